What follows belongs to an exercise in optimizing a design on an open flow for small area and a short achievable clock period; a production flow would make more cautious choices.
RTL that was checked went through simulation tests only; none was proved equivalent to the original.
Runs are listed by start time; runs that overlapped did not see each other's results, and the first one shown may already differ from the original design.
Not every run is shown, and edits may drop behaviour that the tests do not exercise.
Function not checked in runs 3 to 7, 13 to 17, 32 and 44: the RTL went through the layout flow alone.
In runs 31 to 42 and 44 the design's own scripts or RTL, not TritonCTS, make the clock network.
No driver is modelled on the clock port, so clock power and skew are understated where the tree is cut down; a real chip needs a root buffer or a tree.
Power figures rest on the tool's default switching activity, not on a simulated workload.

## flow/run.sh

```bash
#!/bin/bash
# synth_recipe.tcl (not shown) runs the flow's synth.tcl, then flattens the netlist and writes it again
# the make line also repeats each setting of config.mk as NAME=value (left out here)
make -C /OpenROAD-flow-scripts/flow DESIGN_CONFIG=/design/flow/config.mk WORK_HOME=/design/flow/orfs CLKGATE_MAP_FILE= SYNTH_SCRIPT=/design/flow/synth_recipe.tcl finish
```

## flow/config.mk

```make
export PLATFORM = sky130hd
export DESIGN_NAME = cnn_top_with_pool
export DESIGN_NICKNAME = cnn_top_with_pool
export VERILOG_FILES = /design/flow/design.v
export SDC_FILE = /design/flow/constraint.sdc
export NUM_CORES = 4
export LEC_CHECK = 0
export CAP_MARGIN = 20
export CORE_MARGIN = 2
export CORE_UTILIZATION = 40
export SLEW_MARGIN = 20
```

## flow/constraint.sdc

```tcl
create_clock -name core_clock -period 4.0 [get_ports {clk}]
set_input_delay 0.8000 -clock core_clock [delete_from_list [all_inputs] [get_ports {clk}]]
set_output_delay 0.8000 -clock core_clock [all_outputs]
set_load 0.01 [all_outputs]
```

## flow/design.v

```verilog
module linebuffer_3x3 #
(
    parameter DATA_W = 8,
    parameter IMG_W  = 8      
)
(
    input  wire                     clk,
    input  wire                     rst,
    input  wire                     in_valid,
    input  wire signed [DATA_W-1:0] pixel_in,
    output reg                      out_valid,
    output reg signed [DATA_W-1:0]  p00, p01, p02,
    output reg signed [DATA_W-1:0]  p10, p11, p12,
    output reg signed [DATA_W-1:0]  p20, p21, p22
);
    reg signed [DATA_W-1:0] line1 [0:IMG_W-1];
    reg signed [DATA_W-1:0] line2 [0:IMG_W-1];
    integer i;
    reg [15:0] col;  
    always @(posedge clk) begin
        if (rst) begin
            for (i=0; i<IMG_W; i=i+1) begin
                line1[i] <= 0;
                line2[i] <= 0;
            end
            col <= 0;
            out_valid <= 0;
            p00 <= 0; p01 <= 0; p02 <= 0;
            p10 <= 0; p11 <= 0; p12 <= 0;
            p20 <= 0; p21 <= 0; p22 <= 0;
        end
        else if (in_valid) begin
            line2[col] <= line1[col];
            line1[col] <= pixel_in;
            if (col >= 2) begin
                p00 <= line2[col-2];
                p01 <= line2[col-1];
                p02 <= line2[col];
                p10 <= line1[col-2];
                p11 <= line1[col-1];
                p12 <= line1[col];
                p20 <= 0;  
                p21 <= 0;
                p22 <= 0;
                out_valid <= 1'b1;
            end else begin
                out_valid <= 1'b0;
            end
            if (col == IMG_W-1)
                col <= 0;
            else
                col <= col + 1;
        end else begin
            out_valid <= 0;
        end
    end
endmodule
module conv3x3_single_ch #
(
    parameter DATA_W = 8,
    parameter FRAC   = 4,
    parameter W00=0,parameter W01=0,parameter W02=0,
    parameter W10=0,parameter W11=0,parameter W12=0,
    parameter W20=0,parameter W21=0,parameter W22=0,
    parameter BIAS=0
)
(
    input  wire                     clk,
    input  wire                     rst,
    input  wire                     in_valid,
    input  wire signed [DATA_W-1:0] p00,p01,p02,p10,p11,p12,p20,p21,p22,
    output reg  signed [DATA_W-1:0] out_data,
    output reg                      out_valid
);
    reg signed [DATA_W+12:0] acc;
    reg signed [DATA_W+7:0]  prod;
    always @(posedge clk) begin
        if (rst) begin
            out_valid<=0; out_data<=0;
        end else if (in_valid) begin
            acc=0;
            prod=p00*W00; acc=acc+prod;
            prod=p01*W01; acc=acc+prod;
            prod=p02*W02; acc=acc+prod;
            prod=p10*W10; acc=acc+prod;
            prod=p11*W11; acc=acc+prod;
            prod=p12*W12; acc=acc+prod;
            prod=p20*W20; acc=acc+prod;
            prod=p21*W21; acc=acc+prod;
            prod=p22*W22; acc=acc+prod;
            acc=acc+(BIAS<<<FRAC);
            out_data<=acc>>>FRAC;
            out_valid<=1;
        end else
            out_valid<=0;
    end
endmodule
module batchnorm_scale_shift #
(
    parameter DATA_W = 8,
    parameter FRAC   = 4,
    parameter GAMMA  = (1<<FRAC),  
    parameter BETA   = 0           
)
(
    input  wire                     clk,
    input  wire                     rst,
    input  wire signed [DATA_W-1:0] in_data,
    input  wire                     in_valid,
    output reg  signed [DATA_W-1:0] out_data,
    output reg                      out_valid
);
    reg signed [DATA_W+7:0] mult, res;
    always @(posedge clk) begin
        if (rst) begin
            out_data  <= 0;
            out_valid <= 0;
        end else begin
            if (in_valid) begin
                mult = in_data * GAMMA;
                res  = (mult >>> FRAC) + BETA;
                out_data <= res[DATA_W-1:0];
                out_valid <= 1'b1;
            end else
                out_valid <= 1'b0;
        end
    end
endmodule
module leaky_relu #
(
    parameter DATA_W = 8,
    parameter FRAC   = 4,
    parameter A_NUM  = 1,
    parameter A_DEN  = 4
)
(
    input  wire                     clk,
    input  wire                     rst,
    input  wire signed [DATA_W-1:0] in_data,
    input  wire                     in_valid,
    output reg  signed [DATA_W-1:0] out_data,
    output reg                      out_valid
);
    reg signed [DATA_W+7:0] prod;
    reg signed [DATA_W+7:0] scaled;    
    always @(posedge clk) begin
        if (rst) begin
            out_data  <= 0;
            out_valid <= 0;
        end
        else begin
            if (in_valid) begin
                if (in_data[DATA_W-1] == 1'b0) begin
                    out_data <= in_data;
                end
                else begin
                    prod = in_data * A_NUM;
                    if (A_DEN == 1)
                        scaled = prod;
                    else if (A_DEN == 2)
                        scaled = prod >>> 1;
                    else if (A_DEN == 4)
                        scaled = prod >>> 2;
                    else
                        scaled = prod / A_DEN;
                    out_data <= scaled[DATA_W-1:0];
                end
                out_valid <= 1'b1;
            end
            else begin
                out_valid <= 1'b0;
            end
        end
    end
endmodule
module linebuffer_2x2 #
(
    parameter DATA_W = 8,
    parameter IMG_W  = 8
)
(
    input  wire                     clk,
    input  wire                     rst,
    input  wire                     in_valid,
    input  wire signed [DATA_W-1:0] pixel_in,
    output reg                      out_valid,
    output reg signed [DATA_W-1:0]  p00, p01,
    output reg signed [DATA_W-1:0]  p10, p11
);
    reg signed [DATA_W-1:0] linebuf [0:IMG_W-1];
    integer i;
    reg [15:0] col;
    reg row_valid;
    always @(posedge clk) begin
        if (rst) begin
            col <= 0;
            out_valid <= 0;
            for (i=0;i<IMG_W;i=i+1)
                linebuf[i] <= 0;
        end else if (in_valid) begin
            if (col < IMG_W)
                col <= col + 1;
            else
                col <= 1;
            if (row_valid && col >= 2) begin
                p00 <= linebuf[col-2];
                p01 <= linebuf[col-1];
                p10 <= pixel_in;
                p11 <= pixel_in;  
                out_valid <= 1;
            end else begin
                out_valid <= 0;
            end
            linebuf[col-1] <= pixel_in;
        end else begin
            out_valid <= 0;
        end
    end
    always @(posedge clk) begin
        if (rst)
            row_valid <= 0;
        else if (in_valid && col == IMG_W)
            row_valid <= 1;
    end
endmodule
module maxpool2x2 #
(
    parameter DATA_W = 8
)
(
    input  wire                     clk,
    input  wire                     rst,
    input  wire                     in_valid,
    input  wire signed [DATA_W-1:0] p00,
    input  wire signed [DATA_W-1:0] p01,
    input  wire signed [DATA_W-1:0] p10,
    input  wire signed [DATA_W-1:0] p11,
    output reg  signed [DATA_W-1:0] out_data,
    output reg                      out_valid
);
    reg signed [DATA_W-1:0] max1;
    reg signed [DATA_W-1:0] max2;
    always @(posedge clk) begin
        if (rst) begin
            out_valid <= 1'b0;
            out_data  <= {DATA_W{1'b0}};
            max1 <= {DATA_W{1'b0}};
            max2 <= {DATA_W{1'b0}};
        end else begin
            if (in_valid) begin
                if (p00 > p01) max1 <= p00;
                else           max1 <= p01;
                if (p10 > p11) max2 <= p10;
                else           max2 <= p11;
                if ( (p00 > p01 ? p00 : p01) > (p10 > p11 ? p10 : p11) )
                    out_data <= (p00 > p01 ? p00 : p01);
                else
                    out_data <= (p10 > p11 ? p10 : p11);
                out_valid <= 1'b1;
            end else begin
                out_valid <= 1'b0;
            end
        end
    end
endmodule
module cnn_top_with_pool #
(
    parameter DATA_W = 8,
    parameter FRAC   = 4,
    parameter IMG_W  = 32
)
(
    input  wire                     clk,
    input  wire                     rst,
    input  wire                     in_valid,
    input  wire signed [DATA_W-1:0] pixel_in,
    output reg                      out_valid,
    output reg signed [DATA_W-1:0]  out_data
);
    wire lb_valid;
    wire signed [DATA_W-1:0] p00,p01,p02,p10,p11,p12,p20,p21,p22;
    linebuffer_3x3 #(.DATA_W(DATA_W), .IMG_W(IMG_W)) lb (
        .clk(clk), .rst(rst),
        .in_valid(in_valid), .pixel_in(pixel_in),
        .out_valid(lb_valid),
        .p00(p00),.p01(p01),.p02(p02),
        .p10(p10),.p11(p11),.p12(p12),
        .p20(p20),.p21(p21),.p22(p22)
    );
    wire conv_in_valid = lb_valid;
    wire conv_out_valid;
    wire signed [DATA_W-1:0] conv_out_data;
    conv3x3_single_ch #(
        .DATA_W(DATA_W), .FRAC(FRAC),
        .W00(0),  .W01(-16), .W02(0),
        .W10(-16),.W11(64),  .W12(-16),
        .W20(0),  .W21(-16), .W22(0),
        .BIAS(0)
    ) conv (
        .clk(clk), .rst(rst), .in_valid(conv_in_valid),
        .p00(p00),.p01(p01),.p02(p02),
        .p10(p10),.p11(p11),.p12(p12),
        .p20(p20),.p21(p21),.p22(p22),
        .out_data(conv_out_data), .out_valid(conv_out_valid)
    );
    wire bn_in_valid = conv_out_valid;
    wire bn_out_valid;
    wire signed [DATA_W-1:0] bn_out_data;
    batchnorm_scale_shift #(
        .DATA_W(DATA_W), .FRAC(FRAC),
        .GAMMA(24), .BETA(4)
    ) bn (
        .clk(clk), .rst(rst),
        .in_data(conv_out_data), .in_valid(bn_in_valid),
        .out_data(bn_out_data), .out_valid(bn_out_valid)
    );
    wire relu_in_valid = bn_out_valid;
    wire relu_out_valid;
    wire signed [DATA_W-1:0] relu_out_data;
    leaky_relu #(
        .DATA_W(DATA_W), .FRAC(FRAC),
        .A_NUM(1), .A_DEN(4)
    ) lrelu (
        .clk(clk), .rst(rst),
        .in_data(bn_out_data), .in_valid(relu_in_valid),
        .out_data(relu_out_data), .out_valid(relu_out_valid)
    );
    wire lb2_valid;
    wire signed [DATA_W-1:0] pb00,pb01,pb10,pb11;
    linebuffer_2x2 #(.DATA_W(DATA_W), .IMG_W(IMG_W)) pool_lb (
        .clk(clk), .rst(rst),
        .in_valid(relu_out_valid),
        .pixel_in(relu_out_data),
        .out_valid(lb2_valid),
        .p00(pb00), .p01(pb01),
        .p10(pb10), .p11(pb11)
    );
    wire pool_in_valid = lb2_valid;
    wire pool_out_valid;
    wire signed [DATA_W-1:0] pool_out_data;
    maxpool2x2 #(.DATA_W(DATA_W)) pool (
        .clk(clk), .rst(rst),
        .in_valid(pool_in_valid),
        .p00(pb00), .p01(pb01),
        .p10(pb10), .p11(pb11),
        .out_data(pool_out_data), .out_valid(pool_out_valid)
    );
    always @(posedge clk) begin
        if (rst) begin
            out_valid     <= 0;
            out_data      <= 0;
        end else begin
            if (pool_out_valid) begin
                out_valid <= 1'b1;
                out_data  <= pool_out_data;
            end else begin
                out_valid <= 1'b0;
            end
        end
    end
endmodule
```

==> run notes, run 1 <==
- Outcome: complete, no violations
- Std-Cell Core Area: 118000 um2
- Sequential element share of the synthesized area: a little under three fifths
- Aggregate routed wire length: 132000 um
- Pre-CTS WS: 0.437 ns
- Pin count of the biggest net entering global routing: 119
- Maximum resistive drop on vdd: 0.353 mV
- Most frequent cell on the critical path: fa_1
- Cell area reported after detailed placement: roughly 50000 um2
- Post-synthesis cell area: 47300 um2
- Kind of critical path: flip-flop to flip-flop
- Syn nets: 3397
- Wire length of the first global-routing pass: around 200000 um
- Data arrival time of the critical path: 4.16 ns
- Post-synthesis share of cell area spent on full adders, half adders and majority gates: 2.10%
- Post-route setup TNS: 0 ns
- Capture point of the critical path: conv.out_data[7]
- Buffers plus inverters on the worst setup path: 1
- Number of warnings reported in the yosys synthesis log: 7
- Number of design rule violations left after detail routing: 0
- Number of sinks driven by the clock tree: 907
- Count of max-cap constraint violations: 0
- Number of fill cells in the layout: 10228
- Post-Syn Area per Cell: 14.3 um2
- Worst Path Required: between 4 and 5 ns
- Post-Layout Cell Count: 4954
- Worst-case reg-to-reg path depth: 12
- End-of-flow core utilization: 45.4%
- Multiplexer share of the synthesized area: 22.6%
- Total leakage power: 19.5 nW
- Chip width: roughly 350 um
- Number of antenna-violating nets in the routed design: 0
- Power density of the placed cells: between 400 and 500 nW/um2
- Layout Area Growth over Synthesis: 12.8%
- Vert. Die Dim: between 300 and 400 um
- Count of instances resized after the clock tree is built: 0
- Inserted Clock Buffers: between 90 and 100
- Number of buffers added for setup after CTS: 0
- Xor and xnor area share after synthesis: 1.11%
- Maximum fanout count along the critical path: 4
- Number of vias in the routed layout: around 29000
- RSZ-0062 raised after global routing: false
- Post-synthesis instance total: between 3000 and 4000
- Worst clock skew: 0.0410 ns
- Relative slew slack: 28.2%
- Net count, final: 3416
- HPWL after detailed placement: 87500 um
- Largest family of logic cells by synthesized area: multiplexers
- Setup slack of the worst register-to-register path: 0.43 ns
- Yosys reg bits: 907
- CTS tree: yes
- Delay of the slowest cell on the worst path: between 0.5 and 0.6 ns
- Antenna violations before repair: 6
- Boundary pin count: 20
- Commonest non-fill, non-tap cell in the layout: edfxtp_1
- Setup Viol. Count Final: 0
- Commonest cells after routing, fill and taps aside: edfxtp_1, mux4_2, nor2_1
- Grt peak-use layer: met2
- Count of endpoints failing hold in the final timing report: 0
- Compound-Gate Fraction of Synth Area: 2.53%
- Met3 global-route usage: 4.40%
- Worst setup EP type: flip-flop
- Category of cells accounting for the largest share of critical-path delay: simple AND/OR/NAND/NOR gates
- Count of final max-slew check failures: 0
- Crit share post-route: around 89%
- Distinct cell type count of the synthesized netlist: 63
- Share of cells above drive strength 1: 25.4%
- TritonRoute pass-1 iters: 6
- CP Depth: 12
- Avg Vias per Cell: approximately 5.9
- Maximum root-to-sink buffer count: 3
- Share of async-settable or async-resettable flops after synthesis: 0%
- Clock latency reported for the late side of the worst-skew pair: around 0.7 ns
- Post-CTS Hold Buffers: 0
- Number of placement rows: 126
- Met2 usage: about a third
- Cells after DPL: roughly 4800
- Maximum frequency from static timing analysis: 280 MHz
- Worst setup path startpoint: lb.p01[0]
- Final critical delay including setup and external delays: 3.57 ns
- First-iteration detailed-routing DRC count: 3004
- Worst path slowest cell: or4_4
- Worst r2r dst: conv.out_data[7]
- Fraction of met1 tracks used by global routing: between 30% and 40%
- Clk slew on worst S/H paths: about 0.060 ns
- Routability Congestion: 0.856
- Critical register-to-register path startpoint: lb.p01[0]
- Flip-flop cell with the highest count after synthesis: edfxtp_1
- Final setup slack of the worst path: 0.429 ns
- DIE AREA: 121000 um2
- Number of global-route vias before repair: 29070
- Number of flops mapped to enable cells by yosys: just under 800
- Hold Crit Class: flip-flop to flip-flop
- Actual transition at the worst max-transition pin: 1.07 ns
- Effective utilization at floorplan: 40.2%
- Global-route congestion overflow total: 0
- Worst Setup Start Kind: flip-flop
- GRT Overall Usage: 21.9%
- Routed wire per std cell: between 20 and 30 um
- Total non-filler cell area in the finished layout: 53400 um2
- Cell breakdown of the critical path: or4_4, nor2_1, xor2_1, fa_1, inv_1, fa_1, ha_1, o21ai_0, o21bai_1, a21oi_1, or4_1, o2111ai_1
- Clock root buffer: clkbuf_16
- Port Buffer Count: 19
- Simple-gate area share of the yosys netlist: 13.3%
- H-tree level count: 3
synthesized netlist by cell type, types with 8 or more instances:
cell / instances / area share (%)
nor3_1: 16 / 0.17
xor2_1: 32 / 0.59
a22o_1: 8 / 0.15
buf_1: 27 / 0.21
nor2_1: 367 / 2.9
or2_2: 33 / 0.44
mux2_2: 36 / 0.86
edfxtp_1: 792 / 50
nand2b_1: 45 / 0.59
dfxtp_1: 115 / 4.9
o211ai_1: 29 / 0.46
ha_1: 57 / 1.5
xnor2_1: 28 / 0.52
a21oi_1: 33 / 0.35
and3_1: 263 / 3.5
nand4b_1: 8 / 0.15
mux2i_1: 98 / 2.1
and2_1: 260 / 3.4
nand4_1: 8 / 0.11
mux2i_4: 8 / 0.38
inv_1: 65 / 0.52
mux4_2: 406 / 19
clkbuf_1: 185 / 1.5
fa_1: 14 / 0.59
nand2_1: 133 / 1.1
nor2_2: 10 / 0.13
a222oi_1: 11 / 0.23
o21ai_0: 20 / 0.21
buf_2: 37 / 0.39
buf_4: 30 / 0.48
a211oi_1: 16 / 0.25
a31oi_1: 8 / 0.11
nand3_1: 38 / 0.40
o221ai_1: 10 / 0.19
state kept, by name, indices dropped and copies added, names as in the netlist, 6 cells and up, named ones only:
| signal | count |
|---|---|
| lb.line1 | 256 |
| lb.line2 | 256 |
| pool_lb.linebuf | 256 |
| lb.col | 16 |
| pool_lb.col | 16 |
| bn.out_data | 8 |
| conv.out_data | 8 |
| lb.p01 | 8 |
| lb.p10 | 8 |
| lb.p12 | 8 |
| lrelu.out_data | 8 |
| out_data | 8 |
| pool.out_data | 8 |
| pool_lb.p00 | 8 |
| pool_lb.p01 | 8 |
| pool_lb.p11 | 8 |
| lb.p11 | 6 |
per-layer routing:
| metal | share of wire, % | wire (um) |
|---|---|---|
| met5 | 0.029 | 39 |
| met3 | 8.1 | 10700 |
| met4 | 2.9 | 3840 |
| met2 | 48 | 63000 |
| met1 | 41 | 54900 |
worst register-to-register path, cell delays in order, from the launching register on:
cell and delay (ns):
dfxtp_1 0.33, or4_4 0.55, nor2_1 0.13, xor2_1 0.23, fa_1 0.42, inv_1 0.09
fa_1 0.41, ha_1 0.34, o21ai_0 0.09, o21bai_1 0.13, a21oi_1 0.12, or4_1 0.53
o2111ai_1 0.12
power breakdown:
| part | internal [mW] | switching, mW |
|---|---|---|
| Sequential | 10.6 | 0.220 |
| Clock | 5.61 | 3.93 |
| Combinational | 1.33 | 1.87 |
layout make-up:
class / count / area [um2] / share of cell area [%]
repair buffers: 202 / 1870 / 3.50
flip-flops and latches: 907 / 26100 / 48.9
multi-input cells: 2058 / 19900 / 37.2
diodes: 1 / 2.50 / 0.00469
inverters: 66 / 248 / 0.464
well taps: 1536 / 1920 / 3.60
clock buffers: 120 / 2630 / 4.92
clock inverters: 64 / 757 / 1.42
logic make-up (layout without fill, tap and decap cells):
kind of cell             after synthesis  count (layout)
AND/OR/NAND/NOR                     1211            1211
flip-flops                           907             907
multiplexers                         548             548
buffers and inverters                350             452
AO/OA/AOI/OAI                        168             168
adder cells (fa/ha/maj)               71              71
XOR/XNOR                              60              60
other                                  0               1
stage by stage:
stage | power, mW | hold slack [ns]
detailed placement | 14.2 | 0.456
global placement | 14.2 | 0.448
finish | 23.5 | 0.463
global route | 24.3 | 0.502
floorplan | 13.0 | 0.436
CTS | 23.7 | 0.464
worst min path at each step:
stage	startpoint	endpoint	slack [ns]	cells past startpoint
5_1_grt	lb.p11[5]	lb.p11[5]	0.50	2
2_1_floorplan	pool_lb.row_valid	pool_lb.out_valid	0.44	2
4_1_cts	lb.p12[7]	lb.p12[7]	0.46	2
6_report	lb.p12[7]	lb.p12[7]	0.46	2
3_3_place_gp	lb.p12[7]	lb.p12[7]	0.45	2
3_5_place_dp	lb.p12[7]	lb.p12[7]	0.46	2
==> inputs of run 2 (changes only) <==
--- a/flow/design.v
+++ b/flow/design.v
@@ -277,85 +277,79 @@
     output reg                      out_valid,
     output reg signed [DATA_W-1:0]  out_data
 );
-    wire lb_valid;
-    wire signed [DATA_W-1:0] p00,p01,p02,p10,p11,p12,p20,p21,p22;
-    linebuffer_3x3 #(.DATA_W(DATA_W), .IMG_W(IMG_W)) lb (
-        .clk(clk), .rst(rst),
-        .in_valid(in_valid), .pixel_in(pixel_in),
-        .out_valid(lb_valid),
-        .p00(p00),.p01(p01),.p02(p02),
-        .p10(p10),.p11(p11),.p12(p12),
-        .p20(p20),.p21(p21),.p22(p22)
-    );
-    wire conv_in_valid = lb_valid;
-    wire conv_out_valid;
-    wire signed [DATA_W-1:0] conv_out_data;
-    conv3x3_single_ch #(
-        .DATA_W(DATA_W), .FRAC(FRAC),
-        .W00(0),  .W01(-16), .W02(0),
-        .W10(-16),.W11(64),  .W12(-16),
-        .W20(0),  .W21(-16), .W22(0),
-        .BIAS(0)
-    ) conv (
-        .clk(clk), .rst(rst), .in_valid(conv_in_valid),
-        .p00(p00),.p01(p01),.p02(p02),
-        .p10(p10),.p11(p11),.p12(p12),
-        .p20(p20),.p21(p21),.p22(p22),
-        .out_data(conv_out_data), .out_valid(conv_out_valid)
-    );
-    wire bn_in_valid = conv_out_valid;
-    wire bn_out_valid;
-    wire signed [DATA_W-1:0] bn_out_data;
-    batchnorm_scale_shift #(
-        .DATA_W(DATA_W), .FRAC(FRAC),
-        .GAMMA(24), .BETA(4)
-    ) bn (
-        .clk(clk), .rst(rst),
-        .in_data(conv_out_data), .in_valid(bn_in_valid),
-        .out_data(bn_out_data), .out_valid(bn_out_valid)
-    );
-    wire relu_in_valid = bn_out_valid;
-    wire relu_out_valid;
-    wire signed [DATA_W-1:0] relu_out_data;
-    leaky_relu #(
-        .DATA_W(DATA_W), .FRAC(FRAC),
-        .A_NUM(1), .A_DEN(4)
-    ) lrelu (
-        .clk(clk), .rst(rst),
-        .in_data(bn_out_data), .in_valid(relu_in_valid),
-        .out_data(relu_out_data), .out_valid(relu_out_valid)
-    );
-    wire lb2_valid;
-    wire signed [DATA_W-1:0] pb00,pb01,pb10,pb11;
-    linebuffer_2x2 #(.DATA_W(DATA_W), .IMG_W(IMG_W)) pool_lb (
-        .clk(clk), .rst(rst),
-        .in_valid(relu_out_valid),
-        .pixel_in(relu_out_data),
-        .out_valid(lb2_valid),
-        .p00(pb00), .p01(pb01),
-        .p10(pb10), .p11(pb11)
-    );
-    wire pool_in_valid = lb2_valid;
-    wire pool_out_valid;
-    wire signed [DATA_W-1:0] pool_out_data;
-    maxpool2x2 #(.DATA_W(DATA_W)) pool (
-        .clk(clk), .rst(rst),
-        .in_valid(pool_in_valid),
-        .p00(pb00), .p01(pb01),
-        .p10(pb10), .p11(pb11),
-        .out_data(pool_out_data), .out_valid(pool_out_valid)
-    );
+    integer i;
+    reg       v0;
+    reg [7:0] p0;
+    always @(posedge clk) begin
+        p0 <= pixel_in;
+        if (rst) v0 <= 1'b0;
+        else     v0 <= in_valid;
+    end
+    reg  [4:0] col;           
+    reg        row1;          
+    reg  [7:0] x1;            
+    reg  [7:0] t;             
+    reg  [7:0] yl [0:29];     
+    reg  [7:0] c_r;
+    reg        vc;
+    wire       feat = |col[4:1];
+    wire [7:0] yold = row1 ? yl[29] : 8'd0;
     always @(posedge clk) begin
         if (rst) begin
-            out_valid     <= 0;
-            out_data      <= 0;
-        end else begin
-            if (pool_out_valid) begin
-                out_valid <= 1'b1;
-                out_data  <= pool_out_data;
-            end else begin
-                out_valid <= 1'b0;
-            end
+            col  <= 5'd0;
+            row1 <= 1'b0;
+        end else if (v0) begin
+            col <= col + 5'd1;
+            if (&col) row1 <= 1'b1;
+        end
+        if (v0) begin
+            x1 <= p0;
+            t  <= {p0[5:0], 2'b00} - x1;
+        end
+        if (v0 && feat) begin
+            yl[0] <= p0 + x1;
+            for (i = 1; i < 30; i = i + 1)
+                yl[i] <= yl[i-1];
+        end
+        c_r <= t - yold;
+        if (rst) vc <= 1'b0;
+        else     vc <= v0 & feat;
+    end
+    wire [7:0] b = c_r + {c_r[7], c_r[7:1]} + 8'd4;
+    reg  signed [7:0] f_r;
+    reg        vf;
+    always @(posedge clk) begin
+        f_r <= b[7] ? {b[7], b[7], b[7:2]} : b;
+        if (rst) vf <= 1'b0;
+        else     vf <= vc;
+    end
+    reg  [4:0] d;             
+    reg        any;           
+    reg        row2;          
+    reg  signed [7:0] fl [0:30];     
+    reg  signed [7:0] q;             
+    wire       push = |d;
+    wire signed [7:0] fnext = push ? fl[29] : fl[30];
+    wire signed [7:0] r = (f_r > q) ? f_r : q;
+    always @(posedge clk) begin
+        if (rst) begin
+            d    <= 5'd31;
+            any  <= 1'b0;
+            row2 <= 1'b0;
+        end else if (vf) begin
+            d   <= d + 5'd1;
+            any <= 1'b1;
+            if (any && (&d)) row2 <= 1'b1;
+        end
+        if (vf && push) begin
+            fl[0] <= f_r;
+            for (i = 1; i < 31; i = i + 1)
+                fl[i] <= fl[i-1];
         end
+        if (vf)
+            q <= (f_r > fnext) ? f_r : fnext;
+        out_data <= r;
+        if (rst) out_valid <= 1'b0;
+        else     out_valid <= vf & push & row2;
     end
 endmodule
==> run 2 against run 1 <==
Against the previous run:
- clock power shrank about 50%
- largest cell class unchanged
- die area shrank 60%
- routed wire length shrank 83%
- still clean
==> run notes, run 2 <==
- Outcome: complete, no violations
- Count of final max-slew check failures: 0 (unchanged)
- Worst setup EP type: flip-flop
- Syn nets: 936 (-72%)
- Number of antenna-violating nets in the routed design: 0 (unchanged)
- RSZ-0062 raised after global routing: false
- Aggregate routed wire length: 22900 um (-83%)
- H-tree level count: 2 (-1)
- Clk slew on worst S/H paths: 0.06 ns (about the same)
- Maximum frequency from static timing analysis: 288 MHz (+2.8%)
- Number of flops mapped to enable cells by yosys: 512 (-35%)
- Final critical delay including setup and external delays: 3.47 ns (-0.0980 ns)
- Delay of the slowest cell on the worst path: 0.49 ns (-0.06 ns)
- Share of async-settable or async-resettable flops after synthesis: 0% (unchanged)
- Number of buffers added for setup after CTS: 0 (unchanged)
- Inserted Clock Buffers: 51 (-48%)
- Post-CTS Hold Buffers: 0 (unchanged)
- Category of cells accounting for the largest share of critical-path delay: compound AO/OA/AOI/OAI gates
- Count of endpoints failing hold in the final timing report: 0 (unchanged)
- Actual transition at the worst max-transition pin: 0.833 ns (-0.239 ns)
- Relative slew slack: 44.4% (+16 points)
- Avg Vias per Cell: 4.64 (-21%)
- Maximum fanout count along the critical path: 18 (+14)
- Hold wc startpoint: fl[1][6]
- Top cells by count, synth: edfxtp_1, ha_1, dfxtp_1
- First-iteration detailed-routing DRC count: 657 (-78%)
- Post-Layout Cell Count: 1589 (-68%)
- Std-Cell Core Area: 46400 um2 (-61%)
- Port Buffer Count: 19 (unchanged)
- CP Depth: 12 (unchanged)
- Net count, final: 1008 (-70%)
- Total Power: 12.4 mW (-47%)
- Cells after DPL: 1495 (-69%)
- Total leakage power: 7.10 nW (-64%)
- Post-synthesis cell area: 18700 um2 (-60%)
- Most area-consuming cells after synthesis: edfxtp_1, dfxtp_1, ha_1
- Commonest non-fill, non-tap cell in the layout: edfxtp_1
- Share of total power consumed by net switching: 21.1% (-4.5 points)
- DIE AREA: 48500 um2 (-60%)
- Flip-flop cell with the highest count after synthesis: edfxtp_1
- Routability Congestion: 0.791 (-7.7%)
- Yosys reg bits: 561 (-38%)
- Worst path slowest cell: ha_1
- Buffers plus inverters on the worst setup path: 2 (+1)
- Worst r2r dst: q[3]
- Number of global-route vias before repair: 7199 (-75%)
- Sequential element share of the synthesized area: 87.4% (+32 points)
- Count of instances resized after the clock tree is built: 0 (unchanged)
- Proportion of power drawn by the clock network: 38.7% (-1.8 points)
- Count of max-cap constraint violations: 0 (unchanged)
- CTS tree: yes
- Number of sinks driven by the clock tree: 561 (-38%)
- Largest area contributor in the synthesized netlist: edfxtp_1
- Clock root buffer: clkbuf_16
- Number of flip-flops in the largest register: 248
- Share of cells above drive strength 1: 11.9% (-13 points)
- Number of warnings reported in the yosys synthesis log: 3 (-4)
- Chip width: 220 um (-37%)
- Number of fill cells in the layout: 3799 (-63%)
- Number of placement rows: 79 (-37%)
- Psw: 2.62 mW (-56%)
- TritonRoute pass-1 iters: 6 (unchanged)
- Setup slack of the worst register-to-register path: 0.53 ns (+0.10 ns)
- Largest regs: fl (248), yl (240)
- Depth of the worst hold-timing path: 0 (-2)
- Layout Area Growth over Synthesis: 14.6%
- Number of vias in the routed layout: 7374 (-75%)
- Share of total power in sequential cells: 53.6% (+7.7 points)
- Worst Setup Start Kind: flip-flop
- Hold Crit Class: flip-flop to flip-flop
- Kind of critical path: flip-flop to flip-flop
- Cell with the most instances after synthesis: edfxtp_1
- Power density of the placed cells: 578 nW/um2 (+31%)
- Wire length of the first global-routing pass: 37300 um (-81%)
- Maximum resistive drop on vdd: 0.390 mV (+11%)
- Data arrival time of the critical path: 3.74 ns (-0.42 ns)
- Worst-case reg-to-reg path depth: 12 (unchanged)
- Maximum root-to-sink buffer count: 3 (unchanged)
- Worst clock skew: 0.0224 ns (-0.0185 ns)
- Vert. Die Dim: 220 um (-37%)
- Effective utilization at floorplan: 40.4% (+0.19 points)
- GRT Overall Usage: 9.62% (-12 points)
- Critical register-to-register path startpoint: d[1]
- Antenna violations before repair: 0 (-6)
- Commonest cells after routing, fill and taps aside: edfxtp_1, ha_1, clkbuf_16
- Setup Viol. Count Final: 0 (unchanged)
- Distinct cell type count of the synthesized netlist: 50 (-21%)
- Part of the power in combinational logic: 7.7% (-5.9 points)
- Number of design rule violations left after detail routing: 0 (unchanged)
- Pin count of the biggest net entering global routing: 156 (+31%)
- Cell breakdown of the critical path: inv_2, ha_4, nor4b_4, buf_4, mux2i_1, ha_1, nand2_2, a211oi_2, a311o_1, nand2b_1, o21ai_0, o311ai_0
- Post-route setup TNS: 0 ns (unchanged)
- Clock latency reported for the late side of the worst-skew pair: 0.57 ns (-0.13 ns)
- Worst Path Required: 4.27 ns (-0.32 ns)
- Worst-case hold path end point: fl[2][6]
- Largest reg by FF count: fl
- Internal power: 9.78 mW (-44%)
- HPWL after detailed placement: 11800 um (-87%)
- Crit share post-route: 86.8% (-2.5 points)
- Global-route congestion overflow total: 0 (unchanged)
- Post-synthesis instance total: 869 (-74%)
- Boundary pin count: 20 (unchanged)
- Worst Hold Slack: 0.409 ns (-0.0549 ns)
- Post-Syn Area per Cell: 21.5 um2 (+51%)
- Antenna Cells: 0 (-1)
- Area share of the largest cell type after synthesis: 82.1% (+32 points)
- Routed wire per std cell: 14.4 um (-46%)
run 2: worst max path at each step:
stage          start       end  slack (ns)
2_1_floorplan   d[0]  fl[0][0]       -0.89
3_5_place_dp    d[1]      q[3]        0.59
5_1_grt         d[0]      q[7]        0.33
4_1_cts         d[1]      q[3]        0.57
3_3_place_gp    d[1]      q[4]        0.78
6_report        d[1]      q[3]        0.53
run 2: power by group through the flow:
stage          clock network (mW)  logic [mW]  registers [mW]
2_1_floorplan                   0       0.735            6.73
5_1_grt                      5.22        1.08            6.66
4_1_cts                      4.97       0.969            6.65
6_report                     4.80       0.954            6.65
3_5_place_dp                    0       0.961            6.77
3_3_place_gp                    0       0.937            6.77
run 2: layout make-up:
cell class              count  area, um2  area share, %
clock buffers              66       1390           6.50
inverters                  39        146          0.682
multi-input cells         260       2200           10.2
flip-flops and latches    561      16400           76.2
clock inverters            28        292           1.36
repair buffers             28        312           1.45
well taps                 607        759           3.54
run 2: through the flow:
stage / util [%] / area (um2) / setup slack, ns
3_3_place_gp: 42.6 / 19800 / 0.778
2_1_floorplan: - / 18800 / -0.892
5_1_grt: 46.3 / 21500 / 0.335
6_report: 46.3 / 21500 / 0.527
3_5_place_dp: 42.6 / 19800 / 0.593
4_1_cts: 46.3 / 21500 / 0.571
run 2: cell families (layout without fill, tap and decap cells):
group                    count (synthesis)  after routing  share of synthesized area (%)
AO/OA/AOI/OAI                           73             73                           2.68
XOR/XNOR                                30             30                           1.44
adder cells (fa/ha/maj)                 56             56                           3.86
buffers and inverters                   48            161                           1.13
flip-flops                             561            561                           87.4
multiplexers                            25             25                           1.42
AND/OR/NAND/NOR                         76             76                           2.09
run 2: metal layers:
| layer | up-vias | part of all wire (%) | routed length, um | GRT usage [%] |
|---|---|---|---|---|
| met5 | - | 0 | 0 | 0 |
| met4 | 0 | 2.7 | 625 | 3.78 |
| met3 | 59 | 4.1 | 945 | 2.31 |
| met2 | 124 | 41 | 9480 | 12.9 |
| met1 | 3684 | 52 | 11900 | 14.9 |
| li1 | 3507 | - | - | - |
==> inputs of run 3 (changes only) <==
--- a/flow/design.v
+++ b/flow/design.v
@@ -278,78 +278,106 @@
     output reg signed [DATA_W-1:0]  out_data
 );
     integer i;
-    reg       v0;
-    reg [7:0] p0;
-    always @(posedge clk) begin
-        p0 <= pixel_in;
-        if (rst) v0 <= 1'b0;
-        else     v0 <= in_valid;
-    end
     reg  [4:0] col;           
     reg        row1;          
-    reg  [7:0] x1;            
-    reg  [7:0] t;             
-    reg  [7:0] yl [0:29];     
-    reg  [7:0] c_r;
-    reg        vc;
-    wire       feat = |col[4:1];
-    wire [7:0] yold = row1 ? yl[29] : 8'd0;
+    reg  [7:0] p0;
+    reg        v0;            
+    reg        fe0;           
+    reg        m0;            
     always @(posedge clk) begin
+        p0 <= pixel_in;
         if (rst) begin
             col  <= 5'd0;
             row1 <= 1'b0;
-        end else if (v0) begin
-            col <= col + 5'd1;
-            if (&col) row1 <= 1'b1;
+            v0   <= 1'b0;
+            fe0  <= 1'b0;
+        end else begin
+            v0  <= in_valid;
+            fe0 <= in_valid & (|col[4:1]);
+            if (in_valid) begin
+                col <= col + 5'd1;
+                if (&col) row1 <= 1'b1;
+            end
         end
+        m0 <= row1;
+    end
+    reg  [7:0] x1, x2;        
+    reg  [7:0] y1;            
+    reg  [7:0] a1;            
+    reg        fe1, m1;
+    always @(posedge clk) begin
         if (v0) begin
             x1 <= p0;
-            t  <= {p0[5:0], 2'b00} - x1;
+            x2 <= x1;
         end
-        if (v0 && feat) begin
-            yl[0] <= p0 + x1;
+        y1 <= p0 + x1;
+        a1 <= {x1[5:0], 2'b00} - x2;
+        m1 <= m0;
+        if (rst) fe1 <= 1'b0;
+        else     fe1 <= fe0;
+    end
+    reg  [7:0] yl [0:29];     
+    reg  [7:0] c2;
+    reg        fe2;
+    wire [7:0] yold = yl[29] & {8{m1}};
+    always @(posedge clk) begin
+        if (fe1) begin
+            yl[0] <= y1;
             for (i = 1; i < 30; i = i + 1)
                 yl[i] <= yl[i-1];
         end
-        c_r <= t - yold;
-        if (rst) vc <= 1'b0;
-        else     vc <= v0 & feat;
-    end
-    wire [7:0] b = c_r + {c_r[7], c_r[7:1]} + 8'd4;
-    reg  signed [7:0] f_r;
-    reg        vf;
-    always @(posedge clk) begin
-        f_r <= b[7] ? {b[7], b[7], b[7:2]} : b;
-        if (rst) vf <= 1'b0;
-        else     vf <= vc;
+        c2 <= a1 - yold;
+        if (rst) fe2 <= 1'b0;
+        else     fe2 <= fe1;
+    end
+    reg  [7:0] b3;
+    reg        fe3;
+    always @(posedge clk) begin
+        b3 <= c2 + {c2[7], c2[7:1]} + 8'd4;
+        if (rst) fe3 <= 1'b0;
+        else     fe3 <= fe2;
+    end
+    reg  signed [7:0] f4;
+    reg        fe4;
+    always @(posedge clk) begin
+        f4 <= b3[7] ? {b3[7], b3[7], b3[7:2]} : b3;
+        if (rst) fe4 <= 1'b0;
+        else     fe4 <= fe3;
     end
     reg  [4:0] d;             
     reg        any;           
     reg        row2;          
+    reg        push;          
+    reg        res;           
     reg  signed [7:0] fl [0:30];     
     reg  signed [7:0] q;             
-    wire       push = |d;
-    wire signed [7:0] fnext = push ? fl[29] : fl[30];
-    wire signed [7:0] r = (f_r > q) ? f_r : q;
+    wire signed [7:0] fa = fl[29];
+    wire signed [7:0] fb = fl[30];
+    wire signed [7:0] qa = (f4 > fa) ? f4 : fa;
+    wire signed [7:0] qb = (f4 > fb) ? f4 : fb;
     always @(posedge clk) begin
         if (rst) begin
             d    <= 5'd31;
             any  <= 1'b0;
             row2 <= 1'b0;
-        end else if (vf) begin
-            d   <= d + 5'd1;
-            any <= 1'b1;
+            push <= 1'b1;
+            res  <= 1'b0;
+        end else if (fe4) begin
+            d    <= d + 5'd1;
+            any  <= 1'b1;
             if (any && (&d)) row2 <= 1'b1;
+            push <= ~(&d);
+            res  <= ~(&d) & (row2 | (any & (&d)));
         end
-        if (vf && push) begin
-            fl[0] <= f_r;
+        if (fe4 && push) begin
+            fl[0] <= f4;
             for (i = 1; i < 31; i = i + 1)
                 fl[i] <= fl[i-1];
         end
-        if (vf)
-            q <= (f_r > fnext) ? f_r : fnext;
-        out_data <= r;
+        if (fe4)
+            q <= push ? qa : qb;
+        out_data <= (f4 > q) ? f4 : q;
         if (rst) out_valid <= 1'b0;
-        else     out_valid <= vf & push & row2;
+        else     out_valid <= fe4 & res;
     end
 endmodule
==> run 3 against run 2 <==
Against the previous run:
- combinational power grew 15%
- clock power is 1% higher
- non-clock buffer count shrank 2
- fmax rose by 40%
- critical endpoint is now fl[27][0]
- largest cell class unchanged
==> run notes, run 3 <==
- Avg Vias per Cell: 4.63 (-0.23%)
- Flip-flop cell with the highest count after synthesis: edfxtp_1
- Share of cells above drive strength 1: 9.85% (-2.1 points)
- Outcome: complete, no violations
- Routability Congestion: 0.778 (-1.6%)
- Std-Cell Core Area: 47900 um2 (+3.4%)
- Number of antenna-violating nets in the routed design: 0 (unchanged)
- Number of flip-flops in the largest register: 248 (unchanged)
- Delay of the slowest cell on the worst path: 0.75 ns (+0.26 ns)
- Xor and xnor area share after synthesis: 1.44% (-0.0079 points)
- Wire length of the first global-routing pass: 39000 um (+4.4%)
- Count of instances resized after the clock tree is built: 0 (unchanged)
- Commonest cells after routing, fill and taps aside: edfxtp_1, dfxtp_1, ha_1
- Met2 usage: 12.9% (-0.023 points)
- Number of flops mapped to enable cells by yosys: 512 (unchanged)
- Maximum resistive drop on vdd: 0.390 mV (-0.12%)
- Maximum root-to-sink buffer count: 3 (unchanged)
- Hold Crit Class: flip-flop to flip-flop
- Global-route congestion overflow total: 0 (unchanged)
- Count of final max-slew check failures: 0 (unchanged)
- Antenna violations before repair: 0 (unchanged)
- Number of sinks driven by the clock tree: 592 (+5.5%)
- Routed wire per std cell: 14.2 um (-2.0%)
- Buffers plus inverters on the worst setup path: 1 (-1)
- Multiplexer share of the synthesized area: 1.21% (-0.21 points)
- Worst path slowest cell: dfxtp_1
- Largest family of logic cells by synthesized area: adder cells
- Yosys reg bits: 592 (+5.5%)
- DIE AREA: 50600 um2 (+4.2%)
- Setup Viol. Count Final: 0 (unchanged)
- Total leakage power: 7.49 nW (+5.4%)
- Boundary pin count: 20 (unchanged)
- GRT Overall Usage: 9.53% (-0.090 points)
- Number of global-route vias before repair: 7635 (+6.1%)
- Post-route setup TNS: 0 ns (unchanged)
- Distinct cell type count of the synthesized netlist: 43 (-14%)
- Worst clock skew: 0.0163 ns (-0.00616 ns)
- Data arrival time of the critical path: 2.68 ns (-1.06 ns)
- CTS tree: yes
- Actual transition at the worst max-transition pin: 0.849 ns (+0.0159 ns)
- Clock root buffer: clkbuf_16
- Sequential element share of the synthesized area: 87.0% (-0.40 points)
- Syn nets: 1013 (+8.2%)
- Clk slew on worst S/H paths: 0.06 ns (about the same)
- Vert. Die Dim: 225 um (+2.1%)
- Area share of the largest cell type after synthesis: 78.8% (-3.4 points)
- TritonRoute pass-1 iters: 4 (-2)
- Number of design rule violations left after detail routing: 0 (unchanged)
- Pin count of the biggest net entering global routing: 83 (-47%)
- Maximum frequency from static timing analysis: 403 MHz (+40%)
- Relative slew slack: 43.4% (-1.1 points)
- Largest reg by FF count: fl
- Cell with the most instances after synthesis: edfxtp_1
- Count of endpoints failing hold in the final timing report: 0 (unchanged)
- Number of warnings reported in the yosys synthesis log: 3 (unchanged)
- Maximum fanout count along the critical path: 51 (+33)
- Worst Path Required: 4.20 ns (-0.07 ns)
- H-tree level count: 2 (unchanged)
- Crit share post-route: 62.0% (-25 points)
- Total Power: 13.0 mW (+5.2%)
- Power density of the placed cells: 586 nW/um2 (+1.5%)
- Commonest non-fill, non-tap cell in the layout: edfxtp_1
- Worst setup EP type: flip-flop
- Port Buffer Count: 19 (unchanged)
- RSZ-0062 raised after global routing: false
- Post-CTS Hold Buffers: 0 (unchanged)
- Most area-consuming cells after synthesis: edfxtp_1, dfxtp_1, ha_1
- Largest area contributor in the synthesized netlist: edfxtp_1
- Category of cells accounting for the largest share of critical-path delay: flip-flops
- Antenna Cells: 0 (unchanged)
- Inserted Clock Buffers: 53 (+3.9%)
- Met3 global-route usage: 2.41% (+0.10 points)
- Count of max-cap constraint violations: 0 (unchanged)
- Net count, final: 1085 (+7.6%)
- Post-Syn Area per Cell: 20.8 um2 (-3.5%)
- HPWL after detailed placement: 12200 um (+3.5%)
- Largest regs: fl (248), yl (240)
- Kind of critical path: flip-flop to flip-flop
- Cell breakdown of the critical path: and2_4, buf_4
- Worst Setup Start Kind: flip-flop
- Number of buffers added for setup after CTS: 0 (unchanged)
- Clock latency reported for the late side of the worst-skew pair: 0.57 ns (about the same)
- Chip width: 225 um (+2.1%)
- Compound-Gate Fraction of Synth Area: 2.67% (-0.014 points)
- Aggregate routed wire length: 23700 um (+3.1%)
- Fraction of met1 tracks used by global routing: 14.6% (-0.30 points)
- Layout Area Growth over Synthesis: 14.0%
- Share of async-settable or async-resettable flops after synthesis: 0% (unchanged)
- Simple-gate area share of the yosys netlist: 2.44% (+0.35 points)
- Top cells by count, synth: edfxtp_1, dfxtp_1, ha_1
- Post-synthesis instance total: 939 (+8.1%)
- Post-synthesis cell area: 19500 um2 (+4.3%)
- Grt peak-use layer: met1
- First-iteration detailed-routing DRC count: 623 (-5.2%)
- Effective utilization at floorplan: 40.7% (+0.33 points)
- Number of placement rows: 80 (+1.3%)
- Number of vias in the routed layout: 7737 (+4.9%)
- Final critical delay including setup and external delays: 2.48 ns (-0.991 ns)
- Post-synthesis share of cell area spent on full adders, half adders and majority gates: 4.15% (+0.29 points)
## run 3: changes by cell type after synthesis, sizes merged, moves of 5 or more
cell and change:
nor2 +19, ha +7, o221ai +7, nand3 -5, o311ai -8, o21ai -6, inv +9, nor2b +6
dfxtp +31
## run 3: worst paths after layout
kind              depth (start not counted)  slack, ns  from   endpoint
setup / recovery                          2       1.52  push  fl[27][0]
hold reg to reg                           0       0.34    m0         m1
setup reg to reg                          2       1.52  push  fl[27][0]
hold / removal                            0       0.34    m0         m1
## run 3: metrics by stage
| stage | area [um2] | std cells | worst slack (ns) | hold slack [ns] | utilization (%) |
|---|---|---|---|---|---|
| after detailed placement | 20500 | 1571 | 1.50 | 0.327 | 42.9 |
| after floorplan | 19500 | 939 | 0.423 | 0.310 | - |
| after CTS | 22200 | 1671 | 1.50 | 0.340 | 46.4 |
| final | 22200 | 1671 | 1.52 | 0.336 | 46.4 |
| after global placement | 20500 | 1571 | 1.62 | 0.316 | 42.9 |
| after global routing | 22200 | 1671 | 1.33 | 0.352 | 46.4 |
## run 3: power breakdown
group / leakage, nW / internal, mW / total, mW / switching, mW
Sequential: 5.28 / 6.89 / 7.08 / 0.184
Combinational: 1.38 / 0.580 / 1.10 / 0.517
Clock: 0.825 / 2.79 / 4.87 / 2.08
## run 3: cells by family (layout without fill, tap and decap cells)
kind of cell	Yosys count	after routing
AOI/OAI and AO/OA	74	74
DFF	592	592
and+or+nand+nor	99	99
buffers and inverters	57	174
adders and majority gates	63	63
muxes	22	22
xor gates and xnor gates	32	32
## run 3: final cells by class
class | instances | area, um2
clock inverters | 19 | 154
multi-input cells | 290 | 2330
fillers | 3937 | 25700
repair buffers | 26 | 293
flip-flops and latches | 592 | 17000
inverters | 48 | 180
well taps | 615 | 769
clock buffers | 81 | 1540
## run 3: worst reg2reg max path, cell delays in order (launching register included)
cell     delay, ns
dfxtp_1       0.75
and2_4        0.71
buf_4         0.62
## run 3: routing by layer
layer	part of all wire, %	up-vias
met3	5.1	54
met1	52	3842
li1	-	3716
met2	41	125
met4	2.3	0
met5	0	-
==> inputs of run 4 (changes only) <==
--- a/flow/config.mk
+++ b/flow/config.mk
@@ -5,7 +5,9 @@
 export SDC_FILE = /design/flow/constraint.sdc
 export NUM_CORES = 4
 export LEC_CHECK = 0
+export ABC_CLOCK_PERIOD_IN_PS = 1800
 export CAP_MARGIN = 20
 export CORE_MARGIN = 2
 export CORE_UTILIZATION = 40
+export SETUP_SLACK_MARGIN = 2.2
 export SLEW_MARGIN = 20
==> run 4 against run 3 <==
Against the previous run:
- still clean on timing, DRC and antenna
- synthesized area is the same
- register-to-register slack improved by 0.41 ns
- utilization rose by 1.7 points
- total power grew 4.7%
- sequential cell count unchanged
- global-route usage rose by 0.49 points
- clock skew up 0.0026 ns
- routed wire length is 6.7% higher
- final cell count grew 2.5%
- cell area is 3.7% higher
- synthesized cell count is the same
- sequential power up 0.6%
==> run notes, run 4 <==
- Post-synthesis instance total: 939 (unchanged)
- Count of max-cap constraint violations: 0 (unchanged)
- Layout Area Growth over Synthesis: 18.2%
- TritonRoute pass-1 iters: 4 (unchanged)
- Number of design rule violations left after detail routing: 0 (unchanged)
- Largest reg by FF count: fl
- Clock latency reported for the late side of the worst-skew pair: 0.58 ns (about the same)
- Boundary pin count: 20 (unchanged)
- Commonest cells after routing, fill and taps aside: edfxtp_1, dfxtp_1, clkbuf_16
- Actual transition at the worst max-transition pin: 0.900 ns (+0.0507 ns)
- DIE AREA: 50600 um2 (unchanged)
- Antenna violations before repair: 0 (unchanged)
- Routability Congestion: 0.739 (-5.0%)
- Relative slew slack: 40.0% (-3.4 points)
- Avg Vias per Cell: 4.61 (-0.50%)
- Distinct cell type count of the synthesized netlist: 43 (unchanged)
- Share of total power in sequential cells: 52.1% (-2.2 points)
- Total Power: 13.7 mW (+4.7%)
- Critical register-to-register path startpoint: fl[30][5]
- Proportion of power drawn by the clock network: 37.7% (+0.4 points)
- Most area-consuming cells after synthesis: edfxtp_1, dfxtp_1, ha_1
- H-tree level count: 2 (unchanged)
- Worst path slowest cell: a211o_4
- Number of flip-flops in the largest register: 248 (unchanged)
- Post-route setup TNS: 0 ns (unchanged)
- Most frequent cell on the critical path: and3_4
- Category of cells accounting for the largest share of critical-path delay: compound AO/OA/AOI/OAI gates
- Share of async-settable or async-resettable flops after synthesis: 0% (unchanged)
- Cells after DPL: 1573 (+0.13%)
- Power density of the placed cells: 592 nW/um2 (+0.96%)
- Setup Viol. Count Final: 0 (unchanged)
- Maximum root-to-sink buffer count: 3 (unchanged)
- Number of antenna-violating nets in the routed design: 0 (unchanged)
- Total leakage power: 7.82 nW (+4.4%)
- Antenna Cells: 0 (unchanged)
- Syn nets: 1013 (unchanged)
- Count of final max-slew check failures: 0 (unchanged)
- Internal power: 10.7 mW (+4.4%)
- Depth of the worst hold-timing path: 0 (unchanged)
- Chip width: 225 um (unchanged)
- Worst Path Required: 4.31 ns (+0.11 ns)
- First-iteration detailed-routing DRC count: 501 (-20%)
- Maximum fanout count along the critical path: 8 (-84%)
- RSZ-0062 raised after global routing: true
- HPWL after detailed placement: 12500 um (+2.5%)
- Number of warnings reported in the yosys synthesis log: 3 (unchanged)
- Global-route congestion overflow total: 0 (unchanged)
- Aggregate routed wire length: 25200 um (+6.7%)
- Kind of critical path: flip-flop to flip-flop
- Share of cells above drive strength 1: 20.9% (+11 points)
- Cell with the most instances after synthesis: edfxtp_1
- Part of the power in combinational logic: 10.2% (+1.8 points)
- Hold wc startpoint: m0
- Share of total power consumed by net switching: 21.5% (+0.25 points)
- Largest area contributor in the synthesized netlist: edfxtp_1
- Post-synthesis cell area: 19500 um2 (unchanged)
- Cell breakdown of the critical path: inv_2, ha_4, and3_4, o2111ai_2, and3_4, a211o_4, o221ai_2, a21oi_2
- End-of-flow core utilization: 48.1% (+1.7 points)
- Post-CTS Hold Buffers: 0 (unchanged)
- Commonest non-fill, non-tap cell in the layout: edfxtp_1
- Maximum frequency from static timing analysis: 483 MHz (+20%)
- Crit share post-route: 51.7% (-10 points)
- Outcome: complete, no violations
- Number of vias in the routed layout: 7887 (+1.9%)
- Final critical delay including setup and external delays: 2.07 ns (-0.413 ns)
- Total non-filler cell area in the finished layout: 23100 um2 (+3.7%)
- Routed wire per std cell: 14.7 um (+4.2%)
- Inserted Clock Buffers: 55 (+3.8%)
- Psw: 2.94 mW (+5.9%)
- Number of flops mapped to enable cells by yosys: 512 (unchanged)
- Worst setup path startpoint: fl[30][5]
- Port Buffer Count: 19 (unchanged)
- Worst clock skew: 0.0188 ns (+0.00257 ns)
- Pin count of the biggest net entering global routing: 99 (+19%)
- Post-Syn Area per Cell: 20.8 um2 (unchanged)
- Worst-case reg-to-reg path depth: 8 (+6)
- Vert. Die Dim: 225 um (unchanged)
- Net count, final: 1126 (+3.8%)
- Number of sinks driven by the clock tree: 592 (unchanged)
- Worst Setup Start Kind: flip-flop
- Area share of the largest cell type after synthesis: 78.8% (unchanged)
- Wire length of the first global-routing pass: 40800 um (+4.7%)
- Number of global-route vias before repair: 7849 (+2.8%)
- Count of endpoints failing hold in the final timing report: 0 (unchanged)
- Data arrival time of the critical path: 2.38 ns (-0.30 ns)
- Worst setup EP type: flip-flop
- Clock root buffer: clkbuf_16
- GRT Overall Usage: 10.0% (+0.49 points)
- Largest regs: fl (248), yl (240)
- Clk slew on worst S/H paths: 0.06 ns (about the same)
- Effective utilization at floorplan: 40.7% (unchanged)
- Post-Layout Cell Count: 1712 (+2.5%)
- Maximum resistive drop on vdd: 0.361 mV (-7.2%)
- Hold Crit Class: flip-flop to flip-flop
- Worst-case hold path end point: m1
- Cell area reported after detailed placement: 20600 um2 (+0.48%)
- Std-Cell Core Area: 47900 um2 (unchanged)
- Number of placement rows: 80 (unchanged)
- Sequential element share of the synthesized area: 87.0% (unchanged)
- Delay of the slowest cell on the worst path: 0.38 ns (-0.37 ns)
- Buffers plus inverters on the worst setup path: 1 (unchanged)
- CTS tree: yes
- Worst r2r dst: q[6]
- Setup slack of the worst register-to-register path: 1.93 ns (+0.41 ns)
- Flip-flop cell with the highest count after synthesis: edfxtp_1
- Yosys reg bits: 592 (unchanged)
- Top cells by count, synth: edfxtp_1, dfxtp_1, ha_1
run 4: cell counts after synthesis:
No cell type changed its count.
run 4: layout make-up:
cell class | instances | area, um2
inverters | 48 | 183
flip-flops and latches | 592 | 17000
repair buffers | 63 | 573
multi-input cells | 292 | 2710
clock inverters | 19 | 215
clock buffers | 83 | 1600
fillers | 3872 | 24900
well taps | 615 | 769
run 4: what timing repair did:
action / CTS / global route
setup buffers: 26 / 9
setup endpoints to repair: 397 / 104
pin swaps: 29 / 38
cloned: 2 / 0
gates resized for setup: 78 / 39
run 4: how the worst max path moves through the flow:
stage                end  slack [ns]  depth (start not counted)
6_report            q[6]        1.93                          8
5_1_grt             q[4]        1.86                          9
4_1_cts             q[3]        1.94                          8
3_5_place_dp    fl[4][2]        1.54                          2
3_3_place_gp   fl[29][0]        1.63                          2
2_1_floorplan   fl[0][0]        1.14                          3
run 4: worst reg2reg max path: cells and delay by family (launching register included):
| kind | cells | cell delay [ns] |
|---|---|---|
| and+or+nand+nor | 2 | 0.37 |
| adders and majority gates | 1 | 0.26 |
| AOI/OAI and AO/OA | 4 | 0.75 |
| buffers and inverters | 1 | 0.06 |
| DFF | 1 | 0.37 |
run 4: logic make-up after synthesis:
family	Yosys count	share of synthesized area, %
buf+inv	57	1.12
compound gates	74	2.67
flops	592	87.0
simple gates	99	2.44
fa+ha+maj	63	4.15
mux	22	1.21
xor+xnor	32	1.44
run 4: layer usage:
metal	vias up	track usage (%)	wire [um]	part of all wire [%]
met2	103	14.1	10600	42
met4	0	3.59	598	2.4
met1	3928	15.1	13000	51
met5	-	0	0	0
met3	50	2.48	999	4.0
li1	3806	-	-	-
run 4: power groups by stage:
stage	Combinational, mW	Sequential [mW]	Clock [mW]
detailed placement	1.16	7.22	0
finish	1.39	7.12	5.15
global route	1.55	7.15	5.55
CTS	1.29	7.11	5.33
global placement	1.14	7.22	0
floorplan	0.906	7.17	0
run 4: per-stage QoR:
step	setup slack, ns	hold WS, ns
global route	1.86	0.334
finish	1.93	0.327
global placement	1.63	0.319
floorplan	1.14	0.310
detailed placement	1.54	0.319
CTS	1.94	0.332
==> inputs of run 5 (changes only) <==
--- a/flow/design.v
+++ b/flow/design.v
@@ -350,11 +350,10 @@
     reg        push;          
     reg        res;           
     reg  signed [7:0] fl [0:30];     
-    reg  signed [7:0] q;             
-    wire signed [7:0] fa = fl[29];
-    wire signed [7:0] fb = fl[30];
-    wire signed [7:0] qa = (f4 > fa) ? f4 : fa;
-    wire signed [7:0] qb = (f4 > fb) ? f4 : fb;
+    reg  signed [7:0] f1;            
+    reg  signed [7:0] g5;            
+    reg  signed [7:0] f5;
+    reg        v5;
     always @(posedge clk) begin
         if (rst) begin
             d    <= 5'd31;
@@ -375,9 +374,15 @@
                 fl[i] <= fl[i-1];
         end
         if (fe4)
-            q <= push ? qa : qb;
-        out_data <= (f4 > q) ? f4 : q;
+            f1 <= f4;
+        g5 <= (f1 > fl[30]) ? f1 : fl[30];
+        f5 <= f4;
+        if (rst) v5 <= 1'b0;
+        else     v5 <= fe4 & res;
+    end
+    always @(posedge clk) begin
+        out_data <= (f5 > g5) ? f5 : g5;
         if (rst) out_valid <= 1'b0;
-        else     out_valid <= fe4 & res;
+        else     out_valid <= v5;
     end
 endmodule
==> run 5 against run 4 <==
Against the previous run:
- still clean
- clock skew up 0.0038 ns
- register-to-register slack better by 0.13 ns
- sequential power up 2%
- cell area up 0.54%
- via count down 1.9%
- non-clock buffer count down 16
- total power up 1.0%
==> run notes, run 5 <==
- Maximum frequency from static timing analysis: 516 MHz (+6.7%)
- Number of sinks driven by the clock tree: 609 (+2.9%)
- Effective utilization at floorplan: 40.3% (-0.37 points)
- Post-CTS Hold Buffers: 0 (unchanged)
- Number of antenna-violating nets in the routed design: 0 (unchanged)
- Aggregate routed wire length: 25000 um (-0.97%)
- Avg Vias per Cell: 4.57 (-0.74%)
- Proportion of power drawn by the clock network: 39.7% (+2.0 points)
- Data arrival time of the critical path: 2.41 ns (+0.03 ns)
- Maximum resistive drop on vdd: 0.337 mV (-6.9%)
- Number of warnings reported in the yosys synthesis log: 3 (unchanged)
- Area share of the largest cell type after synthesis: 78.3% (-0.43 points)
- Net count, final: 1087 (-3.5%)
- Share of total power consumed by net switching: 20.8% (-0.68 points)
- Worst Path Required: 4.47 ns (+0.16 ns)
- Total non-filler cell area in the finished layout: 23200 um2 (+0.54%)
- Clock latency reported for the late side of the worst-skew pair: 0.61 ns (+0.03 ns)
- Post-route setup TNS: 0 ns (unchanged)
- Share of total power in sequential cells: 52.7% (+0.6 points)
- Cells after DPL: 1563 (-0.64%)
- Post-synthesis instance total: 920 (-2.0%)
- Syn nets: 986 (-2.7%)
- Power density of the placed cells: 595 nW/um2 (+0.48%)
- Clk slew on worst S/H paths: 0.06 ns (about the same)
- Clock root buffer: clkbuf_16
- Layout Area Growth over Synthesis: 18.2% (about the same)
- End-of-flow core utilization: 47.7% (-0.44 points)
- GRT Overall Usage: 9.72% (-0.30 points)
- Hold Crit Class: flip-flop to flip-flop
- Setup Viol. Count Final: 0 (unchanged)
- Antenna violations before repair: 0 (unchanged)
- Flip-flop cell with the highest count after synthesis: edfxtp_1
- Actual transition at the worst max-transition pin: 0.818 ns (-0.0819 ns)
- Final critical delay including setup and external delays: 1.94 ns (-0.130 ns)
- Top cells by count, synth: edfxtp_1, dfxtp_1, ha_1
- Number of flip-flops in the largest register: 248 (unchanged)
- Post-Syn Area per Cell: 21.3 um2 (+2.6%)
- HPWL after detailed placement: 12200 um (-2.5%)
- Pre-CTS WS: 1.85 ns (+0.313 ns)
- Pin count of the biggest net entering global routing: 58 (-41%)
- Yosys reg bits: 609 (+2.9%)
- Number of placement rows: 81 (+1.3%)
- Number of global-route vias before repair: 7698 (-1.9%)
- Number of design rule violations left after detail routing: 0 (unchanged)
- Routed wire per std cell: 14.8 um (+0.20%)
- Number of flops mapped to enable cells by yosys: 512 (unchanged)
- Routability Congestion: 0.743 (+0.45%)
- Maximum fanout count along the critical path: 2 (-6)
- Share of cells above drive strength 1: 20.7% (-0.13 points)
- Final setup slack of the worst path: 2.06 ns (+0.130 ns)
- Inserted Clock Buffers: 57 (+3.6%)
- Total leakage power: 7.89 nW (+0.94%)
- Std-Cell Core Area: 48600 um2 (+1.5%)
- Boundary pin count: 20 (unchanged)
- TritonRoute pass-1 iters: 4 (unchanged)
- Global-route congestion overflow total: 0 (unchanged)
- Wire length of the first global-routing pass: 39500 um (-3.3%)
- Antenna Cells: 0 (unchanged)
- Psw: 2.88 mW (-2.2%)
- Internal power: 10.9 mW (+1.9%)
- CTS tree: yes
- Post-Layout Cell Count: 1692 (-1.2%)
- H-tree level count: 2 (unchanged)
- Cell area reported after detailed placement: 20700 um2 (+0.42%)
- RSZ-0062 raised after global routing: true
- Count of endpoints failing hold in the final timing report: 0 (unchanged)
- Share of async-settable or async-resettable flops after synthesis: 0% (unchanged)
- Number of vias in the routed layout: 7737 (-1.9%)
- Largest regs: fl (248), yl (240)
- Chip width: 226 um (+0.27%)
- Port Buffer Count: 19 (unchanged)
- Cell with the most instances after synthesis: edfxtp_1
- Distinct cell type count of the synthesized netlist: 47 (+9.3%)
- Largest area contributor in the synthesized netlist: edfxtp_1
- Relative slew slack: 45.4% (+5.4 points)
- Count of final max-slew check failures: 0 (unchanged)
- Maximum root-to-sink buffer count: 3 (unchanged)
- Outcome: complete, no violations
- Crit share post-route: 48.5% (-3.2 points)
- Worst clock skew: 0.0226 ns (+0.00381 ns)
- Number of fill cells in the layout: 3943 (+1.8%)
- Worst Setup Start Kind: flip-flop
- Vert. Die Dim: 226 um (+0.27%)
- Kind of critical path: flip-flop to flip-flop
- Total Power: 13.8 mW (+1.0%)
- Count of max-cap constraint violations: 0 (unchanged)
- DIE AREA: 50900 um2 (+0.54%)
- Post-synthesis cell area: 19600 um2 (+0.55%)
- First-iteration detailed-routing DRC count: 589 (+18%)
- Worst setup EP type: flip-flop
- Part of the power in combinational logic: 7.7% (-2.5 points)
- Sequential element share of the synthesized area: 88.2% (+1.3 points)
- Largest reg by FF count: fl
- Commonest cells after routing, fill and taps aside: edfxtp_1, dfxtp_1, clkbuf_16
- Most area-consuming cells after synthesis: edfxtp_1, dfxtp_1, ha_1
- Worst Hold Slack: 0.353 ns (+0.0266 ns)
- Commonest non-fill, non-tap cell in the layout: edfxtp_1
==> run 5: changes by cell type after synthesis, sizes merged, moves of 3 or more <==
cell,change
a21oi,-10
ha,-8
mux2,+8
nor2,-8
mux2i,-7
xnor2,-7
o221ai,-7
nor4,+3
dfxtp,+17
a21boi,+3
==> run 5: layout make-up <==
type	count	area [um2]	share of cell area (%)
clock inverter	33	383	1.65
sequential	609	17300	74.8
timing repair buffer	47	464	2.00
multi-input combinational	256	2470	10.6
inverter	50	188	0.809
clock buffer	75	1570	6.79
tap	622	778	3.36
==> run 5: final timing paths <==
check           to  slack, ns       from  cells after the start
max          c2[6]       2.06  yl[29][0]                      8
min             m1       0.35         m0                      0
max reg2reg  c2[6]       2.06  yl[29][0]                      8
min reg2reg     m1       0.35         m0                      0
==> run 5: cells by family (layout without fill, tap and decap cells) <==
| logic type | after synthesis | count (layout) | share of synthesized area [%] |
|---|---|---|---|
| AO/OA/AOI/OAI | 54 | 54 | 1.94 |
| multiplexers | 23 | 23 | 1.46 |
| AND/OR/NAND/NOR | 97 | 99 | 2.51 |
| adder cells (fa/ha/maj) | 55 | 55 | 3.62 |
| XOR/XNOR | 25 | 25 | 1.12 |
| buffers and inverters | 57 | 205 | 1.13 |
| flip-flops | 609 | 609 | 88.2 |
==> run 5: power groups by stage <==
stage	logic, mW	registers (mW)	clock network, mW
2_1_floorplan	0.599	7.35	0
3_3_place_gp	0.819	7.39	0
3_5_place_dp	0.843	7.39	0
4_1_cts	0.926	7.26	5.67
5_1_grt	1.16	7.29	5.92
6_report	1.06	7.27	5.47
==> run 5: metal layers <==
layer  vias up  routed length [um]  GRT usage (%)
met4         0                 626           4.36
met2       120               10800           13.7
met3        48                1000           2.46
met1      3872               12600           14.2
li1       3697                   -              -
met5         -                   0              0
==> run 5: critical path: stages, from the launching register on <==
cell,delay (ns)
edfxtp_1,0.37
and2_4,0.17
ha_4,0.17
fa_2,0.36
nor2b_2,0.14
o21ai_2,0.08
a21boi_2,0.16
nor4_1,0.07
a311o_1,0.29
==> run 5: what timing repair did <==
item / 4_1_cts / 5_1_grt
gates resized for setup: 60 / 46
cloned: 2 / 1
endpoints found under the hold margin: 0 / 0
buffers inserted: 9 / 9
setup endpoints to repair: 252 / 92
pin swaps: 15 / 21
==> inputs of run 6 (changes only) <==
==> flow/config.mk (replaced) <==
export PLATFORM = sky130hd
export DESIGN_NAME = cnn_top_with_pool
export DESIGN_NICKNAME = cnn_top_with_pool
export VERILOG_FILES = /design/flow/design.v
export SDC_FILE = /design/flow/constraint.sdc
export NUM_CORES = 4
export LEC_CHECK = 0
export ABC_CLOCK_PERIOD_IN_PS = 1600
export CAP_MARGIN = 20
export CORE_MARGIN = 2
export CORE_UTILIZATION = 60
export CTS_CLUSTER_DIAMETER = 60
export CTS_CLUSTER_SIZE = 30
export SETUP_SLACK_MARGIN = 2.4
export SLEW_MARGIN = 20
==> run 6 against run 5 <==
Against the previous run:
- synthesized cell count unchanged
- cell area decreased by 2.4%
- final cell count decreased by 12%
- clock skew decreased by 0.0046 ns
- register-to-register slack got worse by 0.02 ns
- via count decreased by 0.53%
- clock power decreased by 26%
==> run notes, run 6 <==
- Outcome: complete, no violations
- Maximum root-to-sink buffer count: 3 (unchanged)
- Count of final max-slew check failures: 0 (unchanged)
- Most area-consuming cells after synthesis: edfxtp_1, dfxtp_1, ha_1
- Kind of critical path: flip-flop to flip-flop
- Setup slack of the worst register-to-register path: 2.04 ns (-0.02 ns)
- Number of flops mapped to enable cells by yosys: 512 (unchanged)
- Grt peak-use layer: met2
- GRT Overall Usage: 14.7% (+5.0 points)
- Avg Vias per Cell: 5.18 (+13%)
- Post-synthesis instance total: 920 (unchanged)
- Chip width: 185 um (-18%)
- Vert. Die Dim: 185 um (-18%)
- Maximum frequency from static timing analysis: 511 MHz (-0.88%)
- Cell with the most instances after synthesis: edfxtp_1
- Number of sinks driven by the clock tree: 609 (unchanged)
- End-of-flow core utilization: 69.9% (+22 points)
- First-iteration detailed-routing DRC count: 702 (+19%)
- CTS tree: yes
- Final critical delay including setup and external delays: 1.96 ns (+0.0173 ns)
- Post-Syn Area per Cell: 21.3 um2 (unchanged)
- Largest reg by FF count: fl
- Worst r2r dst: b3[7]
- Critical register-to-register path startpoint: c2[2]
- Net count, final: 1084 (-0.28%)
- Clock latency reported for the late side of the worst-skew pair: 0.53 ns (-0.08 ns)
- Total leakage power: 7.69 nW (-2.6%)
- Pre-CTS WS: 1.83 ns (-0.0247 ns)
- Post-synthesis cell area: 19600 um2 (unchanged)
- Actual transition at the worst max-transition pin: 0.739 ns (-0.0787 ns)
- Met3 global-route usage: 2.65% (+0.19 points)
- Worst Path Required: 4.41 ns (-0.06 ns)
- Post-route setup TNS: 0 ns (unchanged)
- Power density of the placed cells: 554 nW/um2 (-6.9%)
- Port Buffer Count: 19 (unchanged)
- Share of cells above drive strength 1: 22.9% (+2.2 points)
- Commonest cells after routing, fill and taps aside: edfxtp_1, dfxtp_1, inv_1
- Depth of the worst hold-timing path: 0 (unchanged)
- DIE AREA: 34200 um2 (-33%)
- Commonest non-fill, non-tap cell in the layout: edfxtp_1
- H-tree level count: 2 (unchanged)
- Hold Crit Class: flip-flop to flip-flop
- RSZ-0062 raised after global routing: true
- Number of antenna-violating nets in the routed design: 0 (unchanged)
- Worst-case reg-to-reg path depth: 9 (+1)
- Effective utilization at floorplan: 60.6% (+20 points)
- Number of placement rows: 66 (-19%)
- Share of async-settable or async-resettable flops after synthesis: 0% (unchanged)
- Met2 usage: 23.0% (+9.3 points)
- Number of warnings reported in the yosys synthesis log: 3 (unchanged)
- Maximum resistive drop on vdd: 0.372 mV (+10%)
- Total Power: 12.5 mW (-9.1%)
- Worst Setup Start Kind: flip-flop
- Boundary pin count: 20 (unchanged)
- Layout Area Growth over Synthesis: 15.4%
- Global-route congestion overflow total: 0 (unchanged)
- Wire length of the first global-routing pass: 39500 um (+0.11%)
- Antenna violations before repair: 0 (unchanged)
- Hold wc startpoint: m0
- Largest regs: fl (248), yl (240)
- Fraction of met1 tracks used by global routing: 21.5% (+7.3 points)
- Number of vias in the routed layout: 7696 (-0.53%)
- Worst clock skew: 0.0180 ns (-0.00462 ns)
- HPWL after detailed placement: 12500 um (+1.9%)
- Area share of the largest cell type after synthesis: 78.3% (unchanged)
- Number of global-route vias before repair: 7610 (-1.1%)
- Pin count of the biggest net entering global routing: 110 (+90%)
- Distinct cell type count of the synthesized netlist: 47 (unchanged)
- Largest area contributor in the synthesized netlist: edfxtp_1
- Worst-case hold path end point: m1
- Routability Congestion: 0.812 (+9.3%)
- Number of flip-flops in the largest register: 248 (unchanged)
- Routed wire per std cell: 17.0 um (+15%)
- Antenna Cells: 0 (unchanged)
- Yosys reg bits: 609 (unchanged)
- TritonRoute pass-1 iters: 6 (+2)
- Maximum fanout count along the critical path: 2 (unchanged)
- Number of design rule violations left after detail routing: 0 (unchanged)
- Data arrival time of the critical path: 2.37 ns (-0.04 ns)
- Clk slew on worst S/H paths: 0.10 ns (+0.04 ns)
- Sequential element share of the synthesized area: 88.2% (unchanged)
- Relative slew slack: 50.6% (+5.2 points)
- Worst setup EP type: flip-flop
- Worst Hold Slack: 0.354 ns (+0.000573 ns)
- Std-Cell Core Area: 32400 um2 (-33%)
- Setup Viol. Count Final: 0 (unchanged)
- Flip-flop cell with the highest count after synthesis: edfxtp_1
- Count of max-cap constraint violations: 0 (unchanged)
- Final setup slack of the worst path: 2.04 ns (-0.0173 ns)
- Clock root buffer: clkbuf_16
- Aggregate routed wire length: 25200 um (+0.99%)
- Top cells by count, synth: edfxtp_1, dfxtp_1, ha_1
- Inserted Clock Buffers: 36 (-37%)
- Crit share post-route: 48.9% (+0.43 points)
- Count of endpoints failing hold in the final timing report: 0 (unchanged)
- Syn nets: 986 (unchanged)
-- run 6: cell counts after synthesis --
No cell type changed its count.
-- run 6: cell type report --
type,count,area (um2)
flip-flops and latches,609,17300
fillers,2039,9730
multi-input cells,256,2610
clock buffers,40,947
repair buffers,65,681
well taps,442,553
clock inverters,23,310
inverters,50,188
-- run 6: worst max-delay path by stage --
stage / startpoint / endpoint / cells past startpoint / slack (ns)
2_1_floorplan: fe4 / fl[0][0] / 3 / 1.14
5_1_grt: c2[1] / b3[7] / 9 / 1.96
3_3_place_gp: rst / d[1] / 2 / 1.92
3_5_place_dp: rst / d[1] / 2 / 1.83
6_report: c2[2] / b3[7] / 9 / 2.04
4_1_cts: c2[2] / b3[7] / 9 / 2.03
-- run 6: worst max-delay path, cell delays in order, from the launching register on --
cell      delay (ns)
dfxtp_2         0.35
ha_4            0.27
ha_4            0.13
inv_2           0.03
fa_2            0.36
nor2b_4         0.13
o21ai_2         0.07
a21boi_2        0.17
nor4_2          0.05
a311o_1         0.27
-- run 6: kinds of logic after synthesis --
group                    share of synthesized area [%]
buffers and inverters                             1.13
AND/OR/NAND/NOR                                   2.51
XOR/XNOR                                          1.12
AO/OA/AOI/OAI                                     1.94
flip-flops                                        88.2
adder cells (fa/ha/maj)                           3.62
multiplexers                                      1.46
-- run 6: where the power goes --
part           switching, mW  leakage, nW  total (mW)  internal, mW
Sequential             0.174         5.42        7.27          7.09
Clock                   2.10        0.611        4.07          1.97
Combinational          0.514         1.65        1.21         0.693
Total                   2.78         7.69        12.5          9.76
-- run 6: per-layer routing --
layer	routed length (um)	vias to the layer above
met5	0	-
li1	-	3675
met4	551	0
met1	12000	3848
met2	11800	130
met3	942	43
-- run 6: through the flow --
stage	cell area, um2	cells
2_1_floorplan	19800	920
3_3_place_gp	20600	1379
3_5_place_dp	20600	1379
4_1_cts	22300	1475
5_1_grt	22600	1485
6_report	22600	1485
-- run 6: repair_timing --
| item | CTS | global route |
|---|---|---|
| buffers inserted | 30 | 9 |
| gates resized for setup | 77 | 54 |
| cloned | 3 | 1 |
| hold buffers | 0 | 0 |
| endpoints found under the setup margin | 407 | 202 |
| pin swaps | 33 | 26 |
==> inputs of run 7 (changes only) <==
--- a/flow/config.mk
+++ b/flow/config.mk
@@ -10,6 +10,6 @@
 export CORE_MARGIN = 2
 export CORE_UTILIZATION = 60
 export CTS_CLUSTER_DIAMETER = 60
-export CTS_CLUSTER_SIZE = 30
+export CTS_CLUSTER_SIZE = 50
 export SETUP_SLACK_MARGIN = 2.4
 export SLEW_MARGIN = 20
==> run 7 against run 6 <==
Against the previous run:
- sequential power about the same
- via count about the same
- non-clock buffer count decreased by 2
- synthesized cell count unchanged
- global-route usage about the same
- critical path depth unchanged
- critical endpoint unchanged
- highest routed layer unchanged
==> run notes, run 7 <==
- Outcome: complete, no violations
- Effective utilization at floorplan: 60.6% (unchanged)
- Number of sinks driven by the clock tree: 609 (unchanged)
- Distinct cell type count of the synthesized netlist: 47 (unchanged)
- Total leakage power: 7.66 nW (-0.29%)
- Clock root buffer: clkbuf_16
- Final critical delay including setup and external delays: 1.97 ns (+0.00881 ns)
- Crit share post-route: 49.1% (+0.22 points)
- Number of placement rows: 66 (unchanged)
- Routed wire per std cell: 17.1 um (+0.35%)
- Global-route congestion overflow total: 0 (unchanged)
- Post-Syn Area per Cell: 21.3 um2 (unchanged)
- RSZ-0062 raised after global routing: true
- Area share of the largest cell type after synthesis: 78.3% (unchanged)
- Maximum root-to-sink buffer count: 3 (unchanged)
- Number of fill cells in the layout: 2038 (-0.049%)
- Layout Area Growth over Synthesis: 15.1%
- Pin count of the biggest net entering global routing: 110 (unchanged)
- Number of design rule violations left after detail routing: 0 (unchanged)
- Syn nets: 986 (unchanged)
- Maximum resistive drop on vdd: 0.367 mV (-1.3%)
- Worst path slowest cell: fa_2
- Number of global-route vias before repair: 7631 (+0.28%)
- GRT Overall Usage: 14.8% (+0.032 points)
- Cell breakdown of the critical path: ha_4, ha_4, inv_2, fa_2, nor2b_4, o21ai_2, a21boi_2, nor4_2, a311o_1
- Sequential element share of the synthesized area: 88.2% (unchanged)
- Maximum frequency from static timing analysis: 509 MHz (-0.45%)
- Antenna Cells: 0 (unchanged)
- Setup Viol. Count Final: 0 (unchanged)
- Relative slew slack: 48.9% (-1.7 points)
- Yosys reg bits: 609 (unchanged)
- Worst clock skew: 0.0189 ns (+0.000906 ns)
- First-iteration detailed-routing DRC count: 677 (-3.6%)
- Actual transition at the worst max-transition pin: 0.765 ns (+0.0258 ns)
- Kind of critical path: flip-flop to flip-flop
- Commonest non-fill, non-tap cell in the layout: edfxtp_1
- Buffers plus inverters on the worst setup path: 1 (unchanged)
- End-of-flow core utilization: 69.8% (-0.19 points)
- Number of flip-flops in the largest register: 248 (unchanged)
- Flip-flop cell with the highest count after synthesis: edfxtp_1
- DIE AREA: 34200 um2 (unchanged)
- Cells after DPL: 1379 (unchanged)
- Most area-consuming cells after synthesis: edfxtp_1, dfxtp_1, ha_1
- Top cells by count, synth: edfxtp_1, dfxtp_1, ha_1
- Std-Cell Core Area: 32400 um2 (unchanged)
- Net count, final: 1082 (-0.18%)
- Clk slew on worst S/H paths: 0.10 ns (about the same)
- Largest regs: fl (248), yl (240)
- Number of warnings reported in the yosys synthesis log: 3 (unchanged)
- Number of flops mapped to enable cells by yosys: 512 (unchanged)
- Boundary pin count: 20 (unchanged)
- Maximum fanout count along the critical path: 2 (unchanged)
- Antenna violations before repair: 0 (unchanged)
- Power density of the placed cells: 553 nW/um2 (-0.15%)
- Worst Setup Start Kind: flip-flop
- Post-Layout Cell Count: 1483 (-0.13%)
- H-tree level count: 2 (unchanged)
- Count of final max-slew check failures: 0 (unchanged)
- Clock latency reported for the late side of the worst-skew pair: 0.54 ns (about the same)
- Post-route setup TNS: 0 ns (unchanged)
- Vert. Die Dim: 185 um (unchanged)
- Largest reg by FF count: fl
- Share of cells above drive strength 1: 22.5% (-0.44 points)
- TritonRoute pass-1 iters: 5 (-1)
- Delay of the slowest cell on the worst path: 0.36 ns (about the same)
- HPWL after detailed placement: 12500 um (unchanged)
- Avg Vias per Cell: 5.18 (about the same)
- Post-synthesis instance total: 920 (unchanged)
- Post-synthesis cell area: 19600 um2 (unchanged)
- Wire length of the first global-routing pass: 39600 um (+0.10%)
- Inserted Clock Buffers: 36 (unchanged)
- Commonest cells after routing, fill and taps aside: edfxtp_1, dfxtp_1, inv_1
- Category of cells accounting for the largest share of critical-path delay: adder cells
- Aggregate routed wire length: 25300 um (+0.21%)
- Routability Congestion: 0.812 (unchanged)
- Worst Path Required: 4.41 ns (about the same)
- Count of endpoints failing hold in the final timing report: 0 (unchanged)
- Worst Hold Slack: 0.366 ns (+0.0117 ns)
- Data arrival time of the critical path: 2.38 ns (about the same)
- Largest area contributor in the synthesized netlist: edfxtp_1
- Number of antenna-violating nets in the routed design: 0 (unchanged)
- Number of vias in the routed layout: 7689 (-0.091%)
- Worst setup EP type: flip-flop
- Share of async-settable or async-resettable flops after synthesis: 0% (unchanged)
- Count of max-cap constraint violations: 0 (unchanged)
- Cell with the most instances after synthesis: edfxtp_1
- CTS tree: yes
- Chip width: 185 um (unchanged)
- Port Buffer Count: 19 (unchanged)
- Most frequent cell on the critical path: ha_4
- Hold Crit Class: flip-flop to flip-flop
## run 7: cell counts after synthesis
No cell type changed its count.
## run 7: stage by stage
step,setup slack [ns],cell area [um2],total power [mW]
finish,2.03,22600,12.5
global route,1.95,22600,13.0
CTS,2.04,22300,12.5
detailed placement,1.83,20600,8.32
global placement,1.92,20600,8.27
floorplan,1.14,19800,8.03
## run 7: power by group
group          total [mW]  switching (mW)  internal (mW)
combinational        1.21           0.519          0.688
clock                4.01            2.07           1.94
sequential           7.27           0.174           7.09
## run 7: path summary, 6_finish.rpt
kind / start / end / slack (ns) / cells after the start
worst min register to register: m0 / m1 / 0.37 / 0
worst max register to register: c2[2] / b3[7] / 2.03 / 9
worst min-delay path: m0 / m1 / 0.37 / 0
worst max-delay path: c2[2] / b3[7] / 2.03 / 9
## run 7: cell families after synthesis
group,count (synthesis),synth area share (%)
DFF,609,88.2
and+or+nand+nor,97,2.51
buffers and inverters,57,1.13
adders and majority gates,55,3.62
AOI/OAI and AO/OA,54,1.94
xor gates and xnor gates,25,1.12
muxes,23,1.46
## run 7: layout make-up
| cell class | count | area (um2) | area share (%) |
|---|---|---|---|
| timing repair buffer | 63 | 666 | 2.95 |
| multi-input combinational | 256 | 2590 | 11.5 |
| tap | 442 | 553 | 2.45 |
| clock buffer | 40 | 937 | 4.15 |
| sequential | 609 | 17300 | 76.8 |
| inverter | 50 | 188 | 0.831 |
| clock inverter | 23 | 300 | 1.33 |
## run 7: timing repair
| item | in CTS | in global routing |
|---|---|---|
| gates resized for setup | 76 | 52 |
| gates cloned | 3 | 1 |
| pin swaps | 30 | 28 |
| setup buffers | 28 | 9 |
| setup endpoints to repair | 407 | 202 |
| hold buffers | 0 | 0 |
## run 7: layer usage
metal,track usage (%),wire (um),up-vias
met1,21.4,12100,3867
met2,23.3,11900,115
li1,-,-,3670
met3,2.63,898,37
met4,4.70,484,0
met5,0,0,-
==> inputs of run 8 (changes only) <==
--- a/flow/design.v
+++ b/flow/design.v
@@ -278,6 +278,28 @@
     output reg signed [DATA_W-1:0]  out_data
 );
     integer i;
+    function gt;
+        input [7:0] a, b;
+        reg   [7:0] ua, ub, g0, e0;
+        reg   [3:0] g1, e1;
+        reg   [1:0] g2, e2;
+        integer j;
+        begin
+            ua = {~a[7], a[6:0]};
+            ub = {~b[7], b[6:0]};
+            g0 = ua & ~ub;
+            e0 = ~(ua ^ ub);
+            for (j = 0; j < 4; j = j + 1) begin
+                g1[j] = g0[2*j+1] | (e0[2*j+1] & g0[2*j]);
+                e1[j] = e0[2*j+1] & e0[2*j];
+            end
+            for (j = 0; j < 2; j = j + 1) begin
+                g2[j] = g1[2*j+1] | (e1[2*j+1] & g1[2*j]);
+                e2[j] = e1[2*j+1] & e1[2*j];
+            end
+            gt = g2[1] | (e2[1] & g2[0]);
+        end
+    endfunction
     reg  [4:0] col;           
     reg        row1;          
     reg  [7:0] p0;
@@ -302,23 +324,29 @@
         m0 <= row1;
     end
     reg  [7:0] x1, x2;        
-    reg  [7:0] y1;            
-    reg  [7:0] a1;            
+    reg  [4:0] yl1;           
+    reg  [3:0] yh1;           
+    reg  [4:0] al1;           
+    reg  [3:0] ah1;           
     reg        fe1, m1;
     always @(posedge clk) begin
         if (v0) begin
             x1 <= p0;
             x2 <= x1;
         end
-        y1 <= p0 + x1;
-        a1 <= {x1[5:0], 2'b00} - x2;
-        m1 <= m0;
+        yl1 <= {1'b0, p0[3:0]} + {1'b0, x1[3:0]};
+        yh1 <= p0[7:4] + x1[7:4];
+        al1 <= {1'b0, x1[1:0], 2'b00} - {1'b0, x2[3:0]};
+        ah1 <= x1[5:2] - x2[7:4];
+        m1  <= m0;
         if (rst) fe1 <= 1'b0;
         else     fe1 <= fe0;
     end
     reg  [7:0] yl [0:29];     
-    reg  [7:0] c2;
+    reg  [4:0] cl2;           
+    reg  [3:0] ch2;           
     reg        fe2;
+    wire [7:0] y1   = {yh1 + {3'b000, yl1[4]}, yl1[3:0]};
     wire [7:0] yold = yl[29] & {8{m1}};
     always @(posedge clk) begin
         if (fe1) begin
@@ -326,21 +354,31 @@
             for (i = 1; i < 30; i = i + 1)
                 yl[i] <= yl[i-1];
         end
-        c2 <= a1 - yold;
+        cl2 <= {1'b0, al1[3:0]} - {1'b0, yold[3:0]};
+        ch2 <= ah1 - yold[7:4] - {3'b000, al1[4]};
         if (rst) fe2 <= 1'b0;
         else     fe2 <= fe1;
     end
-    reg  [7:0] b3;
+    reg  [3:0] bl3;           
+    reg  [1:0] bc3;           
+    reg  [3:0] bh3;           
     reg        fe3;
-    always @(posedge clk) begin
-        b3 <= c2 + {c2[7], c2[7:1]} + 8'd4;
+    wire [3:0] chm  = ch2 - 4'd1;
+    wire [3:0] hs0  = ch2 + {ch2[3], ch2[3:1]};
+    wire [3:0] hs1  = chm + {chm[3], chm[3:1]};
+    wire       c4   = ch2[0] ^ cl2[4];
+    wire [5:0] blo  = {2'b00, cl2[3:0]} + {2'b00, c4, cl2[3:1]} + 6'd4;
+    always @(posedge clk) begin
+        bl3 <= blo[3:0];
+        bc3 <= blo[5:4];
+        bh3 <= cl2[4] ? hs1 : hs0;
         if (rst) fe3 <= 1'b0;
         else     fe3 <= fe2;
     end
-    reg  signed [7:0] f4;
+    reg  [7:0] b4;
     reg        fe4;
     always @(posedge clk) begin
-        f4 <= b3[7] ? {b3[7], b3[7], b3[7:2]} : b3;
+        b4 <= {bh3 + {2'b00, bc3}, bl3};
         if (rst) fe4 <= 1'b0;
         else     fe4 <= fe3;
     end
@@ -351,9 +389,9 @@
     reg        res;           
     reg  signed [7:0] fl [0:30];     
     reg  signed [7:0] f1;            
-    reg  signed [7:0] g5;            
-    reg  signed [7:0] f5;
+    reg  signed [7:0] a5, b5, f5;    
     reg        v5;
+    wire signed [7:0] f4 = b4[7] ? {b4[7], b4[7], b4[7:2]} : b4;
     always @(posedge clk) begin
         if (rst) begin
             d    <= 5'd31;
@@ -375,14 +413,23 @@
         end
         if (fe4)
             f1 <= f4;
-        g5 <= (f1 > fl[30]) ? f1 : fl[30];
+        a5 <= f1;
+        b5 <= fl[30];
         f5 <= f4;
         if (rst) v5 <= 1'b0;
         else     v5 <= fe4 & res;
     end
+    reg  signed [7:0] g6, f6;
+    reg        v6;
+    always @(posedge clk) begin
+        g6 <= gt(a5, b5) ? a5 : b5;
+        f6 <= f5;
+        if (rst) v6 <= 1'b0;
+        else     v6 <= v5;
+    end
     always @(posedge clk) begin
-        out_data <= (f5 > g5) ? f5 : g5;
+        out_data <= gt(f6, g6) ? f6 : g6;
         if (rst) out_valid <= 1'b0;
-        else     out_valid <= v5;
+        else     out_valid <= v6;
     end
 endmodule
--- a/flow/config.mk
+++ b/flow/config.mk
@@ -10,6 +10,6 @@
 export CORE_MARGIN = 2
 export CORE_UTILIZATION = 60
 export CTS_CLUSTER_DIAMETER = 60
-export CTS_CLUSTER_SIZE = 50
+export CTS_CLUSTER_SIZE = 30
 export SETUP_SLACK_MARGIN = 2.4
 export SLEW_MARGIN = 20
==> run 8 against run 7 <==
Against the previous run:
- still clean on timing, DRC and antenna
- register-to-register slack improved by 0.22 ns
- final cell count decreased by 1.1%
- sequential share of layout area rose by 1.8 points
- clock skew shrank 0.0020 ns
- sequential power rose by 4.7%
- first-iteration DRC count decreased by 24%
- synthesized area grew 3.0%
- combinational power shrank 17%
- non-clock buffer count shrank 22
- critical path depth is 8 lower
- total power rose by 2.1%
- cell area increased by 1.2%
- critical path type is now flip-flop to output port
- critical endpoint is now out_data[5]
- largest power group unchanged
==> run notes, run 8 <==
- Outcome: complete, no violations
- Maximum fanout count along the critical path: 1 (-1)
- Maximum root-to-sink buffer count: 3 (unchanged)
- Cell with the most instances after synthesis: edfxtp_1
- Power density of the placed cells: 558 nW/um2 (+0.97%)
- TritonRoute pass-1 iters: 4 (-1)
- Worst Setup Start Kind: flip-flop
- Most area-consuming cells after synthesis: edfxtp_1, dfxtp_1, ha_1
- Layout Area Growth over Synthesis: 13.0%
- Count of final max-slew check failures: 0 (unchanged)
- Std-Cell Core Area: 33400 um2 (+3.1%)
- Antenna Cells: 0 (unchanged)
- Number of sinks driven by the clock tree: 639 (+4.9%)
- Worst clock skew: 0.0170 ns (-0.00195 ns)
- Setup Viol. Count Final: 0 (unchanged)
- Count of max-cap constraint violations: 0 (unchanged)
- Vert. Die Dim: 188 um (+1.5%)
- GRT Overall Usage: 14.3% (-0.47 points)
- Pin count of the biggest net entering global routing: 64 (-42%)
- H-tree level count: 2 (unchanged)
- Number of antenna-violating nets in the routed design: 0 (unchanged)
- Number of placement rows: 67 (+1.5%)
- HPWL after detailed placement: 12900 um (+3.6%)
- Largest regs: fl (248), yl (240)
- Worst path slowest cell: dfxtp_2
- Post-Syn Area per Cell: 22.0 um2 (+3.4%)
- Cell area reported after detailed placement: 21200 um2 (+2.7%)
- First-iteration detailed-routing DRC count: 512 (-24%)
- Number of flip-flops in the largest register: 248 (unchanged)
- Net count, final: 1069 (-1.2%)
- Share of async-settable or async-resettable flops after synthesis: 0% (unchanged)
- Count of endpoints failing hold in the final timing report: 0 (unchanged)
- Post-Layout Cell Count: 1466 (-1.1%)
- Category of cells accounting for the largest share of critical-path delay: flip-flops
- Worst setup EP type: output port
- Maximum frequency from static timing analysis: 562 MHz (+11%)
- Buffers plus inverters on the worst setup path: 1 (unchanged)
- Commonest cells after routing, fill and taps aside: edfxtp_1, dfxtp_1, ha_1
- Crit share post-route: 44.4% (-4.7 points)
- Clock root buffer: clkbuf_16
- Post-synthesis cell area: 20200 um2 (+3.0%)
- Maximum resistive drop on vdd: 0.401 mV (+9.2%)
- Cell breakdown of the critical path: buf_6
- Number of warnings reported in the yosys synthesis log: 3 (unchanged)
- Top cells by count, synth: edfxtp_1, dfxtp_1, ha_1
- RSZ-0062 raised after global routing: true
- Routability Congestion: 0.734 (-9.5%)
- Worst Path Required: 3.20 ns (-1.21 ns)
- Clk slew on worst S/H paths: 0.10 ns (about the same)
- Post-route setup TNS: 0 ns (unchanged)
- Chip width: 188 um (+1.5%)
- Inserted Clock Buffers: 37 (+2.8%)
- Boundary pin count: 20 (unchanged)
- DIE AREA: 35200 um2 (+3.0%)
- Port Buffer Count: 19 (unchanged)
- Number of global-route vias before repair: 7653 (+0.29%)
- Flip-flop cell with the highest count after synthesis: edfxtp_1
- CTS tree: yes
- Wire length of the first global-routing pass: 40100 um (+1.3%)
- Delay of the slowest cell on the worst path: 0.33 ns (-0.03 ns)
- Post-CTS Hold Buffers: 0 (unchanged)
- Post-synthesis instance total: 917 (-0.33%)
- Cells after DPL: 1384 (+0.36%)
- Aggregate routed wire length: 24600 um (-2.7%)
- Number of design rule violations left after detail routing: 0 (unchanged)
- Total leakage power: 7.78 nW (+1.5%)
- Kind of critical path: flip-flop to output port
- Yosys reg bits: 639 (+4.9%)
- Clock latency reported for the late side of the worst-skew pair: 0.54 ns (about the same)
- Avg Vias per Cell: 5.06 (-2.3%)
- Relative slew slack: 43.5% (-5.4 points)
- Final setup slack of the worst path: 2.22 ns (+0.188 ns)
- Sequential element share of the synthesized area: 88.6% (+0.38 points)
- Pre-CTS WS: 1.82 ns (-0.0129 ns)
- Largest reg by FF count: fl
- Final critical delay including setup and external delays: 1.78 ns (-0.188 ns)
- Syn nets: 994 (+0.81%)
- Hold Crit Class: flip-flop to flip-flop
- Routed wire per std cell: 16.8 um (-1.5%)
- Antenna violations before repair: 0 (unchanged)
- Commonest non-fill, non-tap cell in the layout: edfxtp_1
- Share of cells above drive strength 1: 19.4% (-3.1 points)
- Global-route congestion overflow total: 0 (unchanged)
- Actual transition at the worst max-transition pin: 0.846 ns (+0.0809 ns)
- Effective utilization at floorplan: 60.6% (about the same)
- Number of flops mapped to enable cells by yosys: 512 (unchanged)
- Distinct cell type count of the synthesized netlist: 35 (-26%)
- Data arrival time of the critical path: 0.98 ns (-1.40 ns)
- Number of vias in the routed layout: 7425 (-3.4%)
- Area share of the largest cell type after synthesis: 76.0% (-2.3 points)
- Largest area contributor in the synthesized netlist: edfxtp_1
- Total non-filler cell area in the finished layout: 22800 um2 (+1.2%)
[run 8: cell count changes after synthesis, sizes merged, moves of 6 or more]
cell / delta
dfxtp: +30
nor2: -16
xor2: +7
fa: +7
o21ai: -6
nand4: -6
[run 8: final cells by class]
cell class,instances,area [um2]
clock inverter,27,333
tap,448,561
clock buffer,38,930
inverter,45,176
fill,2139,10500
sequential,639,18000
timing repair buffer,41,450
multi-input combinational,228,2420
[run 8: timing repair]
action,CTS,global route
gates resized for setup,84,30
setup endpoints to repair,460,127
setup buffers,11,4
cloned,2,0
pin swaps,10,22
[run 8: where the power goes]
part | switching [mW] | internal (mW)
registers | 0.171 | 7.44
clock network | 2.21 | 1.92
logic | 0.456 | 0.554
total | 2.84 | 9.91
[run 8: layer usage]
| metal | wire (um) | track usage, % | vias to the layer above |
|---|---|---|---|
| met2 | 11500 | 22.6 | 84 |
| met3 | 719 | 2.49 | 53 |
| li1 | - | - | 3575 |
| met1 | 11700 | 20.8 | 3713 |
| met5 | 0 | 0 | - |
| met4 | 659 | 4.51 | 0 |
[run 8: path summary, 6_finish.rpt]
| kind | to | slack [ns] | cells past startpoint | startpoint |
|---|---|---|---|---|
| setup / recovery | out_data[5] | 2.22 | 1 | out_data[5] |
| hold / removal | b4[2] | 0.32 | 0 | bl3[2] |
| setup reg to reg | g6[1] | 2.25 | 7 | b5[2] |
| hold reg to reg | b4[2] | 0.32 | 0 | bl3[2] |
[run 8: cell families after synthesis]
kind of cell | share of synthesized area (%)
flops | 88.6
fa+ha+maj | 4.46
simple gates | 1.55
buf+inv | 0.965
compound gates | 1.66
xor+xnor | 1.47
mux | 1.27
[run 8: through the flow]
stage / hold slack [ns] / util (%) / power (mW)
global route: 0.332 / 68.5 / 13.3
finish: 0.324 / 68.5 / 12.8
floorplan: 0.310 / - / 8.29
detailed placement: 0.315 / 63.4 / 8.59
CTS: 0.324 / 68.0 / 12.8
global placement: 0.313 / 63.4 / 8.54
==> inputs of run 9 (changes only) <==
--- a/flow/design.v
+++ b/flow/design.v
@@ -389,7 +389,8 @@
     reg        res;           
     reg  signed [7:0] fl [0:30];     
     reg  signed [7:0] f1;            
-    reg  signed [7:0] a5, b5, f5;    
+    reg  signed [7:0] g5;            
+    reg  signed [7:0] f5;
     reg        v5;
     wire signed [7:0] f4 = b4[7] ? {b4[7], b4[7], b4[7:2]} : b4;
     always @(posedge clk) begin
@@ -413,23 +414,14 @@
         end
         if (fe4)
             f1 <= f4;
-        a5 <= f1;
-        b5 <= fl[30];
+        g5 <= gt(f1, fl[30]) ? f1 : fl[30];
         f5 <= f4;
         if (rst) v5 <= 1'b0;
         else     v5 <= fe4 & res;
     end
-    reg  signed [7:0] g6, f6;
-    reg        v6;
     always @(posedge clk) begin
-        g6 <= gt(a5, b5) ? a5 : b5;
-        f6 <= f5;
-        if (rst) v6 <= 1'b0;
-        else     v6 <= v5;
-    end
-    always @(posedge clk) begin
-        out_data <= gt(f6, g6) ? f6 : g6;
+        out_data <= gt(f5, g5) ? f5 : g5;
         if (rst) out_valid <= 1'b0;
-        else     out_valid <= v6;
+        else     out_valid <= v5;
     end
 endmodule
==> run 9 against run 8 <==
Against the previous run:
- global-route usage grew 0.34 points
- clock skew grew 0.0026 ns
- critical path type is now flip-flop to flip-flop
- still clean
- sequential cell count decreased by 25
- setup slack lost 0.089 ns
==> run notes, run 9 <==
- Net count, final: 1059 (-0.94%)
- Relative slew slack: 52.2% (+8.7 points)
- Antenna violations before repair: 0 (unchanged)
- Largest reg by FF count: fl
- CP Depth: 7 (+6)
- Worst Setup Start Kind: flip-flop
- Number of antenna-violating nets in the routed design: 0 (unchanged)
- Share of cells above drive strength 1: 18.5% (-0.86 points)
- Largest area contributor in the synthesized netlist: edfxtp_1
- Post-Layout Cell Count: 1448 (-1.2%)
- Worst clock skew: 0.0196 ns (+0.00262 ns)
- Setup Viol. Count Final: 0 (unchanged)
- Number of sinks driven by the clock tree: 614 (-3.9%)
- Vert. Die Dim: 186 um (-1.0%)
- Number of design rule violations left after detail routing: 0 (unchanged)
- Final critical delay including setup and external delays: 1.87 ns (+0.0894 ns)
- HPWL after detailed placement: 12800 um (-0.49%)
- Std-Cell Core Area: 32500 um2 (-2.5%)
- Maximum resistive drop on vdd: 0.382 mV (-4.6%)
- Total Power: 12.6 mW (-1.4%)
- Outcome: complete, no violations
- Total non-filler cell area in the finished layout: 22500 um2 (-1.5%)
- FF/Latch Area: 17500 um2 (-2.8%)
- Actual transition at the worst max-transition pin: 0.717 ns (-0.129 ns)
- Effective utilization at floorplan: 60.8% (+0.24 points)
- Maximum frequency from static timing analysis: 536 MHz (-4.8%)
- Routed wire per std cell: 17.0 um (+1.2%)
- Grt peak-use layer: met2
- Count of max-cap constraint violations: 0 (unchanged)
- Clock latency reported for the late side of the worst-skew pair: 0.54 ns (about the same)
- Aggregate routed wire length: 24600 um (about the same)
- Final setup slack of the worst path: 2.13 ns (-0.0894 ns)
- Largest regs: fl (248), yl (240)
- Worst r2r dst: g5[5]
- Cell breakdown of the critical path: inv_2, ha_4, and4b_1, a211oi_2, o211ai_4, buf_12, mux2_4
- First-iteration detailed-routing DRC count: 439 (-14%)
- Count of final max-slew check failures: 0 (unchanged)
- Crit share post-route: 46.7% (+2.2 points)
- Capture point of the critical path: g5[5]
- Worst Hold Slack: 0.332 ns (+0.00872 ns)
- Worst setup EP type: flip-flop
- Pre-CTS WS: 1.82 ns (+0.00569 ns)
- Hold Crit Class: flip-flop to flip-flop
- Kind of critical path: flip-flop to flip-flop
- Post-synthesis cell area: 19800 um2 (-2.1%)
- Multi-input gate area: 2510 um2 (+3.6%)
- Met3 global-route usage: 2.70% (+0.21 points)
- Delay of the slowest cell on the worst path: 0.44 ns (+0.11 ns)
- Clock root buffer: clkbuf_16
- Distinct cell type count of the synthesized netlist: 36 (+2.9%)
- Critical register-to-register path startpoint: fl[30][2]
- Syn nets: 984 (-1.0%)
- Sequential element share of the synthesized area: 88.0% (-0.62 points)
- Area share of the largest cell type after synthesis: 77.7% (+1.6 points)
- Maximum fanout count along the critical path: 8 (+7)
- Most area-consuming cells after synthesis: edfxtp_1, dfxtp_1, ha_1
- Routability Congestion: 0.771 (+4.9%)
- Share of async-settable or async-resettable flops after synthesis: 0% (unchanged)
- Number of flops mapped to enable cells by yosys: 512 (unchanged)
- Number of warnings reported in the yosys synthesis log: 3 (unchanged)
- Total leakage power: 7.66 nW (-1.6%)
- Post-CTS Hold Buffers: 0 (unchanged)
- Layout Area Growth over Synthesis: 13.7%
- Port Buffer Count: 19 (unchanged)
- TritonRoute pass-1 iters: 4 (unchanged)
- Number of flip-flops in the largest register: 248 (unchanged)
- Worst path slowest cell: edfxtp_1
- Cells after DPL: 1365 (-1.4%)
- Setup slack of the worst register-to-register path: 2.13 ns (-0.12 ns)
- Avg Vias per Cell: 5.16 (+1.8%)
- Cell with the most instances after synthesis: edfxtp_1
- Cell area reported after detailed placement: 20700 um2 (-2.2%)
- Inserted Clock Buffers: 37 (unchanged)
- Post-Syn Area per Cell: 21.9 um2 (-0.81%)
- Flip-flop cell with the highest count after synthesis: edfxtp_1
- Global-route congestion overflow total: 0 (unchanged)
- Worst setup path startpoint: fl[30][2]
- Number of global-route vias before repair: 7551 (-1.3%)
- Power density of the placed cells: 559 nW/um2 (about the same)
- Number of placement rows: 66 (-1.5%)
- Maximum root-to-sink buffer count: 3 (unchanged)
- Buffers plus inverters on the worst setup path: 2 (+1)
- Worst Path Required: 4.41 ns (+1.21 ns)
- Category of cells accounting for the largest share of critical-path delay: flip-flops
- DIE AREA: 34500 um2 (-2.1%)
- End-of-flow core utilization: 69.2% (+0.72 points)
- Top cells by count, synth: edfxtp_1, dfxtp_1, ha_1
- RSZ-0062 raised after global routing: true
- Met2 usage: 23.6% (+0.92 points)
- GRT Overall Usage: 14.7% (+0.34 points)
- Wire length of the first global-routing pass: 39100 um (-2.3%)
- Yosys reg bits: 614 (-3.9%)
- Worst-case reg-to-reg path depth: 7 (unchanged)
- Post-synthesis instance total: 905 (-1.3%)
- H-tree level count: 2 (unchanged)
- Boundary pin count: 20 (unchanged)
- Pin count of the biggest net entering global routing: 121 (+89%)
- Chip width: 186 um (-1.0%)
- Post-route setup TNS: 0 ns (unchanged)
- Count of endpoints failing hold in the final timing report: 0 (unchanged)
- Commonest non-fill, non-tap cell in the layout: edfxtp_1
- Number of vias in the routed layout: 7465 (+0.54%)
- Fraction of met1 tracks used by global routing: 20.3% (-0.46 points)
- Commonest cells after routing, fill and taps aside: edfxtp_1, dfxtp_1, inv_1
- Antenna Cells: 0 (unchanged)
- Clk slew on worst S/H paths: 0.09 ns (about the same)
- CTS tree: yes
- Data arrival time of the critical path: 2.28 ns (+1.30 ns)
- Number of fill cells in the layout: 2057 (-3.8%)
==> run 9: cell count changes in the layout (fill, tap and decap cells not counted), moves of 3 or more <==
cell     before  now
a21oi_1      11    8
buf_12        6    3
dfxtp_1      98   80
dfxtp_2      23   15
inv_1        33   46
==> run 9: metal layers <==
metal | vias up | wire, um
li1 | 3533 | -
met1 | 3773 | 11300
met2 | 104 | 11700
met3 | 55 | 765
met4 | 0 | 831
met5 | - | 0
==> run 9: repair_timing <==
action	CTS	global route
resized for setup	82	35
gates cloned	4	0
buffers inserted	12	2
setup endpoints to repair	392	63
pin swaps	17	15
==> run 9: worst min path at each step <==
stage | start | endpoint | slack [ns] | depth (start not counted)
3_5_place_dp | bl3[1] | b4[1] | 0.32 | 0
3_3_place_gp | bl3[2] | b4[2] | 0.32 | 0
5_1_grt | m0 | m1 | 0.34 | 0
2_1_floorplan | m0 | m1 | 0.31 | 0
6_report | m0 | m1 | 0.33 | 0
4_1_cts | m0 | m1 | 0.33 | 0
==> run 9: power by group <==
group	switching [mW]	internal, mW	total [mW]
Sequential	0.164	7.16	7.33
Combinational	0.546	0.659	1.20
Clock	2.11	1.94	4.04
==> run 9: area by class of cell <==
class | count | area share, %
clock inverter | 24 | 1.35
multi-input combinational | 231 | 11.2
inverter | 56 | 0.967
clock buffer | 41 | 4.27
sequential | 614 | 77.6
tap | 442 | 2.46
timing repair buffer | 40 | 2.23
==> run 9: cells by family (layout without fill, tap and decap cells) <==
kind of cell	count (synthesis)	count (layout)	share of synthesized area, %
buffers and inverters	62	161	1.18
AO/OA/AOI/OAI	44	44	1.70
AND/OR/NAND/NOR	59	61	1.61
flip-flops	614	614	88.0
XOR/XNOR	35	35	1.55
multiplexers	23	23	1.30
adder cells (fa/ha/maj)	68	68	4.68
==> inputs of run 10 (changes only) <==
--- a/flow/design.v
+++ b/flow/design.v
@@ -389,8 +389,7 @@
     reg        res;           
     reg  signed [7:0] fl [0:30];     
     reg  signed [7:0] f1;            
-    reg  signed [7:0] g5;            
-    reg  signed [7:0] f5;
+    reg  signed [7:0] a5, b5, f5;    
     reg        v5;
     wire signed [7:0] f4 = b4[7] ? {b4[7], b4[7], b4[7:2]} : b4;
     always @(posedge clk) begin
@@ -414,14 +413,23 @@
         end
         if (fe4)
             f1 <= f4;
-        g5 <= gt(f1, fl[30]) ? f1 : fl[30];
+        a5 <= f1;
+        b5 <= fl[30];
         f5 <= f4;
         if (rst) v5 <= 1'b0;
         else     v5 <= fe4 & res;
     end
+    reg  signed [7:0] g6, f6;
+    reg        v6;
     always @(posedge clk) begin
-        out_data <= gt(f5, g5) ? f5 : g5;
+        g6 <= gt(a5, b5) ? a5 : b5;
+        f6 <= f5;
+        if (rst) v6 <= 1'b0;
+        else     v6 <= v5;
+    end
+    always @(posedge clk) begin
+        out_data <= gt(f6, g6) ? f6 : g6;
         if (rst) out_valid <= 1'b0;
-        else     out_valid <= v5;
+        else     out_valid <= v6;
     end
 endmodule
--- a/flow/config.mk
+++ b/flow/config.mk
@@ -9,7 +9,8 @@
 export CAP_MARGIN = 20
 export CORE_MARGIN = 2
 export CORE_UTILIZATION = 60
-export CTS_CLUSTER_DIAMETER = 60
-export CTS_CLUSTER_SIZE = 30
+export CTS_BUF_LIST = sky130_fd_sc_hd__clkbuf_8 sky130_fd_sc_hd__clkbuf_16
+export CTS_CLUSTER_DIAMETER = 40
+export CTS_CLUSTER_SIZE = 20
 export SETUP_SLACK_MARGIN = 2.4
 export SLEW_MARGIN = 20
==> run 10 against run 9 <==
Against the previous run:
- die area grew 2.1%
- final cell count is 5.1% higher
- setup slack improved by 0.071 ns
- clock-buffer cell count is 33 higher
- first-iteration DRC count up 12%
- sequential share of layout area shrank 2.6 points
- worst hold slack lost 0.013 ns
- non-clock buffer count rose by 1
- sequential cell count increased by 25
- global-route usage rose by 0.34 points
- clock skew grew 0.0032 ns
==> run notes, run 10 <==
- Top cells by count, synth: edfxtp_1, dfxtp_1, ha_1
- Total leakage power: 8.35 nW (+9.0%)
- Routed wire per std cell: 16.8 um (-1.2%)
- First-iteration detailed-routing DRC count: 493 (+12%)
- Crit share post-route: 44.9% (-1.8 points)
- Number of sinks driven by the clock tree: 639 (+4.1%)
- Worst Path Required: 3.20 ns (-1.21 ns)
- Clk slew on worst S/H paths: 0.07 ns (-0.02 ns)
- Boundary pin count: 20 (unchanged)
- Maximum resistive drop on vdd: 0.510 mV (+33%)
- Cell breakdown of the critical path: buf_2
- Flip-flop cell with the highest count after synthesis: edfxtp_1
- Avg Vias per Cell: 5.07 (-1.7%)
- Number of design rule violations left after detail routing: 0 (unchanged)
- Final critical delay including setup and external delays: 1.80 ns (-0.0706 ns)
- Post-route setup TNS: 0 ns (unchanged)
- CP Depth: 1 (-6)
- Post-synthesis cell area: 20200 um2 (+2.1%)
- Global-route congestion overflow total: 0 (unchanged)
- TritonRoute pass-1 iters: 6 (+2)
- Post-Syn Area per Cell: 22.0 um2 (+0.81%)
- Count of final max-slew check failures: 0 (unchanged)
- Number of flops mapped to enable cells by yosys: 512 (unchanged)
- End-of-flow core utilization: 71.9% (+2.7 points)
- Antenna violations before repair: 0 (unchanged)
- HPWL after detailed placement: 12900 um (+0.50%)
- Clock latency reported for the late side of the worst-skew pair: 0.57 ns (+0.03 ns)
- Largest area contributor in the synthesized netlist: edfxtp_1
- Number of antenna-violating nets in the routed design: 0 (unchanged)
- Commonest cells after routing, fill and taps aside: edfxtp_1, dfxtp_1, clkbuf_16
- Share of async-settable or async-resettable flops after synthesis: 0% (unchanged)
- Number of global-route vias before repair: 8030 (+6.3%)
- Hold Crit Class: flip-flop to flip-flop
- Post-synthesis instance total: 917 (+1.3%)
- Std-Cell Core Area: 33400 um2 (+2.5%)
- Critical register-to-register path startpoint: a5[5]
- Clock root buffer: clkbuf_16
- Buffers plus inverters on the worst setup path: 1 (-1)
- Worst setup path startpoint: out_data[4]
- Worst-case reg-to-reg path depth: 6 (-1)
- Net count, final: 1100 (+3.9%)
- Depth of the worst hold-timing path: 0 (unchanged)
- Setup slack of the worst register-to-register path: 2.24 ns (+0.11 ns)
- Aggregate routed wire length: 25600 um (+3.8%)
- Actual transition at the worst max-transition pin: 0.876 ns (+0.159 ns)
- Category of cells accounting for the largest share of critical-path delay: flip-flops
- Relative slew slack: 41.5% (-11 points)
- Setup Viol. Count Final: 0 (unchanged)
- CTS tree: yes
- H-tree level count: 3 (+1)
- Number of warnings reported in the yosys synthesis log: 3 (unchanged)
- Count of max-cap constraint violations: 0 (unchanged)
- Number of placement rows: 67 (+1.5%)
- Maximum root-to-sink buffer count: 3 (unchanged)
- Maximum frequency from static timing analysis: 557 MHz (+3.9%)
- Pin count of the biggest net entering global routing: 64 (-47%)
- Delay of the slowest cell on the worst path: 0.32 ns (-0.12 ns)
- Post-CTS Hold Buffers: 0 (unchanged)
- Outcome: complete, no violations
- Syn nets: 994 (+1.0%)
- Wire length of the first global-routing pass: 41400 um (+5.8%)
- Share of cells above drive strength 1: 23.2% (+4.7 points)
- Area share of the largest cell type after synthesis: 76.0% (-1.6 points)
- Sequential element share of the synthesized area: 88.6% (+0.62 points)
- Number of vias in the routed layout: 7713 (+3.3%)
- Power density of the placed cells: 626 nW/um2 (+12%)
- Commonest non-fill, non-tap cell in the layout: edfxtp_1
- Largest reg by FF count: fl
- Worst r2r dst: g6[4]
- RSZ-0062 raised after global routing: true
- Chip width: 188 um (+1.0%)
- Yosys reg bits: 639 (+4.1%)
- Effective utilization at floorplan: 60.6% (-0.24 points)
- Distinct cell type count of the synthesized netlist: 35 (-2.8%)
- Capture point of the critical path: out_data[4]
- Antenna Cells: 0 (unchanged)
- Cell with the most instances after synthesis: edfxtp_1
- Data arrival time of the critical path: 1.00 ns (-1.28 ns)
- Routability Congestion: 0.734 (-4.7%)
- Count of endpoints failing hold in the final timing report: 0 (unchanged)
- GRT Overall Usage: 15.0% (+0.34 points)
- Worst clock skew: 0.0228 ns (+0.00323 ns)
- Vert. Die Dim: 188 um (+1.0%)
- Worst setup EP type: output port
- Number of flip-flops in the largest register: 248 (unchanged)
- DIE AREA: 35200 um2 (+2.1%)
- Worst path slowest cell: dfxtp_1
- Most area-consuming cells after synthesis: edfxtp_1, dfxtp_1, ha_1
- Maximum fanout count along the critical path: 1 (-7)
- Inserted Clock Buffers: 68 (+84%)
- Port Buffer Count: 19 (unchanged)
- Worst Setup Start Kind: flip-flop
- Largest regs: fl (248), yl (240)
- Kind of critical path: flip-flop to output port
- Layout Area Growth over Synthesis: 18.6%
run 10: cell families after synthesis:
kind of cell,share of synthesized area [%]
compound gates,1.66
xor+xnor,1.47
fa+ha+maj,4.46
buf+inv,0.965
flops,88.6
mux,1.27
simple gates,1.55
run 10: cell type report:
cell class                      count  area (um2)
Timing Repair Buffer               41         489
Clock inverter                     47         518
Sequential cell                   639       18000
Inverter                           45         176
Fill cell                        2035        9380
Clock buffer                       74        1850
Multi-Input combinational cell    228        2420
Tap cell                          448         561
run 10: per-layer routing:
layer / GRT usage [%] / vias to the layer above / part of all wire, %
li1: - / 3682 / -
met1: 21.2 / 3856 / 46
met2: 22.5 / 117 / 47
met3: 4.04 / 58 / 4.0
met4: 6.18 / 0 / 2.6
met5: 0 / - / 0
run 10: metrics by stage:
step	setup WS [ns]	cell area (um2)	hold WS, ns	total power [mW]	cells
finish	2.20	24000	0.319	15.0	1522
global route	2.16	24000	0.323	15.6	1522
CTS	2.17	23800	0.320	15.1	1516
detailed placement	1.82	21200	0.315	8.59	1384
global placement	1.95	21200	0.313	8.54	1384
floorplan	1.14	20300	0.310	8.29	917
run 10: repair_timing:
item,4_1_cts,5_1_grt
pin swaps,10,20
buffers inserted,9,4
gates cloned,2,2
endpoints found under the setup margin,459,188
resized for setup,80,34
run 10: worst min path at each step:
stage	from	endpoint	slack [ns]
after global placement	bl3[2]	b4[2]	0.31
final	bl3[0]	b4[0]	0.32
after floorplan	f5[7]	f6[7]	0.31
after CTS	bl3[0]	b4[0]	0.32
after detailed placement	f5[3]	f6[3]	0.31
after global routing	bl3[0]	b4[0]	0.32
run 10: where the power goes:
part / switching [mW] / total (mW) / internal (mW)
registers: 0.173 / 7.63 / 7.45
logic: 0.453 / 0.990 / 0.537
clock network: 2.62 / 6.41 / 3.78
==> inputs of run 11 (changes only) <==
--- a/flow/config.mk
+++ b/flow/config.mk
@@ -9,8 +9,7 @@
 export CAP_MARGIN = 20
 export CORE_MARGIN = 2
 export CORE_UTILIZATION = 60
-export CTS_BUF_LIST = sky130_fd_sc_hd__clkbuf_8 sky130_fd_sc_hd__clkbuf_16
-export CTS_CLUSTER_DIAMETER = 40
-export CTS_CLUSTER_SIZE = 20
-export SETUP_SLACK_MARGIN = 2.4
+export CTS_CLUSTER_DIAMETER = 60
+export CTS_CLUSTER_SIZE = 30
+export SETUP_SLACK_MARGIN = 2.25
 export SLEW_MARGIN = 20
==> run 11 against run 10 <==
Against the previous run:
- die area is the same
- critical path type unchanged
- register-to-register slack is essentially flat
- clock-buffer cell count shrank 36
- sequential cell count is the same
==> run notes, run 11 <==
- Maximum root-to-sink buffer count: 3 (unchanged)
- Worst-case reg-to-reg path depth: 6 (unchanged)
- Number of vias in the routed layout: 7482 (-3.0%)
- Count of max-cap constraint violations: 0 (unchanged)
- Depth of the worst hold-timing path: 0 (unchanged)
- Number of flip-flops in the largest register: 248 (unchanged)
- Largest reg by FF count: fl
- Hold Crit Class: flip-flop to flip-flop
- Clk slew on worst S/H paths: 0.10 ns (+0.03 ns)
- Most area-consuming cells after synthesis: edfxtp_1, dfxtp_1, ha_1
- Worst Path Required: 3.20 ns (about the same)
- Worst clock skew: 0.0182 ns (-0.00458 ns)
- Critical register-to-register path startpoint: f6[2]
- Multi-input gate area: 2340 um2 (-3.3%)
- Maximum frequency from static timing analysis: 556 MHz (-0.13%)
- Delay of the slowest cell on the worst path: 0.36 ns (+0.04 ns)
- Met3 global-route usage: 2.75% (-1.3 points)
- Largest area contributor in the synthesized netlist: edfxtp_1
- Std-Cell Core Area: 33400 um2 (unchanged)
- Antenna Cells: 0 (unchanged)
- Kind of critical path: flip-flop to output port
- Post-Layout Cell Count: 1455 (-4.4%)
- Commonest cells after routing, fill and taps aside: edfxtp_1, dfxtp_1, ha_1
- Net count, final: 1059 (-3.7%)
- Worst Hold Slack: 0.325 ns (+0.00650 ns)
- Setup Viol. Count Final: 0 (unchanged)
- Worst path slowest cell: dfxtp_2
- Number of warnings reported in the yosys synthesis log: 3 (unchanged)
- Global-route congestion overflow total: 0 (unchanged)
- First-iteration detailed-routing DRC count: 472 (-4.3%)
- Worst setup EP type: output port
- TritonRoute pass-1 iters: 4 (-2)
- Avg Vias per Cell: 5.14 (+1.5%)
- Count of final max-slew check failures: 0 (unchanged)
- Number of antenna-violating nets in the routed design: 0 (unchanged)
- Chip width: 188 um (unchanged)
- RSZ-0062 raised after global routing: true
- Pin count of the biggest net entering global routing: 90 (+41%)
- Grt peak-use layer: met2
- Buffers plus inverters on the worst setup path: 1 (unchanged)
- DIE AREA: 35200 um2 (unchanged)
- Outcome: complete, no violations
- Post-CTS Hold Buffers: 0 (unchanged)
- Final setup slack of the worst path: 2.20 ns (-0.00227 ns)
- GRT Overall Usage: 14.0% (-0.97 points)
- Top cells by count, synth: edfxtp_1, dfxtp_1, ha_1
- Hold wc startpoint: bl3[3]
- Distinct cell type count of the synthesized netlist: 35 (unchanged)
- Cell area reported after detailed placement: 21000 um2 (-0.50%)
- Routability Congestion: 0.724 (-1.4%)
- Largest regs: fl (248), yl (240)
- CP Depth: 1 (unchanged)
- Pre-CTS WS: 1.86 ns (+0.0428 ns)
- Vert. Die Dim: 188 um (unchanged)
- CTS tree: yes
- Worst r2r dst: out_data[1]
- Sequential element share of the synthesized area: 88.6% (unchanged)
- Cell with the most instances after synthesis: edfxtp_1
- Yosys reg bits: 639 (unchanged)
- Routed wire per std cell: 16.7 um (-0.43%)
- Total leakage power: 7.68 nW (-8.0%)
- Share of cells above drive strength 1: 17.1% (-6.1 points)
- HPWL after detailed placement: 12500 um (-2.7%)
- Number of design rule violations left after detail routing: 0 (unchanged)
- Share of async-settable or async-resettable flops after synthesis: 0% (unchanged)
- Cells after DPL: 1383 (-0.072%)
- Aggregate routed wire length: 24300 um (-4.8%)
- Maximum resistive drop on vdd: 0.336 mV (-34%)
- Flip-flop cell with the highest count after synthesis: edfxtp_1
- Post-route setup TNS: 0 ns (unchanged)
- Number of placement rows: 67 (unchanged)
- Number of sinks driven by the clock tree: 639 (unchanged)
- Inserted Clock Buffers: 36 (-47%)
- Number of global-route vias before repair: 7603 (-5.3%)
- Post-synthesis instance total: 917 (unchanged)
- Layout Area Growth over Synthesis: 12.2%
- Data arrival time of the critical path: 1.00 ns (about the same)
- Post-synthesis cell area: 20200 um2 (unchanged)
- Total Power: 12.5 mW (-16%)
- End-of-flow core utilization: 68.0% (-3.9 points)
- Relative slew slack: 43.8% (+2.3 points)
- Actual transition at the worst max-transition pin: 0.842 ns (-0.0348 ns)
- FF/Latch Area: 18000 um2 (about the same)
- Number of flops mapped to enable cells by yosys: 512 (unchanged)
- Total non-filler cell area in the finished layout: 22700 um2 (-5.4%)
- Clock root buffer: clkbuf_16
- Power density of the placed cells: 553 nW/um2 (-12%)
- H-tree level count: 2 (-1)
- Post-Syn Area per Cell: 22.0 um2 (unchanged)
- Syn nets: 994 (unchanged)
- Maximum fanout count along the critical path: 1 (unchanged)
- Cell breakdown of the critical path: buf_6
- Number of fill cells in the layout: 2164 (+6.3%)
- Crit share post-route: 45.0% (+0.057 points)
- Count of endpoints failing hold in the final timing report: 0 (unchanged)
- Effective utilization at floorplan: 60.6% (unchanged)
- Setup slack of the worst register-to-register path: 2.24 ns (about the same)
- Clock latency reported for the late side of the worst-skew pair: 0.53 ns (-0.04 ns)
- Port Buffer Count: 19 (unchanged)
- Fraction of met1 tracks used by global routing: 20.1% (-1.1 points)
- Boundary pin count: 20 (unchanged)
- Worst Setup Start Kind: flip-flop
- Wire length of the first global-routing pass: 39400 um (-4.7%)
- Met2 usage: 22.4% (-0.17 points)
- Category of cells accounting for the largest share of critical-path delay: flip-flops
- Worst-case hold path end point: b4[3]
- Commonest non-fill, non-tap cell in the layout: edfxtp_1
- Area share of the largest cell type after synthesis: 76.0% (unchanged)
- Antenna violations before repair: 0 (unchanged)
- Final critical delay including setup and external delays: 1.80 ns (+0.00227 ns)
## run 11: power by group
group	internal, mW	switching [mW]	leakage [nW]
clock network	1.87	2.22	0.608
logic	0.457	0.396	1.39
registers	7.44	0.171	5.68
## run 11: layer usage
layer | part of all wire, % | up-vias | routed length (um)
met5 | 0 | - | 0
met4 | 2.0 | 0 | 475
met3 | 3.0 | 43 | 719
met2 | 48 | 82 | 11700
met1 | 47 | 3800 | 11500
li1 | - | 3557 | -
## run 11: final cells by class
class	instances	share of cell area, %
Clock buffer	38	4.10
Sequential cell	639	79.2
Tap cell	448	2.47
Clock inverter	25	1.43
Timing Repair Buffer	32	1.79
Multi-Input combinational cell	228	10.3
Inverter	45	0.744
## run 11: worst max-delay path by stage
stage               startpoint        end  slack (ns)
floorplan                  fe4   fl[0][0]        1.14
global placement           rst       d[1]        1.94
detailed placement         rst        fe0        1.86
CTS                  out_valid  out_valid        2.16
global route         out_valid  out_valid        2.15
finish               out_valid  out_valid        2.20
## run 11: kinds of logic after synthesis
family                   count (synthesis)  synth area share, %
buffers and inverters                   52                0.965
adder cells (fa/ha/maj)                 66                 4.46
flip-flops                             639                 88.6
AO/OA/AOI/OAI                           44                 1.66
XOR/XNOR                                34                 1.47
AND/OR/NAND/NOR                         59                 1.55
multiplexers                            23                 1.27
## run 11: timing repair
| item | in CTS | in global routing |
|---|---|---|
| setup endpoints to repair | 398 | 162 |
| buffers inserted | 5 | 0 |
| resized for setup | 79 | 26 |
| pin swaps | 12 | 10 |
| cloned | 2 | 2 |
==> inputs of run 12 (changes only) <==
==> flow/flow/run.sh (new file) <==
#!/bin/bash
# The standard layout, except that synthesis leaves the adders to ABC
# instead of mapping them onto the library's half- and full-adder cells.
set -euo pipefail
bash standard.sh ADDER_MAP_FILE= finish > standard_make.log 2>&1
==> flow/standard.sh (new file) <==
#!/bin/bash
# synth_recipe.tcl (not shown) runs the flow's synth.tcl, then flattens the netlist and writes it again
# the make line also repeats each setting of config.mk as NAME=value (left out here)
make -C /OpenROAD-flow-scripts/flow DESIGN_CONFIG=/design/flow/config.mk WORK_HOME=/design/flow/orfs CLKGATE_MAP_FILE= SYNTH_SCRIPT=/design/flow/synth_recipe.tcl "${@:-finish}"
--- a/flow/config.mk
+++ b/flow/config.mk
@@ -11,5 +11,5 @@
 export CORE_UTILIZATION = 60
 export CTS_CLUSTER_DIAMETER = 60
 export CTS_CLUSTER_SIZE = 30
-export SETUP_SLACK_MARGIN = 2.25
+export SETUP_SLACK_MARGIN = 2.4
 export SLEW_MARGIN = 20
removed: flow/run.sh
==> run 12 against run 11 <==
Against the previous run:
- clock-buffer cell count is 2 higher
- routed wire length rose by 1.8%
- die area fell by 1.8%
- sequential power hardly changed
- non-clock buffer count rose by 13
- global-route usage up 0.47 points
- largest power group unchanged
- first-iteration DRC count up 0.42%
- critical path type unchanged
- critical path depth is the same
- still clean on timing, DRC and antenna
- sequential cell count stayed put
- synthesized area fell by 1.8%
- clock skew grew 0.0013 ns
- clock power is 3% lower
==> run notes, run 12 <==
- Part of the power in combinational logic: 4.8% (-2.0 points)
- First-iteration detailed-routing DRC count: 474 (+0.42%)
- Boundary pin count: 20 (unchanged)
- Yosys reg bits: 639 (unchanged)
- Clock latency reported for the late side of the worst-skew pair: 0.53 ns (about the same)
- Worst Path Required: 3.20 ns (about the same)
- Layout Area Growth over Synthesis: 11.9%
- Crit share post-route: 44.4% (-0.58 points)
- Pre-CTS WS: 1.80 ns (-0.0559 ns)
- Most area-consuming cells after synthesis: edfxtp_1, dfxtp_1, xnor2_1
- Actual transition at the worst max-transition pin: 0.852 ns (+0.0106 ns)
- Share of total power consumed by net switching: 21.1% (-1.0 points)
- Proportion of power drawn by the clock network: 32.6% (about the same)
- Share of total power in sequential cells: 62.5% (+1.8 points)
- Antenna Cells: 0 (unchanged)
- TritonRoute pass-1 iters: 4 (unchanged)
- Number of warnings reported in the yosys synthesis log: 3 (unchanged)
- Area share of the largest cell type after synthesis: 77.5% (+1.4 points)
- Relative slew slack: 43.2% (-0.63 points)
- H-tree level count: 2 (unchanged)
- Routed wire per std cell: 16.8 um (+0.52%)
- Number of flip-flops in the largest register: 248 (unchanged)
- Worst clock skew: 0.0195 ns (+0.00129 ns)
- Maximum fanout count along the critical path: 1 (unchanged)
- Psw: 2.56 mW (-7.9%)
- Delay of the slowest cell on the worst path: 0.34 ns (-0.02 ns)
- Worst path slowest cell: dfxtp_2
- Cell with the most instances after synthesis: edfxtp_1
- Number of design rule violations left after detail routing: 0 (unchanged)
- Largest area contributor in the synthesized netlist: edfxtp_1
- Commonest non-fill, non-tap cell in the layout: edfxtp_1
- Data arrival time of the critical path: 0.98 ns (-0.02 ns)
- Commonest cells after routing, fill and taps aside: edfxtp_1, dfxtp_1, xnor2_1
- Net count, final: 1018 (-3.9%)
- Maximum resistive drop on vdd: 0.401 mV (+19%)
- Maximum root-to-sink buffer count: 3 (unchanged)
- Pin count of the biggest net entering global routing: 129 (+43%)
- Number of antenna-violating nets in the routed design: 0 (unchanged)
- Chip width: 186 um (-0.90%)
- Distinct cell type count of the synthesized netlist: 46 (+31%)
- Share of async-settable or async-resettable flops after synthesis: 0% (unchanged)
- Number of vias in the routed layout: 7589 (+1.4%)
- Kind of critical path: flip-flop to output port
- Power density of the placed cells: 546 nW/um2 (-1.3%)
- Setup Viol. Count Final: 0 (unchanged)
- Number of global-route vias before repair: 7410 (-2.5%)
- Count of max-cap constraint violations: 0 (unchanged)
- Number of flops mapped to enable cells by yosys: 512 (unchanged)
- Cell breakdown of the critical path: buf_6
- Worst setup EP type: output port
- Internal power: 9.56 mW (-2.1%)
- Syn nets: 939 (-5.5%)
- Hold Crit Class: flip-flop to flip-flop
- GRT Overall Usage: 14.5% (+0.47 points)
- Post-synthesis cell area: 19800 um2 (-1.8%)
- Port Buffer Count: 19 (unchanged)
- Final critical delay including setup and external delays: 1.78 ns (-0.0232 ns)
- RSZ-0062 raised after global routing: true
- Worst Setup Start Kind: flip-flop
- Largest reg by FF count: fl
- HPWL after detailed placement: 13200 um (+5.3%)
- Sequential element share of the synthesized area: 90.3% (+1.7 points)
- CTS tree: yes
- Category of cells accounting for the largest share of critical-path delay: flip-flops
- Clock root buffer: clkbuf_16
- Largest regs: fl (248), yl (240)
- Total leakage power: 7.31 nW (-4.8%)
- Vert. Die Dim: 186 um (-0.90%)
- Clk slew on worst S/H paths: 0.08 ns (-0.02 ns)
- Maximum frequency from static timing analysis: 563 MHz (+1.3%)
- Inserted Clock Buffers: 37 (+2.8%)
- Flip-flop cell with the highest count after synthesis: edfxtp_1
- Number of sinks driven by the clock tree: 639 (unchanged)
- Top cells by count, synth: edfxtp_1, dfxtp_1, xnor2_1
- Buffers plus inverters on the worst setup path: 1 (unchanged)
- Outcome: complete, no violations
- Std-Cell Core Area: 32500 um2 (-2.5%)
- Routability Congestion: 0.778 (+7.5%)
- Post-synthesis instance total: 928 (+1.2%)
- Aggregate routed wire length: 24800 um (+1.8%)
- Number of placement rows: 66 (-1.5%)
- Setup slack of the worst register-to-register path: 2.30 ns (+0.06 ns)
- Final setup slack of the worst path: 2.22 ns (+0.0232 ns)
- Effective utilization at floorplan: 61.0% (+0.40 points)
- DIE AREA: 34600 um2 (-1.8%)
- Count of endpoints failing hold in the final timing report: 0 (unchanged)
- Global-route congestion overflow total: 0 (unchanged)
- Share of cells above drive strength 1: 17.1% (-0.026 points)
- Avg Vias per Cell: 5.15 (+0.12%)
- Post-route setup TNS: 0 ns (unchanged)
- Antenna violations before repair: 0 (unchanged)
- Post-Syn Area per Cell: 21.4 um2 (-3.0%)
- Count of final max-slew check failures: 0 (unchanged)
- Wire length of the first global-routing pass: 38800 um (-1.5%)
run 12: cell types whose count changed in the layout (fill, tap and decap cells not counted), sizes merged, moves of 8 or more:
| cell | previous run | this run |
|---|---|---|
| ha | 56 | 0 |
| inv | 62 | 35 |
| xnor2 | 19 | 42 |
| nor2 | 10 | 28 |
| buf | 20 | 34 |
| maj3 | 0 | 12 |
| a21o | 10 | 0 |
| fa | 10 | 0 |
| nand2 | 17 | 26 |
| a21oi | 14 | 22 |
| o21ai | 3 | 11 |
run 12: cells by family after synthesis:
| kind of cell | synth area share, % |
|---|---|
| compound gates | 2.09 |
| simple gates | 2.77 |
| fa+ha+maj | 0.624 |
| flops | 90.3 |
| xor+xnor | 2.74 |
| mux | 0.901 |
| buf+inv | 0.611 |
run 12: metal layers:
metal  GRT usage [%]  vias up  part of all wire (%)
li1                -     3626                     -
met5               0        -                     0
met3            2.68       57                   3.2
met4            5.04        0                   2.8
met2            23.5      101                    48
met1            20.1     3805                    46
run 12: worst register-to-register path, delay by kind of cell (launching register included):
family / cells / cell delay [ns]
buffers and inverters: 1 / 0.04
and+or+nand+nor: 2 / 0.28
DFF: 1 / 0.34
muxes: 1 / 0.32
AOI/OAI and AO/OA: 2 / 0.63
run 12: final cells by class:
cell class              instances  area, um2
multi-input cells             259       1950
well taps                     442        553
inverters                      25       93.8
repair buffers                 45        469
clock buffers                  40        958
fillers                      2095      10300
flip-flops and latches        639      18000
clock inverters                24        240
run 12: final timing paths:
check,start,to,cells after the start
max reg2reg,g6[3],out_data[3],6
max,out_data[2],out_data[2],1
min,m0,m1,0
min reg2reg,m0,m1,0
run 12: metrics by stage:
step	hold WS, ns	area (um2)	total power [mW]	cells	utilization, %
4_1_cts	0.329	22000	12.2	1460	67.6
3_3_place_gp	0.315	20700	8.22	1388	63.5
5_1_grt	0.339	22200	12.6	1474	68.3
3_5_place_dp	0.312	20700	8.25	1388	63.5
2_1_floorplan	0.310	19900	8.01	928	-
6_report	0.323	22200	12.1	1474	68.3
run 12: power by group through the flow:
stage	sequential (mW)	combinational (mW)	clock, mW
2_1_floorplan	7.67	0.341	0
3_3_place_gp	7.70	0.519	0
3_5_place_dp	7.71	0.537	0
4_1_cts	7.57	0.572	4.10
5_1_grt	7.61	0.641	4.36
6_report	7.58	0.583	3.96
run 12: what timing repair did:
item	4_1_cts	5_1_grt
cloned	2	1
endpoints found under the setup margin	219	219
buffers inserted	6	13
pin swaps	9	13
resized for setup	73	35
hold buffers	0	0
==> inputs of run 13 (changes only) <==
--- a/flow/design.v
+++ b/flow/design.v
@@ -302,45 +302,34 @@
     endfunction
     reg  [4:0] col;           
     reg        row1;          
-    reg  [7:0] p0;
-    reg        v0;            
-    reg        fe0;           
-    reg        m0;            
+    reg  [7:0] x1, x2;        
+    reg  [4:0] yl1;           
+    reg  [3:0] yh1;           
+    reg  [4:0] al1;           
+    reg  [3:0] ah1;           
+    reg        fe1;           
+    reg        m1;            
     always @(posedge clk) begin
-        p0 <= pixel_in;
         if (rst) begin
             col  <= 5'd0;
             row1 <= 1'b0;
-            v0   <= 1'b0;
-            fe0  <= 1'b0;
+            fe1  <= 1'b0;
         end else begin
-            v0  <= in_valid;
-            fe0 <= in_valid & (|col[4:1]);
+            fe1 <= in_valid & (|col[4:1]);
             if (in_valid) begin
                 col <= col + 5'd1;
                 if (&col) row1 <= 1'b1;
             end
         end
-        m0 <= row1;
-    end
-    reg  [7:0] x1, x2;        
-    reg  [4:0] yl1;           
-    reg  [3:0] yh1;           
-    reg  [4:0] al1;           
-    reg  [3:0] ah1;           
-    reg        fe1, m1;
-    always @(posedge clk) begin
-        if (v0) begin
-            x1 <= p0;
+        m1 <= row1;
+        if (in_valid && !rst) begin
+            x1 <= pixel_in;
             x2 <= x1;
         end
-        yl1 <= {1'b0, p0[3:0]} + {1'b0, x1[3:0]};
-        yh1 <= p0[7:4] + x1[7:4];
+        yl1 <= {1'b0, pixel_in[3:0]} + {1'b0, x1[3:0]};
+        yh1 <= pixel_in[7:4] + x1[7:4];
         al1 <= {1'b0, x1[1:0], 2'b00} - {1'b0, x2[3:0]};
         ah1 <= x1[5:2] - x2[7:4];
-        m1  <= m0;
-        if (rst) fe1 <= 1'b0;
-        else     fe1 <= fe0;
     end
     reg  [7:0] yl [0:29];     
     reg  [4:0] cl2;           
==> run 13 against run 12 <==
Against the previous run:
- critical path depth increased by 6
- clock skew rose by 0.0058 ns
- synthesized area down 1.6%
- clock power decreased by 1%
- clock-buffer cell count up 3
- largest power group unchanged
- sequential cell count is 11 lower
- via count down 2.8%
- combinational power up 5.1%
==> run notes, run 13 <==
- Outcome: complete, no violations
- Commonest cells after routing, fill and taps aside: edfxtp_1, dfxtp_1, clkbuf_16
- Avg Vias per Cell: 5.10 (-0.87%)
- Aggregate routed wire length: 23300 um (-6.1%)
- Clock root buffer: clkbuf_16
- Total Power: 12.0 mW (-0.87%)
- GRT Overall Usage: 13.6% (-0.89 points)
- Most frequent cell on the critical path: maj3_2
- Post-route setup TNS: 0 ns (unchanged)
- Sequential element share of the synthesized area: 90.6% (+0.29 points)
- Worst path slowest cell: dfxtp_2
- Compound-Gate Fraction of Synth Area: 1.69% (-0.40 points)
- Post-synthesis cell area: 19500 um2 (-1.6%)
- Count of max-cap constraint violations: 0 (unchanged)
- Number of placement rows: 66 (unchanged)
- Vert. Die Dim: 184 um (-0.76%)
- Xor and xnor area share after synthesis: 2.82% (+0.088 points)
- Count of endpoints failing hold in the final timing report: 0 (unchanged)
- Worst clock skew: 0.0253 ns (+0.00576 ns)
- Area share of the largest cell type after synthesis: 78.7% (+1.2 points)
- Buffers plus inverters on the worst setup path: 1 (unchanged)
- Chip width: 184 um (-0.76%)
- Commonest non-fill, non-tap cell in the layout: edfxtp_1
- Depth of the worst hold-timing path: 0 (unchanged)
- Largest reg by FF count: fl
- Clock latency reported for the late side of the worst-skew pair: 0.53 ns (about the same)
- Flip-flop cell with the highest count after synthesis: edfxtp_1
- Largest area contributor in the synthesized netlist: edfxtp_1
- Global-route congestion overflow total: 0 (unchanged)
- Number of antenna-violating nets in the routed design: 0 (unchanged)
- Maximum root-to-sink buffer count: 3 (unchanged)
- RSZ-0062 raised after global routing: true
- Std-Cell Core Area: 32300 um2 (-0.76%)
- Final critical delay including setup and external delays: 2.07 ns (+0.290 ns)
- Largest family of logic cells by synthesized area: XOR/XNOR gates
- Antenna violations before repair: 0 (unchanged)
- Wire length of the first global-routing pass: 36500 um (-6.1%)
- TritonRoute pass-1 iters: 4 (unchanged)
- Post-synthesis share of cell area spent on full adders, half adders and majority gates: 0.756% (+0.13 points)
- Cell with the most instances after synthesis: edfxtp_1
- Post-Syn Area per Cell: 21.7 um2 (+1.4%)
- Top cells by count, synth: edfxtp_1, dfxtp_1, xnor2_1
- Post-CTS Hold Buffers: 0 (unchanged)
- Share of async-settable or async-resettable flops after synthesis: 0% (unchanged)
- Relative slew slack: 51.0% (+7.8 points)
- Maximum resistive drop on vdd: 0.414 mV (+3.1%)
- Effective utilization at floorplan: 60.5% (-0.49 points)
- Net count, final: 989 (-2.8%)
- Total leakage power: 7.26 nW (-0.60%)
- Routed wire per std cell: 16.1 um (-4.2%)
- CP Depth: 7 (+6)
- Pin count of the biggest net entering global routing: 150 (+16%)
- Category of cells accounting for the largest share of critical-path delay: adder cells
- Most area-consuming cells after synthesis: edfxtp_1, dfxtp_1, xnor2_1
- Largest regs: fl (248), yl (240)
- First-iteration detailed-routing DRC count: 582 (+23%)
- Worst-case reg-to-reg path depth: 7 (+1)
- Setup Viol. Count Final: 0 (unchanged)
- Power density of the placed cells: 547 nW/um2 (+0.31%)
- Multiplexer share of the synthesized area: 1.13% (+0.23 points)
- DIE AREA: 34000 um2 (-1.5%)
- Worst Path Required: 4.40 ns (+1.20 ns)
- Number of sinks driven by the clock tree: 628 (-1.7%)
- Share of cells above drive strength 1: 15.3% (-1.7 points)
- Number of design rule violations left after detail routing: 0 (unchanged)
- Data arrival time of the critical path: 2.47 ns (+1.49 ns)
- Yosys reg bits: 628 (-1.7%)
- Port Buffer Count: 19 (unchanged)
- Number of flip-flops in the largest register: 248 (unchanged)
- Inserted Clock Buffers: 37 (unchanged)
- Layout Area Growth over Synthesis: 12.4%
- Number of flops mapped to enable cells by yosys: 512 (unchanged)
- Count of final max-slew check failures: 0 (unchanged)
- Delay of the slowest cell on the worst path: 0.33 ns (about the same)
- Crit share post-route: 51.6% (+7.2 points)
- HPWL after detailed placement: 11300 um (-14%)
- Simple-gate area share of the yosys netlist: 2.54% (-0.24 points)
- Post-synthesis instance total: 901 (-2.9%)
- Hold Crit Class: flip-flop to flip-flop
- Maximum frequency from static timing analysis: 484 MHz (-14%)
- Distinct cell type count of the synthesized netlist: 41 (-11%)
- Actual transition at the worst max-transition pin: 0.735 ns (-0.117 ns)
- Number of warnings reported in the yosys synthesis log: 3 (unchanged)
- Kind of critical path: flip-flop to flip-flop
- Routability Congestion: 0.770 (-1.1%)
- H-tree level count: 2 (unchanged)
- Clk slew on worst S/H paths: 0.08 ns (about the same)
- Boundary pin count: 20 (unchanged)
- Number of vias in the routed layout: 7380 (-2.8%)
- Maximum fanout count along the critical path: 4 (+3)
- Worst setup EP type: flip-flop
- CTS tree: yes
- Cell breakdown of the critical path: nand2b_4, maj3_2, maj3_2, maj3_2, o21ai_4, buf_6, mux2_4
- Syn nets: 912 (-2.9%)
- Antenna Cells: 0 (unchanged)
- Number of global-route vias before repair: 7115 (-4.0%)
- Worst Setup Start Kind: flip-flop
## run 13: timing repair
action,in CTS,in global routing
pin swaps,8,6
cloned,1,3
setup buffers,13,5
endpoints found under the setup margin,364,266
gates resized for setup,52,21
## run 13: logic make-up after synthesis
family | after synthesis
AO/OA/AOI/OAI | 48
adder cells (fa/ha/maj) | 14
AND/OR/NAND/NOR | 102
buffers and inverters | 26
multiplexers | 20
flip-flops | 628
XOR/XNOR | 63
## run 13: area by class of cell
type                    count  area (um2)
inverters                  19        71.3
clock buffers              43         990
clock inverters            22         218
flip-flops and latches    628       17700
multi-input cells         247        1890
fillers                  2011       10300
well taps                 442         553
repair buffers             45         519
## run 13: layer usage
metal | track usage (%) | vias up | routed length, um
met4 | 4.06 | 0 | 452
met2 | 21.3 | 95 | 11000
met1 | 19.8 | 3723 | 11000
met5 | 0 | - | 0
met3 | 2.69 | 36 | 780
li1 | - | 3526 | -
## run 13: worst paths after layout
kind,from,end,slack (ns)
worst max-delay path,g6[0],out_data[3],1.93
worst min-delay path,f5[5],f6[5],0.33
worst max register to register,g6[0],out_data[3],1.93
worst min register to register,f5[5],f6[5],0.33
## run 13: worst reg2reg max path, delay by kind of cell (launching register included)
kind | cells | cell delay, ns
simple gates | 1 | 0.13
flops | 1 | 0.33
fa+ha+maj | 3 | 0.91
buf+inv | 1 | 0.15
compound gates | 1 | 0.15
mux | 1 | 0.30
## run 13: where the power goes
group | total [mW] | internal, mW | switching [mW]
Clock | 3.92 | 1.88 | 2.04
Sequential | 7.48 | 7.32 | 0.165
Combinational | 0.613 | 0.329 | 0.283
Total | 12.0 | 9.53 | 2.49
## run 13: metrics by stage
stage          setup WS, ns  util [%]  instances  instance area (um2)  hold WS [ns]
4_1_cts                1.93      67.4       1438                21800         0.330
5_1_grt                1.88      68.0       1446                22000         0.333
6_report               1.93      68.0       1446                22000         0.328
3_5_place_dp           1.41      63.2       1359                20400         0.312
3_3_place_gp           1.48      63.2       1359                20400         0.317
2_1_floorplan          1.27         -        901                19700         0.310
==> inputs of run 14 (changes only) <==
--- a/flow/design.v
+++ b/flow/design.v
@@ -364,60 +364,62 @@
         if (rst) fe3 <= 1'b0;
         else     fe3 <= fe2;
     end
-    reg  [7:0] b4;
+    reg  signed [7:0] f4;
     reg        fe4;
+    wire [7:0] b = {bh3 + {2'b00, bc3}, bl3};
     always @(posedge clk) begin
-        b4 <= {bh3 + {2'b00, bc3}, bl3};
+        f4 <= b[7] ? {b[7], b[7], b[7:2]} : b;
         if (rst) fe4 <= 1'b0;
         else     fe4 <= fe3;
     end
+    reg  signed [7:0] fl [0:31];     
+    reg  signed [7:0] f5;
+    reg        c29, c30;      
+    reg        sl5;           
+    reg        fe5;
+    always @(posedge clk) begin
+        f5  <= f4;
+        c29 <= gt(f4, fl[29]);
+        c30 <= gt(f4, fl[30]);
+        if (rst) begin
+            fe5 <= 1'b0;
+            sl5 <= 1'b0;
+        end else begin
+            fe5 <= fe4;
+            sl5 <= fe5;
+        end
+    end
     reg  [4:0] d;             
     reg        any;           
     reg        row2;          
-    reg        push;          
     reg        res;           
-    reg  signed [7:0] fl [0:30];     
-    reg  signed [7:0] f1;            
-    reg  signed [7:0] a5, b5, f5;    
-    reg        v5;
-    wire signed [7:0] f4 = b4[7] ? {b4[7], b4[7], b4[7:2]} : b4;
+    reg  signed [7:0] p6, f6;        
+    reg        v6;
     always @(posedge clk) begin
         if (rst) begin
             d    <= 5'd31;
             any  <= 1'b0;
             row2 <= 1'b0;
-            push <= 1'b1;
             res  <= 1'b0;
-        end else if (fe4) begin
+        end else if (fe5) begin
             d    <= d + 5'd1;
             any  <= 1'b1;
             if (any && (&d)) row2 <= 1'b1;
-            push <= ~(&d);
             res  <= ~(&d) & (row2 | (any & (&d)));
         end
-        if (fe4 && push) begin
-            fl[0] <= f4;
+        if (fe5) begin
+            fl[0] <= f5;
             for (i = 1; i < 31; i = i + 1)
                 fl[i] <= fl[i-1];
+            fl[31] <= (sl5 ? c29 : c30) ? f5 : fl[30];
         end
-        if (fe4)
-            f1 <= f4;
-        a5 <= f1;
-        b5 <= fl[30];
-        f5 <= f4;
-        if (rst) v5 <= 1'b0;
-        else     v5 <= fe4 & res;
-    end
-    reg  signed [7:0] g6, f6;
-    reg        v6;
-    always @(posedge clk) begin
-        g6 <= gt(a5, b5) ? a5 : b5;
+        p6 <= fl[31];
         f6 <= f5;
         if (rst) v6 <= 1'b0;
-        else     v6 <= v5;
+        else     v6 <= fe5 & res;
     end
     always @(posedge clk) begin
-        out_data <= gt(f6, g6) ? f6 : g6;
+        out_data <= gt(f6, p6) ? f6 : p6;
         if (rst) out_valid <= 1'b0;
         else     out_valid <= v6;
     end
==> run 14 against run 13 <==
Against the previous run:
- critical endpoint is now out_data[1]
- worst hold slack gained 0.022 ns
- first-iteration DRC count down 9.3%
- synthesized area shrank 0.81%
- sequential power decreased by 0.7%
- register-to-register slack improved by 0.22 ns
- cell area shrank 0.71%
- largest power group unchanged
- non-clock buffer count is 2 lower
- fmax up 12%
- largest cell class unchanged
==> run notes, run 14 <==
- Maximum root-to-sink buffer count: 3 (unchanged)
- Post-Syn Area per Cell: 21.3 um2 (-1.7%)
- Number of warnings reported in the yosys synthesis log: 3 (unchanged)
- Area share of the largest cell type after synthesis: 79.3% (+0.64 points)
- Wire length of the first global-routing pass: 38100 um (+4.6%)
- Total leakage power: 7.15 nW (-1.6%)
- RSZ-0062 raised after global routing: true
- Cell with the most instances after synthesis: edfxtp_1
- Count of endpoints failing hold in the final timing report: 0 (unchanged)
- Clock root buffer: clkbuf_16
- Maximum fanout count along the critical path: 5 (+1)
- Maximum resistive drop on vdd: 0.373 mV (-9.8%)
- First-iteration detailed-routing DRC count: 528 (-9.3%)
- Most area-consuming cells after synthesis: edfxtp_1, dfxtp_1, xnor2_1
- Proportion of power drawn by the clock network: 32.5% (about the same)
- Data arrival time of the critical path: 2.26 ns (-0.21 ns)
- Number of global-route vias before repair: 7384 (+3.8%)
- Depth of the worst hold-timing path: 0 (unchanged)
- Power density of the placed cells: 557 nW/um2 (+1.7%)
- Part of the power in combinational logic: 6.3% (+1.2 points)
- GRT Overall Usage: 14.3% (+0.67 points)
- Worst-case reg-to-reg path depth: 6 (-1)
- Number of vias in the routed layout: 7541 (+2.2%)
- Psw: 2.60 mW (+4.5%)
- Worst Path Required: 4.42 ns (+0.02 ns)
- Actual transition at the worst max-transition pin: 0.580 ns (-0.155 ns)
- Flip-flop cell with the highest count after synthesis: edfxtp_1
- Worst r2r dst: out_data[1]
- Global-route congestion overflow total: 0 (unchanged)
- Sequential element share of the synthesized area: 89.9% (-0.71 points)
- Number of flops mapped to enable cells by yosys: 512 (unchanged)
- Avg Vias per Cell: 5.34 (+4.6%)
- Crit share post-route: 46.0% (-5.6 points)
- HPWL after detailed placement: 12200 um (+7.7%)
- Number of antenna-violating nets in the routed design: 0 (unchanged)
- Category of cells accounting for the largest share of critical-path delay: compound AO/OA/AOI/OAI gates
- Pin count of the biggest net entering global routing: 118 (-21%)
- Worst Setup Start Kind: flip-flop
- Count of max-cap constraint violations: 0 (unchanged)
- Std-Cell Core Area: 31700 um2 (-1.8%)
- Boundary pin count: 20 (unchanged)
- Share of total power in sequential cells: 61.3% (-1.0 points)
- Setup Viol. Count Final: 0 (unchanged)
- Clk slew on worst S/H paths: 0.09 ns (about the same)
- Number of sinks driven by the clock tree: 614 (-2.2%)
- Count of final max-slew check failures: 0 (unchanged)
- Share of cells above drive strength 1: 16.7% (+1.4 points)
- Total Power: 12.1 mW (+0.99%)
- CTS tree: yes
- TritonRoute pass-1 iters: 4 (unchanged)
- Post-synthesis instance total: 909 (+0.89%)
- Distinct cell type count of the synthesized netlist: 49 (+20%)
- Commonest non-fill, non-tap cell in the layout: edfxtp_1
- Final critical delay including setup and external delays: 1.84 ns (-0.224 ns)
- Number of design rule violations left after detail routing: 0 (unchanged)
- Worst setup path startpoint: p6[2]
- Share of async-settable or async-resettable flops after synthesis: 0% (unchanged)
- Clock latency reported for the late side of the worst-skew pair: 0.53 ns (about the same)
- Hold Crit Class: flip-flop to flip-flop
- Aggregate routed wire length: 24000 um (+3.0%)
- Yosys reg bits: 614 (-2.2%)
- Port Buffer Count: 19 (unchanged)
- Largest reg by FF count: fl
- Commonest cells after routing, fill and taps aside: edfxtp_1, dfxtp_1, xnor2_1
- Outcome: complete, no violations
- Inserted Clock Buffers: 37 (unchanged)
- Setup slack of the worst register-to-register path: 2.16 ns (+0.22 ns)
- Antenna violations before repair: 0 (unchanged)
- Worst clock skew: 0.0139 ns (-0.0114 ns)
- Worst-case hold path end point: p6[7]
- DIE AREA: 33800 um2 (-0.79%)
- Delay of the slowest cell on the worst path: 0.36 ns (+0.03 ns)
- Cell breakdown of the critical path: inv_2, a222oi_1, a221o_1, maj3_2, o21ai_4, mux2_4
- Chip width: 184 um (-0.40%)
- Largest regs: fl (256), yl (240)
- Top cells by count, synth: edfxtp_1, dfxtp_1, xnor2_1
- Maximum frequency from static timing analysis: 543 MHz (+12%)
- Number of placement rows: 65 (-1.5%)
- Net count, final: 996 (+0.71%)
- Critical register-to-register path startpoint: p6[2]
- Worst path slowest cell: a221o_1
- Vert. Die Dim: 184 um (-0.40%)
- Post-route setup TNS: 0 ns (unchanged)
- Syn nets: 920 (+0.88%)
- Internal power: 9.53 mW (about the same)
- Post-synthesis cell area: 19400 um2 (-0.81%)
- H-tree level count: 2 (unchanged)
- Routability Congestion: 0.779 (+1.2%)
- Buffers plus inverters on the worst setup path: 1 (unchanged)
- Relative slew slack: 61.3% (+10 points)
- Worst setup EP type: flip-flop
- Effective utilization at floorplan: 61.1% (+0.59 points)
- Kind of critical path: flip-flop to flip-flop
- Number of flip-flops in the largest register: 256 (+3.2%)
- Antenna Cells: 0 (unchanged)
- Layout Area Growth over Synthesis: 12.5%
- Share of total power consumed by net switching: 21.4% (+0.71 points)
- Hold wc startpoint: fl[31][7]
- Routed wire per std cell: 17.0 um (+5.4%)
- Largest area contributor in the synthesized netlist: edfxtp_1
- Post-CTS Hold Buffers: 0 (unchanged)
run 14: power by group through the flow:
stage               clock [mW]  combinational (mW)  sequential (mW)
global route              4.31               0.835             7.48
global placement             0               0.683             7.55
detailed placement           0               0.710             7.56
floorplan                    0               0.504             7.52
CTS                       4.10               0.728             7.43
finish                    3.94               0.759             7.43
run 14: worst max-delay path by stage:
stage	to	slack (ns)	depth (start not counted)
floorplan	d[4]	1.11	4
global placement	yl1[4]	1.72	5
detailed placement	yl1[4]	1.66	5
CTS	out_data[1]	2.16	6
global route	out_data[1]	2.09	6
finish	out_data[1]	2.16	6
run 14: what timing repair did:
item | in CTS | in global routing
pin swaps | 8 | 10
setup endpoints to repair | 322 | 340
buffers inserted | 12 | 4
gates cloned | 0 | 1
gates resized for setup | 58 | 41
run 14: worst register-to-register path, delay by kind of cell (launching register included):
family / cells / cell delay [ns]
compound gates: 3 / 0.69
flops: 1 / 0.33
buf+inv: 1 / 0.06
mux: 1 / 0.34
fa+ha+maj: 1 / 0.32
run 14: metrics by stage:
stage / setup slack [ns] / hold slack [ns] / util [%] / cells / instance area, um2
floorplan: 1.11 / 0.323 / - / 909 / 19500
global placement: 1.72 / 0.327 / 63.7 / 1331 / 20200
detailed placement: 1.66 / 0.330 / 63.7 / 1331 / 20200
CTS: 2.16 / 0.352 / 68.0 / 1408 / 21600
global route: 2.09 / 0.356 / 68.7 / 1413 / 21800
finish: 2.16 / 0.350 / 68.7 / 1413 / 21800
run 14: cell type report:
class | instances | area [um2]
clock buffer | 39 | 943
tap | 402 | 503
timing repair buffer | 43 | 467
fill | 2018 | 9920
multi-input combinational | 260 | 2070
sequential | 614 | 17400
inverter | 29 | 109
clock inverter | 26 | 267
run 14: logic make-up after synthesis:
logic type,share of synthesized area (%)
flip-flops,89.9
XOR/XNOR,2.80
multiplexers,0.975
adder cells (fa/ha/maj),0.910
AO/OA/AOI/OAI,2.23
AND/OR/NAND/NOR,2.56
buffers and inverters,0.678
run 14: layer usage:
layer | vias to the layer above | global-route usage (%) | share of wire, %
met3 | 40 | 2.58 | 3.3
met1 | 3831 | 21.0 | 48
met5 | - | 0 | 0
met4 | 0 | 4.83 | 2.1
met2 | 91 | 22.0 | 47
li1 | 3579 | - | -
==> inputs of run 15 (changes only) <==
--- a/flow/design.v
+++ b/flow/design.v
@@ -263,6 +263,80 @@
         end
     end
 endmodule
+module cnn_s1_logic (
+    input  wire [7:0] px, x1, x2,
+    output wire [4:0] yl,
+    output wire [3:0] yh,
+    output wire [4:0] al,
+    output wire [3:0] ah
+);
+    assign yl = {1'b0, px[3:0]} + {1'b0, x1[3:0]};
+    assign yh = px[7:4] + x1[7:4];
+    assign al = {1'b0, x1[1:0], 2'b00} - {1'b0, x2[3:0]};
+    assign ah = x1[5:2] - x2[7:4];
+endmodule
+module cnn_s2_logic (
+    input  wire [4:0] yl1,
+    input  wire [3:0] yh1,
+    input  wire [4:0] al1,
+    input  wire [3:0] ah1,
+    input  wire [7:0] yold,
+    output wire [7:0] y,
+    output wire [4:0] cl,
+    output wire [3:0] ch
+);
+    assign y  = {yh1 + {3'b000, yl1[4]}, yl1[3:0]};
+    assign cl = {1'b0, al1[3:0]} - {1'b0, yold[3:0]};
+    assign ch = ah1 - yold[7:4] - {3'b000, al1[4]};
+endmodule
+module cnn_s3_logic (
+    input  wire [4:0] cl2,
+    input  wire [3:0] ch2,
+    output wire [3:0] bl,
+    output wire [1:0] bc,
+    output wire [3:0] bh
+);
+    wire [3:0] chm = ch2 - 4'd1;
+    wire [3:0] hs0 = ch2 + {ch2[3], ch2[3:1]};
+    wire [3:0] hs1 = chm + {chm[3], chm[3:1]};
+    wire       c4  = ch2[0] ^ cl2[4];
+    wire [5:0] blo = {2'b00, cl2[3:0]} + {2'b00, c4, cl2[3:1]} + 6'd4;
+    assign bl = blo[3:0];
+    assign bc = blo[5:4];
+    assign bh = cl2[4] ? hs1 : hs0;
+endmodule
+module cnn_s4_logic (
+    input  wire [3:0] bl3,
+    input  wire [1:0] bc3,
+    input  wire [3:0] bh3,
+    output wire [7:0] f
+);
+    wire [7:0] b = {bh3 + {2'b00, bc3}, bl3};
+    assign f = b[7] ? {b[7], b[7], b[7:2]} : b;
+endmodule
+module cnn_gt8 (
+    input  wire [7:0] a, b,
+    output wire       gt
+);
+    wire [7:0] ua = {~a[7], a[6:0]};
+    wire [7:0] ub = {~b[7], b[6:0]};
+    wire [7:0] g0 = ua & ~ub;
+    wire [7:0] e0 = ~(ua ^ ub);
+    wire [3:0] g1 = {g0[7] | (e0[7] & g0[6]), g0[5] | (e0[5] & g0[4]),
+                     g0[3] | (e0[3] & g0[2]), g0[1] | (e0[1] & g0[0])};
+    wire [3:0] e1 = {e0[7] & e0[6], e0[5] & e0[4], e0[3] & e0[2], e0[1] & e0[0]};
+    wire [1:0] g2 = {g1[3] | (e1[3] & g1[2]), g1[1] | (e1[1] & g1[0])};
+    wire       e2 = e1[3] & e1[2];
+    assign gt = g2[1] | (e2 & g2[0]);
+endmodule
+module cnn_max8 (
+    input  wire [7:0] a, b,
+    output wire [7:0] m
+);
+    wire gt;
+    cnn_gt8 cmp (.a(a), .b(b), .gt(gt));
+    assign m = gt ? a : b;
+endmodule
 module cnn_top_with_pool #
 (
     parameter DATA_W = 8,
@@ -278,28 +352,6 @@
     output reg signed [DATA_W-1:0]  out_data
 );
     integer i;
-    function gt;
-        input [7:0] a, b;
-        reg   [7:0] ua, ub, g0, e0;
-        reg   [3:0] g1, e1;
-        reg   [1:0] g2, e2;
-        integer j;
-        begin
-            ua = {~a[7], a[6:0]};
-            ub = {~b[7], b[6:0]};
-            g0 = ua & ~ub;
-            e0 = ~(ua ^ ub);
-            for (j = 0; j < 4; j = j + 1) begin
-                g1[j] = g0[2*j+1] | (e0[2*j+1] & g0[2*j]);
-                e1[j] = e0[2*j+1] & e0[2*j];
-            end
-            for (j = 0; j < 2; j = j + 1) begin
-                g2[j] = g1[2*j+1] | (e1[2*j+1] & g1[2*j]);
-                e2[j] = e1[2*j+1] & e1[2*j];
-            end
-            gt = g2[1] | (e2[1] & g2[0]);
-        end
-    endfunction
     reg  [4:0] col;           
     reg        row1;          
     reg  [7:0] x1, x2;        
@@ -309,6 +361,10 @@
     reg  [3:0] ah1;           
     reg        fe1;           
     reg        m1;            
+    wire [4:0] yl_n, al_n;
+    wire [3:0] yh_n, ah_n;
+    cnn_s1_logic s1 (.px(pixel_in), .x1(x1), .x2(x2),
+                     .yl(yl_n), .yh(yh_n), .al(al_n), .ah(ah_n));
     always @(posedge clk) begin
         if (rst) begin
             col  <= 5'd0;
@@ -326,25 +382,28 @@
             x1 <= pixel_in;
             x2 <= x1;
         end
-        yl1 <= {1'b0, pixel_in[3:0]} + {1'b0, x1[3:0]};
-        yh1 <= pixel_in[7:4] + x1[7:4];
-        al1 <= {1'b0, x1[1:0], 2'b00} - {1'b0, x2[3:0]};
-        ah1 <= x1[5:2] - x2[7:4];
+        yl1 <= yl_n;
+        yh1 <= yh_n;
+        al1 <= al_n;
+        ah1 <= ah_n;
     end
     reg  [7:0] yl [0:29];     
     reg  [4:0] cl2;           
     reg  [3:0] ch2;           
     reg        fe2;
-    wire [7:0] y1   = {yh1 + {3'b000, yl1[4]}, yl1[3:0]};
-    wire [7:0] yold = yl[29] & {8{m1}};
+    wire [7:0] y1;
+    wire [4:0] cl_n;
+    wire [3:0] ch_n;
+    cnn_s2_logic s2 (.yl1(yl1), .yh1(yh1), .al1(al1), .ah1(ah1),
+                     .yold(yl[29] & {8{m1}}), .y(y1), .cl(cl_n), .ch(ch_n));
     always @(posedge clk) begin
         if (fe1) begin
             yl[0] <= y1;
             for (i = 1; i < 30; i = i + 1)
                 yl[i] <= yl[i-1];
         end
-        cl2 <= {1'b0, al1[3:0]} - {1'b0, yold[3:0]};
-        ch2 <= ah1 - yold[7:4] - {3'b000, al1[4]};
+        cl2 <= cl_n;
+        ch2 <= ch_n;
         if (rst) fe2 <= 1'b0;
         else     fe2 <= fe1;
     end
@@ -352,23 +411,22 @@
     reg  [1:0] bc3;           
     reg  [3:0] bh3;           
     reg        fe3;
-    wire [3:0] chm  = ch2 - 4'd1;
-    wire [3:0] hs0  = ch2 + {ch2[3], ch2[3:1]};
-    wire [3:0] hs1  = chm + {chm[3], chm[3:1]};
-    wire       c4   = ch2[0] ^ cl2[4];
-    wire [5:0] blo  = {2'b00, cl2[3:0]} + {2'b00, c4, cl2[3:1]} + 6'd4;
-    always @(posedge clk) begin
-        bl3 <= blo[3:0];
-        bc3 <= blo[5:4];
-        bh3 <= cl2[4] ? hs1 : hs0;
+    wire [3:0] bl_n, bh_n;
+    wire [1:0] bc_n;
+    cnn_s3_logic s3 (.cl2(cl2), .ch2(ch2), .bl(bl_n), .bc(bc_n), .bh(bh_n));
+    always @(posedge clk) begin
+        bl3 <= bl_n;
+        bc3 <= bc_n;
+        bh3 <= bh_n;
         if (rst) fe3 <= 1'b0;
         else     fe3 <= fe2;
     end
     reg  signed [7:0] f4;
     reg        fe4;
-    wire [7:0] b = {bh3 + {2'b00, bc3}, bl3};
+    wire [7:0] f_n;
+    cnn_s4_logic s4 (.bl3(bl3), .bc3(bc3), .bh3(bh3), .f(f_n));
     always @(posedge clk) begin
-        f4 <= b[7] ? {b[7], b[7], b[7:2]} : b;
+        f4 <= f_n;
         if (rst) fe4 <= 1'b0;
         else     fe4 <= fe3;
     end
@@ -377,10 +435,13 @@
     reg        c29, c30;      
     reg        sl5;           
     reg        fe5;
+    wire       c29_n, c30_n;
+    cnn_gt8 g29 (.a(f4), .b(fl[29]), .gt(c29_n));
+    cnn_gt8 g30 (.a(f4), .b(fl[30]), .gt(c30_n));
     always @(posedge clk) begin
         f5  <= f4;
-        c29 <= gt(f4, fl[29]);
-        c30 <= gt(f4, fl[30]);
+        c29 <= c29_n;
+        c30 <= c30_n;
         if (rst) begin
             fe5 <= 1'b0;
             sl5 <= 1'b0;
@@ -418,8 +479,10 @@
         if (rst) v6 <= 1'b0;
         else     v6 <= fe5 & res;
     end
+    wire [7:0] r_n;
+    cnn_max8 mx (.a(f6), .b(p6), .m(r_n));
     always @(posedge clk) begin
-        out_data <= gt(f6, p6) ? f6 : p6;
+        out_data <= r_n;
         if (rst) out_valid <= 1'b0;
         else     out_valid <= v6;
     end
--- a/flow/config.mk
+++ b/flow/config.mk
@@ -13,3 +13,4 @@
 export CTS_CLUSTER_SIZE = 30
 export SETUP_SLACK_MARGIN = 2.4
 export SLEW_MARGIN = 20
+export SYNTH_HIERARCHICAL = 1
==> run 15 against run 14 <==
Against the previous run:
- clock skew down 0.00052 ns
- final cell count up 1.3%
- non-clock buffer count down 6
- fmax up 4.9%
- total power up 0.84%
- still clean on timing, DRC and antenna
- worst hold slack worse by 0.0039 ns
- combinational power up 16%
- setup slack better by 0.086 ns
- utilization down 1.2 points
- first-iteration DRC count down 1.7%
==> run notes, run 15 <==
- Largest reg by FF count: fl
- Crit share post-route: 43.9% (-2.2 points)
- Final critical delay including setup and external delays: 1.76 ns (-0.0862 ns)
- Multi-input gate area: 2140 um2 (+3.5%)
- Commonest cells after routing, fill and taps aside: edfxtp_1, dfxtp_1, xnor2_1
- Net count, final: 974 (-2.2%)
- DIE AREA: 34300 um2 (+1.5%)
- Internal power: 9.55 mW (+0.14%)
- Cell with the most instances after synthesis: edfxtp_1
- Area share of the largest cell type after synthesis: 78.2% (-1.2 points)
- Number of global-route vias before repair: 7187 (-2.7%)
- Largest regs: fl (256), yl (240)
- Wire length of the first global-routing pass: 36800 um (-3.6%)
- RSZ-0062 raised after global routing: true
- Setup Viol. Count Final: 0 (unchanged)
- Delay of the slowest cell on the worst path: 0.33 ns (-0.03 ns)
- Capture point of the critical path: out_data[1]
- Outcome: complete, no violations
- Depth of the worst hold-timing path: 0 (unchanged)
- Cells after DPL: 1354 (+1.7%)
- Number of placement rows: 66 (+1.5%)
- Clock latency reported for the late side of the worst-skew pair: 0.52 ns (about the same)
- Most area-consuming cells after synthesis: edfxtp_1, dfxtp_1, xnor2_1
- Post-synthesis cell area: 19700 um2 (+1.5%)
- Clock root buffer: clkbuf_16
- Number of sinks driven by the clock tree: 614 (unchanged)
- Worst Setup Start Kind: flip-flop
- GRT Overall Usage: 13.5% (-0.73 points)
- Routability Congestion: 0.777 (-0.32%)
- TritonRoute pass-1 iters: 4 (unchanged)
- Category of cells accounting for the largest share of critical-path delay: flip-flops
- Port Buffer Count: 19 (unchanged)
- Number of flip-flops in the largest register: 256 (unchanged)
- Hold Crit Class: flip-flop to flip-flop
- Pin count of the biggest net entering global routing: 109 (-7.6%)
- Relative slew slack: 68.3% (+6.9 points)
- Part of the power in combinational logic: 7.2% (+0.9 points)
- Total leakage power: 7.15 nW (about the same)
- Number of vias in the routed layout: 7294 (-3.3%)
- Largest area contributor in the synthesized netlist: edfxtp_1
- Number of antenna-violating nets in the routed design: 0 (unchanged)
- Worst clock skew: 0.0134 ns (-0.000523 ns)
- Flip-flop cell with the highest count after synthesis: edfxtp_1
- Layout Area Growth over Synthesis: 11.2%
- Aggregate routed wire length: 23000 um (-4.1%)
- Antenna Cells: 0 (unchanged)
- Worst-case reg-to-reg path depth: 5 (-1)
- Count of final max-slew check failures: 0 (unchanged)
- Maximum resistive drop on vdd: 0.367 mV (-1.7%)
- CP Depth: 1 (-5)
- Power density of the placed cells: 559 nW/um2 (+0.50%)
- Number of design rule violations left after detail routing: 0 (unchanged)
- Yosys reg bits: 614 (unchanged)
- Maximum frequency from static timing analysis: 570 MHz (+4.9%)
- Actual transition at the worst max-transition pin: 0.476 ns (-0.104 ns)
- Share of cells above drive strength 1: 17.2% (+0.47 points)
- Post-route setup TNS: 0 ns (unchanged)
- Proportion of power drawn by the clock network: 31.8% (-0.7 points)
- Commonest non-fill, non-tap cell in the layout: edfxtp_1
- Critical register-to-register path startpoint: m1
- Post-Layout Cell Count: 1431 (+1.3%)
- Worst path slowest cell: dfxtp_2
- Share of total power consumed by net switching: 22.0% (+0.55 points)
- Kind of critical path: flip-flop to output port
- Antenna violations before repair: 0 (unchanged)
- Effective utilization at floorplan: 60.8% (-0.34 points)
- Cell breakdown of the critical path: buf_6
- Inserted Clock Buffers: 37 (unchanged)
- Worst r2r dst: cl2[4]
- Std-Cell Core Area: 32400 um2 (+2.1%)
- Chip width: 185 um (+0.73%)
- Top cells by count, synth: edfxtp_1, dfxtp_1, xnor2_1
- Psw: 2.69 mW (+3.4%)
- Maximum fanout count along the critical path: 1 (-4)
- Count of max-cap constraint violations: 0 (unchanged)
- Avg Vias per Cell: 5.10 (-4.5%)
- Distinct cell type count of the synthesized netlist: 57 (+16%)
- H-tree level count: 2 (unchanged)
- Buffers plus inverters on the worst setup path: 1 (unchanged)
- HPWL after detailed placement: 11800 um (-2.9%)
- Sequential element share of the synthesized area: 88.5% (-1.3 points)
- CTS tree: yes
- Post-Syn Area per Cell: 21.9 um2 (+2.5%)
- Total Power: 12.2 mW (+0.84%)
- Global-route congestion overflow total: 0 (unchanged)
- Boundary pin count: 20 (unchanged)
- Share of async-settable or async-resettable flops after synthesis: 0% (unchanged)
- Number of flops mapped to enable cells by yosys: 512 (unchanged)
- Post-CTS Hold Buffers: 0 (unchanged)
- Maximum root-to-sink buffer count: 3 (unchanged)
- Setup slack of the worst register-to-register path: 2.30 ns (+0.14 ns)
- Worst setup EP type: output port
- Worst Path Required: 3.20 ns (-1.22 ns)
- Clk slew on worst S/H paths: 0.08 ns (about the same)
- Vert. Die Dim: 185 um (+0.73%)
- FF/Latch Area: 17400 um2 (about the same)
- Data arrival time of the critical path: 0.96 ns (-1.30 ns)
- Worst setup path startpoint: out_data[1]
- Count of endpoints failing hold in the final timing report: 0 (unchanged)
- Routed wire per std cell: 16.1 um (-5.3%)
- Post-synthesis instance total: 900 (-0.99%)
- Syn nets: 911 (-0.98%)
- Worst Hold Slack: 0.346 ns (-0.00390 ns)
- Share of total power in sequential cells: 61.0% (-0.3 points)
- First-iteration detailed-routing DRC count: 519 (-1.7%)
- Number of fill cells in the layout: 2135 (+5.8%)
- Number of warnings reported in the yosys synthesis log: 11 (+8)
==> run 15: routing by layer <==
metal | vias up | GRT usage (%) | routed length (um)
met3 | 45 | 2.42 | 705
met1 | 3651 | 19.4 | 11000
met2 | 96 | 21.3 | 10700
met5 | - | 0 | 0
met4 | 0 | 4.63 | 597
li1 | 3502 | - | -
==> run 15: Yosys stat by module (local to each module, per instance), excerpt <==
module,cells inside,cell area (um2)
cnn_s4_logic,26,233
cnn_max8,9,131
cnn_s2_logic,41,312
cnn_top_with_pool,680,17900
cnn_s3_logic,35,251
cnn_gt8,20,155
==> run 15: kinds of logic (layout without fill, tap and decap cells) <==
logic type | Yosys count | after routing | share of synthesized area (%)
fa+ha+maj | 19 | 19 | 1.06
flops | 614 | 614 | 88.5
compound gates | 53 | 53 | 2.13
xor+xnor | 70 | 70 | 3.21
mux | 23 | 23 | 1.56
simple gates | 81 | 81 | 2.45
buf+inv | 40 | 129 | 1.05
==> run 15: through the flow <==
step                      util (%)  setup WS (ns)  cell area [um2]
after floorplan                  -           1.07            19700
after global placement        63.2           1.75            20500
after detailed placement      63.2           1.69            20500
after CTS                     67.1           2.20            21700
after global routing          67.6           2.20            21900
final                         67.6           2.24            21900
==> run 15: power groups by stage <==
stage | combinational [mW] | clock, mW | sequential (mW)
5_1_grt | 0.960 | 4.27 | 7.51
3_5_place_dp | 0.834 | 0 | 7.61
3_3_place_gp | 0.807 | 0 | 7.59
2_1_floorplan | 0.648 | 0 | 7.55
6_report | 0.881 | 3.89 | 7.47
4_1_cts | 0.850 | 4.04 | 7.46
==> run 15: what timing repair did <==
action	CTS	global route
pin swaps	2	5
setup endpoints to repair	250	192
cloned	0	1
setup buffers	5	6
resized for setup	43	26
==> run 15: area by class of cell <==
class,count,area share [%]
Sequential cell,614,79.7
Multi-Input combinational cell,246,9.79
Clock buffer,37,4.23
Tap cell,442,2.53
Timing Repair Buffer,37,2.02
Clock inverter,28,1.25
Inverter,27,0.463
==> run 15: worst min-delay path by stage <==
| stage | startpoint | endpoint | slack (ns) |
|---|---|---|---|
| 2_1_floorplan | fl[31][0] | p6[0] | 0.32 |
| 3_3_place_gp | fl[31][3] | p6[3] | 0.33 |
| 3_5_place_dp | fl[31][1] | p6[1] | 0.33 |
| 4_1_cts | fl[31][4] | p6[4] | 0.35 |
| 5_1_grt | fl[31][4] | p6[4] | 0.35 |
| 6_report | fl[31][4] | p6[4] | 0.35 |
==> inputs of run 16 (changes only) <==
--- a/flow/design.v
+++ b/flow/design.v
@@ -264,32 +264,17 @@
     end
 endmodule
 module cnn_s1_logic (
-    input  wire [7:0] px, x1, x2,
-    output wire [4:0] yl,
-    output wire [3:0] yh,
-    output wire [4:0] al,
-    output wire [3:0] ah
-);
-    assign yl = {1'b0, px[3:0]} + {1'b0, x1[3:0]};
-    assign yh = px[7:4] + x1[7:4];
-    assign al = {1'b0, x1[1:0], 2'b00} - {1'b0, x2[3:0]};
-    assign ah = x1[5:2] - x2[7:4];
-endmodule
-module cnn_s2_logic (
-    input  wire [4:0] yl1,
-    input  wire [3:0] yh1,
-    input  wire [4:0] al1,
-    input  wire [3:0] ah1,
-    input  wire [7:0] yold,
-    output wire [7:0] y,
+    input  wire [7:0] px, x1, t, yold,
+    output wire [7:0] y, tn,
     output wire [4:0] cl,
     output wire [3:0] ch
 );
-    assign y  = {yh1 + {3'b000, yl1[4]}, yl1[3:0]};
-    assign cl = {1'b0, al1[3:0]} - {1'b0, yold[3:0]};
-    assign ch = ah1 - yold[7:4] - {3'b000, al1[4]};
+    assign y  = px + x1;
+    assign tn = {px[5:0], 2'b00} - x1;
+    assign cl = {1'b0, t[3:0]} - {1'b0, yold[3:0]};
+    assign ch = t[7:4] - yold[7:4];
 endmodule
-module cnn_s3_logic (
+module cnn_s2_logic (
     input  wire [4:0] cl2,
     input  wire [3:0] ch2,
     output wire [3:0] bl,
@@ -305,7 +290,7 @@
     assign bc = blo[5:4];
     assign bh = cl2[4] ? hs1 : hs0;
 endmodule
-module cnn_s4_logic (
+module cnn_s3_logic (
     input  wire [3:0] bl3,
     input  wire [1:0] bc3,
     input  wire [3:0] bh3,
@@ -354,58 +339,41 @@
     integer i;
     reg  [4:0] col;           
     reg        row1;          
-    reg  [7:0] x1, x2;        
-    reg  [4:0] yl1;           
-    reg  [3:0] yh1;           
-    reg  [4:0] al1;           
-    reg  [3:0] ah1;           
-    reg        fe1;           
-    reg        m1;            
-    wire [4:0] yl_n, al_n;
-    wire [3:0] yh_n, ah_n;
-    cnn_s1_logic s1 (.px(pixel_in), .x1(x1), .x2(x2),
-                     .yl(yl_n), .yh(yh_n), .al(al_n), .ah(ah_n));
+    reg  [7:0] x1;            
+    reg  [7:0] t;             
+    reg  [7:0] yl [0:29];     
+    reg  [4:0] cl2;           
+    reg  [3:0] ch2;           
+    reg        fe2;           
+    wire       feat = |col[4:1];
+    wire [7:0] y_n, t_n;
+    wire [4:0] cl_n;
+    wire [3:0] ch_n;
+    cnn_s1_logic s1 (.px(pixel_in), .x1(x1), .t(t), .yold(yl[29] & {8{row1}}),
+                     .y(y_n), .tn(t_n), .cl(cl_n), .ch(ch_n));
     always @(posedge clk) begin
         if (rst) begin
             col  <= 5'd0;
             row1 <= 1'b0;
-            fe1  <= 1'b0;
+            fe2  <= 1'b0;
         end else begin
-            fe1 <= in_valid & (|col[4:1]);
+            fe2 <= in_valid & feat;
             if (in_valid) begin
                 col <= col + 5'd1;
                 if (&col) row1 <= 1'b1;
             end
         end
-        m1 <= row1;
-        if (in_valid && !rst) begin
+        if (in_valid) begin
             x1 <= pixel_in;
-            x2 <= x1;
+            t  <= t_n;
         end
-        yl1 <= yl_n;
-        yh1 <= yh_n;
-        al1 <= al_n;
-        ah1 <= ah_n;
-    end
-    reg  [7:0] yl [0:29];     
-    reg  [4:0] cl2;           
-    reg  [3:0] ch2;           
-    reg        fe2;
-    wire [7:0] y1;
-    wire [4:0] cl_n;
-    wire [3:0] ch_n;
-    cnn_s2_logic s2 (.yl1(yl1), .yh1(yh1), .al1(al1), .ah1(ah1),
-                     .yold(yl[29] & {8{m1}}), .y(y1), .cl(cl_n), .ch(ch_n));
-    always @(posedge clk) begin
-        if (fe1) begin
-            yl[0] <= y1;
+        if (in_valid && feat) begin
+            yl[0] <= y_n;
             for (i = 1; i < 30; i = i + 1)
                 yl[i] <= yl[i-1];
         end
         cl2 <= cl_n;
         ch2 <= ch_n;
-        if (rst) fe2 <= 1'b0;
-        else     fe2 <= fe1;
     end
     reg  [3:0] bl3;           
     reg  [1:0] bc3;           
@@ -413,7 +381,7 @@
     reg        fe3;
     wire [3:0] bl_n, bh_n;
     wire [1:0] bc_n;
-    cnn_s3_logic s3 (.cl2(cl2), .ch2(ch2), .bl(bl_n), .bc(bc_n), .bh(bh_n));
+    cnn_s2_logic s2 (.cl2(cl2), .ch2(ch2), .bl(bl_n), .bc(bc_n), .bh(bh_n));
     always @(posedge clk) begin
         bl3 <= bl_n;
         bc3 <= bc_n;
@@ -424,7 +392,7 @@
     reg  signed [7:0] f4;
     reg        fe4;
     wire [7:0] f_n;
-    cnn_s4_logic s4 (.bl3(bl3), .bc3(bc3), .bh3(bh3), .f(f_n));
+    cnn_s3_logic s3 (.bl3(bl3), .bc3(bc3), .bh3(bh3), .f(f_n));
     always @(posedge clk) begin
         f4 <= f_n;
         if (rst) fe4 <= 1'b0;
==> run 16 against run 15 <==
Against the previous run:
- non-clock buffer count increased by 27
- sequential power fell by 2%
- setup slack lost 0.15 ns
- synthesized cell count is 1.6% higher
- clock-buffer cell count rose by 5
- combinational power increased by 12%
==> run notes, run 16 <==
- Power density of the placed cells: 557 nW/um2 (-0.51%)
- Multiplexer share of the synthesized area: 1.58% (+0.018 points)
- Psw: 2.63 mW (-2.3%)
- Maximum frequency from static timing analysis: 524 MHz (-8.0%)
- Flip-flop cell with the highest count after synthesis: edfxtp_1
- Outcome: complete, no violations
- Largest area contributor in the synthesized netlist: edfxtp_1
- Total leakage power: 7.31 nW (+2.3%)
- Number of fill cells in the layout: 1930 (-9.6%)
- Syn nets: 925 (+1.5%)
- Worst-case reg-to-reg path depth: 6 (+1)
- Worst Path Required: 4.26 ns (+1.06 ns)
- Worst Setup Start Kind: flip-flop
- Largest family of logic cells by synthesized area: XOR/XNOR gates
- Chip width: 184 um (-0.56%)
- Relative slew slack: 67.7% (-0.57 points)
- Share of async-settable or async-resettable flops after synthesis: 0% (unchanged)
- Cell area reported after detailed placement: 20200 um2 (-1.1%)
- Sequential element share of the synthesized area: 87.5% (-1.0 points)
- Area share of the largest cell type after synthesis: 79.1% (+0.91 points)
- Commonest non-fill, non-tap cell in the layout: edfxtp_1
- CTS tree: yes
- Post-synthesis cell area: 19400 um2 (-1.2%)
- HPWL after detailed placement: 13400 um (+13%)
- Setup Viol. Count Final: 0 (unchanged)
- Critical register-to-register path startpoint: x1[0]
- Number of global-route vias before repair: 7569 (+5.3%)
- Top cells by count, synth: edfxtp_1, dfxtp_1, xnor2_1
- Avg Vias per Cell: 5.41 (+6.1%)
- Antenna violations before repair: 0 (unchanged)
- Number of flops mapped to enable cells by yosys: 512 (unchanged)
- Crit share post-route: 47.7% (+3.8 points)
- Share of total power consumed by net switching: 21.4% (-0.59 points)
- Part of the power in combinational logic: 8.0% (+0.8 points)
- First-iteration detailed-routing DRC count: 565 (+8.9%)
- Number of sinks driven by the clock tree: 594 (-3.3%)
- GRT Overall Usage: 15.5% (+1.9 points)
- Total non-filler cell area in the finished layout: 22100 um2 (+0.97%)
- Final critical delay including setup and external delays: 1.91 ns (+0.152 ns)
- Std-Cell Core Area: 31700 um2 (-2.0%)
- Net count, final: 1009 (+3.6%)
- Vert. Die Dim: 184 um (-0.56%)
- Post-synthesis instance total: 914 (+1.6%)
- Number of vias in the routed layout: 7713 (+5.7%)
- Internal power: 9.66 mW (+1.2%)
- Clock latency reported for the late side of the worst-skew pair: 0.54 ns (+0.02 ns)
- Worst-case hold path end point: p6[4]
- Number of design rule violations left after detail routing: 0 (unchanged)
- Routability Congestion: 0.877 (+13%)
- Pre-CTS WS: 1.06 ns (-0.631 ns)
- FF/Latch Area: 17000 um2 (-2.3%)
- Maximum resistive drop on vdd: 0.350 mV (-4.7%)
- Boundary pin count: 20 (unchanged)
- Number of antenna-violating nets in the routed design: 0 (unchanged)
- Kind of critical path: flip-flop to flip-flop
- Yosys reg bits: 594 (-3.3%)
- Simple-gate area share of the yosys netlist: 2.91% (+0.46 points)
- Maximum fanout count along the critical path: 5 (+4)
- Proportion of power drawn by the clock network: 32.3% (+0.5 points)
- Data arrival time of the critical path: 2.16 ns (+1.20 ns)
- Hold Crit Class: flip-flop to flip-flop
- TritonRoute pass-1 iters: 4 (unchanged)
- Post-route setup TNS: 0 ns (unchanged)
- RSZ-0062 raised after global routing: true
- Number of warnings reported in the yosys synthesis log: 11 (unchanged)
- Final setup slack of the worst path: 2.09 ns (-0.152 ns)
- Global-route congestion overflow total: 0 (unchanged)
- Worst Hold Slack: 0.345 ns (-0.00103 ns)
- Share of cells above drive strength 1: 21.0% (+3.8 points)
- Count of endpoints failing hold in the final timing report: 0 (unchanged)
- Aggregate routed wire length: 25800 um (+12%)
- Distinct cell type count of the synthesized netlist: 63 (+11%)
- Clk slew on worst S/H paths: 0.10 ns (+0.02 ns)
- Actual transition at the worst max-transition pin: 0.485 ns (+0.00858 ns)
- Largest regs: fl (256), yl (240)
- Depth of the worst hold-timing path: 0 (unchanged)
- Multi-input gate area: 2390 um2 (+12%)
- Commonest cells after routing, fill and taps aside: edfxtp_1, dfxtp_1, xnor2_1
- Port Buffer Count: 19 (unchanged)
- Hold wc startpoint: fl[31][4]
- Worst setup EP type: flip-flop
- Number of flip-flops in the largest register: 256 (unchanged)
- Pin count of the biggest net entering global routing: 100 (-8.3%)
- Effective utilization at floorplan: 61.3% (+0.54 points)
- H-tree level count: 2 (unchanged)
- Xor and xnor area share after synthesis: 3.02% (-0.19 points)
- Post-Syn Area per Cell: 21.3 um2 (-2.7%)
- Wire length of the first global-routing pass: 40700 um (+11%)
- Clock root buffer: clkbuf_16
- Antenna Cells: 0 (unchanged)
- Share of total power in sequential cells: 59.6% (-1.4 points)
- Worst clock skew: 0.0267 ns (+0.0133 ns)
- Maximum root-to-sink buffer count: 3 (unchanged)
- Total Power: 12.3 mW (+0.45%)
- Routed wire per std cell: 18.1 um (+13%)
- Count of max-cap constraint violations: 0 (unchanged)
- Compound-Gate Fraction of Synth Area: 2.89% (+0.76 points)
- Worst r2r dst: t[7]
- Count of final max-slew check failures: 0 (unchanged)
- Most area-consuming cells after synthesis: edfxtp_1, dfxtp_1, xnor2_1
- Post-synthesis share of cell area spent on full adders, half adders and majority gates: 0.843% (-0.22 points)
- Layout Area Growth over Synthesis: 13.6%
- Cell with the most instances after synthesis: edfxtp_1
- Largest reg by FF count: fl
- Setup slack of the worst register-to-register path: 2.09 ns (-0.21 ns)
- Inserted Clock Buffers: 36 (-2.7%)
- Number of placement rows: 65 (-1.5%)
- DIE AREA: 33900 um2 (-1.1%)
==> run 16: cell types whose count changed after synthesis, moves of 6 or more <==
cell	change
nor2_1	+7
nand2_1	+6
xnor2_1	-9
dfxtp_1	-20
==> run 16: metrics by stage <==
step                utilization (%)  cells
floorplan                         -    914
global placement               63.8   1324
detailed placement             63.8   1324
CTS                            69.4   1418
global route                   69.6   1426
finish                         69.6   1426
==> run 16: timing repair <==
action / 4_1_cts / 5_1_grt
endpoints found under the setup margin: 479 / 70
gates cloned: 6 / 0
pin swaps: 13 / 15
hold buffers: 0 / 0
gates resized for setup: 92 / 23
setup buffers: 24 / 8
==> run 16: kinds of logic (layout without fill, tap and decap cells) <==
family	Yosys count	after routing
compound gates	71	72
flops	594	594
xor+xnor	65	65
buf+inv	46	155
mux	23	23
simple gates	100	100
fa+ha+maj	15	15
==> run 16: layout make-up <==
cell class / count / area share [%]
flip-flops and latches: 594 / 77.2
multi-input cells: 275 / 10.8
clock buffers: 42 / 4.46
repair buffers: 64 / 3.60
well taps: 402 / 2.28
clock inverters: 22 / 1.20
inverters: 27 / 0.459
==> run 16: modules after synthesis (local to each module, per instance) <==
module | flip-flops and latches | cells inside
cnn_top_with_pool | 594 | 659
cnn_s2_logic | 0 | 35
cnn_s1_logic | 0 | 125
cnn_max8 | 0 | 9
cnn_s3_logic | 0 | 26
cnn_gt8 | 0 | 20
==> run 16: worst max-delay path, stage by stage, from the launching register on <==
cell and delay [ns]:
edfxtp_1 0.52, buf_4 0.20, o21ai_4 0.20, o2111ai_4 0.20, a41oi_2 0.28, o31ai_2 0.10
xnor2_1 0.14
==> run 16: worst max-delay path by stage <==
stage             start  slack [ns]  endpoint
2_1_floorplan  in_valid        1.06  yl[0][0]
3_3_place_gp   in_valid        1.16  yl[5][2]
3_5_place_dp   in_valid        1.06  yl[9][2]
4_1_cts           x1[0]        2.12  yl[0][5]
5_1_grt           x1[0]        1.99      t[7]
6_report          x1[0]        2.09      t[7]
==> run 16: routing by layer <==
| layer | global-route usage (%) | share of wire (%) |
|---|---|---|
| met2 | 23.9 | 46 |
| met1 | 23.0 | 48 |
| met4 | 4.61 | 2.1 |
| met3 | 2.75 | 3.7 |
| met5 | 0 | 0 |
==> run 16: power groups by stage <==
stage                     Sequential [mW]  Clock (mW)  Combinational, mW
after floorplan                      7.37           0              0.687
after global placement               7.44           0              0.847
after detailed placement             7.46           0              0.873
after CTS                            7.32        4.12              0.966
after global routing                 7.37        4.36               1.07
final                                7.33        3.98              0.987
==> inputs of run 17 (changes only) <==
==> flow/flow/run.sh (replaced) <==
#!/bin/bash
# The standard layout, except that synthesis leaves the adders to ABC
# instead of mapping them onto the library's half- and full-adder cells, and
# clock tree synthesis adds no dummy loads.
set -euo pipefail
bash standard.sh ADDER_MAP_FILE= \
  "CTS_ARGS=-sink_clustering_enable -repair_clock_nets -sink_clustering_size 30 -sink_clustering_max_diameter 60 -dont_use_dummy_load" \
  finish > standard_make.log 2>&1
==> run 17 against run 16 <==
Against the previous run:
- still clean
- utilization decreased by 0.91 points
- global-route usage about the same
- cell area decreased by 1.3%
- combinational power about the same
- non-clock buffer count increased by 1
- clock power decreased by 17%
- routed wire length decreased by 0.29%
- synthesized area unchanged
- sequential power about the same
- critical path type unchanged
==> run notes, run 17 <==
- Net count, final: 1010 (+0.099%)
- Pre-CTS WS: 1.06 ns (unchanged)
- GRT Overall Usage: 15.4% (-0.041 points)
- Worst r2r dst: t[7]
- Post-synthesis share of cell area spent on full adders, half adders and majority gates: 0.843% (unchanged)
- Post-Layout Cell Count: 1400 (-1.8%)
- Maximum fanout count along the critical path: 5 (unchanged)
- Worst setup EP type: flip-flop
- Worst path slowest cell: edfxtp_1
- End-of-flow core utilization: 68.7% (-0.91 points)
- Maximum root-to-sink buffer count: 3 (unchanged)
- Yosys reg bits: 594 (unchanged)
- Power density of the placed cells: 534 nW/um2 (-4.1%)
- H-tree level count: 2 (unchanged)
- Multiplexer share of the synthesized area: 1.58% (unchanged)
- Worst-case hold path end point: p6[7]
- Fraction of met1 tracks used by global routing: 23.2% (+0.11 points)
- Worst Setup Start Kind: flip-flop
- Largest family of logic cells by synthesized area: XOR/XNOR gates
- Worst setup path startpoint: x1[0]
- Final setup slack of the worst path: 2.09 ns (-0.00713 ns)
- Sequential element share of the synthesized area: 87.5% (unchanged)
- Depth of the worst hold-timing path: 0 (unchanged)
- Count of final max-slew check failures: 0 (unchanged)
- Cells after DPL: 1324 (unchanged)
- Commonest non-fill, non-tap cell in the layout: edfxtp_1
- Distinct cell type count of the synthesized netlist: 63 (unchanged)
- Met3 global-route usage: 2.44% (-0.32 points)
- Simple-gate area share of the yosys netlist: 2.91% (unchanged)
- Boundary pin count: 20 (unchanged)
- Actual transition at the worst max-transition pin: 0.482 ns (-0.00253 ns)
- Antenna violations before repair: 0 (unchanged)
- Post-CTS Hold Buffers: 0 (unchanged)
- Clk slew on worst S/H paths: 0.09 ns (about the same)
- Met2 usage: 23.7% (-0.17 points)
- Port Buffer Count: 19 (unchanged)
- Worst-case reg-to-reg path depth: 6 (unchanged)
- Critical register-to-register path startpoint: x1[0]
- Inserted Clock Buffers: 36 (unchanged)
- Pin count of the biggest net entering global routing: 100 (unchanged)
- HPWL after detailed placement: 13400 um (unchanged)
- Effective utilization at floorplan: 61.3% (unchanged)
- Post-route setup TNS: 0 ns (unchanged)
- Top cells by count, synth: edfxtp_1, dfxtp_1, xnor2_1
- Number of design rule violations left after detail routing: 0 (unchanged)
- Compound-Gate Fraction of Synth Area: 2.89% (unchanged)
- Number of sinks driven by the clock tree: 594 (unchanged)
- Largest regs: fl (256), yl (240)
- Number of flops mapped to enable cells by yosys: 512 (unchanged)
- Number of antenna-violating nets in the routed design: 0 (unchanged)
- Crit share post-route: 47.9% (+0.18 points)
- Number of vias in the routed layout: 7723 (+0.13%)
- Share of async-settable or async-resettable flops after synthesis: 0% (unchanged)
- Clock root buffer: clkbuf_16
- First-iteration detailed-routing DRC count: 585 (+3.5%)
- TritonRoute pass-1 iters: 5 (+1)
- Std-Cell Core Area: 31700 um2 (unchanged)
- Setup Viol. Count Final: 0 (unchanged)
- Post-synthesis instance total: 914 (unchanged)
- Count of max-cap constraint violations: 0 (unchanged)
- Number of warnings reported in the yosys synthesis log: 11 (unchanged)
- Data arrival time of the critical path: 2.16 ns (about the same)
- Global-route congestion overflow total: 0 (unchanged)
- Syn nets: 925 (unchanged)
- Hold wc startpoint: fl[31][7]
- Cell breakdown of the critical path: buf_4, o21ai_4, o2111ai_4, a41oi_2, o31ai_2, xnor2_1
- Commonest cells after routing, fill and taps aside: edfxtp_1, dfxtp_1, xnor2_1
- DIE AREA: 33900 um2 (unchanged)
- Cell area reported after detailed placement: 20200 um2 (unchanged)
- Total Power: 11.6 mW (-5.3%)
- Largest area contributor in the synthesized netlist: edfxtp_1
- Cell with the most instances after synthesis: edfxtp_1
- Worst Path Required: 4.25 ns (about the same)
- CTS tree: yes
- Layout Area Growth over Synthesis: 12.1%
- Routed wire per std cell: 18.4 um (+1.6%)
- Post-synthesis cell area: 19400 um2 (unchanged)
- Worst clock skew: 0.0298 ns (+0.00314 ns)
- Clock latency reported for the late side of the worst-skew pair: 0.53 ns (about the same)
- Area share of the largest cell type after synthesis: 79.1% (unchanged)
- Total non-filler cell area in the finished layout: 21800 um2 (-1.3%)
- Largest reg by FF count: fl
- Most area-consuming cells after synthesis: edfxtp_1, dfxtp_1, xnor2_1
- Outcome: complete, no violations
- Final critical delay including setup and external delays: 1.91 ns (+0.00713 ns)
- Grt peak-use layer: met2
- Maximum frequency from static timing analysis: 522 MHz (-0.37%)
- Flip-flop cell with the highest count after synthesis: edfxtp_1
- Relative slew slack: 67.9% (+0.17 points)
- Setup slack of the worst register-to-register path: 2.09 ns (about the same)
- Number of placement rows: 65 (unchanged)
- Count of endpoints failing hold in the final timing report: 0 (unchanged)
- Post-Syn Area per Cell: 21.3 um2 (unchanged)
- Aggregate routed wire length: 25700 um (-0.29%)
- Number of global-route vias before repair: 7555 (-0.18%)
- Hold Crit Class: flip-flop to flip-flop
- Kind of critical path: flip-flop to flip-flop
- Maximum resistive drop on vdd: 0.306 mV (-12%)
- Avg Vias per Cell: 5.52 (+2.0%)
- Chip width: 184 um (unchanged)
- RSZ-0062 raised after global routing: true
- Vert. Die Dim: 184 um (unchanged)
- Xor and xnor area share after synthesis: 3.02% (unchanged)
- Number of flip-flops in the largest register: 256 (unchanged)
- Delay of the slowest cell on the worst path: 0.52 ns (about the same)
- Wire length of the first global-routing pass: 40600 um (-0.19%)
- Share of cells above drive strength 1: 19.6% (-1.4 points)
- Worst Hold Slack: 0.329 ns (-0.0158 ns)
- Total leakage power: 7.17 nW (-1.9%)
- Routability Congestion: 0.877 (unchanged)
run 17: cell count changes in the layout (fill, tap and decap cells not counted), moves of 2 or more:
cell / change
inv_6: -4
clkinv_8: -3
clkinv_2: -4
bufinv_16: -3
clkinv_4: -3
clkbuf_1: -2
clkbuf_8: -2
run 17: what timing repair did:
item	CTS	global route
setup buffers	23	9
setup endpoints to repair	478	86
gates cloned	6	1
pin swaps	13	12
gates resized for setup	93	28
run 17: logic make-up (layout without fill, tap and decap cells):
| group | count (synthesis) | count (layout) |
|---|---|---|
| simple gates | 100 | 100 |
| mux | 23 | 23 |
| xor+xnor | 65 | 65 |
| flops | 594 | 594 |
| other cells | 0 | 1 |
| compound gates | 71 | 72 |
| buf+inv | 46 | 128 |
| fa+ha+maj | 15 | 15 |
run 17: layout make-up:
class,instances,area (um2)
Sequential cell,594,17000
Fill cell,1962,9920
Multi-Input combinational cell,275,2420
Clock buffer,36,901
Timing Repair Buffer,65,823
Tap cell,402,503
Inverter,27,101
Antenna cell,1,2.50
run 17: routing by layer:
layer	wire, um	part of all wire (%)
met5	0	0
met4	617	2.4
met3	882	3.4
met2	11900	46
met1	12400	48
run 17: critical path: cells and delay by family (launching register included):
family / cells / cell delay (ns)
AO/OA/AOI/OAI: 4 / 0.79
XOR/XNOR: 1 / 0.14
buffers and inverters: 1 / 0.20
flip-flops: 1 / 0.52
run 17: worst max path at each step:
stage               endpoint  slack, ns
floorplan           yl[0][0]       1.06
finish                  t[7]       2.09
global placement    yl[5][2]       1.16
global route            t[7]       2.00
CTS                 yl[0][5]       2.13
detailed placement  yl[9][2]       1.06
run 17: where the power goes:
part           total, mW  internal, mW  switching [mW]
logic               1.01         0.592           0.416
registers           7.33          7.05           0.281
clock network       3.30          1.60            1.70
run 17: Yosys stat by module, one instance, submodules excluded:
module / flip-flops and latches / cells inside / cell area [um2]
cnn_s3_logic: 0 / 26 / 233
cnn_s1_logic: 0 / 125 / 862
cnn_gt8: 0 / 20 / 155
cnn_top_with_pool: 594 / 659 / 17500
cnn_max8: 0 / 9 / 131
cnn_s2_logic: 0 / 35 / 251
==> inputs of run 18 (changes only) <==
--- a/flow/design.v
+++ b/flow/design.v
@@ -264,17 +264,32 @@
     end
 endmodule
 module cnn_s1_logic (
-    input  wire [7:0] px, x1, t, yold,
-    output wire [7:0] y, tn,
+    input  wire [7:0] px, x1, x2,
+    output wire [4:0] yl,
+    output wire [3:0] yh,
+    output wire [4:0] al,
+    output wire [3:0] ah
+);
+    assign yl = {1'b0, px[3:0]} + {1'b0, x1[3:0]};
+    assign yh = px[7:4] + x1[7:4];
+    assign al = {1'b0, x1[1:0], 2'b00} - {1'b0, x2[3:0]};
+    assign ah = x1[5:2] - x2[7:4];
+endmodule
+module cnn_s2_logic (
+    input  wire [4:0] yl1,
+    input  wire [3:0] yh1,
+    input  wire [4:0] al1,
+    input  wire [3:0] ah1,
+    input  wire [7:0] yold,
+    output wire [7:0] y,
     output wire [4:0] cl,
     output wire [3:0] ch
 );
-    assign y  = px + x1;
-    assign tn = {px[5:0], 2'b00} - x1;
-    assign cl = {1'b0, t[3:0]} - {1'b0, yold[3:0]};
-    assign ch = t[7:4] - yold[7:4];
+    assign y  = {yh1 + {3'b000, yl1[4]}, yl1[3:0]};
+    assign cl = {1'b0, al1[3:0]} - {1'b0, yold[3:0]};
+    assign ch = ah1 - yold[7:4] - {3'b000, al1[4]};
 endmodule
-module cnn_s2_logic (
+module cnn_s3_logic (
     input  wire [4:0] cl2,
     input  wire [3:0] ch2,
     output wire [3:0] bl,
@@ -290,7 +305,7 @@
     assign bc = blo[5:4];
     assign bh = cl2[4] ? hs1 : hs0;
 endmodule
-module cnn_s3_logic (
+module cnn_s4_logic (
     input  wire [3:0] bl3,
     input  wire [1:0] bc3,
     input  wire [3:0] bh3,
@@ -314,14 +329,6 @@
     wire       e2 = e1[3] & e1[2];
     assign gt = g2[1] | (e2 & g2[0]);
 endmodule
-module cnn_max8 (
-    input  wire [7:0] a, b,
-    output wire [7:0] m
-);
-    wire gt;
-    cnn_gt8 cmp (.a(a), .b(b), .gt(gt));
-    assign m = gt ? a : b;
-endmodule
 module cnn_top_with_pool #
 (
     parameter DATA_W = 8,
@@ -339,41 +346,58 @@
     integer i;
     reg  [4:0] col;           
     reg        row1;          
-    reg  [7:0] x1;            
-    reg  [7:0] t;             
-    reg  [7:0] yl [0:29];     
-    reg  [4:0] cl2;           
-    reg  [3:0] ch2;           
-    reg        fe2;           
-    wire       feat = |col[4:1];
-    wire [7:0] y_n, t_n;
-    wire [4:0] cl_n;
-    wire [3:0] ch_n;
-    cnn_s1_logic s1 (.px(pixel_in), .x1(x1), .t(t), .yold(yl[29] & {8{row1}}),
-                     .y(y_n), .tn(t_n), .cl(cl_n), .ch(ch_n));
+    reg  [7:0] x1, x2;        
+    reg  [4:0] yl1;           
+    reg  [3:0] yh1;           
+    reg  [4:0] al1;           
+    reg  [3:0] ah1;           
+    reg        fe1;           
+    reg        m1;            
+    wire [4:0] yl_n, al_n;
+    wire [3:0] yh_n, ah_n;
+    cnn_s1_logic s1 (.px(pixel_in), .x1(x1), .x2(x2),
+                     .yl(yl_n), .yh(yh_n), .al(al_n), .ah(ah_n));
     always @(posedge clk) begin
         if (rst) begin
             col  <= 5'd0;
             row1 <= 1'b0;
-            fe2  <= 1'b0;
+            fe1  <= 1'b0;
         end else begin
-            fe2 <= in_valid & feat;
+            fe1 <= in_valid & (|col[4:1]);
             if (in_valid) begin
                 col <= col + 5'd1;
                 if (&col) row1 <= 1'b1;
             end
         end
-        if (in_valid) begin
+        m1 <= row1;
+        if (in_valid && !rst) begin
             x1 <= pixel_in;
-            t  <= t_n;
+            x2 <= x1;
         end
-        if (in_valid && feat) begin
-            yl[0] <= y_n;
+        yl1 <= yl_n;
+        yh1 <= yh_n;
+        al1 <= al_n;
+        ah1 <= ah_n;
+    end
+    reg  [7:0] yl [0:29];     
+    reg  [4:0] cl2;           
+    reg  [3:0] ch2;           
+    reg        fe2;
+    wire [7:0] y1;
+    wire [4:0] cl_n;
+    wire [3:0] ch_n;
+    cnn_s2_logic s2 (.yl1(yl1), .yh1(yh1), .al1(al1), .ah1(ah1),
+                     .yold(yl[29] & {8{m1}}), .y(y1), .cl(cl_n), .ch(ch_n));
+    always @(posedge clk) begin
+        if (fe1) begin
+            yl[0] <= y1;
             for (i = 1; i < 30; i = i + 1)
                 yl[i] <= yl[i-1];
         end
         cl2 <= cl_n;
         ch2 <= ch_n;
+        if (rst) fe2 <= 1'b0;
+        else     fe2 <= fe1;
     end
     reg  [3:0] bl3;           
     reg  [1:0] bc3;           
@@ -381,7 +405,7 @@
     reg        fe3;
     wire [3:0] bl_n, bh_n;
     wire [1:0] bc_n;
-    cnn_s2_logic s2 (.cl2(cl2), .ch2(ch2), .bl(bl_n), .bc(bc_n), .bh(bh_n));
+    cnn_s3_logic s3 (.cl2(cl2), .ch2(ch2), .bl(bl_n), .bc(bc_n), .bh(bh_n));
     always @(posedge clk) begin
         bl3 <= bl_n;
         bc3 <= bc_n;
@@ -392,7 +416,7 @@
     reg  signed [7:0] f4;
     reg        fe4;
     wire [7:0] f_n;
-    cnn_s3_logic s3 (.bl3(bl3), .bc3(bc3), .bh3(bh3), .f(f_n));
+    cnn_s4_logic s4 (.bl3(bl3), .bc3(bc3), .bh3(bh3), .f(f_n));
     always @(posedge clk) begin
         f4 <= f_n;
         if (rst) fe4 <= 1'b0;
@@ -401,15 +425,20 @@
     reg  signed [7:0] fl [0:31];     
     reg  signed [7:0] f5;
     reg        c29, c30;      
+    reg        cr5;           
     reg        sl5;           
     reg        fe5;
-    wire       c29_n, c30_n;
+    wire       c29_n, c30_n, c31_n, cf_n;
+    wire       merge = sl5 ? c29 : c30;     
     cnn_gt8 g29 (.a(f4), .b(fl[29]), .gt(c29_n));
     cnn_gt8 g30 (.a(f4), .b(fl[30]), .gt(c30_n));
+    cnn_gt8 g31 (.a(f4), .b(fl[31]), .gt(c31_n));
+    cnn_gt8 gf5 (.a(f4), .b(f5),     .gt(cf_n));
     always @(posedge clk) begin
         f5  <= f4;
         c29 <= c29_n;
         c30 <= c30_n;
+        cr5 <= fe5 ? (merge ? cf_n : c30_n) : c31_n;
         if (rst) begin
             fe5 <= 1'b0;
             sl5 <= 1'b0;
@@ -422,8 +451,6 @@
     reg        any;           
     reg        row2;          
     reg        res;           
-    reg  signed [7:0] p6, f6;        
-    reg        v6;
     always @(posedge clk) begin
         if (rst) begin
             d    <= 5'd31;
@@ -440,18 +467,10 @@
             fl[0] <= f5;
             for (i = 1; i < 31; i = i + 1)
                 fl[i] <= fl[i-1];
-            fl[31] <= (sl5 ? c29 : c30) ? f5 : fl[30];
+            fl[31] <= merge ? f5 : fl[30];
         end
-        p6 <= fl[31];
-        f6 <= f5;
-        if (rst) v6 <= 1'b0;
-        else     v6 <= fe5 & res;
-    end
-    wire [7:0] r_n;
-    cnn_max8 mx (.a(f6), .b(p6), .m(r_n));
-    always @(posedge clk) begin
-        out_data <= r_n;
+        out_data <= cr5 ? f5 : fl[31];
         if (rst) out_valid <= 1'b0;
-        else     out_valid <= v6;
+        else     out_valid <= fe5 & res;
     end
 endmodule
==> flow/flow/run.sh (replaced) <==
#!/bin/bash
# The standard layout, except that synthesis leaves the adders to ABC
# instead of mapping them onto the library's half- and full-adder cells.
set -euo pipefail
bash standard.sh ADDER_MAP_FILE= finish > standard_make.log 2>&1
==> run 18 against run 17 <==
Against the previous run:
- routed wire length shrank 9.6%
- clock-buffer cell count increased by 7
- still clean on timing, DRC and antenna
- worst hold slack better by 0.068 ns
- largest cell class unchanged
- non-clock buffer count decreased by 26
- sequential power barely moved
- utilization decreased by 0.46 points
- sequential share of layout area is 0.63 points higher
- via count fell by 4.8%
- critical path type is now flip-flop to output port
- setup slack better by 0.17 ns
==> run notes, run 18 <==
- Area share of the largest cell type after synthesis: 78.9% (-0.12 points)
- Number of design rule violations left after detail routing: 0 (unchanged)
- Clk slew on worst S/H paths: 0.10 ns (about the same)
- Maximum frequency from static timing analysis: 572 MHz (+9.5%)
- Multi-input gate area: 2230 um2 (-8.2%)
- Routability Congestion: 0.773 (-12%)
- Share of async-settable or async-resettable flops after synthesis: 0% (unchanged)
- Antenna violations before repair: 0 (unchanged)
- Most area-consuming cells after synthesis: edfxtp_1, dfxtp_1, xnor2_1
- First-iteration detailed-routing DRC count: 545 (-6.8%)
- Actual transition at the worst max-transition pin: 0.503 ns (+0.0206 ns)
- Effective utilization at floorplan: 61.2% (-0.066 points)
- Yosys reg bits: 598 (+0.67%)
- HPWL after detailed placement: 11900 um (-11%)
- Clock root buffer: clkbuf_16
- GRT Overall Usage: 14.0% (-1.4 points)
- Share of cells above drive strength 1: 16.8% (-2.8 points)
- Number of fill cells in the layout: 2010 (+2.4%)
- Commonest non-fill, non-tap cell in the layout: edfxtp_1
- Post-synthesis instance total: 906 (-0.88%)
- Syn nets: 917 (-0.86%)
- Count of final max-slew check failures: 0 (unchanged)
- Relative slew slack: 66.5% (-1.4 points)
- Number of global-route vias before repair: 7308 (-3.3%)
- Buffers plus inverters on the worst setup path: 1 (unchanged)
- Final setup slack of the worst path: 2.25 ns (+0.167 ns)
- Largest regs: fl (256), yl (240)
- Power density of the placed cells: 563 nW/um2 (+5.5%)
- Largest reg by FF count: fl
- Pre-CTS WS: 1.71 ns (+0.653 ns)
- Number of flops mapped to enable cells by yosys: 512 (unchanged)
- H-tree level count: 2 (unchanged)
- Layout Area Growth over Synthesis: 11.5%
- Outcome: complete, no violations
- Worst setup EP type: output port
- Crit share post-route: 43.7% (-4.2 points)
- Number of vias in the routed layout: 7355 (-4.8%)
- Net count, final: 981 (-2.9%)
- Worst clock skew: 0.0295 ns (-0.000312 ns)
- Number of flip-flops in the largest register: 256 (unchanged)
- Avg Vias per Cell: 5.14 (-6.8%)
- CTS tree: yes
- Chip width: 184 um (about the same)
- Cell breakdown of the critical path: buf_2
- Setup Viol. Count Final: 0 (unchanged)
- FF/Latch Area: 17100 um2 (+0.39%)
- Final critical delay including setup and external delays: 1.75 ns (-0.167 ns)
- Hold Crit Class: flip-flop to flip-flop
- Worst Path Required: 3.20 ns (-1.05 ns)
- Post-route setup TNS: 0 ns (unchanged)
- Worst Setup Start Kind: flip-flop
- Top cells by count, synth: edfxtp_1, dfxtp_1, xnor2_1
- Sequential element share of the synthesized area: 87.8% (+0.28 points)
- Total leakage power: 7.10 nW (-1.0%)
- Pin count of the biggest net entering global routing: 108 (+8.0%)
- DIE AREA: 33900 um2 (+0.14%)
- Worst path slowest cell: dfxtp_1
- TritonRoute pass-1 iters: 4 (-1)
- Wire length of the first global-routing pass: 37600 um (-7.4%)
- RSZ-0062 raised after global routing: true
- Commonest cells after routing, fill and taps aside: edfxtp_1, dfxtp_1, xnor2_1
- Number of warnings reported in the yosys synthesis log: 11 (unchanged)
- Maximum resistive drop on vdd: 0.387 mV (+26%)
- Inserted Clock Buffers: 36 (unchanged)
- Maximum fanout count along the critical path: 1 (-4)
- Port Buffer Count: 19 (unchanged)
- Boundary pin count: 20 (unchanged)
- Count of max-cap constraint violations: 0 (unchanged)
- Number of sinks driven by the clock tree: 598 (+0.67%)
- Delay of the slowest cell on the worst path: 0.31 ns (-0.21 ns)
- Number of antenna-violating nets in the routed design: 0 (unchanged)
- Std-Cell Core Area: 31800 um2 (+0.26%)
- Flip-flop cell with the highest count after synthesis: edfxtp_1
- Largest area contributor in the synthesized netlist: edfxtp_1
- Data arrival time of the critical path: 0.95 ns (-1.21 ns)
- Count of endpoints failing hold in the final timing report: 0 (unchanged)
- Clock latency reported for the late side of the worst-skew pair: 0.53 ns (about the same)
- Antenna Cells: 0 (-1)
- Post-Syn Area per Cell: 21.5 um2 (+1.0%)
- Vert. Die Dim: 184 um (about the same)
- Number of placement rows: 65 (unchanged)
- Maximum root-to-sink buffer count: 3 (unchanged)
- Aggregate routed wire length: 23300 um (-9.6%)
- Category of cells accounting for the largest share of critical-path delay: flip-flops
- Global-route congestion overflow total: 0 (unchanged)
- Distinct cell type count of the synthesized netlist: 56 (-11%)
- Cell with the most instances after synthesis: edfxtp_1
- Post-CTS Hold Buffers: 0 (unchanged)
- Kind of critical path: flip-flop to output port
- Post-synthesis cell area: 19500 um2 (+0.15%)
- Routed wire per std cell: 16.3 um (-12%)
==> run 18: changes by cell type in the layout (fill, tap and decap cells not counted), moves of 7 or more <==
| cell | change |
|---|---|
| buf_4 | -16 |
| dfxtp_1 | +15 |
| xnor2_1 | +14 |
| dfxtp_2 | -11 |
| buf_6 | -9 |
| mux2_2 | +8 |
| mux2_4 | -8 |
| inv_1 | +7 |
| nand2_1 | -7 |
| nor2_1 | -7 |
==> run 18: modules after synthesis (local to each module, per instance) <==
module             times used  cell area [um2]
cnn_top_with_pool           1            17700
cnn_s1_logic                1              370
cnn_s2_logic                1              312
cnn_s3_logic                1              251
cnn_s4_logic                1              233
cnn_gt8                     4              155
==> run 18: metal layers <==
metal	GRT usage [%]	wire length (um)	up-vias
met5	0	0	-
met4	4.03	501	0
met3	2.69	836	44
met2	21.6	10500	98
met1	20.8	11400	3681
li1	-	-	3532
==> run 18: where the power goes <==
part	switching, mW	total (mW)	internal (mW)
combinational	0.376	0.937	0.561
sequential	0.319	7.32	7.00
clock	2.00	3.97	1.97
==> run 18: cell type report <==
cell class	instances	area share, %
clock inverter	21	1.23
sequential	598	78.8
tap	435	2.51
timing repair buffer	39	2.00
multi-input combinational	262	10.3
inverter	33	0.571
clock buffer	43	4.61
==> run 18: cell families after synthesis <==
| family | after synthesis | synth area share [%] |
|---|---|---|
| AO/OA/AOI/OAI | 60 | 2.46 |
| XOR/XNOR | 72 | 3.33 |
| adder cells (fa/ha/maj) | 22 | 1.25 |
| buffers and inverters | 46 | 1.11 |
| flip-flops | 598 | 87.8 |
| multiplexers | 24 | 1.48 |
| AND/OR/NAND/NOR | 84 | 2.58 |
==> run 18: final timing paths <==
check | slack (ns) | end | cells after the start | from
worst max-delay path | 2.25 | out_data[2] | 1 | out_data[2]
worst min-delay path | 0.40 | yl[26][3] | 0 | yl[25][3]
worst max register to register | 2.31 | cl2[4] | 5 | m1
worst min register to register | 0.40 | yl[26][3] | 0 | yl[25][3]
==> run 18: stage by stage <==
step | instances | util (%) | total power [mW] | cell area, um2 | hold WS, ns
after floorplan | 906 | - | 8.12 | 19500 | 0.330
after detailed placement | 1355 | 63.7 | 8.39 | 20300 | 0.359
after CTS | 1426 | 68.0 | 12.3 | 21600 | 0.385
after global placement | 1355 | 63.7 | 8.36 | 20300 | 0.363
final | 1431 | 68.3 | 12.2 | 21700 | 0.397
after global routing | 1431 | 68.3 | 12.7 | 21700 | 0.400
==> run 18: what timing repair did <==
item | in CTS | in global routing
setup buffers | 7 | 5
pin swaps | 2 | 2
hold endpoints to repair | 0 | 0
setup endpoints to repair | 396 | 214
gates resized for setup | 40 | 9
==> inputs of run 19 (changes only) <==
==> flow/flow/run.sh (replaced) <==
#!/bin/bash
# The standard layout, except that synthesis leaves the adders to ABC
# instead of mapping them onto the library's half- and full-adder cells, and
# clock tree synthesis adds no dummy loads.
set -euo pipefail
bash standard.sh ADDER_MAP_FILE= \
  "CTS_ARGS=-sink_clustering_enable -repair_clock_nets -sink_clustering_size 30 -sink_clustering_max_diameter 60 -dont_use_dummy_load" \
  finish > standard_make.log 2>&1
==> run 19 against run 18 <==
Against the previous run:
- fmax is 0.85% higher
- synthesized area stayed put
- register-to-register slack hardly changed
- total power is 5.6% lower
- sequential cell count stayed put
- via count is 0.37% lower
- clock-buffer cell count is 7 lower
- largest power group unchanged
==> run notes, run 19 <==
- Share of total power consumed by net switching: 20.7% (-1.4 points)
- Most area-consuming cells after synthesis: edfxtp_1, dfxtp_1, xnor2_1
- RSZ-0062 raised after global routing: true
- Largest regs: fl (256), yl (240)
- GRT Overall Usage: 14.1% (+0.064 points)
- Number of design rule violations left after detail routing: 0 (unchanged)
- Setup Viol. Count Final: 0 (unchanged)
- Maximum fanout count along the critical path: 1 (unchanged)
- Post-synthesis instance total: 906 (unchanged)
- Maximum frequency from static timing analysis: 577 MHz (+0.85%)
- Vert. Die Dim: 184 um (unchanged)
- Flip-flop cell with the highest count after synthesis: edfxtp_1
- Buffers plus inverters on the worst setup path: 1 (unchanged)
- Share of cells above drive strength 1: 14.8% (-2.0 points)
- Routability Congestion: 0.773 (unchanged)
- First-iteration detailed-routing DRC count: 553 (+1.5%)
- Cell with the most instances after synthesis: edfxtp_1
- Aggregate routed wire length: 23500 um (+0.99%)
- Number of flip-flops in the largest register: 256 (unchanged)
- HPWL after detailed placement: 11900 um (unchanged)
- Data arrival time of the critical path: 0.93 ns (-0.02 ns)
- Crit share post-route: 43.3% (-0.37 points)
- Post-route setup TNS: 0 ns (unchanged)
- Count of endpoints failing hold in the final timing report: 0 (unchanged)
- Clock latency reported for the late side of the worst-skew pair: 0.53 ns (about the same)
- Outcome: complete, no violations
- Count of max-cap constraint violations: 0 (unchanged)
- Distinct cell type count of the synthesized netlist: 56 (unchanged)
- Setup slack of the worst register-to-register path: 2.31 ns (about the same)
- Xor and xnor area share after synthesis: 3.33% (unchanged)
- Maximum resistive drop on vdd: 0.383 mV (-0.90%)
- Simple-gate area share of the yosys netlist: 2.58% (unchanged)
- Worst path slowest cell: dfxtp_1
- Syn nets: 917 (unchanged)
- CTS tree: yes
- Yosys reg bits: 598 (unchanged)
- Final setup slack of the worst path: 2.27 ns (+0.0147 ns)
- Maximum root-to-sink buffer count: 3 (unchanged)
- Pin count of the biggest net entering global routing: 92 (-15%)
- Compound-Gate Fraction of Synth Area: 2.46% (unchanged)
- Total non-filler cell area in the finished layout: 21400 um2 (-1.5%)
- Number of vias in the routed layout: 7328 (-0.37%)
- Post-synthesis share of cell area spent on full adders, half adders and majority gates: 1.25% (unchanged)
- Global-route congestion overflow total: 0 (unchanged)
- Number of antenna-violating nets in the routed design: 0 (unchanged)
- Delay of the slowest cell on the worst path: 0.31 ns (about the same)
- Port Buffer Count: 19 (unchanged)
- Antenna Cells: 0 (unchanged)
- Net count, final: 982 (+0.10%)
- FF/Latch Area: 17100 um2 (unchanged)
- Final critical delay including setup and external delays: 1.73 ns (-0.0147 ns)
- Worst Path Required: 3.20 ns (about the same)
- Sequential element share of the synthesized area: 87.8% (unchanged)
- Effective utilization at floorplan: 61.2% (unchanged)
- Layout Area Growth over Synthesis: 9.75%
- Clock root buffer: clkbuf_16
- Inserted Clock Buffers: 36 (unchanged)
- Area share of the largest cell type after synthesis: 78.9% (unchanged)
- Worst Setup Start Kind: flip-flop
- Proportion of power drawn by the clock network: 28.6% (-3.9 points)
- Multiplexer share of the synthesized area: 1.48% (unchanged)
- Kind of critical path: flip-flop to output port
- Count of final max-slew check failures: 0 (unchanged)
- Cell area reported after detailed placement: 20300 um2 (unchanged)
- Cell breakdown of the critical path: buf_2
- Category of cells accounting for the largest share of critical-path delay: flip-flops
- Wire length of the first global-routing pass: 37700 um (+0.15%)
- Number of fill cells in the layout: 2050 (+2.0%)
- Number of placement rows: 65 (unchanged)
- Actual transition at the worst max-transition pin: 0.468 ns (-0.0353 ns)
- Psw: 2.39 mW (-11%)
- Number of warnings reported in the yosys synthesis log: 11 (unchanged)
- Part of the power in combinational logic: 8.0% (+0.3 points)
- Total Power: 11.5 mW (-5.6%)
- Clk slew on worst S/H paths: 0.10 ns (about the same)
- Worst Hold Slack: 0.356 ns (-0.0409 ns)
- Boundary pin count: 20 (unchanged)
- Relative slew slack: 68.8% (+2.4 points)
- Internal power: 9.15 mW (-4.0%)
- Worst setup EP type: output port
- H-tree level count: 2 (unchanged)
- Std-Cell Core Area: 31800 um2 (unchanged)
- Share of total power in sequential cells: 63.4% (+3.5 points)
- Multi-input gate area: 2230 um2 (unchanged)
- Antenna violations before repair: 0 (unchanged)
- Post-Syn Area per Cell: 21.5 um2 (unchanged)
- Number of global-route vias before repair: 7264 (-0.60%)
- Top cells by count, synth: edfxtp_1, dfxtp_1, xnor2_1
- Number of sinks driven by the clock tree: 598 (unchanged)
- Worst clock skew: 0.0645 ns (+0.0350 ns)
- Largest area contributor in the synthesized netlist: edfxtp_1
- Routed wire per std cell: 16.7 um (+2.9%)
- Commonest cells after routing, fill and taps aside: edfxtp_1, dfxtp_1, xnor2_1
- Commonest non-fill, non-tap cell in the layout: edfxtp_1
- Largest family of logic cells by synthesized area: XOR/XNOR gates
- Avg Vias per Cell: 5.22 (+1.5%)
- Post-synthesis cell area: 19500 um2 (unchanged)
- Share of async-settable or async-resettable flops after synthesis: 0% (unchanged)
- Chip width: 184 um (unchanged)
- Largest reg by FF count: fl
- Hold Crit Class: flip-flop to flip-flop
- Number of flops mapped to enable cells by yosys: 512 (unchanged)
- Total leakage power: 6.95 nW (-2.1%)
- Power density of the placed cells: 540 nW/um2 (-4.1%)
- DIE AREA: 33900 um2 (unchanged)
- TritonRoute pass-1 iters: 4 (unchanged)
- Pre-CTS WS: 1.71 ns (unchanged)
## run 19: cells by family after synthesis
group,after synthesis
flip-flops,598
AND/OR/NAND/NOR,84
XOR/XNOR,72
AO/OA/AOI/OAI,60
buffers and inverters,46
multiplexers,24
adder cells (fa/ha/maj),22
## run 19: per-stage QoR
stage / utilization, % / cells
after floorplan: - / 906
after global placement: 63.7 / 1355
after detailed placement: 63.7 / 1355
after CTS: 66.9 / 1399
after global routing: 67.2 / 1404
final: 67.2 / 1404
## run 19: power groups by stage
stage	clock network [mW]	registers, mW	logic (mW)
after floorplan	0	7.38	0.740
after global placement	0	7.45	0.906
after detailed placement	0	7.47	0.926
after CTS	3.44	7.32	0.904
after global routing	3.65	7.36	1.01
final	3.30	7.32	0.922
## run 19: per-layer routing
metal | part of all wire (%) | GRT usage (%) | up-vias
li1 | - | - | 3501
met1 | 49 | 21.1 | 3699
met2 | 45 | 21.5 | 87
met3 | 3.4 | 2.61 | 41
met4 | 2.1 | 4.16 | 0
met5 | 0 | 0 | -
## run 19: layout make-up
class	count	share of cell area [%]
sequential	598	80.1
inverter	33	0.580
timing repair buffer	40	2.20
multi-input combinational	262	10.4
clock buffer	36	4.21
tap	435	2.55
## run 19: Yosys stat by module, one instance, submodules excluded
module             times used  cell area [um2]  cells
cnn_top_with_pool           1            17700    675
cnn_s1_logic                1              370     49
cnn_s2_logic                1              312     41
cnn_s3_logic                1              251     35
cnn_s4_logic                1              233     26
cnn_gt8                     4              155     20
## run 19: path summary, 6_finish.rpt
path,start,to,cells past startpoint
min,yl[14][4],yl[15][4],0
max,out_data[2],out_data[2],1
max reg2reg,m1,cl2[4],5
min reg2reg,yl[14][4],yl[15][4],0
## run 19: what timing repair did
item / CTS / global route
pin swaps: 2 / 2
hold buffers: 0 / 0
endpoints found under the hold margin: 0 / 0
cloned: 1 / 0
gates resized for setup: 40 / 10
setup buffers: 7 / 5
endpoints found under the setup margin: 396 / 161
==> inputs of run 20 (changes only) <==
--- a/flow/config.mk
+++ b/flow/config.mk
@@ -9,8 +9,6 @@
 export CAP_MARGIN = 20
 export CORE_MARGIN = 2
 export CORE_UTILIZATION = 60
-export CTS_CLUSTER_DIAMETER = 60
-export CTS_CLUSTER_SIZE = 30
-export SETUP_SLACK_MARGIN = 2.4
+export SETUP_SLACK_MARGIN = 2.3
 export SLEW_MARGIN = 20
 export SYNTH_HIERARCHICAL = 1
==> run 20 against run 19 <==
Against the previous run:
- largest power group unchanged
- largest cell class unchanged
- global-route usage increased by 0.10 points
- worst hold slack lost 0.0082 ns
- setup slack got worse by 0.0084 ns
- routed wire length fell by 1.5%
- combinational power down 1%
- sequential cell count unchanged
- die area stayed put
- total power grew 0.63%
==> run notes, run 20 <==
- Delay of the slowest cell on the worst path: 0.32 ns (about the same)
- Sequential element share of the synthesized area: 87.8% (unchanged)
- Maximum root-to-sink buffer count: 3 (unchanged)
- Worst r2r dst: cl2[4]
- Met1 Routed Length: 11500 um (-1.1%)
- Cell breakdown of the critical path: buf_6
- Cell with the most instances after synthesis: edfxtp_1
- Worst clock skew: 0.0405 ns (-0.0241 ns)
- Flip-flop cell with the highest count after synthesis: edfxtp_1
- Number of placement rows: 65 (unchanged)
- Commonest non-fill, non-tap cell in the layout: edfxtp_1
- Routed length on met3: 742 um (-6.7%)
- Std-Cell Core Area: 31800 um2 (unchanged)
- Worst Path Required: 3.20 ns (about the same)
- GRT Overall Usage: 14.2% (+0.10 points)
- Share of cells above drive strength 1: 14.2% (-0.53 points)
- Clock latency reported for the late side of the worst-skew pair: 0.54 ns (about the same)
- Clk slew on worst S/H paths: 0.07 ns (-0.03 ns)
- Actual transition at the worst max-transition pin: 0.739 ns (+0.271 ns)
- Post-Syn Area per Cell: 21.5 um2 (unchanged)
- Largest regs: fl (256), yl (240)
- Capture point of the critical path: out_data[0]
- Avg Vias per Cell: 5.24 (+0.32%)
- CTS tree: yes
- Antenna Cells: 0 (unchanged)
- Most area-consuming cells after synthesis: edfxtp_1, dfxtp_1, xnor2_1
- Post-Layout Cell Count: 1398 (-0.43%)
- Max layer used: met4
- Aggregate routed wire length: 23200 um (-1.5%)
- Global-route congestion overflow total: 0 (unchanged)
- Commonest cells after routing, fill and taps aside: edfxtp_1, dfxtp_1, xnor2_1
- Layout Area Growth over Synthesis: 9.16%
- Largest area contributor in the synthesized netlist: edfxtp_1
- CP Depth: 1 (unchanged)
- Effective utilization at floorplan: 61.2% (unchanged)
- Routability Congestion: 0.774 (+0.14%)
- Antenna violations before repair: 0 (unchanged)
- Worst setup path startpoint: out_data[0]
- Number of global-route vias before repair: 7333 (+0.95%)
- Count of final max-slew check failures: 0 (unchanged)
- Share of async-settable or async-resettable flops after synthesis: 0% (unchanged)
- Worst path slowest cell: dfxtp_2
- Number of vias in the routed layout: 7320 (-0.11%)
- Net count, final: 976 (-0.61%)
- RSZ-0062 raised after global routing: true
- Distinct cell type count of the synthesized netlist: 56 (unchanged)
- DIE AREA: 33900 um2 (unchanged)
- Wire length of the first global-routing pass: 37900 um (+0.59%)
- Maximum frequency from static timing analysis: 574 MHz (-0.48%)
- Number of flops mapped to enable cells by yosys: 512 (unchanged)
- Yosys reg bits: 598 (unchanged)
- Post-synthesis cell area: 19500 um2 (unchanged)
- Vert. Die Dim: 184 um (unchanged)
- Number of antenna-violating nets in the routed design: 0 (unchanged)
- Crit share post-route: 43.5% (+0.21 points)
- H-tree level count: 2 (unchanged)
- Maximum resistive drop on vdd: 0.322 mV (-16%)
- Number of sinks driven by the clock tree: 598 (unchanged)
- Post-route setup TNS: 0 ns (unchanged)
- Port Buffer Count: 19 (unchanged)
- Setup slack of the worst register-to-register path: 2.30 ns (about the same)
- Hold Crit Class: flip-flop to flip-flop
- Outcome: complete, no violations
- Setup Viol. Count Final: 0 (unchanged)
- HPWL after detailed placement: 12100 um (+1.8%)
- Buffers plus inverters on the worst setup path: 1 (unchanged)
- Chip width: 184 um (unchanged)
- Depth of the worst hold-timing path: 0 (unchanged)
- TritonRoute pass-1 iters: 4 (unchanged)
- Category of cells accounting for the largest share of critical-path delay: flip-flops
- Total leakage power: 6.89 nW (-0.91%)
- Boundary pin count: 20 (unchanged)
- Power density of the placed cells: 546 nW/um2 (+1.2%)
- Cells after DPL: 1355 (unchanged)
- Clock root buffer: clkbuf_16
- Count of max-cap constraint violations: 0 (unchanged)
- Count of endpoints failing hold in the final timing report: 0 (unchanged)
- Worst Setup Start Kind: flip-flop
- First-iteration detailed-routing DRC count: 572 (+3.4%)
- Amount of wire on met2 after detailed routing: 10400 um (-1.9%)
- Maximum fanout count along the critical path: 1 (unchanged)
- Worst-case reg-to-reg path depth: 5 (unchanged)
- Data arrival time of the critical path: 0.94 ns (about the same)
- Syn nets: 917 (unchanged)
- Pin count of the biggest net entering global routing: 84 (-8.7%)
- Critical register-to-register path startpoint: yl[29][0]
- Area share of the largest cell type after synthesis: 78.9% (unchanged)
- Number of flip-flops in the largest register: 256 (unchanged)
- Worst setup EP type: output port
- Number of warnings reported in the yosys synthesis log: 11 (unchanged)
- Post-synthesis instance total: 906 (unchanged)
- Routed wire per std cell: 16.6 um (-1.0%)
- Number of design rule violations left after detail routing: 0 (unchanged)
- Largest reg by FF count: fl
- Relative slew slack: 50.7% (-18 points)
- Final critical delay including setup and external delays: 1.74 ns (+0.00837 ns)
- Kind of critical path: flip-flop to output port
- Inserted Clock Buffers: 37 (+2.8%)
- Top cells by count, synth: edfxtp_1, dfxtp_1, xnor2_1
run 20: cell counts after synthesis:
Identical to the previous run, type by type.
run 20: final cells by class:
| type | count | area (um2) |
|---|---|---|
| sequential | 598 | 17100 |
| fill | 2048 | 10500 |
| multi-input combinational | 262 | 2210 |
| clock buffer | 37 | 926 |
| tap | 435 | 544 |
| timing repair buffer | 33 | 342 |
| inverter | 33 | 124 |
run 20: worst min path at each step:
stage / startpoint / to / slack, ns
5_1_grt: row1 / m1 / 0.36
4_1_cts: row1 / m1 / 0.35
3_3_place_gp: row1 / m1 / 0.36
2_1_floorplan: row1 / m1 / 0.33
3_5_place_dp: row1 / m1 / 0.35
6_report: row1 / m1 / 0.35
run 20: timing repair:
action / 4_1_cts / 5_1_grt
setup endpoints to repair: 387 / 93
pin swaps: 4 / 3
hold buffers: 0 / 0
resized for setup: 44 / 18
buffers inserted: 5 / 1
run 20: cells by family (layout without fill, tap and decap cells):
kind of cell	Yosys count	after routing	synth area share, %
DFF	598	598	87.8
and+or+nand+nor	84	84	2.58
xor gates and xnor gates	72	72	3.33
AOI/OAI and AO/OA	60	60	2.46
buffers and inverters	46	103	1.11
muxes	24	24	1.48
adders and majority gates	22	22	1.25
run 20: stage by stage:
step	total power, mW	hold slack [ns]	worst slack [ns]	utilization (%)	area [um2]
floorplan	8.12	0.331	1.08	-	19500
global placement	8.36	0.357	1.48	63.6	20200
detailed placement	8.39	0.355	1.36	63.6	20200
CTS	11.8	0.351	2.07	66.7	21200
global route	12.1	0.357	2.22	66.9	21300
finish	11.6	0.348	2.26	66.9	21300
run 20: Yosys stat by module, one instance, submodules excluded:
module	flip-flops and latches	copies in the design	cell area [um2]
cnn_s4_logic	0	1	233
cnn_s2_logic	0	1	312
cnn_s1_logic	0	1	370
cnn_gt8	0	4	155
cnn_top_with_pool	598	1	17700
cnn_s3_logic	0	1	251
run 20: where the power goes:
group	total, mW	switching [mW]	internal, mW
combinational	0.912	0.364	0.548
sequential	7.33	0.326	7.01
clock	3.37	1.72	1.64
total	11.6	2.41	9.20
run 20: metal layers:
metal,vias to the layer above,global-route usage [%]
met5,-,0
met4,0,4.58
met3,36,2.69
met2,86,21.6
met1,3705,21.1
li1,3493,-
==> inputs of run 21 (changes only) <==
--- a/flow/config.mk
+++ b/flow/config.mk
@@ -8,7 +8,7 @@
 export ABC_CLOCK_PERIOD_IN_PS = 1600
 export CAP_MARGIN = 20
 export CORE_MARGIN = 2
-export CORE_UTILIZATION = 60
-export SETUP_SLACK_MARGIN = 2.3
+export CORE_UTILIZATION = 70
+export SETUP_SLACK_MARGIN = 2.4
 export SLEW_MARGIN = 20
 export SYNTH_HIERARCHICAL = 1
==> run 21 against run 20 <==
Against the previous run:
- non-clock buffer count unchanged
- register-to-register slack gained 0.02 ns
- routed wire length shrank 1.9%
- synthesized cell count did not move
- sequential power about the same
- clock-buffer cell count stayed put
- worst hold slack better by 0.023 ns
- setup slack about the same
- clock power decreased by 1%
- clock skew decreased by 0.017 ns
- cell area about the same
==> run notes, run 21 <==
- Grt peak-use layer: met2
- Maximum resistive drop on vdd: 0.417 mV (+30%)
- Number of placement rows: 61 (-6.2%)
- Met3 global-route usage: 2.87% (+0.18 points)
- Effective utilization at floorplan: 70.7% (+9.4 points)
- Number of flip-flops in the largest register: 256 (unchanged)
- Setup Viol. Count Final: 0 (unchanged)
- Post-Syn Area per Cell: 21.5 um2 (unchanged)
- Worst setup path startpoint: out_data[6]
- Cell breakdown of the critical path: buf_2
- Post-synthesis instance total: 906 (unchanged)
- End-of-flow core utilization: 77.1% (+10 points)
- Net count, final: 976 (unchanged)
- Post-route setup TNS: 0 ns (unchanged)
- Routability Congestion: 0.779 (+0.68%)
- Final setup slack of the worst path: 2.26 ns (-0.000340 ns)
- Top cells by count, synth: edfxtp_1, dfxtp_1, xnor2_1
- Yosys reg bits: 598 (unchanged)
- Power density of the placed cells: 546 nW/um2 (about the same)
- Hold Crit Class: flip-flop to flip-flop
- Sequential element share of the synthesized area: 87.8% (unchanged)
- Buffers plus inverters on the worst setup path: 1 (unchanged)
- Clock latency reported for the late side of the worst-skew pair: 0.52 ns (-0.02 ns)
- Avg Vias per Cell: 5.43 (+3.7%)
- Number of design rule violations left after detail routing: 0 (unchanged)
- Count of final max-slew check failures: 0 (unchanged)
- CTS tree: yes
- Commonest non-fill, non-tap cell in the layout: edfxtp_1
- Setup slack of the worst register-to-register path: 2.32 ns (+0.02 ns)
- Count of max-cap constraint violations: 0 (unchanged)
- Number of sinks driven by the clock tree: 598 (unchanged)
- Pre-CTS WS: 1.36 ns (-0.000290 ns)
- Share of cells above drive strength 1: 14.6% (+0.42 points)
- Delay of the slowest cell on the worst path: 0.31 ns (about the same)
- Worst path slowest cell: dfxtp_1
- Cell with the most instances after synthesis: edfxtp_1
- Maximum frequency from static timing analysis: 574 MHz (about the same)
- Critical register-to-register path startpoint: yl[29][0]
- Number of vias in the routed layout: 7284 (-0.49%)
- Hold wc startpoint: row1
- Clock root buffer: clkbuf_16
- Relative slew slack: 67.5% (+17 points)
- Total non-filler cell area in the finished layout: 21200 um2 (about the same)
- Distinct cell type count of the synthesized netlist: 56 (unchanged)
- Worst clock skew: 0.0239 ns (-0.0166 ns)
- Number of global-route vias before repair: 6991 (-4.7%)
- Flip-flop cell with the highest count after synthesis: edfxtp_1
- Cell area reported after detailed placement: 20200 um2 (-0.23%)
- Layout Area Growth over Synthesis: 9.11% (about the same)
- Depth of the worst hold-timing path: 0 (unchanged)
- Syn nets: 917 (unchanged)
- First-iteration detailed-routing DRC count: 623 (+8.9%)
- Cells after DPL: 1294 (-4.5%)
- Boundary pin count: 20 (unchanged)
- Wire length of the first global-routing pass: 35400 um (-6.6%)
- RSZ-0062 raised after global routing: true
- Total Power: 11.6 mW (about the same)
- DIE AREA: 29200 um2 (-14%)
- Largest area contributor in the synthesized netlist: edfxtp_1
- Area share of the largest cell type after synthesis: 78.9% (unchanged)
- Number of warnings reported in the yosys synthesis log: 11 (unchanged)
- Inserted Clock Buffers: 37 (unchanged)
- Global-route congestion overflow total: 0 (unchanged)
- Final critical delay including setup and external delays: 1.74 ns (+0.000340 ns)
- Maximum fanout count along the critical path: 1 (unchanged)
- Pin count of the biggest net entering global routing: 104 (+24%)
- Crit share post-route: 43.5% (about the same)
- Maximum root-to-sink buffer count: 3 (unchanged)
- Number of flops mapped to enable cells by yosys: 512 (unchanged)
- Count of endpoints failing hold in the final timing report: 0 (unchanged)
- Share of async-settable or async-resettable flops after synthesis: 0% (unchanged)
- Worst setup EP type: output port
- Worst Path Required: 3.20 ns (about the same)
- Aggregate routed wire length: 22700 um (-1.9%)
- HPWL after detailed placement: 11700 um (-3.2%)
- Worst-case hold path end point: m1
- Category of cells accounting for the largest share of critical-path delay: flip-flops
- Data arrival time of the critical path: 0.94 ns (about the same)
- Largest regs: fl (256), yl (240)
- Commonest cells after routing, fill and taps aside: edfxtp_1, dfxtp_1, xnor2_1
- GRT Overall Usage: 15.6% (+1.5 points)
- Kind of critical path: flip-flop to output port
- CP Depth: 1 (unchanged)
- Clk slew on worst S/H paths: 0.07 ns (about the same)
- Vert. Die Dim: 171 um (-7.3%)
- Most area-consuming cells after synthesis: edfxtp_1, dfxtp_1, xnor2_1
- Worst Hold Slack: 0.371 ns (+0.0227 ns)
- Fraction of met1 tracks used by global routing: 23.7% (+2.5 points)
- Largest reg by FF count: fl
- Met2 usage: 23.7% (+2.2 points)
- Worst r2r dst: cl2[4]
- Antenna Cells: 0 (unchanged)
- Worst-case reg-to-reg path depth: 5 (unchanged)
- TritonRoute pass-1 iters: 4 (unchanged)
- Worst Setup Start Kind: flip-flop
- Chip width: 171 um (-7.3%)
- Antenna violations before repair: 0 (unchanged)
- Actual transition at the worst max-transition pin: 0.487 ns (-0.252 ns)
- Port Buffer Count: 19 (unchanged)
- Post-CTS Hold Buffers: 0 (unchanged)
- H-tree level count: 2 (unchanged)
- Post-synthesis cell area: 19500 um2 (unchanged)
- Number of antenna-violating nets in the routed design: 0 (unchanged)
- Routed wire per std cell: 16.9 um (+2.3%)
- Std-Cell Core Area: 27600 um2 (-13%)
- Post-Layout Cell Count: 1341 (-4.1%)
- Outcome: complete, no violations
- Total leakage power: 6.91 nW (+0.39%)
-- run 21: changes by cell type in the layout (fill, tap and decap cells not counted), sizes merged --
cell	previous run	this run
clkdlybuf4s50	7	5
clkbuf	37	38
dlymetal6s2s	1	2
-- run 21: layout make-up --
cell class	count	area, um2
clock buffer	37	926
tap	378	473
multi-input combinational	262	2210
inverter	33	124
timing repair buffer	33	398
sequential	598	17100
fill	1464	6300
-- run 21: power by group --
part	internal [mW]	leakage, nW	total, mW	switching [mW]
Sequential	7.01	5.34	7.33	0.320
Clock	1.64	0.456	3.33	1.69
Combinational	0.571	1.12	0.947	0.376
Total	9.22	6.91	11.6	2.38
-- run 21: per-layer routing --
layer  share of wire [%]  wire [um]
met5                   0          0
met4                 2.1        469
met3                 3.3        759
met2                  46      10400
met1                  49      11100
-- run 21: logic make-up (layout without fill, tap and decap cells) --
group / Yosys count / in the layout / synth area share, %
flops: 598 / 598 / 87.8
buf+inv: 46 / 103 / 1.11
xor+xnor: 72 / 72 / 3.33
simple gates: 84 / 84 / 2.58
mux: 24 / 24 / 1.48
fa+ha+maj: 22 / 22 / 1.25
compound gates: 60 / 60 / 2.46
-- run 21: timing repair --
action                                  4_1_cts  5_1_grt
endpoints found under the setup margin      417      206
pin swaps                                     2        2
setup buffers                                 7        3
gates resized for setup                      40       21
-- run 21: worst max path at each step --
stage | to | slack (ns)
final | out_data[6] | 2.26
after global routing | out_data[6] | 2.21
after CTS | out_data[6] | 2.23
after detailed placement | x1[0] | 1.36
after global placement | x1[0] | 1.50
after floorplan | d[4] | 1.08
-- run 21: per-module statistics from Yosys, one instance, submodules excluded --
| module | area [um2] | times used | flops+latches |
|---|---|---|---|
| cnn_s2_logic | 312 | 1 | 0 |
| cnn_s3_logic | 251 | 1 | 0 |
| cnn_s1_logic | 370 | 1 | 0 |
| cnn_gt8 | 155 | 4 | 0 |
| cnn_s4_logic | 233 | 1 | 0 |
| cnn_top_with_pool | 17700 | 1 | 598 |
==> inputs of run 22 (changes only) <==
==> flow/flow/run.sh (replaced) <==
#!/bin/bash
# The standard layout, except that synthesis leaves the adders to ABC
# instead of mapping them onto the library's half- and full-adder cells, and
# clock tree synthesis builds the tree from clkbuf_8 below a clkbuf_16 root,
# without dummy loads.
set -euo pipefail
bash standard.sh ADDER_MAP_FILE= \
  "CTS_ARGS=-sink_clustering_enable -repair_clock_nets -dont_use_dummy_load -root_buf sky130_fd_sc_hd__clkbuf_16 -buf_list sky130_fd_sc_hd__clkbuf_8 -sink_clustering_size 20 -sink_clustering_max_diameter 50" \
  finish > standard_make.log 2>&1
--- a/flow/config.mk
+++ b/flow/config.mk
@@ -8,7 +8,7 @@
 export ABC_CLOCK_PERIOD_IN_PS = 1600
 export CAP_MARGIN = 20
 export CORE_MARGIN = 2
-export CORE_UTILIZATION = 70
-export SETUP_SLACK_MARGIN = 2.4
+export CORE_UTILIZATION = 60
+export SETUP_SLACK_MARGIN = 2.3
 export SLEW_MARGIN = 20
 export SYNTH_HIERARCHICAL = 1
==> run 22 against run 21 <==
Against the previous run:
- still clean
- global-route usage fell by 1.5 points
- final cell count increased by 4.8%
- via count increased by 0.80%
- total power shrank 5.3%
- synthesized area unchanged
- clock-buffer cell count increased by 7
- utilization is 11 points lower
- largest cell class unchanged
==> run notes, run 22 <==
- Share of cells above drive strength 1: 14.8% (+0.19 points)
- FF/Latch Area: 17100 um2 (about the same)
- Number of design rule violations left after detail routing: 0 (unchanged)
- Number of flops mapped to enable cells by yosys: 512 (unchanged)
- Total leakage power: 6.77 nW (-2.0%)
- Data arrival time of the critical path: 0.95 ns (about the same)
- First-iteration detailed-routing DRC count: 526 (-16%)
- Met3 global-route usage: 2.67% (-0.20 points)
- CP Depth: 1 (unchanged)
- Clock root buffer: clkbuf_16
- HPWL after detailed placement: 12100 um (+3.3%)
- Hold Crit Class: flip-flop to flip-flop
- Final setup slack of the worst path: 2.25 ns (-0.0130 ns)
- Outcome: complete, no violations
- Largest regs: fl (256), yl (240)
- Maximum root-to-sink buffer count: 3 (unchanged)
- Net count, final: 984 (+0.82%)
- Worst-case reg-to-reg path depth: 5 (unchanged)
- Chip width: 184 um (+7.8%)
- Maximum resistive drop on vdd: 0.297 mV (-29%)
- Depth of the worst hold-timing path: 0 (unchanged)
- Post-Syn Area per Cell: 21.5 um2 (unchanged)
- Internal power: 8.65 mW (-6.2%)
- Worst Path Required: 3.20 ns (about the same)
- Number of sinks driven by the clock tree: 598 (unchanged)
- Largest reg by FF count: fl
- Number of vias in the routed layout: 7342 (+0.80%)
- Largest area contributor in the synthesized netlist: edfxtp_1
- TritonRoute pass-1 iters: 4 (unchanged)
- Aggregate routed wire length: 23400 um (+2.8%)
- Yosys reg bits: 598 (unchanged)
- Pre-CTS WS: 1.36 ns (+0.000290 ns)
- Vert. Die Dim: 184 um (+7.8%)
- Top cells by count, synth: edfxtp_1, dfxtp_1, xnor2_1
- Count of max-cap constraint violations: 0 (unchanged)
- Routed wire per std cell: 16.6 um (-1.9%)
- Cell area reported after detailed placement: 20200 um2 (+0.24%)
- Layout Area Growth over Synthesis: 7.89%
- Effective utilization at floorplan: 61.2% (-9.4 points)
- Number of antenna-violating nets in the routed design: 0 (unchanged)
- Power density of the placed cells: 523 nW/um2 (-4.2%)
- Commonest non-fill, non-tap cell in the layout: edfxtp_1
- Syn nets: 917 (unchanged)
- Share of async-settable or async-resettable flops after synthesis: 0% (unchanged)
- Clock latency reported for the late side of the worst-skew pair: 0.51 ns (about the same)
- Boundary pin count: 20 (unchanged)
- Clk slew on worst S/H paths: 0.10 ns (+0.03 ns)
- Maximum fanout count along the critical path: 1 (unchanged)
- Number of global-route vias before repair: 7373 (+5.5%)
- Commonest cells after routing, fill and taps aside: edfxtp_1, dfxtp_1, xnor2_1
- Distinct cell type count of the synthesized netlist: 56 (unchanged)
- Area share of the largest cell type after synthesis: 78.9% (unchanged)
- Buffers plus inverters on the worst setup path: 1 (unchanged)
- Worst clock skew: 0.0417 ns (+0.0178 ns)
- Number of placement rows: 65 (+6.6%)
- Pin count of the biggest net entering global routing: 84 (-19%)
- Post-synthesis cell area: 19500 um2 (unchanged)
- Routability Congestion: 0.774 (-0.68%)
- Worst Hold Slack: 0.377 ns (+0.00632 ns)
- Relative slew slack: 51.1% (-16 points)
- Number of flip-flops in the largest register: 256 (unchanged)
- Category of cells accounting for the largest share of critical-path delay: flip-flops
- Met2 usage: 21.6% (-2.2 points)
- Antenna violations before repair: 0 (unchanged)
- Multi-input gate area: 2210 um2 (unchanged)
- Maximum frequency from static timing analysis: 570 MHz (-0.74%)
- Flip-flop cell with the highest count after synthesis: edfxtp_1
- Most area-consuming cells after synthesis: edfxtp_1, dfxtp_1, xnor2_1
- Delay of the slowest cell on the worst path: 0.32 ns (about the same)
- Post-synthesis instance total: 906 (unchanged)
- Post-route setup TNS: 0 ns (unchanged)
- Std-Cell Core Area: 31800 um2 (+15%)
- Setup Viol. Count Final: 0 (unchanged)
- Kind of critical path: flip-flop to output port
- Count of final max-slew check failures: 0 (unchanged)
- Worst setup EP type: output port
- Psw: 2.34 mW (-1.7%)
- Fraction of met1 tracks used by global routing: 20.9% (-2.8 points)
- Global-route congestion overflow total: 0 (unchanged)
- H-tree level count: 2 (unchanged)
- Worst Setup Start Kind: flip-flop
- Part of the power in combinational logic: 8.2% (about the same)
- Avg Vias per Cell: 5.22 (-3.9%)
- Actual transition at the worst max-transition pin: 0.734 ns (+0.247 ns)
- Antenna Cells: 0 (unchanged)
- Post-CTS Hold Buffers: 0 (unchanged)
- Share of total power consumed by net switching: 21.3% (+0.78 points)
- GRT Overall Usage: 14.1% (-1.5 points)
- Proportion of power drawn by the clock network: 25.1% (-3.6 points)
- Total non-filler cell area in the finished layout: 21000 um2 (-1.1%)
- Count of endpoints failing hold in the final timing report: 0 (unchanged)
- Inserted Clock Buffers: 44 (+19%)
- Grt peak-use layer: met2
- Port Buffer Count: 19 (unchanged)
- Cell breakdown of the critical path: buf_2
- Wire length of the first global-routing pass: 37900 um (+7.0%)
- Number of fill cells in the layout: 2070 (+41%)
- Number of warnings reported in the yosys synthesis log: 11 (unchanged)
- Sequential element share of the synthesized area: 87.8% (unchanged)
- Cell with the most instances after synthesis: edfxtp_1
- CTS tree: yes
- Final critical delay including setup and external delays: 1.75 ns (+0.0130 ns)
- DIE AREA: 33900 um2 (+16%)
- RSZ-0062 raised after global routing: true
- Post-Layout Cell Count: 1406 (+4.8%)
- Worst path slowest cell: dfxtp_1
- Cells after DPL: 1355 (+4.7%)
- Crit share post-route: 43.9% (+0.33 points)
- Share of total power in sequential cells: 66.6% (+3.5 points)
run 22: cell counts after synthesis:
Identical to the previous run, type by type.
run 22: path summary, 6_finish.rpt:
path                     from     endpoint  slack (ns)
setup / recovery  out_data[1]  out_data[1]        2.25
setup reg to reg    yl[29][0]       cl2[4]        2.28
hold reg to reg     yl[17][2]    yl[18][2]        0.38
hold / removal      yl[17][2]    yl[18][2]        0.38
run 22: metrics by stage:
stage	power (mW)	util (%)
after detailed placement	8.39	63.6
after CTS	11.1	65.8
after global routing	11.5	66.1
after global placement	8.36	63.6
final	11.0	66.1
after floorplan	8.12	-
run 22: logic make-up after synthesis:
| logic type | count (synthesis) | share of synthesized area, % |
|---|---|---|
| compound gates | 60 | 2.46 |
| xor+xnor | 72 | 3.33 |
| fa+ha+maj | 22 | 1.25 |
| buf+inv | 46 | 1.11 |
| flops | 598 | 87.8 |
| mux | 24 | 1.48 |
| simple gates | 84 | 2.58 |
run 22: metal layers:
metal	wire [um]	vias to the layer above
li1	-	3494
met1	11400	3709
met2	10700	93
met3	750	46
met4	558	0
met5	0	-
run 22: area by class of cell:
cell class	count	area share, %
clock buffers	44	3.15
repair buffers	34	1.70
inverters	33	0.590
well taps	435	2.59
multi-input cells	262	10.5
flip-flops and latches	598	81.4
run 22: power by group through the flow:
stage               clock, mW  combinational [mW]  sequential [mW]
finish                   2.76               0.906             7.33
global route             3.12                1.00             7.38
CTS                      2.91               0.896             7.32
detailed placement          0               0.927             7.46
global placement            0               0.914             7.44
floorplan                   0               0.739             7.38
run 22: repair_timing:
action                     4_1_cts  5_1_grt
setup buffers                    5        2
resized for setup               41       19
setup endpoints to repair      351       90
pin swaps                        3        2
run 22: per-module statistics from Yosys, one instance, submodules excluded:
module             copies in the design  area [um2]  cells
cnn_s1_logic                          1         370     49
cnn_s2_logic                          1         312     41
cnn_gt8                               4         155     20
cnn_top_with_pool                     1       17700    675
cnn_s3_logic                          1         251     35
cnn_s4_logic                          1         233     26
==> inputs of run 23 (changes only) <==
==> flow/flow/run.sh (replaced) <==
#!/bin/bash
# The standard layout (standard.sh), with two changes:
#  - synthesis leaves the adders to ABC instead of mapping them onto the
#    library's half- and full-adder cells (ADDER_MAP_FILE empty);
#  - clock tree synthesis adds no dummy loads, and flow/cts_hook.tcl then
#    drives TritonCTS's leaf buffers straight from three root buffers on the
#    clock port, removing the H-tree buffers in between.
# make's output goes to standard_make.log; each ORFS step logs under orfs/logs.
set -euo pipefail
here=$(pwd)
bash standard.sh ADDER_MAP_FILE= \
  "CTS_ARGS=-sink_clustering_enable -repair_clock_nets -dont_use_dummy_load -sink_clustering_size 30 -sink_clustering_max_diameter 60" \
  "PRE_CTS_TCL=$here/flow/cts_hook.tcl" \
  finish > standard_make.log 2>&1
==> flow/flow/cts_hook.tcl (new file) <==
# Run before ORFS's clock tree synthesis. Wraps clock_tree_synthesis so that,
# once TritonCTS has built its tree, the intermediate H-tree buffers are
# removed: the leaf buffers are driven straight from a few root buffers on the
# clock port, each placed at the centre of the leaf buffers it drives.
set ::my_cts_roots 3

rename clock_tree_synthesis my_tritoncts
proc clock_tree_synthesis { args } {
  my_tritoncts {*}$args
  my_flatten_clock_tree
}

proc my_flatten_clock_tree { } {
  set block [ord::get_db_block]
  set db [ord::get_db]
  set port_net [$block findNet clk]
  set master [$db findMaster sky130_fd_sc_hd__clkbuf_16]

  # clock buffers: instances whose master name has clkbuf and whose A pin is on a clock net
  set bufs {}
  foreach inst [$block getInsts] {
    set m [[$inst getMaster] getName]
    if { [string match "sky130_fd_sc_hd__clkbuf_*" $m] } {
      set a [$inst findITerm A]
      set x [$inst findITerm X]
      if { $a eq "NULL" || $x eq "NULL" } { continue }
      set an [$a getNet]
      set xn [$x getNet]
      if { $an eq "NULL" || $xn eq "NULL" } { continue }
      if { [$an getSigType] ne "CLOCK" && $an ne $port_net } { continue }
      lappend bufs $inst
    }
  }
  # leaves: buffers whose output drives anything that is not a clock buffer
  set leaves {}
  set inner {}
  foreach inst $bufs {
    set xn [[$inst findITerm X] getNet]
    set leaf 0
    foreach it [$xn getITerms] {
      if { [$it isOutputSignal] } { continue }
      set li [$it getInst]
      if { [lsearch -exact $bufs $li] < 0 } { set leaf 1; break }
    }
    if { $leaf } { lappend leaves $inst } else { lappend inner $inst }
  }
  puts "my_flatten_clock_tree: [llength $bufs] clock buffers, [llength $leaves] leaves, [llength $inner] inner"
  if { [llength $leaves] < 2 } { return }
  # a leaf buffer must not also drive other clock buffers
  foreach inst $leaves {
    foreach it [[[$inst findITerm X] getNet] getITerms] {
      if { [$it isOutputSignal] } { continue }
      if { [lsearch -exact $bufs [$it getInst]] >= 0 } {
        puts "my_flatten_clock_tree: leaf [$inst getName] drives a clock buffer, tree left as built"
        return
      }
    }
  }
  # nothing but the inner buffers may sit on the port net
  foreach it [$port_net getITerms] {
    if { [lsearch -exact $inner [$it getInst]] < 0 } {
      puts "my_flatten_clock_tree: port net drives [[$it getInst] getName], tree left as built"
      return
    }
  }
  # remove the inner buffers and their nets
  foreach inst $inner {
    set xn [[$inst findITerm X] getNet]
    foreach it [$xn getITerms] { $it disconnect }
    [$inst findITerm A] disconnect
    odb::dbInst_destroy $inst
    if { $xn ne $port_net } { odb::dbNet_destroy $xn }
  }
  # group the leaves by x into my_cts_roots groups of equal size
  set pts {}
  foreach inst $leaves {
    set loc [$inst getLocation]
    lappend pts [list [lindex $loc 0] [lindex $loc 1] $inst]
  }
  set pts [lsort -integer -index 0 $pts]
  set n [llength $pts]
  set k $::my_cts_roots
  for { set g 0 } { $g < $k } { incr g } {
    set lo [expr { $g * $n / $k }]
    set hi [expr { ($g + 1) * $n / $k }]
    set grp [lrange $pts $lo [expr { $hi - 1 }]]
    set sx 0; set sy 0
    foreach p $grp { incr sx [lindex $p 0]; incr sy [lindex $p 1] }
    set cx [expr { $sx / [llength $grp] }]
    set cy [expr { $sy / [llength $grp] }]
    set rb [odb::dbInst_create $block $master "clkbuf_root_${g}_clk"]
    set rn [odb::dbNet_create $block "clknet_root_${g}_clk"]
    $rn setSigType CLOCK
    [$rb findITerm A] connect $port_net
    [$rb findITerm X] connect $rn
    $rb setLocation $cx $cy
    $rb setPlacementStatus PLACED
    foreach p $grp { [[lindex $p 2] findITerm A] connect $rn }
  }
  puts "my_flatten_clock_tree: [llength $leaves] leaves now driven by $k root buffers"
}
==> run 23 against run 22 <==
Against the previous run:
- sequential cell count unchanged
- first-iteration DRC count up 11%
- still clean
- fmax is 4.1% higher
- global-route usage down 0.13 points
- via count shrank 0.19%
- die area unchanged
- register-to-register slack gained 0.04 ns
- largest power group unchanged
- final cell count fell by 0.71%
- clock power increased by 17%
==> run notes, run 23 <==
- Outcome: complete, no violations
- Depth of the worst hold-timing path: 0 (unchanged)
- RSZ-0062 raised after global routing: true
- Worst setup EP type: flip-flop
- Flip-flop cell with the highest count after synthesis: edfxtp_1
- Total non-filler cell area in the finished layout: 21200 um2 (+0.74%)
- Largest reg by FF count: fl
- Number of placement rows: 65 (unchanged)
- Area share of the largest cell type after synthesis: 78.9% (unchanged)
- Setup Viol. Count Final: 0 (unchanged)
- Hold wc startpoint: row1
- Worst path slowest cell: edfxtp_1
- Distinct cell type count of the synthesized netlist: 56 (unchanged)
- Cell with the most instances after synthesis: edfxtp_1
- Setup slack of the worst register-to-register path: 2.32 ns (+0.04 ns)
- Yosys reg bits: 598 (unchanged)
- Share of async-settable or async-resettable flops after synthesis: 0% (unchanged)
- Avg Vias per Cell: 5.25 (+0.52%)
- Largest regs: fl (256), yl (240)
- Sequential element share of the synthesized area: 87.8% (unchanged)
- Number of sinks driven by the clock tree: 598 (unchanged)
- Commonest cells after routing, fill and taps aside: edfxtp_1, dfxtp_1, xnor2_1
- Worst r2r dst: cl2[4]
- Data arrival time of the critical path: 1.96 ns (+1.01 ns)
- Global-route congestion overflow total: 0 (unchanged)
- Chip width: 184 um (unchanged)
- Number of vias in the routed layout: 7328 (-0.19%)
- Net count, final: 974 (-1.0%)
- Aggregate routed wire length: 23100 um (-1.1%)
- Top cells by count, synth: edfxtp_1, dfxtp_1, xnor2_1
- Number of global-route vias before repair: 7330 (-0.58%)
- Cell area reported after detailed placement: 20200 um2 (unchanged)
- Post-route setup TNS: 0 ns (unchanged)
- Largest area contributor in the synthesized netlist: edfxtp_1
- Number of antenna-violating nets in the routed design: 0 (unchanged)
- Port Buffer Count: 19 (unchanged)
- Count of final max-slew check failures: 0 (unchanged)
- Antenna violations before repair: 0 (unchanged)
- First-iteration detailed-routing DRC count: 584 (+11%)
- Number of flops mapped to enable cells by yosys: 512 (unchanged)
- Total leakage power: 6.84 nW (+1.0%)
- Delay of the slowest cell on the worst path: 0.36 ns (+0.04 ns)
- Post-Syn Area per Cell: 21.5 um2 (unchanged)
- Number of fill cells in the layout: 2056 (-0.68%)
- Std-Cell Core Area: 31800 um2 (unchanged)
- Maximum fanout count along the critical path: 2 (+1)
- Commonest non-fill, non-tap cell in the layout: edfxtp_1
- Worst clock skew: 0.0406 ns (-0.00106 ns)
- Final critical delay including setup and external delays: 1.68 ns (-0.0698 ns)
- Cell breakdown of the critical path: and2_4, nor2b_4, maj3_2, maj3_2, maj3_2
- Clock latency reported for the late side of the worst-skew pair: 0.40 ns (-0.11 ns)
- Routability Congestion: 0.774 (unchanged)
- Post-synthesis instance total: 906 (unchanged)
- TritonRoute pass-1 iters: 4 (unchanged)
- Boundary pin count: 20 (unchanged)
- Vert. Die Dim: 184 um (unchanged)
- Maximum frequency from static timing analysis: 594 MHz (+4.1%)
- Number of flip-flops in the largest register: 256 (unchanged)
- Worst-case hold path end point: m1
- DIE AREA: 33900 um2 (unchanged)
- Number of design rule violations left after detail routing: 0 (unchanged)
- Clk slew on worst S/H paths: 0.07 ns (-0.03 ns)
- Number of warnings reported in the yosys synthesis log: 11 (unchanged)
- Syn nets: 917 (unchanged)
- Routed wire per std cell: 16.6 um (-0.37%)
- Share of cells above drive strength 1: 13.7% (-1.1 points)
- Relative slew slack: 50.1% (-0.98 points)
- Most frequent cell on the critical path: maj3_2
- Actual transition at the worst max-transition pin: 0.748 ns (+0.0147 ns)
- Power density of the placed cells: 540 nW/um2 (+3.3%)
- Critical register-to-register path startpoint: yl[29][0]
- Count of max-cap constraint violations: 0 (unchanged)
- Antenna Cells: 0 (unchanged)
- Maximum resistive drop on vdd: 0.324 mV (+9.0%)
- Pin count of the biggest net entering global routing: 84 (unchanged)
- Layout Area Growth over Synthesis: 8.69%
- Hold Crit Class: flip-flop to flip-flop
- Count of endpoints failing hold in the final timing report: 0 (unchanged)
- Post-synthesis cell area: 19500 um2 (unchanged)
- HPWL after detailed placement: 12100 um (unchanged)
- Wire length of the first global-routing pass: 37900 um (about the same)
- Effective utilization at floorplan: 61.2% (unchanged)
- Worst Setup Start Kind: flip-flop
- Worst-case reg-to-reg path depth: 5 (unchanged)
- Worst Path Required: 4.28 ns (+1.08 ns)
- Kind of critical path: flip-flop to flip-flop
- Most area-consuming cells after synthesis: edfxtp_1, dfxtp_1, xnor2_1
- Crit share post-route: 42.1% (-1.7 points)
- GRT Overall Usage: 14.0% (-0.13 points)
## run 23: cell counts after synthesis
No cell type changed its count.
## run 23: cell type report, clock buffers not listed
cell class,instances,area [um2],area share [%]
sequential,598,17100,80.8
buffer,3,75.1,0.355
timing repair buffer,33,303,1.43
tap,435,544,2.57
multi-input combinational,262,2210,10.5
inverter,33,124,0.585
## run 23: critical path: cells and delay by family (launching register included)
family,cells,cell delay [ns]
adders and majority gates,3,0.92
DFF,1,0.36
and+or+nand+nor,2,0.29
## run 23: per-layer routing
| metal | vias up | GRT usage [%] | wire length [um] |
|---|---|---|---|
| li1 | 3487 | - | - |
| met1 | 3713 | 21.1 | 11400 |
| met2 | 81 | 21.5 | 10500 |
| met3 | 47 | 2.49 | 752 |
| met4 | 0 | 3.90 | 533 |
| met5 | - | 0 | 0 |
## run 23: worst max-delay path by stage
stage	start	to	slack, ns	cells after the start
after global routing	yl[29][0]	cl2[4]	2.26	5
after detailed placement	rst	x1[7]	1.36	2
after floorplan	fe5	d[4]	1.08	5
final	yl[29][0]	cl2[4]	2.32	5
after global placement	rst	x1[0]	1.48	2
after CTS	m1	cl2[4]	2.29	5
## run 23: what timing repair did
action / 4_1_cts / 5_1_grt
endpoints found under the setup margin: 389 / 109
pin swaps: 4 / 3
gates resized for setup: 50 / 6
hold buffers: 0 / 0
setup buffers: 5 / 1
## run 23: power breakdown
part	total (mW)	internal [mW]	switching, mW
Clock	3.23	1.55	1.68
Combinational	0.883	0.519	0.364
Sequential	7.32	7.00	0.319
Total	11.4	9.07	2.37
## run 23: stage by stage
| step | hold WS (ns) | util (%) | total power, mW | instances | setup WS [ns] |
|---|---|---|---|---|---|
| 6_report | 0.348 | 66.6 | 11.4 | 1396 | 2.32 |
| 5_1_grt | 0.357 | 66.6 | 11.9 | 1396 | 2.26 |
| 4_1_cts | 0.351 | 66.5 | 11.6 | 1395 | 2.29 |
| 3_5_place_dp | 0.355 | 63.6 | 8.39 | 1355 | 1.36 |
| 3_3_place_gp | 0.357 | 63.6 | 8.36 | 1355 | 1.48 |
| 2_1_floorplan | 0.331 | - | 8.12 | 906 | 1.08 |
## run 23: modules after synthesis (local to each module, per instance)
module	flops+latches	cells
cnn_s2_logic	0	41
cnn_s4_logic	0	26
cnn_top_with_pool	598	675
cnn_s1_logic	0	49
cnn_s3_logic	0	35
cnn_gt8	0	20
## run 23: logic make-up after synthesis
kind of cell | after synthesis | synth area share [%]
buffers and inverters | 46 | 1.11
muxes | 24 | 1.48
and+or+nand+nor | 84 | 2.58
xor gates and xnor gates | 72 | 3.33
AOI/OAI and AO/OA | 60 | 2.46
DFF | 598 | 87.8
adders and majority gates | 22 | 1.25
==> inputs of run 24 (changes only) <==
--- a/flow/design.v
+++ b/flow/design.v
@@ -275,19 +275,27 @@
     assign al = {1'b0, x1[1:0], 2'b00} - {1'b0, x2[3:0]};
     assign ah = x1[5:2] - x2[7:4];
 endmodule
-module cnn_s2_logic (
+module cnn_s2_y (
     input  wire [4:0] yl1,
     input  wire [3:0] yh1,
-    input  wire [4:0] al1,
-    input  wire [3:0] ah1,
-    input  wire [7:0] yold,
-    output wire [7:0] y,
-    output wire [4:0] cl,
+    output wire [7:0] y
+);
+    assign y = {yh1 + {3'b000, yl1[4]}, yl1[3:0]};
+endmodule
+module cnn_s2_cl (
+    input  wire [3:0] al,
+    input  wire [3:0] yold,
+    output wire [4:0] cl
+);
+    assign cl = {1'b0, al} - {1'b0, yold};
+endmodule
+module cnn_s2_ch (
+    input  wire [3:0] ah,
+    input  wire [3:0] yold,
+    input  wire       ab,
     output wire [3:0] ch
 );
-    assign y  = {yh1 + {3'b000, yl1[4]}, yl1[3:0]};
-    assign cl = {1'b0, al1[3:0]} - {1'b0, yold[3:0]};
-    assign ch = ah1 - yold[7:4] - {3'b000, al1[4]};
+    assign ch = ah - yold - {3'b000, ab};
 endmodule
 module cnn_s3_logic (
     input  wire [4:0] cl2,
@@ -344,6 +352,13 @@
     output reg signed [DATA_W-1:0]  out_data
 );
     integer i;
+    reg  [7:0] p0;
+    reg        v0;            
+    always @(posedge clk) begin
+        p0 <= pixel_in;
+        if (rst) v0 <= 1'b0;
+        else     v0 <= in_valid;
+    end
     reg  [4:0] col;           
     reg        row1;          
     reg  [7:0] x1, x2;        
@@ -352,10 +367,10 @@
     reg  [4:0] al1;           
     reg  [3:0] ah1;           
     reg        fe1;           
-    reg        m1;            
+    reg        mw1;           
     wire [4:0] yl_n, al_n;
     wire [3:0] yh_n, ah_n;
-    cnn_s1_logic s1 (.px(pixel_in), .x1(x1), .x2(x2),
+    cnn_s1_logic s1 (.px(p0), .x1(x1), .x2(x2),
                      .yl(yl_n), .yh(yh_n), .al(al_n), .ah(ah_n));
     always @(posedge clk) begin
         if (rst) begin
@@ -363,15 +378,15 @@
             row1 <= 1'b0;
             fe1  <= 1'b0;
         end else begin
-            fe1 <= in_valid & (|col[4:1]);
-            if (in_valid) begin
+            fe1 <= v0 & (|col[4:1]);
+            if (v0) begin
                 col <= col + 5'd1;
                 if (&col) row1 <= 1'b1;
             end
         end
-        m1 <= row1;
-        if (in_valid && !rst) begin
-            x1 <= pixel_in;
+        mw1 <= row1 | (&col);
+        if (v0) begin
+            x1 <= p0;
             x2 <= x1;
         end
         yl1 <= yl_n;
@@ -386,14 +401,17 @@
     wire [7:0] y1;
     wire [4:0] cl_n;
     wire [3:0] ch_n;
-    cnn_s2_logic s2 (.yl1(yl1), .yh1(yh1), .al1(al1), .ah1(ah1),
-                     .yold(yl[29] & {8{m1}}), .y(y1), .cl(cl_n), .ch(ch_n));
+    cnn_s2_y  s2y (.yl1(yl1), .yh1(yh1), .y(y1));
+    cnn_s2_cl s2l (.al(al1[3:0]), .yold(yl[29][3:0]), .cl(cl_n));
+    cnn_s2_ch s2h (.ah(ah1), .yold(yl[29][7:4]), .ab(al1[4]), .ch(ch_n));
     always @(posedge clk) begin
         if (fe1) begin
             yl[0] <= y1;
-            for (i = 1; i < 30; i = i + 1)
+            for (i = 1; i < 29; i = i + 1)
                 yl[i] <= yl[i-1];
         end
+        if (rst)      yl[29] <= 8'd0;
+        else if (fe1) yl[29] <= yl[28] & {8{mw1}};
         cl2 <= cl_n;
         ch2 <= ch_n;
         if (rst) fe2 <= 1'b0;
==> run 24 against run 23 <==
Against the previous run:
- routed wire length grew 6.2%
- still clean
- sequential cell count rose by 9
- setup slack improved by 0.044 ns
- synthesized cell count is 3.6% higher
- critical endpoint is now out_data[1]
- final cell count up 2.4%
- sequential share of layout area down 0.29 points
- worst hold slack improved by 0.041 ns
- clock skew rose by 0.0066 ns
- critical path depth shrank 4
- synthesized area is 1.2% higher
- via count is 1.6% higher
- first-iteration DRC count is 20% lower
==> run notes, run 24 <==
- Outcome: complete, no violations
- Final critical delay including setup and external delays: 1.64 ns (-0.0440 ns)
- Antenna violations before repair: 0 (unchanged)
- Category of cells accounting for the largest share of critical-path delay: flip-flops
- Number of design rule violations left after detail routing: 0 (unchanged)
- Total Power: 11.5 mW (+0.20%)
- Number of placement rows: 66 (+1.5%)
- Global-route congestion overflow total: 0 (unchanged)
- Count of max-cap constraint violations: 0 (unchanged)
- GRT Overall Usage: 14.3% (+0.25 points)
- Data arrival time of the critical path: 0.84 ns (-1.12 ns)
- TritonRoute pass-1 iters: 6 (+2)
- Worst setup EP type: output port
- Net count, final: 1000 (+2.7%)
- Distinct cell type count of the synthesized netlist: 56 (unchanged)
- Setup slack of the worst register-to-register path: 2.37 ns (+0.05 ns)
- Std-Cell Core Area: 32500 um2 (+2.1%)
- Most area-consuming cells after synthesis: edfxtp_1, dfxtp_1, xnor2_1
- Flip-flop cell with the highest count after synthesis: edfxtp_1
- RSZ-0062 raised after global routing: false
- Largest regs: fl (256), yl (240)
- Post-CTS Hold Buffers: 0 (unchanged)
- Kind of critical path: flip-flop to output port
- Area share of the largest cell type after synthesis: 76.8% (-2.1 points)
- Number of warnings reported in the yosys synthesis log: 11 (unchanged)
- Buffers plus inverters on the worst setup path: 1 (+1)
- Relative slew slack: 61.3% (+11 points)
- Worst Setup Start Kind: flip-flop
- Maximum fanout count along the critical path: 1 (-1)
- Antenna Cells: 0 (unchanged)
- Routed wire per std cell: 17.2 um (+3.7%)
- Cell with the most instances after synthesis: edfxtp_1
- Port Buffer Count: 19 (unchanged)
- Number of global-route vias before repair: 7341 (+0.15%)
- Share of async-settable or async-resettable flops after synthesis: 0% (unchanged)
- Commonest cells after routing, fill and taps aside: edfxtp_1, dfxtp_1, xnor2_1
- Hold Crit Class: flip-flop to flip-flop
- Worst Path Required: 3.20 ns (-1.08 ns)
- Cell breakdown of the critical path: buf_2
- Critical register-to-register path startpoint: sl5
- Commonest non-fill, non-tap cell in the layout: edfxtp_1
- Worst-case reg-to-reg path depth: 2 (-3)
- Total leakage power: 6.92 nW (+1.1%)
- Count of final max-slew check failures: 0 (unchanged)
- Post-route setup TNS: 0 ns (unchanged)
- Number of vias in the routed layout: 7448 (+1.6%)
- Top cells by count, synth: edfxtp_1, dfxtp_1, xnor2_1
- Number of flops mapped to enable cells by yosys: 504 (-1.6%)
- Worst-case hold path end point: fl[2][3]
- Avg Vias per Cell: 5.21 (-0.71%)
- Sequential element share of the synthesized area: 87.3% (-0.51 points)
- Maximum resistive drop on vdd: 0.492 mV (+52%)
- Post-Syn Area per Cell: 21.0 um2 (-2.4%)
- Clock latency reported for the late side of the worst-skew pair: 0.42 ns (+0.02 ns)
- Largest reg by FF count: fl
- Routability Congestion: 0.747 (-3.5%)
- Pin count of the biggest net entering global routing: 130 (+55%)
- DIE AREA: 34300 um2 (+1.1%)
- Number of antenna-violating nets in the routed design: 0 (unchanged)
- HPWL after detailed placement: 13000 um (+7.5%)
- Total non-filler cell area in the finished layout: 21400 um2 (+0.93%)
- Number of fill cells in the layout: 2133 (+3.7%)
- Yosys reg bits: 607 (+1.5%)
- Cell area reported after detailed placement: 20500 um2 (+1.2%)
- Largest area contributor in the synthesized netlist: edfxtp_1
- Setup Viol. Count Final: 0 (unchanged)
- Maximum frequency from static timing analysis: 609 MHz (+2.7%)
- Layout Area Growth over Synthesis: 8.43%
- Boundary pin count: 20 (unchanged)
- Share of cells above drive strength 1: 13.1% (-0.67 points)
- CP Depth: 1 (-4)
- Crit share post-route: 41.0% (-1.1 points)
- Chip width: 185 um (+0.57%)
- Post-synthesis instance total: 939 (+3.6%)
- Worst Hold Slack: 0.390 ns (+0.0414 ns)
- Clk slew on worst S/H paths: 0.09 ns (+0.02 ns)
- First-iteration detailed-routing DRC count: 466 (-20%)
- Worst r2r dst: fl[31][7]
- Count of endpoints failing hold in the final timing report: 0 (unchanged)
- Syn nets: 950 (+3.6%)
- Vert. Die Dim: 185 um (+0.57%)
- Actual transition at the worst max-transition pin: 0.581 ns (-0.168 ns)
- Delay of the slowest cell on the worst path: 0.32 ns (-0.04 ns)
- Aggregate routed wire length: 24500 um (+6.2%)
- Power density of the placed cells: 536 nW/um2 (-0.72%)
- Effective utilization at floorplan: 60.7% (-0.53 points)
- Worst clock skew: 0.0472 ns (+0.00658 ns)
- Number of flip-flops in the largest register: 256 (unchanged)
- Depth of the worst hold-timing path: 0 (unchanged)
- Number of sinks driven by the clock tree: 607 (+1.5%)
- Post-synthesis cell area: 19700 um2 (+1.2%)
- Hold wc startpoint: fl[1][3]
- Worst path slowest cell: dfxtp_1
- Wire length of the first global-routing pass: 38600 um (+2.0%)
-- run 24: modules after synthesis (local to each module, per instance), excerpt --
| module | copies in the design | area, um2 |
|---|---|---|
| cnn_gt8 | 4 | 155 |
| cnn_s2_ch | 1 | 145 |
| cnn_s2_cl | 1 | 113 |
| cnn_s2_y | 1 | 80.1 |
| cnn_s3_logic | 1 | 251 |
| cnn_s4_logic | 1 | 233 |
| cnn_top_with_pool | 1 | 17900 |
-- run 24: cell families (layout without fill, tap and decap cells) --
logic type | after synthesis | after routing | share of synthesized area (%)
XOR/XNOR | 71 | 71 | 3.25
AO/OA/AOI/OAI | 69 | 69 | 2.71
AND/OR/NAND/NOR | 99 | 99 | 2.98
adder cells (fa/ha/maj) | 21 | 21 | 1.18
multiplexers | 24 | 24 | 1.46
flip-flops | 607 | 607 | 87.3
buffers and inverters | 48 | 96 | 1.14
-- run 24: repair_timing --
action | CTS | global route
setup endpoints to repair | 328 | 170
pin swaps | 0 | 0
buffers inserted | 1 | 2
resized for setup | 38 | 3
gates cloned | 0 | 0
-- run 24: worst max path at each step --
stage,from,endpoint,slack (ns)
after global routing,out_data[1],out_data[1],2.31
after CTS,rst,col[4],2.17
after detailed placement,rst,col[4],1.47
final,out_data[1],out_data[1],2.36
after floorplan,fe5,d[4],1.08
after global placement,rst,col[4],1.51
-- run 24: routing by layer --
metal,vias to the layer above,routed length [um],global-route usage (%)
met4,0,654,4.19
met5,-,0,0
met1,3760,11800,21.3
met2,73,11400,22.1
met3,44,652,2.26
li1,3571,-,-
-- run 24: where the power goes --
part | internal, mW | leakage (nW) | switching, mW
combinational | 0.518 | 1.09 | 0.355
sequential | 7.02 | 5.39 | 0.310
clock | 1.55 | 0.431 | 1.70
-- run 24: area by class of cell, clock buffers not listed --
type                       instances  area [um2]  share of cell area, %
sequential                       607       17200                   80.5
multi-input combinational        284        2320                   10.8
tap                              442         553                   2.59
timing repair buffer              28         290                   1.36
inverter                          33         124                  0.580
buffer                             3        75.1                  0.351
-- run 24: through the flow --
stage / worst slack (ns) / utilization, % / instances
global route: 2.31 / 65.8 / 1429
global placement: 1.51 / 63.1 / 1391
floorplan: 1.08 / - / 939
detailed placement: 1.47 / 63.1 / 1391
finish: 2.36 / 65.8 / 1429
CTS: 2.17 / 65.7 / 1427
-- run 24: worst register-to-register path, stage by stage, from the launching register on --
cell and delay, ns:
dfxtp_1 0.48, mux2i_4 0.50, mux2_2 0.38
==> inputs of run 25 (changes only) <==
--- a/flow/flow/run.sh
+++ b/flow/flow/run.sh
@@ -3,7 +3,7 @@
 #  - synthesis leaves the adders to ABC instead of mapping them onto the
 #    library's half- and full-adder cells (ADDER_MAP_FILE empty);
 #  - clock tree synthesis adds no dummy loads, and flow/cts_hook.tcl then
-#    drives TritonCTS's leaf buffers straight from three root buffers on the
+#    drives TritonCTS's leaf buffers straight from four root buffers on the
 #    clock port, removing the H-tree buffers in between.
 # make's output goes to standard_make.log; each ORFS step logs under orfs/logs.
 set -euo pipefail
--- a/flow/flow/cts_hook.tcl
+++ b/flow/flow/cts_hook.tcl
@@ -2,7 +2,7 @@
 # once TritonCTS has built its tree, the intermediate H-tree buffers are
 # removed: the leaf buffers are driven straight from a few root buffers on the
 # clock port, each placed at the centre of the leaf buffers it drives.
-set ::my_cts_roots 3
+set ::my_cts_roots 4
 
 rename clock_tree_synthesis my_tritoncts
 proc clock_tree_synthesis { args } {
==> run 25 against run 24 <==
Against the previous run:
- still clean
- cell area is 0.33% higher
- synthesized area unchanged
- utilization grew 0.22 points
- final cell count grew 0.14%
- routed wire length about the same
- total power is 0.45% higher
- synthesized cell count did not move
- sequential power hardly changed
- global-route usage about the same
- setup slack lost 0.023 ns
- first-iteration DRC count increased by 1.1%
- register-to-register slack better by 0.03 ns
- largest cell class unchanged
==> run notes, run 25 <==
- Post-CTS Hold Buffers: 0 (unchanged)
- Share of cells above drive strength 1: 13.0% (-0.026 points)
- Kind of critical path: flip-flop to output port
- Yosys reg bits: 607 (unchanged)
- Number of sinks driven by the clock tree: 607 (unchanged)
- Final critical delay including setup and external delays: 1.66 ns (+0.0233 ns)
- Pin count of the biggest net entering global routing: 130 (unchanged)
- Port Buffer Count: 19 (unchanged)
- Worst path slowest cell: dfxtp_1
- Actual transition at the worst max-transition pin: 0.562 ns (-0.0184 ns)
- Distinct cell type count of the synthesized netlist: 56 (unchanged)
- Commonest cells after routing, fill and taps aside: edfxtp_1, dfxtp_1, xnor2_1
- Area share of the largest cell type after synthesis: 76.8% (unchanged)
- Post-Layout Cell Count: 1431 (+0.14%)
- Count of endpoints failing hold in the final timing report: 0 (unchanged)
- Antenna violations before repair: 0 (unchanged)
- Post-Syn Area per Cell: 21.0 um2 (unchanged)
- Setup Viol. Count Final: 0 (unchanged)
- Layout Area Growth over Synthesis: 8.79%
- Vert. Die Dim: 185 um (unchanged)
- Count of max-cap constraint violations: 0 (unchanged)
- Cells after DPL: 1391 (unchanged)
- Outcome: complete, no violations
- Delay of the slowest cell on the worst path: 0.30 ns (-0.02 ns)
- Number of global-route vias before repair: 7351 (+0.14%)
- Effective utilization at floorplan: 60.7% (unchanged)
- Crit share post-route: 41.6% (+0.58 points)
- Syn nets: 950 (unchanged)
- Data arrival time of the critical path: 0.86 ns (+0.02 ns)
- Commonest non-fill, non-tap cell in the layout: edfxtp_1
- Global-route congestion overflow total: 0 (unchanged)
- Cell with the most instances after synthesis: edfxtp_1
- Relative slew slack: 62.5% (+1.2 points)
- Largest area contributor in the synthesized netlist: edfxtp_1
- Maximum fanout count along the critical path: 1 (unchanged)
- Aggregate routed wire length: 24500 um (about the same)
- Maximum frequency from static timing analysis: 601 MHz (-1.4%)
- Share of async-settable or async-resettable flops after synthesis: 0% (unchanged)
- Number of design rule violations left after detail routing: 0 (unchanged)
- TritonRoute pass-1 iters: 4 (-2)
- Top cells by count, synth: edfxtp_1, dfxtp_1, xnor2_1
- Number of vias in the routed layout: 7490 (+0.56%)
- Net count, final: 1002 (+0.20%)
- Worst Setup Start Kind: flip-flop
- Clock latency reported for the late side of the worst-skew pair: 0.37 ns (-0.05 ns)
- Antenna Cells: 0 (unchanged)
- Number of fill cells in the layout: 2125 (-0.38%)
- Number of antenna-violating nets in the routed design: 0 (unchanged)
- Total non-filler cell area in the finished layout: 21400 um2 (+0.33%)
- Wire length of the first global-routing pass: 38600 um (-0.13%)
- Total leakage power: 6.95 nW (+0.41%)
- Std-Cell Core Area: 32500 um2 (unchanged)
- RSZ-0062 raised after global routing: false
- Chip width: 185 um (unchanged)
- Cell area reported after detailed placement: 20500 um2 (unchanged)
- Cell breakdown of the critical path: clkdlybuf4s15_1
- Avg Vias per Cell: 5.23 (+0.42%)
- Number of placement rows: 66 (unchanged)
- Worst Path Required: 3.20 ns (about the same)
- Maximum resistive drop on vdd: 0.403 mV (-18%)
- Number of warnings reported in the yosys synthesis log: 11 (unchanged)
- Routed wire per std cell: 17.2 um (-0.13%)
- Most area-consuming cells after synthesis: edfxtp_1, dfxtp_1, xnor2_1
- Clk slew on worst S/H paths: 0.09 ns (about the same)
- First-iteration detailed-routing DRC count: 471 (+1.1%)
- End-of-flow core utilization: 66.0% (+0.22 points)
- Number of flops mapped to enable cells by yosys: 504 (unchanged)
- Sequential element share of the synthesized area: 87.3% (unchanged)
- Post-synthesis cell area: 19700 um2 (unchanged)
- Post-route setup TNS: 0 ns (unchanged)
- Count of final max-slew check failures: 0 (unchanged)
- Worst setup EP type: output port
- Buffers plus inverters on the worst setup path: 1 (unchanged)
- Largest reg by FF count: fl
- Hold Crit Class: flip-flop to flip-flop
- Number of flip-flops in the largest register: 256 (unchanged)
- Post-synthesis instance total: 939 (unchanged)
- GRT Overall Usage: 14.2% (about the same)
- HPWL after detailed placement: 13000 um (unchanged)
- Worst clock skew: 0.0315 ns (-0.0157 ns)
- Boundary pin count: 20 (unchanged)
- Power density of the placed cells: 537 nW/um2 (+0.12%)
- Flip-flop cell with the highest count after synthesis: edfxtp_1
- Largest regs: fl (256), yl (240)
- DIE AREA: 34300 um2 (unchanged)
- Routability Congestion: 0.747 (unchanged)
- Category of cells accounting for the largest share of critical-path delay: flip-flops
## run 25: cell type report, clock buffers not listed
cell class	count	area, um2	share of cell area [%]
sequential	607	17200	80.3
buffer	4	100	0.467
inverter	33	124	0.578
timing repair buffer	29	337	1.57
multi-input combinational	284	2320	10.8
tap	442	553	2.58
## run 25: logic make-up after synthesis
group,synth area share [%]
buffers and inverters,1.14
multiplexers,1.46
AO/OA/AOI/OAI,2.71
adder cells (fa/ha/maj),1.18
flip-flops,87.3
AND/OR/NAND/NOR,2.98
XOR/XNOR,3.25
## run 25: what timing repair did
item | in CTS | in global routing
gates cloned | 0 | 1
resized for setup | 33 | 4
endpoints found under the setup margin | 320 | 155
endpoints found under the hold margin | 0 | 0
buffers inserted | 1 | 2
## run 25: modules after synthesis (local to each module, per instance), excerpt
module / cells / times used / cell area [um2] / flip-flops and latches
cnn_gt8: 20 / 4 / 155 / 0
cnn_s1_logic: 49 / 1 / 370 / 0
cnn_s2_cl: 14 / 1 / 113 / 0
cnn_s2_y: 11 / 1 / 80.1 / 0
cnn_s3_logic: 35 / 1 / 251 / 0
cnn_s4_logic: 26 / 1 / 233 / 0
cnn_top_with_pool: 706 / 1 / 17900 / 607
## run 25: final timing paths
check / from / to / slack (ns) / cells past startpoint
setup / recovery: out_data[5] / out_data[5] / 2.34 / 1
hold / removal: fl[1][3] / fl[2][3] / 0.39 / 0
setup reg to reg: yl[29][0] / cl2[4] / 2.40 / 4
hold reg to reg: fl[1][3] / fl[2][3] / 0.39 / 0
## run 25: metal layers
metal | GRT usage (%) | share of wire, % | vias to the layer above | wire length, um
met3 | 2.20 | 2.3 | 41 | 567
met1 | 21.2 | 49 | 3794 | 11900
met2 | 22.2 | 47 | 82 | 11400
met5 | 0 | 0 | - | 0
met4 | 4.19 | 2.6 | 0 | 640
li1 | - | - | 3573 | -
## run 25: power by group
group / internal [mW] / leakage [nW] / total (mW) / switching, mW
combinational: 0.523 / 1.11 / 0.878 / 0.355
clock: 1.60 / 0.444 / 3.30 / 1.70
sequential: 7.02 / 5.39 / 7.33 / 0.311
total: 9.15 / 6.95 / 11.5 / 2.36
## run 25: metrics by stage
stage	hold WS, ns	setup slack, ns	total power, mW
after floorplan	0.377	1.08	8.13
after global placement	0.400	1.51	8.36
after detailed placement	0.395	1.47	8.40
after CTS	0.395	2.16	11.7
after global routing	0.390	2.31	12.0
final	0.393	2.34	11.5
==> inputs of run 26 (changes only) <==
--- a/flow/flow/run.sh
+++ b/flow/flow/run.sh
@@ -3,7 +3,7 @@
 #  - synthesis leaves the adders to ABC instead of mapping them onto the
 #    library's half- and full-adder cells (ADDER_MAP_FILE empty);
 #  - clock tree synthesis adds no dummy loads, and flow/cts_hook.tcl then
-#    drives TritonCTS's leaf buffers straight from four root buffers on the
+#    drives TritonCTS's leaf buffers straight from three root buffers on the
 #    clock port, removing the H-tree buffers in between.
 # make's output goes to standard_make.log; each ORFS step logs under orfs/logs.
 set -euo pipefail
--- a/flow/flow/cts_hook.tcl
+++ b/flow/flow/cts_hook.tcl
@@ -2,7 +2,7 @@
 # once TritonCTS has built its tree, the intermediate H-tree buffers are
 # removed: the leaf buffers are driven straight from a few root buffers on the
 # clock port, each placed at the centre of the leaf buffers it drives.
-set ::my_cts_roots 4
+set ::my_cts_roots 3
 
 rename clock_tree_synthesis my_tritoncts
 proc clock_tree_synthesis { args } {
--- a/flow/config.mk
+++ b/flow/config.mk
@@ -9,6 +9,6 @@
 export CAP_MARGIN = 20
 export CORE_MARGIN = 2
 export CORE_UTILIZATION = 60
-export SETUP_SLACK_MARGIN = 2.3
+export SETUP_SLACK_MARGIN = 2.45
 export SLEW_MARGIN = 20
 export SYNTH_HIERARCHICAL = 1
==> run 26 against run 25 <==
Against the previous run:
- still clean
- critical path depth did not move
- sequential cell count did not move
- global-route usage rose by 0.33 points
- clock power fell by 2%
- die area did not move
- routed wire length rose by 0.85%
- critical endpoint is now out_data[1]
- highest routed layer unchanged
==> run notes, run 26 <==
- Cell with the most instances after synthesis: edfxtp_1
- Aggregate routed wire length: 24800 um (+0.85%)
- Antenna violations before repair: 0 (unchanged)
- Post-synthesis instance total: 939 (unchanged)
- Worst Path Required: 3.20 ns (about the same)
- Total non-filler cell area in the finished layout: 21600 um2 (+0.55%)
- Maximum fanout count along the critical path: 1 (unchanged)
- Pin count of the biggest net entering global routing: 85 (-35%)
- Effective utilization at floorplan: 60.7% (unchanged)
- First-iteration detailed-routing DRC count: 455 (-3.4%)
- Count of endpoints failing hold in the final timing report: 0 (unchanged)
- Vert. Die Dim: 185 um (unchanged)
- Worst Hold Slack: 0.389 ns (-0.00361 ns)
- Routed wire per std cell: 17.2 um (+0.15%)
- Outcome: complete, no violations
- Kind of critical path: flip-flop to output port
- Commonest non-fill, non-tap cell in the layout: edfxtp_1
- Count of final max-slew check failures: 0 (unchanged)
- RSZ-0062 raised after global routing: true
- Worst path slowest cell: dfxtp_2
- Boundary pin count: 20 (unchanged)
- Antenna Cells: 0 (unchanged)
- Hold Crit Class: flip-flop to flip-flop
- Count of max-cap constraint violations: 0 (unchanged)
- Post-Syn Area per Cell: 21.0 um2 (unchanged)
- Number of flops mapped to enable cells by yosys: 504 (unchanged)
- Wire length of the first global-routing pass: 39300 um (+1.8%)
- Clk slew on worst S/H paths: 0.09 ns (about the same)
- Post-route setup TNS: 0 ns (unchanged)
- Sequential element share of the synthesized area: 87.3% (unchanged)
- Buffers plus inverters on the worst setup path: 1 (unchanged)
- Delay of the slowest cell on the worst path: 0.32 ns (+0.02 ns)
- Actual transition at the worst max-transition pin: 0.528 ns (-0.0345 ns)
- Crit share post-route: 40.9% (-0.73 points)
- Avg Vias per Cell: 5.23 (about the same)
- Number of antenna-violating nets in the routed design: 0 (unchanged)
- Total leakage power: 7.00 nW (+0.83%)
- Number of warnings reported in the yosys synthesis log: 11 (unchanged)
- Relative slew slack: 64.8% (+2.3 points)
- Yosys reg bits: 607 (unchanged)
- TritonRoute pass-1 iters: 5 (+1)
- Top cells by count, synth: edfxtp_1, dfxtp_1, xnor2_1
- Layout Area Growth over Synthesis: 9.39%
- Worst setup EP type: output port
- GRT Overall Usage: 14.6% (+0.33 points)
- Post-CTS Hold Buffers: 0 (unchanged)
- Global-route congestion overflow total: 0 (unchanged)
- Data arrival time of the critical path: 0.83 ns (-0.03 ns)
- Worst clock skew: 0.0484 ns (+0.0169 ns)
- HPWL after detailed placement: 13000 um (unchanged)
- DIE AREA: 34300 um2 (unchanged)
- Number of placement rows: 66 (unchanged)
- Number of design rule violations left after detail routing: 0 (unchanged)
- Chip width: 185 um (unchanged)
- Share of async-settable or async-resettable flops after synthesis: 0% (unchanged)
- Cell breakdown of the critical path: buf_6
- Share of cells above drive strength 1: 15.2% (+2.2 points)
- Number of global-route vias before repair: 7428 (+1.0%)
- Maximum frequency from static timing analysis: 612 MHz (+1.8%)
- Routability Congestion: 0.747 (unchanged)
- Setup Viol. Count Final: 0 (unchanged)
- Power density of the placed cells: 535 nW/um2 (-0.29%)
- Category of cells accounting for the largest share of critical-path delay: flip-flops
- Port Buffer Count: 19 (unchanged)
- Commonest cells after routing, fill and taps aside: edfxtp_1, dfxtp_1, xnor2_1
- Maximum resistive drop on vdd: 0.489 mV (+21%)
- Area share of the largest cell type after synthesis: 76.8% (unchanged)
- Post-synthesis cell area: 19700 um2 (unchanged)
- Largest reg by FF count: fl
- Distinct cell type count of the synthesized netlist: 56 (unchanged)
- Cell area reported after detailed placement: 20500 um2 (unchanged)
- Worst Setup Start Kind: flip-flop
- Net count, final: 1012 (+1.0%)
- Largest regs: fl (256), yl (240)
- Clock latency reported for the late side of the worst-skew pair: 0.42 ns (+0.05 ns)
- Flip-flop cell with the highest count after synthesis: edfxtp_1
- Number of vias in the routed layout: 7541 (+0.68%)
- Number of sinks driven by the clock tree: 607 (unchanged)
- Largest area contributor in the synthesized netlist: edfxtp_1
- Most area-consuming cells after synthesis: edfxtp_1, dfxtp_1, xnor2_1
- Syn nets: 950 (unchanged)
- Final critical delay including setup and external delays: 1.63 ns (-0.0293 ns)
- Number of flip-flops in the largest register: 256 (unchanged)
- Std-Cell Core Area: 32500 um2 (unchanged)
run 26: cell count changes in the layout (fill, tap and decap cells not counted), sizes merged:
cell           delta
buf              +14
bufbuf            +1
clkbuf            -4
clkdlybuf4s15     -2
clkdlybuf4s18     +1
run 26: worst reg2reg max path: stages (launching register included):
cell     delay [ns]
dfxtp_2        0.33
nor2b_4        0.13
maj3_2         0.32
maj3_2         0.33
maj3_2         0.30
run 26: cell type report, clock buffers not listed:
cell class | instances | area [um2]
Tap cell | 442 | 553
Multi-Input combinational cell | 284 | 2320
Inverter | 33 | 124
Sequential cell | 607 | 17200
Buffer | 3 | 75.1
Fill cell | 2114 | 10900
Timing Repair Buffer | 40 | 457
run 26: cell families after synthesis:
| family | share of synthesized area (%) |
|---|---|
| buffers and inverters | 1.14 |
| AO/OA/AOI/OAI | 2.71 |
| XOR/XNOR | 3.25 |
| flip-flops | 87.3 |
| multiplexers | 1.46 |
| AND/OR/NAND/NOR | 2.98 |
| adder cells (fa/ha/maj) | 1.18 |
run 26: power breakdown:
group | switching [mW] | internal, mW
clock network | 1.70 | 1.55
registers | 0.311 | 7.03
logic | 0.369 | 0.577
total | 2.38 | 9.16
run 26: final timing paths:
check | start | to | slack, ns | depth (start not counted)
min | fl[1][3] | fl[2][3] | 0.39 | 0
max | out_data[1] | out_data[1] | 2.37 | 1
min reg2reg | fl[1][3] | fl[2][3] | 0.39 | 0
max reg2reg | yl[29][0] | cl2[4] | 2.49 | 4
run 26: per-module statistics from Yosys, one instance, submodules excluded:
| module | area [um2] | copies in the design | flops+latches | cells inside |
|---|---|---|---|---|
| cnn_top_with_pool | 17900 | 1 | 607 | 706 |
| cnn_s1_logic | 370 | 1 | 0 | 49 |
| cnn_s3_logic | 251 | 1 | 0 | 35 |
| cnn_s4_logic | 233 | 1 | 0 | 26 |
| cnn_gt8 | 155 | 4 | 0 | 20 |
| cnn_s2_ch | 145 | 1 | 0 | 18 |
| cnn_s2_cl | 113 | 1 | 0 | 14 |
| cnn_s2_y | 80.1 | 1 | 0 | 11 |
run 26: metal layers:
metal  share of wire (%)  vias to the layer above  global-route usage, %  routed length, um
li1                    -                     3601                      -                  -
met1                  48                     3823                   21.5              11900
met2                  47                       71                   22.9              11500
met3                 2.7                       46                   2.26                664
met4                 2.7                        0                   4.35                675
met5                   0                        -                      0                  0
run 26: through the flow:
stage	utilization, %	power [mW]	cells	worst slack [ns]
finish	66.4	11.5	1441	2.37
global route	66.4	12.0	1441	2.32
CTS	66.2	11.7	1437	2.33
detailed placement	63.1	8.40	1391	1.47
global placement	63.1	8.36	1391	1.51
floorplan	-	8.13	939	1.08
run 26: repair_timing:
item / 4_1_cts / 5_1_grt
endpoints found under the setup margin: 424 / 21
pin swaps: 2 / 4
resized for setup: 44 / 16
setup buffers: 10 / 4
gates cloned: 1 / 0
==> inputs of run 27 (changes only) <==
--- a/flow/flow/run.sh
+++ b/flow/flow/run.sh
@@ -3,7 +3,7 @@
 #  - synthesis leaves the adders to ABC instead of mapping them onto the
 #    library's half- and full-adder cells (ADDER_MAP_FILE empty);
 #  - clock tree synthesis adds no dummy loads, and flow/cts_hook.tcl then
-#    drives TritonCTS's leaf buffers straight from three root buffers on the
+#    drives TritonCTS's leaf buffers straight from four root buffers on the
 #    clock port, removing the H-tree buffers in between.
 # make's output goes to standard_make.log; each ORFS step logs under orfs/logs.
 set -euo pipefail
--- a/flow/flow/cts_hook.tcl
+++ b/flow/flow/cts_hook.tcl
@@ -2,7 +2,7 @@
 # once TritonCTS has built its tree, the intermediate H-tree buffers are
 # removed: the leaf buffers are driven straight from a few root buffers on the
 # clock port, each placed at the centre of the leaf buffers it drives.
-set ::my_cts_roots 3
+set ::my_cts_roots 4
 
 rename clock_tree_synthesis my_tritoncts
 proc clock_tree_synthesis { args } {
--- a/flow/config.mk
+++ b/flow/config.mk
@@ -9,6 +9,6 @@
 export CAP_MARGIN = 20
 export CORE_MARGIN = 2
 export CORE_UTILIZATION = 60
-export SETUP_SLACK_MARGIN = 2.45
+export SETUP_SLACK_MARGIN = 2.65
 export SLEW_MARGIN = 20
 export SYNTH_HIERARCHICAL = 1
==> run 27 against run 26 <==
Against the previous run:
- routed wire length is 2.5% higher
- critical endpoint is now out_data[4]
- synthesized area stayed put
- combinational power is 8% higher
- total power is 1.2% higher
- utilization is 0.93 points higher
- largest cell class unchanged
- highest routed layer unchanged
- synthesized cell count stayed put
- final cell count is 1.6% higher
- first-iteration DRC count is 15% higher
- sequential share of layout area is 1.1 points lower
- clock power is 2% higher
- still clean
==> run notes, run 27 <==
- Outcome: complete, no violations
- Wire length of the first global-routing pass: 40600 um (+3.3%)
- Chip width: 185 um (unchanged)
- Post-synthesis instance total: 939 (unchanged)
- Net count, final: 1035 (+2.3%)
- Share of cells above drive strength 1: 18.3% (+3.1 points)
- Part of the power in combinational logic: 8.7% (+0.5 points)
- Number of flip-flops in the largest register: 256 (unchanged)
- Boundary pin count: 20 (unchanged)
- Layout Area Growth over Synthesis: 10.9%
- Top cells by count, synth: edfxtp_1, dfxtp_1, xnor2_1
- Total leakage power: 7.20 nW (+2.8%)
- Relative slew slack: 72.3% (+7.5 points)
- Antenna Cells: 0 (unchanged)
- Data arrival time of the critical path: 0.78 ns (-0.05 ns)
- Post-Syn Area per Cell: 21.0 um2 (unchanged)
- Met2 usage: 24.5% (+1.6 points)
- Crit share post-route: 39.6% (-1.3 points)
- Port Buffer Count: 19 (unchanged)
- Syn nets: 950 (unchanged)
- Yosys reg bits: 607 (unchanged)
- Largest area contributor in the synthesized netlist: edfxtp_1
- Number of sinks driven by the clock tree: 607 (unchanged)
- TritonRoute pass-1 iters: 4 (-1)
- HPWL after detailed placement: 13400 um (+2.7%)
- Grt peak-use layer: met2
- Count of final max-slew check failures: 0 (unchanged)
- Pin count of the biggest net entering global routing: 94 (+11%)
- Number of warnings reported in the yosys synthesis log: 11 (unchanged)
- Number of design rule violations left after detail routing: 0 (unchanged)
- Final critical delay including setup and external delays: 1.58 ns (-0.0505 ns)
- Proportion of power drawn by the clock network: 28.4% (+0.2 points)
- Buffers plus inverters on the worst setup path: 1 (unchanged)
- Distinct cell type count of the synthesized netlist: 56 (unchanged)
- GRT Overall Usage: 15.1% (+0.48 points)
- Routed wire per std cell: 17.3 um (+0.87%)
- Post-synthesis cell area: 19700 um2 (unchanged)
- Count of max-cap constraint violations: 0 (unchanged)
- Avg Vias per Cell: 5.25 (+0.35%)
- Aggregate routed wire length: 25400 um (+2.5%)
- Power density of the placed cells: 534 nW/um2 (-0.18%)
- Number of flops mapped to enable cells by yosys: 504 (unchanged)
- Cell with the most instances after synthesis: edfxtp_1
- Number of placement rows: 66 (unchanged)
- Total Power: 11.7 mW (+1.2%)
- Commonest cells after routing, fill and taps aside: edfxtp_1, dfxtp_1, xnor2_1
- Largest regs: fl (256), yl (240)
- Flip-flop cell with the highest count after synthesis: edfxtp_1
- Setup Viol. Count Final: 0 (unchanged)
- Antenna violations before repair: 0 (unchanged)
- Share of total power consumed by net switching: 20.7% (+0.054 points)
- Number of antenna-violating nets in the routed design: 0 (unchanged)
- Kind of critical path: flip-flop to output port
- Post-CTS Hold Buffers: 0 (unchanged)
- Sequential element share of the synthesized area: 87.3% (unchanged)
- Worst Setup Start Kind: flip-flop
- RSZ-0062 raised after global routing: true
- Delay of the slowest cell on the worst path: 0.32 ns (about the same)
- First-iteration detailed-routing DRC count: 523 (+15%)
- Most area-consuming cells after synthesis: edfxtp_1, dfxtp_1, xnor2_1
- Std-Cell Core Area: 32500 um2 (unchanged)
- Worst Hold Slack: 0.372 ns (-0.0167 ns)
- Worst path slowest cell: dfxtp_2
- DIE AREA: 34300 um2 (unchanged)
- Count of endpoints failing hold in the final timing report: 0 (unchanged)
- Category of cells accounting for the largest share of critical-path delay: flip-flops
- Number of vias in the routed layout: 7688 (+1.9%)
- End-of-flow core utilization: 67.3% (+0.93 points)
- Clock latency reported for the late side of the worst-skew pair: 0.36 ns (-0.06 ns)
- Share of total power in sequential cells: 62.9% (-0.7 points)
- Actual transition at the worst max-transition pin: 0.415 ns (-0.113 ns)
- Number of global-route vias before repair: 7731 (+4.1%)
- Share of async-settable or async-resettable flops after synthesis: 0% (unchanged)
- Pre-CTS WS: 1.53 ns (+0.0558 ns)
- Vert. Die Dim: 185 um (unchanged)
- Hold Crit Class: flip-flop to flip-flop
- Internal power: 9.26 mW (+1.2%)
- Routability Congestion: 0.782 (+4.8%)
- Area share of the largest cell type after synthesis: 76.8% (unchanged)
- Largest reg by FF count: fl
- Worst Path Required: 3.20 ns (about the same)
- Effective utilization at floorplan: 60.7% (unchanged)
- Global-route congestion overflow total: 0 (unchanged)
- Psw: 2.42 mW (+1.5%)
- Maximum resistive drop on vdd: 0.353 mV (-28%)
- Post-route setup TNS: 0 ns (unchanged)
- Maximum fanout count along the critical path: 1 (unchanged)
- Fraction of met1 tracks used by global routing: 21.5% (about the same)
- Final setup slack of the worst path: 2.42 ns (+0.0505 ns)
- Met3 global-route usage: 2.08% (-0.18 points)
- Maximum frequency from static timing analysis: 631 MHz (+3.2%)
- Worst clock skew: 0.0352 ns (-0.0133 ns)
- Worst setup EP type: output port
- Clk slew on worst S/H paths: 0.08 ns (about the same)
- Cell breakdown of the critical path: buf_6
- Commonest non-fill, non-tap cell in the layout: edfxtp_1
## run 27: cells by family (layout without fill, tap and decap cells)
group                    after synthesis  count (layout)  share of synthesized area, %
buffers and inverters                 48             131                          1.14
AND/OR/NAND/NOR                       99              99                          2.98
XOR/XNOR                              71              71                          3.25
multiplexers                          24              24                          1.46
AO/OA/AOI/OAI                         69              69                          2.71
adder cells (fa/ha/maj)               21              21                          1.18
flip-flops                           607             607                          87.3
## run 27: layout make-up, clock buffers not listed
| type | instances | area, um2 |
|---|---|---|
| plain buffers | 4 | 100 |
| fillers | 2094 | 10600 |
| inverters | 33 | 124 |
| multi-input cells | 284 | 2400 |
| flip-flops and latches | 607 | 17200 |
| well taps | 442 | 553 |
| repair buffers | 62 | 648 |
## run 27: per-module statistics from Yosys (local to each module, per instance), excerpt
| module | cells | flops+latches |
|---|---|---|
| cnn_s1_logic | 49 | 0 |
| cnn_s3_logic | 35 | 0 |
| cnn_s4_logic | 26 | 0 |
| cnn_gt8 | 20 | 0 |
| cnn_s2_ch | 18 | 0 |
| cnn_s2_cl | 14 | 0 |
| cnn_s2_y | 11 | 0 |
## run 27: metrics by stage
| step | std cells | instance area, um2 |
|---|---|---|
| final | 1464 | 21900 |
| after global routing | 1464 | 21900 |
| after CTS | 1457 | 21800 |
| after detailed placement | 1393 | 20500 |
| after global placement | 1393 | 20500 |
| after floorplan | 939 | 19800 |
## run 27: metal layers
metal / vias to the layer above / wire, um
met1: 3869 / 12100
met3: 51 / 692
li1: 3647 / -
met5: - / 0
met4: 0 / 720
met2: 121 / 11900
## run 27: final timing paths
check	startpoint	endpoint	slack, ns	depth (start not counted)
setup / recovery	out_data[4]	out_data[4]	2.42	1
setup reg to reg	yl[29][0]	cl2[4]	2.52	4
hold / removal	f4[0]	f5[0]	0.37	0
hold reg to reg	f4[0]	f5[0]	0.37	0
## run 27: power by group through the flow
stage / Sequential (mW) / Combinational, mW / Clock [mW]
floorplan: 7.39 / 0.742 / 0
global placement: 7.47 / 0.904 / 0
detailed placement: 7.48 / 0.916 / 0
CTS: 7.35 / 0.996 / 3.45
global route: 7.39 / 1.10 / 3.63
finish: 7.35 / 1.02 / 3.32
## run 27: timing repair
action                     in CTS  in global routing
setup endpoints to repair     474                132
resized for setup              71                 12
pin swaps                       7                  4
gates cloned                    0                  1
buffers inserted               28                  6
==> inputs of run 28 (changes only) <==
--- a/flow/config.mk
+++ b/flow/config.mk
@@ -9,6 +9,6 @@
 export CAP_MARGIN = 20
 export CORE_MARGIN = 2
 export CORE_UTILIZATION = 60
-export SETUP_SLACK_MARGIN = 2.65
+export SETUP_SLACK_MARGIN = 2.45
 export SLEW_MARGIN = 20
 export SYNTH_HIERARCHICAL = 1
==> run 28 against run 27 <==
Against the previous run:
- synthesized area is the same
- setup slack got worse by 0.013 ns
- final cell count fell by 1.5%
- sequential share of layout area rose by 0.99 points
- die area unchanged
- cell area down 1.3%
- largest power group unchanged
- register-to-register slack lost 0.03 ns
- combinational power decreased by 7%
- fmax is 0.80% lower
- synthesized cell count unchanged
- critical path depth unchanged
==> run notes, run 28 <==
- Outcome: complete, no violations
- Largest area contributor in the synthesized netlist: edfxtp_1
- Largest regs: fl (256), yl (240)
- Cell breakdown of the critical path: buf_6
- Total Power: 11.6 mW (-0.79%)
- Category of cells accounting for the largest share of critical-path delay: flip-flops
- Post-CTS Hold Buffers: 0 (unchanged)
- Most area-consuming cells after synthesis: edfxtp_1, dfxtp_1, xnor2_1
- Routed wire per std cell: 17.1 um (-1.2%)
- Psw: 2.38 mW (-1.5%)
- Number of design rule violations left after detail routing: 0 (unchanged)
- Post-synthesis cell area: 19700 um2 (unchanged)
- Number of placement rows: 66 (unchanged)
- Delay of the slowest cell on the worst path: 0.32 ns (about the same)
- Port Buffer Count: 19 (unchanged)
- TritonRoute pass-1 iters: 4 (unchanged)
- Maximum fanout count along the critical path: 1 (unchanged)
- Aggregate routed wire length: 24700 um (-2.7%)
- Area share of the largest cell type after synthesis: 76.8% (unchanged)
- Routability Congestion: 0.747 (-4.6%)
- Count of max-cap constraint violations: 0 (unchanged)
- Post-synthesis instance total: 939 (unchanged)
- Proportion of power drawn by the clock network: 28.5% (about the same)
- Cell with the most instances after synthesis: edfxtp_1
- Post-Syn Area per Cell: 21.0 um2 (unchanged)
- Effective utilization at floorplan: 60.7% (unchanged)
- Share of total power consumed by net switching: 20.5% (-0.16 points)
- Top cells by count, synth: edfxtp_1, dfxtp_1, xnor2_1
- Number of warnings reported in the yosys synthesis log: 11 (unchanged)
- Boundary pin count: 20 (unchanged)
- Flip-flop cell with the highest count after synthesis: edfxtp_1
- Worst clock skew: 0.0313 ns (-0.00384 ns)
- Yosys reg bits: 607 (unchanged)
- Setup Viol. Count Final: 0 (unchanged)
- Final critical delay including setup and external delays: 1.60 ns (+0.0128 ns)
- Crit share post-route: 39.9% (+0.32 points)
- Number of sinks driven by the clock tree: 607 (unchanged)
- Setup slack of the worst register-to-register path: 2.49 ns (-0.03 ns)
- Data arrival time of the critical path: 0.80 ns (+0.02 ns)
- Kind of critical path: flip-flop to output port
- Net count, final: 1013 (-2.1%)
- Chip width: 185 um (unchanged)
- Share of async-settable or async-resettable flops after synthesis: 0% (unchanged)
- Wire length of the first global-routing pass: 39100 um (-3.6%)
- Hold Crit Class: flip-flop to flip-flop
- Number of vias in the routed layout: 7512 (-2.3%)
- Layout Area Growth over Synthesis: 9.49%
- Hold wc startpoint: fl[1][3]
- Commonest non-fill, non-tap cell in the layout: edfxtp_1
- Maximum resistive drop on vdd: 0.389 mV (+10%)
- Maximum frequency from static timing analysis: 626 MHz (-0.80%)
- Commonest cells after routing, fill and taps aside: edfxtp_1, dfxtp_1, xnor2_1
- Antenna violations before repair: 0 (unchanged)
- Number of flip-flops in the largest register: 256 (unchanged)
- Actual transition at the worst max-transition pin: 0.501 ns (+0.0865 ns)
- Syn nets: 950 (unchanged)
- Number of antenna-violating nets in the routed design: 0 (unchanged)
- Internal power: 9.21 mW (-0.59%)
- Critical register-to-register path startpoint: yl[29][0]
- Count of final max-slew check failures: 0 (unchanged)
- Worst-case hold path end point: fl[2][3]
- DIE AREA: 34300 um2 (unchanged)
- Worst Path Required: 3.20 ns (about the same)
- Worst Hold Slack: 0.392 ns (+0.0197 ns)
- Sequential element share of the synthesized area: 87.3% (unchanged)
- Total leakage power: 7.02 nW (-2.5%)
- Post-Layout Cell Count: 1442 (-1.5%)
- HPWL after detailed placement: 13000 um (-2.7%)
- Antenna Cells: 0 (unchanged)
- Distinct cell type count of the synthesized netlist: 56 (unchanged)
- Number of global-route vias before repair: 7414 (-4.1%)
- Avg Vias per Cell: 5.21 (-0.80%)
- Cells after DPL: 1391 (-0.14%)
- Final setup slack of the worst path: 2.40 ns (-0.0128 ns)
- Number of fill cells in the layout: 2120 (+1.2%)
- RSZ-0062 raised after global routing: true
- Depth of the worst hold-timing path: 0 (unchanged)
- Worst-case reg-to-reg path depth: 4 (unchanged)
- GRT Overall Usage: 14.5% (-0.55 points)
- First-iteration detailed-routing DRC count: 459 (-12%)
- Power density of the placed cells: 537 nW/um2 (+0.51%)
- Clock latency reported for the late side of the worst-skew pair: 0.36 ns (about the same)
- Worst setup EP type: output port
- Number of flops mapped to enable cells by yosys: 504 (unchanged)
- Worst Setup Start Kind: flip-flop
- Vert. Die Dim: 185 um (unchanged)
- Share of total power in sequential cells: 63.3% (+0.4 points)
- Std-Cell Core Area: 32500 um2 (unchanged)
- Pin count of the biggest net entering global routing: 130 (+38%)
- Largest reg by FF count: fl
- Pre-CTS WS: 1.47 ns (-0.0558 ns)
- Clk slew on worst S/H paths: 0.09 ns (about the same)
- Global-route congestion overflow total: 0 (unchanged)
- Worst r2r dst: cl2[4]
- Part of the power in combinational logic: 8.2% (-0.5 points)
- Post-route setup TNS: 0 ns (unchanged)
- Worst path slowest cell: dfxtp_2
- Share of cells above drive strength 1: 15.3% (-3.0 points)
- Relative slew slack: 66.6% (-5.7 points)
- Count of endpoints failing hold in the final timing report: 0 (unchanged)
- Buffers plus inverters on the worst setup path: 1 (unchanged)
-- run 28: cell families after synthesis --
family	share of synthesized area, %
compound gates	2.71
xor+xnor	3.25
fa+ha+maj	1.18
buf+inv	1.14
flops	87.3
mux	1.46
simple gates	2.98
-- run 28: final cells by class, clock buffers not listed --
| class | instances | area [um2] | area share, % |
|---|---|---|---|
| Tap cell | 442 | 553 | 2.56 |
| Multi-Input combinational cell | 284 | 2320 | 10.8 |
| Inverter | 33 | 124 | 0.574 |
| Sequential cell | 607 | 17200 | 79.8 |
| Timing Repair Buffer | 40 | 452 | 2.09 |
| Buffer | 4 | 100 | 0.464 |
-- run 28: stage by stage --
step                utilization (%)  cell area (um2)
floorplan                         -            19800
global placement               63.1            20500
detailed placement             63.1            20500
CTS                            66.2            21500
global route                   66.5            21600
finish                         66.5            21600
-- run 28: worst max-delay path by stage --
stage | from | endpoint | cells after the start
after global placement | rst | col[4] | 4
after CTS | out_data[1] | out_data[1] | 1
after detailed placement | rst | col[4] | 4
final | out_data[1] | out_data[1] | 1
after floorplan | fe5 | d[4] | 5
after global routing | out_data[0] | out_data[0] | 1
-- run 28: power groups by stage --
stage          logic [mW]  clock network, mW  registers, mW
2_1_floorplan       0.742                  0           7.39
3_3_place_gp        0.902                  0           7.46
3_5_place_dp        0.921                  0           7.48
4_1_cts             0.932               3.43           7.34
5_1_grt              1.04               3.64           7.39
6_report            0.947               3.30           7.34
-- run 28: timing repair --
action	CTS	global route
setup buffers	10	4
pin swaps	2	4
endpoints found under the setup margin	426	147
gates resized for setup	44	17
gates cloned	0	1
-- run 28: per-module statistics from Yosys (local to each module, per instance) --
module	cells	times used	area [um2]
cnn_s2_y	11	1	80.1
cnn_s1_logic	49	1	370
cnn_gt8	20	4	155
cnn_s4_logic	26	1	233
cnn_s2_ch	18	1	145
cnn_top_with_pool	706	1	17900
cnn_s2_cl	14	1	113
cnn_s3_logic	35	1	251
-- run 28: layer usage --
metal  vias up  global-route usage, %  share of wire, %  wire length [um]
li1       3595                      -                 -                 -
met1      3797                   21.4                49             12000
met2        77                   22.8                46             11500
met3        43                   2.20               2.3               567
met4         0                   4.32               2.7               660
met5         -                      0                 0                 0
==> inputs of run 29 (changes only) <==
--- a/flow/flow/cts_hook.tcl
+++ b/flow/flow/cts_hook.tcl
@@ -71,7 +71,8 @@
     odb::dbInst_destroy $inst
     if { $xn ne $port_net } { odb::dbNet_destroy $xn }
   }
-  # group the leaves by x into my_cts_roots groups of equal size
+  # group the leaves into my_cts_roots groups of equal size: split by x
+  # into two halves, then each half by y
   set pts {}
   foreach inst $leaves {
     set loc [$inst getLocation]
@@ -79,11 +80,19 @@
   }
   set pts [lsort -integer -index 0 $pts]
   set n [llength $pts]
-  set k $::my_cts_roots
-  for { set g 0 } { $g < $k } { incr g } {
-    set lo [expr { $g * $n / $k }]
-    set hi [expr { ($g + 1) * $n / $k }]
-    set grp [lrange $pts $lo [expr { $hi - 1 }]]
+  set half [expr { $n / 2 }]
+  set groups {}
+  foreach part [list [lrange $pts 0 [expr { $half - 1 }]] [lrange $pts $half end]] {
+    set part [lsort -integer -index 1 $part]
+    set m [llength $part]
+    set per [expr { $::my_cts_roots / 2 }]
+    for { set g 0 } { $g < $per } { incr g } {
+      lappend groups [lrange $part [expr { $g * $m / $per }] [expr { ($g + 1) * $m / $per - 1 }]]
+    }
+  }
+  set k [llength $groups]
+  set g 0
+  foreach grp $groups {
     set sx 0; set sy 0
     foreach p $grp { incr sx [lindex $p 0]; incr sy [lindex $p 1] }
     set cx [expr { $sx / [llength $grp] }]
@@ -96,6 +105,7 @@
     $rb setLocation $cx $cy
     $rb setPlacementStatus PLACED
     foreach p $grp { [[lindex $p 2] findITerm A] connect $rn }
+    incr g
   }
   puts "my_flatten_clock_tree: [llength $leaves] leaves now driven by $k root buffers"
 }
==> run 29 against run 28 <==
Against the previous run:
- register-to-register slack is essentially flat
- still clean
- die area unchanged
- global-route usage rose by 0.17 points
- final cell count did not move
- first-iteration DRC count shrank 2.8%
- critical path depth did not move
- clock power is essentially flat
- sequential power about the same
- critical endpoint unchanged
- synthesized area unchanged
- combinational power barely moved
- sequential share of layout area about the same
- setup slack improved by 0.011 ns
==> run notes, run 29 <==
- Net count, final: 1013 (unchanged)
- Post-route setup TNS: 0 ns (unchanged)
- Count of final max-slew check failures: 0 (unchanged)
- Share of total power in sequential cells: 63.4% (about the same)
- Area share of the largest cell type after synthesis: 76.8% (unchanged)
- Port Buffer Count: 19 (unchanged)
- Worst Setup Start Kind: flip-flop
- Number of vias in the routed layout: 7530 (+0.24%)
- Number of warnings reported in the yosys synthesis log: 11 (unchanged)
- Count of max-cap constraint violations: 0 (unchanged)
- Flip-flop cell with the highest count after synthesis: edfxtp_1
- Final critical delay including setup and external delays: 1.59 ns (-0.0113 ns)
- Boundary pin count: 20 (unchanged)
- Number of global-route vias before repair: 7449 (+0.47%)
- Worst path slowest cell: dfxtp_2
- Buffers plus inverters on the worst setup path: 1 (unchanged)
- DIE AREA: 34300 um2 (unchanged)
- Syn nets: 950 (unchanged)
- Crit share post-route: 39.6% (-0.28 points)
- Share of total power consumed by net switching: 20.5% (about the same)
- Share of async-settable or async-resettable flops after synthesis: 0% (unchanged)
- Largest regs: fl (256), yl (240)
- Maximum resistive drop on vdd: 0.391 mV (+0.49%)
- Vert. Die Dim: 185 um (unchanged)
- Layout Area Growth over Synthesis: 9.48% (about the same)
- Category of cells accounting for the largest share of critical-path delay: flip-flops
- Power density of the placed cells: 537 nW/um2 (about the same)
- Cell with the most instances after synthesis: edfxtp_1
- Number of design rule violations left after detail routing: 0 (unchanged)
- Share of cells above drive strength 1: 15.2% (-0.10 points)
- Worst clock skew: 0.0315 ns (+0.000209 ns)
- Post-Syn Area per Cell: 21.0 um2 (unchanged)
- Critical register-to-register path startpoint: yl[29][0]
- First-iteration detailed-routing DRC count: 446 (-2.8%)
- Count of endpoints failing hold in the final timing report: 0 (unchanged)
- HPWL after detailed placement: 13000 um (unchanged)
- Psw: 2.38 mW (about the same)
- Data arrival time of the critical path: 0.79 ns (about the same)
- Post-synthesis cell area: 19700 um2 (unchanged)
- Chip width: 185 um (unchanged)
- Worst setup path startpoint: out_data[1]
- Routability Congestion: 0.747 (unchanged)
- Largest area contributor in the synthesized netlist: edfxtp_1
- Worst setup EP type: output port
- Post-synthesis instance total: 939 (unchanged)
- Number of antenna-violating nets in the routed design: 0 (unchanged)
- Outcome: complete, no violations
- GRT Overall Usage: 14.7% (+0.17 points)
- RSZ-0062 raised after global routing: true
- Pin count of the biggest net entering global routing: 130 (unchanged)
- Clock latency reported for the late side of the worst-skew pair: 0.37 ns (about the same)
- Total Power: 11.6 mW (unchanged)
- Kind of critical path: flip-flop to output port
- Wire length of the first global-routing pass: 39200 um (+0.19%)
- Setup Viol. Count Final: 0 (unchanged)
- Cell breakdown of the critical path: buf_6
- Commonest non-fill, non-tap cell in the layout: edfxtp_1
- Actual transition at the worst max-transition pin: 0.507 ns (+0.00529 ns)
- Effective utilization at floorplan: 60.7% (unchanged)
- Delay of the slowest cell on the worst path: 0.32 ns (about the same)
- Maximum fanout count along the critical path: 1 (unchanged)
- TritonRoute pass-1 iters: 4 (unchanged)
- Part of the power in combinational logic: 8.2% (about the same)
- Routed wire per std cell: 17.2 um (+0.59%)
- Total leakage power: 7.01 nW (about the same)
- Number of sinks driven by the clock tree: 607 (unchanged)
- Most area-consuming cells after synthesis: edfxtp_1, dfxtp_1, xnor2_1
- Yosys reg bits: 607 (unchanged)
- Top cells by count, synth: edfxtp_1, dfxtp_1, xnor2_1
- Relative slew slack: 66.2% (-0.35 points)
- Antenna Cells: 0 (unchanged)
- Sequential element share of the synthesized area: 87.3% (unchanged)
- Worst Path Required: 3.20 ns (about the same)
- Global-route congestion overflow total: 0 (unchanged)
- Hold wc startpoint: fl[7][2]
- Antenna violations before repair: 0 (unchanged)
- Number of placement rows: 66 (unchanged)
- Maximum frequency from static timing analysis: 631 MHz (+0.71%)
- Commonest cells after routing, fill and taps aside: edfxtp_1, dfxtp_1, xnor2_1
- Std-Cell Core Area: 32500 um2 (unchanged)
- Number of flip-flops in the largest register: 256 (unchanged)
- Internal power: 9.21 mW (about the same)
- Distinct cell type count of the synthesized netlist: 56 (unchanged)
- Aggregate routed wire length: 24800 um (+0.59%)
- Proportion of power drawn by the clock network: 28.5% (about the same)
- Hold Crit Class: flip-flop to flip-flop
- Number of flops mapped to enable cells by yosys: 504 (unchanged)
- Avg Vias per Cell: 5.22 (+0.24%)
- Clk slew on worst S/H paths: 0.08 ns (about the same)
- Largest reg by FF count: fl
## run 29: cell counts after synthesis
No cell type changed its count.
## run 29: routing by layer
layer  GRT usage (%)  wire length (um)
met1            21.3             12000
met2            22.9             11700
met3            2.46               701
met4            5.14               509
met5               0                 0
## run 29: Yosys stat by module (local to each module, per instance), excerpt
module	cells inside	area [um2]
cnn_top_with_pool	706	17900
cnn_s3_logic	35	251
cnn_s4_logic	26	233
cnn_gt8	20	155
cnn_s2_ch	18	145
cnn_s2_cl	14	113
cnn_s2_y	11	80.1
## run 29: logic make-up (layout without fill, tap and decap cells)
family          Yosys count  after routing  share of synthesized area (%)
simple gates             99             99                           2.98
flops                   607            607                           87.3
mux                      24             24                           1.46
compound gates           69             69                           2.71
buf+inv                  48            109                           1.14
fa+ha+maj                21             21                           1.18
xor+xnor                 71             71                           3.25
## run 29: what timing repair did
action	in CTS	in global routing
pin swaps	2	4
endpoints found under the hold margin	0	0
cloned	0	1
resized for setup	45	15
buffers inserted	10	4
hold buffers	0	0
endpoints found under the setup margin	426	142
## run 29: layout make-up, clock buffers not listed
class                           instances  area, um2
Tap cell                              442        553
Sequential cell                       607      17200
Fill cell                            2117      10900
Multi-Input combinational cell        284       2320
Buffer                                  4        100
Timing Repair Buffer                   40        452
Inverter                               33        124
## run 29: path summary, 6_finish.rpt
path / depth (start not counted) / slack [ns] / end
setup / recovery: 1 / 2.41 / out_data[1]
hold / removal: 0 / 0.40 / fl[8][2]
setup reg to reg: 4 / 2.49 / cl2[4]
hold reg to reg: 0 / 0.40 / fl[8][2]
## run 29: power groups by stage
stage	clock [mW]	combinational (mW)	sequential, mW
after floorplan	0	0.742	7.39
after global placement	0	0.902	7.46
after detailed placement	0	0.921	7.48
after CTS	3.43	0.932	7.34
after global routing	3.65	1.04	7.39
final	3.30	0.947	7.34
## run 29: metrics by stage
stage | worst slack, ns | instance area [um2] | std cells | utilization (%) | hold WS, ns
floorplan | 1.08 | 19800 | 939 | - | 0.377
global placement | 1.51 | 20500 | 1391 | 63.1 | 0.400
detailed placement | 1.47 | 20500 | 1391 | 63.1 | 0.395
CTS | 2.38 | 21500 | 1437 | 66.2 | 0.393
global route | 2.37 | 21600 | 1442 | 66.5 | 0.391
finish | 2.41 | 21600 | 1442 | 66.5 | 0.395
==> inputs of run 30 (changes only) <==
--- a/flow/flow/run.sh
+++ b/flow/flow/run.sh
@@ -9,6 +9,6 @@
 set -euo pipefail
 here=$(pwd)
 bash standard.sh ADDER_MAP_FILE= \
-  "CTS_ARGS=-sink_clustering_enable -repair_clock_nets -dont_use_dummy_load -sink_clustering_size 30 -sink_clustering_max_diameter 60" \
+  "CTS_ARGS=-sink_clustering_enable -repair_clock_nets -dont_use_dummy_load -sink_clustering_size 20 -sink_clustering_max_diameter 50" \
   "PRE_CTS_TCL=$here/flow/cts_hook.tcl" \
   finish > standard_make.log 2>&1
==> run 30 against run 29 <==
Against the previous run:
- highest routed layer unchanged
- utilization is 0.66 points higher
- synthesized area stayed put
- register-to-register slack worse by 0.02 ns
- critical path depth stayed put
- routed wire length is 2.3% higher
- die area stayed put
- global-route usage is 0.26 points higher
- still clean
- worst hold slack better by 0.00066 ns
==> run notes, run 30 <==
- Commonest cells after routing, fill and taps aside: edfxtp_1, dfxtp_1, xnor2_1
- Largest regs: fl (256), yl (240)
- Max layer used: met4
- Worst clock skew: 0.0301 ns (-0.00142 ns)
- Routed wire per std cell: 17.5 um (+1.6%)
- Post-route setup TNS: 0 ns (unchanged)
- Kind of critical path: flip-flop to output port
- CP Depth: 1 (unchanged)
- Worst-case reg-to-reg path depth: 4 (unchanged)
- Amount of wire on met2 after detailed routing: 12100 um (+3.4%)
- Post-CTS Hold Buffers: 0 (unchanged)
- Proportion of power drawn by the clock network: 30.6% (+2.1 points)
- Yosys reg bits: 607 (unchanged)
- First-iteration detailed-routing DRC count: 490 (+9.9%)
- Routability Congestion: 0.747 (unchanged)
- Number of flip-flops in the largest register: 256 (unchanged)
- Setup Viol. Count Final: 0 (unchanged)
- DIE AREA: 34300 um2 (unchanged)
- Psw: 2.45 mW (+3.1%)
- Power density of the placed cells: 549 nW/um2 (+2.2%)
- Cell breakdown of the critical path: buf_6
- Layout Area Growth over Synthesis: 10.6%
- Final setup slack of the worst path: 2.40 ns (-0.0145 ns)
- Hold Crit Class: flip-flop to flip-flop
- Top cells by count, synth: edfxtp_1, dfxtp_1, xnor2_1
- Port Buffer Count: 19 (unchanged)
- Antenna violations before repair: 0 (unchanged)
- Worst path slowest cell: dfxtp_2
- Post-synthesis instance total: 939 (unchanged)
- Aggregate routed wire length: 25400 um (+2.3%)
- Boundary pin count: 20 (unchanged)
- Internal power: 9.51 mW (+3.3%)
- Total non-filler cell area in the finished layout: 21800 um2 (+0.99%)
- Total leakage power: 7.12 nW (+1.5%)
- Std-Cell Core Area: 32500 um2 (unchanged)
- Largest area contributor in the synthesized netlist: edfxtp_1
- Worst Path Required: 3.20 ns (about the same)
- Hold wc startpoint: yl[22][7]
- Category of cells accounting for the largest share of critical-path delay: flip-flops
- Relative slew slack: 64.2% (-2.1 points)
- Outcome: complete, no violations
- Share of total power in sequential cells: 61.4% (-2.0 points)
- Post-synthesis cell area: 19700 um2 (unchanged)
- Most area-consuming cells after synthesis: edfxtp_1, dfxtp_1, xnor2_1
- Worst setup EP type: output port
- Area share of the largest cell type after synthesis: 76.8% (unchanged)
- Number of fill cells in the layout: 2090 (-1.3%)
- Commonest non-fill, non-tap cell in the layout: edfxtp_1
- Delay of the slowest cell on the worst path: 0.32 ns (about the same)
- Actual transition at the worst max-transition pin: 0.538 ns (+0.0309 ns)
- Wire length of the first global-routing pass: 40000 um (+2.2%)
- Final critical delay including setup and external delays: 1.60 ns (+0.0145 ns)
- HPWL after detailed placement: 13000 um (unchanged)
- Number of flops mapped to enable cells by yosys: 504 (unchanged)
- Number of global-route vias before repair: 7658 (+2.8%)
- Worst Hold Slack: 0.396 ns (+0.000659 ns)
- Buffers plus inverters on the worst setup path: 1 (unchanged)
- Met1 Routed Length: 12000 um (+0.48%)
- Effective utilization at floorplan: 60.7% (unchanged)
- Pre-CTS WS: 1.47 ns (unchanged)
- Sequential element share of the synthesized area: 87.3% (unchanged)
- Number of warnings reported in the yosys synthesis log: 11 (unchanged)
- Share of async-settable or async-resettable flops after synthesis: 0% (unchanged)
- Chip width: 185 um (unchanged)
- Cell area reported after detailed placement: 20500 um2 (unchanged)
- Vert. Die Dim: 185 um (unchanged)
- Pin count of the biggest net entering global routing: 85 (-35%)
- Number of sinks driven by the clock tree: 607 (unchanged)
- Share of total power consumed by net switching: 20.5% (-0.036 points)
- Worst setup path startpoint: out_data[2]
- Data arrival time of the critical path: 0.80 ns (about the same)
- Clock latency reported for the late side of the worst-skew pair: 0.38 ns (about the same)
- Worst Setup Start Kind: flip-flop
- Global-route congestion overflow total: 0 (unchanged)
- Crit share post-route: 40.0% (+0.36 points)
- Count of max-cap constraint violations: 0 (unchanged)
- GRT Overall Usage: 14.9% (+0.26 points)
- Syn nets: 950 (unchanged)
- Number of placement rows: 66 (unchanged)
- Maximum resistive drop on vdd: 0.369 mV (-5.7%)
- Maximum fanout count along the critical path: 1 (unchanged)
- RSZ-0062 raised after global routing: true
- Share of cells above drive strength 1: 16.1% (+0.86 points)
- Critical register-to-register path startpoint: bc3[1]
- Number of design rule violations left after detail routing: 0 (unchanged)
- Avg Vias per Cell: 5.23 (+0.17%)
- TritonRoute pass-1 iters: 4 (unchanged)
- Net count, final: 1022 (+0.89%)
- Depth of the worst hold-timing path: 0 (unchanged)
- Post-Syn Area per Cell: 21.0 um2 (unchanged)
- Count of endpoints failing hold in the final timing report: 0 (unchanged)
- Antenna Cells: 0 (unchanged)
- End-of-flow core utilization: 67.1% (+0.66 points)
- Maximum frequency from static timing analysis: 625 MHz (-0.91%)
- Number of vias in the routed layout: 7590 (+0.80%)
- Largest reg by FF count: fl
- Part of the power in combinational logic: 8.0% (-0.2 points)
- Number of antenna-violating nets in the routed design: 0 (unchanged)
- Routed length on met3: 829 um (+18%)
- Distinct cell type count of the synthesized netlist: 56 (unchanged)
- Flip-flop cell with the highest count after synthesis: edfxtp_1
- Count of final max-slew check failures: 0 (unchanged)
- Clk slew on worst S/H paths: 0.08 ns (about the same)
- Cell with the most instances after synthesis: edfxtp_1
[run 30: cell families after synthesis]
logic type	share of synthesized area (%)
flops	87.3
simple gates	2.98
xor+xnor	3.25
compound gates	2.71
buf+inv	1.14
mux	1.46
fa+ha+maj	1.18
[run 30: final timing paths]
path / slack [ns] / to
worst max-delay path: 2.40 / out_data[2]
worst min-delay path: 0.40 / yl[23][7]
worst max register to register: 2.47 / f4[0]
worst min register to register: 0.40 / yl[23][7]
[run 30: per-module statistics from Yosys (local to each module, per instance)]
| module | times used | area [um2] | flops+latches | cells inside |
|---|---|---|---|---|
| cnn_gt8 | 4 | 155 | 0 | 20 |
| cnn_s1_logic | 1 | 370 | 0 | 49 |
| cnn_s2_ch | 1 | 145 | 0 | 18 |
| cnn_s2_cl | 1 | 113 | 0 | 14 |
| cnn_s2_y | 1 | 80.1 | 0 | 11 |
| cnn_s3_logic | 1 | 251 | 0 | 35 |
| cnn_s4_logic | 1 | 233 | 0 | 26 |
| cnn_top_with_pool | 1 | 17900 | 607 | 706 |
[run 30: metrics by stage]
| step | power (mW) | instances |
|---|---|---|
| after global placement | 8.36 | 1391 |
| after detailed placement | 8.40 | 1391 |
| after global routing | 12.5 | 1451 |
| after floorplan | 8.13 | 939 |
| after CTS | 12.1 | 1445 |
| final | 12.0 | 1451 |
[run 30: worst reg2reg max path: stages, from the launching register on]
cell     delay (ns)
dfxtp_4        0.36
o211a_4        0.27
o21ai_4        0.17
xor2_4         0.27
mux2_4         0.33
[run 30: power by group through the flow]
stage	sequential, mW	combinational, mW	clock, mW
after floorplan	7.39	0.742	0
after global placement	7.46	0.902	0
after detailed placement	7.48	0.921	0
after CTS	7.34	0.937	3.80
after global routing	7.39	1.05	4.02
final	7.35	0.958	3.66
[run 30: layout make-up, clock buffers not listed]
cell class              instances  area [um2]  share of cell area [%]
flip-flops and latches        607       17200                    79.1
multi-input cells             284        2320                    10.7
well taps                     442         553                    2.54
repair buffers                 42         487                    2.23
inverters                      33         124                   0.569
plain buffers                   4         100                   0.459
[run 30: timing repair]
action	in CTS	in global routing
pin swaps	2	5
setup endpoints to repair	428	34
cloned	1	0
buffers inserted	10	6
gates resized for setup	45	16
[run 30: layer usage]
layer  track usage, %  up-vias
met2             23.6       92
met3             2.83       38
met5                0        -
li1                 -     3620
met4             4.98        0
met1             21.3     3840
==> inputs of run 31 (changes only) <==
--- a/flow/flow/run.sh
+++ b/flow/flow/run.sh
@@ -3,8 +3,9 @@
 #  - synthesis leaves the adders to ABC instead of mapping them onto the
 #    library's half- and full-adder cells (ADDER_MAP_FILE empty);
 #  - clock tree synthesis adds no dummy loads, and flow/cts_hook.tcl then
-#    drives TritonCTS's leaf buffers straight from four root buffers on the
-#    clock port, removing the H-tree buffers in between.
+#    drives TritonCTS's leaf buffers straight from four roots on the clock port,
+#    removing the H-tree buffers in between, and makes roots and leaves
+#    inverters.
 # make's output goes to standard_make.log; each ORFS step logs under orfs/logs.
 set -euo pipefail
 here=$(pwd)
--- a/flow/flow/cts_hook.tcl
+++ b/flow/flow/cts_hook.tcl
@@ -1,8 +1,14 @@
 # Run before ORFS's clock tree synthesis. Wraps clock_tree_synthesis so that,
 # once TritonCTS has built its tree, the intermediate H-tree buffers are
-# removed: the leaf buffers are driven straight from a few root buffers on the
-# clock port, each placed at the centre of the leaf buffers it drives.
+# removed: the leaves are driven straight from four roots on the clock port,
+# each placed at the centre of the leaves it drives (the leaves split into
+# two halves by x, each half into two by y). Roots and leaves become
+# inverters (clkinv_16 and clkinv_8), two in series on every path, so each
+# flip-flop still sees the clock's rising edge.
 set ::my_cts_roots 4
+set ::my_cts_inv 1
+set ::my_cts_inv_root sky130_fd_sc_hd__clkinv_16
+set ::my_cts_inv_leaf sky130_fd_sc_hd__clkinv_8
 
 rename clock_tree_synthesis my_tritoncts
 proc clock_tree_synthesis { args } {
@@ -91,17 +97,50 @@
     }
   }
   set k [llength $groups]
+  set rmaster $master
+  set rout X
+  if { $::my_cts_inv } {
+    # two levels of inverters in place of two levels of buffers
+    set rmaster [$db findMaster $::my_cts_inv_root]
+    set rout Y
+    set imaster [$db findMaster $::my_cts_inv_leaf]
+    set newpts {}
+    foreach p $pts {
+      set inst [lindex $p 2]
+      set an [[$inst findITerm A] getNet]
+      set xn [[$inst findITerm X] getNet]
+      set nm [$inst getName]
+      [$inst findITerm A] disconnect
+      [$inst findITerm X] disconnect
+      odb::dbInst_destroy $inst
+      set ni [odb::dbInst_create $block $imaster $nm]
+      if { $an ne "NULL" } { [$ni findITerm A] connect $an }
+      [$ni findITerm Y] connect $xn
+      $ni setLocation [lindex $p 0] [lindex $p 1]
+      $ni setPlacementStatus PLACED
+      lappend newpts [list [lindex $p 0] [lindex $p 1] $ni]
+    }
+    set map {}
+    foreach p $pts q $newpts { dict set map [lindex $p 2] [lindex $q 2] }
+    set ng {}
+    foreach grp $groups {
+      set l {}
+      foreach p $grp { lappend l [list [lindex $p 0] [lindex $p 1] [dict get $map [lindex $p 2]]] }
+      lappend ng $l
+    }
+    set groups $ng
+  }
   set g 0
   foreach grp $groups {
     set sx 0; set sy 0
     foreach p $grp { incr sx [lindex $p 0]; incr sy [lindex $p 1] }
     set cx [expr { $sx / [llength $grp] }]
     set cy [expr { $sy / [llength $grp] }]
-    set rb [odb::dbInst_create $block $master "clkbuf_root_${g}_clk"]
+    set rb [odb::dbInst_create $block $rmaster "clkbuf_root_${g}_clk"]
     set rn [odb::dbNet_create $block "clknet_root_${g}_clk"]
     $rn setSigType CLOCK
     [$rb findITerm A] connect $port_net
-    [$rb findITerm X] connect $rn
+    [$rb findITerm $rout] connect $rn
     $rb setLocation $cx $cy
     $rb setPlacementStatus PLACED
     foreach p $grp { [[lindex $p 2] findITerm A] connect $rn }
==> run 31 against run 30 <==
Against the previous run:
- die area unchanged
- cell area down 1.9%
- combinational power down 2%
- fmax up 4.3%
- sequential cell count unchanged
- critical path type is now flip-flop to flip-flop
- highest routed layer unchanged
==> run notes, run 31 <==
- Number of sinks driven by the clock tree: 607 (unchanged)
- Worst Setup Start Kind: flip-flop
- Worst clock skew: 0.0430 ns (+0.0129 ns)
- Antenna Cells: 0 (unchanged)
- Worst r2r dst: yl[3][5]
- Global-route congestion overflow total: 0 (unchanged)
- Number of global-route vias before repair: 7610 (-0.63%)
- Area share of the largest cell type after synthesis: 76.8% (unchanged)
- Cells after DPL: 1391 (unchanged)
- Total leakage power: 6.87 nW (-3.4%)
- Relative slew slack: 61.0% (-3.2 points)
- HPWL after detailed placement: 13000 um (unchanged)
- Sequential element share of the synthesized area: 87.3% (unchanged)
- Number of flops mapped to enable cells by yosys: 504 (unchanged)
- Depth of the worst hold-timing path: 0 (unchanged)
- Worst Path Required: 3.87 ns (+0.67 ns)
- Share of total power in sequential cells: 67.3% (+5.9 points)
- Count of max-cap constraint violations: 0 (unchanged)
- Actual transition at the worst max-transition pin: 0.585 ns (+0.0477 ns)
- Number of design rule violations left after detail routing: 0 (unchanged)
- Avg Vias per Cell: 5.24 (+0.19%)
- Commonest non-fill, non-tap cell in the layout: edfxtp_1
- Layout Area Growth over Synthesis: 8.52%
- Worst-case reg-to-reg path depth: 1 (-3)
- Worst path slowest cell: dfxtp_4
- Crit share post-route: 38.4% (-1.6 points)
- Number of warnings reported in the yosys synthesis log: 11 (unchanged)
- Setup slack of the worst register-to-register path: 2.47 ns (about the same)
- Post-synthesis instance total: 939 (unchanged)
- Distinct cell type count of the synthesized netlist: 56 (unchanged)
- Post-Syn Area per Cell: 21.0 um2 (unchanged)
- Amount of wire on met2 after detailed routing: 11600 um (-3.6%)
- Antenna violations before repair: 0 (unchanged)
- Number of vias in the routed layout: 7594 (+0.053%)
- Post-CTS Hold Buffers: 0 (unchanged)
- Maximum frequency from static timing analysis: 651 MHz (+4.3%)
- Share of cells above drive strength 1: 15.5% (-0.56 points)
- Pin count of the biggest net entering global routing: 130 (+53%)
- DIE AREA: 34300 um2 (unchanged)
- Internal power: 8.05 mW (-15%)
- Maximum fanout count along the critical path: 129 (+128)
- Largest area contributor in the synthesized netlist: edfxtp_1
- Number of antenna-violating nets in the routed design: 0 (unchanged)
- Most area-consuming cells after synthesis: edfxtp_1, dfxtp_1, xnor2_1
- Part of the power in combinational logic: 8.6% (+0.6 points)
- Cell area reported after detailed placement: 20500 um2 (unchanged)
- Post-route setup TNS: 0 ns (unchanged)
- Data arrival time of the critical path: 1.41 ns (+0.61 ns)
- Clk slew on worst S/H paths: 0.08 ns (about the same)
- GRT Overall Usage: 14.8% (-0.11 points)
- TritonRoute pass-1 iters: 4 (unchanged)
- Std-Cell Core Area: 32500 um2 (unchanged)
- Clock latency reported for the late side of the worst-skew pair: 0.26 ns (-0.12 ns)
- Effective utilization at floorplan: 60.7% (unchanged)
- Proportion of power drawn by the clock network: 24.1% (-6.5 points)
- Chip width: 185 um (unchanged)
- Final critical delay including setup and external delays: 1.53 ns (-0.0653 ns)
- Routed length on met3: 829 um (unchanged)
- Yosys reg bits: 607 (unchanged)
- Number of placement rows: 66 (unchanged)
- Top cells by count, synth: edfxtp_1, dfxtp_1, xnor2_1
- Power density of the placed cells: 510 nW/um2 (-7.1%)
- CP Depth: 1 (unchanged)
- Category of cells accounting for the largest share of critical-path delay: flip-flops
- Largest reg by FF count: fl
- Setup Viol. Count Final: 0 (unchanged)
- Hold Crit Class: flip-flop to flip-flop
- Port Buffer Count: 19 (unchanged)
- Critical register-to-register path startpoint: fe1
- Delay of the slowest cell on the worst path: 0.59 ns (+0.27 ns)
- Total non-filler cell area in the finished layout: 21400 um2 (-1.9%)
- Buffers plus inverters on the worst setup path: 1 (unchanged)
- Max layer used: met4
- Worst-case hold path end point: f5[1]
- Post-Layout Cell Count: 1449 (-0.14%)
- Number of fill cells in the layout: 2132 (+2.0%)
- Aggregate routed wire length: 24900 um (-2.0%)
- Boundary pin count: 20 (unchanged)
- Wire length of the first global-routing pass: 39600 um (-1.1%)
- Post-synthesis cell area: 19700 um2 (unchanged)
- Met1 Routed Length: 11800 um (-1.6%)
- Vert. Die Dim: 185 um (unchanged)
- Worst setup EP type: flip-flop
- Cell breakdown of the critical path: buf_16
- Cell with the most instances after synthesis: edfxtp_1
- Syn nets: 950 (unchanged)
- Flip-flop cell with the highest count after synthesis: edfxtp_1
- Kind of critical path: flip-flop to flip-flop
- RSZ-0062 raised after global routing: true
- Number of flip-flops in the largest register: 256 (unchanged)
- Largest regs: fl (256), yl (240)
- Hold wc startpoint: f4[1]
- Share of total power consumed by net switching: 26.2% (+5.7 points)
- Share of async-settable or async-resettable flops after synthesis: 0% (unchanged)
- Count of final max-slew check failures: 0 (unchanged)
- Outcome: complete, no violations
- Psw: 2.85 mW (+16%)
- Final setup slack of the worst path: 2.47 ns (+0.0653 ns)
- Count of endpoints failing hold in the final timing report: 0 (unchanged)
- Routability Congestion: 0.747 (unchanged)
- First-iteration detailed-routing DRC count: 578 (+18%)
- Maximum resistive drop on vdd: 0.369 mV (-0.14%)
- Commonest cells after routing, fill and taps aside: edfxtp_1, dfxtp_1, xnor2_1
- Net count, final: 1020 (-0.20%)
- Pre-CTS WS: 1.47 ns (unchanged)
- Routed wire per std cell: 17.2 um (-1.9%)
run 31: cell types whose count changed in the layout (fill, tap and decap cells not counted), sizes merged:
cell and delta:
clkdlybuf4s18 -1, bufbuf -1, clkbuf -43, clkinv +43
run 31: what timing repair did:
item / 4_1_cts / 5_1_grt
endpoints found under the setup margin: 428 / 141
gates resized for setup: 44 / 9
gates cloned: 0 / 0
buffers inserted: 10 / 5
pin swaps: 3 / 3
run 31: final cells by class:
| type | count | area [um2] | share of cell area (%) |
|---|---|---|---|
| Timing Repair Buffer | 40 | 412 | 1.93 |
| Inverter | 76 | 878 | 4.11 |
| Sequential cell | 607 | 17200 | 80.5 |
| Multi-Input combinational cell | 284 | 2320 | 10.9 |
| Tap cell | 442 | 553 | 2.59 |
run 31: kinds of logic (layout without fill, tap and decap cells):
kind of cell | Yosys count | after routing | synth area share, %
flip-flops | 607 | 607 | 87.3
multiplexers | 24 | 24 | 1.46
AND/OR/NAND/NOR | 99 | 99 | 2.98
adder cells (fa/ha/maj) | 21 | 21 | 1.18
buffers and inverters | 48 | 116 | 1.14
AO/OA/AOI/OAI | 69 | 69 | 2.71
XOR/XNOR | 71 | 71 | 3.25
run 31: how the worst max path moves through the flow:
| stage | startpoint | endpoint | slack [ns] |
|---|---|---|---|
| 6_report | fe1 | yl[3][5] | 2.47 |
| 2_1_floorplan | fe5 | d[4] | 1.08 |
| 3_3_place_gp | rst | col[4] | 1.51 |
| 5_1_grt | fe1 | yl[5][4] | 2.36 |
| 3_5_place_dp | rst | col[4] | 1.47 |
| 4_1_cts | rst | col[4] | 2.36 |
run 31: per-stage QoR:
step / hold WS (ns) / power, mW / utilization (%)
floorplan: 0.377 / 8.13 / -
global placement: 0.400 / 8.36 / 63.1
detailed placement: 0.395 / 8.40 / 63.1
CTS: 0.397 / 11.1 / 65.8
global route: 0.409 / 11.4 / 65.9
finish: 0.394 / 10.9 / 65.9
run 31: metal layers:
layer | GRT usage, % | vias up
met5 | 0 | -
met4 | 5.52 | 0
met3 | 2.79 | 47
met2 | 23.2 | 94
met1 | 21.1 | 3844
li1 | - | 3609
run 31: power groups by stage:
| stage | sequential [mW] | combinational (mW) | clock, mW |
|---|---|---|---|
| after CTS | 7.34 | 0.939 | 2.78 |
| final | 7.34 | 0.942 | 2.63 |
| after floorplan | 7.39 | 0.742 | 0 |
| after detailed placement | 7.48 | 0.921 | 0 |
| after global placement | 7.46 | 0.902 | 0 |
| after global routing | 7.38 | 1.03 | 3.01 |
run 31: per-module statistics from Yosys (local to each module, per instance):
module             cell area (um2)  times used
cnn_gt8                        155           4
cnn_s4_logic                   233           1
cnn_s2_cl                      113           1
cnn_top_with_pool            17900           1
cnn_s2_y                      80.1           1
cnn_s2_ch                      145           1
cnn_s1_logic                   370           1
cnn_s3_logic                   251           1
==> inputs of run 32 (changes only) <==
--- a/flow/design.v
+++ b/flow/design.v
@@ -354,8 +354,10 @@
     integer i;
     reg  [7:0] p0;
     reg        v0;            
+    reg        rs0;           
     always @(posedge clk) begin
-        p0 <= pixel_in;
+        p0  <= pixel_in;
+        rs0 <= rst;
         if (rst) v0 <= 1'b0;
         else     v0 <= in_valid;
     end
@@ -373,17 +375,15 @@
     cnn_s1_logic s1 (.px(p0), .x1(x1), .x2(x2),
                      .yl(yl_n), .yh(yh_n), .al(al_n), .ah(ah_n));
     always @(posedge clk) begin
-        if (rst) begin
+        if (rs0) begin
             col  <= 5'd0;
             row1 <= 1'b0;
-            fe1  <= 1'b0;
-        end else begin
-            fe1 <= v0 & (|col[4:1]);
-            if (v0) begin
-                col <= col + 5'd1;
-                if (&col) row1 <= 1'b1;
-            end
+        end else if (v0) begin
+            col <= col + 5'd1;
+            if (&col) row1 <= 1'b1;
         end
+        if (rst) fe1 <= 1'b0;
+        else     fe1 <= v0 & (|col[4:1]);
         mw1 <= row1 | (&col);
         if (v0) begin
             x1 <= p0;
@@ -410,7 +410,7 @@
             for (i = 1; i < 29; i = i + 1)
                 yl[i] <= yl[i-1];
         end
-        if (rst)      yl[29] <= 8'd0;
+        if (rs0)      yl[29] <= 8'd0;
         else if (fe1) yl[29] <= yl[28] & {8{mw1}};
         cl2 <= cl_n;
         ch2 <= ch_n;
@@ -470,7 +470,7 @@
     reg        row2;          
     reg        res;           
     always @(posedge clk) begin
-        if (rst) begin
+        if (rs0) begin
             d    <= 5'd31;
             any  <= 1'b0;
             row2 <= 1'b0;
--- a/flow/flow/run.sh
+++ b/flow/flow/run.sh
@@ -10,6 +10,6 @@
 set -euo pipefail
 here=$(pwd)
 bash standard.sh ADDER_MAP_FILE= \
-  "CTS_ARGS=-sink_clustering_enable -repair_clock_nets -dont_use_dummy_load -sink_clustering_size 20 -sink_clustering_max_diameter 50" \
+  "CTS_ARGS=-sink_clustering_enable -repair_clock_nets -dont_use_dummy_load -sink_clustering_size 30 -sink_clustering_max_diameter 60" \
   "PRE_CTS_TCL=$here/flow/cts_hook.tcl" \
   finish > standard_make.log 2>&1
==> run 32 against run 31 <==
Against the previous run:
- synthesized area about the same
- synthesized cell count stayed put
- clock power is 7% lower
- global-route usage decreased by 0.66 points
- final cell count down 0.76%
- first-iteration DRC count increased by 5.2%
- fmax fell by 0.96%
- via count down 0.34%
- worst hold slack got worse by 0.035 ns
- utilization shrank 0.46 points
- sequential cell count is 1 higher
- largest power group unchanged
==> run notes, run 32 <==
- Outcome: complete, no violations
- Syn nets: 950 (unchanged)
- Effective utilization at floorplan: 60.8% (about the same)
- DIE AREA: 34300 um2 (about the same)
- Actual transition at the worst max-transition pin: 0.838 ns (+0.253 ns)
- Share of async-settable or async-resettable flops after synthesis: 0% (unchanged)
- Top cells by count, synth: edfxtp_1, dfxtp_1, xnor2_1
- Hold Crit Class: flip-flop to flip-flop
- Flip-flop cell with the highest count after synthesis: edfxtp_1
- Routability Congestion: 0.839 (+12%)
- Number of fill cells in the layout: 2145 (+0.61%)
- Layout Area Growth over Synthesis: 7.68%
- Multi-input gate area: 2330 um2 (+0.32%)
- Clock latency reported for the late side of the worst-skew pair: 0.24 ns (-0.02 ns)
- Maximum frequency from static timing analysis: 645 MHz (-0.96%)
- Wire length of the first global-routing pass: 38400 um (-3.1%)
- Worst Path Required: 4.10 ns (+0.23 ns)
- Post-Syn Area per Cell: 21.0 um2 (about the same)
- Share of cells above drive strength 1: 14.4% (-1.1 points)
- Number of flops mapped to enable cells by yosys: 504 (unchanged)
- First-iteration detailed-routing DRC count: 608 (+5.2%)
- RSZ-0062 raised after global routing: false
- Global-route congestion overflow total: 0 (unchanged)
- Count of final max-slew check failures: 0 (unchanged)
- Boundary pin count: 20 (unchanged)
- Worst Hold Slack: 0.359 ns (-0.0345 ns)
- HPWL after detailed placement: 12200 um (-6.4%)
- Antenna violations before repair: 0 (unchanged)
- Number of warnings reported in the yosys synthesis log: 11 (unchanged)
- Largest regs: fl (256), yl (240)
- Number of global-route vias before repair: 7488 (-1.6%)
- Post-synthesis instance total: 939 (unchanged)
- Largest area contributor in the synthesized netlist: edfxtp_1
- Maximum fanout count along the critical path: 3 (-98%)
- Clk slew on worst S/H paths: 0.10 ns (+0.02 ns)
- Yosys reg bits: 608 (+0.16%)
- Cell with the most instances after synthesis: edfxtp_1
- Commonest non-fill, non-tap cell in the layout: edfxtp_1
- Most area-consuming cells after synthesis: edfxtp_1, dfxtp_1, xnor2_1
- Area share of the largest cell type after synthesis: 76.8% (about the same)
- Number of antenna-violating nets in the routed design: 0 (unchanged)
- Number of vias in the routed layout: 7568 (-0.34%)
- Largest reg by FF count: fl
- Crit share post-route: 38.7% (+0.37 points)
- Worst setup EP type: flip-flop
- Antenna Cells: 0 (unchanged)
- Count of endpoints failing hold in the final timing report: 0 (unchanged)
- Port Buffer Count: 19 (unchanged)
- Sequential element share of the synthesized area: 87.3% (about the same)
- Post-CTS Hold Buffers: 0 (unchanged)
- Met2 usage: 21.4% (-1.8 points)
- Number of design rule violations left after detail routing: 0 (unchanged)
- Worst clock skew: 0.0562 ns (+0.0132 ns)
- Fraction of met1 tracks used by global routing: 20.7% (-0.38 points)
- Total Power: 10.7 mW (-2.0%)
- TritonRoute pass-1 iters: 4 (unchanged)
- Commonest cells after routing, fill and taps aside: edfxtp_1, dfxtp_1, xnor2_1
- Distinct cell type count of the synthesized netlist: 56 (unchanged)
- Std-Cell Core Area: 32500 um2 (unchanged)
- Met3 global-route usage: 3.66% (+0.87 points)
- GRT Overall Usage: 14.2% (-0.66 points)
- Aggregate routed wire length: 23700 um (-4.7%)
- Total leakage power: 6.81 nW (-0.88%)
- Kind of critical path: flip-flop to flip-flop
- Number of flip-flops in the largest register: 256 (unchanged)
- Worst Setup Start Kind: flip-flop
- Number of placement rows: 66 (unchanged)
- Vert. Die Dim: 185 um (about the same)
- Relative slew slack: 44.0% (-17 points)
- Grt peak-use layer: met2
- Routed wire per std cell: 16.5 um (-4.0%)
- Chip width: 185 um (about the same)
- Number of sinks driven by the clock tree: 608 (+0.16%)
- FF/Latch Area: 17200 um2 (about the same)
- Data arrival time of the critical path: 1.65 ns (+0.24 ns)
- Setup Viol. Count Final: 0 (unchanged)
- Post-route setup TNS: 0 ns (unchanged)
- Post-synthesis cell area: 19700 um2 (about the same)
- Net count, final: 1009 (-1.1%)
- Maximum resistive drop on vdd: 0.339 mV (-8.0%)
- Pin count of the biggest net entering global routing: 137 (+5.4%)
- Final critical delay including setup and external delays: 1.55 ns (+0.0149 ns)
- Count of max-cap constraint violations: 0 (unchanged)
- Power density of the placed cells: 503 nW/um2 (-1.3%)
- Avg Vias per Cell: 5.26 (+0.42%)
[run 32: cell count changes in the layout (fill, tap and decap cells not counted), moves of 2 or more]
cell      change
clkinv_8      -7
buf_2         -2
dfxtp_1       +3
buf_4         -3
buf_16        -2
[run 32: repair_timing]
action / CTS / global route
setup endpoints to repair: 27 / 17
gates cloned: 1 / 0
buffers inserted: 7 / 4
gates resized for setup: 33 / 13
pin swaps: 2 / 6
[run 32: routing by layer]
| metal | up-vias | part of all wire [%] |
|---|---|---|
| li1 | 3590 | - |
| met2 | 86 | 46 |
| met1 | 3855 | 48 |
| met3 | 37 | 3.7 |
| met5 | - | 0 |
| met4 | 0 | 2.1 |
[run 32: cell type report]
type                    instances  share of cell area [%]
well taps                     442                    2.60
inverters                      69                    3.60
repair buffers                 35                    1.67
flip-flops and latches        608                    81.1
multi-input cells             284                    11.0
[run 32: metrics by stage]
step           utilization (%)  setup WS (ns)  area (um2)  std cells
6_report                  65.4           2.45       21200       1438
5_1_grt                   65.4           2.44       21200       1438
4_1_cts                   65.3           2.37       21200       1434
3_5_place_dp              63.1           2.20       20500       1390
3_3_place_gp              63.1           2.22       20500       1390
2_1_floorplan                -           1.08       19800        939
[run 32: cell families after synthesis]
logic type	share of synthesized area, %
adders and majority gates	1.18
xor gates and xnor gates	3.25
buffers and inverters	1.11
AOI/OAI and AO/OA	2.71
muxes	1.46
and+or+nand+nor	2.98
DFF	87.3
[run 32: Yosys stat by module (local to each module, per instance)]
module	area (um2)	cells inside	flip-flops and latches	copies in the design
cnn_s1_logic	370	49	0	1
cnn_gt8	155	20	0	4
cnn_s2_ch	145	18	0	1
cnn_top_with_pool	17900	706	608	1
cnn_s2_cl	113	14	0	1
cnn_s3_logic	251	35	0	1
cnn_s2_y	80.1	11	0	1
cnn_s4_logic	233	26	0	1
[run 32: power by group]
group          internal [mW]  switching [mW]
sequential              7.03           0.316
clock                  0.396            2.04
combinational          0.551           0.351
total                   7.98            2.71
[run 32: critical path, cell delays in order, from the launching register on]
cell     delay (ns)
dfxtp_2        0.34
nor2b_4        0.12
maj3_2         0.33
maj3_2         0.34
maj3_2         0.31
[run 32: final timing paths]
| kind | start | to | slack, ns | cells after the start |
|---|---|---|---|---|
| worst min-delay path | yl[18][0] | yl[19][0] | 0.36 | 0 |
| worst max-delay path | yl[29][0] | cl2[4] | 2.45 | 4 |
| worst min register to register | yl[18][0] | yl[19][0] | 0.36 | 0 |
| worst max register to register | yl[29][0] | cl2[4] | 2.45 | 4 |
==> inputs of run 33 (changes only) <==
--- a/flow/design.v
+++ b/flow/design.v
@@ -354,10 +354,8 @@
     integer i;
     reg  [7:0] p0;
     reg        v0;            
-    reg        rs0;           
     always @(posedge clk) begin
-        p0  <= pixel_in;
-        rs0 <= rst;
+        p0 <= pixel_in;
         if (rst) v0 <= 1'b0;
         else     v0 <= in_valid;
     end
@@ -375,15 +373,17 @@
     cnn_s1_logic s1 (.px(p0), .x1(x1), .x2(x2),
                      .yl(yl_n), .yh(yh_n), .al(al_n), .ah(ah_n));
     always @(posedge clk) begin
-        if (rs0) begin
+        if (rst) begin
             col  <= 5'd0;
             row1 <= 1'b0;
-        end else if (v0) begin
-            col <= col + 5'd1;
-            if (&col) row1 <= 1'b1;
+            fe1  <= 1'b0;
+        end else begin
+            fe1 <= v0 & (|col[4:1]);
+            if (v0) begin
+                col <= col + 5'd1;
+                if (&col) row1 <= 1'b1;
+            end
         end
-        if (rst) fe1 <= 1'b0;
-        else     fe1 <= v0 & (|col[4:1]);
         mw1 <= row1 | (&col);
         if (v0) begin
             x1 <= p0;
@@ -410,7 +410,7 @@
             for (i = 1; i < 29; i = i + 1)
                 yl[i] <= yl[i-1];
         end
-        if (rs0)      yl[29] <= 8'd0;
+        if (rst)      yl[29] <= 8'd0;
         else if (fe1) yl[29] <= yl[28] & {8{mw1}};
         cl2 <= cl_n;
         ch2 <= ch_n;
@@ -470,7 +470,7 @@
     reg        row2;          
     reg        res;           
     always @(posedge clk) begin
-        if (rs0) begin
+        if (rst) begin
             d    <= 5'd31;
             any  <= 1'b0;
             row2 <= 1'b0;
==> run 33 against run 32 <==
Against the previous run:
- still clean
- clock power is essentially flat
- synthesized area about the same
- combinational power grew 3.8%
- clock skew decreased by 0.019 ns
- routed wire length increased by 4.5%
- critical path type is now primary input to flip-flop
- largest cell class unchanged
- largest power group unchanged
==> run notes, run 33 <==
- Area share of the largest cell type after synthesis: 76.8% (about the same)
- Top cells by count, synth: edfxtp_1, dfxtp_1, xnor2_1
- Maximum fanout count along the critical path: 30 (+27)
- Actual transition at the worst max-transition pin: 0.514 ns (-0.325 ns)
- Commonest non-fill, non-tap cell in the layout: edfxtp_1
- Boundary pin count: 20 (unchanged)
- Number of flops mapped to enable cells by yosys: 504 (unchanged)
- Kind of critical path: primary input to flip-flop
- Number of fill cells in the layout: 2138 (-0.33%)
- Number of warnings reported in the yosys synthesis log: 11 (unchanged)
- Flip-flop cell with the highest count after synthesis: edfxtp_1
- Delay of the slowest cell on the worst path: 0.42 ns (+0.08 ns)
- Number of placement rows: 66 (unchanged)
- Worst path slowest cell: buf_2
- Post-Syn Area per Cell: 21.0 um2 (about the same)
- Count of max-cap constraint violations: 0 (unchanged)
- GRT Overall Usage: 14.8% (+0.59 points)
- Clock latency reported for the late side of the worst-skew pair: 0.24 ns (about the same)
- Largest regs: fl (256), yl (240)
- Worst Setup Start Kind: primary input
- Number of flip-flops in the largest register: 256 (unchanged)
- Commonest cells after routing, fill and taps aside: edfxtp_1, dfxtp_1, xnor2_1
- Hold wc startpoint: fl[1][3]
- Share of async-settable or async-resettable flops after synthesis: 0% (unchanged)
- Buffers plus inverters on the worst setup path: 1 (+1)
- RSZ-0062 raised after global routing: true
- Cell with the most instances after synthesis: edfxtp_1
- Pin count of the biggest net entering global routing: 85 (-38%)
- Yosys reg bits: 607 (-0.16%)
- Worst-case reg-to-reg path depth: 4 (unchanged)
- Setup slack of the worst register-to-register path: 2.49 ns (+0.04 ns)
- Syn nets: 950 (unchanged)
- Routability Congestion: 0.747 (-11%)
- TritonRoute pass-1 iters: 4 (unchanged)
- Post-route setup TNS: 0 ns (unchanged)
- Power density of the placed cells: 503 nW/um2 (-0.11%)
- Maximum resistive drop on vdd: 0.326 mV (-3.9%)
- Setup Viol. Count Final: 0 (unchanged)
- Avg Vias per Cell: 5.22 (-0.86%)
- Routed wire per std cell: 17.2 um (+4.2%)
- Depth of the worst hold-timing path: 0 (unchanged)
- Number of global-route vias before repair: 7488 (unchanged)
- Critical register-to-register path startpoint: yl[29][0]
- Largest area contributor in the synthesized netlist: edfxtp_1
- Worst Path Required: 4.12 ns (+0.02 ns)
- Aggregate routed wire length: 24800 um (+4.5%)
- Distinct cell type count of the synthesized netlist: 56 (unchanged)
- Crit share post-route: 38.2% (-0.54 points)
- Share of cells above drive strength 1: 14.9% (+0.54 points)
- Worst-case hold path end point: fl[2][3]
- Net count, final: 1013 (+0.40%)
- Port Buffer Count: 19 (unchanged)
- DIE AREA: 34300 um2 (about the same)
- Worst r2r dst: cl2[4]
- Post-synthesis instance total: 939 (unchanged)
- Data arrival time of the critical path: 1.65 ns (about the same)
- Cell area reported after detailed placement: 20500 um2 (about the same)
- Std-Cell Core Area: 32500 um2 (unchanged)
- Wire length of the first global-routing pass: 39400 um (+2.7%)
- Worst setup EP type: flip-flop
- Effective utilization at floorplan: 60.7% (about the same)
- Clk slew on worst S/H paths: 0.10 ns (about the same)
- Count of endpoints failing hold in the final timing report: 0 (unchanged)
- Total non-filler cell area in the finished layout: 21300 um2 (+0.30%)
- Largest reg by FF count: fl
- HPWL after detailed placement: 13000 um (+6.9%)
- Total leakage power: 6.84 nW (+0.35%)
- First-iteration detailed-routing DRC count: 484 (-20%)
- Antenna Cells: 0 (unchanged)
- Global-route congestion overflow total: 0 (unchanged)
- Number of antenna-violating nets in the routed design: 0 (unchanged)
- Hold Crit Class: flip-flop to flip-flop
- Number of vias in the routed layout: 7524 (-0.58%)
- Outcome: complete, no violations
- Category of cells accounting for the largest share of critical-path delay: buffers and inverters
- Chip width: 185 um (about the same)
- Number of sinks driven by the clock tree: 607 (-0.16%)
- Final critical delay including setup and external delays: 1.53 ns (-0.0217 ns)
- Post-synthesis cell area: 19700 um2 (about the same)
- Count of final max-slew check failures: 0 (unchanged)
- Maximum frequency from static timing analysis: 654 MHz (+1.4%)
- Cell breakdown of the critical path: buf_2, nand2b_1, a21oi_1, a31o_2
- Most area-consuming cells after synthesis: edfxtp_1, dfxtp_1, xnor2_1
- Antenna violations before repair: 0 (unchanged)
- Layout Area Growth over Synthesis: 8.08%
- Relative slew slack: 65.8% (+22 points)
- Number of design rule violations left after detail routing: 0 (unchanged)
- Worst clock skew: 0.0367 ns (-0.0195 ns)
- Vert. Die Dim: 185 um (about the same)
- Sequential element share of the synthesized area: 87.3% (about the same)
-- run 33: cell types whose count changed after synthesis --
cell	change
dfxtp_1	-1
clkbuf_1	-2
buf_1	+1
buf_2	+2
-- run 33: kinds of logic (layout without fill, tap and decap cells) --
group	count (synthesis)	after routing	synth area share, %
mux	24	24	1.46
xor+xnor	71	71	3.25
flops	607	607	87.3
simple gates	99	99	2.98
fa+ha+maj	21	21	1.18
compound gates	69	69	2.71
buf+inv	48	109	1.14
-- run 33: how the worst max path moves through the flow --
stage                        end  slack (ns)  depth (start not counted)  startpoint
after CTS                 col[4]        2.34                          4         rst
after global placement    col[4]        1.51                          4         rst
final                     col[4]        2.47                          4         rst
after floorplan             d[4]        1.08                          5         fe5
after global routing      col[4]        2.42                          4         rst
after detailed placement  col[4]        1.47                          4         rst
-- run 33: repair_timing --
item	in CTS	in global routing
pin swaps	2	4
hold endpoints to repair	0	0
hold buffers	0	0
setup endpoints to repair	426	13
gates resized for setup	41	11
cloned	1	0
setup buffers	10	4
-- run 33: power by group --
part           switching, mW  internal [mW]  leakage [nW]
combinational          0.371          0.565          1.18
sequential             0.309           7.03          5.40
clock                   2.04          0.397         0.266
total                   2.72           7.99          6.84
-- run 33: cell type report --
type	count	area (um2)	area share (%)
Multi-Input combinational cell	284	2320	10.9
Inverter	69	764	3.59
Tap cell	442	553	2.60
Timing Repair Buffer	40	440	2.07
Sequential cell	607	17200	80.8
-- run 33: through the flow --
step	total power [mW]	hold WS, ns	setup WS (ns)	std cells	util [%]
2_1_floorplan	8.13	0.377	1.08	939	-
3_3_place_gp	8.36	0.400	1.51	1391	63.1
3_5_place_dp	8.40	0.395	1.47	1391	63.1
4_1_cts	10.9	0.395	2.34	1438	65.5
5_1_grt	11.2	0.389	2.42	1442	65.6
6_report	10.7	0.393	2.47	1442	65.6
-- run 33: Yosys stat by module, one instance, submodules excluded, a selection --
| module | times used | flip-flops and latches | cell area (um2) |
|---|---|---|---|
| cnn_s4_logic | 1 | 0 | 233 |
| cnn_gt8 | 4 | 0 | 155 |
| cnn_s2_y | 1 | 0 | 80.1 |
| cnn_s1_logic | 1 | 0 | 370 |
| cnn_top_with_pool | 1 | 607 | 17900 |
| cnn_s2_cl | 1 | 0 | 113 |
-- run 33: metal layers --
layer | GRT usage [%] | wire [um] | vias up
li1 | - | - | 3599
met1 | 21.3 | 11900 | 3809
met2 | 23.1 | 11600 | 76
met3 | 2.42 | 651 | 40
met4 | 5.40 | 615 | 0
met5 | 0 | 0 | -
==> inputs of run 34 (changes only) <==
--- a/flow/design.v
+++ b/flow/design.v
@@ -270,24 +270,84 @@
     output wire [4:0] al,
     output wire [3:0] ah
 );
-    assign yl = {1'b0, px[3:0]} + {1'b0, x1[3:0]};
-    assign yh = px[7:4] + x1[7:4];
-    assign al = {1'b0, x1[1:0], 2'b00} - {1'b0, x2[3:0]};
-    assign ah = x1[5:2] - x2[7:4];
+    function [5:0] add5;
+        input [4:0] a, b;
+        input       ci;
+        reg   [4:0] g, p;
+        reg         c1, c2, c3, c4, c5;
+        begin
+            g  = a & b;
+            p  = a ^ b;
+            c1 = g[0] | (p[0] & ci);
+            c2 = g[1] | (p[1] & g[0]) | (p[1] & p[0] & ci);
+            c3 = g[2] | (p[2] & g[1]) | (p[2] & p[1] & g[0]) | (p[2] & p[1] & p[0] & ci);
+            c4 = g[3] | (p[3] & g[2]) | (p[3] & p[2] & g[1]) | (p[3] & p[2] & p[1] & g[0])
+               | (p[3] & p[2] & p[1] & p[0] & ci);
+            c5 = g[4] | (p[4] & g[3]) | (p[4] & p[3] & g[2]) | (p[4] & p[3] & p[2] & g[1])
+               | (p[4] & p[3] & p[2] & p[1] & g[0]) | (p[4] & p[3] & p[2] & p[1] & p[0] & ci);
+            add5 = {c5, p ^ {c4, c3, c2, c1, ci}};
+        end
+    endfunction
+    wire [5:0] ys = add5({1'b0, px[3:0]}, {1'b0, x1[3:0]}, 1'b0);
+    wire [5:0] yt = add5({1'b0, px[7:4]}, {1'b0, x1[7:4]}, 1'b0);
+    wire [5:0] as = add5({1'b0, x1[1:0], 2'b00}, ~{1'b0, x2[3:0]}, 1'b1);
+    wire [5:0] at = add5({1'b0, x1[5:2]}, ~{1'b0, x2[7:4]}, 1'b1);
+    assign yl = ys[4:0];
+    assign yh = yt[3:0];
+    assign al = as[4:0];
+    assign ah = at[3:0];
 endmodule
 module cnn_s2_y (
     input  wire [4:0] yl1,
     input  wire [3:0] yh1,
     output wire [7:0] y
 );
-    assign y = {yh1 + {3'b000, yl1[4]}, yl1[3:0]};
+    function [5:0] add5;
+        input [4:0] a, b;
+        input       ci;
+        reg   [4:0] g, p;
+        reg         c1, c2, c3, c4, c5;
+        begin
+            g  = a & b;
+            p  = a ^ b;
+            c1 = g[0] | (p[0] & ci);
+            c2 = g[1] | (p[1] & g[0]) | (p[1] & p[0] & ci);
+            c3 = g[2] | (p[2] & g[1]) | (p[2] & p[1] & g[0]) | (p[2] & p[1] & p[0] & ci);
+            c4 = g[3] | (p[3] & g[2]) | (p[3] & p[2] & g[1]) | (p[3] & p[2] & p[1] & g[0])
+               | (p[3] & p[2] & p[1] & p[0] & ci);
+            c5 = g[4] | (p[4] & g[3]) | (p[4] & p[3] & g[2]) | (p[4] & p[3] & p[2] & g[1])
+               | (p[4] & p[3] & p[2] & p[1] & g[0]) | (p[4] & p[3] & p[2] & p[1] & p[0] & ci);
+            add5 = {c5, p ^ {c4, c3, c2, c1, ci}};
+        end
+    endfunction
+    wire [5:0] yt = add5({1'b0, yh1}, 5'd0, yl1[4]);
+    assign y = {yt[3:0], yl1[3:0]};
 endmodule
 module cnn_s2_cl (
     input  wire [3:0] al,
     input  wire [3:0] yold,
     output wire [4:0] cl
 );
-    assign cl = {1'b0, al} - {1'b0, yold};
+    function [5:0] add5;
+        input [4:0] a, b;
+        input       ci;
+        reg   [4:0] g, p;
+        reg         c1, c2, c3, c4, c5;
+        begin
+            g  = a & b;
+            p  = a ^ b;
+            c1 = g[0] | (p[0] & ci);
+            c2 = g[1] | (p[1] & g[0]) | (p[1] & p[0] & ci);
+            c3 = g[2] | (p[2] & g[1]) | (p[2] & p[1] & g[0]) | (p[2] & p[1] & p[0] & ci);
+            c4 = g[3] | (p[3] & g[2]) | (p[3] & p[2] & g[1]) | (p[3] & p[2] & p[1] & g[0])
+               | (p[3] & p[2] & p[1] & p[0] & ci);
+            c5 = g[4] | (p[4] & g[3]) | (p[4] & p[3] & g[2]) | (p[4] & p[3] & p[2] & g[1])
+               | (p[4] & p[3] & p[2] & p[1] & g[0]) | (p[4] & p[3] & p[2] & p[1] & p[0] & ci);
+            add5 = {c5, p ^ {c4, c3, c2, c1, ci}};
+        end
+    endfunction
+    wire [5:0] d = add5({1'b0, al}, ~{1'b0, yold}, 1'b1);
+    assign cl = d[4:0];
 endmodule
 module cnn_s2_ch (
     input  wire [3:0] ah,
@@ -295,7 +355,26 @@
     input  wire       ab,
     output wire [3:0] ch
 );
-    assign ch = ah - yold - {3'b000, ab};
+    function [5:0] add5;
+        input [4:0] a, b;
+        input       ci;
+        reg   [4:0] g, p;
+        reg         c1, c2, c3, c4, c5;
+        begin
+            g  = a & b;
+            p  = a ^ b;
+            c1 = g[0] | (p[0] & ci);
+            c2 = g[1] | (p[1] & g[0]) | (p[1] & p[0] & ci);
+            c3 = g[2] | (p[2] & g[1]) | (p[2] & p[1] & g[0]) | (p[2] & p[1] & p[0] & ci);
+            c4 = g[3] | (p[3] & g[2]) | (p[3] & p[2] & g[1]) | (p[3] & p[2] & p[1] & g[0])
+               | (p[3] & p[2] & p[1] & p[0] & ci);
+            c5 = g[4] | (p[4] & g[3]) | (p[4] & p[3] & g[2]) | (p[4] & p[3] & p[2] & g[1])
+               | (p[4] & p[3] & p[2] & p[1] & g[0]) | (p[4] & p[3] & p[2] & p[1] & p[0] & ci);
+            add5 = {c5, p ^ {c4, c3, c2, c1, ci}};
+        end
+    endfunction
+    wire [5:0] d = add5({1'b0, ah}, ~{1'b0, yold}, ~ab);
+    assign ch = d[3:0];
 endmodule
 module cnn_s3_logic (
     input  wire [4:0] cl2,
@@ -304,11 +383,33 @@
     output wire [1:0] bc,
     output wire [3:0] bh
 );
+    function [5:0] add5;
+        input [4:0] a, b;
+        input       ci;
+        reg   [4:0] g, p;
+        reg         c1, c2, c3, c4, c5;
+        begin
+            g  = a & b;
+            p  = a ^ b;
+            c1 = g[0] | (p[0] & ci);
+            c2 = g[1] | (p[1] & g[0]) | (p[1] & p[0] & ci);
+            c3 = g[2] | (p[2] & g[1]) | (p[2] & p[1] & g[0]) | (p[2] & p[1] & p[0] & ci);
+            c4 = g[3] | (p[3] & g[2]) | (p[3] & p[2] & g[1]) | (p[3] & p[2] & p[1] & g[0])
+               | (p[3] & p[2] & p[1] & p[0] & ci);
+            c5 = g[4] | (p[4] & g[3]) | (p[4] & p[3] & g[2]) | (p[4] & p[3] & p[2] & g[1])
+               | (p[4] & p[3] & p[2] & p[1] & g[0]) | (p[4] & p[3] & p[2] & p[1] & p[0] & ci);
+            add5 = {c5, p ^ {c4, c3, c2, c1, ci}};
+        end
+    endfunction
     wire [3:0] chm = ch2 - 4'd1;
     wire [3:0] hs0 = ch2 + {ch2[3], ch2[3:1]};
     wire [3:0] hs1 = chm + {chm[3], chm[3:1]};
     wire       c4  = ch2[0] ^ cl2[4];
-    wire [5:0] blo = {2'b00, cl2[3:0]} + {2'b00, c4, cl2[3:1]} + 6'd4;
+    wire [3:0] ta  = cl2[3:0];
+    wire [3:0] tb  = {c4, cl2[3:1]};
+    wire [3:0] sv  = ta ^ tb ^ 4'b0100;
+    wire [3:0] cv  = (ta & tb) | ((ta | tb) & 4'b0100);
+    wire [5:0] blo = add5({1'b0, sv}, {cv, 1'b0}, 1'b0);
     assign bl = blo[3:0];
     assign bc = blo[5:4];
     assign bh = cl2[4] ? hs1 : hs0;
@@ -319,7 +420,26 @@
     input  wire [3:0] bh3,
     output wire [7:0] f
 );
-    wire [7:0] b = {bh3 + {2'b00, bc3}, bl3};
+    function [5:0] add5;
+        input [4:0] a, b;
+        input       ci;
+        reg   [4:0] g, p;
+        reg         c1, c2, c3, c4, c5;
+        begin
+            g  = a & b;
+            p  = a ^ b;
+            c1 = g[0] | (p[0] & ci);
+            c2 = g[1] | (p[1] & g[0]) | (p[1] & p[0] & ci);
+            c3 = g[2] | (p[2] & g[1]) | (p[2] & p[1] & g[0]) | (p[2] & p[1] & p[0] & ci);
+            c4 = g[3] | (p[3] & g[2]) | (p[3] & p[2] & g[1]) | (p[3] & p[2] & p[1] & g[0])
+               | (p[3] & p[2] & p[1] & p[0] & ci);
+            c5 = g[4] | (p[4] & g[3]) | (p[4] & p[3] & g[2]) | (p[4] & p[3] & p[2] & g[1])
+               | (p[4] & p[3] & p[2] & p[1] & g[0]) | (p[4] & p[3] & p[2] & p[1] & p[0] & ci);
+            add5 = {c5, p ^ {c4, c3, c2, c1, ci}};
+        end
+    endfunction
+    wire [5:0] bt = add5({1'b0, bh3}, {3'b000, bc3}, 1'b0);
+    wire [7:0] b  = {bt[3:0], bl3};
     assign f = b[7] ? {b[7], b[7], b[7:2]} : b;
 endmodule
 module cnn_gt8 (
@@ -354,8 +474,10 @@
     integer i;
     reg  [7:0] p0;
     reg        v0;            
+    reg        rs0;           
     always @(posedge clk) begin
-        p0 <= pixel_in;
+        p0  <= pixel_in;
+        rs0 <= rst;
         if (rst) v0 <= 1'b0;
         else     v0 <= in_valid;
     end
@@ -373,17 +495,15 @@
     cnn_s1_logic s1 (.px(p0), .x1(x1), .x2(x2),
                      .yl(yl_n), .yh(yh_n), .al(al_n), .ah(ah_n));
     always @(posedge clk) begin
-        if (rst) begin
+        if (rs0) begin
             col  <= 5'd0;
             row1 <= 1'b0;
-            fe1  <= 1'b0;
-        end else begin
-            fe1 <= v0 & (|col[4:1]);
-            if (v0) begin
-                col <= col + 5'd1;
-                if (&col) row1 <= 1'b1;
-            end
+        end else if (v0) begin
+            col <= col + 5'd1;
+            if (&col) row1 <= 1'b1;
         end
+        if (rst) fe1 <= 1'b0;
+        else     fe1 <= v0 & (|col[4:1]);
         mw1 <= row1 | (&col);
         if (v0) begin
             x1 <= p0;
@@ -410,7 +530,7 @@
             for (i = 1; i < 29; i = i + 1)
                 yl[i] <= yl[i-1];
         end
-        if (rst)      yl[29] <= 8'd0;
+        if (rs0)      yl[29] <= 8'd0;
         else if (fe1) yl[29] <= yl[28] & {8{mw1}};
         cl2 <= cl_n;
         ch2 <= ch_n;
@@ -470,7 +590,7 @@
     reg        row2;          
     reg        res;           
     always @(posedge clk) begin
-        if (rst) begin
+        if (rs0) begin
             d    <= 5'd31;
             any  <= 1'b0;
             row2 <= 1'b0;
==> run 34 against run 33 <==
Against the previous run:
- final cell count rose by 1.5%
- die area rose by 0.61%
- highest routed layer unchanged
- synthesized cell count rose by 2.1%
- fmax rose by 0.45%
- first-iteration DRC count fell by 8.9%
- critical path depth fell by 1
- setup slack improved by 0.0068 ns
- cell area rose by 0.46%
- still clean
- critical endpoint is now out_valid
- sequential power barely moved
- register-to-register slack improved by 0.04 ns
- worst hold slack got worse by 0.012 ns
- via count rose by 0.93%
==> run notes, run 34 <==
- Crit share post-route: 38.0% (-0.17 points)
- Simple-gate area share of the yosys netlist: 3.33% (+0.35 points)
- Aggregate routed wire length: 23700 um (-4.2%)
- HPWL after detailed placement: 12700 um (-2.5%)
- Part of the power in combinational logic: 8.6% (about the same)
- Post-synthesis share of cell area spent on full adders, half adders and majority gates: 0.997% (-0.18 points)
- Number of warnings reported in the yosys synthesis log: 17 (+6)
- Count of endpoints failing hold in the final timing report: 0 (unchanged)
- Area share of the largest cell type after synthesis: 76.3% (-0.47 points)
- Cell with the most instances after synthesis: edfxtp_1
- Hold Crit Class: flip-flop to flip-flop
- Number of global-route vias before repair: 7701 (+2.8%)
- Boundary pin count: 20 (unchanged)
- Maximum resistive drop on vdd: 0.298 mV (-8.6%)
- Largest reg by FF count: fl
- Yosys reg bits: 608 (+0.16%)
- Data arrival time of the critical path: 1.67 ns (+0.02 ns)
- Avg Vias per Cell: 5.19 (-0.52%)
- Depth of the worst hold-timing path: 0 (unchanged)
- Top cells by count, synth: edfxtp_1, dfxtp_1, xnor2_1
- Worst-case reg-to-reg path depth: 4 (unchanged)
- Delay of the slowest cell on the worst path: 0.62 ns (+0.20 ns)
- Pin count of the biggest net entering global routing: 96 (+13%)
- Net count, final: 1034 (+2.1%)
- Count of max-cap constraint violations: 0 (unchanged)
- Flip-flop cell with the highest count after synthesis: edfxtp_1
- Outcome: complete, no violations
- Maximum frequency from static timing analysis: 657 MHz (+0.45%)
- Commonest cells after routing, fill and taps aside: edfxtp_1, dfxtp_1, xnor2_1
- Share of cells above drive strength 1: 14.9% (about the same)
- Global-route congestion overflow total: 0 (unchanged)
- Post-Syn Area per Cell: 20.7 um2 (-1.5%)
- RSZ-0062 raised after global routing: false
- Most area-consuming cells after synthesis: edfxtp_1, dfxtp_1, xnor2_1
- Number of vias in the routed layout: 7594 (+0.93%)
- Multiplexer share of the synthesized area: 1.50% (+0.042 points)
- Final critical delay including setup and external delays: 1.52 ns (-0.00681 ns)
- Worst-case hold path end point: yl[0][0]
- Clock latency reported for the late side of the worst-skew pair: 0.24 ns (about the same)
- Worst clock skew: 0.0357 ns (-0.000981 ns)
- Compound-Gate Fraction of Synth Area: 3.00% (+0.29 points)
- Number of placement rows: 66 (unchanged)
- Post-synthesis cell area: 19800 um2 (+0.62%)
- Routed wire per std cell: 16.2 um (-5.6%)
- Clk slew on worst S/H paths: 0.09 ns (about the same)
- Commonest non-fill, non-tap cell in the layout: edfxtp_1
- GRT Overall Usage: 14.1% (-0.67 points)
- Hold wc startpoint: yl1[0]
- Largest regs: fl (256), yl (240)
- Setup Viol. Count Final: 0 (unchanged)
- Number of antenna-violating nets in the routed design: 0 (unchanged)
- Total leakage power: 6.89 nW (+0.73%)
- Share of total power in sequential cells: 68.8% (+0.3 points)
- Chip width: 186 um (+0.30%)
- Syn nets: 970 (+2.1%)
- Worst Setup Start Kind: primary input
- Antenna Cells: 0 (unchanged)
- Layout Area Growth over Synthesis: 7.91%
- Proportion of power drawn by the clock network: 22.6% (about the same)
- Antenna violations before repair: 0 (unchanged)
- Vert. Die Dim: 186 um (+0.30%)
- Number of sinks driven by the clock tree: 608 (+0.16%)
- Xor and xnor area share after synthesis: 3.22% (-0.033 points)
- Maximum fanout count along the critical path: 8 (-73%)
- Count of final max-slew check failures: 0 (unchanged)
- Sequential element share of the synthesized area: 86.8% (-0.43 points)
- Worst r2r dst: ah1[3]
- Effective utilization at floorplan: 60.9% (+0.22 points)
- Wire length of the first global-routing pass: 38600 um (-2.1%)
- Share of async-settable or async-resettable flops after synthesis: 0% (unchanged)
- End-of-flow core utilization: 65.8% (+0.13 points)
- Post-route setup TNS: 0 ns (unchanged)
- Relative slew slack: 47.9% (-18 points)
- Kind of critical path: primary input to flip-flop
- Critical register-to-register path startpoint: x2[4]
- Distinct cell type count of the synthesized netlist: 63 (+13%)
- CP Depth: 3 (-1)
- Actual transition at the worst max-transition pin: 0.780 ns (+0.267 ns)
- Setup slack of the worst register-to-register path: 2.53 ns (+0.04 ns)
- Port Buffer Count: 19 (unchanged)
- Buffers plus inverters on the worst setup path: 1 (unchanged)
- Std-Cell Core Area: 32500 um2 (+0.25%)
- TritonRoute pass-1 iters: 4 (unchanged)
- Internal power: 7.99 mW (about the same)
- Post-CTS Hold Buffers: 0 (unchanged)
- Post-synthesis instance total: 959 (+2.1%)
- Share of total power consumed by net switching: 25.2% (-0.15 points)
- Largest area contributor in the synthesized netlist: edfxtp_1
- Routability Congestion: 0.784 (+5.0%)
- Worst Hold Slack: 0.381 ns (-0.0118 ns)
- Cell breakdown of the critical path: clkdlybuf4s50_1, nor2b_1, and2_1
- Largest family of logic cells by synthesized area: simple AND/OR/NAND/NOR gates
- Number of flip-flops in the largest register: 256 (unchanged)
- Worst setup EP type: flip-flop
- Number of flops mapped to enable cells by yosys: 504 (unchanged)
- Number of design rule violations left after detail routing: 0 (unchanged)
- Worst Path Required: 4.15 ns (+0.03 ns)
- Number of fill cells in the layout: 2216 (+3.6%)
- Power density of the placed cells: 499 nW/um2 (-0.62%)
- Worst path slowest cell: clkdlybuf4s50_1
- First-iteration detailed-routing DRC count: 441 (-8.9%)
- Category of cells accounting for the largest share of critical-path delay: buffers and inverters
- Psw: 2.70 mW (-0.74%)
- DIE AREA: 34500 um2 (+0.61%)
## run 34: cell count changes after synthesis, moves of 2 or more
cell      previous run  this run
nor2b_1             19        17
inv_1               33        37
xnor2_1             56        51
nor3b_1              3         1
clkbuf_1             0         2
nor2_1              24        28
nor3_1               2         4
o21ai_1              1         3
nand2b_1            15        20
maj3_2              18        14
## run 34: logic make-up after synthesis
logic type	Yosys count
AO/OA/AOI/OAI	76
buffers and inverters	50
XOR/XNOR	69
AND/OR/NAND/NOR	113
adder cells (fa/ha/maj)	18
multiplexers	25
flip-flops	608
## run 34: what timing repair did
action	in CTS	in global routing
setup buffers	8	6
gates resized for setup	30	15
setup endpoints to repair	425	139
pin swaps	0	2
## run 34: per-module statistics from Yosys (local to each module, per instance)
| module | flops+latches | cells inside | area (um2) | copies in the design |
|---|---|---|---|---|
| cnn_s1_logic | 0 | 49 | 372 | 1 |
| cnn_s2_ch | 0 | 27 | 208 | 1 |
| cnn_s2_cl | 0 | 24 | 174 | 1 |
| cnn_s3_logic | 0 | 36 | 234 | 1 |
| cnn_s2_y | 0 | 11 | 80.1 | 1 |
| cnn_gt8 | 0 | 20 | 155 | 4 |
| cnn_top_with_pool | 608 | 706 | 17900 | 1 |
| cnn_s4_logic | 0 | 26 | 233 | 1 |
## run 34: per-stage QoR
| stage | area, um2 | power [mW] | std cells | setup slack, ns |
|---|---|---|---|---|
| final | 21400 | 10.7 | 1463 | 2.48 |
| after global routing | 21400 | 11.2 | 1463 | 2.46 |
| after CTS | 21400 | 10.9 | 1457 | 2.35 |
| after detailed placement | 20600 | 8.41 | 1413 | 2.16 |
| after global placement | 20600 | 8.38 | 1413 | 2.23 |
| after floorplan | 19900 | 8.13 | 959 | 1.08 |
## run 34: worst max path at each step
stage          startpoint   endpoint  slack [ns]
2_1_floorplan         fe5       d[4]        1.08
4_1_cts         out_valid  out_valid        2.35
3_3_place_gp          rst  out_valid        2.23
6_report              rst  out_valid        2.48
3_5_place_dp          fe1   yl[8][5]        2.16
5_1_grt             x2[4]     ah1[3]        2.46
## run 34: final cells by class
type / count / area, um2 / area share (%)
inverter: 73 / 779 / 3.64
multi-input combinational: 301 / 2430 / 11.3
sequential: 608 / 17200 / 80.6
tap: 442 / 553 / 2.58
timing repair buffer: 39 / 398 / 1.86
## run 34: metal layers
| layer | global-route usage (%) | up-vias | part of all wire, % |
|---|---|---|---|
| li1 | - | 3680 | - |
| met3 | 2.35 | 48 | 2.8 |
| met5 | 0 | - | 0 |
| met4 | 5.26 | 0 | 2.5 |
| met2 | 21.8 | 74 | 46 |
| met1 | 20.5 | 3792 | 49 |
## run 34: power by group through the flow
stage          Combinational (mW)  Sequential [mW]  Clock (mW)
2_1_floorplan               0.736             7.40           0
3_3_place_gp                0.900             7.48           0
3_5_place_dp                0.914             7.50           0
4_1_cts                     0.941             7.35        2.58
5_1_grt                      1.01             7.40        2.79
6_report                    0.917             7.35        2.42
==> inputs of run 35 (changes only) <==
--- a/flow/config.mk
+++ b/flow/config.mk
@@ -9,6 +9,6 @@
 export CAP_MARGIN = 20
 export CORE_MARGIN = 2
 export CORE_UTILIZATION = 60
-export SETUP_SLACK_MARGIN = 2.45
+export SETUP_SLACK_MARGIN = 3.0
 export SLEW_MARGIN = 20
 export SYNTH_HIERARCHICAL = 1
==> run 35 against run 34 <==
Against the previous run:
- synthesized cell count stayed put
- register-to-register slack hardly changed
- critical endpoint is now f4[1]
- critical path type is now flip-flop to flip-flop
- die area stayed put
- utilization is 13 points higher
- first-iteration DRC count is 20% higher
- cell area is 20% higher
- sequential share of layout area is 13 points lower
- clock power is 2% higher
- synthesized area stayed put
- highest routed layer unchanged
- largest cell class unchanged
- critical path depth is 1 higher
- routed wire length is 42% higher
- total power is 3.1% higher
==> run notes, run 35 <==
- Outcome: complete, no violations
- Share of async-settable or async-resettable flops after synthesis: 0% (unchanged)
- Cell breakdown of the critical path: o211a_4, o21ai_4, xor2_4, mux2_4
- Hold Crit Class: flip-flop to flip-flop
- Effective utilization at floorplan: 60.9% (unchanged)
- Worst setup EP type: flip-flop
- Number of flops mapped to enable cells by yosys: 504 (unchanged)
- Post-synthesis cell area: 19800 um2 (unchanged)
- Flip-flop cell with the highest count after synthesis: edfxtp_1
- Maximum frequency from static timing analysis: 682 MHz (+3.8%)
- Part of the power in combinational logic: 10.2% (+1.6 points)
- Critical register-to-register path startpoint: bc3[1]
- Simple-gate area share of the yosys netlist: 3.33% (unchanged)
- Pre-CTS WS: 2.07 ns (-0.0821 ns)
- Final critical delay including setup and external delays: 1.47 ns (-0.0558 ns)
- Share of total power consumed by net switching: 25.9% (+0.70 points)
- Worst setup path startpoint: bc3[1]
- Setup slack of the worst register-to-register path: 2.53 ns (about the same)
- Proportion of power drawn by the clock network: 22.5% (about the same)
- Worst-case hold path end point: yl[26][0]
- Share of cells above drive strength 1: 35.4% (+20 points)
- Worst Setup Start Kind: flip-flop
- Distinct cell type count of the synthesized netlist: 63 (unchanged)
- Commonest cells after routing, fill and taps aside: edfxtp_1, buf_16, dfxtp_1
- Share of total power in sequential cells: 67.3% (-1.5 points)
- Total leakage power: 8.74 nW (+27%)
- Post-CTS Hold Buffers: 0 (unchanged)
- Category of cells accounting for the largest share of critical-path delay: compound AO/OA/AOI/OAI gates
- Multiplexer share of the synthesized area: 1.50% (unchanged)
- Sequential element share of the synthesized area: 86.8% (unchanged)
- Number of design rule violations left after detail routing: 0 (unchanged)
- Delay of the slowest cell on the worst path: 0.35 ns (-0.27 ns)
- Aggregate routed wire length: 33800 um (+42%)
- Antenna Cells: 0 (unchanged)
- Layout Area Growth over Synthesis: 29.6%
- Power density of the placed cells: 429 nW/um2 (-14%)
- Yosys reg bits: 608 (unchanged)
- Number of placement rows: 66 (unchanged)
- First-iteration detailed-routing DRC count: 530 (+20%)
- Vert. Die Dim: 186 um (unchanged)
- Post-synthesis share of cell area spent on full adders, half adders and majority gates: 0.997% (unchanged)
- Xor and xnor area share after synthesis: 3.22% (unchanged)
- Crit share post-route: 36.6% (-1.4 points)
- Net count, final: 1226 (+19%)
- Actual transition at the worst max-transition pin: 0.462 ns (-0.318 ns)
- Multi-input gate area: 2800 um2 (+16%)
- Kind of critical path: flip-flop to flip-flop
- Routed wire per std cell: 20.4 um (+26%)
- Worst r2r dst: f4[1]
- Port Buffer Count: 19 (unchanged)
- Largest reg by FF count: fl
- Number of vias in the routed layout: 8778 (+16%)
- Cell area reported after detailed placement: 20800 um2 (+0.65%)
- DIE AREA: 34500 um2 (unchanged)
- Clock latency reported for the late side of the worst-skew pair: 0.24 ns (about the same)
- Avg Vias per Cell: 5.30 (+2.2%)
- Clk slew on worst S/H paths: 0.09 ns (about the same)
- Top cells by count, synth: edfxtp_1, dfxtp_1, xnor2_1
- Number of sinks driven by the clock tree: 608 (unchanged)
- Count of final max-slew check failures: 0 (unchanged)
- Global-route congestion overflow total: 0 (unchanged)
- Number of flip-flops in the largest register: 256 (unchanged)
- Relative slew slack: 69.2% (+21 points)
- Hold wc startpoint: yl[25][0]
- Final setup slack of the worst path: 2.53 ns (+0.0558 ns)
- Number of global-route vias before repair: 9005 (+17%)
- Post-synthesis instance total: 959 (unchanged)
- Psw: 2.86 mW (+5.9%)
- Std-Cell Core Area: 32500 um2 (unchanged)
- Syn nets: 970 (unchanged)
- Cell with the most instances after synthesis: edfxtp_1
- Total non-filler cell area in the finished layout: 25700 um2 (+20%)
- Commonest non-fill, non-tap cell in the layout: edfxtp_1
- Internal power: 8.16 mW (+2.1%)
- RSZ-0062 raised after global routing: true
- Worst-case reg-to-reg path depth: 4 (unchanged)
- Most area-consuming cells after synthesis: edfxtp_1, dfxtp_1, xnor2_1
- Chip width: 186 um (unchanged)
- Number of warnings reported in the yosys synthesis log: 17 (unchanged)
- Largest area contributor in the synthesized netlist: edfxtp_1
- Largest regs: fl (256), yl (240)
- Compound-Gate Fraction of Synth Area: 3.00% (unchanged)
- Antenna violations before repair: 0 (unchanged)
- Depth of the worst hold-timing path: 0 (unchanged)
- TritonRoute pass-1 iters: 4 (unchanged)
- Count of max-cap constraint violations: 0 (unchanged)
- Pin count of the biggest net entering global routing: 31 (-68%)
- Worst Path Required: 4.10 ns (-0.05 ns)
- Routability Congestion: 0.762 (-2.7%)
- Post-route setup TNS: 0 ns (unchanged)
- Number of fill cells in the layout: 1676 (-24%)
- Buffers plus inverters on the worst setup path: 0 (-1)
- Number of antenna-violating nets in the routed design: 0 (unchanged)
- HPWL after detailed placement: 13400 um (+5.4%)
- Area share of the largest cell type after synthesis: 76.3% (unchanged)
- Maximum fanout count along the critical path: 4 (-4)
- Worst path slowest cell: dfxtp_4
- Boundary pin count: 20 (unchanged)
- Largest family of logic cells by synthesized area: simple AND/OR/NAND/NOR gates
- GRT Overall Usage: 19.9% (+5.8 points)
- Total Power: 11.0 mW (+3.1%)
- Wire length of the first global-routing pass: 51000 um (+32%)
- Setup Viol. Count Final: 0 (unchanged)
- Maximum resistive drop on vdd: 0.357 mV (+20%)
- Data arrival time of the critical path: 1.57 ns (-0.10 ns)
- FF/Latch Area: 17300 um2 (+0.41%)
- Post-Syn Area per Cell: 20.7 um2 (unchanged)
- Worst clock skew: 0.0419 ns (+0.00620 ns)
- Count of endpoints failing hold in the final timing report: 0 (unchanged)
run 35: changes by cell type in the layout (fill, tap and decap cells not counted), sizes merged:
| cell | delta |
|---|---|
| clkbuf | +3 |
| buf | +190 |
| clkdlybuf4s15 | +1 |
| dlygate4sd2 | +8 |
| clkdlybuf4s50 | -10 |
run 35: worst max-delay path by stage:
| stage | endpoint | cells after the start |
|---|---|---|
| CTS | f4[2] | 4 |
| global route | f4[2] | 4 |
| floorplan | d[4] | 5 |
| finish | f4[1] | 4 |
| global placement | res | 3 |
| detailed placement | res | 3 |
run 35: logic make-up after synthesis:
family	Yosys count
flops	608
simple gates	113
fa+ha+maj	18
buf+inv	50
compound gates	76
mux	25
xor+xnor	69
run 35: metrics by stage:
| stage | hold WS (ns) | util [%] | std cells |
|---|---|---|---|
| finish | 0.384 | 79.0 | 1655 |
| global route | 0.377 | 79.0 | 1655 |
| CTS | 0.377 | 76.4 | 1617 |
| detailed placement | 0.391 | 63.8 | 1414 |
| global placement | 0.402 | 63.8 | 1414 |
| floorplan | 0.377 | - | 959 |
run 35: layer usage:
layer	routed length (um)	global-route usage, %
met1	14200	26.4
met2	18000	35.0
met3	929	2.58
met4	641	5.20
met5	0	0
run 35: worst register-to-register path: cells and delay by family, from the launching register on:
kind	cells	cell delay (ns)
flip-flops	1	0.35
AO/OA/AOI/OAI	2	0.44
XOR/XNOR	1	0.25
multiplexers	1	0.32
run 35: per-module statistics from Yosys (local to each module, per instance):
module	area, um2	cells
cnn_top_with_pool	17900	706
cnn_s1_logic	372	49
cnn_s3_logic	234	36
cnn_s4_logic	233	26
cnn_s2_ch	208	27
cnn_s2_cl	174	24
cnn_gt8	155	20
cnn_s2_y	80.1	11
run 35: power by group through the flow:
stage	sequential, mW	clock, mW	combinational, mW
floorplan	7.42	0	0.778
global placement	7.52	0	0.944
detailed placement	7.53	0	0.962
CTS	7.40	2.58	1.09
global route	7.46	2.81	1.23
finish	7.41	2.47	1.13
run 35: layout make-up:
class                           count  share of cell area (%)
Inverter                           73                    3.03
Multi-Input combinational cell    301                    10.9
Sequential cell                   608                    67.4
Tap cell                          442                    2.15
Timing Repair Buffer              231                    16.5
run 35: repair_timing:
item / in CTS / in global routing
buffers inserted: 101 / 33
resized for setup: 238 / 79
gates cloned: 66 / 5
setup endpoints to repair: 578 / 536
pin swaps: 21 / 20
==> inputs of run 36 (changes only) <==
--- a/flow/config.mk
+++ b/flow/config.mk
@@ -9,6 +9,6 @@
 export CAP_MARGIN = 20
 export CORE_MARGIN = 2
 export CORE_UTILIZATION = 60
-export SETUP_SLACK_MARGIN = 3.0
+export SETUP_SLACK_MARGIN = 2.8
 export SLEW_MARGIN = 20
 export SYNTH_HIERARCHICAL = 1
==> run 36 against run 35 <==
Against the previous run:
- still clean on timing, DRC and antenna
- setup slack improved by 0.0085 ns
- worst hold slack worse by 0.00073 ns
- critical path depth down 3
- highest routed layer unchanged
==> run notes, run 36 <==
- Proportion of power drawn by the clock network: 22.4% (about the same)
- Number of design rule violations left after detail routing: 0 (unchanged)
- Routed wire per std cell: 17.6 um (-14%)
- Avg Vias per Cell: 5.28 (-0.53%)
- Aggregate routed wire length: 26600 um (-21%)
- Maximum fanout count along the critical path: 1 (-3)
- Antenna violations before repair: 0 (unchanged)
- Crit share post-route: 36.4% (-0.21 points)
- Total non-filler cell area in the finished layout: 22300 um2 (-13%)
- HPWL after detailed placement: 12800 um (-4.6%)
- Global-route congestion overflow total: 0 (unchanged)
- Count of max-cap constraint violations: 0 (unchanged)
- GRT Overall Usage: 15.6% (-4.3 points)
- Total leakage power: 7.33 nW (-16%)
- Layout Area Growth over Synthesis: 12.3%
- Xor and xnor area share after synthesis: 3.22% (unchanged)
- Count of endpoints failing hold in the final timing report: 0 (unchanged)
- Maximum resistive drop on vdd: 0.300 mV (-16%)
- Vert. Die Dim: 186 um (unchanged)
- Post-route setup TNS: 0 ns (unchanged)
- Clock latency reported for the late side of the worst-skew pair: 0.23 ns (about the same)
- Kind of critical path: flip-flop to output port
- Number of warnings reported in the yosys synthesis log: 17 (unchanged)
- Final critical delay including setup and external delays: 1.46 ns (-0.00847 ns)
- TritonRoute pass-1 iters: 4 (unchanged)
- Top cells by count, synth: edfxtp_1, dfxtp_1, xnor2_1
- Clk slew on worst S/H paths: 0.10 ns (about the same)
- Commonest cells after routing, fill and taps aside: edfxtp_1, dfxtp_1, xnor2_1
- Sequential element share of the synthesized area: 86.8% (unchanged)
- Share of async-settable or async-resettable flops after synthesis: 0% (unchanged)
- Antenna Cells: 0 (unchanged)
- Boundary pin count: 20 (unchanged)
- Post-synthesis instance total: 959 (unchanged)
- Pre-CTS WS: 2.23 ns (+0.156 ns)
- Worst Path Required: 3.20 ns (-0.90 ns)
- Effective utilization at floorplan: 60.9% (unchanged)
- Routability Congestion: 0.763 (+0.10%)
- Largest area contributor in the synthesized netlist: edfxtp_1
- Number of flip-flops in the largest register: 256 (unchanged)
- Share of cells above drive strength 1: 21.7% (-14 points)
- Syn nets: 970 (unchanged)
- Wire length of the first global-routing pass: 41600 um (-18%)
- Largest family of logic cells by synthesized area: simple AND/OR/NAND/NOR gates
- Category of cells accounting for the largest share of critical-path delay: flip-flops
- Simple-gate area share of the yosys netlist: 3.33% (unchanged)
- DIE AREA: 34500 um2 (unchanged)
- Port Buffer Count: 19 (unchanged)
- Delay of the slowest cell on the worst path: 0.32 ns (-0.03 ns)
- Yosys reg bits: 608 (unchanged)
- Worst setup EP type: output port
- Flip-flop cell with the highest count after synthesis: edfxtp_1
- Net count, final: 1077 (-12%)
- Chip width: 186 um (unchanged)
- Setup Viol. Count Final: 0 (unchanged)
- Buffers plus inverters on the worst setup path: 1 (+1)
- Number of sinks driven by the clock tree: 608 (unchanged)
- Compound-Gate Fraction of Synth Area: 3.00% (unchanged)
- Psw: 2.79 mW (-2.3%)
- Largest reg by FF count: fl
- RSZ-0062 raised after global routing: true
- Number of vias in the routed layout: 7945 (-9.5%)
- Number of flops mapped to enable cells by yosys: 504 (unchanged)
- Hold Crit Class: flip-flop to flip-flop
- Area share of the largest cell type after synthesis: 76.3% (unchanged)
- Share of total power consumed by net switching: 25.6% (-0.31 points)
- Part of the power in combinational logic: 9.9% (-0.3 points)
- Number of global-route vias before repair: 7860 (-13%)
- Post-synthesis share of cell area spent on full adders, half adders and majority gates: 0.997% (unchanged)
- Data arrival time of the critical path: 0.66 ns (-0.91 ns)
- Cell area reported after detailed placement: 20700 um2 (-0.36%)
- Maximum frequency from static timing analysis: 686 MHz (+0.58%)
- Pin count of the biggest net entering global routing: 85 (+170%)
- First-iteration detailed-routing DRC count: 550 (+3.8%)
- Number of antenna-violating nets in the routed design: 0 (unchanged)
- Cell breakdown of the critical path: buf_6
- Relative slew slack: 71.1% (+1.9 points)
- Internal power: 8.10 mW (-0.73%)
- Power density of the placed cells: 489 nW/um2 (+14%)
- Cells after DPL: 1412 (-0.14%)
- Count of final max-slew check failures: 0 (unchanged)
- Distinct cell type count of the synthesized netlist: 63 (unchanged)
- Multiplexer share of the synthesized area: 1.50% (unchanged)
- Number of fill cells in the layout: 2107 (+26%)
- Outcome: complete, no violations
- Cell with the most instances after synthesis: edfxtp_1
- Most area-consuming cells after synthesis: edfxtp_1, dfxtp_1, xnor2_1
- Std-Cell Core Area: 32500 um2 (unchanged)
- Number of placement rows: 66 (unchanged)
- Post-Syn Area per Cell: 20.7 um2 (unchanged)
- Share of total power in sequential cells: 67.8% (+0.5 points)
- Post-synthesis cell area: 19800 um2 (unchanged)
- Actual transition at the worst max-transition pin: 0.433 ns (-0.0287 ns)
- Post-Layout Cell Count: 1506 (-9.0%)
- Worst path slowest cell: dfxtp_2
- Worst Setup Start Kind: flip-flop
- Largest regs: fl (256), yl (240)
- Post-CTS Hold Buffers: 0 (unchanged)
- Commonest non-fill, non-tap cell in the layout: edfxtp_1
- Final setup slack of the worst path: 2.54 ns (+0.00847 ns)
- Worst clock skew: 0.0440 ns (+0.00205 ns)
[run 36: changes by cell type in the layout (fill, tap and decap cells not counted), moves of 7 or more]
cell / previous run / this run
buf_2: 0 / 7
dfxtp_4: 16 / 8
nor2b_1: 5 / 16
buf_6: 48 / 12
dlygate4sd2_1: 8 / 0
buf_12: 53 / 5
buf_8: 15 / 1
nor2b_4: 15 / 7
clkdlybuf4s50_1: 0 / 9
buf_16: 73 / 10
dfxtp_2: 25 / 10
dfxtp_1: 63 / 86
[run 36: modules after synthesis, one instance, submodules excluded]
module | cells | flops+latches
cnn_s2_cl | 24 | 0
cnn_top_with_pool | 706 | 608
cnn_s2_y | 11 | 0
cnn_s4_logic | 26 | 0
cnn_s2_ch | 27 | 0
cnn_s1_logic | 49 | 0
cnn_s3_logic | 36 | 0
cnn_gt8 | 20 | 0
[run 36: cell type report]
cell class                 count  area (um2)  area share, %
inverter                      73         779           3.50
multi-input combinational    301        2590           11.6
sequential                   608       17300           77.5
tap                          442         553           2.48
timing repair buffer          82        1080           4.84
[run 36: routing by layer]
| layer | share of wire, % | track usage (%) |
|---|---|---|
| met3 | 3.3 | 2.64 |
| met4 | 2.2 | 5.10 |
| met1 | 47 | 22.6 |
| met5 | 0 | 0 |
| met2 | 47 | 24.6 |
[run 36: what timing repair did]
action	in CTS	in global routing
hold endpoints to repair	0	0
gates resized for setup	76	29
pin swaps	6	10
endpoints found under the setup margin	508	137
cloned	6	5
setup buffers	38	9
[run 36: final timing paths]
kind         startpoint         to  slack (ns)  cells after the start
max reg2reg      bh3[1]      f4[0]        2.55                      4
min            yl[6][7]   yl[7][7]        0.38                      0
max           out_valid  out_valid        2.54                      1
min reg2reg    yl[6][7]   yl[7][7]        0.38                      0
[run 36: cell families after synthesis]
family                     Yosys count
muxes                               25
and+or+nand+nor                    113
DFF                                608
AOI/OAI and AO/OA                   76
adders and majority gates           18
xor gates and xnor gates            69
buffers and inverters               50
[run 36: power by group through the flow]
stage	Combinational [mW]	Sequential (mW)	Clock (mW)
detailed placement	0.944	7.51	0
CTS	1.02	7.37	2.57
floorplan	0.771	7.40	0
global placement	0.925	7.50	0
finish	1.07	7.38	2.44
global route	1.17	7.42	2.83
[run 36: through the flow]
stage                     power, mW  hold slack, ns  util (%)
after global routing           11.4           0.385      68.4
after detailed placement       8.46           0.391      63.6
after floorplan                8.17           0.377         -
after CTS                      11.0           0.380      67.5
final                          10.9           0.383      68.4
after global placement         8.42           0.389      63.6
[run 36: worst register-to-register path, cell delays in order, from the launching register on]
cell and delay, ns:
dfxtp_4 0.35, o211a_4 0.25, o21ai_4 0.17, xor2_4 0.25, mux2_4 0.32
==> inputs of run 37 (changes only) <==
--- a/flow/config.mk
+++ b/flow/config.mk
@@ -9,6 +9,6 @@
 export CAP_MARGIN = 20
 export CORE_MARGIN = 2
 export CORE_UTILIZATION = 60
-export SETUP_SLACK_MARGIN = 2.8
+export SETUP_SLACK_MARGIN = 2.6
 export SLEW_MARGIN = 20
 export SYNTH_HIERARCHICAL = 1
==> run 37 against run 36 <==
Against the previous run:
- global-route usage decreased by 0.40 points
- via count decreased by 1.8%
- total power decreased by 1.5%
- first-iteration DRC count increased by 2.4%
- die area unchanged
- clock skew increased by 0.0020 ns
- still clean
- register-to-register slack about the same
- synthesized cell count unchanged
- final cell count decreased by 2.3%
==> run notes, run 37 <==
- Outcome: complete, no violations
- Aggregate routed wire length: 25300 um (-4.7%)
- TritonRoute pass-1 iters: 4 (unchanged)
- Post-CTS Hold Buffers: 0 (unchanged)
- Worst clock skew: 0.0460 ns (+0.00200 ns)
- Count of endpoints failing hold in the final timing report: 0 (unchanged)
- Boundary pin count: 20 (unchanged)
- Power density of the placed cells: 498 nW/um2 (+1.7%)
- Hold Crit Class: flip-flop to flip-flop
- Global-route congestion overflow total: 0 (unchanged)
- RSZ-0062 raised after global routing: true
- Number of fill cells in the layout: 2159 (+2.5%)
- Number of vias in the routed layout: 7804 (-1.8%)
- Share of async-settable or async-resettable flops after synthesis: 0% (unchanged)
- Worst setup EP type: flip-flop
- Avg Vias per Cell: 5.31 (+0.56%)
- Std-Cell Core Area: 32500 um2 (unchanged)
- Pre-CTS WS: 2.11 ns (-0.123 ns)
- Number of warnings reported in the yosys synthesis log: 17 (unchanged)
- Post-synthesis cell area: 19800 um2 (unchanged)
- Number of placement rows: 66 (unchanged)
- Kind of critical path: flip-flop to flip-flop
- Data arrival time of the critical path: 1.56 ns (+0.90 ns)
- Yosys reg bits: 608 (unchanged)
- Maximum resistive drop on vdd: 0.344 mV (+15%)
- Maximum frequency from static timing analysis: 691 MHz (+0.67%)
- Distinct cell type count of the synthesized netlist: 63 (unchanged)
- Effective utilization at floorplan: 60.9% (unchanged)
- Top cells by count, synth: edfxtp_1, dfxtp_1, xnor2_1
- Vert. Die Dim: 186 um (unchanged)
- Pin count of the biggest net entering global routing: 88 (+3.5%)
- Post-Syn Area per Cell: 20.7 um2 (unchanged)
- Net count, final: 1042 (-3.2%)
- Most area-consuming cells after synthesis: edfxtp_1, dfxtp_1, xnor2_1
- Setup Viol. Count Final: 0 (unchanged)
- Number of antenna-violating nets in the routed design: 0 (unchanged)
- Commonest cells after routing, fill and taps aside: edfxtp_1, dfxtp_1, xnor2_1
- Largest area contributor in the synthesized netlist: edfxtp_1
- Post-route setup TNS: 0 ns (unchanged)
- Clk slew on worst S/H paths: 0.08 ns (-0.02 ns)
- Chip width: 186 um (unchanged)
- Number of flip-flops in the largest register: 256 (unchanged)
- Sequential element share of the synthesized area: 86.8% (unchanged)
- HPWL after detailed placement: 13500 um (+5.6%)
- Relative slew slack: 69.8% (-1.2 points)
- Worst Path Required: 4.11 ns (+0.91 ns)
- Total leakage power: 6.96 nW (-5.0%)
- Cell with the most instances after synthesis: edfxtp_1
- Wire length of the first global-routing pass: 40800 um (-1.9%)
- Post-synthesis instance total: 959 (unchanged)
- Port Buffer Count: 19 (unchanged)
- DIE AREA: 34500 um2 (unchanged)
- Routability Congestion: 0.745 (-2.4%)
- Number of design rule violations left after detail routing: 0 (unchanged)
- Cells after DPL: 1412 (unchanged)
- Antenna Cells: 0 (unchanged)
- Depth of the worst hold-timing path: 0 (unchanged)
- Area share of the largest cell type after synthesis: 76.3% (unchanged)
- Routed wire per std cell: 17.2 um (-2.4%)
- Total Power: 10.7 mW (-1.5%)
- Layout Area Growth over Synthesis: 8.70%
- Count of final max-slew check failures: 0 (unchanged)
- Flip-flop cell with the highest count after synthesis: edfxtp_1
- Crit share post-route: 36.2% (-0.24 points)
- Post-Layout Cell Count: 1471 (-2.3%)
- Commonest non-fill, non-tap cell in the layout: edfxtp_1
- Final critical delay including setup and external delays: 1.45 ns (-0.00974 ns)
- Worst Setup Start Kind: flip-flop
- Largest reg by FF count: fl
- Share of cells above drive strength 1: 16.5% (-5.2 points)
- Number of sinks driven by the clock tree: 608 (unchanged)
- GRT Overall Usage: 15.2% (-0.40 points)
- Antenna violations before repair: 0 (unchanged)
- Count of max-cap constraint violations: 0 (unchanged)
- Clock latency reported for the late side of the worst-skew pair: 0.23 ns (about the same)
- Maximum fanout count along the critical path: 5 (+4)
- Syn nets: 970 (unchanged)
- Number of global-route vias before repair: 7814 (-0.59%)
- Worst-case reg-to-reg path depth: 4 (unchanged)
- Number of flops mapped to enable cells by yosys: 504 (unchanged)
- Actual transition at the worst max-transition pin: 0.452 ns (+0.0183 ns)
- First-iteration detailed-routing DRC count: 563 (+2.4%)
- Largest regs: fl (256), yl (240)
- Final setup slack of the worst path: 2.55 ns (+0.00974 ns)
==> run 37: cell counts after synthesis <==
Identical to the previous run, type by type.
==> run 37: worst paths after layout <==
path / startpoint / endpoint / slack [ns]
worst min register to register: yl[9][1] / yl[10][1] / 0.39
worst min-delay path: yl[9][1] / yl[10][1] / 0.39
worst max register to register: bh3[1] / f4[2] / 2.55
worst max-delay path: bh3[1] / f4[2] / 2.55
==> run 37: per-stage QoR <==
step | util [%] | instance area, um2 | hold WS (ns)
final | 66.2 | 21500 | 0.387
after global placement | 63.4 | 20600 | 0.402
after floorplan | - | 19900 | 0.377
after detailed placement | 63.4 | 20600 | 0.391
after global routing | 66.2 | 21500 | 0.394
after CTS | 66.0 | 21500 | 0.387
==> run 37: worst max-delay path, cell delays in order (launching register included) <==
cell,delay (ns)
dfxtp_4,0.36
o211a_4,0.26
o21ai_4,0.17
xor2_4,0.24
mux2_4,0.32
==> run 37: logic make-up (layout without fill, tap and decap cells) <==
group	after synthesis	after routing	share of synthesized area, %
simple gates	113	113	3.33
fa+ha+maj	18	18	0.997
mux	25	25	1.50
xor+xnor	69	69	3.22
flops	608	608	86.8
compound gates	76	76	3.00
buf+inv	50	120	1.11
==> run 37: cell type report <==
type	instances	area [um2]	share of cell area, %
Inverter	72	763	3.54
Multi-Input combinational cell	301	2450	11.4
Sequential cell	608	17300	80.1
Tap cell	442	553	2.57
Timing Repair Buffer	48	529	2.46
==> run 37: timing repair <==
action / 4_1_cts / 5_1_grt
endpoints found under the setup margin: 429 / 149
gates cloned: 1 / 0
hold endpoints to repair: 0 / 0
gates resized for setup: 49 / 17
pin swaps: 3 / 4
setup buffers: 17 / 6
==> run 37: power breakdown <==
part | internal [mW] | total [mW] | switching, mW
Clock | 0.390 | 2.40 | 2.01
Sequential | 7.04 | 7.36 | 0.316
Combinational | 0.583 | 0.965 | 0.382
Total | 8.02 | 10.7 | 2.71
==> run 37: per-module statistics from Yosys, one instance, submodules excluded <==
module	cell area [um2]	flops+latches
cnn_top_with_pool	17900	608
cnn_s1_logic	372	0
cnn_s3_logic	234	0
cnn_s4_logic	233	0
cnn_s2_ch	208	0
cnn_s2_cl	174	0
cnn_gt8	155	0
cnn_s2_y	80.1	0
==> run 37: routing by layer <==
metal  wire length [um]  part of all wire, %  GRT usage, %  vias to the layer above
met5                  0                    0             0                        -
met4                583                  2.3          4.60                        0
met3                797                  3.1          3.19                       45
met2              11900                   47          24.5                       84
met1              12000                   47          21.2                     3980
li1                   -                    -             -                     3695
==> inputs of run 38 (changes only) <==
--- a/flow/config.mk
+++ b/flow/config.mk
@@ -9,6 +9,6 @@
 export CAP_MARGIN = 20
 export CORE_MARGIN = 2
 export CORE_UTILIZATION = 60
-export SETUP_SLACK_MARGIN = 2.6
+export SETUP_SLACK_MARGIN = 2.55
 export SLEW_MARGIN = 20
 export SYNTH_HIERARCHICAL = 1
==> run 38 against run 37 <==
Against the previous run:
- die area did not move
- cell area barely moved
- setup slack got worse by 0.019 ns
- sequential cell count stayed put
- critical endpoint is now out_data[6]
- final cell count is essentially flat
- fmax decreased by 1.3%
==> run notes, run 38 <==
- Post-Syn Area per Cell: 20.7 um2 (unchanged)
- Routability Congestion: 0.780 (+4.7%)
- Cell area reported after detailed placement: 20600 um2 (unchanged)
- Number of flip-flops in the largest register: 256 (unchanged)
- Cell with the most instances after synthesis: edfxtp_1
- Setup slack of the worst register-to-register path: 2.55 ns (about the same)
- Power density of the placed cells: 497 nW/um2 (-0.13%)
- Sequential element share of the synthesized area: 86.8% (unchanged)
- Aggregate routed wire length: 24700 um (-2.6%)
- Boundary pin count: 20 (unchanged)
- Cell breakdown of the critical path: buf_2
- DIE AREA: 34500 um2 (unchanged)
- Outcome: complete, no violations
- Number of flops mapped to enable cells by yosys: 504 (unchanged)
- Largest reg by FF count: fl
- Global-route congestion overflow total: 0 (unchanged)
- Maximum resistive drop on vdd: 0.279 mV (-19%)
- Buffers plus inverters on the worst setup path: 1 (+1)
- Number of vias in the routed layout: 7752 (-0.67%)
- Wire length of the first global-routing pass: 39500 um (-3.2%)
- Antenna violations before repair: 0 (unchanged)
- Distinct cell type count of the synthesized netlist: 63 (unchanged)
- Routed wire per std cell: 16.7 um (-2.7%)
- Flip-flop cell with the highest count after synthesis: edfxtp_1
- Setup Viol. Count Final: 0 (unchanged)
- Maximum frequency from static timing analysis: 682 MHz (-1.3%)
- Category of cells accounting for the largest share of critical-path delay: flip-flops
- RSZ-0062 raised after global routing: true
- Worst Hold Slack: 0.383 ns (-0.00366 ns)
- Pin count of the biggest net entering global routing: 92 (+4.5%)
- Number of global-route vias before repair: 7801 (-0.17%)
- Worst setup EP type: output port
- Share of async-settable or async-resettable flops after synthesis: 0% (unchanged)
- Yosys reg bits: 608 (unchanged)
- Port Buffer Count: 19 (unchanged)
- Hold wc startpoint: yl[26][3]
- Hold Crit Class: flip-flop to flip-flop
- Number of placement rows: 66 (unchanged)
- Maximum fanout count along the critical path: 1 (-4)
- Largest area contributor in the synthesized netlist: edfxtp_1
- Total leakage power: 6.97 nW (about the same)
- Data arrival time of the critical path: 0.67 ns (-0.89 ns)
- Actual transition at the worst max-transition pin: 0.434 ns (-0.0177 ns)
- Critical register-to-register path startpoint: x2[4]
- Syn nets: 970 (unchanged)
- Count of final max-slew check failures: 0 (unchanged)
- Antenna Cells: 0 (unchanged)
- Net count, final: 1043 (+0.096%)
- Post-route setup TNS: 0 ns (unchanged)
- Worst Setup Start Kind: flip-flop
- Worst Path Required: 3.20 ns (-0.91 ns)
- Layout Area Growth over Synthesis: 8.59% (about the same)
- TritonRoute pass-1 iters: 5 (+1)
- Post-synthesis instance total: 959 (unchanged)
- Clk slew on worst S/H paths: 0.10 ns (+0.02 ns)
- Number of antenna-violating nets in the routed design: 0 (unchanged)
- Relative slew slack: 71.1% (+1.2 points)
- Number of sinks driven by the clock tree: 608 (unchanged)
- GRT Overall Usage: 14.5% (-0.66 points)
- Commonest non-fill, non-tap cell in the layout: edfxtp_1
- Kind of critical path: flip-flop to output port
- Worst clock skew: 0.0523 ns (+0.00628 ns)
- Post-synthesis cell area: 19800 um2 (unchanged)
- Depth of the worst hold-timing path: 0 (unchanged)
- Avg Vias per Cell: 5.27 (-0.73%)
- Chip width: 186 um (unchanged)
- Final critical delay including setup and external delays: 1.47 ns (+0.0188 ns)
- Count of endpoints failing hold in the final timing report: 0 (unchanged)
- Top cells by count, synth: edfxtp_1, dfxtp_1, xnor2_1
- HPWL after detailed placement: 13100 um (-3.1%)
- Commonest cells after routing, fill and taps aside: edfxtp_1, dfxtp_1, xnor2_1
- Share of cells above drive strength 1: 16.3% (-0.21 points)
- Number of design rule violations left after detail routing: 0 (unchanged)
- End-of-flow core utilization: 66.2% (about the same)
- Crit share post-route: 36.7% (+0.47 points)
- Total non-filler cell area in the finished layout: 21500 um2 (about the same)
- Worst-case hold path end point: yl[27][3]
- First-iteration detailed-routing DRC count: 450 (-20%)
- Vert. Die Dim: 186 um (unchanged)
- Count of max-cap constraint violations: 0 (unchanged)
- Most area-consuming cells after synthesis: edfxtp_1, dfxtp_1, xnor2_1
- Clock latency reported for the late side of the worst-skew pair: 0.25 ns (+0.02 ns)
- Delay of the slowest cell on the worst path: 0.32 ns (-0.04 ns)
- Number of warnings reported in the yosys synthesis log: 17 (unchanged)
- Worst r2r dst: ah1[3]
- Area share of the largest cell type after synthesis: 76.3% (unchanged)
- Largest regs: fl (256), yl (240)
- Std-Cell Core Area: 32500 um2 (unchanged)
- Effective utilization at floorplan: 60.9% (unchanged)
- Worst-case reg-to-reg path depth: 4 (unchanged)
- Worst path slowest cell: dfxtp_1
run 38: cell counts after synthesis:
Identical to the previous run, type by type.
run 38: per-layer routing:
| metal | share of wire [%] | GRT usage (%) | vias to the layer above | wire length, um |
|---|---|---|---|---|
| met1 | 48 | 21.0 | 3896 | 11800 |
| met3 | 3.4 | 2.97 | 47 | 834 |
| met4 | 2.3 | 4.16 | 0 | 559 |
| li1 | - | - | 3703 | - |
| met5 | 0 | 0 | - | 0 |
| met2 | 46 | 22.8 | 106 | 11400 |
run 38: worst max-delay path by stage:
stage	cells after the start	slack (ns)	endpoint	from
3_5_place_dp	1	2.03	fl[16][5]	fe5
3_3_place_gp	1	2.12	fl[16][5]	fe5
5_1_grt	6	2.49	cr5	f4[0]
2_1_floorplan	5	1.08	d[4]	fe5
6_report	1	2.53	out_data[6]	out_data[6]
4_1_cts	1	2.51	out_data[6]	out_data[6]
run 38: per-module statistics from Yosys (local to each module, per instance):
module	flip-flops and latches	times used
cnn_s1_logic	0	1
cnn_s2_cl	0	1
cnn_s2_y	0	1
cnn_gt8	0	4
cnn_s3_logic	0	1
cnn_s2_ch	0	1
cnn_top_with_pool	608	1
cnn_s4_logic	0	1
run 38: where the power goes:
part / total (mW) / internal, mW / switching [mW]
Sequential: 7.36 / 7.04 / 0.316
Combinational: 0.970 / 0.588 / 0.381
Clock: 2.37 / 0.382 / 1.99
run 38: kinds of logic after synthesis:
logic type | Yosys count | share of synthesized area [%]
AO/OA/AOI/OAI | 76 | 3.00
XOR/XNOR | 69 | 3.22
multiplexers | 25 | 1.50
adder cells (fa/ha/maj) | 18 | 0.997
AND/OR/NAND/NOR | 113 | 3.33
buffers and inverters | 50 | 1.11
flip-flops | 608 | 86.8
run 38: stage by stage:
step	total power [mW]	worst slack, ns	std cells
finish	10.7	2.53	1472
global route	11.2	2.49	1472
CTS	10.8	2.51	1461
detailed placement	8.42	2.03	1415
global placement	8.38	2.12	1415
floorplan	8.14	1.08	959
run 38: layout make-up:
| type | count | area [um2] |
|---|---|---|
| Inverter | 71 | 747 |
| Sequential cell | 608 | 17200 |
| Fill cell | 2195 | 11000 |
| Timing Repair Buffer | 50 | 534 |
| Tap cell | 442 | 553 |
| Multi-Input combinational cell | 301 | 2450 |
run 38: what timing repair did:
action                                  CTS  global route
endpoints found under the setup margin  269           167
resized for setup                        49            12
cloned                                    1             0
setup buffers                            11            11
hold buffers                              0             0
pin swaps                                 4             8
==> inputs of run 39 (changes only) <==
--- a/flow/config.mk
+++ b/flow/config.mk
@@ -9,6 +9,6 @@
 export CAP_MARGIN = 20
 export CORE_MARGIN = 2
 export CORE_UTILIZATION = 60
-export SETUP_SLACK_MARGIN = 2.55
+export SETUP_SLACK_MARGIN = 2.65
 export SLEW_MARGIN = 20
 export SYNTH_HIERARCHICAL = 1
==> run 39 against run 38 <==
Against the previous run:
- critical endpoint is now out_data[5]
- register-to-register slack hardly changed
- critical path type unchanged
- combinational power is 4% higher
- critical path depth stayed put
- via count is 1.3% higher
- synthesized area stayed put
- clock power is 3% higher
- final cell count is 1.1% higher
- fmax is 0.36% lower
==> run notes, run 39 <==
- Aggregate routed wire length: 25800 um (+4.9%)
- Routed wire per std cell: 17.4 um (+3.7%)
- Maximum frequency from static timing analysis: 680 MHz (-0.36%)
- Yosys reg bits: 608 (unchanged)
- Total non-filler cell area in the finished layout: 21800 um2 (+1.3%)
- Number of flip-flops in the largest register: 256 (unchanged)
- Crit share post-route: 36.8% (+0.13 points)
- Antenna violations before repair: 0 (unchanged)
- Post-synthesis instance total: 959 (unchanged)
- Net count, final: 1059 (+1.5%)
- Commonest non-fill, non-tap cell in the layout: edfxtp_1
- Worst-case reg-to-reg path depth: 4 (unchanged)
- Std-Cell Core Area: 32500 um2 (unchanged)
- Number of global-route vias before repair: 7880 (+1.0%)
- Count of endpoints failing hold in the final timing report: 0 (unchanged)
- Number of placement rows: 66 (unchanged)
- Number of vias in the routed layout: 7853 (+1.3%)
- Share of cells above drive strength 1: 18.5% (+2.1 points)
- Clock latency reported for the late side of the worst-skew pair: 0.24 ns (about the same)
- Area share of the largest cell type after synthesis: 76.3% (unchanged)
- Port Buffer Count: 19 (unchanged)
- Post-route setup TNS: 0 ns (unchanged)
- Boundary pin count: 20 (unchanged)
- Actual transition at the worst max-transition pin: 0.474 ns (+0.0399 ns)
- Count of max-cap constraint violations: 0 (unchanged)
- Most area-consuming cells after synthesis: edfxtp_1, dfxtp_1, xnor2_1
- Maximum resistive drop on vdd: 0.285 mV (+1.9%)
- Cell area reported after detailed placement: 20600 um2 (unchanged)
- Number of warnings reported in the yosys synthesis log: 17 (unchanged)
- Number of sinks driven by the clock tree: 608 (unchanged)
- Number of flops mapped to enable cells by yosys: 504 (unchanged)
- Data arrival time of the critical path: 0.67 ns (about the same)
- End-of-flow core utilization: 67.0% (+0.87 points)
- HPWL after detailed placement: 12800 um (-2.3%)
- Antenna Cells: 0 (unchanged)
- Chip width: 186 um (unchanged)
- Pin count of the biggest net entering global routing: 103 (+12%)
- Largest regs: fl (256), yl (240)
- Worst path slowest cell: dfxtp_2
- Largest reg by FF count: fl
- Effective utilization at floorplan: 60.9% (unchanged)
- Clk slew on worst S/H paths: 0.08 ns (-0.02 ns)
- Cell breakdown of the critical path: buf_6
- Avg Vias per Cell: 5.28 (+0.21%)
- First-iteration detailed-routing DRC count: 479 (+6.4%)
- Power density of the placed cells: 496 nW/um2 (-0.13%)
- Worst Hold Slack: 0.387 ns (+0.00375 ns)
- Post-synthesis cell area: 19800 um2 (unchanged)
- Syn nets: 970 (unchanged)
- TritonRoute pass-1 iters: 4 (-1)
- Depth of the worst hold-timing path: 0 (unchanged)
- Worst Path Required: 3.20 ns (about the same)
- Global-route congestion overflow total: 0 (unchanged)
- Hold wc startpoint: f4[0]
- Number of design rule violations left after detail routing: 0 (unchanged)
- Relative slew slack: 68.4% (-2.7 points)
- Vert. Die Dim: 186 um (unchanged)
- Maximum fanout count along the critical path: 1 (unchanged)
- Number of antenna-violating nets in the routed design: 0 (unchanged)
- Distinct cell type count of the synthesized netlist: 63 (unchanged)
- RSZ-0062 raised after global routing: true
- Routability Congestion: 0.777 (-0.45%)
- Top cells by count, synth: edfxtp_1, dfxtp_1, xnor2_1
- Post-Syn Area per Cell: 20.7 um2 (unchanged)
- Worst-case hold path end point: f5[0]
- Cell with the most instances after synthesis: edfxtp_1
- DIE AREA: 34500 um2 (unchanged)
- Count of final max-slew check failures: 0 (unchanged)
- Category of cells accounting for the largest share of critical-path delay: flip-flops
- Largest area contributor in the synthesized netlist: edfxtp_1
- Worst r2r dst: f4[0]
- Setup Viol. Count Final: 0 (unchanged)
- Wire length of the first global-routing pass: 40900 um (+3.4%)
- Outcome: complete, no violations
- Delay of the slowest cell on the worst path: 0.33 ns (about the same)
- Buffers plus inverters on the worst setup path: 1 (unchanged)
- GRT Overall Usage: 15.2% (+0.64 points)
- Layout Area Growth over Synthesis: 10.0%
- Critical register-to-register path startpoint: bh3[1]
- Flip-flop cell with the highest count after synthesis: edfxtp_1
- Hold Crit Class: flip-flop to flip-flop
- Total leakage power: 7.10 nW (+1.9%)
- Worst Setup Start Kind: flip-flop
- Share of async-settable or async-resettable flops after synthesis: 0% (unchanged)
- Setup slack of the worst register-to-register path: 2.55 ns (about the same)
- Kind of critical path: flip-flop to output port
- Sequential element share of the synthesized area: 86.8% (unchanged)
- Worst clock skew: 0.0347 ns (-0.0176 ns)
- Worst setup EP type: output port
- Post-CTS Hold Buffers: 0 (unchanged)
- Commonest cells after routing, fill and taps aside: edfxtp_1, dfxtp_1, xnor2_1
- Final critical delay including setup and external delays: 1.47 ns (+0.00522 ns)
-- run 39: power by group --
part / leakage, nW / switching (mW) / internal [mW]
Combinational: 1.43 / 0.391 / 0.618
Clock: 0.266 / 2.04 / 0.396
Sequential: 5.41 / 0.328 / 7.05
Total: 7.10 / 2.76 / 8.06
-- run 39: worst max path at each step --
stage / start / to / depth (start not counted) / slack (ns)
6_report: out_data[5] / out_data[5] / 1 / 2.53
5_1_grt: out_data[5] / out_data[5] / 1 / 2.50
4_1_cts: out_data[5] / out_data[5] / 1 / 2.48
3_5_place_dp: fe1 / yl[29][5] / 4 / 2.14
3_3_place_gp: fe1 / yl[29][3] / 4 / 2.25
2_1_floorplan: fe5 / d[4] / 5 / 1.08
-- run 39: cells by family (layout without fill, tap and decap cells) --
kind of cell	Yosys count	after routing	share of synthesized area, %
AO/OA/AOI/OAI	76	76	3.00
multiplexers	25	25	1.50
flip-flops	608	608	86.8
AND/OR/NAND/NOR	113	113	3.33
XOR/XNOR	69	69	3.22
adder cells (fa/ha/maj)	18	18	0.997
buffers and inverters	50	137	1.11
-- run 39: final cells by class --
| cell class | count | area [um2] |
|---|---|---|
| multi-input cells | 301 | 2460 |
| repair buffers | 64 | 759 |
| flip-flops and latches | 608 | 17300 |
| inverters | 73 | 779 |
| well taps | 442 | 553 |
| fillers | 2120 | 10700 |
-- run 39: timing repair --
| action | 4_1_cts | 5_1_grt |
|---|---|---|
| pin swaps | 5 | 7 |
| buffers inserted | 23 | 13 |
| endpoints found under the hold margin | 0 | 0 |
| gates cloned | 3 | 1 |
| resized for setup | 59 | 16 |
| setup endpoints to repair | 430 | 177 |
-- run 39: per-module statistics from Yosys, one instance, submodules excluded --
module	cell area (um2)	flops+latches	cells
cnn_s2_ch	208	0	27
cnn_s2_cl	174	0	24
cnn_s2_y	80.1	0	11
cnn_top_with_pool	17900	608	706
cnn_gt8	155	0	20
cnn_s4_logic	233	0	26
cnn_s1_logic	372	0	49
cnn_s3_logic	234	0	36
-- run 39: stage by stage --
stage / std cells / setup slack, ns / power, mW
floorplan: 959 / 1.08 / 8.14
global placement: 1412 / 2.25 / 8.38
detailed placement: 1412 / 2.14 / 8.43
CTS: 1474 / 2.48 / 10.9
global route: 1488 / 2.50 / 11.3
finish: 1488 / 2.53 / 10.8
-- run 39: per-layer routing --
metal  up-vias  wire length (um)  GRT usage (%)
li1       3720                 -              -
met1      3978             12300           21.8
met2       114             12100           23.8
met3        41               846           2.64
met4         0               612           5.51
met5         -                 0              0
==> inputs of run 40 (changes only) <==
--- a/flow/design.v
+++ b/flow/design.v
@@ -263,12 +263,10 @@
         end
     end
 endmodule
-module cnn_s1_logic (
-    input  wire [7:0] px, x1, x2,
+module cnn_s1_y (
+    input  wire [7:0] px, x1,
     output wire [4:0] yl,
-    output wire [3:0] yh,
-    output wire [4:0] al,
-    output wire [3:0] ah
+    output wire [3:0] yh
 );
     function [5:0] add5;
         input [4:0] a, b;
@@ -290,10 +288,34 @@
     endfunction
     wire [5:0] ys = add5({1'b0, px[3:0]}, {1'b0, x1[3:0]}, 1'b0);
     wire [5:0] yt = add5({1'b0, px[7:4]}, {1'b0, x1[7:4]}, 1'b0);
-    wire [5:0] as = add5({1'b0, x1[1:0], 2'b00}, ~{1'b0, x2[3:0]}, 1'b1);
-    wire [5:0] at = add5({1'b0, x1[5:2]}, ~{1'b0, x2[7:4]}, 1'b1);
     assign yl = ys[4:0];
     assign yh = yt[3:0];
+endmodule
+module cnn_s1_a (
+    input  wire [7:0] x1, x2,
+    output wire [4:0] al,
+    output wire [3:0] ah
+);
+    function [5:0] add5;
+        input [4:0] a, b;
+        input       ci;
+        reg   [4:0] g, p;
+        reg         c1, c2, c3, c4, c5;
+        begin
+            g  = a & b;
+            p  = a ^ b;
+            c1 = g[0] | (p[0] & ci);
+            c2 = g[1] | (p[1] & g[0]) | (p[1] & p[0] & ci);
+            c3 = g[2] | (p[2] & g[1]) | (p[2] & p[1] & g[0]) | (p[2] & p[1] & p[0] & ci);
+            c4 = g[3] | (p[3] & g[2]) | (p[3] & p[2] & g[1]) | (p[3] & p[2] & p[1] & g[0])
+               | (p[3] & p[2] & p[1] & p[0] & ci);
+            c5 = g[4] | (p[4] & g[3]) | (p[4] & p[3] & g[2]) | (p[4] & p[3] & p[2] & g[1])
+               | (p[4] & p[3] & p[2] & p[1] & g[0]) | (p[4] & p[3] & p[2] & p[1] & p[0] & ci);
+            add5 = {c5, p ^ {c4, c3, c2, c1, ci}};
+        end
+    endfunction
+    wire [5:0] as = add5({1'b0, x1[1:0], 2'b00}, ~{1'b0, x2[3:0]}, 1'b1);
+    wire [5:0] at = add5({1'b0, x1[5:2]}, ~{1'b0, x2[7:4]}, 1'b1);
     assign al = as[4:0];
     assign ah = at[3:0];
 endmodule
@@ -418,7 +440,7 @@
     input  wire [3:0] bl3,
     input  wire [1:0] bc3,
     input  wire [3:0] bh3,
-    output wire [7:0] f
+    output wire [7:0] b
 );
     function [5:0] add5;
         input [4:0] a, b;
@@ -439,8 +461,7 @@
         end
     endfunction
     wire [5:0] bt = add5({1'b0, bh3}, {3'b000, bc3}, 1'b0);
-    wire [7:0] b  = {bt[3:0], bl3};
-    assign f = b[7] ? {b[7], b[7], b[7:2]} : b;
+    assign b = {bt[3:0], bl3};
 endmodule
 module cnn_gt8 (
     input  wire [7:0] a, b,
@@ -472,6 +493,10 @@
     output reg signed [DATA_W-1:0]  out_data
 );
     integer i;
+    function [7:0] relu;
+        input [7:0] b;
+        relu = b[7] ? {b[7], b[7], b[7:2]} : b;
+    endfunction
     reg  [7:0] p0;
     reg        v0;            
     reg        rs0;           
@@ -492,8 +517,8 @@
     reg        mw1;           
     wire [4:0] yl_n, al_n;
     wire [3:0] yh_n, ah_n;
-    cnn_s1_logic s1 (.px(p0), .x1(x1), .x2(x2),
-                     .yl(yl_n), .yh(yh_n), .al(al_n), .ah(ah_n));
+    cnn_s1_y s1y (.px(p0), .x1(x1), .yl(yl_n), .yh(yh_n));
+    cnn_s1_a s1a (.x1(x1), .x2(x2), .al(al_n), .ah(ah_n));
     always @(posedge clk) begin
         if (rs0) begin
             col  <= 5'd0;
@@ -551,10 +576,10 @@
         if (rst) fe3 <= 1'b0;
         else     fe3 <= fe2;
     end
-    reg  signed [7:0] f4;
+    reg  signed [7:0] f4;     
     reg        fe4;
     wire [7:0] f_n;
-    cnn_s4_logic s4 (.bl3(bl3), .bc3(bc3), .bh3(bh3), .f(f_n));
+    cnn_s4_logic s4 (.bl3(bl3), .bc3(bc3), .bh3(bh3), .b(f_n));
     always @(posedge clk) begin
         f4 <= f_n;
         if (rst) fe4 <= 1'b0;
@@ -607,7 +632,7 @@
                 fl[i] <= fl[i-1];
             fl[31] <= merge ? f5 : fl[30];
         end
-        out_data <= cr5 ? f5 : fl[31];
+        out_data <= relu(cr5 ? f5 : fl[31]);
         if (rst) out_valid <= 1'b0;
         else     out_valid <= fe5 & res;
     end
--- a/flow/config.mk
+++ b/flow/config.mk
@@ -9,6 +9,6 @@
 export CAP_MARGIN = 20
 export CORE_MARGIN = 2
 export CORE_UTILIZATION = 60
-export SETUP_SLACK_MARGIN = 2.65
+export SETUP_SLACK_MARGIN = 2.6
 export SLEW_MARGIN = 20
 export SYNTH_HIERARCHICAL = 1
==> run 40 against run 39 <==
Against the previous run:
- total power shrank 2.9%
- sequential power shrank 1%
- register-to-register slack gained 0.04 ns
- final cell count shrank 0.47%
- clock power is essentially flat
- fmax grew 0.73%
- via count shrank 0.78%
- worst hold slack lost 0.059 ns
- cell area shrank 1.2%
- critical path depth is the same
- synthesized area is essentially flat
- critical endpoint is now out_data[4]
- largest cell class unchanged
- largest power group unchanged
==> run notes, run 40 <==
- Largest area contributor in the synthesized netlist: edfxtp_1
- Pin count of the biggest net entering global routing: 103 (unchanged)
- Cell with the most instances after synthesis: edfxtp_1
- Post-route setup TNS: 0 ns (unchanged)
- Number of antenna-violating nets in the routed design: 0 (unchanged)
- Vert. Die Dim: 186 um (about the same)
- Global-route congestion overflow total: 0 (unchanged)
- Actual transition at the worst max-transition pin: 0.487 ns (+0.0135 ns)
- Number of global-route vias before repair: 7768 (-1.4%)
- Cell area reported after detailed placement: 20600 um2 (-0.33%)
- Number of sinks driven by the clock tree: 608 (unchanged)
- Buffers plus inverters on the worst setup path: 1 (unchanged)
- Antenna violations before repair: 0 (unchanged)
- Post-synthesis instance total: 968 (+0.94%)
- Syn nets: 979 (+0.93%)
- Aggregate routed wire length: 26000 um (+0.73%)
- RSZ-0062 raised after global routing: true
- Outcome: complete, no violations
- Category of cells accounting for the largest share of critical-path delay: flip-flops
- Fraction of met1 tracks used by global routing: 20.8% (-0.97 points)
- Layout Area Growth over Synthesis: 8.79%
- Met2 usage: 24.8% (+0.95 points)
- Total leakage power: 6.98 nW (-1.7%)
- Part of the power in combinational logic: 7.4% (-1.9 points)
- Maximum frequency from static timing analysis: 685 MHz (+0.73%)
- Worst Setup Start Kind: flip-flop
- Wire length of the first global-routing pass: 40500 um (-0.83%)
- Area share of the largest cell type after synthesis: 76.4% (about the same)
- End-of-flow core utilization: 66.3% (-0.77 points)
- Proportion of power drawn by the clock network: 23.2% (+0.7 points)
- Internal power: 7.86 mW (-2.6%)
- Worst Path Required: 3.20 ns (about the same)
- Psw: 2.65 mW (-3.9%)
- Largest regs: fl (256), yl (240)
- Avg Vias per Cell: 5.26 (-0.31%)
- Kind of critical path: flip-flop to output port
- Cell breakdown of the critical path: buf_6
- Worst clock skew: 0.0479 ns (+0.0132 ns)
- Met3 global-route usage: 3.46% (+0.82 points)
- Most area-consuming cells after synthesis: edfxtp_1, dfxtp_1, xnor2_1
- Setup Viol. Count Final: 0 (unchanged)
- Count of endpoints failing hold in the final timing report: 0 (unchanged)
- Yosys reg bits: 608 (unchanged)
- Crit share post-route: 36.5% (-0.27 points)
- Flip-flop cell with the highest count after synthesis: edfxtp_1
- Largest reg by FF count: fl
- Clk slew on worst S/H paths: 0.08 ns (about the same)
- Worst Hold Slack: 0.327 ns (-0.0593 ns)
- First-iteration detailed-routing DRC count: 441 (-7.9%)
- Post-synthesis cell area: 19800 um2 (about the same)
- Clock latency reported for the late side of the worst-skew pair: 0.25 ns (about the same)
- Number of vias in the routed layout: 7792 (-0.78%)
- Port Buffer Count: 19 (unchanged)
- Hold Crit Class: flip-flop to flip-flop
- Chip width: 186 um (about the same)
- Data arrival time of the critical path: 0.66 ns (about the same)
- Maximum fanout count along the critical path: 1 (unchanged)
- Top cells by count, synth: edfxtp_1, dfxtp_1, xnor2_1
- Relative slew slack: 67.5% (-0.90 points)
- Sequential element share of the synthesized area: 86.9% (about the same)
- Grt peak-use layer: met2
- Number of design rule violations left after detail routing: 0 (unchanged)
- HPWL after detailed placement: 13900 um (+8.8%)
- Effective utilization at floorplan: 60.9% (about the same)
- Number of flops mapped to enable cells by yosys: 504 (unchanged)
- Std-Cell Core Area: 32500 um2 (unchanged)
- Number of flip-flops in the largest register: 256 (unchanged)
- Maximum resistive drop on vdd: 0.327 mV (+15%)
- Boundary pin count: 20 (unchanged)
- Share of async-settable or async-resettable flops after synthesis: 0% (unchanged)
- Routability Congestion: 0.804 (+3.6%)
- Pre-CTS WS: 2.18 ns (+0.0347 ns)
- Share of total power in sequential cells: 69.4% (+1.2 points)
- Number of fill cells in the layout: 2171 (+2.4%)
- Worst path slowest cell: dfxtp_2
- Number of warnings reported in the yosys synthesis log: 18 (+1)
- Count of final max-slew check failures: 0 (unchanged)
- Worst setup EP type: output port
- Commonest non-fill, non-tap cell in the layout: edfxtp_1
- Post-Syn Area per Cell: 20.5 um2 (-0.96%)
- Count of max-cap constraint violations: 0 (unchanged)
- Number of placement rows: 66 (unchanged)
- Share of total power consumed by net switching: 25.2% (-0.26 points)
- Commonest cells after routing, fill and taps aside: edfxtp_1, dfxtp_1, xnor2_1
- Total non-filler cell area in the finished layout: 21600 um2 (-1.2%)
- Power density of the placed cells: 488 nW/um2 (-1.8%)
- Delay of the slowest cell on the worst path: 0.32 ns (about the same)
- DIE AREA: 34500 um2 (about the same)
- TritonRoute pass-1 iters: 4 (unchanged)
- Net count, final: 1052 (-0.66%)
- Share of cells above drive strength 1: 15.5% (-3.0 points)
- Antenna Cells: 0 (unchanged)
- GRT Overall Usage: 15.3% (+0.084 points)
- Final critical delay including setup and external delays: 1.46 ns (-0.0107 ns)
- Distinct cell type count of the synthesized netlist: 60 (-4.8%)
- Routed wire per std cell: 17.6 um (+1.2%)
- Final setup slack of the worst path: 2.54 ns (+0.0107 ns)
==> run 40: cell count changes in the layout (fill, tap and decap cells not counted), sizes merged, moves of 2 or more <==
cell | before | now
a21o | 2 | 0
nand2b | 20 | 22
a211oi | 0 | 5
buf | 51 | 42
inv | 37 | 33
mux2 | 19 | 8
nand2 | 14 | 18
mux2i | 6 | 13
a21oi | 19 | 22
o21ai | 14 | 11
nor2b | 24 | 30
==> run 40: Yosys stat by module (local to each module, per instance), excerpt <==
module / cells / flip-flops and latches / area [um2]
cnn_gt8: 20 / 0 / 155
cnn_s1_a: 25 / 0 / 189
cnn_s1_y: 25 / 0 / 201
cnn_s2_ch: 27 / 0 / 208
cnn_s3_logic: 36 / 0 / 234
cnn_top_with_pool: 726 / 608 / 18000
==> run 40: repair_timing <==
| item | CTS | global route |
|---|---|---|
| endpoints found under the hold margin | 0 | 0 |
| pin swaps | 2 | 2 |
| resized for setup | 53 | 6 |
| hold buffers | 0 | 0 |
| endpoints found under the setup margin | 463 | 118 |
| gates cloned | 2 | 1 |
| buffers inserted | 16 | 11 |
==> run 40: area by class of cell <==
cell class	count	area [um2]	share of cell area (%)
tap	442	553	2.56
inverter	70	769	3.57
sequential	608	17200	80.0
multi-input combinational	307	2400	11.1
timing repair buffer	54	597	2.77
==> run 40: cell families after synthesis <==
| group | Yosys count | synth area share [%] |
|---|---|---|
| AO/OA/AOI/OAI | 77 | 2.96 |
| AND/OR/NAND/NOR | 123 | 3.66 |
| adder cells (fa/ha/maj) | 17 | 0.960 |
| XOR/XNOR | 69 | 3.13 |
| multiplexers | 21 | 1.17 |
| buffers and inverters | 53 | 1.25 |
| flip-flops | 608 | 86.9 |
==> run 40: path summary, 6_finish.rpt <==
kind	startpoint	slack, ns	endpoint	cells after the start
setup reg to reg	x2[4]	2.59	ah1[3]	4
hold / removal	bl3[2]	0.33	f4[2]	0
hold reg to reg	bl3[2]	0.33	f4[2]	0
setup / recovery	out_data[4]	2.54	out_data[4]	1
==> run 40: metal layers <==
| metal | wire (um) | vias up |
|---|---|---|
| li1 | - | 3720 |
| met1 | 12100 | 3932 |
| met2 | 12400 | 86 |
| met3 | 825 | 54 |
| met4 | 709 | 0 |
| met5 | 0 | - |
==> run 40: stage by stage <==
step	power, mW	instances
2_1_floorplan	7.93	968
3_3_place_gp	8.15	1415
3_5_place_dp	8.19	1415
4_1_cts	10.6	1469
5_1_grt	11.0	1481
6_report	10.5	1481
==> run 40: power groups by stage <==
stage	Sequential [mW]	Combinational (mW)	Clock, mW
global placement	7.42	0.730	0
finish	7.30	0.779	2.44
floorplan	7.34	0.595	0
CTS	7.30	0.761	2.57
detailed placement	7.44	0.749	0
global route	7.33	0.851	2.82
==> inputs of run 41 (changes only) <==
--- a/flow/config.mk
+++ b/flow/config.mk
@@ -9,6 +9,6 @@
 export CAP_MARGIN = 20
 export CORE_MARGIN = 2
 export CORE_UTILIZATION = 60
-export SETUP_SLACK_MARGIN = 2.6
+export SETUP_SLACK_MARGIN = 2.55
 export SLEW_MARGIN = 20
 export SYNTH_HIERARCHICAL = 1
==> run 41 against run 40 <==
Against the previous run:
- global-route usage fell by 0.19 points
- setup slack lost 0.0057 ns
- synthesized area did not move
==> run notes, run 41 <==
- Commonest non-fill, non-tap cell in the layout: edfxtp_1
- Psw: 2.64 mW (-0.39%)
- Maximum fanout count along the critical path: 1 (unchanged)
- Count of final max-slew check failures: 0 (unchanged)
- Number of global-route vias before repair: 7704 (-0.82%)
- Internal power: 7.84 mW (-0.19%)
- Avg Vias per Cell: 5.27 (+0.14%)
- Final critical delay including setup and external delays: 1.47 ns (+0.00570 ns)
- Hold Crit Class: flip-flop to flip-flop
- Commonest cells after routing, fill and taps aside: edfxtp_1, dfxtp_1, xnor2_1
- Count of max-cap constraint violations: 0 (unchanged)
- Share of cells above drive strength 1: 14.8% (-0.72 points)
- Most area-consuming cells after synthesis: edfxtp_1, dfxtp_1, xnor2_1
- Worst r2r dst: ah1[3]
- Total leakage power: 6.92 nW (-0.81%)
- Port Buffer Count: 19 (unchanged)
- Part of the power in combinational logic: 7.2% (-0.2 points)
- Effective utilization at floorplan: 60.9% (unchanged)
- Wire length of the first global-routing pass: 40000 um (-1.2%)
- Routed wire per std cell: 17.6 um (+0.18%)
- Distinct cell type count of the synthesized netlist: 60 (unchanged)
- Largest area contributor in the synthesized netlist: edfxtp_1
- Syn nets: 979 (unchanged)
- Flip-flop cell with the highest count after synthesis: edfxtp_1
- Crit share post-route: 36.7% (+0.14 points)
- Data arrival time of the critical path: 0.67 ns (about the same)
- Count of endpoints failing hold in the final timing report: 0 (unchanged)
- TritonRoute pass-1 iters: 4 (unchanged)
- Routability Congestion: 0.804 (unchanged)
- Number of design rule violations left after detail routing: 0 (unchanged)
- Worst Path Required: 3.20 ns (about the same)
- Category of cells accounting for the largest share of critical-path delay: flip-flops
- Global-route congestion overflow total: 0 (unchanged)
- Yosys reg bits: 608 (unchanged)
- Critical register-to-register path startpoint: x2[4]
- Outcome: complete, no violations
- Post-synthesis instance total: 968 (unchanged)
- Layout Area Growth over Synthesis: 8.35%
- HPWL after detailed placement: 13900 um (unchanged)
- Relative slew slack: 67.5% (about the same)
- Post-CTS Hold Buffers: 0 (unchanged)
- Delay of the slowest cell on the worst path: 0.32 ns (about the same)
- First-iteration detailed-routing DRC count: 403 (-8.6%)
- Aggregate routed wire length: 25900 um (-0.50%)
- Cells after DPL: 1415 (unchanged)
- Post-Layout Cell Count: 1471 (-0.68%)
- CP Depth: 1 (unchanged)
- Share of async-settable or async-resettable flops after synthesis: 0% (unchanged)
- Power density of the placed cells: 488 nW/um2 (+0.16%)
- RSZ-0062 raised after global routing: true
- Worst setup path startpoint: out_data[4]
- Buffers plus inverters on the worst setup path: 1 (unchanged)
- Maximum resistive drop on vdd: 0.325 mV (-0.76%)
- Worst path slowest cell: dfxtp_2
- Clk slew on worst S/H paths: 0.08 ns (about the same)
- Number of antenna-violating nets in the routed design: 0 (unchanged)
- Post-Syn Area per Cell: 20.5 um2 (unchanged)
- Area share of the largest cell type after synthesis: 76.4% (unchanged)
- Setup Viol. Count Final: 0 (unchanged)
- Worst setup EP type: output port
- Number of flops mapped to enable cells by yosys: 504 (unchanged)
- Number of placement rows: 66 (unchanged)
- Worst clock skew: 0.0461 ns (-0.00174 ns)
- Share of total power in sequential cells: 69.6% (+0.2 points)
- Post-route setup TNS: 0 ns (unchanged)
- Top cells by count, synth: edfxtp_1, dfxtp_1, xnor2_1
- Boundary pin count: 20 (unchanged)
- Capture point of the critical path: out_data[4]
- Number of warnings reported in the yosys synthesis log: 18 (unchanged)
- Cell with the most instances after synthesis: edfxtp_1
- Antenna violations before repair: 0 (unchanged)
- Proportion of power drawn by the clock network: 23.2% (about the same)
- Std-Cell Core Area: 32500 um2 (unchanged)
- Maximum frequency from static timing analysis: 682 MHz (-0.39%)
- Chip width: 186 um (unchanged)
- Worst-case reg-to-reg path depth: 4 (unchanged)
- Number of vias in the routed layout: 7750 (-0.54%)
- Setup slack of the worst register-to-register path: 2.58 ns (about the same)
- Antenna Cells: 0 (unchanged)
- Vert. Die Dim: 186 um (unchanged)
- Worst Setup Start Kind: flip-flop
- GRT Overall Usage: 15.1% (-0.19 points)
- Pin count of the biggest net entering global routing: 103 (unchanged)
- Clock latency reported for the late side of the worst-skew pair: 0.25 ns (about the same)
- Largest reg by FF count: fl
- DIE AREA: 34500 um2 (unchanged)
- Share of total power consumed by net switching: 25.2% (-0.038 points)
- Number of flip-flops in the largest register: 256 (unchanged)
- Post-synthesis cell area: 19800 um2 (unchanged)
- Actual transition at the worst max-transition pin: 0.487 ns (-0.000229 ns)
- Number of sinks driven by the clock tree: 608 (unchanged)
- Largest regs: fl (256), yl (240)
- Cell breakdown of the critical path: clkbuf_2
- Net count, final: 1042 (-0.95%)
- Kind of critical path: flip-flop to output port
- Sequential element share of the synthesized area: 86.9% (unchanged)
## run 41: cell counts after synthesis
Identical to the previous run, type by type.
## run 41: per-layer routing
metal / part of all wire [%] / GRT usage (%) / up-vias
li1: - / - / 3701
met1: 46 / 20.5 / 3903
met2: 48 / 24.4 / 90
met3: 3.2 / 3.46 / 56
met4: 2.8 / 4.88 / 0
met5: 0 / 0 / -
## run 41: cell families after synthesis
| kind of cell | share of synthesized area, % |
|---|---|
| XOR/XNOR | 3.13 |
| adder cells (fa/ha/maj) | 0.960 |
| flip-flops | 86.9 |
| AO/OA/AOI/OAI | 2.96 |
| buffers and inverters | 1.25 |
| AND/OR/NAND/NOR | 3.66 |
| multiplexers | 1.17 |
## run 41: worst min path at each step
stage	slack, ns	from	cells past startpoint	end
after CTS	0.33	bl3[2]	0	f4[2]
after global placement	0.31	bl3[3]	0	f4[3]
final	0.33	bl3[2]	0	f4[2]
after floorplan	0.38	f4[0]	0	f5[0]
after detailed placement	0.31	bl3[2]	0	f4[2]
after global routing	0.34	yl1[2]	0	yl[0][2]
## run 41: layout make-up
cell class	instances	area [um2]
sequential	608	17200
fill	2166	11100
multi-input combinational	307	2400
inverter	70	769
tap	442	553
timing repair buffer	44	509
## run 41: power groups by stage
stage	clock, mW	combinational (mW)	sequential (mW)
4_1_cts	2.57	0.754	7.30
2_1_floorplan	0	0.595	7.34
3_3_place_gp	0	0.730	7.42
3_5_place_dp	0	0.749	7.44
6_report	2.43	0.760	7.30
5_1_grt	2.82	0.831	7.33
## run 41: what timing repair did
action	CTS	global route
cloned	1	3
setup buffers	9	7
endpoints found under the setup margin	456	113
gates resized for setup	45	12
pin swaps	0	1
## run 41: stage by stage
stage	worst slack [ns]	hold slack (ns)	instance area [um2]	util, %	power [mW]
2_1_floorplan	1.08	0.377	19900	-	7.93
3_3_place_gp	2.23	0.313	20600	63.2	8.15
3_5_place_dp	2.18	0.312	20600	63.2	8.19
4_1_cts	2.38	0.330	21300	65.5	10.6
5_1_grt	2.49	0.344	21500	66.0	11.0
6_report	2.53	0.328	21500	66.0	10.5
## run 41: Yosys stat by module, one instance, submodules excluded, excerpt
| module | area (um2) | times used |
|---|---|---|
| cnn_gt8 | 155 | 4 |
| cnn_s1_a | 189 | 1 |
| cnn_s1_y | 201 | 1 |
| cnn_s2_ch | 208 | 1 |
| cnn_s2_y | 80.1 | 1 |
| cnn_s4_logic | 105 | 1 |
| cnn_top_with_pool | 18000 | 1 |
==> inputs of run 42 (changes only) <==
--- a/flow/config.mk
+++ b/flow/config.mk
@@ -8,7 +8,7 @@
 export ABC_CLOCK_PERIOD_IN_PS = 1600
 export CAP_MARGIN = 20
 export CORE_MARGIN = 2
-export CORE_UTILIZATION = 60
-export SETUP_SLACK_MARGIN = 2.55
+export CORE_UTILIZATION = 70
+export SETUP_SLACK_MARGIN = 2.6
 export SLEW_MARGIN = 20
 export SYNTH_HIERARCHICAL = 1
==> run 42 against run 41 <==
Against the previous run:
- critical path type unchanged
- sequential cell count stayed put
- utilization up 11 points
- final cell count shrank 3.9%
- critical endpoint is now out_valid
- worst hold slack gained 0.00093 ns
- largest cell class unchanged
- clock power hardly changed
- synthesized cell count unchanged
==> run notes, run 42 <==
- Number of placement rows: 61 (-7.6%)
- Post-Syn Area per Cell: 20.5 um2 (unchanged)
- Wire length of the first global-routing pass: 41600 um (+3.8%)
- Number of design rule violations left after detail routing: 0 (unchanged)
- Outcome: complete, no violations
- Post-CTS Hold Buffers: 0 (unchanged)
- Antenna Cells: 0 (unchanged)
- Number of flip-flops in the largest register: 256 (unchanged)
- Count of endpoints failing hold in the final timing report: 0 (unchanged)
- Setup slack of the worst register-to-register path: 2.57 ns (about the same)
- First-iteration detailed-routing DRC count: 688 (+71%)
- Flip-flop cell with the highest count after synthesis: edfxtp_1
- Antenna violations before repair: 0 (unchanged)
- Number of vias in the routed layout: 7808 (+0.75%)
- Routed wire per std cell: 19.0 um (+7.9%)
- Kind of critical path: flip-flop to output port
- Power density of the placed cells: 490 nW/um2 (+0.42%)
- Maximum resistive drop on vdd: 0.337 mV (+3.8%)
- GRT Overall Usage: 18.6% (+3.6 points)
- Setup Viol. Count Final: 0 (unchanged)
- Aggregate routed wire length: 26900 um (+3.7%)
- HPWL after detailed placement: 13800 um (-0.49%)
- Data arrival time of the critical path: 0.65 ns (-0.02 ns)
- Maximum fanout count along the critical path: 1 (unchanged)
- Total leakage power: 6.96 nW (+0.50%)
- Worst Path Required: 3.20 ns (about the same)
- Worst-case reg-to-reg path depth: 4 (unchanged)
- Delay of the slowest cell on the worst path: 0.33 ns (about the same)
- Post-Layout Cell Count: 1413 (-3.9%)
- Sequential element share of the synthesized area: 86.9% (unchanged)
- Largest family of logic cells by synthesized area: simple AND/OR/NAND/NOR gates
- Count of max-cap constraint violations: 0 (unchanged)
- Clock latency reported for the late side of the worst-skew pair: 0.23 ns (-0.02 ns)
- Depth of the worst hold-timing path: 0 (unchanged)
- Xor and xnor area share after synthesis: 3.12% (unchanged)
- Number of warnings reported in the yosys synthesis log: 18 (unchanged)
- Avg Vias per Cell: 5.53 (+4.9%)
- Yosys reg bits: 608 (unchanged)
- Number of antenna-violating nets in the routed design: 0 (unchanged)
- Hold wc startpoint: bl3[2]
- Relative slew slack: 67.1% (-0.34 points)
- Share of cells above drive strength 1: 16.2% (+1.5 points)
- Final critical delay including setup and external delays: 1.45 ns (-0.0147 ns)
- Largest reg by FF count: fl
- DIE AREA: 29700 um2 (-14%)
- Chip width: 172 um (-7.3%)
- Number of global-route vias before repair: 7812 (+1.4%)
- Layout Area Growth over Synthesis: 8.23%
- Multiplexer share of the synthesized area: 1.17% (unchanged)
- Hold Crit Class: flip-flop to flip-flop
- Worst r2r dst: ah1[3]
- Largest area contributor in the synthesized netlist: edfxtp_1
- Worst setup EP type: output port
- Worst path slowest cell: dfxtp_2
- Worst clock skew: 0.0549 ns (+0.00874 ns)
- Crit share post-route: 36.3% (-0.37 points)
- Routability Congestion: 0.810 (+0.72%)
- Number of sinks driven by the clock tree: 608 (unchanged)
- Pin count of the biggest net entering global routing: 72 (-30%)
- Cell breakdown of the critical path: buf_6
- Cell with the most instances after synthesis: edfxtp_1
- Actual transition at the worst max-transition pin: 0.492 ns (+0.00515 ns)
- Syn nets: 979 (unchanged)
- Number of flops mapped to enable cells by yosys: 504 (unchanged)
- Worst-case hold path end point: f4[2]
- Category of cells accounting for the largest share of critical-path delay: flip-flops
- Count of final max-slew check failures: 0 (unchanged)
- Post-synthesis instance total: 968 (unchanged)
- Post-synthesis share of cell area spent on full adders, half adders and majority gates: 0.960% (unchanged)
- Post-route setup TNS: 0 ns (unchanged)
- Area share of the largest cell type after synthesis: 76.4% (unchanged)
- Maximum frequency from static timing analysis: 689 MHz (+1.0%)
- Post-synthesis cell area: 19800 um2 (unchanged)
- Top cells by count, synth: edfxtp_1, dfxtp_1, xnor2_1
- Cells after DPL: 1354 (-4.3%)
- Commonest non-fill, non-tap cell in the layout: edfxtp_1
- Clk slew on worst S/H paths: 0.08 ns (about the same)
- RSZ-0062 raised after global routing: true
- Most area-consuming cells after synthesis: edfxtp_1, dfxtp_1, xnor2_1
- Std-Cell Core Area: 27900 um2 (-14%)
- TritonRoute pass-1 iters: 5 (+1)
- Vert. Die Dim: 172 um (-7.3%)
- Effective utilization at floorplan: 71.1% (+10 points)
- Global-route congestion overflow total: 0 (unchanged)
- Buffers plus inverters on the worst setup path: 1 (unchanged)
- Worst Setup Start Kind: flip-flop
- Port Buffer Count: 19 (unchanged)
- Worst setup path startpoint: out_valid
- Simple-gate area share of the yosys netlist: 3.66% (unchanged)
- Largest regs: fl (256), yl (240)
- Compound-Gate Fraction of Synth Area: 2.96% (unchanged)
- Critical register-to-register path startpoint: x2[4]
- Boundary pin count: 20 (unchanged)
- Commonest cells after routing, fill and taps aside: edfxtp_1, dfxtp_1, xnor2_1
- Distinct cell type count of the synthesized netlist: 60 (unchanged)
- Share of async-settable or async-resettable flops after synthesis: 0% (unchanged)
- Net count, final: 1048 (+0.58%)
## run 42: worst max-delay path by stage
stage	end	cells past startpoint	slack (ns)
3_3_place_gp	yl[22][7]	1	2.07
6_report	out_valid	1	2.55
3_5_place_dp	yl[23][6]	1	1.97
4_1_cts	out_valid	1	2.54
5_1_grt	cr5	6	2.49
2_1_floorplan	d[4]	5	1.08
## run 42: final cells by class
cell class	instances	area (um2)
Fill cell	1503	6410
Inverter	69	753
Multi-Input combinational cell	307	2410
Sequential cell	608	17300
Tap cell	378	473
Timing Repair Buffer	51	553
## run 42: report_power, final
group	total (mW)	switching, mW	internal, mW
clock	2.42	2.03	0.390
combinational	0.785	0.323	0.462
sequential	7.31	0.296	7.02
total	10.5	2.65	7.87
## run 42: per-stage QoR
| step | utilization, % | setup slack (ns) | hold slack, ns | power [mW] | cell area, um2 |
|---|---|---|---|---|---|
| 5_1_grt | 77.0 | 2.49 | 0.334 | 11.0 | 21400 |
| 4_1_cts | 76.7 | 2.54 | 0.329 | 10.6 | 21400 |
| 3_3_place_gp | 73.6 | 2.07 | 0.313 | 8.15 | 20500 |
| 2_1_floorplan | - | 1.08 | 0.377 | 7.93 | 19900 |
| 3_5_place_dp | 73.6 | 1.97 | 0.314 | 8.18 | 20500 |
| 6_report | 77.0 | 2.55 | 0.328 | 10.5 | 21400 |
## run 42: timing repair
action / 4_1_cts / 5_1_grt
cloned: 1 / 0
pin swaps: 3 / 3
buffers inserted: 18 / 5
gates resized for setup: 59 / 21
endpoints found under the setup margin: 468 / 76
## run 42: logic make-up (layout without fill, tap and decap cells)
group,Yosys count,in the layout
flops,608,608
simple gates,123,123
compound gates,77,77
xor+xnor,69,69
buf+inv,53,120
mux,21,21
fa+ha+maj,17,17
## run 42: Yosys stat by module, one instance, submodules excluded
module	times used	flops+latches	area, um2	cells inside
cnn_gt8	4	0	155	20
cnn_s1_a	1	0	189	25
cnn_s1_y	1	0	201	25
cnn_s2_ch	1	0	208	27
cnn_s2_cl	1	0	174	24
cnn_s2_y	1	0	80.1	11
cnn_s3_logic	1	0	234	36
cnn_s4_logic	1	0	105	14
cnn_top_with_pool	1	608	18000	726
## run 42: per-layer routing
layer	vias up	part of all wire [%]	track usage (%)
met2	127	49	30.8
met1	3922	45	25.8
li1	3712	-	-
met5	-	0	0
met4	0	2.6	5.70
met3	47	3.4	3.59
==> inputs of run 43 (changes only) <==
--- a/flow/config.mk
+++ b/flow/config.mk
@@ -8,7 +8,7 @@
 export ABC_CLOCK_PERIOD_IN_PS = 1600
 export CAP_MARGIN = 20
 export CORE_MARGIN = 2
-export CORE_UTILIZATION = 70
+export CORE_UTILIZATION = 80
 export SETUP_SLACK_MARGIN = 2.6
 export SLEW_MARGIN = 20
 export SYNTH_HIERARCHICAL = 1
==> run 43 against run 42 <==
Against the previous run:
- synthesized cell count unchanged
- the flow now stops in global routing (5_1_grt)
- synthesized area unchanged
==> run notes, run 43 <==
- Antenna violations before repair: 0
- Routability Congestion: 0.833 (+2.8%)
- Compound-Gate Fraction of Synth Area: 2.96% (unchanged)
- Share of async-settable or async-resettable flops after synthesis: 0% (unchanged)
- Pin count of the biggest net entering global routing: 72
- Most area-consuming cells after synthesis: edfxtp_1, dfxtp_1, xnor2_1
- Worst endpoint type: register data pin
- Multiplexer share of the synthesized area: 1.17% (unchanged)
- Number of warnings reported in the yosys synthesis log: 18 (unchanged)
- Flip-flop cell with the highest count after synthesis: edfxtp_1
- Area share of the largest cell type after synthesis: 76.4% (unchanged)
- Top cells by count, synth: edfxtp_1, dfxtp_1, xnor2_1
- Xor and xnor area share after synthesis: 3.12% (unchanged)
- Port Buffer Count: 19 (unchanged)
- Effective utilization at floorplan: 81.5% (+10 points)
- Stage reached: global routing (5_1_grt)
- Cell with the most instances after synthesis: edfxtp_1
- Worst endpoint left by the global-route repair_timing run: cr5$_DFF_P_/D
- Chip width: 161 um (-6.3%)
- Number of flops mapped to enable cells by yosys: 504 (unchanged)
- Post-synthesis cell area: 19800 um2 (unchanged)
- Post-Syn Area per Cell: 20.5 um2 (unchanged)
- Syn nets: 979 (unchanged)
- Distinct cell type count of the synthesized netlist: 60 (unchanged)
- Simple-gate area share of the yosys netlist: 3.66% (unchanged)
- Tool error message: [ERROR DPL-0033] detailed placement checks failed during check placement.
- Number of sinks driven by the clock tree: 608 (unchanged)
- Boundary pin count: 20 (unchanged)
- Outcome: aborted with a tool error
- Sequential element share of the synthesized area: 86.9% (unchanged)
- Largest area contributor in the synthesized netlist: edfxtp_1
- Inserted Clock Buffers: 30
- Post-synthesis share of cell area spent on full adders, half adders and majority gates: 0.960% (unchanged)
- Vert. Die Dim: 161 um (-6.3%)
- Yosys reg bits: 608 (unchanged)
- Post-synthesis instance total: 968 (unchanged)
- Largest family of logic cells by synthesized area: simple AND/OR/NAND/NOR gates
- HPWL after detailed placement: 17900 um (+29%)
- Number of placement rows: 57 (-6.6%)
-- run 43: metrics by stage --
step / instances / area [um2] / setup WS, ns
after CTS: 1350 / 21300 / 2.50
after global placement: 1299 / 20400 / 2.21
after floorplan: 968 / 19900 / 1.08
after detailed placement: 1299 / 20400 / 2.09
-- run 43: timing repair --
action	in CTS
pin swaps	10
gates resized for setup	68
hold buffers	0
gates cloned	1
buffers inserted	19
setup endpoints to repair	439
-- run 43: kinds of logic after synthesis --
kind of cell    Yosys count
compound gates           77
xor+xnor                 69
fa+ha+maj                17
buf+inv                  53
flops                   608
mux                      21
simple gates            123
-- run 43: Yosys stat by module, one instance, submodules excluded, a selection --
| module | area (um2) | flip-flops and latches | times used |
|---|---|---|---|
| cnn_top_with_pool | 18000 | 608 | 1 |
| cnn_s3_logic | 234 | 0 | 1 |
| cnn_s2_ch | 208 | 0 | 1 |
| cnn_s1_a | 189 | 0 | 1 |
| cnn_s2_cl | 174 | 0 | 1 |
| cnn_gt8 | 155 | 0 | 4 |
| cnn_s4_logic | 105 | 0 | 1 |
| cnn_s2_y | 80.1 | 0 | 1 |
-- run 43: worst max path at each step --
stage	slack, ns	to
after floorplan	1.08	d[4]
after global placement	2.21	res
after detailed placement	2.09	res
after CTS	2.50	ah1[3]
-- run 43: power by group through the flow --
stage | Combinational [mW] | Clock, mW | Sequential, mW
floorplan | 0.595 | 0 | 7.34
global placement | 0.707 | 0 | 7.41
detailed placement | 0.773 | 0 | 7.45
CTS | 0.874 | 2.42 | 7.36
==> inputs of run 44 (changes only) <==
--- a/flow/design.v
+++ b/flow/design.v
@@ -265,36 +265,7 @@
 endmodule
 module cnn_s1_y (
     input  wire [7:0] px, x1,
-    output wire [4:0] yl,
-    output wire [3:0] yh
-);
-    function [5:0] add5;
-        input [4:0] a, b;
-        input       ci;
-        reg   [4:0] g, p;
-        reg         c1, c2, c3, c4, c5;
-        begin
-            g  = a & b;
-            p  = a ^ b;
-            c1 = g[0] | (p[0] & ci);
-            c2 = g[1] | (p[1] & g[0]) | (p[1] & p[0] & ci);
-            c3 = g[2] | (p[2] & g[1]) | (p[2] & p[1] & g[0]) | (p[2] & p[1] & p[0] & ci);
-            c4 = g[3] | (p[3] & g[2]) | (p[3] & p[2] & g[1]) | (p[3] & p[2] & p[1] & g[0])
-               | (p[3] & p[2] & p[1] & p[0] & ci);
-            c5 = g[4] | (p[4] & g[3]) | (p[4] & p[3] & g[2]) | (p[4] & p[3] & p[2] & g[1])
-               | (p[4] & p[3] & p[2] & p[1] & g[0]) | (p[4] & p[3] & p[2] & p[1] & p[0] & ci);
-            add5 = {c5, p ^ {c4, c3, c2, c1, ci}};
-        end
-    endfunction
-    wire [5:0] ys = add5({1'b0, px[3:0]}, {1'b0, x1[3:0]}, 1'b0);
-    wire [5:0] yt = add5({1'b0, px[7:4]}, {1'b0, x1[7:4]}, 1'b0);
-    assign yl = ys[4:0];
-    assign yh = yt[3:0];
-endmodule
-module cnn_s1_a (
-    input  wire [7:0] x1, x2,
-    output wire [4:0] al,
-    output wire [3:0] ah
+    output wire [7:0] y
 );
     function [5:0] add5;
         input [4:0] a, b;
@@ -314,15 +285,14 @@
             add5 = {c5, p ^ {c4, c3, c2, c1, ci}};
         end
     endfunction
-    wire [5:0] as = add5({1'b0, x1[1:0], 2'b00}, ~{1'b0, x2[3:0]}, 1'b1);
-    wire [5:0] at = add5({1'b0, x1[5:2]}, ~{1'b0, x2[7:4]}, 1'b1);
-    assign al = as[4:0];
-    assign ah = at[3:0];
+    wire [5:0] lo  = add5({1'b0, px[3:0]}, {1'b0, x1[3:0]}, 1'b0);
+    wire [5:0] hi0 = add5({1'b0, px[7:4]}, {1'b0, x1[7:4]}, 1'b0);
+    wire [5:0] hi1 = add5({1'b0, px[7:4]}, {1'b0, x1[7:4]}, 1'b1);
+    assign y = {lo[4] ? hi1[3:0] : hi0[3:0], lo[3:0]};
 endmodule
-module cnn_s2_y (
-    input  wire [4:0] yl1,
-    input  wire [3:0] yh1,
-    output wire [7:0] y
+module cnn_s1_t (
+    input  wire [7:0] px, x1,
+    output wire [7:0] t
 );
     function [5:0] add5;
         input [4:0] a, b;
@@ -342,11 +312,13 @@
             add5 = {c5, p ^ {c4, c3, c2, c1, ci}};
         end
     endfunction
-    wire [5:0] yt = add5({1'b0, yh1}, 5'd0, yl1[4]);
-    assign y = {yt[3:0], yl1[3:0]};
+    wire [5:0] lo  = add5({1'b0, px[1:0], 2'b00}, ~{1'b0, x1[3:0]}, 1'b1);
+    wire [5:0] hi0 = add5({1'b0, px[5:2]}, ~{1'b0, x1[7:4]}, 1'b0);
+    wire [5:0] hi1 = add5({1'b0, px[5:2]}, ~{1'b0, x1[7:4]}, 1'b1);
+    assign t = {lo[4] ? hi0[3:0] : hi1[3:0], lo[3:0]};     
 endmodule
-module cnn_s2_cl (
-    input  wire [3:0] al,
+module cnn_s1_cl (
+    input  wire [3:0] t,
     input  wire [3:0] yold,
     output wire [4:0] cl
 );
@@ -368,13 +340,12 @@
             add5 = {c5, p ^ {c4, c3, c2, c1, ci}};
         end
     endfunction
-    wire [5:0] d = add5({1'b0, al}, ~{1'b0, yold}, 1'b1);
+    wire [5:0] d = add5({1'b0, t}, ~{1'b0, yold}, 1'b1);
     assign cl = d[4:0];
 endmodule
-module cnn_s2_ch (
-    input  wire [3:0] ah,
+module cnn_s1_ch (
+    input  wire [3:0] t,
     input  wire [3:0] yold,
-    input  wire       ab,
     output wire [3:0] ch
 );
     function [5:0] add5;
@@ -395,7 +366,7 @@
             add5 = {c5, p ^ {c4, c3, c2, c1, ci}};
         end
     endfunction
-    wire [5:0] d = add5({1'b0, ah}, ~{1'b0, yold}, ~ab);
+    wire [5:0] d = add5({1'b0, t}, ~{1'b0, yold}, 1'b1);
     assign ch = d[3:0];
 endmodule
 module cnn_s3_logic (
@@ -508,17 +479,21 @@
     end
     reg  [4:0] col;           
     reg        row1;          
-    reg  [7:0] x1, x2;        
-    reg  [4:0] yl1;           
-    reg  [3:0] yh1;           
-    reg  [4:0] al1;           
-    reg  [3:0] ah1;           
-    reg        fe1;           
-    reg        mw1;           
-    wire [4:0] yl_n, al_n;
-    wire [3:0] yh_n, ah_n;
-    cnn_s1_y s1y (.px(p0), .x1(x1), .yl(yl_n), .yh(yh_n));
-    cnn_s1_a s1a (.x1(x1), .x2(x2), .al(al_n), .ah(ah_n));
+    reg  [7:0] x1;            
+    reg  [7:0] t;             
+    reg  [7:0] yl [0:29];     
+    reg  [4:0] cl2;           
+    reg  [3:0] ch2;           
+    reg        fe2;           
+    wire       feat = v0 & (|col[4:1]);
+    wire       mw   = row1 | (&col);    
+    wire [7:0] y_n, t_n;
+    wire [4:0] cl_n;
+    wire [3:0] ch_n;
+    cnn_s1_y  s1y (.px(p0), .x1(x1), .y(y_n));
+    cnn_s1_t  s1t (.px(p0), .x1(x1), .t(t_n));
+    cnn_s1_cl s1l (.t(t[3:0]), .yold(yl[29][3:0]), .cl(cl_n));
+    cnn_s1_ch s1h (.t(t[7:4]), .yold(yl[29][7:4]), .ch(ch_n));
     always @(posedge clk) begin
         if (rs0) begin
             col  <= 5'd0;
@@ -527,40 +502,21 @@
             col <= col + 5'd1;
             if (&col) row1 <= 1'b1;
         end
-        if (rst) fe1 <= 1'b0;
-        else     fe1 <= v0 & (|col[4:1]);
-        mw1 <= row1 | (&col);
         if (v0) begin
             x1 <= p0;
-            x2 <= x1;
+            t  <= t_n;
         end
-        yl1 <= yl_n;
-        yh1 <= yh_n;
-        al1 <= al_n;
-        ah1 <= ah_n;
-    end
-    reg  [7:0] yl [0:29];     
-    reg  [4:0] cl2;           
-    reg  [3:0] ch2;           
-    reg        fe2;
-    wire [7:0] y1;
-    wire [4:0] cl_n;
-    wire [3:0] ch_n;
-    cnn_s2_y  s2y (.yl1(yl1), .yh1(yh1), .y(y1));
-    cnn_s2_cl s2l (.al(al1[3:0]), .yold(yl[29][3:0]), .cl(cl_n));
-    cnn_s2_ch s2h (.ah(ah1), .yold(yl[29][7:4]), .ab(al1[4]), .ch(ch_n));
-    always @(posedge clk) begin
-        if (fe1) begin
-            yl[0] <= y1;
+        if (feat) begin
+            yl[0] <= y_n;
             for (i = 1; i < 29; i = i + 1)
                 yl[i] <= yl[i-1];
         end
-        if (rs0)      yl[29] <= 8'd0;
-        else if (fe1) yl[29] <= yl[28] & {8{mw1}};
+        if (rs0)       yl[29] <= 8'd0;
+        else if (feat) yl[29] <= yl[28] & {8{mw}};
         cl2 <= cl_n;
         ch2 <= ch_n;
         if (rst) fe2 <= 1'b0;
-        else     fe2 <= fe1;
+        else     fe2 <= feat;
     end
     reg  [3:0] bl3;           
     reg  [1:0] bc3;           
--- a/flow/config.mk
+++ b/flow/config.mk
@@ -8,7 +8,7 @@
 export ABC_CLOCK_PERIOD_IN_PS = 1600
 export CAP_MARGIN = 20
 export CORE_MARGIN = 2
-export CORE_UTILIZATION = 80
+export CORE_UTILIZATION = 60
 export SETUP_SLACK_MARGIN = 2.6
 export SLEW_MARGIN = 20
 export SYNTH_HIERARCHICAL = 1
==> run 44 against run 43 <==
Against the previous run:
- synthesized area is 2.0% lower
- the run now finishes clean
- synthesized cell count down 2.2%
==> run notes, run 44 <==
- Kind of critical path: flip-flop to flip-flop
- HPWL after detailed placement: 13400 um (-25%)
- Share of total power consumed by net switching: between 20 and 25%
- Number of fill cells in the layout: 2008
- Std-Cell Core Area: 31700 um2
- Routed wire per std cell: 18.5 um
- Layout Area Growth over Synthesis: 11.6%
- Maximum resistive drop on vdd: 0.353 mV
- Most area-consuming cells after synthesis: edfxtp_1, dfxtp_1, xnor2_1
- Crit share post-route: 42.9%
- Maximum frequency from static timing analysis: 582 MHz
- Internal power: 7.45 mW
- Commonest non-fill, non-tap cell in the layout: edfxtp_1
- Worst setup EP type: flip-flop
- Largest area contributor in the synthesized netlist: edfxtp_1
- Count of final max-slew check failures: 0
- Largest reg by FF count: fl
- Commonest cells after routing, fill and taps aside: edfxtp_1, dfxtp_1, inv_1
- Boundary pin count: 20 (unchanged)
- Share of cells above drive strength 1: 18.5%
- Setup Viol. Count Final: 0
- DIE AREA: 33800 um2
- Hold Crit Class: flip-flop to flip-flop
- Syn nets: 958 (-2.1%)
- RSZ-0062 raised after global routing: true
- Aggregate routed wire length: 26700 um
- Top cells by count, synth: edfxtp_1, dfxtp_1, inv_1
- Clk slew on worst S/H paths: roughly 0.090 ns
- Part of the power in combinational logic: 5.9%
- Data arrival time of the critical path: around 1.7 ns
- Antenna Cells: 0
- Power density of the placed cells: 455 nW/um2
- Post-synthesis instance total: 947 (-2.2%)
- Relative slew slack: 66.6%
- Post-route setup TNS: 0 ns
- Worst Hold Slack: roughly 0.33 ns
- Net count, final: 1053
- Count of endpoints failing hold in the final timing report: 0
- Vert. Die Dim: 184 um (+14%)
- Port Buffer Count: 19 (unchanged)
- Cell with the most instances after synthesis: edfxtp_1
- Avg Vias per Cell: 5.41
- Wire length of the first global-routing pass: between 40000 and 50000 um
- Maximum fanout count along the critical path: 4
- End-of-flow core utilization: 68.3%
- Total leakage power: 7.07 nW
- Routability Congestion: 0.763 (-8.4%)
- Number of design rule violations left after detail routing: 0
- Largest regs: fl (256), yl (240)
- Final critical delay including setup and external delays: 1.72 ns
- Number of vias in the routed layout: approximately 7800
- Worst Setup Start Kind: flip-flop
- First-iteration detailed-routing DRC count: around 550
- Multi-input gate area: 2460 um2
- Number of antenna-violating nets in the routed design: 0
- Number of warnings reported in the yosys synthesis log: 17 (-1)
- Effective utilization at floorplan: 61.2% (-20 points)
- FF/Latch Area: about 17000 um2
- Global-route congestion overflow total: 0
- Count of max-cap constraint violations: 0
- Proportion of power drawn by the clock network: 24.1%
- Number of global-route vias before repair: 8004
- Antenna violations before repair: 0
- Post-Syn Area per Cell: 20.5 um2 (+0.13%)
- Actual transition at the worst max-transition pin: 0.500 ns
- Share of total power in sequential cells: between 70% and 80%
- Share of async-settable or async-resettable flops after synthesis: 0% (unchanged)
- Psw: 2.40 mW
- Flip-flop cell with the highest count after synthesis: edfxtp_1
- Clock latency reported for the late side of the worst-skew pair: 0.25 ns
- Chip width: 184 um (+14%)
- Number of placement rows: 65 (+14%)
- Worst Path Required: 3.95 ns
- GRT Overall Usage: 16.3%
- TritonRoute pass-1 iters: 5
- Post-synthesis cell area: 19400 um2 (-2.0%)
- Pin count of the biggest net entering global routing: 59
- Yosys reg bits: 588 (-3.3%)
- Number of sinks driven by the clock tree: 588 (-3.3%)
- Number of flip-flops in the largest register: roughly 260
- Sequential element share of the synthesized area: 86.6% (-0.25 points)
- Post-CTS Hold Buffers: 0 (unchanged)
- Distinct cell type count of the synthesized netlist: 60 (unchanged)
- Outcome: complete, no violations
- Worst clock skew: 0.0591 ns
- Number of flops mapped to enable cells by yosys: 504 (unchanged)
- Area share of the largest cell type after synthesis: 78.0% (+1.6 points)
[run 44: cell types whose count changed after synthesis, moves of 7 or more]
cell	before	now
nand2_1	17	24
nor2b_1	23	14
inv_1	33	46
nor2_1	28	19
nand3_1	4	13
xnor2_1	50	43
a21oi_1	20	12
o41ai_1	0	8
dfxtp_1	104	84
[run 44: metal layers]
metal  part of all wire (%)  vias to the layer above  GRT usage (%)
met2                     48                      101           26.9
li1                       -                     3713              -
met4                    2.2                        0           4.93
met5                      0                        -              0
met3                    2.8                       39           2.46
met1                     47                     3948           23.1
[run 44: layout make-up]
class	instances	share of cell area [%]
flip-flops and latches	588	77.8
well taps	402	2.32
inverters	81	3.71
repair buffers	73	4.76
multi-input cells	298	11.4
[run 44: stage by stage]
step	instances	setup slack, ns	area (um2)	power (mW)
floorplan	947	-0.908	19400	7.35
global placement	1359	1.57	20100	7.52
detailed placement	1359	1.51	20100	7.53
CTS	1433	2.29	21400	9.92
global route	1442	2.24	21700	10.3
finish	1442	2.28	21700	9.85
[run 44: kinds of logic after synthesis]
group                      Yosys count  share of synthesized area [%]
adders and majority gates           18                           1.04
xor gates and xnor gates            64                           2.93
AOI/OAI and AO/OA                   80                           3.52
and+or+nand+nor                    117                           3.49
DFF                                588                           86.6
buffers and inverters               61                           1.35
muxes                               19                           1.05
[run 44: final timing paths]
path	end	startpoint	slack, ns	depth (start not counted)
setup / recovery	yl[0][5]	x1[2]	2.28	5
setup reg to reg	yl[0][5]	x1[2]	2.28	5
hold / removal	f4[3]	bl3[3]	0.33	0
hold reg to reg	f4[3]	bl3[3]	0.33	0
[run 44: repair_timing]
item                                    CTS  global route
endpoints found under the setup margin  538           269
endpoints found under the hold margin     0             0
pin swaps                                 9             4
gates cloned                             12             3
buffers inserted                         27             6
gates resized for setup                  85            24
[run 44: power by group through the flow]
stage | clock network [mW] | registers (mW) | logic (mW)
floorplan | 0 | 6.98 | 0.372
global placement | 0 | 7.03 | 0.482
detailed placement | 0 | 7.04 | 0.488
CTS | 2.50 | 6.90 | 0.526
global route | 2.71 | 6.93 | 0.635
finish | 2.37 | 6.90 | 0.579
[run 44: per-module statistics from Yosys (local to each module, per instance)]
module	times used	flops+latches	cells inside	cell area, um2
cnn_gt8	4	0	20	155
cnn_s1_ch	1	0	12	105
cnn_s1_cl	1	0	24	174
cnn_s1_t	1	0	36	289
cnn_s1_y	1	0	33	255
cnn_s3_logic	1	0	36	234
cnn_s4_logic	1	0	14	105
cnn_top_with_pool	1	588	712	17600
[run 44: worst max-delay path, cell delays in order (launching register included)]
cell and delay [ns]:
edfxtp_1 0.47, nor2_2 0.21, o311ai_2 0.14, and2_4 0.16
maj3_2 0.30, xor2_1 0.14

==> port drivers added, routing unchanged <==
Ports are ideal in the flow. The routed layouts listed here were re-timed in OpenROAD.
Step 1, drivers: a clkbuf_16 drives clk and a buf_2 each remaining input, both assumed.
Step 2, shift: input delay + t, output delay - t, t = (earliest + latest rising clock arrival at the registers) / 2. This alone moves slack from input paths to output paths.
a / b / c = ideal ports / drivers / drivers and shift; a / b = the first two.
| run | shift t [ns] | setup WS [ns] | worst hold slack (ns) | slew at the worst register clock pin (ns) |
|---|---|---|---|---|
| run 1 | 0.748 | 0.429 / 0.429 / 0.410 | 0.463 / 0.463 / 0.463 | 0.06 / 0.06 |
| run 2 | 0.605 | 0.527 / 0.527 / 0.527 | 0.409 / 0.409 / 0.409 | 0.06 / 0.06 |
| run 3 | 0.613 | 1.518 / 1.518 / 1.518 | 0.336 / 0.336 / 0.336 | 0.07 / 0.07 |
| run 4 | 0.628 | 1.931 / 1.931 / 1.931 | 0.327 / 0.327 / 0.327 | 0.07 / 0.07 |
| run 5 | 0.644 | 2.061 / 2.061 / 1.866 | 0.353 / 0.353 / 0.353 | 0.07 / 0.07 |
| run 6 | 0.580 | 2.043 / 2.043 / 2.043 | 0.354 / 0.354 / 0.354 | 0.10 / 0.10 |
| run 7 | 0.576 | 2.035 / 2.035 / 2.035 | 0.366 / 0.366 / 0.366 | 0.10 / 0.10 |
| run 8 | 0.577 | 2.222 / 2.172 / 2.006 | 0.324 / 0.324 / 0.324 | 0.10 / 0.10 |
| run 9 | 0.572 | 2.133 / 2.133 / 2.007 | 0.332 / 0.332 / 0.332 | 0.10 / 0.10 |
| run 10 | 0.611 | 2.203 / 2.152 / 2.015 | 0.319 / 0.319 / 0.319 | 0.07 / 0.07 |
| run 11 | 0.581 | 2.201 / 2.148 / 1.873 | 0.325 / 0.325 / 0.325 | 0.10 / 0.10 |
| run 12 | 0.575 | 2.224 / 2.172 / 1.968 | 0.323 / 0.323 / 0.323 | 0.10 / 0.10 |
| run 13 | 0.568 | 1.935 / 1.935 / 1.863 | 0.328 / 0.328 / 0.328 | 0.10 / 0.10 |
| run 14 | 0.575 | 2.158 / 2.158 / 1.926 | 0.350 / 0.350 / 0.350 | 0.09 / 0.09 |
| run 15 | 0.571 | 2.245 / 2.194 / 1.886 | 0.346 / 0.346 / 0.346 | 0.10 / 0.10 |
| run 16 | 0.575 | 2.093 / 2.093 / 1.604 | 0.345 / 0.345 / 0.345 | 0.10 / 0.10 |
| run 17 | 0.561 | 2.086 / 2.086 / 1.590 | 0.329 / 0.329 / 0.329 | 0.09 / 0.09 |
| run 18 | 0.563 | 2.252 / 2.203 / 1.897 | 0.397 / 0.397 / 0.397 | 0.10 / 0.10 |
| run 19 | 0.549 | 2.267 / 2.218 / 1.910 | 0.356 / 0.356 / 0.356 | 0.10 / 0.10 |
| run 20 | 0.568 | 2.259 / 2.206 / 1.829 | 0.348 / 0.348 / 0.348 | 0.10 / 0.10 |
| run 21 | 0.559 | 2.258 / 2.207 / 1.869 | 0.371 / 0.371 / 0.371 | 0.09 / 0.09 |
| run 22 | 0.549 | 2.245 / 2.193 / 1.860 | 0.377 / 0.377 / 0.377 | 0.11 / 0.11 |
| run 23 | 0.460 | 2.315 / 2.300 / 1.915 | 0.348 / 0.348 / 0.348 | 0.10 / 0.10 |
| run 24 | 0.470 | 2.359 / 2.281 / 2.195 | 0.390 / 0.390 / 0.390 | 0.10 / 0.10 |
| run 25 | 0.442 | 2.336 / 2.247 / 2.193 | 0.393 / 0.393 / 0.393 | 0.10 / 0.10 |
| run 26 | 0.470 | 2.365 / 2.287 / 2.117 | 0.389 / 0.389 / 0.389 | 0.10 / 0.10 |
| run 27 | 0.440 | 2.416 / 2.325 / 2.134 | 0.372 / 0.372 / 0.372 | 0.09 / 0.09 |
| run 28 | 0.442 | 2.403 / 2.314 / 2.235 | 0.392 / 0.392 / 0.392 | 0.10 / 0.10 |
| run 29 | 0.455 | 2.414 / 2.309 / 2.235 | 0.395 / 0.395 / 0.395 | 0.10 / 0.10 |
| run 30 | 0.464 | 2.400 / 2.297 / 2.116 | 0.396 / 0.396 / 0.396 | 0.08 / 0.08 |
| run 31 | 0.474 | 2.465 / 2.264 / 2.238 | 0.394 / 0.393 / 0.393 | 0.08 / 0.09 |
| run 32 | 0.450 | 2.450 / 2.289 / 2.449 | 0.359 / 0.357 / 0.357 | 0.10 / 0.10 |
| run 33 | 0.460 | 2.472 / 2.289 / 2.228 | 0.393 / 0.392 / 0.392 | 0.10 / 0.10 |
| run 34 | 0.456 | 2.479 / 2.264 / 2.228 | 0.381 / 0.381 / 0.381 | 0.10 / 0.10 |
| run 35 | 0.463 | 2.535 / 2.314 / 2.534 | 0.384 / 0.383 / 0.383 | 0.10 / 0.10 |
| run 36 | 0.454 | 2.543 / 2.304 / 2.551 | 0.383 / 0.382 / 0.382 | 0.10 / 0.10 |
| run 37 | 0.454 | 2.553 / 2.326 / 2.461 | 0.387 / 0.387 / 0.387 | 0.10 / 0.10 |
| run 38 | 0.452 | 2.534 / 2.298 / 2.463 | 0.383 / 0.383 / 0.383 | 0.10 / 0.11 |
| run 39 | 0.454 | 2.529 / 2.296 / 2.459 | 0.387 / 0.387 / 0.387 | 0.09 / 0.09 |
| run 40 | 0.465 | 2.539 / 2.299 / 2.457 | 0.327 / 0.328 / 0.328 | 0.10 / 0.11 |
| run 41 | 0.465 | 2.534 / 2.293 / 2.446 | 0.328 / 0.328 / 0.328 | 0.10 / 0.10 |
| run 42 | 0.446 | 2.548 / 2.307 / 2.514 | 0.328 / 0.329 / 0.329 | 0.10 / 0.10 |
| run 44 | 0.454 | 2.283 / 2.271 / 2.282 | 0.327 / 0.327 / 0.327 | 0.10 / 0.10 |
After both steps every run listed still meets setup and hold. For run 17, which loses most, drivers alone change the setup slack by 0.000 ns; drivers and shift together by -0.496 ns.
